Source: an optimization exercise on an open RTL-to-GDS flow (aim: small area, a short achievable clock period and few clock cycles per item). Production flows keep margins and buffers that such runs may drop. At most, simulation tests tie the RTL to the original design; equivalence was not proved. The runs stand in the order in which they began. Some may have run side by side, so a run need not build on the results above it, and the first need not be the original design. Some runs may be left out. An edit can pass the tests and still lose a function that they never use. For runs 2 and 23, only the layout was checked, not whether the RTL still works. Power and IR drop assume default switching activity.

--- flow/run.sh ---
#!/bin/bash
# synth_recipe.tcl (not shown) runs the flow's synth.tcl, then flattens the netlist and writes it again
# the make line also repeats each setting of config.mk as NAME=value (left out here)
make -C /OpenROAD-flow-scripts/flow DESIGN_CONFIG=/design/flow/config.mk WORK_HOME=/design/flow/orfs CLKGATE_MAP_FILE= SYNTH_SCRIPT=/design/flow/synth_recipe.tcl finish
--- flow/config.mk ---
export PLATFORM = sky130hd
export DESIGN_NAME = fpu_s
export DESIGN_NICKNAME = fpu_s
export VERILOG_FILES = /design/flow/design.v
export SDC_FILE = /design/flow/constraint.sdc
export NUM_CORES = 8
export LEC_CHECK = 0
export CAP_MARGIN = 20
export CORE_MARGIN = 2
export CORE_UTILIZATION = 40
export SLEW_MARGIN = 20
--- flow/constraint.sdc ---
create_clock -name core_clock -period 20.0 [get_ports {clk}]
set_input_delay 4.0000 -clock core_clock [delete_from_list [all_inputs] [get_ports {clk}]]
set_output_delay 4.0000 -clock core_clock [all_outputs]
set_load 0.01 [all_outputs]
--- flow/design.v ---
module fpu_s (
  input         clk,
  input         rst_n,
  input         req_valid,
  input  [6:0]  req_opcode,
  input  [6:0]  req_f7,
  input  [2:0]  req_rm,
  input  [4:0]  req_rs2,
  input  [31:0] req_v1,
  input  [31:0] req_v2,
  input  [31:0] req_v3,
  output        resp_valid,
  output [31:0] resp_value,
  output [4:0]  resp_fflags
);
  wire [63:0] word_fst;
  mkFBox_Core u_fbox (
    .verbosity(4'd0),
    .CLK(clk),
    .RST_N(rst_n),
    .EN_server_reset_request_put(1'b0),
    .RDY_server_reset_request_put(),
    .EN_server_reset_response_get(1'b0),
    .RDY_server_reset_response_get(),
    .req_opcode(req_opcode),
    .req_f7(req_f7),
    .req_rm(req_rm),
    .req_rs2(req_rs2),
    .req_v1({32'hFFFF_FFFF, req_v1}),
    .req_v2({32'hFFFF_FFFF, req_v2}),
    .req_v3({32'hFFFF_FFFF, req_v3}),
    .EN_req(req_valid),
    .valid(resp_valid),
    .word_fst(word_fst),
    .word_snd(resp_fflags)
  );
  assign resp_value = word_fst[31:0];
endmodule
module mkFBox_Core(verbosity,
		   CLK,
		   RST_N,
		   EN_server_reset_request_put,
		   RDY_server_reset_request_put,
		   EN_server_reset_response_get,
		   RDY_server_reset_response_get,
		   req_opcode,
		   req_f7,
		   req_rm,
		   req_rs2,
		   req_v1,
		   req_v2,
		   req_v3,
		   EN_req,
		   valid,
		   word_fst,
		   word_snd);
  input  [3 : 0] verbosity;
  input  CLK;
  input  RST_N;
  input  EN_server_reset_request_put;
  output RDY_server_reset_request_put;
  input  EN_server_reset_response_get;
  output RDY_server_reset_response_get;
  input  [6 : 0] req_opcode;
  input  [6 : 0] req_f7;
  input  [2 : 0] req_rm;
  input  [4 : 0] req_rs2;
  input  [63 : 0] req_v1;
  input  [63 : 0] req_v2;
  input  [63 : 0] req_v3;
  input  EN_req;
  output valid;
  output [63 : 0] word_fst;
  output [4 : 0] word_snd;
  wire [63 : 0] word_fst;
  wire [4 : 0] word_snd;
  wire RDY_server_reset_request_put, RDY_server_reset_response_get, valid;
  wire [68 : 0] dw_result_wget;
  wire dw_valid_wget, dw_valid_whas;
  reg [214 : 0] requestR;
  wire [214 : 0] requestR_D_IN;
  wire requestR_EN;
  reg [69 : 0] resultR;
  reg [69 : 0] resultR_D_IN;
  wire resultR_EN;
  reg [1 : 0] stateR;
  reg [1 : 0] stateR_D_IN;
  wire stateR_EN;
  reg [201 : 0] fpu_server_core_request_put;
  wire [69 : 0] fpu_server_core_response_get;
  wire fpu_EN_server_core_request_put,
       fpu_EN_server_core_response_get,
       fpu_EN_server_reset_request_put,
       fpu_EN_server_reset_response_get,
       fpu_RDY_server_core_request_put,
       fpu_RDY_server_core_response_get,
       fpu_RDY_server_reset_request_put,
       fpu_RDY_server_reset_response_get;
  wire frmFpuF_CLR, frmFpuF_DEQ, frmFpuF_D_IN, frmFpuF_ENQ;
  wire resetReqsF_CLR,
       resetReqsF_DEQ,
       resetReqsF_EMPTY_N,
       resetReqsF_ENQ,
       resetReqsF_FULL_N;
  wire resetRspsF_CLR,
       resetRspsF_DEQ,
       resetRspsF_EMPTY_N,
       resetRspsF_ENQ,
       resetRspsF_FULL_N;
  wire WILL_FIRE_RL_doFADD_S,
       WILL_FIRE_RL_doFCLASS_S,
       WILL_FIRE_RL_doFCVT_S_W,
       WILL_FIRE_RL_doFCVT_S_WU,
       WILL_FIRE_RL_doFCVT_WU_S,
       WILL_FIRE_RL_doFCVT_W_S,
       WILL_FIRE_RL_doFDIV_S,
       WILL_FIRE_RL_doFEQ_S,
       WILL_FIRE_RL_doFLE_S,
       WILL_FIRE_RL_doFLT_S,
       WILL_FIRE_RL_doFMADD_S,
       WILL_FIRE_RL_doFMAX_S,
       WILL_FIRE_RL_doFMIN_S,
       WILL_FIRE_RL_doFMSUB_S,
       WILL_FIRE_RL_doFMUL_S,
       WILL_FIRE_RL_doFMV_W_X,
       WILL_FIRE_RL_doFMV_X_W,
       WILL_FIRE_RL_doFNMADD_S,
       WILL_FIRE_RL_doFNMSUB_S,
       WILL_FIRE_RL_doFSGNJN_S,
       WILL_FIRE_RL_doFSGNJX_S,
       WILL_FIRE_RL_doFSGNJ_S,
       WILL_FIRE_RL_doFSQRT_S,
       WILL_FIRE_RL_doFSUB_S,
       WILL_FIRE_RL_rl_get_fpu_result,
       WILL_FIRE_RL_rl_reset_begin,
       WILL_FIRE_RL_rl_reset_end;
  wire [214 : 0] MUX_requestR_write_1__VAL_2;
  wire [201 : 0] MUX_fpu_server_core_request_put_1__VAL_1,
		 MUX_fpu_server_core_request_put_1__VAL_2,
		 MUX_fpu_server_core_request_put_1__VAL_3,
		 MUX_fpu_server_core_request_put_1__VAL_4,
		 MUX_fpu_server_core_request_put_1__VAL_5,
		 MUX_fpu_server_core_request_put_1__VAL_6,
		 MUX_fpu_server_core_request_put_1__VAL_7,
		 MUX_fpu_server_core_request_put_1__VAL_8,
		 MUX_fpu_server_core_request_put_1__VAL_9;
  wire [69 : 0] MUX_resultR_write_1__VAL_10,
		MUX_resultR_write_1__VAL_11,
		MUX_resultR_write_1__VAL_12,
		MUX_resultR_write_1__VAL_13,
		MUX_resultR_write_1__VAL_14,
		MUX_resultR_write_1__VAL_15,
		MUX_resultR_write_1__VAL_16,
		MUX_resultR_write_1__VAL_17,
		MUX_resultR_write_1__VAL_18,
		MUX_resultR_write_1__VAL_19,
		MUX_resultR_write_1__VAL_4,
		MUX_resultR_write_1__VAL_5,
		MUX_resultR_write_1__VAL_6,
		MUX_resultR_write_1__VAL_7,
		MUX_resultR_write_1__VAL_8,
		MUX_resultR_write_1__VAL_9;
  wire [68 : 0] MUX_dw_result_wset_1__VAL_1;
  reg [31 : 0] v__h1190;
  reg [31 : 0] v__h1673;
  reg [31 : 0] v__h1860;
  reg [31 : 0] v__h2060;
  reg [31 : 0] v__h2274;
  reg [31 : 0] v__h2446;
  reg [31 : 0] v__h2618;
  reg [31 : 0] v__h2797;
  reg [31 : 0] v__h2984;
  reg [31 : 0] v__h3181;
  reg [31 : 0] v__h3364;
  reg [31 : 0] v__h3537;
  reg [31 : 0] v__h3726;
  reg [31 : 0] v__h10932;
  reg [31 : 0] v__h17820;
  reg [31 : 0] v__h19451;
  reg [31 : 0] v__h20238;
  reg [31 : 0] v__h22902;
  reg [31 : 0] v__h25463;
  reg [31 : 0] v__h25623;
  reg [31 : 0] v__h25799;
  reg [31 : 0] v__h27316;
  reg [31 : 0] v__h28421;
  reg [31 : 0] v__h29546;
  reg [31 : 0] v__h1184;
  reg [31 : 0] v__h1667;
  reg [31 : 0] v__h1854;
  reg [31 : 0] v__h2054;
  reg [31 : 0] v__h2268;
  reg [31 : 0] v__h2440;
  reg [31 : 0] v__h2612;
  reg [31 : 0] v__h2791;
  reg [31 : 0] v__h2978;
  reg [31 : 0] v__h3175;
  reg [31 : 0] v__h3358;
  reg [31 : 0] v__h3531;
  reg [31 : 0] v__h3720;
  reg [31 : 0] v__h10926;
  reg [31 : 0] v__h17814;
  reg [31 : 0] v__h19445;
  reg [31 : 0] v__h20232;
  reg [31 : 0] v__h22896;
  reg [31 : 0] v__h25457;
  reg [31 : 0] v__h25617;
  reg [31 : 0] v__h25793;
  reg [31 : 0] v__h27310;
  reg [31 : 0] v__h28415;
  reg [31 : 0] v__h29540;
  reg [22 : 0] CASE_guard453_0b0_sfd___3443_BITS_31_TO_9_0b1__ETC__q19,
	       CASE_guard453_0b0_sfd___3443_BITS_31_TO_9_0b1__ETC__q20,
	       CASE_guard6375_0b0_sfd___36365_BITS_31_TO_9_0b_ETC__q27,
	       CASE_guard6375_0b0_sfd___36365_BITS_31_TO_9_0b_ETC__q28,
	       CASE_guard6901_0b0_sfd___36365_BITS_30_TO_8_0b_ETC__q25,
	       CASE_guard6901_0b0_sfd___36365_BITS_30_TO_8_0b_ETC__q26,
	       CASE_guard983_0b0_sfd___3443_BITS_30_TO_8_0b1__ETC__q21,
	       CASE_guard983_0b0_sfd___3443_BITS_30_TO_8_0b1__ETC__q22,
	       IF_IF_requestR_3_BIT_214_4_THEN_requestR_3_BIT_ETC___d434,
	       IF_IF_requestR_3_BIT_214_4_THEN_requestR_3_BIT_ETC___d452,
	       IF_IF_requestR_3_BIT_214_4_THEN_requestR_3_BIT_ETC___d753,
	       IF_IF_requestR_3_BIT_214_4_THEN_requestR_3_BIT_ETC___d768;
  reg [7 : 0] CASE_guard453_0b0_0_0b1_0_0b10_out_exp872_0b11_ETC__q12,
	      CASE_guard453_0b0_0_0b1_theResult___exp869_0b1_ETC__q11,
	      CASE_guard6375_0b0_0_0b1_0_0b10_out_exp6791_0b_ETC__q6,
	      CASE_guard6375_0b0_0_0b1_theResult___exp6788_0_ETC__q7,
	      CASE_guard6901_0b0_x6916_BITS_7_TO_0_0b1_theRe_ETC__q23,
	      CASE_guard6901_0b0_x6916_BITS_7_TO_0_0b1_x6916_ETC__q24,
	      CASE_guard983_0b0_x998_BITS_7_TO_0_0b1_theResu_ETC__q17,
	      CASE_guard983_0b0_x998_BITS_7_TO_0_0b1_x998_BI_ETC__q18,
	      CASE_requestR_BITS_194_TO_192_0x3_IF_guard6375_ETC__q8,
	      IF_IF_requestR_3_BIT_214_4_THEN_requestR_3_BIT_ETC___d382,
	      IF_IF_requestR_3_BIT_214_4_THEN_requestR_3_BIT_ETC___d411,
	      IF_IF_requestR_3_BIT_214_4_THEN_requestR_3_BIT_ETC___d730;
  reg [2 : 0] IF_IF_requestR_3_BIT_214_4_THEN_requestR_3_BIT_ETC___d45;
  reg CASE_guard453_0b0_requestR_BITS_191_TO_128_BIT_ETC__q13,
      CASE_guard983_0b0_requestR_BITS_191_TO_128_BIT_ETC__q15,
      CASE_requestR_BITS_194_TO_192_0x2_requestR_BIT_ETC__q14,
      CASE_requestR_BITS_194_TO_192_0x2_requestR_BIT_ETC__q16;
  wire [63 : 0] IF_IF_requestR_3_BIT_214_4_THEN_requestR_3_BIT_ETC___d1064,
		IF_IF_requestR_3_BIT_214_4_THEN_requestR_3_BIT_ETC___d1081,
		IF_IF_requestR_3_BIT_214_4_THEN_requestR_3_BIT_ETC___d1157,
		requestR_BITS_127_TO_64__q3,
		requestR_BITS_191_TO_128__q1,
		res___1__h29650,
		res___1__h29885,
		res___1__h29895,
		res___1__h29914,
		res__h21004,
		res__h21240,
		res__h26751,
		res__h28268,
		res__h29373,
		res__h29930,
		res__h30122,
		x__h11019,
		x__h17906,
		x__h19539,
		x__h20328,
		x__h22992,
		x__h25707,
		x__h25885,
		x__h27402,
		x__h28507,
		x__h29630,
		x__h30041,
		x__h3273,
		x__h3449,
		x__h3622,
		x__h3813;
  wire [56 : 0] IF_IF_requestR_3_BIT_214_4_THEN_requestR_3_BIT_ETC___d857,
		b__h18152,
		x__h18828,
		x__h19963;
  wire [32 : 0] _theResult_____2__h18087, out1___1__h18579;
  wire [31 : 0] IF_IF_requestR_3_BIT_214_4_THEN_requestR_3_BIT_ETC___d1059,
		IF_IF_requestR_3_BIT_214_4_THEN_requestR_3_BIT_ETC___d1060,
		IF_IF_requestR_3_BIT_214_4_THEN_requestR_3_BIT_ETC___d1075,
		IF_IF_requestR_3_BIT_214_4_THEN_requestR_3_BIT_ETC___d1077,
		IF_IF_requestR_3_BIT_214_4_THEN_requestR_3_BIT_ETC___d845,
		IF_IF_requestR_3_BIT_214_4_THEN_requestR_3_BIT_ETC___d916,
		IF_IF_requestR_3_BIT_214_4_THEN_requestR_3_BIT_ETC___d977,
		IF_NEG_SEXT_IF_requestR_3_BIT_214_4_THEN_reque_ETC___d912,
		IF_NEG_SEXT_IF_requestR_3_BIT_214_4_THEN_reque_ETC___d914,
		IF_NEG_SEXT_IF_requestR_3_BIT_214_4_THEN_reque_ETC___d975,
		requestR_BITS_191_TO_128_BITS_31_TO_0__q2,
		sfd___3__h16365,
		sfd___3__h9443,
		sfd__h3834,
		x__h17909,
		x__h19542,
		x__h3280,
		x__h3456,
		x__h3629,
		x__h3819;
  wire [24 : 0] sfd__h10013,
		sfd__h16392,
		sfd__h16931,
		sfd__h9470,
		value__h18154;
  wire [22 : 0] IF_IF_IF_IF_requestR_3_BIT_214_4_THEN_requestR_ETC___d428,
		IF_IF_IF_IF_requestR_3_BIT_214_4_THEN_requestR_ETC___d430,
		IF_IF_IF_IF_requestR_3_BIT_214_4_THEN_requestR_ETC___d446,
		IF_IF_IF_IF_requestR_3_BIT_214_4_THEN_requestR_ETC___d448,
		_theResult___fst_sfd__h10520,
		_theResult___fst_sfd__h10523,
		_theResult___fst_sfd__h16885,
		_theResult___fst_sfd__h17437,
		_theResult___fst_sfd__h17440,
		_theResult___fst_sfd__h9967,
		_theResult___sfd__h10423,
		_theResult___sfd__h16789,
		_theResult___sfd__h17341,
		_theResult___sfd__h9870,
		_theResult___snd_fst_sfd__h10526,
		_theResult___snd_fst_sfd__h17443,
		out_sfd__h10426,
		out_sfd__h16792,
		out_sfd__h17344,
		out_sfd__h9873;
  wire [19 : 0] NEG_SEXT_IF_requestR_3_BIT_214_4_THEN_requestR_ETC___d850,
		NEG_SEXT_IF_requestR_3_BIT_214_4_THEN_requestR_ETC___d882,
		NEG_SEXT_IF_requestR_3_BIT_214_4_THEN_requestR_ETC___d883,
		NEG_SEXT_IF_requestR_3_BIT_214_4_THEN_requestR_ETC___d948;
  wire [8 : 0] _32_MINUS_0_CONCAT_IF_IF_IF_requestR_3_BIT_214__ETC___d290,
	       _32_MINUS_0_CONCAT_IF_IF_requestR_3_BIT_214_4_T_ETC___d649,
	       x__h16916,
	       x__h9998;
  wire [7 : 0] IF_IF_IF_IF_requestR_3_BIT_214_4_THEN_requestR_ETC___d379,
	       IF_IF_IF_IF_requestR_3_BIT_214_4_THEN_requestR_ETC___d405,
	       IF_IF_IF_IF_requestR_3_BIT_214_4_THEN_requestR_ETC___d407,
	       IF_IF_requestR_3_BIT_214_4_THEN_requestR_3_BIT_ETC___d417,
	       _theResult___exp__h10422,
	       _theResult___exp__h16788,
	       _theResult___exp__h17340,
	       _theResult___exp__h9869,
	       _theResult___fst_exp__h10519,
	       _theResult___fst_exp__h10522,
	       _theResult___fst_exp__h16884,
	       _theResult___fst_exp__h17436,
	       _theResult___fst_exp__h17439,
	       _theResult___fst_exp__h9966,
	       _theResult___snd_fst_exp__h10525,
	       _theResult___snd_fst_exp__h10528,
	       _theResult___snd_fst_exp__h10531,
	       _theResult___snd_fst_exp__h17442,
	       _theResult___snd_fst_exp__h17445,
	       _theResult___snd_fst_exp__h17448,
	       din_inc___2_exp__h10565,
	       din_inc___2_exp__h17478,
	       out_exp__h10425,
	       out_exp__h16791,
	       out_exp__h17343,
	       out_exp__h9872,
	       requestR_BITS_191_TO_128_BITS_30_TO_23_MINUS_127__q29;
  wire [6 : 0] requestR_BITS_206_TO_200__q32;
  wire [5 : 0] IF_IF_IF_requestR_3_BIT_214_4_THEN_requestR_3__ETC___d287,
	       IF_IF_requestR_3_BIT_214_4_THEN_requestR_3_BIT_ETC___d646;
  wire [4 : 0] x__h10691,
	       x__h17582,
	       x__h19242,
	       x__h20041,
	       x__h22360,
	       x__h28287;
  wire [1 : 0] IF_sfd___3443_BIT_7_THEN_2_ELSE_0__q10,
	       IF_sfd___3443_BIT_8_THEN_2_ELSE_0__q9,
	       IF_sfd___36365_BIT_7_THEN_2_ELSE_0__q5,
	       IF_sfd___36365_BIT_8_THEN_2_ELSE_0__q4,
	       IF_x8828_BIT_24_THEN_2_ELSE_0__q30,
	       IF_x9963_BIT_24_THEN_2_ELSE_0__q31,
	       guard__h16375,
	       guard__h16901,
	       guard__h18085,
	       guard__h18639,
	       guard__h19742,
	       guard__h9453,
	       guard__h9983;
  wire IF_32_MINUS_0_CONCAT_IF_IF_IF_requestR_3_BIT_2_ETC___d357,
       IF_32_MINUS_0_CONCAT_IF_IF_IF_requestR_3_BIT_2_ETC___d507,
       IF_32_MINUS_0_CONCAT_IF_IF_requestR_3_BIT_214__ETC___d822,
       IF_IF_requestR_3_BIT_214_4_THEN_requestR_3_BIT_ETC___d1053,
       IF_IF_requestR_3_BIT_214_4_THEN_requestR_3_BIT_ETC___d498,
       IF_IF_requestR_3_BIT_214_4_THEN_requestR_3_BIT_ETC___d501,
       IF_IF_requestR_3_BIT_214_4_THEN_requestR_3_BIT_ETC___d510,
       IF_IF_requestR_3_BIT_214_4_THEN_requestR_3_BIT_ETC___d874,
       IF_IF_requestR_3_BIT_214_4_THEN_requestR_3_BIT_ETC___d906,
       IF_IF_requestR_3_BIT_214_4_THEN_requestR_3_BIT_ETC___d969,
       IF_NEG_SEXT_IF_requestR_3_BIT_214_4_THEN_reque_ETC___d938,
       IF_requestR_3_BIT_214_4_THEN_requestR_3_BITS_1_ETC___d1018,
       IF_requestR_3_BIT_214_4_THEN_requestR_3_BITS_1_ETC___d1029,
       IF_requestR_3_BIT_214_4_THEN_requestR_3_BITS_1_ETC___d1033,
       IF_requestR_3_BIT_214_4_THEN_requestR_3_BITS_1_ETC___d1042,
       IF_requestR_3_BIT_214_4_THEN_requestR_3_BITS_1_ETC___d1044,
       IF_requestR_3_BIT_214_4_THEN_requestR_3_BITS_1_ETC___d1045,
       IF_requestR_3_BIT_214_4_THEN_requestR_3_BITS_1_ETC___d1049,
       IF_requestR_3_BIT_214_4_THEN_requestR_3_BITS_1_ETC___d1050,
       IF_requestR_3_BIT_214_4_THEN_requestR_3_BITS_1_ETC___d1067,
       IF_requestR_3_BIT_214_4_THEN_requestR_3_BITS_1_ETC___d1107,
       IF_requestR_3_BIT_214_4_THEN_requestR_3_BITS_1_ETC___d1117,
       IF_requestR_3_BIT_214_4_THEN_requestR_3_BITS_1_ETC___d1122,
       IF_requestR_3_BIT_214_4_THEN_requestR_3_BITS_1_ETC___d813,
       IF_requestR_3_BIT_214_4_THEN_requestR_3_BITS_1_ETC___d816,
       IF_requestR_3_BIT_214_4_THEN_requestR_3_BITS_1_ETC___d825,
       IF_requestR_3_BIT_214_4_THEN_requestR_3_BITS_1_ETC___d987,
       IF_requestR_3_BIT_214_4_THEN_requestR_3_BITS_1_ETC___d998,
       NEG_SEXT_IF_requestR_3_BIT_214_4_THEN_requestR_ETC___d885,
       NEG_SEXT_IF_requestR_3_BIT_214_4_THEN_requestR_ETC___d950,
       NOT_IF_IF_requestR_3_BIT_214_4_THEN_requestR_3_ETC___d295,
       NOT_IF_requestR_3_BIT_214_4_THEN_requestR_3_BI_ETC___d1057,
       NOT_IF_requestR_3_BIT_214_4_THEN_requestR_3_BI_ETC___d1118,
       NOT_IF_requestR_3_BIT_214_4_THEN_requestR_3_BI_ETC___d1143,
       NOT_IF_requestR_3_BIT_214_4_THEN_requestR_3_BI_ETC___d739,
       NOT_IF_requestR_3_BIT_214_4_THEN_requestR_3_BI_ETC___d927,
       NOT_IF_requestR_3_BIT_214_4_THEN_requestR_3_BI_ETC___d992,
       NOT_verbosity_ULE_1_6___d27,
       _32_MINUS_0_CONCAT_IF_IF_IF_requestR_3_BIT_214__ETC___d291,
       _32_MINUS_0_CONCAT_IF_IF_IF_requestR_3_BIT_214__ETC___d293,
       _32_MINUS_0_CONCAT_IF_IF_IF_requestR_3_BIT_214__ETC___d296,
       _32_MINUS_0_CONCAT_IF_IF_requestR_3_BIT_214_4_T_ETC___d650,
       _32_MINUS_0_CONCAT_IF_IF_requestR_3_BIT_214_4_T_ETC___d651,
       _32_MINUS_0_CONCAT_IF_IF_requestR_3_BIT_214_4_T_ETC___d652;
  assign RDY_server_reset_request_put = resetReqsF_FULL_N ;
  assign RDY_server_reset_response_get = resetRspsF_EMPTY_N ;
  assign valid = dw_valid_whas && dw_valid_wget ;
  assign word_fst = dw_result_wget[68:5] ;
  assign word_snd = dw_result_wget[4:0] ;
  mkFPU fpu(.CLK(CLK),
	    .RST_N(RST_N),
	    .server_core_request_put(fpu_server_core_request_put),
	    .EN_server_core_request_put(fpu_EN_server_core_request_put),
	    .EN_server_core_response_get(fpu_EN_server_core_response_get),
	    .EN_server_reset_request_put(fpu_EN_server_reset_request_put),
	    .EN_server_reset_response_get(fpu_EN_server_reset_response_get),
	    .RDY_server_core_request_put(fpu_RDY_server_core_request_put),
	    .server_core_response_get(fpu_server_core_response_get),
	    .RDY_server_core_response_get(fpu_RDY_server_core_response_get),
	    .RDY_server_reset_request_put(fpu_RDY_server_reset_request_put),
	    .RDY_server_reset_response_get(fpu_RDY_server_reset_response_get));
  FIFO2 #(.width(32'd1), .guarded(1'd1)) frmFpuF(.RST(RST_N),
						 .CLK(CLK),
						 .D_IN(frmFpuF_D_IN),
						 .ENQ(frmFpuF_ENQ),
						 .DEQ(frmFpuF_DEQ),
						 .CLR(frmFpuF_CLR),
						 .D_OUT(),
						 .FULL_N(),
						 .EMPTY_N());
  FIFO20 #(.guarded(1'd1)) resetReqsF(.RST(RST_N),
				      .CLK(CLK),
				      .ENQ(resetReqsF_ENQ),
				      .DEQ(resetReqsF_DEQ),
				      .CLR(resetReqsF_CLR),
				      .FULL_N(resetReqsF_FULL_N),
				      .EMPTY_N(resetReqsF_EMPTY_N));
  FIFO20 #(.guarded(1'd1)) resetRspsF(.RST(RST_N),
				      .CLK(CLK),
				      .ENQ(resetRspsF_ENQ),
				      .DEQ(resetRspsF_DEQ),
				      .CLR(resetRspsF_CLR),
				      .FULL_N(resetRspsF_FULL_N),
				      .EMPTY_N(resetRspsF_EMPTY_N));
  assign WILL_FIRE_RL_rl_reset_end =
	     fpu_RDY_server_reset_response_get && resetRspsF_FULL_N &&
	     stateR == 2'd0 ;
  assign WILL_FIRE_RL_doFADD_S =
	     fpu_RDY_server_core_request_put && requestR[214] &&
	     stateR == 2'd1 &&
	     requestR[213:207] == 7'b1010011 &&
	     requestR[206:200] == 7'h0 ;
  assign WILL_FIRE_RL_doFSUB_S =
	     fpu_RDY_server_core_request_put && requestR[214] &&
	     stateR == 2'd1 &&
	     requestR[213:207] == 7'b1010011 &&
	     requestR[206:200] == 7'h04 ;
  assign WILL_FIRE_RL_doFMUL_S =
	     fpu_RDY_server_core_request_put && requestR[214] &&
	     stateR == 2'd1 &&
	     requestR[213:207] == 7'b1010011 &&
	     requestR[206:200] == 7'h08 ;
  assign WILL_FIRE_RL_doFMADD_S =
	     fpu_RDY_server_core_request_put && requestR[214] &&
	     stateR == 2'd1 &&
	     requestR[213:207] == 7'b1000011 &&
	     requestR_BITS_206_TO_200__q32[1:0] == 2'd0 ;
  assign WILL_FIRE_RL_doFMSUB_S =
	     fpu_RDY_server_core_request_put && requestR[214] &&
	     stateR == 2'd1 &&
	     requestR[213:207] == 7'b1000111 &&
	     requestR_BITS_206_TO_200__q32[1:0] == 2'd0 ;
  assign WILL_FIRE_RL_doFNMADD_S =
	     fpu_RDY_server_core_request_put && requestR[214] &&
	     stateR == 2'd1 &&
	     requestR[213:207] == 7'b1001111 &&
	     requestR_BITS_206_TO_200__q32[1:0] == 2'd0 ;
  assign WILL_FIRE_RL_doFNMSUB_S =
	     fpu_RDY_server_core_request_put && requestR[214] &&
	     stateR == 2'd1 &&
	     requestR[213:207] == 7'b1001011 &&
	     requestR_BITS_206_TO_200__q32[1:0] == 2'd0 ;
  assign WILL_FIRE_RL_doFDIV_S =
	     fpu_RDY_server_core_request_put && requestR[214] &&
	     stateR == 2'd1 &&
	     requestR[213:207] == 7'b1010011 &&
	     requestR[206:200] == 7'h0C ;
  assign WILL_FIRE_RL_doFSQRT_S =
	     fpu_RDY_server_core_request_put && requestR[214] &&
	     stateR == 2'd1 &&
	     requestR[213:207] == 7'b1010011 &&
	     requestR[206:200] == 7'h2C ;
  assign WILL_FIRE_RL_doFSGNJ_S =
	     requestR[214] && stateR == 2'd1 &&
	     requestR[213:207] == 7'b1010011 &&
	     requestR[206:200] == 7'h10 &&
	     requestR[194:192] == 3'h0 ;
  assign WILL_FIRE_RL_doFSGNJN_S =
	     requestR[214] && stateR == 2'd1 &&
	     requestR[213:207] == 7'b1010011 &&
	     requestR[206:200] == 7'h10 &&
	     requestR[194:192] == 3'h1 ;
  assign WILL_FIRE_RL_doFSGNJX_S =
	     requestR[214] && stateR == 2'd1 &&
	     requestR[213:207] == 7'b1010011 &&
	     requestR[206:200] == 7'h10 &&
	     requestR[194:192] == 3'h2 ;
  assign WILL_FIRE_RL_doFCVT_S_W =
	     requestR[214] && stateR == 2'd1 &&
	     requestR[213:207] == 7'b1010011 &&
	     requestR[206:200] == 7'h68 &&
	     requestR[199:195] == 5'd0 ;
  assign WILL_FIRE_RL_doFCVT_S_WU =
	     requestR[214] && stateR == 2'd1 &&
	     requestR[213:207] == 7'b1010011 &&
	     requestR[206:200] == 7'h68 &&
	     requestR[199:195] == 5'd1 ;
  assign WILL_FIRE_RL_doFCVT_W_S =
	     requestR[214] && stateR == 2'd1 &&
	     requestR[213:207] == 7'b1010011 &&
	     requestR[206:200] == 7'h60 &&
	     requestR[199:195] == 5'd0 ;
  assign WILL_FIRE_RL_doFCVT_WU_S =
	     requestR[214] && stateR == 2'd1 &&
	     requestR[213:207] == 7'b1010011 &&
	     requestR[206:200] == 7'h60 &&
	     requestR[199:195] == 5'd1 ;
  assign WILL_FIRE_RL_doFMIN_S =
	     requestR[214] && stateR == 2'd1 &&
	     requestR[213:207] == 7'b1010011 &&
	     requestR[206:200] == 7'h14 &&
	     requestR[194:192] == 3'h0 ;
  assign WILL_FIRE_RL_doFMAX_S =
	     requestR[214] && stateR == 2'd1 &&
	     requestR[213:207] == 7'b1010011 &&
	     requestR[206:200] == 7'h14 &&
	     requestR[194:192] == 3'h1 ;
  assign WILL_FIRE_RL_doFMV_W_X =
	     requestR[214] && stateR == 2'd1 &&
	     requestR[213:207] == 7'b1010011 &&
	     requestR[206:200] == 7'h78 &&
	     requestR[194:192] == 3'h0 ;
  assign WILL_FIRE_RL_doFMV_X_W =
	     requestR[214] && stateR == 2'd1 &&
	     requestR[213:207] == 7'b1010011 &&
	     requestR[206:200] == 7'h70 &&
	     requestR[194:192] == 3'h0 ;
  assign WILL_FIRE_RL_doFEQ_S =
	     requestR[214] && stateR == 2'd1 &&
	     requestR[213:207] == 7'b1010011 &&
	     requestR[206:200] == 7'h50 &&
	     requestR[194:192] == 3'h2 ;
  assign WILL_FIRE_RL_doFLT_S =
	     requestR[214] && stateR == 2'd1 &&
	     requestR[213:207] == 7'b1010011 &&
	     requestR[206:200] == 7'h50 &&
	     requestR[194:192] == 3'h1 ;
  assign WILL_FIRE_RL_doFLE_S =
	     requestR[214] && stateR == 2'd1 &&
	     requestR[213:207] == 7'b1010011 &&
	     requestR[206:200] == 7'h50 &&
	     requestR[194:192] == 3'h0 ;
  assign WILL_FIRE_RL_doFCLASS_S =
	     requestR[214] && stateR == 2'd1 &&
	     requestR[213:207] == 7'b1010011 &&
	     requestR[206:200] == 7'h70 &&
	     requestR[194:192] == 3'h1 ;
  assign WILL_FIRE_RL_rl_get_fpu_result =
	     fpu_RDY_server_core_response_get && stateR == 2'd2 ;
  assign WILL_FIRE_RL_rl_reset_begin =
	     fpu_RDY_server_reset_request_put && resetReqsF_EMPTY_N ;
  assign MUX_dw_result_wset_1__VAL_1 =
	     { x__h30041, fpu_server_core_response_get[4:0] } ;
  assign MUX_fpu_server_core_request_put_1__VAL_1 =
	     { 1'd1,
	       requestR[191:128],
	       1'd1,
	       requestR[127:64],
	       65'h0AAAAAAAAAAAAAAAA,
	       IF_IF_requestR_3_BIT_214_4_THEN_requestR_3_BIT_ETC___d45,
	       4'd0 } ;
  assign MUX_fpu_server_core_request_put_1__VAL_2 =
	     { 1'd1,
	       requestR[191:128],
	       1'd1,
	       requestR[127:64],
	       65'h0AAAAAAAAAAAAAAAA,
	       IF_IF_requestR_3_BIT_214_4_THEN_requestR_3_BIT_ETC___d45,
	       4'd1 } ;
  assign MUX_fpu_server_core_request_put_1__VAL_3 =
	     { 1'd1,
	       requestR[191:128],
	       1'd1,
	       requestR[127:64],
	       65'h0AAAAAAAAAAAAAAAA,
	       IF_IF_requestR_3_BIT_214_4_THEN_requestR_3_BIT_ETC___d45,
	       4'd2 } ;
  assign MUX_fpu_server_core_request_put_1__VAL_4 =
	     { 1'd1,
	       requestR[191:128],
	       1'd1,
	       requestR[127:64],
	       1'd1,
	       requestR[63:0],
	       IF_IF_requestR_3_BIT_214_4_THEN_requestR_3_BIT_ETC___d45,
	       4'd5 } ;
  assign MUX_fpu_server_core_request_put_1__VAL_5 =
	     { 1'd1,
	       requestR[191:128],
	       1'd1,
	       requestR[127:64],
	       1'd1,
	       requestR[63:0],
	       IF_IF_requestR_3_BIT_214_4_THEN_requestR_3_BIT_ETC___d45,
	       4'd6 } ;
  assign MUX_fpu_server_core_request_put_1__VAL_6 =
	     { 1'd1,
	       requestR[191:128],
	       1'd1,
	       requestR[127:64],
	       1'd1,
	       requestR[63:0],
	       IF_IF_requestR_3_BIT_214_4_THEN_requestR_3_BIT_ETC___d45,
	       4'd7 } ;
  assign MUX_fpu_server_core_request_put_1__VAL_7 =
	     { 1'd1,
	       requestR[191:128],
	       1'd1,
	       requestR[127:64],
	       1'd1,
	       requestR[63:0],
	       IF_IF_requestR_3_BIT_214_4_THEN_requestR_3_BIT_ETC___d45,
	       4'd8 } ;
  assign MUX_fpu_server_core_request_put_1__VAL_8 =
	     { 1'd1,
	       requestR[191:128],
	       1'd1,
	       requestR[127:64],
	       65'h0AAAAAAAAAAAAAAAA,
	       IF_IF_requestR_3_BIT_214_4_THEN_requestR_3_BIT_ETC___d45,
	       4'd3 } ;
  assign MUX_fpu_server_core_request_put_1__VAL_9 =
	     { 1'd1,
	       requestR[191:128],
	       130'h15555555555555554AAAAAAAAAAAAAAAA,
	       IF_IF_requestR_3_BIT_214_4_THEN_requestR_3_BIT_ETC___d45,
	       4'd4 } ;
  assign MUX_requestR_write_1__VAL_2 =
	     { 1'd1,
	       req_opcode,
	       req_f7,
	       req_rs2,
	       req_rm,
	       req_v1,
	       req_v2,
	       req_v3 } ;
  assign MUX_resultR_write_1__VAL_4 =
	     { 1'd1, x__h30041, fpu_server_core_response_get[4:0] } ;
  assign MUX_resultR_write_1__VAL_5 = { 1'd1, x__h29630, 5'd0 } ;
  assign MUX_resultR_write_1__VAL_6 = { 1'd1, x__h28507, x__h28287 } ;
  assign MUX_resultR_write_1__VAL_7 = { 1'd1, x__h27402, x__h28287 } ;
  assign MUX_resultR_write_1__VAL_8 = { 1'd1, x__h25885, x__h22360 } ;
  assign MUX_resultR_write_1__VAL_9 = { 1'd1, x__h25707, 5'd0 } ;
  assign MUX_resultR_write_1__VAL_10 = { 1'd1, res__h21240, 5'd0 } ;
  assign MUX_resultR_write_1__VAL_11 = { 1'd1, x__h22992, x__h22360 } ;
  assign MUX_resultR_write_1__VAL_12 = { 1'd1, x__h20328, x__h22360 } ;
  assign MUX_resultR_write_1__VAL_13 = { 1'd1, x__h19539, x__h20041 } ;
  assign MUX_resultR_write_1__VAL_14 = { 1'd1, x__h17906, x__h19242 } ;
  assign MUX_resultR_write_1__VAL_15 = { 1'd1, x__h11019, x__h17582 } ;
  assign MUX_resultR_write_1__VAL_16 = { 1'd1, x__h3813, x__h10691 } ;
  assign MUX_resultR_write_1__VAL_17 = { 1'd1, x__h3622, 5'd0 } ;
  assign MUX_resultR_write_1__VAL_18 = { 1'd1, x__h3449, 5'd0 } ;
  assign MUX_resultR_write_1__VAL_19 = { 1'd1, x__h3273, 5'd0 } ;
  assign dw_valid_wget = stateR != 2'd3 || resultR[69] ;
  assign dw_valid_whas = stateR == 2'd3 || WILL_FIRE_RL_rl_get_fpu_result ;
  assign dw_result_wget =
	     WILL_FIRE_RL_rl_get_fpu_result ?
	       MUX_dw_result_wset_1__VAL_1 :
	       resultR[68:0] ;
  assign requestR_D_IN =
	     WILL_FIRE_RL_rl_reset_begin ?
	       215'h2AAAAAAAAAAAAAAAAAAAAAAAAAAAAAAAAAAAAAAAAAAAAAAAAAAAAA :
	       MUX_requestR_write_1__VAL_2 ;
  assign requestR_EN = WILL_FIRE_RL_rl_reset_begin || EN_req ;
  always@(WILL_FIRE_RL_rl_reset_begin or
	  EN_req or
	  stateR or
	  WILL_FIRE_RL_rl_get_fpu_result or
	  MUX_resultR_write_1__VAL_4 or
	  WILL_FIRE_RL_doFCLASS_S or
	  MUX_resultR_write_1__VAL_5 or
	  WILL_FIRE_RL_doFLE_S or
	  MUX_resultR_write_1__VAL_6 or
	  WILL_FIRE_RL_doFLT_S or
	  MUX_resultR_write_1__VAL_7 or
	  WILL_FIRE_RL_doFEQ_S or
	  MUX_resultR_write_1__VAL_8 or
	  WILL_FIRE_RL_doFMV_X_W or
	  MUX_resultR_write_1__VAL_9 or
	  WILL_FIRE_RL_doFMV_W_X or
	  MUX_resultR_write_1__VAL_10 or
	  WILL_FIRE_RL_doFMAX_S or
	  MUX_resultR_write_1__VAL_11 or
	  WILL_FIRE_RL_doFMIN_S or
	  MUX_resultR_write_1__VAL_12 or
	  WILL_FIRE_RL_doFCVT_WU_S or
	  MUX_resultR_write_1__VAL_13 or
	  WILL_FIRE_RL_doFCVT_W_S or
	  MUX_resultR_write_1__VAL_14 or
	  WILL_FIRE_RL_doFCVT_S_WU or
	  MUX_resultR_write_1__VAL_15 or
	  WILL_FIRE_RL_doFCVT_S_W or
	  MUX_resultR_write_1__VAL_16 or
	  WILL_FIRE_RL_doFSGNJX_S or
	  MUX_resultR_write_1__VAL_17 or
	  WILL_FIRE_RL_doFSGNJN_S or
	  MUX_resultR_write_1__VAL_18 or
	  WILL_FIRE_RL_doFSGNJ_S or MUX_resultR_write_1__VAL_19)
  case (1'b1)
    WILL_FIRE_RL_rl_reset_begin || EN_req || stateR == 2'd3:
	resultR_D_IN = 70'h0AAAAAAAAAAAAAAAAA;
    WILL_FIRE_RL_rl_get_fpu_result: resultR_D_IN = MUX_resultR_write_1__VAL_4;
    WILL_FIRE_RL_doFCLASS_S: resultR_D_IN = MUX_resultR_write_1__VAL_5;
    WILL_FIRE_RL_doFLE_S: resultR_D_IN = MUX_resultR_write_1__VAL_6;
    WILL_FIRE_RL_doFLT_S: resultR_D_IN = MUX_resultR_write_1__VAL_7;
    WILL_FIRE_RL_doFEQ_S: resultR_D_IN = MUX_resultR_write_1__VAL_8;
    WILL_FIRE_RL_doFMV_X_W: resultR_D_IN = MUX_resultR_write_1__VAL_9;
    WILL_FIRE_RL_doFMV_W_X: resultR_D_IN = MUX_resultR_write_1__VAL_10;
    WILL_FIRE_RL_doFMAX_S: resultR_D_IN = MUX_resultR_write_1__VAL_11;
    WILL_FIRE_RL_doFMIN_S: resultR_D_IN = MUX_resultR_write_1__VAL_12;
    WILL_FIRE_RL_doFCVT_WU_S: resultR_D_IN = MUX_resultR_write_1__VAL_13;
    WILL_FIRE_RL_doFCVT_W_S: resultR_D_IN = MUX_resultR_write_1__VAL_14;
    WILL_FIRE_RL_doFCVT_S_WU: resultR_D_IN = MUX_resultR_write_1__VAL_15;
    WILL_FIRE_RL_doFCVT_S_W: resultR_D_IN = MUX_resultR_write_1__VAL_16;
    WILL_FIRE_RL_doFSGNJX_S: resultR_D_IN = MUX_resultR_write_1__VAL_17;
    WILL_FIRE_RL_doFSGNJN_S: resultR_D_IN = MUX_resultR_write_1__VAL_18;
    WILL_FIRE_RL_doFSGNJ_S: resultR_D_IN = MUX_resultR_write_1__VAL_19;
    default: resultR_D_IN = 70'h2AAAAAAAAAAAAAAAAA   ;
  endcase
  assign resultR_EN =
	     stateR == 2'd3 || WILL_FIRE_RL_rl_reset_begin || EN_req ||
	     WILL_FIRE_RL_doFSGNJ_S ||
	     WILL_FIRE_RL_doFSGNJN_S ||
	     WILL_FIRE_RL_doFSGNJX_S ||
	     WILL_FIRE_RL_doFCVT_S_W ||
	     WILL_FIRE_RL_doFCVT_S_WU ||
	     WILL_FIRE_RL_doFCVT_W_S ||
	     WILL_FIRE_RL_doFCVT_WU_S ||
	     WILL_FIRE_RL_doFMIN_S ||
	     WILL_FIRE_RL_doFMAX_S ||
	     WILL_FIRE_RL_doFMV_W_X ||
	     WILL_FIRE_RL_doFMV_X_W ||
	     WILL_FIRE_RL_doFEQ_S ||
	     WILL_FIRE_RL_doFLT_S ||
	     WILL_FIRE_RL_doFLE_S ||
	     WILL_FIRE_RL_doFCLASS_S ||
	     WILL_FIRE_RL_rl_get_fpu_result ;
  always@(WILL_FIRE_RL_rl_reset_begin or
	  EN_req or
	  WILL_FIRE_RL_rl_get_fpu_result or
	  WILL_FIRE_RL_doFCLASS_S or
	  WILL_FIRE_RL_doFLE_S or
	  WILL_FIRE_RL_doFLT_S or
	  WILL_FIRE_RL_doFEQ_S or
	  WILL_FIRE_RL_doFMV_X_W or
	  WILL_FIRE_RL_doFMV_W_X or
	  WILL_FIRE_RL_doFMAX_S or
	  WILL_FIRE_RL_doFMIN_S or
	  WILL_FIRE_RL_doFCVT_WU_S or
	  WILL_FIRE_RL_doFCVT_W_S or
	  WILL_FIRE_RL_doFCVT_S_WU or
	  WILL_FIRE_RL_doFCVT_S_W or
	  WILL_FIRE_RL_doFSGNJX_S or
	  WILL_FIRE_RL_doFSGNJN_S or
	  WILL_FIRE_RL_doFSGNJ_S or
	  WILL_FIRE_RL_doFSQRT_S or
	  WILL_FIRE_RL_doFDIV_S or
	  WILL_FIRE_RL_doFNMSUB_S or
	  WILL_FIRE_RL_doFNMADD_S or
	  WILL_FIRE_RL_doFMSUB_S or
	  WILL_FIRE_RL_doFMADD_S or
	  WILL_FIRE_RL_doFMUL_S or
	  WILL_FIRE_RL_doFSUB_S or
	  WILL_FIRE_RL_doFADD_S or WILL_FIRE_RL_rl_reset_end)
  case (1'b1)
    WILL_FIRE_RL_rl_reset_begin: stateR_D_IN = 2'd0;
    EN_req: stateR_D_IN = 2'd1;
    WILL_FIRE_RL_rl_get_fpu_result || WILL_FIRE_RL_doFCLASS_S ||
    WILL_FIRE_RL_doFLE_S ||
    WILL_FIRE_RL_doFLT_S ||
    WILL_FIRE_RL_doFEQ_S ||
    WILL_FIRE_RL_doFMV_X_W ||
    WILL_FIRE_RL_doFMV_W_X ||
    WILL_FIRE_RL_doFMAX_S ||
    WILL_FIRE_RL_doFMIN_S ||
    WILL_FIRE_RL_doFCVT_WU_S ||
    WILL_FIRE_RL_doFCVT_W_S ||
    WILL_FIRE_RL_doFCVT_S_WU ||
    WILL_FIRE_RL_doFCVT_S_W ||
    WILL_FIRE_RL_doFSGNJX_S ||
    WILL_FIRE_RL_doFSGNJN_S ||
    WILL_FIRE_RL_doFSGNJ_S:
	stateR_D_IN = 2'd3;
    WILL_FIRE_RL_doFSQRT_S || WILL_FIRE_RL_doFDIV_S ||
    WILL_FIRE_RL_doFNMSUB_S ||
    WILL_FIRE_RL_doFNMADD_S ||
    WILL_FIRE_RL_doFMSUB_S ||
    WILL_FIRE_RL_doFMADD_S ||
    WILL_FIRE_RL_doFMUL_S ||
    WILL_FIRE_RL_doFSUB_S ||
    WILL_FIRE_RL_doFADD_S:
	stateR_D_IN = 2'd2;
    WILL_FIRE_RL_rl_reset_end: stateR_D_IN = 2'd1;
    default: stateR_D_IN = 2'b10   ;
  endcase
  assign stateR_EN =
	     WILL_FIRE_RL_rl_reset_begin || WILL_FIRE_RL_rl_reset_end ||
	     EN_req ||
	     WILL_FIRE_RL_doFSQRT_S ||
	     WILL_FIRE_RL_doFDIV_S ||
	     WILL_FIRE_RL_doFNMSUB_S ||
	     WILL_FIRE_RL_doFNMADD_S ||
	     WILL_FIRE_RL_doFMSUB_S ||
	     WILL_FIRE_RL_doFMADD_S ||
	     WILL_FIRE_RL_doFMUL_S ||
	     WILL_FIRE_RL_doFSUB_S ||
	     WILL_FIRE_RL_doFADD_S ||
	     WILL_FIRE_RL_rl_get_fpu_result ||
	     WILL_FIRE_RL_doFCLASS_S ||
	     WILL_FIRE_RL_doFLE_S ||
	     WILL_FIRE_RL_doFLT_S ||
	     WILL_FIRE_RL_doFEQ_S ||
	     WILL_FIRE_RL_doFMV_X_W ||
	     WILL_FIRE_RL_doFMV_W_X ||
	     WILL_FIRE_RL_doFMAX_S ||
	     WILL_FIRE_RL_doFMIN_S ||
	     WILL_FIRE_RL_doFCVT_WU_S ||
	     WILL_FIRE_RL_doFCVT_W_S ||
	     WILL_FIRE_RL_doFCVT_S_WU ||
	     WILL_FIRE_RL_doFCVT_S_W ||
	     WILL_FIRE_RL_doFSGNJX_S ||
	     WILL_FIRE_RL_doFSGNJN_S ||
	     WILL_FIRE_RL_doFSGNJ_S ;
  always@(WILL_FIRE_RL_doFADD_S or
	  MUX_fpu_server_core_request_put_1__VAL_1 or
	  WILL_FIRE_RL_doFSUB_S or
	  MUX_fpu_server_core_request_put_1__VAL_2 or
	  WILL_FIRE_RL_doFMUL_S or
	  MUX_fpu_server_core_request_put_1__VAL_3 or
	  WILL_FIRE_RL_doFMADD_S or
	  MUX_fpu_server_core_request_put_1__VAL_4 or
	  WILL_FIRE_RL_doFMSUB_S or
	  MUX_fpu_server_core_request_put_1__VAL_5 or
	  WILL_FIRE_RL_doFNMADD_S or
	  MUX_fpu_server_core_request_put_1__VAL_6 or
	  WILL_FIRE_RL_doFNMSUB_S or
	  MUX_fpu_server_core_request_put_1__VAL_7 or
	  WILL_FIRE_RL_doFDIV_S or
	  MUX_fpu_server_core_request_put_1__VAL_8 or
	  WILL_FIRE_RL_doFSQRT_S or MUX_fpu_server_core_request_put_1__VAL_9)
  begin
    case (1'b1) 
      WILL_FIRE_RL_doFADD_S:
	  fpu_server_core_request_put =
	      MUX_fpu_server_core_request_put_1__VAL_1;
      WILL_FIRE_RL_doFSUB_S:
	  fpu_server_core_request_put =
	      MUX_fpu_server_core_request_put_1__VAL_2;
      WILL_FIRE_RL_doFMUL_S:
	  fpu_server_core_request_put =
	      MUX_fpu_server_core_request_put_1__VAL_3;
      WILL_FIRE_RL_doFMADD_S:
	  fpu_server_core_request_put =
	      MUX_fpu_server_core_request_put_1__VAL_4;
      WILL_FIRE_RL_doFMSUB_S:
	  fpu_server_core_request_put =
	      MUX_fpu_server_core_request_put_1__VAL_5;
      WILL_FIRE_RL_doFNMADD_S:
	  fpu_server_core_request_put =
	      MUX_fpu_server_core_request_put_1__VAL_6;
      WILL_FIRE_RL_doFNMSUB_S:
	  fpu_server_core_request_put =
	      MUX_fpu_server_core_request_put_1__VAL_7;
      WILL_FIRE_RL_doFDIV_S:
	  fpu_server_core_request_put =
	      MUX_fpu_server_core_request_put_1__VAL_8;
      WILL_FIRE_RL_doFSQRT_S:
	  fpu_server_core_request_put =
	      MUX_fpu_server_core_request_put_1__VAL_9;
      default: fpu_server_core_request_put =
		   202'h2AAAAAAAAAAAAAAAAAAAAAAAAAAAAAAAAAAAAAAAAAAAAAAAAAA   ;
    endcase
  end
  assign fpu_EN_server_core_request_put =
	     WILL_FIRE_RL_doFADD_S || WILL_FIRE_RL_doFSUB_S ||
	     WILL_FIRE_RL_doFMUL_S ||
	     WILL_FIRE_RL_doFMADD_S ||
	     WILL_FIRE_RL_doFMSUB_S ||
	     WILL_FIRE_RL_doFNMADD_S ||
	     WILL_FIRE_RL_doFNMSUB_S ||
	     WILL_FIRE_RL_doFDIV_S ||
	     WILL_FIRE_RL_doFSQRT_S ;
  assign fpu_EN_server_core_response_get = WILL_FIRE_RL_rl_get_fpu_result ;
  assign fpu_EN_server_reset_request_put = WILL_FIRE_RL_rl_reset_begin ;
  assign fpu_EN_server_reset_response_get = WILL_FIRE_RL_rl_reset_end ;
  assign frmFpuF_D_IN = 1'b0 ;
  assign frmFpuF_ENQ = 1'b0 ;
  assign frmFpuF_DEQ = 1'b0 ;
  assign frmFpuF_CLR = WILL_FIRE_RL_rl_reset_begin ;
  assign resetReqsF_ENQ = EN_server_reset_request_put ;
  assign resetReqsF_DEQ = WILL_FIRE_RL_rl_reset_begin ;
  assign resetReqsF_CLR = 1'b0 ;
  assign resetRspsF_ENQ = WILL_FIRE_RL_rl_reset_end ;
  assign resetRspsF_DEQ = EN_server_reset_response_get ;
  assign resetRspsF_CLR = 1'b0 ;
  assign IF_32_MINUS_0_CONCAT_IF_IF_IF_requestR_3_BIT_2_ETC___d357 =
	     _32_MINUS_0_CONCAT_IF_IF_IF_requestR_3_BIT_214__ETC___d296 ?
	       ((requestR[194:192] != 3'h1 && requestR[194:192] != 3'h2 &&
		 requestR[194:192] != 3'h3 &&
		 requestR[194:192] != 3'h4) ?
		  CASE_guard453_0b0_requestR_BITS_191_TO_128_BIT_ETC__q13 :
		  CASE_requestR_BITS_194_TO_192_0x2_requestR_BIT_ETC__q14) :
	       ((x__h9998[7:0] == 8'd255) ?
		  requestR_BITS_191_TO_128__q1[31] :
		  ((requestR[194:192] != 3'h1 && requestR[194:192] != 3'h2 &&
		    requestR[194:192] != 3'h3 &&
		    requestR[194:192] != 3'h4) ?
		     CASE_guard983_0b0_requestR_BITS_191_TO_128_BIT_ETC__q15 :
		     CASE_requestR_BITS_194_TO_192_0x2_requestR_BIT_ETC__q16)) ;
  assign IF_32_MINUS_0_CONCAT_IF_IF_IF_requestR_3_BIT_2_ETC___d507 =
	     _32_MINUS_0_CONCAT_IF_IF_IF_requestR_3_BIT_214__ETC___d296 ?
	       guard__h9453 != 2'b0 :
	       x__h9998[7:0] != 8'd255 && guard__h9983 != 2'b0 ;
  assign IF_32_MINUS_0_CONCAT_IF_IF_requestR_3_BIT_214__ETC___d822 =
	     _32_MINUS_0_CONCAT_IF_IF_requestR_3_BIT_214_4_T_ETC___d652 ?
	       guard__h16375 != 2'b0 :
	       x__h16916[7:0] != 8'd255 && guard__h16901 != 2'b0 ;
  assign IF_IF_IF_IF_requestR_3_BIT_214_4_THEN_requestR_ETC___d379 =
	     (guard__h9453 == 2'b0) ?
	       8'd0 :
	       (requestR_BITS_191_TO_128__q1[31] ?
		  _theResult___exp__h9869 :
		  8'd0) ;
  assign IF_IF_IF_IF_requestR_3_BIT_214_4_THEN_requestR_ETC___d405 =
	     (guard__h9983 == 2'b0 || requestR_BITS_191_TO_128__q1[31]) ?
	       x__h9998[7:0] :
	       _theResult___exp__h10422 ;
  assign IF_IF_IF_IF_requestR_3_BIT_214_4_THEN_requestR_ETC___d407 =
	     (guard__h9983 == 2'b0) ?
	       x__h9998[7:0] :
	       (requestR_BITS_191_TO_128__q1[31] ?
		  _theResult___exp__h10422 :
		  x__h9998[7:0]) ;
  assign IF_IF_IF_IF_requestR_3_BIT_214_4_THEN_requestR_ETC___d428 =
	     (guard__h9453 == 2'b0 || requestR_BITS_191_TO_128__q1[31]) ?
	       sfd___3__h9443[31:9] :
	       _theResult___sfd__h9870 ;
  assign IF_IF_IF_IF_requestR_3_BIT_214_4_THEN_requestR_ETC___d430 =
	     (guard__h9453 == 2'b0) ?
	       sfd___3__h9443[31:9] :
	       (requestR_BITS_191_TO_128__q1[31] ?
		  _theResult___sfd__h9870 :
		  sfd___3__h9443[31:9]) ;
  assign IF_IF_IF_IF_requestR_3_BIT_214_4_THEN_requestR_ETC___d446 =
	     (guard__h9983 == 2'b0 || requestR_BITS_191_TO_128__q1[31]) ?
	       sfd___3__h9443[30:8] :
	       _theResult___sfd__h10423 ;
  assign IF_IF_IF_IF_requestR_3_BIT_214_4_THEN_requestR_ETC___d448 =
	     (guard__h9983 == 2'b0) ?
	       sfd___3__h9443[30:8] :
	       (requestR_BITS_191_TO_128__q1[31] ?
		  _theResult___sfd__h10423 :
		  sfd___3__h9443[30:8]) ;
  assign IF_IF_IF_requestR_3_BIT_214_4_THEN_requestR_3__ETC___d287 =
	     sfd__h3834[31] ?
	       6'd0 :
	       (sfd__h3834[30] ?
		  6'd1 :
		  (sfd__h3834[29] ?
		     6'd2 :
		     (sfd__h3834[28] ?
			6'd3 :
			(sfd__h3834[27] ?
			   6'd4 :
			   (sfd__h3834[26] ?
			      6'd5 :
			      (sfd__h3834[25] ?
				 6'd6 :
				 (sfd__h3834[24] ?
				    6'd7 :
				    (sfd__h3834[23] ?
				       6'd8 :
				       (sfd__h3834[22] ?
					  6'd9 :
					  (sfd__h3834[21] ?
					     6'd10 :
					     (sfd__h3834[20] ?
						6'd11 :
						(sfd__h3834[19] ?
						   6'd12 :
						   (sfd__h3834[18] ?
						      6'd13 :
						      (sfd__h3834[17] ?
							 6'd14 :
							 (sfd__h3834[16] ?
							    6'd15 :
							    (sfd__h3834[15] ?
							       6'd16 :
							       (sfd__h3834[14] ?
								  6'd17 :
								  (sfd__h3834[13] ?
								     6'd18 :
								     (sfd__h3834[12] ?
									6'd19 :
									(sfd__h3834[11] ?
									   6'd20 :
									   (sfd__h3834[10] ?
									      6'd21 :
									      (sfd__h3834[9] ?
										 6'd22 :
										 (sfd__h3834[8] ?
										    6'd23 :
										    (sfd__h3834[7] ?
										       6'd24 :
										       (sfd__h3834[6] ?
											  6'd25 :
											  (sfd__h3834[5] ?
											     6'd26 :
											     (sfd__h3834[4] ?
												6'd27 :
												(sfd__h3834[3] ?
												   6'd28 :
												   (sfd__h3834[2] ?
												      6'd29 :
												      (sfd__h3834[1] ?
													 6'd30 :
													 (sfd__h3834[0] ?
													    6'd31 :
													    6'd32))))))))))))))))))))))))))))))) ;
  assign IF_IF_requestR_3_BIT_214_4_THEN_requestR_3_BIT_ETC___d1053 =
	     requestR_BITS_191_TO_128__q1[31] ?
	       !IF_requestR_3_BIT_214_4_THEN_requestR_3_BITS_1_ETC___d1042 ||
	       IF_requestR_3_BIT_214_4_THEN_requestR_3_BITS_1_ETC___d1044 &&
	       !IF_requestR_3_BIT_214_4_THEN_requestR_3_BITS_1_ETC___d1045 :
	       IF_requestR_3_BIT_214_4_THEN_requestR_3_BITS_1_ETC___d1049 ||
	       IF_requestR_3_BIT_214_4_THEN_requestR_3_BITS_1_ETC___d1044 &&
	       IF_requestR_3_BIT_214_4_THEN_requestR_3_BITS_1_ETC___d1050 ;
  assign IF_IF_requestR_3_BIT_214_4_THEN_requestR_3_BIT_ETC___d1059 =
	     IF_requestR_3_BIT_214_4_THEN_requestR_3_BITS_1_ETC___d1033 ?
	       requestR_BITS_127_TO_64__q3[31:0] :
	       (NOT_IF_requestR_3_BIT_214_4_THEN_requestR_3_BI_ETC___d1057 ?
		  requestR_BITS_191_TO_128__q1[31:0] :
		  requestR_BITS_127_TO_64__q3[31:0]) ;
  assign IF_IF_requestR_3_BIT_214_4_THEN_requestR_3_BIT_ETC___d1060 =
	     (requestR_BITS_127_TO_64__q3[30:23] == 8'd255 &&
	      requestR_BITS_127_TO_64__q3[22] ||
	      IF_requestR_3_BIT_214_4_THEN_requestR_3_BITS_1_ETC___d1029) ?
	       requestR_BITS_191_TO_128__q1[31:0] :
	       IF_IF_requestR_3_BIT_214_4_THEN_requestR_3_BIT_ETC___d1059 ;
  assign IF_IF_requestR_3_BIT_214_4_THEN_requestR_3_BIT_ETC___d1064 =
	     (requestR_BITS_127_TO_64__q3[30:23] == 8'd255 &&
	      requestR_BITS_127_TO_64__q3[22:0] != 23'd0 &&
	      !requestR_BITS_127_TO_64__q3[22]) ?
	       res__h21240 :
	       ((requestR_BITS_191_TO_128__q1[30:23] == 8'd255 &&
		 requestR_BITS_191_TO_128__q1[22] &&
		 requestR_BITS_127_TO_64__q3[30:23] == 8'd255 &&
		 requestR_BITS_127_TO_64__q3[22]) ?
		  64'hFFFFFFFF7FC00000 :
		  { 32'hFFFFFFFF,
		    (requestR_BITS_191_TO_128__q1[30:23] == 8'd255 &&
		     requestR_BITS_191_TO_128__q1[22]) ?
		      requestR_BITS_127_TO_64__q3[31:0] :
		      IF_IF_requestR_3_BIT_214_4_THEN_requestR_3_BIT_ETC___d1060 }) ;
  assign IF_IF_requestR_3_BIT_214_4_THEN_requestR_3_BIT_ETC___d1075 =
	     IF_requestR_3_BIT_214_4_THEN_requestR_3_BITS_1_ETC___d1033 ?
	       requestR_BITS_191_TO_128__q1[31:0] :
	       (NOT_IF_requestR_3_BIT_214_4_THEN_requestR_3_BI_ETC___d1057 ?
		  requestR_BITS_127_TO_64__q3[31:0] :
		  requestR_BITS_191_TO_128__q1[31:0]) ;
  assign IF_IF_requestR_3_BIT_214_4_THEN_requestR_3_BIT_ETC___d1077 =
	     (requestR_BITS_127_TO_64__q3[30:23] == 8'd255 &&
	      requestR_BITS_127_TO_64__q3[22]) ?
	       requestR_BITS_191_TO_128__q1[31:0] :
	       (IF_requestR_3_BIT_214_4_THEN_requestR_3_BITS_1_ETC___d1029 ?
		  requestR_BITS_127_TO_64__q3[31:0] :
		  IF_IF_requestR_3_BIT_214_4_THEN_requestR_3_BIT_ETC___d1075) ;
  assign IF_IF_requestR_3_BIT_214_4_THEN_requestR_3_BIT_ETC___d1081 =
	     (requestR_BITS_127_TO_64__q3[30:23] == 8'd255 &&
	      requestR_BITS_127_TO_64__q3[22:0] != 23'd0 &&
	      !requestR_BITS_127_TO_64__q3[22]) ?
	       res__h21240 :
	       ((requestR_BITS_191_TO_128__q1[30:23] == 8'd255 &&
		 requestR_BITS_191_TO_128__q1[22] &&
		 requestR_BITS_127_TO_64__q3[30:23] == 8'd255 &&
		 requestR_BITS_127_TO_64__q3[22]) ?
		  64'hFFFFFFFF7FC00000 :
		  { 32'hFFFFFFFF,
		    (requestR_BITS_191_TO_128__q1[30:23] == 8'd255 &&
		     requestR_BITS_191_TO_128__q1[22]) ?
		      requestR_BITS_127_TO_64__q3[31:0] :
		      IF_IF_requestR_3_BIT_214_4_THEN_requestR_3_BIT_ETC___d1077 }) ;
  assign IF_IF_requestR_3_BIT_214_4_THEN_requestR_3_BIT_ETC___d1157 =
	     (requestR_BITS_191_TO_128__q1[30:23] == 8'd0 &&
	      requestR_BITS_191_TO_128__q1[22:0] == 23'd0) ?
	       res___1__h29895 :
	       ((requestR_BITS_191_TO_128__q1[30:23] == 8'd0) ?
		  res___1__h29914 :
		  res__h29930) ;
  assign IF_IF_requestR_3_BIT_214_4_THEN_requestR_3_BIT_ETC___d417 =
	     (requestR_BITS_191_TO_128__q1[31:0] == 32'd0 ||
	      !sfd__h3834[31] && !sfd__h3834[30] && !sfd__h3834[29] &&
	      !sfd__h3834[28] &&
	      !sfd__h3834[27] &&
	      !sfd__h3834[26] &&
	      !sfd__h3834[25] &&
	      !sfd__h3834[24] &&
	      !sfd__h3834[23] &&
	      !sfd__h3834[22] &&
	      !sfd__h3834[21] &&
	      !sfd__h3834[20] &&
	      !sfd__h3834[19] &&
	      !sfd__h3834[18] &&
	      !sfd__h3834[17] &&
	      !sfd__h3834[16] &&
	      !sfd__h3834[15] &&
	      !sfd__h3834[14] &&
	      !sfd__h3834[13] &&
	      !sfd__h3834[12] &&
	      !sfd__h3834[11] &&
	      !sfd__h3834[10] &&
	      !sfd__h3834[9] &&
	      !sfd__h3834[8] &&
	      !sfd__h3834[7] &&
	      !sfd__h3834[6] &&
	      !sfd__h3834[5] &&
	      !sfd__h3834[4] &&
	      !sfd__h3834[3] &&
	      !sfd__h3834[2] &&
	      !sfd__h3834[1] &&
	      !sfd__h3834[0]) ?
	       8'd0 :
	       _theResult___snd_fst_exp__h10531 ;
  assign IF_IF_requestR_3_BIT_214_4_THEN_requestR_3_BIT_ETC___d498 =
	     (sfd__h3834[31] || sfd__h3834[30] || sfd__h3834[29] ||
	      sfd__h3834[28] ||
	      sfd__h3834[27] ||
	      sfd__h3834[26] ||
	      sfd__h3834[25] ||
	      sfd__h3834[24] ||
	      sfd__h3834[23] ||
	      sfd__h3834[22] ||
	      sfd__h3834[21] ||
	      sfd__h3834[20] ||
	      sfd__h3834[19] ||
	      sfd__h3834[18] ||
	      sfd__h3834[17] ||
	      sfd__h3834[16] ||
	      sfd__h3834[15] ||
	      sfd__h3834[14] ||
	      sfd__h3834[13] ||
	      sfd__h3834[12] ||
	      sfd__h3834[11] ||
	      sfd__h3834[10] ||
	      sfd__h3834[9] ||
	      sfd__h3834[8] ||
	      sfd__h3834[7] ||
	      sfd__h3834[6] ||
	      sfd__h3834[5] ||
	      sfd__h3834[4] ||
	      sfd__h3834[3] ||
	      sfd__h3834[2] ||
	      sfd__h3834[1] ||
	      sfd__h3834[0]) &&
	     (!_32_MINUS_0_CONCAT_IF_IF_IF_requestR_3_BIT_214__ETC___d291 ||
	      !_32_MINUS_0_CONCAT_IF_IF_IF_requestR_3_BIT_214__ETC___d293 &&
	      !_32_MINUS_0_CONCAT_IF_IF_IF_requestR_3_BIT_214__ETC___d296 &&
	      _theResult___fst_exp__h10522 == 8'd255 &&
	      _theResult___fst_sfd__h10523 == 23'd0) ;
  assign IF_IF_requestR_3_BIT_214_4_THEN_requestR_3_BIT_ETC___d501 =
	     (sfd__h3834[31] || sfd__h3834[30] || sfd__h3834[29] ||
	      sfd__h3834[28] ||
	      sfd__h3834[27] ||
	      sfd__h3834[26] ||
	      sfd__h3834[25] ||
	      sfd__h3834[24] ||
	      sfd__h3834[23] ||
	      sfd__h3834[22] ||
	      sfd__h3834[21] ||
	      sfd__h3834[20] ||
	      sfd__h3834[19] ||
	      sfd__h3834[18] ||
	      sfd__h3834[17] ||
	      sfd__h3834[16] ||
	      sfd__h3834[15] ||
	      sfd__h3834[14] ||
	      sfd__h3834[13] ||
	      sfd__h3834[12] ||
	      sfd__h3834[11] ||
	      sfd__h3834[10] ||
	      sfd__h3834[9] ||
	      sfd__h3834[8] ||
	      sfd__h3834[7] ||
	      sfd__h3834[6] ||
	      sfd__h3834[5] ||
	      sfd__h3834[4] ||
	      sfd__h3834[3] ||
	      sfd__h3834[2] ||
	      sfd__h3834[1] ||
	      sfd__h3834[0]) &&
	     _32_MINUS_0_CONCAT_IF_IF_IF_requestR_3_BIT_214__ETC___d291 &&
	     _32_MINUS_0_CONCAT_IF_IF_IF_requestR_3_BIT_214__ETC___d293 ;
  assign IF_IF_requestR_3_BIT_214_4_THEN_requestR_3_BIT_ETC___d510 =
	     (sfd__h3834[31] || sfd__h3834[30] || sfd__h3834[29] ||
	      sfd__h3834[28] ||
	      sfd__h3834[27] ||
	      sfd__h3834[26] ||
	      sfd__h3834[25] ||
	      sfd__h3834[24] ||
	      sfd__h3834[23] ||
	      sfd__h3834[22] ||
	      sfd__h3834[21] ||
	      sfd__h3834[20] ||
	      sfd__h3834[19] ||
	      sfd__h3834[18] ||
	      sfd__h3834[17] ||
	      sfd__h3834[16] ||
	      sfd__h3834[15] ||
	      sfd__h3834[14] ||
	      sfd__h3834[13] ||
	      sfd__h3834[12] ||
	      sfd__h3834[11] ||
	      sfd__h3834[10] ||
	      sfd__h3834[9] ||
	      sfd__h3834[8] ||
	      sfd__h3834[7] ||
	      sfd__h3834[6] ||
	      sfd__h3834[5] ||
	      sfd__h3834[4] ||
	      sfd__h3834[3] ||
	      sfd__h3834[2] ||
	      sfd__h3834[1] ||
	      sfd__h3834[0]) &&
	     _32_MINUS_0_CONCAT_IF_IF_IF_requestR_3_BIT_214__ETC___d291 &&
	     !_32_MINUS_0_CONCAT_IF_IF_IF_requestR_3_BIT_214__ETC___d293 &&
	     IF_32_MINUS_0_CONCAT_IF_IF_IF_requestR_3_BIT_2_ETC___d507 ;
  assign IF_IF_requestR_3_BIT_214_4_THEN_requestR_3_BIT_ETC___d646 =
	     requestR_BITS_191_TO_128__q1[31] ?
	       6'd0 :
	       (requestR_BITS_191_TO_128__q1[30] ?
		  6'd1 :
		  (requestR_BITS_191_TO_128__q1[29] ?
		     6'd2 :
		     (requestR_BITS_191_TO_128__q1[28] ?
			6'd3 :
			(requestR_BITS_191_TO_128__q1[27] ?
			   6'd4 :
			   (requestR_BITS_191_TO_128__q1[26] ?
			      6'd5 :
			      (requestR_BITS_191_TO_128__q1[25] ?
				 6'd6 :
				 (requestR_BITS_191_TO_128__q1[24] ?
				    6'd7 :
				    (requestR_BITS_191_TO_128__q1[23] ?
				       6'd8 :
				       (requestR_BITS_191_TO_128__q1[22] ?
					  6'd9 :
					  (requestR_BITS_191_TO_128__q1[21] ?
					     6'd10 :
					     (requestR_BITS_191_TO_128__q1[20] ?
						6'd11 :
						(requestR_BITS_191_TO_128__q1[19] ?
						   6'd12 :
						   (requestR_BITS_191_TO_128__q1[18] ?
						      6'd13 :
						      (requestR_BITS_191_TO_128__q1[17] ?
							 6'd14 :
							 (requestR_BITS_191_TO_128__q1[16] ?
							    6'd15 :
							    (requestR_BITS_191_TO_128__q1[15] ?
							       6'd16 :
							       (requestR_BITS_191_TO_128__q1[14] ?
								  6'd17 :
								  (requestR_BITS_191_TO_128__q1[13] ?
								     6'd18 :
								     (requestR_BITS_191_TO_128__q1[12] ?
									6'd19 :
									(requestR_BITS_191_TO_128__q1[11] ?
									   6'd20 :
									   (requestR_BITS_191_TO_128__q1[10] ?
									      6'd21 :
									      (requestR_BITS_191_TO_128__q1[9] ?
										 6'd22 :
										 (requestR_BITS_191_TO_128__q1[8] ?
										    6'd23 :
										    (requestR_BITS_191_TO_128__q1[7] ?
										       6'd24 :
										       (requestR_BITS_191_TO_128__q1[6] ?
											  6'd25 :
											  (requestR_BITS_191_TO_128__q1[5] ?
											     6'd26 :
											     (requestR_BITS_191_TO_128__q1[4] ?
												6'd27 :
												(requestR_BITS_191_TO_128__q1[3] ?
												   6'd28 :
												   (requestR_BITS_191_TO_128__q1[2] ?
												      6'd29 :
												      (requestR_BITS_191_TO_128__q1[1] ?
													 6'd30 :
													 (requestR_BITS_191_TO_128__q1[0] ?
													    6'd31 :
													    6'd32))))))))))))))))))))))))))))))) ;
  assign IF_IF_requestR_3_BIT_214_4_THEN_requestR_3_BIT_ETC___d845 =
	     requestR_BITS_191_TO_128__q1[31] ? 32'h80000000 : 32'h7FFFFFFF ;
  assign IF_IF_requestR_3_BIT_214_4_THEN_requestR_3_BIT_ETC___d857 =
	     requestR_BITS_191_TO_128__q1[31] ? -b__h18152 : b__h18152 ;
  assign IF_IF_requestR_3_BIT_214_4_THEN_requestR_3_BIT_ETC___d874 =
	     (requestR[194:192] != 3'h1 && requestR[194:192] != 3'h2 &&
	      requestR[194:192] != 3'h3 &&
	      requestR[194:192] != 3'h4) ?
	       ((guard__h18085 == 2'b10) ?
		  IF_IF_requestR_3_BIT_214_4_THEN_requestR_3_BIT_ETC___d857[24] :
		  guard__h18085 == 2'b11) :
	       ((requestR[194:192] == 3'h3) ?
		  guard__h18085 != 2'd0 :
		  requestR[194:192] == 3'h1 &&
		  IF_IF_requestR_3_BIT_214_4_THEN_requestR_3_BIT_ETC___d857[56] &&
		  guard__h18085 != 2'd0) ;
  assign IF_IF_requestR_3_BIT_214_4_THEN_requestR_3_BIT_ETC___d906 =
	     (requestR[194:192] != 3'h1 && requestR[194:192] != 3'h2 &&
	      requestR[194:192] != 3'h3 &&
	      requestR[194:192] != 3'h4) ?
	       ((guard__h18639 == 2'b10) ?
		  x__h18828[25] :
		  guard__h18639 == 2'b11) :
	       ((requestR[194:192] == 3'h3) ?
		  guard__h18639 != 2'd0 :
		  requestR[194:192] == 3'h1 && x__h18828[56] &&
		  guard__h18639 != 2'd0) ;
  assign IF_IF_requestR_3_BIT_214_4_THEN_requestR_3_BIT_ETC___d916 =
	     (requestR_BITS_191_TO_128__q1[30:23] == 8'd255 &&
	      requestR_BITS_191_TO_128__q1[22:0] == 23'd0) ?
	       IF_IF_requestR_3_BIT_214_4_THEN_requestR_3_BIT_ETC___d845 :
	       ((requestR_BITS_191_TO_128__q1[30:23] == 8'd0 &&
		 requestR_BITS_191_TO_128__q1[22:0] == 23'd0) ?
		  32'd0 :
		  IF_NEG_SEXT_IF_requestR_3_BIT_214_4_THEN_reque_ETC___d914) ;
  assign IF_IF_requestR_3_BIT_214_4_THEN_requestR_3_BIT_ETC___d969 =
	     (requestR[194:192] != 3'h1 && requestR[194:192] != 3'h2 &&
	      requestR[194:192] != 3'h3 &&
	      requestR[194:192] != 3'h4) ?
	       ((guard__h19742 == 2'b10) ?
		  x__h19963[25] :
		  guard__h19742 == 2'b11) :
	       requestR[194:192] == 3'h3 && guard__h19742 != 2'd0 ;
  assign IF_IF_requestR_3_BIT_214_4_THEN_requestR_3_BIT_ETC___d977 =
	     (requestR_BITS_191_TO_128__q1[30:23] == 8'd0 &&
	      requestR_BITS_191_TO_128__q1[22:0] == 23'd0) ?
	       32'd0 :
	       (NEG_SEXT_IF_requestR_3_BIT_214_4_THEN_requestR_ETC___d948[19] ?
		  32'hFFFFFFFF :
		  IF_NEG_SEXT_IF_requestR_3_BIT_214_4_THEN_reque_ETC___d975) ;
  assign IF_NEG_SEXT_IF_requestR_3_BIT_214_4_THEN_reque_ETC___d912 =
	     NEG_SEXT_IF_requestR_3_BIT_214_4_THEN_requestR_ETC___d885 ?
	       (IF_IF_requestR_3_BIT_214_4_THEN_requestR_3_BIT_ETC___d906 ?
		  ((x__h18828[56:25] == 32'h7FFFFFFF) ?
		     x__h18828[56:25] :
		     x__h18828[56:25] + 32'd1) :
		  x__h18828[56:25]) :
	       32'd0 ;
  assign IF_NEG_SEXT_IF_requestR_3_BIT_214_4_THEN_reque_ETC___d914 =
	     (NEG_SEXT_IF_requestR_3_BIT_214_4_THEN_requestR_ETC___d850 ==
	      20'd1048545) ?
	       ((_theResult_____2__h18087[32:31] == 2'b11) ?
		  _theResult_____2__h18087[31:0] :
		  IF_IF_requestR_3_BIT_214_4_THEN_requestR_3_BIT_ETC___d845) :
	       (NEG_SEXT_IF_requestR_3_BIT_214_4_THEN_requestR_ETC___d883[19] ?
		  IF_IF_requestR_3_BIT_214_4_THEN_requestR_3_BIT_ETC___d845 :
		  IF_NEG_SEXT_IF_requestR_3_BIT_214_4_THEN_reque_ETC___d912) ;
  assign IF_NEG_SEXT_IF_requestR_3_BIT_214_4_THEN_reque_ETC___d938 =
	     (NEG_SEXT_IF_requestR_3_BIT_214_4_THEN_requestR_ETC___d850 ==
	      20'd1048545) ?
	       _theResult_____2__h18087[32:31] == 2'b11 &&
	       guard__h18085 != 2'd0 :
	       !NEG_SEXT_IF_requestR_3_BIT_214_4_THEN_requestR_ETC___d883[19] &&
	       (!NEG_SEXT_IF_requestR_3_BIT_214_4_THEN_requestR_ETC___d885 ||
		guard__h18639 != 2'd0) ;
  assign IF_NEG_SEXT_IF_requestR_3_BIT_214_4_THEN_reque_ETC___d975 =
	     NEG_SEXT_IF_requestR_3_BIT_214_4_THEN_requestR_ETC___d950 ?
	       (IF_IF_requestR_3_BIT_214_4_THEN_requestR_3_BIT_ETC___d969 ?
		  ((x__h19963[56:25] == 32'hFFFFFFFF) ?
		     x__h19963[56:25] :
		     x__h19963[56:25] + 32'd1) :
		  x__h19963[56:25]) :
	       32'd0 ;
  assign IF_requestR_3_BIT_214_4_THEN_requestR_3_BITS_1_ETC___d1018 =
	     requestR_BITS_191_TO_128__q1[30:23] == 8'd255 &&
	     requestR_BITS_191_TO_128__q1[22:0] != 23'd0 &&
	     !requestR_BITS_191_TO_128__q1[22] &&
	     requestR_BITS_127_TO_64__q3[30:23] == 8'd255 &&
	     requestR_BITS_127_TO_64__q3[22:0] != 23'd0 &&
	     !requestR_BITS_127_TO_64__q3[22] ;
  assign IF_requestR_3_BIT_214_4_THEN_requestR_3_BITS_1_ETC___d1029 =
	     requestR_BITS_191_TO_128__q1[30:23] == 8'd0 &&
	     requestR_BITS_191_TO_128__q1[22:0] == 23'd0 &&
	     requestR_BITS_191_TO_128__q1[31] &&
	     requestR_BITS_127_TO_64__q3[30:23] == 8'd0 &&
	     requestR_BITS_127_TO_64__q3[22:0] == 23'd0 &&
	     !requestR_BITS_127_TO_64__q3[31] ;
  assign IF_requestR_3_BIT_214_4_THEN_requestR_3_BITS_1_ETC___d1033 =
	     requestR_BITS_127_TO_64__q3[30:23] == 8'd0 &&
	     requestR_BITS_127_TO_64__q3[22:0] == 23'd0 &&
	     requestR_BITS_127_TO_64__q3[31] &&
	     requestR_BITS_191_TO_128__q1[30:23] == 8'd0 &&
	     requestR_BITS_191_TO_128__q1[22:0] == 23'd0 &&
	     !requestR_BITS_191_TO_128__q1[31] ;
  assign IF_requestR_3_BIT_214_4_THEN_requestR_3_BITS_1_ETC___d1042 =
	     requestR_BITS_191_TO_128__q1[30:23] <=
	     requestR_BITS_127_TO_64__q3[30:23] ;
  assign IF_requestR_3_BIT_214_4_THEN_requestR_3_BITS_1_ETC___d1044 =
	     requestR_BITS_191_TO_128__q1[30:23] ==
	     requestR_BITS_127_TO_64__q3[30:23] ;
  assign IF_requestR_3_BIT_214_4_THEN_requestR_3_BITS_1_ETC___d1045 =
	     requestR_BITS_191_TO_128__q1[22:0] <=
	     requestR_BITS_127_TO_64__q3[22:0] ;
  assign IF_requestR_3_BIT_214_4_THEN_requestR_3_BITS_1_ETC___d1049 =
	     requestR_BITS_191_TO_128__q1[30:23] <
	     requestR_BITS_127_TO_64__q3[30:23] ;
  assign IF_requestR_3_BIT_214_4_THEN_requestR_3_BITS_1_ETC___d1050 =
	     requestR_BITS_191_TO_128__q1[22:0] <
	     requestR_BITS_127_TO_64__q3[22:0] ;
  assign IF_requestR_3_BIT_214_4_THEN_requestR_3_BITS_1_ETC___d1067 =
	     requestR_BITS_191_TO_128__q1[30:23] == 8'd255 &&
	     requestR_BITS_191_TO_128__q1[22:0] != 23'd0 &&
	     !requestR_BITS_191_TO_128__q1[22] ||
	     requestR_BITS_127_TO_64__q3[30:23] == 8'd255 &&
	     requestR_BITS_127_TO_64__q3[22:0] != 23'd0 &&
	     !requestR_BITS_127_TO_64__q3[22] ;
  assign IF_requestR_3_BIT_214_4_THEN_requestR_3_BITS_1_ETC___d1107 =
	     IF_requestR_3_BIT_214_4_THEN_requestR_3_BITS_1_ETC___d1067 ||
	     requestR_BITS_191_TO_128__q1[30:23] == 8'd255 &&
	     requestR_BITS_191_TO_128__q1[22] ||
	     requestR_BITS_127_TO_64__q3[30:23] == 8'd255 &&
	     requestR_BITS_127_TO_64__q3[22] ;
  assign IF_requestR_3_BIT_214_4_THEN_requestR_3_BITS_1_ETC___d1117 =
	     IF_requestR_3_BIT_214_4_THEN_requestR_3_BITS_1_ETC___d1042 &&
	     (!IF_requestR_3_BIT_214_4_THEN_requestR_3_BITS_1_ETC___d1044 ||
	      IF_requestR_3_BIT_214_4_THEN_requestR_3_BITS_1_ETC___d1045) &&
	     !IF_requestR_3_BIT_214_4_THEN_requestR_3_BITS_1_ETC___d1049 &&
	     (!IF_requestR_3_BIT_214_4_THEN_requestR_3_BITS_1_ETC___d1044 ||
	      !IF_requestR_3_BIT_214_4_THEN_requestR_3_BITS_1_ETC___d1050) ;
  assign IF_requestR_3_BIT_214_4_THEN_requestR_3_BITS_1_ETC___d1122 =
	     requestR_BITS_191_TO_128__q1[30:23] == 8'd0 &&
	     requestR_BITS_191_TO_128__q1[22:0] == 23'd0 &&
	     requestR_BITS_127_TO_64__q3[30:23] == 8'd0 &&
	     requestR_BITS_127_TO_64__q3[22:0] == 23'd0 ||
	     (!requestR_BITS_191_TO_128__q1[31] ||
	      requestR_BITS_127_TO_64__q3[31]) &&
	     (requestR_BITS_191_TO_128__q1[31] ||
	      !requestR_BITS_127_TO_64__q3[31]) &&
	     (requestR_BITS_191_TO_128__q1[31] ?
		IF_requestR_3_BIT_214_4_THEN_requestR_3_BITS_1_ETC___d1117 :
		NOT_IF_requestR_3_BIT_214_4_THEN_requestR_3_BI_ETC___d1118) ;
  assign IF_requestR_3_BIT_214_4_THEN_requestR_3_BITS_1_ETC___d813 =
	     (requestR_BITS_191_TO_128__q1[31] ||
	      requestR_BITS_191_TO_128__q1[30] ||
	      requestR_BITS_191_TO_128__q1[29] ||
	      requestR_BITS_191_TO_128__q1[28] ||
	      requestR_BITS_191_TO_128__q1[27] ||
	      requestR_BITS_191_TO_128__q1[26] ||
	      requestR_BITS_191_TO_128__q1[25] ||
	      requestR_BITS_191_TO_128__q1[24] ||
	      requestR_BITS_191_TO_128__q1[23] ||
	      requestR_BITS_191_TO_128__q1[22] ||
	      requestR_BITS_191_TO_128__q1[21] ||
	      requestR_BITS_191_TO_128__q1[20] ||
	      requestR_BITS_191_TO_128__q1[19] ||
	      requestR_BITS_191_TO_128__q1[18] ||
	      requestR_BITS_191_TO_128__q1[17] ||
	      requestR_BITS_191_TO_128__q1[16] ||
	      requestR_BITS_191_TO_128__q1[15] ||
	      requestR_BITS_191_TO_128__q1[14] ||
	      requestR_BITS_191_TO_128__q1[13] ||
	      requestR_BITS_191_TO_128__q1[12] ||
	      requestR_BITS_191_TO_128__q1[11] ||
	      requestR_BITS_191_TO_128__q1[10] ||
	      requestR_BITS_191_TO_128__q1[9] ||
	      requestR_BITS_191_TO_128__q1[8] ||
	      requestR_BITS_191_TO_128__q1[7] ||
	      requestR_BITS_191_TO_128__q1[6] ||
	      requestR_BITS_191_TO_128__q1[5] ||
	      requestR_BITS_191_TO_128__q1[4] ||
	      requestR_BITS_191_TO_128__q1[3] ||
	      requestR_BITS_191_TO_128__q1[2] ||
	      requestR_BITS_191_TO_128__q1[1] ||
	      requestR_BITS_191_TO_128__q1[0]) &&
	     (!_32_MINUS_0_CONCAT_IF_IF_requestR_3_BIT_214_4_T_ETC___d650 ||
	      !_32_MINUS_0_CONCAT_IF_IF_requestR_3_BIT_214_4_T_ETC___d651 &&
	      !_32_MINUS_0_CONCAT_IF_IF_requestR_3_BIT_214_4_T_ETC___d652 &&
	      _theResult___fst_exp__h17439 == 8'd255 &&
	      _theResult___fst_sfd__h17440 == 23'd0) ;
  assign IF_requestR_3_BIT_214_4_THEN_requestR_3_BITS_1_ETC___d816 =
	     (requestR_BITS_191_TO_128__q1[31] ||
	      requestR_BITS_191_TO_128__q1[30] ||
	      requestR_BITS_191_TO_128__q1[29] ||
	      requestR_BITS_191_TO_128__q1[28] ||
	      requestR_BITS_191_TO_128__q1[27] ||
	      requestR_BITS_191_TO_128__q1[26] ||
	      requestR_BITS_191_TO_128__q1[25] ||
	      requestR_BITS_191_TO_128__q1[24] ||
	      requestR_BITS_191_TO_128__q1[23] ||
	      requestR_BITS_191_TO_128__q1[22] ||
	      requestR_BITS_191_TO_128__q1[21] ||
	      requestR_BITS_191_TO_128__q1[20] ||
	      requestR_BITS_191_TO_128__q1[19] ||
	      requestR_BITS_191_TO_128__q1[18] ||
	      requestR_BITS_191_TO_128__q1[17] ||
	      requestR_BITS_191_TO_128__q1[16] ||
	      requestR_BITS_191_TO_128__q1[15] ||
	      requestR_BITS_191_TO_128__q1[14] ||
	      requestR_BITS_191_TO_128__q1[13] ||
	      requestR_BITS_191_TO_128__q1[12] ||
	      requestR_BITS_191_TO_128__q1[11] ||
	      requestR_BITS_191_TO_128__q1[10] ||
	      requestR_BITS_191_TO_128__q1[9] ||
	      requestR_BITS_191_TO_128__q1[8] ||
	      requestR_BITS_191_TO_128__q1[7] ||
	      requestR_BITS_191_TO_128__q1[6] ||
	      requestR_BITS_191_TO_128__q1[5] ||
	      requestR_BITS_191_TO_128__q1[4] ||
	      requestR_BITS_191_TO_128__q1[3] ||
	      requestR_BITS_191_TO_128__q1[2] ||
	      requestR_BITS_191_TO_128__q1[1] ||
	      requestR_BITS_191_TO_128__q1[0]) &&
	     _32_MINUS_0_CONCAT_IF_IF_requestR_3_BIT_214_4_T_ETC___d650 &&
	     _32_MINUS_0_CONCAT_IF_IF_requestR_3_BIT_214_4_T_ETC___d651 ;
  assign IF_requestR_3_BIT_214_4_THEN_requestR_3_BITS_1_ETC___d825 =
	     (requestR_BITS_191_TO_128__q1[31] ||
	      requestR_BITS_191_TO_128__q1[30] ||
	      requestR_BITS_191_TO_128__q1[29] ||
	      requestR_BITS_191_TO_128__q1[28] ||
	      requestR_BITS_191_TO_128__q1[27] ||
	      requestR_BITS_191_TO_128__q1[26] ||
	      requestR_BITS_191_TO_128__q1[25] ||
	      requestR_BITS_191_TO_128__q1[24] ||
	      requestR_BITS_191_TO_128__q1[23] ||
	      requestR_BITS_191_TO_128__q1[22] ||
	      requestR_BITS_191_TO_128__q1[21] ||
	      requestR_BITS_191_TO_128__q1[20] ||
	      requestR_BITS_191_TO_128__q1[19] ||
	      requestR_BITS_191_TO_128__q1[18] ||
	      requestR_BITS_191_TO_128__q1[17] ||
	      requestR_BITS_191_TO_128__q1[16] ||
	      requestR_BITS_191_TO_128__q1[15] ||
	      requestR_BITS_191_TO_128__q1[14] ||
	      requestR_BITS_191_TO_128__q1[13] ||
	      requestR_BITS_191_TO_128__q1[12] ||
	      requestR_BITS_191_TO_128__q1[11] ||
	      requestR_BITS_191_TO_128__q1[10] ||
	      requestR_BITS_191_TO_128__q1[9] ||
	      requestR_BITS_191_TO_128__q1[8] ||
	      requestR_BITS_191_TO_128__q1[7] ||
	      requestR_BITS_191_TO_128__q1[6] ||
	      requestR_BITS_191_TO_128__q1[5] ||
	      requestR_BITS_191_TO_128__q1[4] ||
	      requestR_BITS_191_TO_128__q1[3] ||
	      requestR_BITS_191_TO_128__q1[2] ||
	      requestR_BITS_191_TO_128__q1[1] ||
	      requestR_BITS_191_TO_128__q1[0]) &&
	     _32_MINUS_0_CONCAT_IF_IF_requestR_3_BIT_214_4_T_ETC___d650 &&
	     !_32_MINUS_0_CONCAT_IF_IF_requestR_3_BIT_214_4_T_ETC___d651 &&
	     IF_32_MINUS_0_CONCAT_IF_IF_requestR_3_BIT_214__ETC___d822 ;
  assign IF_requestR_3_BIT_214_4_THEN_requestR_3_BITS_1_ETC___d987 =
	     requestR_BITS_191_TO_128__q1[30:23] == 8'd255 &&
	     requestR_BITS_191_TO_128__q1[22:0] != 23'd0 ||
	     requestR_BITS_191_TO_128__q1[30:23] == 8'd255 &&
	     requestR_BITS_191_TO_128__q1[22:0] == 23'd0 ||
	     (requestR_BITS_191_TO_128__q1[30:23] != 8'd0 ||
	      requestR_BITS_191_TO_128__q1[22:0] != 23'd0) &&
	     (NEG_SEXT_IF_requestR_3_BIT_214_4_THEN_requestR_ETC___d948[19] ||
	      NEG_SEXT_IF_requestR_3_BIT_214_4_THEN_requestR_ETC___d950 &&
	      IF_IF_requestR_3_BIT_214_4_THEN_requestR_3_BIT_ETC___d969 &&
	      x__h19963[56:25] == 32'hFFFFFFFF) ;
  assign IF_requestR_3_BIT_214_4_THEN_requestR_3_BITS_1_ETC___d998 =
	     { IF_requestR_3_BIT_214_4_THEN_requestR_3_BITS_1_ETC___d987,
	       3'd0,
	       (requestR_BITS_191_TO_128__q1[30:23] != 8'd255 ||
		requestR_BITS_191_TO_128__q1[22:0] == 23'd0) &&
	       (requestR_BITS_191_TO_128__q1[30:23] != 8'd255 ||
		requestR_BITS_191_TO_128__q1[22:0] != 23'd0) &&
	       NOT_IF_requestR_3_BIT_214_4_THEN_requestR_3_BI_ETC___d992 } ==
	     5'd0 ||
	     IF_requestR_3_BIT_214_4_THEN_requestR_3_BITS_1_ETC___d987 ;
  assign IF_sfd___3443_BIT_7_THEN_2_ELSE_0__q10 =
	     sfd___3__h9443[7] ? 2'd2 : 2'd0 ;
  assign IF_sfd___3443_BIT_8_THEN_2_ELSE_0__q9 =
	     sfd___3__h9443[8] ? 2'd2 : 2'd0 ;
  assign IF_sfd___36365_BIT_7_THEN_2_ELSE_0__q5 =
	     sfd___3__h16365[7] ? 2'd2 : 2'd0 ;
  assign IF_sfd___36365_BIT_8_THEN_2_ELSE_0__q4 =
	     sfd___3__h16365[8] ? 2'd2 : 2'd0 ;
  assign IF_x8828_BIT_24_THEN_2_ELSE_0__q30 = x__h18828[24] ? 2'd2 : 2'd0 ;
  assign IF_x9963_BIT_24_THEN_2_ELSE_0__q31 = x__h19963[24] ? 2'd2 : 2'd0 ;
  assign NEG_SEXT_IF_requestR_3_BIT_214_4_THEN_requestR_ETC___d850 =
	     -{ {12{requestR_BITS_191_TO_128_BITS_30_TO_23_MINUS_127__q29[7]}},
		requestR_BITS_191_TO_128_BITS_30_TO_23_MINUS_127__q29 } ;
  assign NEG_SEXT_IF_requestR_3_BIT_214_4_THEN_requestR_ETC___d882 =
	     NEG_SEXT_IF_requestR_3_BIT_214_4_THEN_requestR_ETC___d850 +
	     20'd32 ;
  assign NEG_SEXT_IF_requestR_3_BIT_214_4_THEN_requestR_ETC___d883 =
	     NEG_SEXT_IF_requestR_3_BIT_214_4_THEN_requestR_ETC___d882 -
	     20'd2 ;
  assign NEG_SEXT_IF_requestR_3_BIT_214_4_THEN_requestR_ETC___d885 =
	     (NEG_SEXT_IF_requestR_3_BIT_214_4_THEN_requestR_ETC___d883 ^
	      20'h80000) <=
	     20'd524320 ;
  assign NEG_SEXT_IF_requestR_3_BIT_214_4_THEN_requestR_ETC___d948 =
	     NEG_SEXT_IF_requestR_3_BIT_214_4_THEN_requestR_ETC___d882 -
	     20'd1 ;
  assign NEG_SEXT_IF_requestR_3_BIT_214_4_THEN_requestR_ETC___d950 =
	     (NEG_SEXT_IF_requestR_3_BIT_214_4_THEN_requestR_ETC___d948 ^
	      20'h80000) <=
	     20'd524320 ;
  assign NOT_IF_IF_requestR_3_BIT_214_4_THEN_requestR_3_ETC___d295 =
	     !sfd__h3834[31] && !sfd__h3834[30] && !sfd__h3834[29] &&
	     !sfd__h3834[28] &&
	     !sfd__h3834[27] &&
	     !sfd__h3834[26] &&
	     !sfd__h3834[25] &&
	     !sfd__h3834[24] &&
	     !sfd__h3834[23] &&
	     !sfd__h3834[22] &&
	     !sfd__h3834[21] &&
	     !sfd__h3834[20] &&
	     !sfd__h3834[19] &&
	     !sfd__h3834[18] &&
	     !sfd__h3834[17] &&
	     !sfd__h3834[16] &&
	     !sfd__h3834[15] &&
	     !sfd__h3834[14] &&
	     !sfd__h3834[13] &&
	     !sfd__h3834[12] &&
	     !sfd__h3834[11] &&
	     !sfd__h3834[10] &&
	     !sfd__h3834[9] &&
	     !sfd__h3834[8] &&
	     !sfd__h3834[7] &&
	     !sfd__h3834[6] &&
	     !sfd__h3834[5] &&
	     !sfd__h3834[4] &&
	     !sfd__h3834[3] &&
	     !sfd__h3834[2] &&
	     !sfd__h3834[1] &&
	     !sfd__h3834[0] ||
	     !_32_MINUS_0_CONCAT_IF_IF_IF_requestR_3_BIT_214__ETC___d291 ||
	     _32_MINUS_0_CONCAT_IF_IF_IF_requestR_3_BIT_214__ETC___d293 ;
  assign NOT_IF_requestR_3_BIT_214_4_THEN_requestR_3_BI_ETC___d1057 =
	     (requestR_BITS_191_TO_128__q1[30:23] != 8'd255 ||
	      requestR_BITS_191_TO_128__q1[22:0] == 23'd0) &&
	     (requestR_BITS_127_TO_64__q3[30:23] != 8'd255 ||
	      requestR_BITS_127_TO_64__q3[22:0] == 23'd0) &&
	     (requestR_BITS_191_TO_128__q1[30:23] != 8'd0 ||
	      requestR_BITS_191_TO_128__q1[22:0] != 23'd0 ||
	      requestR_BITS_127_TO_64__q3[30:23] != 8'd0 ||
	      requestR_BITS_127_TO_64__q3[22:0] != 23'd0) &&
	     (requestR_BITS_191_TO_128__q1[31] &&
	      !requestR_BITS_127_TO_64__q3[31] ||
	      (requestR_BITS_191_TO_128__q1[31] ||
	       !requestR_BITS_127_TO_64__q3[31]) &&
	      IF_IF_requestR_3_BIT_214_4_THEN_requestR_3_BIT_ETC___d1053) ;
  assign NOT_IF_requestR_3_BIT_214_4_THEN_requestR_3_BI_ETC___d1118 =
	     !IF_requestR_3_BIT_214_4_THEN_requestR_3_BITS_1_ETC___d1049 &&
	     (!IF_requestR_3_BIT_214_4_THEN_requestR_3_BITS_1_ETC___d1044 ||
	      !IF_requestR_3_BIT_214_4_THEN_requestR_3_BITS_1_ETC___d1050) &&
	     IF_requestR_3_BIT_214_4_THEN_requestR_3_BITS_1_ETC___d1042 &&
	     (!IF_requestR_3_BIT_214_4_THEN_requestR_3_BITS_1_ETC___d1044 ||
	      IF_requestR_3_BIT_214_4_THEN_requestR_3_BITS_1_ETC___d1045) ;
  assign NOT_IF_requestR_3_BIT_214_4_THEN_requestR_3_BI_ETC___d1143 =
	     (requestR_BITS_191_TO_128__q1[30:23] != 8'd255 ||
	      requestR_BITS_191_TO_128__q1[22:0] == 23'd0) &&
	     (requestR_BITS_127_TO_64__q3[30:23] != 8'd255 ||
	      requestR_BITS_127_TO_64__q3[22:0] == 23'd0) &&
	     (requestR_BITS_191_TO_128__q1[31] &&
	      !requestR_BITS_127_TO_64__q3[31] ||
	      (requestR_BITS_191_TO_128__q1[31] ||
	       !requestR_BITS_127_TO_64__q3[31]) &&
	      IF_IF_requestR_3_BIT_214_4_THEN_requestR_3_BIT_ETC___d1053 ||
	      IF_requestR_3_BIT_214_4_THEN_requestR_3_BITS_1_ETC___d1122) ;
  assign NOT_IF_requestR_3_BIT_214_4_THEN_requestR_3_BI_ETC___d739 =
	     !requestR_BITS_191_TO_128__q1[31] &&
	     !requestR_BITS_191_TO_128__q1[30] &&
	     !requestR_BITS_191_TO_128__q1[29] &&
	     !requestR_BITS_191_TO_128__q1[28] &&
	     !requestR_BITS_191_TO_128__q1[27] &&
	     !requestR_BITS_191_TO_128__q1[26] &&
	     !requestR_BITS_191_TO_128__q1[25] &&
	     !requestR_BITS_191_TO_128__q1[24] &&
	     !requestR_BITS_191_TO_128__q1[23] &&
	     !requestR_BITS_191_TO_128__q1[22] &&
	     !requestR_BITS_191_TO_128__q1[21] &&
	     !requestR_BITS_191_TO_128__q1[20] &&
	     !requestR_BITS_191_TO_128__q1[19] &&
	     !requestR_BITS_191_TO_128__q1[18] &&
	     !requestR_BITS_191_TO_128__q1[17] &&
	     !requestR_BITS_191_TO_128__q1[16] &&
	     !requestR_BITS_191_TO_128__q1[15] &&
	     !requestR_BITS_191_TO_128__q1[14] &&
	     !requestR_BITS_191_TO_128__q1[13] &&
	     !requestR_BITS_191_TO_128__q1[12] &&
	     !requestR_BITS_191_TO_128__q1[11] &&
	     !requestR_BITS_191_TO_128__q1[10] &&
	     !requestR_BITS_191_TO_128__q1[9] &&
	     !requestR_BITS_191_TO_128__q1[8] &&
	     !requestR_BITS_191_TO_128__q1[7] &&
	     !requestR_BITS_191_TO_128__q1[6] &&
	     !requestR_BITS_191_TO_128__q1[5] &&
	     !requestR_BITS_191_TO_128__q1[4] &&
	     !requestR_BITS_191_TO_128__q1[3] &&
	     !requestR_BITS_191_TO_128__q1[2] &&
	     !requestR_BITS_191_TO_128__q1[1] &&
	     !requestR_BITS_191_TO_128__q1[0] ||
	     !_32_MINUS_0_CONCAT_IF_IF_requestR_3_BIT_214_4_T_ETC___d650 ||
	     _32_MINUS_0_CONCAT_IF_IF_requestR_3_BIT_214_4_T_ETC___d651 ;
  assign NOT_IF_requestR_3_BIT_214_4_THEN_requestR_3_BI_ETC___d927 =
	     (requestR_BITS_191_TO_128__q1[30:23] != 8'd0 ||
	      requestR_BITS_191_TO_128__q1[22:0] != 23'd0) &&
	     ((NEG_SEXT_IF_requestR_3_BIT_214_4_THEN_requestR_ETC___d850 ==
	       20'd1048545) ?
		_theResult_____2__h18087[32:31] != 2'b11 :
		NEG_SEXT_IF_requestR_3_BIT_214_4_THEN_requestR_ETC___d883[19] ||
		NEG_SEXT_IF_requestR_3_BIT_214_4_THEN_requestR_ETC___d885 &&
		IF_IF_requestR_3_BIT_214_4_THEN_requestR_3_BIT_ETC___d906 &&
		x__h18828[56:25] == 32'h7FFFFFFF) ;
  assign NOT_IF_requestR_3_BIT_214_4_THEN_requestR_3_BI_ETC___d992 =
	     (requestR_BITS_191_TO_128__q1[30:23] != 8'd0 ||
	      requestR_BITS_191_TO_128__q1[22:0] != 23'd0) &&
	     !NEG_SEXT_IF_requestR_3_BIT_214_4_THEN_requestR_ETC___d948[19] &&
	     (!NEG_SEXT_IF_requestR_3_BIT_214_4_THEN_requestR_ETC___d950 ||
	      guard__h19742 != 2'd0) ;
  assign NOT_verbosity_ULE_1_6___d27 = verbosity > 4'd1 ;
  assign _32_MINUS_0_CONCAT_IF_IF_IF_requestR_3_BIT_214__ETC___d290 =
	     (9'd32 -
	      { 3'd0,
		IF_IF_IF_requestR_3_BIT_214_4_THEN_requestR_3__ETC___d287 }) -
	     9'd1 ;
  assign _32_MINUS_0_CONCAT_IF_IF_IF_requestR_3_BIT_214__ETC___d291 =
	     (_32_MINUS_0_CONCAT_IF_IF_IF_requestR_3_BIT_214__ETC___d290 ^
	      9'h100) <=
	     9'd383 ;
  assign _32_MINUS_0_CONCAT_IF_IF_IF_requestR_3_BIT_214__ETC___d293 =
	     (_32_MINUS_0_CONCAT_IF_IF_IF_requestR_3_BIT_214__ETC___d290 ^
	      9'h100) <
	     9'd107 ;
  assign _32_MINUS_0_CONCAT_IF_IF_IF_requestR_3_BIT_214__ETC___d296 =
	     (_32_MINUS_0_CONCAT_IF_IF_IF_requestR_3_BIT_214__ETC___d290 ^
	      9'h100) <
	     9'd130 ;
  assign _32_MINUS_0_CONCAT_IF_IF_requestR_3_BIT_214_4_T_ETC___d649 =
	     (9'd32 -
	      { 3'd0,
		IF_IF_requestR_3_BIT_214_4_THEN_requestR_3_BIT_ETC___d646 }) -
	     9'd1 ;
  assign _32_MINUS_0_CONCAT_IF_IF_requestR_3_BIT_214_4_T_ETC___d650 =
	     (_32_MINUS_0_CONCAT_IF_IF_requestR_3_BIT_214_4_T_ETC___d649 ^
	      9'h100) <=
	     9'd383 ;
  assign _32_MINUS_0_CONCAT_IF_IF_requestR_3_BIT_214_4_T_ETC___d651 =
	     (_32_MINUS_0_CONCAT_IF_IF_requestR_3_BIT_214_4_T_ETC___d649 ^
	      9'h100) <
	     9'd107 ;
  assign _32_MINUS_0_CONCAT_IF_IF_requestR_3_BIT_214_4_T_ETC___d652 =
	     (_32_MINUS_0_CONCAT_IF_IF_requestR_3_BIT_214_4_T_ETC___d649 ^
	      9'h100) <
	     9'd130 ;
  assign _theResult_____2__h18087 =
	     IF_IF_requestR_3_BIT_214_4_THEN_requestR_3_BIT_ETC___d874 ?
	       out1___1__h18579 :
	       IF_IF_requestR_3_BIT_214_4_THEN_requestR_3_BIT_ETC___d857[56:24] ;
  assign _theResult___exp__h10422 =
	     sfd__h10013[24] ?
	       ((x__h9998[7:0] == 8'd254) ?
		  8'd255 :
		  din_inc___2_exp__h10565) :
	       ((x__h9998[7:0] == 8'd0 && sfd__h10013[24:23] == 2'b01) ?
		  8'd1 :
		  x__h9998[7:0]) ;
  assign _theResult___exp__h16788 =
	     (sfd__h16392[24] || sfd__h16392[24:23] == 2'b01) ? 8'd1 : 8'd0 ;
  assign _theResult___exp__h17340 =
	     sfd__h16931[24] ?
	       ((x__h16916[7:0] == 8'd254) ?
		  8'd255 :
		  din_inc___2_exp__h17478) :
	       ((x__h16916[7:0] == 8'd0 && sfd__h16931[24:23] == 2'b01) ?
		  8'd1 :
		  x__h16916[7:0]) ;
  assign _theResult___exp__h9869 =
	     (sfd__h9470[24] || sfd__h9470[24:23] == 2'b01) ? 8'd1 : 8'd0 ;
  assign _theResult___fst_exp__h10519 =
	     (requestR[194:192] != 3'h1 && requestR[194:192] != 3'h2 &&
	      requestR[194:192] != 3'h3 &&
	      requestR[194:192] != 3'h4) ?
	       CASE_guard983_0b0_x998_BITS_7_TO_0_0b1_x998_BI_ETC__q18 :
	       IF_IF_requestR_3_BIT_214_4_THEN_requestR_3_BIT_ETC___d411 ;
  assign _theResult___fst_exp__h10522 =
	     (x__h9998[7:0] == 8'd255) ?
	       x__h9998[7:0] :
	       _theResult___fst_exp__h10519 ;
  assign _theResult___fst_exp__h16884 =
	     (requestR[194:192] != 3'h1 && requestR[194:192] != 3'h2 &&
	      requestR[194:192] != 3'h3 &&
	      requestR[194:192] != 3'h4) ?
	       CASE_guard6375_0b0_0_0b1_0_0b10_out_exp6791_0b_ETC__q6 :
	       CASE_requestR_BITS_194_TO_192_0x3_IF_guard6375_ETC__q8 ;
  assign _theResult___fst_exp__h17436 =
	     (requestR[194:192] != 3'h1 && requestR[194:192] != 3'h2 &&
	      requestR[194:192] != 3'h3 &&
	      requestR[194:192] != 3'h4) ?
	       CASE_guard6901_0b0_x6916_BITS_7_TO_0_0b1_x6916_ETC__q24 :
	       IF_IF_requestR_3_BIT_214_4_THEN_requestR_3_BIT_ETC___d730 ;
  assign _theResult___fst_exp__h17439 =
	     (x__h16916[7:0] == 8'd255) ?
	       x__h16916[7:0] :
	       _theResult___fst_exp__h17436 ;
  assign _theResult___fst_exp__h9966 =
	     (requestR[194:192] != 3'h1 && requestR[194:192] != 3'h2 &&
	      requestR[194:192] != 3'h3 &&
	      requestR[194:192] != 3'h4) ?
	       CASE_guard453_0b0_0_0b1_0_0b10_out_exp872_0b11_ETC__q12 :
	       IF_IF_requestR_3_BIT_214_4_THEN_requestR_3_BIT_ETC___d382 ;
  assign _theResult___fst_sfd__h10520 =
	     (requestR[194:192] != 3'h1 && requestR[194:192] != 3'h2 &&
	      requestR[194:192] != 3'h3 &&
	      requestR[194:192] != 3'h4) ?
	       CASE_guard983_0b0_sfd___3443_BITS_30_TO_8_0b1__ETC__q22 :
	       IF_IF_requestR_3_BIT_214_4_THEN_requestR_3_BIT_ETC___d452 ;
  assign _theResult___fst_sfd__h10523 =
	     (x__h9998[7:0] == 8'd255) ?
	       sfd___3__h9443[30:8] :
	       _theResult___fst_sfd__h10520 ;
  assign _theResult___fst_sfd__h16885 =
	     (requestR[194:192] != 3'h1 && requestR[194:192] != 3'h2 &&
	      requestR[194:192] != 3'h3 &&
	      requestR[194:192] != 3'h4) ?
	       CASE_guard6375_0b0_sfd___36365_BITS_31_TO_9_0b_ETC__q28 :
	       IF_IF_requestR_3_BIT_214_4_THEN_requestR_3_BIT_ETC___d753 ;
  assign _theResult___fst_sfd__h17437 =
	     (requestR[194:192] != 3'h1 && requestR[194:192] != 3'h2 &&
	      requestR[194:192] != 3'h3 &&
	      requestR[194:192] != 3'h4) ?
	       CASE_guard6901_0b0_sfd___36365_BITS_30_TO_8_0b_ETC__q26 :
	       IF_IF_requestR_3_BIT_214_4_THEN_requestR_3_BIT_ETC___d768 ;
  assign _theResult___fst_sfd__h17440 =
	     (x__h16916[7:0] == 8'd255) ?
	       sfd___3__h16365[30:8] :
	       _theResult___fst_sfd__h17437 ;
  assign _theResult___fst_sfd__h9967 =
	     (requestR[194:192] != 3'h1 && requestR[194:192] != 3'h2 &&
	      requestR[194:192] != 3'h3 &&
	      requestR[194:192] != 3'h4) ?
	       CASE_guard453_0b0_sfd___3443_BITS_31_TO_9_0b1__ETC__q20 :
	       IF_IF_requestR_3_BIT_214_4_THEN_requestR_3_BIT_ETC___d434 ;
  assign _theResult___sfd__h10423 =
	     sfd__h10013[24] ?
	       ((x__h9998[7:0] == 8'd254) ? 23'd0 : sfd__h10013[23:1]) :
	       sfd__h10013[22:0] ;
  assign _theResult___sfd__h16789 =
	     sfd__h16392[24] ? sfd__h16392[23:1] : sfd__h16392[22:0] ;
  assign _theResult___sfd__h17341 =
	     sfd__h16931[24] ?
	       ((x__h16916[7:0] == 8'd254) ? 23'd0 : sfd__h16931[23:1]) :
	       sfd__h16931[22:0] ;
  assign _theResult___sfd__h9870 =
	     sfd__h9470[24] ? sfd__h9470[23:1] : sfd__h9470[22:0] ;
  assign _theResult___snd_fst_exp__h10525 =
	     _32_MINUS_0_CONCAT_IF_IF_IF_requestR_3_BIT_214__ETC___d296 ?
	       _theResult___fst_exp__h9966 :
	       _theResult___fst_exp__h10522 ;
  assign _theResult___snd_fst_exp__h10528 =
	     _32_MINUS_0_CONCAT_IF_IF_IF_requestR_3_BIT_214__ETC___d293 ?
	       8'd0 :
	       _theResult___snd_fst_exp__h10525 ;
  assign _theResult___snd_fst_exp__h10531 =
	     _32_MINUS_0_CONCAT_IF_IF_IF_requestR_3_BIT_214__ETC___d291 ?
	       _theResult___snd_fst_exp__h10528 :
	       8'd255 ;
  assign _theResult___snd_fst_exp__h17442 =
	     _32_MINUS_0_CONCAT_IF_IF_requestR_3_BIT_214_4_T_ETC___d652 ?
	       _theResult___fst_exp__h16884 :
	       _theResult___fst_exp__h17439 ;
  assign _theResult___snd_fst_exp__h17445 =
	     _32_MINUS_0_CONCAT_IF_IF_requestR_3_BIT_214_4_T_ETC___d651 ?
	       8'd0 :
	       _theResult___snd_fst_exp__h17442 ;
  assign _theResult___snd_fst_exp__h17448 =
	     _32_MINUS_0_CONCAT_IF_IF_requestR_3_BIT_214_4_T_ETC___d650 ?
	       _theResult___snd_fst_exp__h17445 :
	       8'd255 ;
  assign _theResult___snd_fst_sfd__h10526 =
	     _32_MINUS_0_CONCAT_IF_IF_IF_requestR_3_BIT_214__ETC___d296 ?
	       _theResult___fst_sfd__h9967 :
	       _theResult___fst_sfd__h10523 ;
  assign _theResult___snd_fst_sfd__h17443 =
	     _32_MINUS_0_CONCAT_IF_IF_requestR_3_BIT_214_4_T_ETC___d652 ?
	       _theResult___fst_sfd__h16885 :
	       _theResult___fst_sfd__h17440 ;
  assign b__h18152 = { value__h18154, 32'd0 } ;
  assign din_inc___2_exp__h10565 = x__h9998[7:0] + 8'd1 ;
  assign din_inc___2_exp__h17478 = x__h16916[7:0] + 8'd1 ;
  assign guard__h16375 =
	     { IF_sfd___36365_BIT_8_THEN_2_ELSE_0__q4[1],
	       { sfd___3__h16365[7:0], 23'd0 } != 31'd0 } ;
  assign guard__h16901 =
	     { IF_sfd___36365_BIT_7_THEN_2_ELSE_0__q5[1],
	       { sfd___3__h16365[6:0], 24'd0 } != 31'd0 } ;
  assign guard__h18085 =
	     { IF_IF_requestR_3_BIT_214_4_THEN_requestR_3_BIT_ETC___d857[23],
	       { IF_IF_requestR_3_BIT_214_4_THEN_requestR_3_BIT_ETC___d857[22:0],
		 33'd0 } !=
	       56'd0 } ;
  assign guard__h18639 =
	     { IF_x8828_BIT_24_THEN_2_ELSE_0__q30[1],
	       { x__h18828[23:0], 32'd0 } != 56'd0 } ;
  assign guard__h19742 =
	     { IF_x9963_BIT_24_THEN_2_ELSE_0__q31[1],
	       { x__h19963[23:0], 32'd0 } != 56'd0 } ;
  assign guard__h9453 =
	     { IF_sfd___3443_BIT_8_THEN_2_ELSE_0__q9[1],
	       { sfd___3__h9443[7:0], 23'd0 } != 31'd0 } ;
  assign guard__h9983 =
	     { IF_sfd___3443_BIT_7_THEN_2_ELSE_0__q10[1],
	       { sfd___3__h9443[6:0], 24'd0 } != 31'd0 } ;
  assign out1___1__h18579 =
	     IF_IF_requestR_3_BIT_214_4_THEN_requestR_3_BIT_ETC___d857[56:24] +
	     33'd1 ;
  assign out_exp__h10425 =
	     sfd___3__h9443[8] ? _theResult___exp__h10422 : x__h9998[7:0] ;
  assign out_exp__h16791 =
	     sfd___3__h16365[9] ? _theResult___exp__h16788 : 8'd0 ;
  assign out_exp__h17343 =
	     sfd___3__h16365[8] ? _theResult___exp__h17340 : x__h16916[7:0] ;
  assign out_exp__h9872 = sfd___3__h9443[9] ? _theResult___exp__h9869 : 8'd0 ;
  assign out_sfd__h10426 =
	     sfd___3__h9443[8] ?
	       _theResult___sfd__h10423 :
	       sfd___3__h9443[30:8] ;
  assign out_sfd__h16792 =
	     sfd___3__h16365[9] ?
	       _theResult___sfd__h16789 :
	       sfd___3__h16365[31:9] ;
  assign out_sfd__h17344 =
	     sfd___3__h16365[8] ?
	       _theResult___sfd__h17341 :
	       sfd___3__h16365[30:8] ;
  assign out_sfd__h9873 =
	     sfd___3__h9443[9] ?
	       _theResult___sfd__h9870 :
	       sfd___3__h9443[31:9] ;
  assign requestR_BITS_127_TO_64__q3 = requestR[127:64] ;
  assign requestR_BITS_191_TO_128_BITS_30_TO_23_MINUS_127__q29 =
	     requestR_BITS_191_TO_128__q1[30:23] - 8'd127 ;
  assign requestR_BITS_191_TO_128_BITS_31_TO_0__q2 =
	     requestR_BITS_191_TO_128__q1[31:0] ;
  assign requestR_BITS_191_TO_128__q1 = requestR[191:128] ;
  assign requestR_BITS_206_TO_200__q32 = requestR[206:200] ;
  assign res___1__h29650 =
	     (requestR_BITS_191_TO_128__q1[30:23] == 8'd255 &&
	      requestR_BITS_191_TO_128__q1[22]) ?
	       64'd512 :
	       64'd256 ;
  assign res___1__h29885 =
	     requestR_BITS_191_TO_128__q1[31] ? 64'd1 : 64'd128 ;
  assign res___1__h29895 = requestR_BITS_191_TO_128__q1[31] ? 64'd8 : 64'd16 ;
  assign res___1__h29914 = requestR_BITS_191_TO_128__q1[31] ? 64'd4 : 64'd32 ;
  assign res__h21004 = { 32'hFFFFFFFF, requestR_BITS_127_TO_64__q3[31:0] } ;
  assign res__h21240 = { 32'hFFFFFFFF, requestR_BITS_191_TO_128__q1[31:0] } ;
  assign res__h26751 =
	     ((requestR_BITS_191_TO_128__q1[30:23] != 8'd255 ||
	       requestR_BITS_191_TO_128__q1[22:0] == 23'd0) &&
	      (requestR_BITS_127_TO_64__q3[30:23] != 8'd255 ||
	       requestR_BITS_127_TO_64__q3[22:0] == 23'd0) &&
	      IF_requestR_3_BIT_214_4_THEN_requestR_3_BITS_1_ETC___d1122) ?
	       64'd1 :
	       64'd0 ;
  assign res__h28268 =
	     NOT_IF_requestR_3_BIT_214_4_THEN_requestR_3_BI_ETC___d1057 ?
	       64'd1 :
	       64'd0 ;
  assign res__h29373 =
	     NOT_IF_requestR_3_BIT_214_4_THEN_requestR_3_BI_ETC___d1143 ?
	       64'd1 :
	       64'd0 ;
  assign res__h29930 = requestR_BITS_191_TO_128__q1[31] ? 64'd2 : 64'd64 ;
  assign res__h30122 = { 32'hFFFFFFFF, fpu_server_core_response_get[36:5] } ;
  assign sfd___3__h16365 =
	     requestR_BITS_191_TO_128__q1[31:0] <<
	     IF_IF_requestR_3_BIT_214_4_THEN_requestR_3_BIT_ETC___d646 ;
  assign sfd___3__h9443 =
	     sfd__h3834 <<
	     IF_IF_IF_requestR_3_BIT_214_4_THEN_requestR_3__ETC___d287 ;
  assign sfd__h10013 =
	     { 1'b0, x__h9998[7:0] != 8'd0, sfd___3__h9443[30:8] } + 25'd1 ;
  assign sfd__h16392 = { 2'd0, sfd___3__h16365[31:9] } + 25'd1 ;
  assign sfd__h16931 =
	     { 1'b0, x__h16916[7:0] != 8'd0, sfd___3__h16365[30:8] } + 25'd1 ;
  assign sfd__h3834 =
	     requestR_BITS_191_TO_128__q1[31] ?
	       -requestR_BITS_191_TO_128__q1[31:0] :
	       requestR_BITS_191_TO_128__q1[31:0] ;
  assign sfd__h9470 = { 2'd0, sfd___3__h9443[31:9] } + 25'd1 ;
  assign value__h18154 =
	     { 1'b0,
	       requestR_BITS_191_TO_128__q1[30:23] != 8'd0,
	       requestR_BITS_191_TO_128__q1[22:0] } ;
  assign x__h10691 =
	     { 2'd0,
	       requestR_BITS_191_TO_128__q1[31:0] != 32'd0 &&
	       IF_IF_requestR_3_BIT_214_4_THEN_requestR_3_BIT_ETC___d498,
	       requestR_BITS_191_TO_128__q1[31:0] != 32'd0 &&
	       IF_IF_requestR_3_BIT_214_4_THEN_requestR_3_BIT_ETC___d501,
	       requestR_BITS_191_TO_128__q1[31:0] != 32'd0 &&
	       IF_IF_requestR_3_BIT_214_4_THEN_requestR_3_BIT_ETC___d510 } ;
  assign x__h11019 =
	     { 33'h1FFFFFFFE,
	       (requestR_BITS_191_TO_128__q1[31:0] == 32'd0) ?
		 8'd0 :
		 _theResult___snd_fst_exp__h17448,
	       (requestR_BITS_191_TO_128__q1[31:0] == 32'd0 ||
		NOT_IF_requestR_3_BIT_214_4_THEN_requestR_3_BI_ETC___d739) ?
		 23'd0 :
		 _theResult___snd_fst_sfd__h17443 } ;
  assign x__h16916 =
	     _32_MINUS_0_CONCAT_IF_IF_requestR_3_BIT_214_4_T_ETC___d649 +
	     9'd127 ;
  assign x__h17582 =
	     { 2'd0,
	       requestR_BITS_191_TO_128__q1[31:0] != 32'd0 &&
	       IF_requestR_3_BIT_214_4_THEN_requestR_3_BITS_1_ETC___d813,
	       requestR_BITS_191_TO_128__q1[31:0] != 32'd0 &&
	       IF_requestR_3_BIT_214_4_THEN_requestR_3_BITS_1_ETC___d816,
	       requestR_BITS_191_TO_128__q1[31:0] != 32'd0 &&
	       IF_requestR_3_BIT_214_4_THEN_requestR_3_BITS_1_ETC___d825 } ;
  assign x__h17906 = { {32{x__h17909[31]}}, x__h17909 } ;
  assign x__h17909 =
	     (requestR_BITS_191_TO_128__q1[30:23] == 8'd255 &&
	      requestR_BITS_191_TO_128__q1[22:0] != 23'd0 ||
	      !requestR_BITS_191_TO_128__q1[31] &&
	      requestR_BITS_191_TO_128__q1[30:23] == 8'd255 &&
	      requestR_BITS_191_TO_128__q1[22:0] == 23'd0) ?
	       32'h7FFFFFFF :
	       IF_IF_requestR_3_BIT_214_4_THEN_requestR_3_BIT_ETC___d916 ;
  assign x__h18828 =
	     IF_IF_requestR_3_BIT_214_4_THEN_requestR_3_BIT_ETC___d857 >>
	     NEG_SEXT_IF_requestR_3_BIT_214_4_THEN_requestR_ETC___d883 |
	     ~(57'h1FFFFFFFFFFFFFF >>
	       NEG_SEXT_IF_requestR_3_BIT_214_4_THEN_requestR_ETC___d883) &
	     {57{IF_IF_requestR_3_BIT_214_4_THEN_requestR_3_BIT_ETC___d857[56]}} ;
  assign x__h19242 =
	     { requestR_BITS_191_TO_128__q1[30:23] == 8'd255 &&
	       requestR_BITS_191_TO_128__q1[22:0] != 23'd0 ||
	       requestR_BITS_191_TO_128__q1[30:23] == 8'd255 &&
	       requestR_BITS_191_TO_128__q1[22:0] == 23'd0 ||
	       NOT_IF_requestR_3_BIT_214_4_THEN_requestR_3_BI_ETC___d927,
	       3'd0,
	       (requestR_BITS_191_TO_128__q1[30:23] != 8'd255 ||
		requestR_BITS_191_TO_128__q1[22:0] == 23'd0) &&
	       (requestR_BITS_191_TO_128__q1[30:23] != 8'd255 ||
		requestR_BITS_191_TO_128__q1[22:0] != 23'd0) &&
	       (requestR_BITS_191_TO_128__q1[30:23] != 8'd0 ||
		requestR_BITS_191_TO_128__q1[22:0] != 23'd0) &&
	       IF_NEG_SEXT_IF_requestR_3_BIT_214_4_THEN_reque_ETC___d938 } ;
  assign x__h19539 = { {32{x__h19542[31]}}, x__h19542 } ;
  assign x__h19542 =
	     (requestR_BITS_191_TO_128__q1[30:23] == 8'd255 &&
	      requestR_BITS_191_TO_128__q1[22:0] != 23'd0 ||
	      !requestR_BITS_191_TO_128__q1[31] &&
	      requestR_BITS_191_TO_128__q1[30:23] == 8'd255 &&
	      requestR_BITS_191_TO_128__q1[22:0] == 23'd0) ?
	       32'hFFFFFFFF :
	       (requestR_BITS_191_TO_128__q1[31] ?
		  32'd0 :
		  ((requestR_BITS_191_TO_128__q1[30:23] == 8'd255 &&
		    requestR_BITS_191_TO_128__q1[22:0] == 23'd0) ?
		     32'hFFFFFFFF :
		     IF_IF_requestR_3_BIT_214_4_THEN_requestR_3_BIT_ETC___d977)) ;
  assign x__h19963 =
	     { requestR_BITS_191_TO_128__q1[30:23] != 8'd0,
	       requestR_BITS_191_TO_128__q1[22:0],
	       33'd0 } >>
	     NEG_SEXT_IF_requestR_3_BIT_214_4_THEN_requestR_ETC___d948 ;
  assign x__h20041 =
	     { requestR_BITS_191_TO_128__q1[31] ?
		 IF_requestR_3_BIT_214_4_THEN_requestR_3_BITS_1_ETC___d998 :
		 IF_requestR_3_BIT_214_4_THEN_requestR_3_BITS_1_ETC___d987,
	       3'd0,
	       (requestR_BITS_191_TO_128__q1[30:23] != 8'd255 ||
		requestR_BITS_191_TO_128__q1[22:0] == 23'd0) &&
	       (requestR_BITS_191_TO_128__q1[30:23] != 8'd255 ||
		requestR_BITS_191_TO_128__q1[22:0] != 23'd0) &&
	       NOT_IF_requestR_3_BIT_214_4_THEN_requestR_3_BI_ETC___d992 } ;
  assign x__h20328 =
	     IF_requestR_3_BIT_214_4_THEN_requestR_3_BITS_1_ETC___d1018 ?
	       64'hFFFFFFFF7FC00000 :
	       ((requestR_BITS_191_TO_128__q1[30:23] == 8'd255 &&
		 requestR_BITS_191_TO_128__q1[22:0] != 23'd0 &&
		 !requestR_BITS_191_TO_128__q1[22]) ?
		  res__h21004 :
		  IF_IF_requestR_3_BIT_214_4_THEN_requestR_3_BIT_ETC___d1064) ;
  assign x__h22360 =
	     { IF_requestR_3_BIT_214_4_THEN_requestR_3_BITS_1_ETC___d1067,
	       4'd0 } ;
  assign x__h22992 =
	     IF_requestR_3_BIT_214_4_THEN_requestR_3_BITS_1_ETC___d1018 ?
	       64'hFFFFFFFF7FC00000 :
	       ((requestR_BITS_191_TO_128__q1[30:23] == 8'd255 &&
		 requestR_BITS_191_TO_128__q1[22:0] != 23'd0 &&
		 !requestR_BITS_191_TO_128__q1[22]) ?
		  res__h21004 :
		  IF_IF_requestR_3_BIT_214_4_THEN_requestR_3_BIT_ETC___d1081) ;
  assign x__h25707 =
	     { {32{requestR_BITS_191_TO_128_BITS_31_TO_0__q2[31]}},
	       requestR_BITS_191_TO_128_BITS_31_TO_0__q2 } ;
  assign x__h25885 =
	     IF_requestR_3_BIT_214_4_THEN_requestR_3_BITS_1_ETC___d1107 ?
	       64'd0 :
	       res__h26751 ;
  assign x__h27402 =
	     IF_requestR_3_BIT_214_4_THEN_requestR_3_BITS_1_ETC___d1107 ?
	       64'd0 :
	       res__h28268 ;
  assign x__h28287 =
	     { requestR_BITS_191_TO_128__q1[30:23] == 8'd255 &&
	       requestR_BITS_191_TO_128__q1[22:0] != 23'd0 ||
	       requestR_BITS_127_TO_64__q3[30:23] == 8'd255 &&
	       requestR_BITS_127_TO_64__q3[22:0] != 23'd0,
	       4'd0 } ;
  assign x__h28507 =
	     IF_requestR_3_BIT_214_4_THEN_requestR_3_BITS_1_ETC___d1107 ?
	       64'd0 :
	       res__h29373 ;
  assign x__h29630 =
	     (requestR_BITS_191_TO_128__q1[30:23] == 8'd255 &&
	      requestR_BITS_191_TO_128__q1[22:0] != 23'd0) ?
	       res___1__h29650 :
	       ((requestR_BITS_191_TO_128__q1[30:23] == 8'd255 &&
		 requestR_BITS_191_TO_128__q1[22:0] == 23'd0) ?
		  res___1__h29885 :
		  IF_IF_requestR_3_BIT_214_4_THEN_requestR_3_BIT_ETC___d1157) ;
  assign x__h30041 =
	     fpu_server_core_response_get[69] ?
	       ((fpu_server_core_response_get[35:28] == 8'd255 &&
		 fpu_server_core_response_get[27:5] != 23'd0) ?
		  64'hFFFFFFFF7FC00000 :
		  res__h30122) :
	       ((fpu_server_core_response_get[67:57] == 11'd2047 &&
		 fpu_server_core_response_get[56:5] != 52'd0) ?
		  64'h7FF8000000000000 :
		  fpu_server_core_response_get[68:5]) ;
  assign x__h3273 = { 32'hFFFFFFFF, x__h3280 } ;
  assign x__h3280 =
	     { requestR_BITS_127_TO_64__q3[31],
	       requestR_BITS_191_TO_128__q1[30:0] } ;
  assign x__h3449 = { 32'hFFFFFFFF, x__h3456 } ;
  assign x__h3456 =
	     { !requestR_BITS_127_TO_64__q3[31],
	       requestR_BITS_191_TO_128__q1[30:0] } ;
  assign x__h3622 = { 32'hFFFFFFFF, x__h3629 } ;
  assign x__h3629 =
	     { requestR_BITS_191_TO_128__q1[31] !=
	       requestR_BITS_127_TO_64__q3[31],
	       requestR_BITS_191_TO_128__q1[30:0] } ;
  assign x__h3813 = { 32'hFFFFFFFF, x__h3819 } ;
  assign x__h3819 =
	     { requestR_BITS_191_TO_128__q1[31:0] != 32'd0 &&
	       (NOT_IF_IF_requestR_3_BIT_214_4_THEN_requestR_3_ETC___d295 ?
		  requestR_BITS_191_TO_128__q1[31] :
		  IF_32_MINUS_0_CONCAT_IF_IF_IF_requestR_3_BIT_2_ETC___d357),
	       IF_IF_requestR_3_BIT_214_4_THEN_requestR_3_BIT_ETC___d417,
	       (requestR_BITS_191_TO_128__q1[31:0] == 32'd0 ||
		NOT_IF_IF_requestR_3_BIT_214_4_THEN_requestR_3_ETC___d295) ?
		 23'd0 :
		 _theResult___snd_fst_sfd__h10526 } ;
  assign x__h9998 =
	     _32_MINUS_0_CONCAT_IF_IF_IF_requestR_3_BIT_214__ETC___d290 +
	     9'd127 ;
  always@(guard__h16375 or out_exp__h16791 or _theResult___exp__h16788)
  begin
    case (guard__h16375)
      2'b0, 2'b01:
	  CASE_guard6375_0b0_0_0b1_0_0b10_out_exp6791_0b_ETC__q6 = 8'd0;
      2'b10:
	  CASE_guard6375_0b0_0_0b1_0_0b10_out_exp6791_0b_ETC__q6 =
	      out_exp__h16791;
      2'b11:
	  CASE_guard6375_0b0_0_0b1_0_0b10_out_exp6791_0b_ETC__q6 =
	      _theResult___exp__h16788;
    endcase
  end
  always@(guard__h16375 or _theResult___exp__h16788)
  begin
    case (guard__h16375)
      2'b0: CASE_guard6375_0b0_0_0b1_theResult___exp6788_0_ETC__q7 = 8'd0;
      2'b01, 2'b10, 2'b11:
	  CASE_guard6375_0b0_0_0b1_theResult___exp6788_0_ETC__q7 =
	      _theResult___exp__h16788;
    endcase
  end
  always@(requestR or
	  guard__h16375 or
	  _theResult___exp__h16788 or
	  CASE_guard6375_0b0_0_0b1_theResult___exp6788_0_ETC__q7)
  begin
    case (requestR[194:192])
      3'h3:
	  CASE_requestR_BITS_194_TO_192_0x3_IF_guard6375_ETC__q8 =
	      (guard__h16375 == 2'b0) ? 8'd0 : _theResult___exp__h16788;
      3'h4:
	  CASE_requestR_BITS_194_TO_192_0x3_IF_guard6375_ETC__q8 =
	      CASE_guard6375_0b0_0_0b1_theResult___exp6788_0_ETC__q7;
      default: CASE_requestR_BITS_194_TO_192_0x3_IF_guard6375_ETC__q8 = 8'd0;
    endcase
  end
  always@(requestR)
  begin
    case (requestR[194:192])
      3'h0:
	  IF_IF_requestR_3_BIT_214_4_THEN_requestR_3_BIT_ETC___d45 =
	      requestR[194:192];
      3'h1: IF_IF_requestR_3_BIT_214_4_THEN_requestR_3_BIT_ETC___d45 = 3'd4;
      3'h2: IF_IF_requestR_3_BIT_214_4_THEN_requestR_3_BIT_ETC___d45 = 3'd3;
      3'h3: IF_IF_requestR_3_BIT_214_4_THEN_requestR_3_BIT_ETC___d45 = 3'd2;
      3'h4: IF_IF_requestR_3_BIT_214_4_THEN_requestR_3_BIT_ETC___d45 = 3'd1;
      default: IF_IF_requestR_3_BIT_214_4_THEN_requestR_3_BIT_ETC___d45 =
		   3'd0;
    endcase
  end
  always@(guard__h9453 or _theResult___exp__h9869)
  begin
    case (guard__h9453)
      2'b0: CASE_guard453_0b0_0_0b1_theResult___exp869_0b1_ETC__q11 = 8'd0;
      2'b01, 2'b10, 2'b11:
	  CASE_guard453_0b0_0_0b1_theResult___exp869_0b1_ETC__q11 =
	      _theResult___exp__h9869;
    endcase
  end
  always@(requestR or
	  IF_IF_IF_IF_requestR_3_BIT_214_4_THEN_requestR_ETC___d379 or
	  guard__h9453 or
	  requestR_BITS_191_TO_128__q1 or
	  _theResult___exp__h9869 or
	  CASE_guard453_0b0_0_0b1_theResult___exp869_0b1_ETC__q11)
  begin
    case (requestR[194:192])
      3'h2:
	  IF_IF_requestR_3_BIT_214_4_THEN_requestR_3_BIT_ETC___d382 =
	      IF_IF_IF_IF_requestR_3_BIT_214_4_THEN_requestR_ETC___d379;
      3'h3:
	  IF_IF_requestR_3_BIT_214_4_THEN_requestR_3_BIT_ETC___d382 =
	      (guard__h9453 == 2'b0 || requestR_BITS_191_TO_128__q1[31]) ?
		8'd0 :
		_theResult___exp__h9869;
      3'h4:
	  IF_IF_requestR_3_BIT_214_4_THEN_requestR_3_BIT_ETC___d382 =
	      CASE_guard453_0b0_0_0b1_theResult___exp869_0b1_ETC__q11;
      default: IF_IF_requestR_3_BIT_214_4_THEN_requestR_3_BIT_ETC___d382 =
		   8'd0;
    endcase
  end
  always@(guard__h9453 or out_exp__h9872 or _theResult___exp__h9869)
  begin
    case (guard__h9453)
      2'b0, 2'b01:
	  CASE_guard453_0b0_0_0b1_0_0b10_out_exp872_0b11_ETC__q12 = 8'd0;
      2'b10:
	  CASE_guard453_0b0_0_0b1_0_0b10_out_exp872_0b11_ETC__q12 =
	      out_exp__h9872;
      2'b11:
	  CASE_guard453_0b0_0_0b1_0_0b10_out_exp872_0b11_ETC__q12 =
	      _theResult___exp__h9869;
    endcase
  end
  always@(guard__h9453 or requestR_BITS_191_TO_128__q1)
  begin
    case (guard__h9453)
      2'b0, 2'b01, 2'b10:
	  CASE_guard453_0b0_requestR_BITS_191_TO_128_BIT_ETC__q13 =
	      requestR_BITS_191_TO_128__q1[31];
      2'd3:
	  CASE_guard453_0b0_requestR_BITS_191_TO_128_BIT_ETC__q13 =
	      guard__h9453 == 2'b11 && requestR_BITS_191_TO_128__q1[31];
    endcase
  end
  always@(requestR or requestR_BITS_191_TO_128__q1 or guard__h9453)
  begin
    case (requestR[194:192])
      3'h2, 3'h3:
	  CASE_requestR_BITS_194_TO_192_0x2_requestR_BIT_ETC__q14 =
	      requestR_BITS_191_TO_128__q1[31];
      3'h4:
	  CASE_requestR_BITS_194_TO_192_0x2_requestR_BIT_ETC__q14 =
	      (guard__h9453 == 2'b0) ?
		requestR_BITS_191_TO_128__q1[31] :
		(guard__h9453 == 2'b01 || guard__h9453 == 2'b10 ||
		 guard__h9453 == 2'b11) &&
		requestR_BITS_191_TO_128__q1[31];
      default: CASE_requestR_BITS_194_TO_192_0x2_requestR_BIT_ETC__q14 =
		   requestR[194:192] == 3'h1 &&
		   requestR_BITS_191_TO_128__q1[31];
    endcase
  end
  always@(guard__h9983 or requestR_BITS_191_TO_128__q1)
  begin
    case (guard__h9983)
      2'b0, 2'b01, 2'b10:
	  CASE_guard983_0b0_requestR_BITS_191_TO_128_BIT_ETC__q15 =
	      requestR_BITS_191_TO_128__q1[31];
      2'd3:
	  CASE_guard983_0b0_requestR_BITS_191_TO_128_BIT_ETC__q15 =
	      guard__h9983 == 2'b11 && requestR_BITS_191_TO_128__q1[31];
    endcase
  end
  always@(requestR or requestR_BITS_191_TO_128__q1 or guard__h9983)
  begin
    case (requestR[194:192])
      3'h2, 3'h3:
	  CASE_requestR_BITS_194_TO_192_0x2_requestR_BIT_ETC__q16 =
	      requestR_BITS_191_TO_128__q1[31];
      3'h4:
	  CASE_requestR_BITS_194_TO_192_0x2_requestR_BIT_ETC__q16 =
	      (guard__h9983 == 2'b0) ?
		requestR_BITS_191_TO_128__q1[31] :
		(guard__h9983 == 2'b01 || guard__h9983 == 2'b10 ||
		 guard__h9983 == 2'b11) &&
		requestR_BITS_191_TO_128__q1[31];
      default: CASE_requestR_BITS_194_TO_192_0x2_requestR_BIT_ETC__q16 =
		   requestR[194:192] == 3'h1 &&
		   requestR_BITS_191_TO_128__q1[31];
    endcase
  end
  always@(guard__h9983 or x__h9998 or _theResult___exp__h10422)
  begin
    case (guard__h9983)
      2'b0:
	  CASE_guard983_0b0_x998_BITS_7_TO_0_0b1_theResu_ETC__q17 =
	      x__h9998[7:0];
      2'b01, 2'b10, 2'b11:
	  CASE_guard983_0b0_x998_BITS_7_TO_0_0b1_theResu_ETC__q17 =
	      _theResult___exp__h10422;
    endcase
  end
  always@(requestR or
	  x__h9998 or
	  IF_IF_IF_IF_requestR_3_BIT_214_4_THEN_requestR_ETC___d407 or
	  IF_IF_IF_IF_requestR_3_BIT_214_4_THEN_requestR_ETC___d405 or
	  CASE_guard983_0b0_x998_BITS_7_TO_0_0b1_theResu_ETC__q17)
  begin
    case (requestR[194:192])
      3'h1:
	  IF_IF_requestR_3_BIT_214_4_THEN_requestR_3_BIT_ETC___d411 =
	      x__h9998[7:0];
      3'h2:
	  IF_IF_requestR_3_BIT_214_4_THEN_requestR_3_BIT_ETC___d411 =
	      IF_IF_IF_IF_requestR_3_BIT_214_4_THEN_requestR_ETC___d407;
      3'h3:
	  IF_IF_requestR_3_BIT_214_4_THEN_requestR_3_BIT_ETC___d411 =
	      IF_IF_IF_IF_requestR_3_BIT_214_4_THEN_requestR_ETC___d405;
      3'h4:
	  IF_IF_requestR_3_BIT_214_4_THEN_requestR_3_BIT_ETC___d411 =
	      CASE_guard983_0b0_x998_BITS_7_TO_0_0b1_theResu_ETC__q17;
      default: IF_IF_requestR_3_BIT_214_4_THEN_requestR_3_BIT_ETC___d411 =
		   8'd0;
    endcase
  end
  always@(guard__h9983 or
	  x__h9998 or out_exp__h10425 or _theResult___exp__h10422)
  begin
    case (guard__h9983)
      2'b0, 2'b01:
	  CASE_guard983_0b0_x998_BITS_7_TO_0_0b1_x998_BI_ETC__q18 =
	      x__h9998[7:0];
      2'b10:
	  CASE_guard983_0b0_x998_BITS_7_TO_0_0b1_x998_BI_ETC__q18 =
	      out_exp__h10425;
      2'b11:
	  CASE_guard983_0b0_x998_BITS_7_TO_0_0b1_x998_BI_ETC__q18 =
	      _theResult___exp__h10422;
    endcase
  end
  always@(guard__h9453 or sfd___3__h9443 or _theResult___sfd__h9870)
  begin
    case (guard__h9453)
      2'b0:
	  CASE_guard453_0b0_sfd___3443_BITS_31_TO_9_0b1__ETC__q19 =
	      sfd___3__h9443[31:9];
      2'b01, 2'b10, 2'b11:
	  CASE_guard453_0b0_sfd___3443_BITS_31_TO_9_0b1__ETC__q19 =
	      _theResult___sfd__h9870;
    endcase
  end
  always@(requestR or
	  sfd___3__h9443 or
	  IF_IF_IF_IF_requestR_3_BIT_214_4_THEN_requestR_ETC___d430 or
	  IF_IF_IF_IF_requestR_3_BIT_214_4_THEN_requestR_ETC___d428 or
	  CASE_guard453_0b0_sfd___3443_BITS_31_TO_9_0b1__ETC__q19)
  begin
    case (requestR[194:192])
      3'h1:
	  IF_IF_requestR_3_BIT_214_4_THEN_requestR_3_BIT_ETC___d434 =
	      sfd___3__h9443[31:9];
      3'h2:
	  IF_IF_requestR_3_BIT_214_4_THEN_requestR_3_BIT_ETC___d434 =
	      IF_IF_IF_IF_requestR_3_BIT_214_4_THEN_requestR_ETC___d430;
      3'h3:
	  IF_IF_requestR_3_BIT_214_4_THEN_requestR_3_BIT_ETC___d434 =
	      IF_IF_IF_IF_requestR_3_BIT_214_4_THEN_requestR_ETC___d428;
      3'h4:
	  IF_IF_requestR_3_BIT_214_4_THEN_requestR_3_BIT_ETC___d434 =
	      CASE_guard453_0b0_sfd___3443_BITS_31_TO_9_0b1__ETC__q19;
      default: IF_IF_requestR_3_BIT_214_4_THEN_requestR_3_BIT_ETC___d434 =
		   23'd0;
    endcase
  end
  always@(guard__h9453 or
	  sfd___3__h9443 or out_sfd__h9873 or _theResult___sfd__h9870)
  begin
    case (guard__h9453)
      2'b0, 2'b01:
	  CASE_guard453_0b0_sfd___3443_BITS_31_TO_9_0b1__ETC__q20 =
	      sfd___3__h9443[31:9];
      2'b10:
	  CASE_guard453_0b0_sfd___3443_BITS_31_TO_9_0b1__ETC__q20 =
	      out_sfd__h9873;
      2'b11:
	  CASE_guard453_0b0_sfd___3443_BITS_31_TO_9_0b1__ETC__q20 =
	      _theResult___sfd__h9870;
    endcase
  end
  always@(guard__h9983 or sfd___3__h9443 or _theResult___sfd__h10423)
  begin
    case (guard__h9983)
      2'b0:
	  CASE_guard983_0b0_sfd___3443_BITS_30_TO_8_0b1__ETC__q21 =
	      sfd___3__h9443[30:8];
      2'b01, 2'b10, 2'b11:
	  CASE_guard983_0b0_sfd___3443_BITS_30_TO_8_0b1__ETC__q21 =
	      _theResult___sfd__h10423;
    endcase
  end
  always@(requestR or
	  sfd___3__h9443 or
	  IF_IF_IF_IF_requestR_3_BIT_214_4_THEN_requestR_ETC___d448 or
	  IF_IF_IF_IF_requestR_3_BIT_214_4_THEN_requestR_ETC___d446 or
	  CASE_guard983_0b0_sfd___3443_BITS_30_TO_8_0b1__ETC__q21)
  begin
    case (requestR[194:192])
      3'h1:
	  IF_IF_requestR_3_BIT_214_4_THEN_requestR_3_BIT_ETC___d452 =
	      sfd___3__h9443[30:8];
      3'h2:
	  IF_IF_requestR_3_BIT_214_4_THEN_requestR_3_BIT_ETC___d452 =
	      IF_IF_IF_IF_requestR_3_BIT_214_4_THEN_requestR_ETC___d448;
      3'h3:
	  IF_IF_requestR_3_BIT_214_4_THEN_requestR_3_BIT_ETC___d452 =
	      IF_IF_IF_IF_requestR_3_BIT_214_4_THEN_requestR_ETC___d446;
      3'h4:
	  IF_IF_requestR_3_BIT_214_4_THEN_requestR_3_BIT_ETC___d452 =
	      CASE_guard983_0b0_sfd___3443_BITS_30_TO_8_0b1__ETC__q21;
      default: IF_IF_requestR_3_BIT_214_4_THEN_requestR_3_BIT_ETC___d452 =
		   23'd0;
    endcase
  end
  always@(guard__h9983 or
	  sfd___3__h9443 or out_sfd__h10426 or _theResult___sfd__h10423)
  begin
    case (guard__h9983)
      2'b0, 2'b01:
	  CASE_guard983_0b0_sfd___3443_BITS_30_TO_8_0b1__ETC__q22 =
	      sfd___3__h9443[30:8];
      2'b10:
	  CASE_guard983_0b0_sfd___3443_BITS_30_TO_8_0b1__ETC__q22 =
	      out_sfd__h10426;
      2'b11:
	  CASE_guard983_0b0_sfd___3443_BITS_30_TO_8_0b1__ETC__q22 =
	      _theResult___sfd__h10423;
    endcase
  end
  always@(guard__h16901 or x__h16916 or _theResult___exp__h17340)
  begin
    case (guard__h16901)
      2'b0:
	  CASE_guard6901_0b0_x6916_BITS_7_TO_0_0b1_theRe_ETC__q23 =
	      x__h16916[7:0];
      2'b01, 2'b10, 2'b11:
	  CASE_guard6901_0b0_x6916_BITS_7_TO_0_0b1_theRe_ETC__q23 =
	      _theResult___exp__h17340;
    endcase
  end
  always@(requestR or
	  x__h16916 or
	  guard__h16901 or
	  _theResult___exp__h17340 or
	  CASE_guard6901_0b0_x6916_BITS_7_TO_0_0b1_theRe_ETC__q23)
  begin
    case (requestR[194:192])
      3'h1, 3'h2:
	  IF_IF_requestR_3_BIT_214_4_THEN_requestR_3_BIT_ETC___d730 =
	      x__h16916[7:0];
      3'h3:
	  IF_IF_requestR_3_BIT_214_4_THEN_requestR_3_BIT_ETC___d730 =
	      (guard__h16901 == 2'b0) ?
		x__h16916[7:0] :
		_theResult___exp__h17340;
      3'h4:
	  IF_IF_requestR_3_BIT_214_4_THEN_requestR_3_BIT_ETC___d730 =
	      CASE_guard6901_0b0_x6916_BITS_7_TO_0_0b1_theRe_ETC__q23;
      default: IF_IF_requestR_3_BIT_214_4_THEN_requestR_3_BIT_ETC___d730 =
		   8'd0;
    endcase
  end
  always@(guard__h16901 or
	  x__h16916 or out_exp__h17343 or _theResult___exp__h17340)
  begin
    case (guard__h16901)
      2'b0, 2'b01:
	  CASE_guard6901_0b0_x6916_BITS_7_TO_0_0b1_x6916_ETC__q24 =
	      x__h16916[7:0];
      2'b10:
	  CASE_guard6901_0b0_x6916_BITS_7_TO_0_0b1_x6916_ETC__q24 =
	      out_exp__h17343;
      2'b11:
	  CASE_guard6901_0b0_x6916_BITS_7_TO_0_0b1_x6916_ETC__q24 =
	      _theResult___exp__h17340;
    endcase
  end
  always@(guard__h16901 or sfd___3__h16365 or _theResult___sfd__h17341)
  begin
    case (guard__h16901)
      2'b0:
	  CASE_guard6901_0b0_sfd___36365_BITS_30_TO_8_0b_ETC__q25 =
	      sfd___3__h16365[30:8];
      2'b01, 2'b10, 2'b11:
	  CASE_guard6901_0b0_sfd___36365_BITS_30_TO_8_0b_ETC__q25 =
	      _theResult___sfd__h17341;
    endcase
  end
  always@(requestR or
	  sfd___3__h16365 or
	  guard__h16901 or
	  _theResult___sfd__h17341 or
	  CASE_guard6901_0b0_sfd___36365_BITS_30_TO_8_0b_ETC__q25)
  begin
    case (requestR[194:192])
      3'h1, 3'h2:
	  IF_IF_requestR_3_BIT_214_4_THEN_requestR_3_BIT_ETC___d768 =
	      sfd___3__h16365[30:8];
      3'h3:
	  IF_IF_requestR_3_BIT_214_4_THEN_requestR_3_BIT_ETC___d768 =
	      (guard__h16901 == 2'b0) ?
		sfd___3__h16365[30:8] :
		_theResult___sfd__h17341;
      3'h4:
	  IF_IF_requestR_3_BIT_214_4_THEN_requestR_3_BIT_ETC___d768 =
	      CASE_guard6901_0b0_sfd___36365_BITS_30_TO_8_0b_ETC__q25;
      default: IF_IF_requestR_3_BIT_214_4_THEN_requestR_3_BIT_ETC___d768 =
		   23'd0;
    endcase
  end
  always@(guard__h16901 or
	  sfd___3__h16365 or out_sfd__h17344 or _theResult___sfd__h17341)
  begin
    case (guard__h16901)
      2'b0, 2'b01:
	  CASE_guard6901_0b0_sfd___36365_BITS_30_TO_8_0b_ETC__q26 =
	      sfd___3__h16365[30:8];
      2'b10:
	  CASE_guard6901_0b0_sfd___36365_BITS_30_TO_8_0b_ETC__q26 =
	      out_sfd__h17344;
      2'b11:
	  CASE_guard6901_0b0_sfd___36365_BITS_30_TO_8_0b_ETC__q26 =
	      _theResult___sfd__h17341;
    endcase
  end
  always@(guard__h16375 or sfd___3__h16365 or _theResult___sfd__h16789)
  begin
    case (guard__h16375)
      2'b0:
	  CASE_guard6375_0b0_sfd___36365_BITS_31_TO_9_0b_ETC__q27 =
	      sfd___3__h16365[31:9];
      2'b01, 2'b10, 2'b11:
	  CASE_guard6375_0b0_sfd___36365_BITS_31_TO_9_0b_ETC__q27 =
	      _theResult___sfd__h16789;
    endcase
  end
  always@(requestR or
	  sfd___3__h16365 or
	  guard__h16375 or
	  _theResult___sfd__h16789 or
	  CASE_guard6375_0b0_sfd___36365_BITS_31_TO_9_0b_ETC__q27)
  begin
    case (requestR[194:192])
      3'h1, 3'h2:
	  IF_IF_requestR_3_BIT_214_4_THEN_requestR_3_BIT_ETC___d753 =
	      sfd___3__h16365[31:9];
      3'h3:
	  IF_IF_requestR_3_BIT_214_4_THEN_requestR_3_BIT_ETC___d753 =
	      (guard__h16375 == 2'b0) ?
		sfd___3__h16365[31:9] :
		_theResult___sfd__h16789;
      3'h4:
	  IF_IF_requestR_3_BIT_214_4_THEN_requestR_3_BIT_ETC___d753 =
	      CASE_guard6375_0b0_sfd___36365_BITS_31_TO_9_0b_ETC__q27;
      default: IF_IF_requestR_3_BIT_214_4_THEN_requestR_3_BIT_ETC___d753 =
		   23'd0;
    endcase
  end
  always@(guard__h16375 or
	  sfd___3__h16365 or out_sfd__h16792 or _theResult___sfd__h16789)
  begin
    case (guard__h16375)
      2'b0, 2'b01:
	  CASE_guard6375_0b0_sfd___36365_BITS_31_TO_9_0b_ETC__q28 =
	      sfd___3__h16365[31:9];
      2'b10:
	  CASE_guard6375_0b0_sfd___36365_BITS_31_TO_9_0b_ETC__q28 =
	      out_sfd__h16792;
      2'b11:
	  CASE_guard6375_0b0_sfd___36365_BITS_31_TO_9_0b_ETC__q28 =
	      _theResult___sfd__h16789;
    endcase
  end
  always@(posedge CLK)
  begin
    if (RST_N == 1'b0)
      begin
        stateR <=  2'd0;
      end
    else
      begin
        if (stateR_EN) stateR <=  stateR_D_IN;
      end
    if (requestR_EN) requestR <=  requestR_D_IN;
    if (resultR_EN) resultR <=  resultR_D_IN;
  end
endmodule   
module mkFPU(CLK,
	     RST_N,
	     server_core_request_put,
	     EN_server_core_request_put,
	     RDY_server_core_request_put,
	     EN_server_core_response_get,
	     server_core_response_get,
	     RDY_server_core_response_get,
	     EN_server_reset_request_put,
	     RDY_server_reset_request_put,
	     EN_server_reset_response_get,
	     RDY_server_reset_response_get);
  input  CLK;
  input  RST_N;
  input  [201 : 0] server_core_request_put;
  input  EN_server_core_request_put;
  output RDY_server_core_request_put;
  input  EN_server_core_response_get;
  output [69 : 0] server_core_response_get;
  output RDY_server_core_response_get;
  input  EN_server_reset_request_put;
  output RDY_server_reset_request_put;
  input  EN_server_reset_response_get;
  output RDY_server_reset_response_get;
  wire [69 : 0] server_core_response_get;
  wire RDY_server_core_request_put,
       RDY_server_core_response_get,
       RDY_server_reset_request_put,
       RDY_server_reset_response_get;
  reg [36 : 0] resWire_wget;
  wire crg_done_EN_port0__write,
       crg_done_EN_port1__write,
       crg_done_port1__read,
       crg_done_port2__read,
       resWire_whas;
  reg crg_done;
  wire crg_done_D_IN, crg_done_EN;
  reg [59 : 0] rg_b;
  wire [59 : 0] rg_b_D_IN;
  wire rg_b_EN;
  reg rg_busy;
  wire rg_busy_D_IN, rg_busy_EN;
  reg [4 : 0] rg_index;
  wire [4 : 0] rg_index_D_IN;
  wire rg_index_EN;
  reg [59 : 0] rg_r;
  wire [59 : 0] rg_r_D_IN;
  wire rg_r_EN;
  reg [60 : 0] rg_res;
  wire [60 : 0] rg_res_D_IN;
  wire rg_res_EN;
  reg [59 : 0] rg_s;
  wire [59 : 0] rg_s_D_IN;
  wire rg_s_EN;
  wire [115 : 0] fFirst_D_IN, fFirst_D_OUT;
  wire fFirst_CLR, fFirst_DEQ, fFirst_EMPTY_N, fFirst_ENQ, fFirst_FULL_N;
  wire [115 : 0] fNext_0_D_IN, fNext_0_D_OUT;
  wire fNext_0_CLR, fNext_0_DEQ, fNext_0_EMPTY_N, fNext_0_ENQ, fNext_0_FULL_N;
  wire [115 : 0] fNext_1_D_IN, fNext_1_D_OUT;
  wire fNext_1_CLR, fNext_1_DEQ, fNext_1_EMPTY_N, fNext_1_ENQ, fNext_1_FULL_N;
  wire [115 : 0] fNext_10_D_IN, fNext_10_D_OUT;
  wire fNext_10_CLR,
       fNext_10_DEQ,
       fNext_10_EMPTY_N,
       fNext_10_ENQ,
       fNext_10_FULL_N;
  wire [115 : 0] fNext_11_D_IN, fNext_11_D_OUT;
  wire fNext_11_CLR,
       fNext_11_DEQ,
       fNext_11_EMPTY_N,
       fNext_11_ENQ,
       fNext_11_FULL_N;
  wire [115 : 0] fNext_12_D_IN, fNext_12_D_OUT;
  wire fNext_12_CLR,
       fNext_12_DEQ,
       fNext_12_EMPTY_N,
       fNext_12_ENQ,
       fNext_12_FULL_N;
  wire [115 : 0] fNext_13_D_IN, fNext_13_D_OUT;
  wire fNext_13_CLR,
       fNext_13_DEQ,
       fNext_13_EMPTY_N,
       fNext_13_ENQ,
       fNext_13_FULL_N;
  wire [115 : 0] fNext_14_D_IN, fNext_14_D_OUT;
  wire fNext_14_CLR,
       fNext_14_DEQ,
       fNext_14_EMPTY_N,
       fNext_14_ENQ,
       fNext_14_FULL_N;
  wire [115 : 0] fNext_15_D_IN, fNext_15_D_OUT;
  wire fNext_15_CLR,
       fNext_15_DEQ,
       fNext_15_EMPTY_N,
       fNext_15_ENQ,
       fNext_15_FULL_N;
  wire [115 : 0] fNext_16_D_IN, fNext_16_D_OUT;
  wire fNext_16_CLR,
       fNext_16_DEQ,
       fNext_16_EMPTY_N,
       fNext_16_ENQ,
       fNext_16_FULL_N;
  wire [115 : 0] fNext_17_D_IN, fNext_17_D_OUT;
  wire fNext_17_CLR,
       fNext_17_DEQ,
       fNext_17_EMPTY_N,
       fNext_17_ENQ,
       fNext_17_FULL_N;
  wire [115 : 0] fNext_18_D_IN, fNext_18_D_OUT;
  wire fNext_18_CLR,
       fNext_18_DEQ,
       fNext_18_EMPTY_N,
       fNext_18_ENQ,
       fNext_18_FULL_N;
  wire [115 : 0] fNext_19_D_IN, fNext_19_D_OUT;
  wire fNext_19_CLR,
       fNext_19_DEQ,
       fNext_19_EMPTY_N,
       fNext_19_ENQ,
       fNext_19_FULL_N;
  wire [115 : 0] fNext_2_D_IN, fNext_2_D_OUT;
  wire fNext_2_CLR, fNext_2_DEQ, fNext_2_EMPTY_N, fNext_2_ENQ, fNext_2_FULL_N;
  wire [115 : 0] fNext_20_D_IN, fNext_20_D_OUT;
  wire fNext_20_CLR,
       fNext_20_DEQ,
       fNext_20_EMPTY_N,
       fNext_20_ENQ,
       fNext_20_FULL_N;
  wire [115 : 0] fNext_21_D_IN, fNext_21_D_OUT;
  wire fNext_21_CLR,
       fNext_21_DEQ,
       fNext_21_EMPTY_N,
       fNext_21_ENQ,
       fNext_21_FULL_N;
  wire [115 : 0] fNext_22_D_IN, fNext_22_D_OUT;
  wire fNext_22_CLR,
       fNext_22_DEQ,
       fNext_22_EMPTY_N,
       fNext_22_ENQ,
       fNext_22_FULL_N;
  wire [115 : 0] fNext_23_D_IN, fNext_23_D_OUT;
  wire fNext_23_CLR,
       fNext_23_DEQ,
       fNext_23_EMPTY_N,
       fNext_23_ENQ,
       fNext_23_FULL_N;
  wire [115 : 0] fNext_24_D_IN, fNext_24_D_OUT;
  wire fNext_24_CLR,
       fNext_24_DEQ,
       fNext_24_EMPTY_N,
       fNext_24_ENQ,
       fNext_24_FULL_N;
  wire [115 : 0] fNext_25_D_IN, fNext_25_D_OUT;
  wire fNext_25_CLR,
       fNext_25_DEQ,
       fNext_25_EMPTY_N,
       fNext_25_ENQ,
       fNext_25_FULL_N;
  wire [115 : 0] fNext_26_D_IN, fNext_26_D_OUT;
  wire fNext_26_CLR,
       fNext_26_DEQ,
       fNext_26_EMPTY_N,
       fNext_26_ENQ,
       fNext_26_FULL_N;
  wire [115 : 0] fNext_27_D_IN, fNext_27_D_OUT;
  wire fNext_27_CLR,
       fNext_27_DEQ,
       fNext_27_EMPTY_N,
       fNext_27_ENQ,
       fNext_27_FULL_N;
  wire [115 : 0] fNext_28_D_IN, fNext_28_D_OUT;
  wire fNext_28_CLR,
       fNext_28_DEQ,
       fNext_28_EMPTY_N,
       fNext_28_ENQ,
       fNext_28_FULL_N;
  wire [115 : 0] fNext_3_D_IN, fNext_3_D_OUT;
  wire fNext_3_CLR, fNext_3_DEQ, fNext_3_EMPTY_N, fNext_3_ENQ, fNext_3_FULL_N;
  wire [115 : 0] fNext_4_D_IN, fNext_4_D_OUT;
  wire fNext_4_CLR, fNext_4_DEQ, fNext_4_EMPTY_N, fNext_4_ENQ, fNext_4_FULL_N;
  wire [115 : 0] fNext_5_D_IN, fNext_5_D_OUT;
  wire fNext_5_CLR, fNext_5_DEQ, fNext_5_EMPTY_N, fNext_5_ENQ, fNext_5_FULL_N;
  wire [115 : 0] fNext_6_D_IN, fNext_6_D_OUT;
  wire fNext_6_CLR, fNext_6_DEQ, fNext_6_EMPTY_N, fNext_6_ENQ, fNext_6_FULL_N;
  wire [115 : 0] fNext_7_D_IN, fNext_7_D_OUT;
  wire fNext_7_CLR, fNext_7_DEQ, fNext_7_EMPTY_N, fNext_7_ENQ, fNext_7_FULL_N;
  wire [115 : 0] fNext_8_D_IN, fNext_8_D_OUT;
  wire fNext_8_CLR, fNext_8_DEQ, fNext_8_EMPTY_N, fNext_8_ENQ, fNext_8_FULL_N;
  wire [115 : 0] fNext_9_D_IN, fNext_9_D_OUT;
  wire fNext_9_CLR, fNext_9_DEQ, fNext_9_EMPTY_N, fNext_9_ENQ, fNext_9_FULL_N;
  wire [83 : 0] fRequest_D_IN, fRequest_D_OUT;
  wire fRequest_CLR,
       fRequest_DEQ,
       fRequest_EMPTY_N,
       fRequest_ENQ,
       fRequest_FULL_N;
  wire [55 : 0] fResponse_D_IN, fResponse_D_OUT;
  wire fResponse_CLR,
       fResponse_DEQ,
       fResponse_EMPTY_N,
       fResponse_ENQ,
       fResponse_FULL_N;
  wire [66 : 0] fpu_div_fOperands_S0_D_IN, fpu_div_fOperands_S0_D_OUT;
  wire fpu_div_fOperands_S0_CLR,
       fpu_div_fOperands_S0_DEQ,
       fpu_div_fOperands_S0_EMPTY_N,
       fpu_div_fOperands_S0_ENQ,
       fpu_div_fOperands_S0_FULL_N;
  wire [36 : 0] fpu_div_fResult_S5_D_IN, fpu_div_fResult_S5_D_OUT;
  wire fpu_div_fResult_S5_CLR,
       fpu_div_fResult_S5_DEQ,
       fpu_div_fResult_S5_EMPTY_N,
       fpu_div_fResult_S5_ENQ,
       fpu_div_fResult_S5_FULL_N;
  wire [164 : 0] fpu_div_fState_S1_D_IN, fpu_div_fState_S1_D_OUT;
  wire fpu_div_fState_S1_CLR,
       fpu_div_fState_S1_DEQ,
       fpu_div_fState_S1_EMPTY_N,
       fpu_div_fState_S1_ENQ,
       fpu_div_fState_S1_FULL_N;
  wire [80 : 0] fpu_div_fState_S2_D_IN, fpu_div_fState_S2_D_OUT;
  wire fpu_div_fState_S2_CLR,
       fpu_div_fState_S2_DEQ,
       fpu_div_fState_S2_EMPTY_N,
       fpu_div_fState_S2_ENQ,
       fpu_div_fState_S2_FULL_N;
  wire [101 : 0] fpu_div_fState_S3_D_IN, fpu_div_fState_S3_D_OUT;
  wire fpu_div_fState_S3_CLR,
       fpu_div_fState_S3_DEQ,
       fpu_div_fState_S3_EMPTY_N,
       fpu_div_fState_S3_ENQ,
       fpu_div_fState_S3_FULL_N;
  wire [74 : 0] fpu_div_fState_S4_D_IN, fpu_div_fState_S4_D_OUT;
  wire fpu_div_fState_S4_CLR,
       fpu_div_fState_S4_DEQ,
       fpu_div_fState_S4_EMPTY_N,
       fpu_div_fState_S4_ENQ,
       fpu_div_fState_S4_FULL_N;
  wire [99 : 0] fpu_madd_fOperand_S0_D_IN, fpu_madd_fOperand_S0_D_OUT;
  wire fpu_madd_fOperand_S0_CLR,
       fpu_madd_fOperand_S0_DEQ,
       fpu_madd_fOperand_S0_EMPTY_N,
       fpu_madd_fOperand_S0_ENQ,
       fpu_madd_fOperand_S0_FULL_N;
  wire [47 : 0] fpu_madd_fProd_S2_D_IN, fpu_madd_fProd_S2_D_OUT;
  wire fpu_madd_fProd_S2_CLR,
       fpu_madd_fProd_S2_DEQ,
       fpu_madd_fProd_S2_EMPTY_N,
       fpu_madd_fProd_S2_ENQ,
       fpu_madd_fProd_S2_FULL_N;
  wire [47 : 0] fpu_madd_fProd_S3_D_IN, fpu_madd_fProd_S3_D_OUT;
  wire fpu_madd_fProd_S3_CLR,
       fpu_madd_fProd_S3_DEQ,
       fpu_madd_fProd_S3_EMPTY_N,
       fpu_madd_fProd_S3_ENQ,
       fpu_madd_fProd_S3_FULL_N;
  wire [36 : 0] fpu_madd_fResult_S9_D_IN, fpu_madd_fResult_S9_D_OUT;
  wire fpu_madd_fResult_S9_CLR,
       fpu_madd_fResult_S9_DEQ,
       fpu_madd_fResult_S9_EMPTY_N,
       fpu_madd_fResult_S9_ENQ,
       fpu_madd_fResult_S9_FULL_N;
  wire [132 : 0] fpu_madd_fState_S1_D_IN, fpu_madd_fState_S1_D_OUT;
  wire fpu_madd_fState_S1_CLR,
       fpu_madd_fState_S1_DEQ,
       fpu_madd_fState_S1_EMPTY_N,
       fpu_madd_fState_S1_ENQ,
       fpu_madd_fState_S1_FULL_N;
  wire [84 : 0] fpu_madd_fState_S2_D_IN, fpu_madd_fState_S2_D_OUT;
  wire fpu_madd_fState_S2_CLR,
       fpu_madd_fState_S2_DEQ,
       fpu_madd_fState_S2_EMPTY_N,
       fpu_madd_fState_S2_ENQ,
       fpu_madd_fState_S2_FULL_N;
  wire [84 : 0] fpu_madd_fState_S3_D_IN, fpu_madd_fState_S3_D_OUT;
  wire fpu_madd_fState_S3_CLR,
       fpu_madd_fState_S3_DEQ,
       fpu_madd_fState_S3_EMPTY_N,
       fpu_madd_fState_S3_ENQ,
       fpu_madd_fState_S3_FULL_N;
  wire [107 : 0] fpu_madd_fState_S4_D_IN, fpu_madd_fState_S4_D_OUT;
  wire fpu_madd_fState_S4_CLR,
       fpu_madd_fState_S4_DEQ,
       fpu_madd_fState_S4_EMPTY_N,
       fpu_madd_fState_S4_ENQ,
       fpu_madd_fState_S4_FULL_N;
  wire [119 : 0] fpu_madd_fState_S5_D_IN, fpu_madd_fState_S5_D_OUT;
  wire fpu_madd_fState_S5_CLR,
       fpu_madd_fState_S5_DEQ,
       fpu_madd_fState_S5_EMPTY_N,
       fpu_madd_fState_S5_ENQ,
       fpu_madd_fState_S5_FULL_N;
  wire [109 : 0] fpu_madd_fState_S6_D_IN, fpu_madd_fState_S6_D_OUT;
  wire fpu_madd_fState_S6_CLR,
       fpu_madd_fState_S6_DEQ,
       fpu_madd_fState_S6_EMPTY_N,
       fpu_madd_fState_S6_ENQ,
       fpu_madd_fState_S6_FULL_N;
  wire [109 : 0] fpu_madd_fState_S7_D_IN, fpu_madd_fState_S7_D_OUT;
  wire fpu_madd_fState_S7_CLR,
       fpu_madd_fState_S7_DEQ,
       fpu_madd_fState_S7_EMPTY_N,
       fpu_madd_fState_S7_ENQ,
       fpu_madd_fState_S7_FULL_N;
  wire [76 : 0] fpu_madd_fState_S8_D_IN, fpu_madd_fState_S8_D_OUT;
  wire fpu_madd_fState_S8_CLR,
       fpu_madd_fState_S8_DEQ,
       fpu_madd_fState_S8_EMPTY_N,
       fpu_madd_fState_S8_ENQ,
       fpu_madd_fState_S8_FULL_N;
  wire [34 : 0] fpu_sqr_fOperand_S0_D_IN, fpu_sqr_fOperand_S0_D_OUT;
  wire fpu_sqr_fOperand_S0_CLR,
       fpu_sqr_fOperand_S0_DEQ,
       fpu_sqr_fOperand_S0_EMPTY_N,
       fpu_sqr_fOperand_S0_ENQ,
       fpu_sqr_fOperand_S0_FULL_N;
  wire [36 : 0] fpu_sqr_fResult_S5_D_IN, fpu_sqr_fResult_S5_D_OUT;
  wire fpu_sqr_fResult_S5_CLR,
       fpu_sqr_fResult_S5_DEQ,
       fpu_sqr_fResult_S5_EMPTY_N,
       fpu_sqr_fResult_S5_ENQ,
       fpu_sqr_fResult_S5_FULL_N;
  wire [102 : 0] fpu_sqr_fState_S1_D_IN, fpu_sqr_fState_S1_D_OUT;
  wire fpu_sqr_fState_S1_CLR,
       fpu_sqr_fState_S1_DEQ,
       fpu_sqr_fState_S1_EMPTY_N,
       fpu_sqr_fState_S1_ENQ,
       fpu_sqr_fState_S1_FULL_N;
  wire [72 : 0] fpu_sqr_fState_S2_D_IN, fpu_sqr_fState_S2_D_OUT;
  wire fpu_sqr_fState_S2_CLR,
       fpu_sqr_fState_S2_DEQ,
       fpu_sqr_fState_S2_EMPTY_N,
       fpu_sqr_fState_S2_ENQ,
       fpu_sqr_fState_S2_FULL_N;
  wire [103 : 0] fpu_sqr_fState_S3_D_IN, fpu_sqr_fState_S3_D_OUT;
  wire fpu_sqr_fState_S3_CLR,
       fpu_sqr_fState_S3_DEQ,
       fpu_sqr_fState_S3_EMPTY_N,
       fpu_sqr_fState_S3_ENQ,
       fpu_sqr_fState_S3_FULL_N;
  wire [74 : 0] fpu_sqr_fState_S4_D_IN, fpu_sqr_fState_S4_D_OUT;
  wire fpu_sqr_fState_S4_CLR,
       fpu_sqr_fState_S4_DEQ,
       fpu_sqr_fState_S4_EMPTY_N,
       fpu_sqr_fState_S4_ENQ,
       fpu_sqr_fState_S4_FULL_N;
  wire [201 : 0] iFifo_D_IN, iFifo_D_OUT;
  wire iFifo_CLR, iFifo_DEQ, iFifo_EMPTY_N, iFifo_ENQ, iFifo_FULL_N;
  wire isNegateFifo_CLR,
       isNegateFifo_DEQ,
       isNegateFifo_D_IN,
       isNegateFifo_D_OUT,
       isNegateFifo_EMPTY_N,
       isNegateFifo_ENQ,
       isNegateFifo_FULL_N;
  wire [69 : 0] oFifo_D_IN, oFifo_D_OUT;
  wire oFifo_CLR, oFifo_DEQ, oFifo_EMPTY_N, oFifo_ENQ, oFifo_FULL_N;
  wire resetReqsF_CLR,
       resetReqsF_DEQ,
       resetReqsF_EMPTY_N,
       resetReqsF_ENQ,
       resetReqsF_FULL_N;
  wire resetRspsF_CLR,
       resetRspsF_DEQ,
       resetRspsF_EMPTY_N,
       resetRspsF_ENQ,
       resetRspsF_FULL_N;
  wire [2 : 0] rmdFifo_D_IN;
  wire rmdFifo_CLR, rmdFifo_DEQ, rmdFifo_EMPTY_N, rmdFifo_ENQ, rmdFifo_FULL_N;
  wire WILL_FIRE_RL_fpu_sqr_s2_stage, WILL_FIRE_RL_start_op;
  wire [60 : 0] MUX_rg_res_write_1__VAL_2;
  wire [59 : 0] MUX_rg_b_write_1__VAL_1,
		MUX_rg_b_write_1__VAL_2,
		MUX_rg_r_write_1__VAL_2,
		MUX_rg_s_write_1__VAL_1,
		MUX_rg_s_write_1__VAL_2;
  wire [4 : 0] MUX_rg_index_write_1__VAL_2;
  wire MUX_crg_done_port1__write_1__SEL_1, MUX_crg_done_port1__write_1__SEL_2;
  reg [66 : 0] CASE_iFifoD_OUT_BITS_3_TO_0_0_iFifoD_OUT_BIT_ETC__q49;
  reg [31 : 0] CASE_fpu_div_fState_S4D_OUT_BITS_36_TO_34_0_C_ETC__q45,
	       CASE_fpu_sqr_fState_S4D_OUT_BITS_36_TO_34_0_C_ETC__q55,
	       CASE_iFifoD_OUT_BITS_3_TO_0_0_iFifoD_OUT_BIT_ETC__q48;
  reg [30 : 0] CASE_fpu_div_fState_S3D_OUT_BITS_63_TO_61_0_2_ETC__q47,
	       CASE_fpu_div_fState_S4D_OUT_BITS_1_TO_0_0_0_0_ETC__q44,
	       CASE_fpu_div_fState_S4D_OUT_BITS_1_TO_0_0b0_f_ETC__q43,
	       CASE_fpu_div_fState_S4D_OUT_BITS_36_TO_34_2_I_ETC__q41,
	       CASE_fpu_madd_fState_S8D_OUT_BITS_2_TO_1_0b0__ETC__q36,
	       CASE_fpu_madd_fState_S8D_OUT_BITS_2_TO_1_0b0__ETC__q37,
	       CASE_fpu_madd_fState_S8D_OUT_BITS_38_TO_36_0__ETC__q38,
	       CASE_fpu_sqr_fState_S4D_OUT_BITS_1_TO_0_0_0_0_ETC__q54,
	       CASE_fpu_sqr_fState_S4D_OUT_BITS_1_TO_0_0b0_f_ETC__q53,
	       CASE_fpu_sqr_fState_S4D_OUT_BITS_36_TO_34_2_I_ETC__q51;
  reg [22 : 0] CASE_fpu_div_fState_S4D_OUT_BITS_1_TO_0_0b0_f_ETC__q1,
	       CASE_fpu_div_fState_S4D_OUT_BITS_1_TO_0_0b0_f_ETC__q2,
	       CASE_fpu_madd_fState_S8D_OUT_BITS_2_TO_1_0b0__ETC__q5,
	       CASE_fpu_madd_fState_S8D_OUT_BITS_2_TO_1_0b0__ETC__q6,
	       CASE_fpu_sqr_fState_S4D_OUT_BITS_1_TO_0_0b0_f_ETC__q3,
	       CASE_fpu_sqr_fState_S4D_OUT_BITS_1_TO_0_0b0_f_ETC__q4,
	       _theResult___fst_sfd__h19397,
	       _theResult___fst_sfd__h19683,
	       _theResult___fst_sfd__h32982,
	       _theResult___fst_sfd__h65045,
	       _theResult___fst_sfd__h91534;
  reg [7 : 0] CASE_fpu_div_fState_S4D_OUT_BITS_1_TO_0_0b0_f_ETC__q13,
	      CASE_fpu_div_fState_S4D_OUT_BITS_1_TO_0_0b0_f_ETC__q14,
	      CASE_fpu_madd_fState_S8D_OUT_BITS_2_TO_1_0b0__ETC__q30,
	      CASE_fpu_madd_fState_S8D_OUT_BITS_2_TO_1_0b0__ETC__q31,
	      CASE_fpu_sqr_fState_S4D_OUT_BITS_1_TO_0_0b0_f_ETC__q20,
	      CASE_fpu_sqr_fState_S4D_OUT_BITS_1_TO_0_0b0_f_ETC__q21,
	      _theResult___fst_exp__h19396,
	      _theResult___fst_exp__h32981,
	      _theResult___fst_exp__h65044,
	      _theResult___fst_exp__h91533;
  reg CASE_fpu_div_fOperands_S0D_OUT_BITS_2_TO_0_0__ETC__q9,
      CASE_fpu_div_fState_S3D_OUT_BITS_63_TO_61_0_f_ETC__q46,
      CASE_fpu_div_fState_S4D_OUT_BITS_1_TO_0_0b0_f_ETC__q42,
      CASE_fpu_div_fState_S4D_OUT_BITS_36_TO_34_2_f_ETC__q40,
      CASE_fpu_madd_fState_S8D_OUT_BITS_2_TO_1_0b0__ETC__q32,
      CASE_fpu_madd_fState_S8D_OUT_BITS_38_TO_36_0__ETC__q33,
      CASE_fpu_sqr_fState_S4D_OUT_BITS_1_TO_0_0b0_f_ETC__q52,
      CASE_fpu_sqr_fState_S4D_OUT_BITS_36_TO_34_2_f_ETC__q50;
  wire [76 : 0] IF_NOT_fpu_madd_fState_S4_first__250_BIT_66_25_ETC___d2294;
  wire [65 : 0] IF_NOT_fpu_madd_fState_S4_first__250_BIT_66_25_ETC___d2293;
  wire [60 : 0] IF_IF_rg_index_192_EQ_31_207_THEN_NOT_rg_res_1_ETC___d1233,
		IF_rg_index_192_EQ_31_207_THEN_rg_res_196_ELSE_ETC___d1232;
  wire [59 : 0] IF_IF_rg_index_192_EQ_31_207_OR_rg_res_196_BIT_ETC___d1230,
		IF_rg_index_192_EQ_31_207_OR_rg_res_196_BIT_60_ETC___d1216,
		IF_rg_index_192_EQ_31_207_OR_rg_res_196_BIT_60_ETC___d1227,
		IF_rg_index_192_EQ_31_207_OR_rg_res_196_BIT_60_ETC___d1239,
		IF_rg_res_196_BIT_60_197_THEN_rg_res_196_BITS__ETC___d1205,
		_theResult___fst__h33823,
		_theResult___fst__h33952,
		_theResult___snd_fst__h33825,
		_theResult___snd_fst__h33954,
		_theResult___snd_snd__h34001,
		_theResult___snd_snd__h34076,
		_theResult___snd_snd_snd__h33828,
		_theResult___snd_snd_snd__h33957,
		b___1__h53600,
		b__h33960,
		b__h34073,
		r__h34011,
		r__h34015,
		r__h34085,
		r__h34123,
		s__h34010,
		s__h34084,
		sum__h33958,
		sum__h34071,
		x__h58416;
  wire [57 : 0] IF_fpu_madd_fOperand_S0_first__769_BITS_65_TO__ETC___d1906,
		b__h1067,
		b__h1378,
		b__h1689,
		b__h2000,
		b__h2311,
		b__h2622,
		b__h2933,
		b__h3244,
		b__h3555,
		b__h3866,
		b__h4177,
		b__h4488,
		b__h4799,
		b__h5110,
		b__h5421,
		b__h5732,
		b__h6043,
		b__h6354,
		b__h6665,
		b__h6976,
		b__h7287,
		b__h756,
		b__h7598,
		b__h7909,
		b__h8220,
		b__h8531,
		b__h8842,
		b__h9153,
		b__h9464,
		b__h9698,
		value__h9663;
  wire [55 : 0] x__h25062;
  wire [47 : 0] IF_0_CONCAT_IF_IF_898_MINUS_fpu_madd_fState_S3_ETC__q23,
		_theResult___fst__h76026,
		_theResult___snd__h83566,
		_theResult___snd__h83580,
		_theResult___snd__h83582,
		_theResult___snd__h83594,
		_theResult___snd__h83600,
		_theResult___snd__h83618,
		_theResult___snd__h83623,
		fpu_madd_fProd_S3_first__945_SRL_IF_898_MINUS__ETC___d1948,
		sfdBC__h75325,
		sfdin__h83543,
		x__h76095;
  wire [36 : 0] IF_fpu_madd_fState_S8_first__530_BIT_35_533_AN_ETC___d2651;
  wire [31 : 0] IF_IF_fpu_madd_fOperand_S0_first__769_BIT_99_7_ETC___d1881,
		IF_IF_fpu_madd_fOperand_S0_first__769_BIT_99_7_ETC___d1884,
		IF_fpu_div_fOperands_S0_first__95_BITS_33_TO_2_ETC___d713,
		IF_fpu_madd_fOperand_S0_first__769_BITS_65_TO__ETC___d1883,
		NOT_fpu_div_fOperands_S0_first__95_BITS_65_TO__ETC___d710,
		fpu_div_fState_S3_first__38_BIT_60_55_CONCAT_I_ETC___d1072;
  wire [30 : 0] IF_0_CONCAT_IF_fpu_sqr_fState_S3_first__455_BI_ETC__q18,
		IF_0b0_CONCAT_NOT_fpu_div_fState_S4_first__078_ETC___d1115,
		IF_0b0_CONCAT_NOT_fpu_madd_fState_S8_first__53_ETC___d2635,
		IF_0b0_CONCAT_NOT_fpu_sqr_fState_S4_first__653_ETC___d1690,
		IF_IF_898_MINUS_fpu_madd_fState_S3_first__933__ETC___d2238,
		IF_IF_fpu_div_fState_S3_first__38_BITS_59_TO_5_ETC___d1065,
		IF_IF_fpu_madd_fOperand_S0_first__769_BIT_99_7_ETC___d1876,
		IF_IF_fpu_madd_fState_S7_first__339_BIT_67_343_ETC___d2522,
		IF_fpu_madd_fOperand_S0_first__769_BITS_65_TO__ETC___d1877,
		IF_fpu_madd_fOperand_S0_first__769_BIT_99_770__ETC___d1844,
		IF_fpu_madd_fState_S3_first__933_BITS_9_TO_0_9_ETC___d2240,
		IF_fpu_sqr_fState_S3_first__455_BIT_30_463_AND_ETC___d1645,
		_theResult___snd__h64035,
		_theResult___snd__h64050,
		_theResult___snd__h64052,
		_theResult___snd__h64065,
		_theResult___snd__h64071,
		_theResult___snd__h64089,
		_theResult___snd__h64094,
		result__h58410,
		sfdin__h64012,
		v__h58340;
  wire [29 : 0] sfd___1__h43481, sfd__h34881, sfd__h34883, x__h43472;
  wire [28 : 0] IF_0_CONCAT_IF_IF_fpu_div_fState_S3_first__38__ETC__q11,
		IF_fNext_28D_OUT_BIT_57_THEN_fNext_28_first___ETC__q39,
		_theResult____h25900,
		_theResult___snd__h27543,
		_theResult___snd__h31989,
		_theResult___snd__h32004,
		_theResult___snd__h32006,
		_theResult___snd__h32019,
		_theResult___snd__h32025,
		_theResult___snd__h32043,
		_theResult___snd__h32048,
		_theResult___snd_snd_snd__h27023,
		b__h380,
		fNext_28_first__76_BITS_86_TO_58_78_PLUS_NEG_I_ETC___d481,
		result__h25914,
		result__h25945,
		result__h26095,
		sfdin__h27178,
		sfdin__h31966,
		v__h25858,
		x__h26034;
  wire [27 : 0] IF_0_CONCAT_IF_IF_fpu_madd_fState_S7_first__33_ETC__q28,
		_theResult___snd__h90517,
		_theResult___snd__h90531,
		_theResult___snd__h90533,
		_theResult___snd__h90545,
		_theResult___snd__h90551,
		_theResult___snd__h90569,
		_theResult___snd__h90574,
		fpu_madd_fState_S5_first__299_BITS_27_TO_0_305_ETC___d2310,
		guard__h84951,
		result__h84956,
		sfdA__h84164,
		sfdBC__h84165,
		sfd__h85687,
		sfdin__h90494,
		value__h25958,
		x__h25123,
		x__h84532,
		x__h84536,
		x__h84943,
		x__h85447,
		x__h85456;
  wire [24 : 0] sfd__h32613,
		sfd__h64676,
		sfd__h91157,
		value__h25065,
		value__h38985;
  wire [23 : 0] sfdA__h9983,
		sfdA__h9987,
		sfdB__h9984,
		sfdB__h9989,
		x__h73954,
		x__h73966;
  wire [22 : 0] IF_fpu_div_fOperands_S0_first__95_BITS_33_TO_2_ETC___d708,
		_theResult___fst_sfd__h32985,
		_theResult___fst_sfd__h65048,
		_theResult___fst_sfd__h65657,
		_theResult___sfd__h32904,
		_theResult___sfd__h64967,
		_theResult___sfd__h91456,
		_theResult___snd_fst_sfd__h24998,
		out_sfd__h32907,
		out_sfd__h64970,
		out_sfd__h91459,
		sfd__h19066,
		sfd__h19069,
		sfd__h34934,
		sfd__h67233,
		sfd__h67236,
		sfd__h67239;
  wire [9 : 0] IF_fpu_div_fOperands_S0_first__95_BITS_65_TO_5_ETC___d625,
	       IF_fpu_madd_fState_S4_first__250_BITS_32_TO_25_ETC___d2262,
	       IF_fpu_madd_fState_S4_first__250_BITS_64_TO_57_ETC___d2267,
	       IF_fpu_sqr_fOperand_S0_first__262_BITS_33_TO_2_ETC___d1340,
	       _898_MINUS_fpu_madd_fState_S3_first__933_BITS_9_ETC___d1943,
	       value__h25010,
	       value__h25186,
	       value__h83483,
	       value__h90432,
	       x__h38586,
	       x__h38604,
	       x__h76128,
	       x__h85055;
  wire [8 : 0] IF_IF_898_MINUS_fpu_madd_fState_S3_first__933__ETC___d1967,
	       IF_IF_898_MINUS_fpu_madd_fState_S3_first__933__ETC___d2166,
	       IF_IF_fpu_div_fState_S3_first__38_BITS_59_TO_5_ETC___d1018,
	       IF_IF_fpu_div_fState_S3_first__38_BITS_59_TO_5_ETC___d895,
	       IF_fpu_madd_fState_S7_first__339_BITS_65_TO_56_ETC___d2354,
	       IF_fpu_madd_fState_S7_first__339_BITS_65_TO_56_ETC___d2473,
	       IF_fpu_sqr_fOperand_S0_first__262_BITS_33_TO_2_ETC__q16,
	       IF_fpu_sqr_fState_S3_first__455_BITS_61_TO_54__ETC___d1468,
	       IF_fpu_sqr_fState_S3_first__455_BITS_61_TO_54__ETC___d1599;
  wire [7 : 0] IF_fpu_div_fOperands_S0_first__95_BITS_33_TO_2_ETC___d691,
	       IF_fpu_div_fState_S4_first__078_BITS_32_TO_25__ETC___d1112,
	       IF_fpu_madd_fState_S8_first__530_BITS_33_TO_26_ETC___d2556,
	       IF_fpu_madd_fState_S8_first__530_BITS_33_TO_26_ETC___d2581,
	       IF_fpu_sqr_fState_S4_first__653_BITS_32_TO_25__ETC___d1687,
	       _theResult___exp__h32903,
	       _theResult___exp__h64966,
	       _theResult___exp__h91455,
	       _theResult___fst__h24958,
	       _theResult___fst_exp__h31923,
	       _theResult___fst_exp__h31926,
	       _theResult___fst_exp__h31929,
	       _theResult___fst_exp__h31972,
	       _theResult___fst_exp__h31975,
	       _theResult___fst_exp__h31995,
	       _theResult___fst_exp__h32011,
	       _theResult___fst_exp__h32050,
	       _theResult___fst_exp__h32056,
	       _theResult___fst_exp__h32059,
	       _theResult___fst_exp__h32984,
	       _theResult___fst_exp__h64018,
	       _theResult___fst_exp__h64021,
	       _theResult___fst_exp__h64041,
	       _theResult___fst_exp__h64057,
	       _theResult___fst_exp__h64096,
	       _theResult___fst_exp__h64102,
	       _theResult___fst_exp__h64105,
	       _theResult___fst_exp__h65047,
	       _theResult___fst_exp__h83549,
	       _theResult___fst_exp__h83552,
	       _theResult___fst_exp__h83571,
	       _theResult___fst_exp__h83586,
	       _theResult___fst_exp__h83625,
	       _theResult___fst_exp__h83631,
	       _theResult___fst_exp__h83634,
	       _theResult___fst_exp__h90500,
	       _theResult___fst_exp__h90503,
	       _theResult___fst_exp__h90522,
	       _theResult___fst_exp__h90537,
	       _theResult___fst_exp__h90576,
	       _theResult___fst_exp__h90582,
	       _theResult___fst_exp__h90585,
	       _theResult___snd_fst_exp__h24970,
	       _theResult___snd_fst_exp__h24973,
	       _theResult___snd_fst_exp__h24997,
	       din_exp3466_MINUS_127__q22,
	       din_exp__h83466,
	       din_inc___2_exp__h32994,
	       din_inc___2_exp__h65057,
	       din_inc___2_exp__h91540,
	       fpu_div_fOperands_S0D_OUT_BITS_33_TO_26_MINUS_ETC__q8,
	       fpu_div_fOperands_S0D_OUT_BITS_65_TO_58_MINUS_ETC__q7,
	       fpu_madd_fOperand_S0D_OUT_BITS_33_TO_26_MINUS_ETC__q35,
	       fpu_madd_fOperand_S0D_OUT_BITS_65_TO_58_MINUS_ETC__q34,
	       fpu_madd_fState_S4D_OUT_BITS_32_TO_25_MINUS_127__q25,
	       fpu_madd_fState_S4D_OUT_BITS_64_TO_57_MINUS_127__q26,
	       fpu_sqr_fOperand_S0D_OUT_BITS_33_TO_26_MINUS_127__q15,
	       fpu_sqr_fState_S3D_OUT_BITS_61_TO_54_MINUS_127__q17,
	       out_exp__h32906,
	       out_exp__h64969,
	       out_exp__h91458,
	       theResult___fst_exp1929_MINUS_127__q10,
	       value0432_BITS_7_TO_0_MINUS_127__q27,
	       x__h25177,
	       x__h26041,
	       x__h65583;
  wire [5 : 0] IF_IF_898_MINUS_fpu_madd_fState_S3_first__933__ETC___d2164,
	       IF_fpu_sqr_fState_S1_first__364_BIT_29_370_THE_ETC___d1430,
	       x__h57985;
  wire [4 : 0] IF_IF_fpu_div_fState_S3_first__38_BITS_59_TO_5_ETC___d1016,
	       IF_IF_fpu_div_fState_S3_first__38_BITS_59_TO_5_ETC___d1062,
	       IF_IF_fpu_madd_fState_S7_first__339_BIT_67_343_ETC___d2471,
	       IF_fpu_div_fState_S3_first__38_BITS_59_TO_52_3_ETC___d1057,
	       IF_fpu_madd_fState_S3_first__933_BIT_84_935_TH_ETC___d2229,
	       IF_fpu_sqr_fOperand_S0_first__262_BITS_33_TO_2_ETC___d1338,
	       IF_fpu_sqr_fState_S3_first__455_BIT_30_463_THE_ETC___d1597,
	       b__h11175,
	       b__h15091,
	       fpu_madd_fState_S3_first__933_BITS_51_TO_47_93_ETC___d2205,
	       fpu_madd_fState_S7_first__339_BITS_76_TO_72_34_ETC___d2512,
	       fpu_madd_fState_S8_first__530_BITS_43_TO_39_60_ETC___d2613,
	       x__h43511;
  wire [2 : 0] IF_fpu_sqr_fState_S3_first__455_BIT_103_457_TH_ETC___d1638,
	       NOT_fpu_madd_fState_S3_first__933_BITS_9_TO_0__ETC___d2227;
  wire [1 : 0] IF_sfdin0494_BIT_4_THEN_2_ELSE_0__q29,
	       IF_sfdin1966_BIT_5_THEN_2_ELSE_0__q12,
	       IF_sfdin3543_BIT_24_THEN_2_ELSE_0__q24,
	       IF_sfdin4012_BIT_7_THEN_2_ELSE_0__q19,
	       _theResult___snd_fst__h32078,
	       _theResult___snd_fst__h64124,
	       _theResult___snd_fst__h83651,
	       _theResult___snd_fst__h90602,
	       _theResult___snd_snd__h83971,
	       _theResult___snd_snd_snd__h83957,
	       _theResult___snd_snd_snd__h83969,
	       guardBC__h75329,
	       guard__h27006,
	       guard__h58912,
	       guard__h85691,
	       x__h90885;
  wire IF_IF_fpu_madd_fOperand_S0_first__769_BIT_99_7_ETC___d1866,
       IF_NOT_fpu_madd_fState_S3_first__933_BITS_9_TO_ETC___d2207,
       IF_NOT_fpu_madd_fState_S3_first__933_BITS_9_TO_ETC___d2210,
       IF_fpu_div_fOperands_S0_first__95_BITS_33_TO_2_ETC___d680,
       IF_fpu_div_fOperands_S0_first__95_BITS_65_TO_5_ETC___d626,
       IF_fpu_div_fOperands_S0_first__95_BITS_65_TO_5_ETC___d628,
       IF_fpu_div_fOperands_S0_first__95_BITS_65_TO_5_ETC___d763,
       IF_fpu_div_fState_S3_first__38_BITS_59_TO_52_3_ETC___d872,
       IF_fpu_madd_fOperand_S0_first__769_BIT_99_770__ETC___d1828,
       IF_fpu_madd_fOperand_S0_first__769_BIT_99_770__ETC___d1871,
       IF_fpu_madd_fOperand_S0_first__769_BIT_99_770__ETC___d1894,
       IF_fpu_madd_fState_S3_first__933_BITS_9_TO_0_9_ETC___d2220,
       IF_fpu_madd_fState_S3_first__933_BITS_9_TO_0_9_ETC___d2225,
       IF_fpu_madd_fState_S8_first__530_BIT_35_533_AN_ETC___d2630,
       IF_rg_index_192_EQ_31_207_OR_rg_res_196_BIT_60_ETC___d1241,
       IF_rg_index_192_EQ_31_207_THEN_NOT_rg_res_196__ETC___d1211,
       NOT_IF_fpu_madd_fOperand_S0_first__769_BIT_99__ETC___d1893,
       NOT_fpu_div_fOperands_S0_first__95_BITS_33_TO__ETC___d745,
       NOT_fpu_div_fOperands_S0_first__95_BITS_33_TO__ETC___d752,
       NOT_fpu_div_fOperands_S0_first__95_BITS_65_TO__ETC___d658,
       NOT_fpu_madd_fOperand_S0_first__769_BITS_65_TO_ETC___d1867,
       NOT_fpu_madd_fOperand_S0_first__769_BIT_66_817_ETC___d1820,
       NOT_fpu_madd_fState_S3_first__933_BITS_9_TO_0__ETC___d2214,
       NOT_fpu_madd_fState_S4_first__250_BIT_66_256_2_ETC___d2283,
       _0_CONCAT_IF_IF_898_MINUS_fpu_madd_fState_S3_fi_ETC___d2167,
       _0_CONCAT_IF_IF_fpu_div_fState_S3_first__38_BIT_ETC___d1019,
       _0_CONCAT_IF_IF_fpu_madd_fState_S7_first__339_B_ETC___d2474,
       _0_CONCAT_IF_fpu_sqr_fState_S3_first__455_BIT_3_ETC___d1600,
       _898_MINUS_fpu_madd_fState_S3_first__933_BITS_9_ETC___d1944,
       fpu_div_fOperands_S0_first__95_BITS_33_TO_26_0_ETC___d632,
       fpu_div_fOperands_S0_first__95_BITS_65_TO_58_9_ETC___d659,
       fpu_div_fOperands_S0_first__95_BITS_65_TO_58_9_ETC___d694,
       fpu_div_fOperands_S0_first__95_BITS_65_TO_58_9_ETC___d762,
       fpu_div_fOperands_S0_first__95_BIT_66_61_EQ_fp_ETC___d663,
       fpu_madd_fOperand_S0_first__769_BITS_65_TO_58__ETC___d1823,
       fpu_madd_fOperand_S0_first__769_BITS_65_TO_58__ETC___d1870,
       fpu_madd_fOperand_S0_first__769_BIT_99_770_AND_ETC___d1821,
       fpu_madd_fState_S3_first__933_BITS_9_TO_0_937__ETC___d1938,
       fpu_madd_fState_S3_first__933_BITS_9_TO_0_937__ETC___d1940,
       rg_s_220_ULT_rg_r_203_PLUS_rg_b_198_221___d1222,
       sfdlsb__h25940,
       sfdlsb__h76024,
       value_BIT_23___h39081;
  assign RDY_server_core_request_put = iFifo_FULL_N ;
  assign server_core_response_get = oFifo_D_OUT ;
  assign RDY_server_core_response_get = oFifo_EMPTY_N ;
  assign RDY_server_reset_request_put = resetReqsF_FULL_N ;
  assign RDY_server_reset_response_get = resetRspsF_EMPTY_N ;
  FIFOL1 #(.width(32'd116)) fFirst(.RST(RST_N),
				   .CLK(CLK),
				   .D_IN(fFirst_D_IN),
				   .ENQ(fFirst_ENQ),
				   .DEQ(fFirst_DEQ),
				   .CLR(fFirst_CLR),
				   .D_OUT(fFirst_D_OUT),
				   .FULL_N(fFirst_FULL_N),
				   .EMPTY_N(fFirst_EMPTY_N));
  FIFOL1 #(.width(32'd116)) fNext_0(.RST(RST_N),
				    .CLK(CLK),
				    .D_IN(fNext_0_D_IN),
				    .ENQ(fNext_0_ENQ),
				    .DEQ(fNext_0_DEQ),
				    .CLR(fNext_0_CLR),
				    .D_OUT(fNext_0_D_OUT),
				    .FULL_N(fNext_0_FULL_N),
				    .EMPTY_N(fNext_0_EMPTY_N));
  FIFOL1 #(.width(32'd116)) fNext_1(.RST(RST_N),
				    .CLK(CLK),
				    .D_IN(fNext_1_D_IN),
				    .ENQ(fNext_1_ENQ),
				    .DEQ(fNext_1_DEQ),
				    .CLR(fNext_1_CLR),
				    .D_OUT(fNext_1_D_OUT),
				    .FULL_N(fNext_1_FULL_N),
				    .EMPTY_N(fNext_1_EMPTY_N));
  FIFOL1 #(.width(32'd116)) fNext_10(.RST(RST_N),
				     .CLK(CLK),
				     .D_IN(fNext_10_D_IN),
				     .ENQ(fNext_10_ENQ),
				     .DEQ(fNext_10_DEQ),
				     .CLR(fNext_10_CLR),
				     .D_OUT(fNext_10_D_OUT),
				     .FULL_N(fNext_10_FULL_N),
				     .EMPTY_N(fNext_10_EMPTY_N));
  FIFOL1 #(.width(32'd116)) fNext_11(.RST(RST_N),
				     .CLK(CLK),
				     .D_IN(fNext_11_D_IN),
				     .ENQ(fNext_11_ENQ),
				     .DEQ(fNext_11_DEQ),
				     .CLR(fNext_11_CLR),
				     .D_OUT(fNext_11_D_OUT),
				     .FULL_N(fNext_11_FULL_N),
				     .EMPTY_N(fNext_11_EMPTY_N));
  FIFOL1 #(.width(32'd116)) fNext_12(.RST(RST_N),
				     .CLK(CLK),
				     .D_IN(fNext_12_D_IN),
				     .ENQ(fNext_12_ENQ),
				     .DEQ(fNext_12_DEQ),
				     .CLR(fNext_12_CLR),
				     .D_OUT(fNext_12_D_OUT),
				     .FULL_N(fNext_12_FULL_N),
				     .EMPTY_N(fNext_12_EMPTY_N));
  FIFOL1 #(.width(32'd116)) fNext_13(.RST(RST_N),
				     .CLK(CLK),
				     .D_IN(fNext_13_D_IN),
				     .ENQ(fNext_13_ENQ),
				     .DEQ(fNext_13_DEQ),
				     .CLR(fNext_13_CLR),
				     .D_OUT(fNext_13_D_OUT),
				     .FULL_N(fNext_13_FULL_N),
				     .EMPTY_N(fNext_13_EMPTY_N));
  FIFOL1 #(.width(32'd116)) fNext_14(.RST(RST_N),
				     .CLK(CLK),
				     .D_IN(fNext_14_D_IN),
				     .ENQ(fNext_14_ENQ),
				     .DEQ(fNext_14_DEQ),
				     .CLR(fNext_14_CLR),
				     .D_OUT(fNext_14_D_OUT),
				     .FULL_N(fNext_14_FULL_N),
				     .EMPTY_N(fNext_14_EMPTY_N));
  FIFOL1 #(.width(32'd116)) fNext_15(.RST(RST_N),
				     .CLK(CLK),
				     .D_IN(fNext_15_D_IN),
				     .ENQ(fNext_15_ENQ),
				     .DEQ(fNext_15_DEQ),
				     .CLR(fNext_15_CLR),
				     .D_OUT(fNext_15_D_OUT),
				     .FULL_N(fNext_15_FULL_N),
				     .EMPTY_N(fNext_15_EMPTY_N));
  FIFOL1 #(.width(32'd116)) fNext_16(.RST(RST_N),
				     .CLK(CLK),
				     .D_IN(fNext_16_D_IN),
				     .ENQ(fNext_16_ENQ),
				     .DEQ(fNext_16_DEQ),
				     .CLR(fNext_16_CLR),
				     .D_OUT(fNext_16_D_OUT),
				     .FULL_N(fNext_16_FULL_N),
				     .EMPTY_N(fNext_16_EMPTY_N));
  FIFOL1 #(.width(32'd116)) fNext_17(.RST(RST_N),
				     .CLK(CLK),
				     .D_IN(fNext_17_D_IN),
				     .ENQ(fNext_17_ENQ),
				     .DEQ(fNext_17_DEQ),
				     .CLR(fNext_17_CLR),
				     .D_OUT(fNext_17_D_OUT),
				     .FULL_N(fNext_17_FULL_N),
				     .EMPTY_N(fNext_17_EMPTY_N));
  FIFOL1 #(.width(32'd116)) fNext_18(.RST(RST_N),
				     .CLK(CLK),
				     .D_IN(fNext_18_D_IN),
				     .ENQ(fNext_18_ENQ),
				     .DEQ(fNext_18_DEQ),
				     .CLR(fNext_18_CLR),
				     .D_OUT(fNext_18_D_OUT),
				     .FULL_N(fNext_18_FULL_N),
				     .EMPTY_N(fNext_18_EMPTY_N));
  FIFOL1 #(.width(32'd116)) fNext_19(.RST(RST_N),
				     .CLK(CLK),
				     .D_IN(fNext_19_D_IN),
				     .ENQ(fNext_19_ENQ),
				     .DEQ(fNext_19_DEQ),
				     .CLR(fNext_19_CLR),
				     .D_OUT(fNext_19_D_OUT),
				     .FULL_N(fNext_19_FULL_N),
				     .EMPTY_N(fNext_19_EMPTY_N));
  FIFOL1 #(.width(32'd116)) fNext_2(.RST(RST_N),
				    .CLK(CLK),
				    .D_IN(fNext_2_D_IN),
				    .ENQ(fNext_2_ENQ),
				    .DEQ(fNext_2_DEQ),
				    .CLR(fNext_2_CLR),
				    .D_OUT(fNext_2_D_OUT),
				    .FULL_N(fNext_2_FULL_N),
				    .EMPTY_N(fNext_2_EMPTY_N));
  FIFOL1 #(.width(32'd116)) fNext_20(.RST(RST_N),
				     .CLK(CLK),
				     .D_IN(fNext_20_D_IN),
				     .ENQ(fNext_20_ENQ),
				     .DEQ(fNext_20_DEQ),
				     .CLR(fNext_20_CLR),
				     .D_OUT(fNext_20_D_OUT),
				     .FULL_N(fNext_20_FULL_N),
				     .EMPTY_N(fNext_20_EMPTY_N));
  FIFOL1 #(.width(32'd116)) fNext_21(.RST(RST_N),
				     .CLK(CLK),
				     .D_IN(fNext_21_D_IN),
				     .ENQ(fNext_21_ENQ),
				     .DEQ(fNext_21_DEQ),
				     .CLR(fNext_21_CLR),
				     .D_OUT(fNext_21_D_OUT),
				     .FULL_N(fNext_21_FULL_N),
				     .EMPTY_N(fNext_21_EMPTY_N));
  FIFOL1 #(.width(32'd116)) fNext_22(.RST(RST_N),
				     .CLK(CLK),
				     .D_IN(fNext_22_D_IN),
				     .ENQ(fNext_22_ENQ),
				     .DEQ(fNext_22_DEQ),
				     .CLR(fNext_22_CLR),
				     .D_OUT(fNext_22_D_OUT),
				     .FULL_N(fNext_22_FULL_N),
				     .EMPTY_N(fNext_22_EMPTY_N));
  FIFOL1 #(.width(32'd116)) fNext_23(.RST(RST_N),
				     .CLK(CLK),
				     .D_IN(fNext_23_D_IN),
				     .ENQ(fNext_23_ENQ),
				     .DEQ(fNext_23_DEQ),
				     .CLR(fNext_23_CLR),
				     .D_OUT(fNext_23_D_OUT),
				     .FULL_N(fNext_23_FULL_N),
				     .EMPTY_N(fNext_23_EMPTY_N));
  FIFOL1 #(.width(32'd116)) fNext_24(.RST(RST_N),
				     .CLK(CLK),
				     .D_IN(fNext_24_D_IN),
				     .ENQ(fNext_24_ENQ),
				     .DEQ(fNext_24_DEQ),
				     .CLR(fNext_24_CLR),
				     .D_OUT(fNext_24_D_OUT),
				     .FULL_N(fNext_24_FULL_N),
				     .EMPTY_N(fNext_24_EMPTY_N));
  FIFOL1 #(.width(32'd116)) fNext_25(.RST(RST_N),
				     .CLK(CLK),
				     .D_IN(fNext_25_D_IN),
				     .ENQ(fNext_25_ENQ),
				     .DEQ(fNext_25_DEQ),
				     .CLR(fNext_25_CLR),
				     .D_OUT(fNext_25_D_OUT),
				     .FULL_N(fNext_25_FULL_N),
				     .EMPTY_N(fNext_25_EMPTY_N));
  FIFOL1 #(.width(32'd116)) fNext_26(.RST(RST_N),
				     .CLK(CLK),
				     .D_IN(fNext_26_D_IN),
				     .ENQ(fNext_26_ENQ),
				     .DEQ(fNext_26_DEQ),
				     .CLR(fNext_26_CLR),
				     .D_OUT(fNext_26_D_OUT),
				     .FULL_N(fNext_26_FULL_N),
				     .EMPTY_N(fNext_26_EMPTY_N));
  FIFOL1 #(.width(32'd116)) fNext_27(.RST(RST_N),
				     .CLK(CLK),
				     .D_IN(fNext_27_D_IN),
				     .ENQ(fNext_27_ENQ),
				     .DEQ(fNext_27_DEQ),
				     .CLR(fNext_27_CLR),
				     .D_OUT(fNext_27_D_OUT),
				     .FULL_N(fNext_27_FULL_N),
				     .EMPTY_N(fNext_27_EMPTY_N));
  FIFOL1 #(.width(32'd116)) fNext_28(.RST(RST_N),
				     .CLK(CLK),
				     .D_IN(fNext_28_D_IN),
				     .ENQ(fNext_28_ENQ),
				     .DEQ(fNext_28_DEQ),
				     .CLR(fNext_28_CLR),
				     .D_OUT(fNext_28_D_OUT),
				     .FULL_N(fNext_28_FULL_N),
				     .EMPTY_N(fNext_28_EMPTY_N));
  FIFOL1 #(.width(32'd116)) fNext_3(.RST(RST_N),
				    .CLK(CLK),
				    .D_IN(fNext_3_D_IN),
				    .ENQ(fNext_3_ENQ),
				    .DEQ(fNext_3_DEQ),
				    .CLR(fNext_3_CLR),
				    .D_OUT(fNext_3_D_OUT),
				    .FULL_N(fNext_3_FULL_N),
				    .EMPTY_N(fNext_3_EMPTY_N));
  FIFOL1 #(.width(32'd116)) fNext_4(.RST(RST_N),
				    .CLK(CLK),
				    .D_IN(fNext_4_D_IN),
				    .ENQ(fNext_4_ENQ),
				    .DEQ(fNext_4_DEQ),
				    .CLR(fNext_4_CLR),
				    .D_OUT(fNext_4_D_OUT),
				    .FULL_N(fNext_4_FULL_N),
				    .EMPTY_N(fNext_4_EMPTY_N));
  FIFOL1 #(.width(32'd116)) fNext_5(.RST(RST_N),
				    .CLK(CLK),
				    .D_IN(fNext_5_D_IN),
				    .ENQ(fNext_5_ENQ),
				    .DEQ(fNext_5_DEQ),
				    .CLR(fNext_5_CLR),
				    .D_OUT(fNext_5_D_OUT),
				    .FULL_N(fNext_5_FULL_N),
				    .EMPTY_N(fNext_5_EMPTY_N));
  FIFOL1 #(.width(32'd116)) fNext_6(.RST(RST_N),
				    .CLK(CLK),
				    .D_IN(fNext_6_D_IN),
				    .ENQ(fNext_6_ENQ),
				    .DEQ(fNext_6_DEQ),
				    .CLR(fNext_6_CLR),
				    .D_OUT(fNext_6_D_OUT),
				    .FULL_N(fNext_6_FULL_N),
				    .EMPTY_N(fNext_6_EMPTY_N));
  FIFOL1 #(.width(32'd116)) fNext_7(.RST(RST_N),
				    .CLK(CLK),
				    .D_IN(fNext_7_D_IN),
				    .ENQ(fNext_7_ENQ),
				    .DEQ(fNext_7_DEQ),
				    .CLR(fNext_7_CLR),
				    .D_OUT(fNext_7_D_OUT),
				    .FULL_N(fNext_7_FULL_N),
				    .EMPTY_N(fNext_7_EMPTY_N));
  FIFOL1 #(.width(32'd116)) fNext_8(.RST(RST_N),
				    .CLK(CLK),
				    .D_IN(fNext_8_D_IN),
				    .ENQ(fNext_8_ENQ),
				    .DEQ(fNext_8_DEQ),
				    .CLR(fNext_8_CLR),
				    .D_OUT(fNext_8_D_OUT),
				    .FULL_N(fNext_8_FULL_N),
				    .EMPTY_N(fNext_8_EMPTY_N));
  FIFOL1 #(.width(32'd116)) fNext_9(.RST(RST_N),
				    .CLK(CLK),
				    .D_IN(fNext_9_D_IN),
				    .ENQ(fNext_9_ENQ),
				    .DEQ(fNext_9_DEQ),
				    .CLR(fNext_9_CLR),
				    .D_OUT(fNext_9_D_OUT),
				    .FULL_N(fNext_9_FULL_N),
				    .EMPTY_N(fNext_9_EMPTY_N));
  FIFOL1 #(.width(32'd84)) fRequest(.RST(RST_N),
				    .CLK(CLK),
				    .D_IN(fRequest_D_IN),
				    .ENQ(fRequest_ENQ),
				    .DEQ(fRequest_DEQ),
				    .CLR(fRequest_CLR),
				    .D_OUT(fRequest_D_OUT),
				    .FULL_N(fRequest_FULL_N),
				    .EMPTY_N(fRequest_EMPTY_N));
  FIFOL1 #(.width(32'd56)) fResponse(.RST(RST_N),
				     .CLK(CLK),
				     .D_IN(fResponse_D_IN),
				     .ENQ(fResponse_ENQ),
				     .DEQ(fResponse_DEQ),
				     .CLR(fResponse_CLR),
				     .D_OUT(fResponse_D_OUT),
				     .FULL_N(fResponse_FULL_N),
				     .EMPTY_N(fResponse_EMPTY_N));
  FIFOL1 #(.width(32'd67)) fpu_div_fOperands_S0(.RST(RST_N),
						.CLK(CLK),
						.D_IN(fpu_div_fOperands_S0_D_IN),
						.ENQ(fpu_div_fOperands_S0_ENQ),
						.DEQ(fpu_div_fOperands_S0_DEQ),
						.CLR(fpu_div_fOperands_S0_CLR),
						.D_OUT(fpu_div_fOperands_S0_D_OUT),
						.FULL_N(fpu_div_fOperands_S0_FULL_N),
						.EMPTY_N(fpu_div_fOperands_S0_EMPTY_N));
  FIFOL1 #(.width(32'd37)) fpu_div_fResult_S5(.RST(RST_N),
					      .CLK(CLK),
					      .D_IN(fpu_div_fResult_S5_D_IN),
					      .ENQ(fpu_div_fResult_S5_ENQ),
					      .DEQ(fpu_div_fResult_S5_DEQ),
					      .CLR(fpu_div_fResult_S5_CLR),
					      .D_OUT(fpu_div_fResult_S5_D_OUT),
					      .FULL_N(fpu_div_fResult_S5_FULL_N),
					      .EMPTY_N(fpu_div_fResult_S5_EMPTY_N));
  FIFOL1 #(.width(32'd165)) fpu_div_fState_S1(.RST(RST_N),
					      .CLK(CLK),
					      .D_IN(fpu_div_fState_S1_D_IN),
					      .ENQ(fpu_div_fState_S1_ENQ),
					      .DEQ(fpu_div_fState_S1_DEQ),
					      .CLR(fpu_div_fState_S1_CLR),
					      .D_OUT(fpu_div_fState_S1_D_OUT),
					      .FULL_N(fpu_div_fState_S1_FULL_N),
					      .EMPTY_N(fpu_div_fState_S1_EMPTY_N));
  FIFOL1 #(.width(32'd81)) fpu_div_fState_S2(.RST(RST_N),
					     .CLK(CLK),
					     .D_IN(fpu_div_fState_S2_D_IN),
					     .ENQ(fpu_div_fState_S2_ENQ),
					     .DEQ(fpu_div_fState_S2_DEQ),
					     .CLR(fpu_div_fState_S2_CLR),
					     .D_OUT(fpu_div_fState_S2_D_OUT),
					     .FULL_N(fpu_div_fState_S2_FULL_N),
					     .EMPTY_N(fpu_div_fState_S2_EMPTY_N));
  FIFOL1 #(.width(32'd102)) fpu_div_fState_S3(.RST(RST_N),
					      .CLK(CLK),
					      .D_IN(fpu_div_fState_S3_D_IN),
					      .ENQ(fpu_div_fState_S3_ENQ),
					      .DEQ(fpu_div_fState_S3_DEQ),
					      .CLR(fpu_div_fState_S3_CLR),
					      .D_OUT(fpu_div_fState_S3_D_OUT),
					      .FULL_N(fpu_div_fState_S3_FULL_N),
					      .EMPTY_N(fpu_div_fState_S3_EMPTY_N));
  FIFOL1 #(.width(32'd75)) fpu_div_fState_S4(.RST(RST_N),
					     .CLK(CLK),
					     .D_IN(fpu_div_fState_S4_D_IN),
					     .ENQ(fpu_div_fState_S4_ENQ),
					     .DEQ(fpu_div_fState_S4_DEQ),
					     .CLR(fpu_div_fState_S4_CLR),
					     .D_OUT(fpu_div_fState_S4_D_OUT),
					     .FULL_N(fpu_div_fState_S4_FULL_N),
					     .EMPTY_N(fpu_div_fState_S4_EMPTY_N));
  FIFOL1 #(.width(32'd100)) fpu_madd_fOperand_S0(.RST(RST_N),
						 .CLK(CLK),
						 .D_IN(fpu_madd_fOperand_S0_D_IN),
						 .ENQ(fpu_madd_fOperand_S0_ENQ),
						 .DEQ(fpu_madd_fOperand_S0_DEQ),
						 .CLR(fpu_madd_fOperand_S0_CLR),
						 .D_OUT(fpu_madd_fOperand_S0_D_OUT),
						 .FULL_N(fpu_madd_fOperand_S0_FULL_N),
						 .EMPTY_N(fpu_madd_fOperand_S0_EMPTY_N));
  FIFOL1 #(.width(32'd48)) fpu_madd_fProd_S2(.RST(RST_N),
					     .CLK(CLK),
					     .D_IN(fpu_madd_fProd_S2_D_IN),
					     .ENQ(fpu_madd_fProd_S2_ENQ),
					     .DEQ(fpu_madd_fProd_S2_DEQ),
					     .CLR(fpu_madd_fProd_S2_CLR),
					     .D_OUT(fpu_madd_fProd_S2_D_OUT),
					     .FULL_N(fpu_madd_fProd_S2_FULL_N),
					     .EMPTY_N(fpu_madd_fProd_S2_EMPTY_N));
  FIFOL1 #(.width(32'd48)) fpu_madd_fProd_S3(.RST(RST_N),
					     .CLK(CLK),
					     .D_IN(fpu_madd_fProd_S3_D_IN),
					     .ENQ(fpu_madd_fProd_S3_ENQ),
					     .DEQ(fpu_madd_fProd_S3_DEQ),
					     .CLR(fpu_madd_fProd_S3_CLR),
					     .D_OUT(fpu_madd_fProd_S3_D_OUT),
					     .FULL_N(fpu_madd_fProd_S3_FULL_N),
					     .EMPTY_N(fpu_madd_fProd_S3_EMPTY_N));
  FIFOL1 #(.width(32'd37)) fpu_madd_fResult_S9(.RST(RST_N),
					       .CLK(CLK),
					       .D_IN(fpu_madd_fResult_S9_D_IN),
					       .ENQ(fpu_madd_fResult_S9_ENQ),
					       .DEQ(fpu_madd_fResult_S9_DEQ),
					       .CLR(fpu_madd_fResult_S9_CLR),
					       .D_OUT(fpu_madd_fResult_S9_D_OUT),
					       .FULL_N(fpu_madd_fResult_S9_FULL_N),
					       .EMPTY_N(fpu_madd_fResult_S9_EMPTY_N));
  FIFOL1 #(.width(32'd133)) fpu_madd_fState_S1(.RST(RST_N),
					       .CLK(CLK),
					       .D_IN(fpu_madd_fState_S1_D_IN),
					       .ENQ(fpu_madd_fState_S1_ENQ),
					       .DEQ(fpu_madd_fState_S1_DEQ),
					       .CLR(fpu_madd_fState_S1_CLR),
					       .D_OUT(fpu_madd_fState_S1_D_OUT),
					       .FULL_N(fpu_madd_fState_S1_FULL_N),
					       .EMPTY_N(fpu_madd_fState_S1_EMPTY_N));
  FIFOL1 #(.width(32'd85)) fpu_madd_fState_S2(.RST(RST_N),
					      .CLK(CLK),
					      .D_IN(fpu_madd_fState_S2_D_IN),
					      .ENQ(fpu_madd_fState_S2_ENQ),
					      .DEQ(fpu_madd_fState_S2_DEQ),
					      .CLR(fpu_madd_fState_S2_CLR),
					      .D_OUT(fpu_madd_fState_S2_D_OUT),
					      .FULL_N(fpu_madd_fState_S2_FULL_N),
					      .EMPTY_N(fpu_madd_fState_S2_EMPTY_N));
  FIFOL1 #(.width(32'd85)) fpu_madd_fState_S3(.RST(RST_N),
					      .CLK(CLK),
					      .D_IN(fpu_madd_fState_S3_D_IN),
					      .ENQ(fpu_madd_fState_S3_ENQ),
					      .DEQ(fpu_madd_fState_S3_DEQ),
					      .CLR(fpu_madd_fState_S3_CLR),
					      .D_OUT(fpu_madd_fState_S3_D_OUT),
					      .FULL_N(fpu_madd_fState_S3_FULL_N),
					      .EMPTY_N(fpu_madd_fState_S3_EMPTY_N));
  FIFOL1 #(.width(32'd108)) fpu_madd_fState_S4(.RST(RST_N),
					       .CLK(CLK),
					       .D_IN(fpu_madd_fState_S4_D_IN),
					       .ENQ(fpu_madd_fState_S4_ENQ),
					       .DEQ(fpu_madd_fState_S4_DEQ),
					       .CLR(fpu_madd_fState_S4_CLR),
					       .D_OUT(fpu_madd_fState_S4_D_OUT),
					       .FULL_N(fpu_madd_fState_S4_FULL_N),
					       .EMPTY_N(fpu_madd_fState_S4_EMPTY_N));
  FIFOL1 #(.width(32'd120)) fpu_madd_fState_S5(.RST(RST_N),
					       .CLK(CLK),
					       .D_IN(fpu_madd_fState_S5_D_IN),
					       .ENQ(fpu_madd_fState_S5_ENQ),
					       .DEQ(fpu_madd_fState_S5_DEQ),
					       .CLR(fpu_madd_fState_S5_CLR),
					       .D_OUT(fpu_madd_fState_S5_D_OUT),
					       .FULL_N(fpu_madd_fState_S5_FULL_N),
					       .EMPTY_N(fpu_madd_fState_S5_EMPTY_N));
  FIFOL1 #(.width(32'd110)) fpu_madd_fState_S6(.RST(RST_N),
					       .CLK(CLK),
					       .D_IN(fpu_madd_fState_S6_D_IN),
					       .ENQ(fpu_madd_fState_S6_ENQ),
					       .DEQ(fpu_madd_fState_S6_DEQ),
					       .CLR(fpu_madd_fState_S6_CLR),
					       .D_OUT(fpu_madd_fState_S6_D_OUT),
					       .FULL_N(fpu_madd_fState_S6_FULL_N),
					       .EMPTY_N(fpu_madd_fState_S6_EMPTY_N));
  FIFOL1 #(.width(32'd110)) fpu_madd_fState_S7(.RST(RST_N),
					       .CLK(CLK),
					       .D_IN(fpu_madd_fState_S7_D_IN),
					       .ENQ(fpu_madd_fState_S7_ENQ),
					       .DEQ(fpu_madd_fState_S7_DEQ),
					       .CLR(fpu_madd_fState_S7_CLR),
					       .D_OUT(fpu_madd_fState_S7_D_OUT),
					       .FULL_N(fpu_madd_fState_S7_FULL_N),
					       .EMPTY_N(fpu_madd_fState_S7_EMPTY_N));
  FIFOL1 #(.width(32'd77)) fpu_madd_fState_S8(.RST(RST_N),
					      .CLK(CLK),
					      .D_IN(fpu_madd_fState_S8_D_IN),
					      .ENQ(fpu_madd_fState_S8_ENQ),
					      .DEQ(fpu_madd_fState_S8_DEQ),
					      .CLR(fpu_madd_fState_S8_CLR),
					      .D_OUT(fpu_madd_fState_S8_D_OUT),
					      .FULL_N(fpu_madd_fState_S8_FULL_N),
					      .EMPTY_N(fpu_madd_fState_S8_EMPTY_N));
  FIFOL1 #(.width(32'd35)) fpu_sqr_fOperand_S0(.RST(RST_N),
					       .CLK(CLK),
					       .D_IN(fpu_sqr_fOperand_S0_D_IN),
					       .ENQ(fpu_sqr_fOperand_S0_ENQ),
					       .DEQ(fpu_sqr_fOperand_S0_DEQ),
					       .CLR(fpu_sqr_fOperand_S0_CLR),
					       .D_OUT(fpu_sqr_fOperand_S0_D_OUT),
					       .FULL_N(fpu_sqr_fOperand_S0_FULL_N),
					       .EMPTY_N(fpu_sqr_fOperand_S0_EMPTY_N));
  FIFOL1 #(.width(32'd37)) fpu_sqr_fResult_S5(.RST(RST_N),
					      .CLK(CLK),
					      .D_IN(fpu_sqr_fResult_S5_D_IN),
					      .ENQ(fpu_sqr_fResult_S5_ENQ),
					      .DEQ(fpu_sqr_fResult_S5_DEQ),
					      .CLR(fpu_sqr_fResult_S5_CLR),
					      .D_OUT(fpu_sqr_fResult_S5_D_OUT),
					      .FULL_N(fpu_sqr_fResult_S5_FULL_N),
					      .EMPTY_N(fpu_sqr_fResult_S5_EMPTY_N));
  FIFOL1 #(.width(32'd103)) fpu_sqr_fState_S1(.RST(RST_N),
					      .CLK(CLK),
					      .D_IN(fpu_sqr_fState_S1_D_IN),
					      .ENQ(fpu_sqr_fState_S1_ENQ),
					      .DEQ(fpu_sqr_fState_S1_DEQ),
					      .CLR(fpu_sqr_fState_S1_CLR),
					      .D_OUT(fpu_sqr_fState_S1_D_OUT),
					      .FULL_N(fpu_sqr_fState_S1_FULL_N),
					      .EMPTY_N(fpu_sqr_fState_S1_EMPTY_N));
  FIFOL1 #(.width(32'd73)) fpu_sqr_fState_S2(.RST(RST_N),
					     .CLK(CLK),
					     .D_IN(fpu_sqr_fState_S2_D_IN),
					     .ENQ(fpu_sqr_fState_S2_ENQ),
					     .DEQ(fpu_sqr_fState_S2_DEQ),
					     .CLR(fpu_sqr_fState_S2_CLR),
					     .D_OUT(fpu_sqr_fState_S2_D_OUT),
					     .FULL_N(fpu_sqr_fState_S2_FULL_N),
					     .EMPTY_N(fpu_sqr_fState_S2_EMPTY_N));
  FIFOL1 #(.width(32'd104)) fpu_sqr_fState_S3(.RST(RST_N),
					      .CLK(CLK),
					      .D_IN(fpu_sqr_fState_S3_D_IN),
					      .ENQ(fpu_sqr_fState_S3_ENQ),
					      .DEQ(fpu_sqr_fState_S3_DEQ),
					      .CLR(fpu_sqr_fState_S3_CLR),
					      .D_OUT(fpu_sqr_fState_S3_D_OUT),
					      .FULL_N(fpu_sqr_fState_S3_FULL_N),
					      .EMPTY_N(fpu_sqr_fState_S3_EMPTY_N));
  FIFOL1 #(.width(32'd75)) fpu_sqr_fState_S4(.RST(RST_N),
					     .CLK(CLK),
					     .D_IN(fpu_sqr_fState_S4_D_IN),
					     .ENQ(fpu_sqr_fState_S4_ENQ),
					     .DEQ(fpu_sqr_fState_S4_DEQ),
					     .CLR(fpu_sqr_fState_S4_CLR),
					     .D_OUT(fpu_sqr_fState_S4_D_OUT),
					     .FULL_N(fpu_sqr_fState_S4_FULL_N),
					     .EMPTY_N(fpu_sqr_fState_S4_EMPTY_N));
  FIFO2 #(.width(32'd202), .guarded(1'd1)) iFifo(.RST(RST_N),
						 .CLK(CLK),
						 .D_IN(iFifo_D_IN),
						 .ENQ(iFifo_ENQ),
						 .DEQ(iFifo_DEQ),
						 .CLR(iFifo_CLR),
						 .D_OUT(iFifo_D_OUT),
						 .FULL_N(iFifo_FULL_N),
						 .EMPTY_N(iFifo_EMPTY_N));
  FIFO2 #(.width(32'd1), .guarded(1'd1)) isNegateFifo(.RST(RST_N),
						      .CLK(CLK),
						      .D_IN(isNegateFifo_D_IN),
						      .ENQ(isNegateFifo_ENQ),
						      .DEQ(isNegateFifo_DEQ),
						      .CLR(isNegateFifo_CLR),
						      .D_OUT(isNegateFifo_D_OUT),
						      .FULL_N(isNegateFifo_FULL_N),
						      .EMPTY_N(isNegateFifo_EMPTY_N));
  FIFO2 #(.width(32'd70), .guarded(1'd1)) oFifo(.RST(RST_N),
						.CLK(CLK),
						.D_IN(oFifo_D_IN),
						.ENQ(oFifo_ENQ),
						.DEQ(oFifo_DEQ),
						.CLR(oFifo_CLR),
						.D_OUT(oFifo_D_OUT),
						.FULL_N(oFifo_FULL_N),
						.EMPTY_N(oFifo_EMPTY_N));
  FIFO20 #(.guarded(1'd1)) resetReqsF(.RST(RST_N),
				      .CLK(CLK),
				      .ENQ(resetReqsF_ENQ),
				      .DEQ(resetReqsF_DEQ),
				      .CLR(resetReqsF_CLR),
				      .FULL_N(resetReqsF_FULL_N),
				      .EMPTY_N(resetReqsF_EMPTY_N));
  FIFO20 #(.guarded(1'd1)) resetRspsF(.RST(RST_N),
				      .CLK(CLK),
				      .ENQ(resetRspsF_ENQ),
				      .DEQ(resetRspsF_DEQ),
				      .CLR(resetRspsF_CLR),
				      .FULL_N(resetRspsF_FULL_N),
				      .EMPTY_N(resetRspsF_EMPTY_N));
  FIFO2 #(.width(32'd3), .guarded(1'd1)) rmdFifo(.RST(RST_N),
						 .CLK(CLK),
						 .D_IN(rmdFifo_D_IN),
						 .ENQ(rmdFifo_ENQ),
						 .DEQ(rmdFifo_DEQ),
						 .CLR(rmdFifo_CLR),
						 .D_OUT(),
						 .FULL_N(rmdFifo_FULL_N),
						 .EMPTY_N(rmdFifo_EMPTY_N));
  assign WILL_FIRE_RL_fpu_sqr_s2_stage =
	     fpu_sqr_fState_S1_EMPTY_N && fpu_sqr_fState_S2_FULL_N &&
	     !rg_busy ;
  assign WILL_FIRE_RL_start_op =
	     iFifo_EMPTY_N && isNegateFifo_FULL_N && rmdFifo_FULL_N &&
	     fpu_madd_fOperand_S0_FULL_N &&
	     fpu_div_fOperands_S0_FULL_N &&
	     fpu_sqr_fOperand_S0_FULL_N ;
  assign MUX_crg_done_port1__write_1__SEL_1 = rg_busy && rg_index == 5'd15 ;
  assign MUX_crg_done_port1__write_1__SEL_2 =
	     WILL_FIRE_RL_fpu_sqr_s2_stage && !fpu_sqr_fState_S1_D_OUT[102] ;
  assign MUX_rg_b_write_1__VAL_1 =
	     fpu_sqr_fState_S1_D_OUT[29] ?
	       60'h400000000000000 :
	       b___1__h53600 ;
  assign MUX_rg_b_write_1__VAL_2 =
	     (rg_index == 5'd30) ?
	       IF_rg_index_192_EQ_31_207_OR_rg_res_196_BIT_60_ETC___d1216 :
	       _theResult___fst__h33823 ;
  assign MUX_rg_index_write_1__VAL_2 = rg_index + 5'd1 ;
  assign MUX_rg_r_write_1__VAL_2 =
	     (rg_index == 5'd30) ?
	       IF_rg_index_192_EQ_31_207_OR_rg_res_196_BIT_60_ETC___d1227 :
	       _theResult___snd_snd_snd__h33828 ;
  assign MUX_rg_res_write_1__VAL_2 =
	     (rg_index == 5'd30) ?
	       { rg_res[60] || rg_b == 60'd0,
		 IF_rg_res_196_BIT_60_197_THEN_rg_res_196_BITS__ETC___d1205 } :
	       IF_IF_rg_index_192_EQ_31_207_THEN_NOT_rg_res_1_ETC___d1233 ;
  assign MUX_rg_s_write_1__VAL_1 = { fpu_sqr_fState_S1_D_OUT[29:0], 30'd0 } ;
  assign MUX_rg_s_write_1__VAL_2 =
	     (rg_index == 5'd30) ?
	       IF_rg_index_192_EQ_31_207_OR_rg_res_196_BIT_60_ETC___d1239 :
	       _theResult___snd_fst__h33825 ;
  always@(fpu_madd_fResult_S9_EMPTY_N or
	  fpu_madd_fResult_S9_D_OUT or
	  fpu_div_fResult_S5_EMPTY_N or
	  fpu_div_fResult_S5_D_OUT or
	  fpu_sqr_fResult_S5_EMPTY_N or fpu_sqr_fResult_S5_D_OUT)
  begin
    case (1'b1) 
      fpu_madd_fResult_S9_EMPTY_N: resWire_wget = fpu_madd_fResult_S9_D_OUT;
      fpu_div_fResult_S5_EMPTY_N: resWire_wget = fpu_div_fResult_S5_D_OUT;
      fpu_sqr_fResult_S5_EMPTY_N: resWire_wget = fpu_sqr_fResult_S5_D_OUT;
      default: resWire_wget = 37'h0AAAAAAAAA   ;
    endcase
  end
  assign resWire_whas =
	     fpu_madd_fResult_S9_EMPTY_N || fpu_div_fResult_S5_EMPTY_N ||
	     fpu_sqr_fResult_S5_EMPTY_N ;
  assign crg_done_EN_port0__write =
	     fpu_sqr_fState_S2_EMPTY_N && fpu_sqr_fState_S3_FULL_N &&
	     crg_done &&
	     !fpu_sqr_fState_S2_D_OUT[72] ;
  assign crg_done_port1__read = !crg_done_EN_port0__write && crg_done ;
  assign crg_done_EN_port1__write =
	     rg_busy && rg_index == 5'd15 ||
	     WILL_FIRE_RL_fpu_sqr_s2_stage && !fpu_sqr_fState_S1_D_OUT[102] ;
  assign crg_done_port2__read =
	     crg_done_EN_port1__write ?
	       MUX_crg_done_port1__write_1__SEL_1 :
	       crg_done_port1__read ;
  assign crg_done_D_IN = crg_done_port2__read ;
  assign crg_done_EN = 1'b1 ;
  assign rg_b_D_IN =
	     MUX_crg_done_port1__write_1__SEL_2 ?
	       MUX_rg_b_write_1__VAL_1 :
	       MUX_rg_b_write_1__VAL_2 ;
  assign rg_b_EN =
	     WILL_FIRE_RL_fpu_sqr_s2_stage && !fpu_sqr_fState_S1_D_OUT[102] ||
	     rg_busy ;
  assign rg_busy_D_IN = !MUX_crg_done_port1__write_1__SEL_1 ;
  assign rg_busy_EN =
	     rg_busy && rg_index == 5'd15 ||
	     WILL_FIRE_RL_fpu_sqr_s2_stage && !fpu_sqr_fState_S1_D_OUT[102] ;
  assign rg_index_D_IN =
	     MUX_crg_done_port1__write_1__SEL_2 ?
	       5'd0 :
	       MUX_rg_index_write_1__VAL_2 ;
  assign rg_index_EN =
	     WILL_FIRE_RL_fpu_sqr_s2_stage && !fpu_sqr_fState_S1_D_OUT[102] ||
	     rg_busy ;
  assign rg_r_D_IN =
	     MUX_crg_done_port1__write_1__SEL_2 ?
	       60'd0 :
	       MUX_rg_r_write_1__VAL_2 ;
  assign rg_r_EN =
	     WILL_FIRE_RL_fpu_sqr_s2_stage && !fpu_sqr_fState_S1_D_OUT[102] ||
	     rg_busy ;
  assign rg_res_D_IN =
	     MUX_crg_done_port1__write_1__SEL_2 ?
	       61'h0AAAAAAAAAAAAAAA :
	       MUX_rg_res_write_1__VAL_2 ;
  assign rg_res_EN =
	     WILL_FIRE_RL_fpu_sqr_s2_stage && !fpu_sqr_fState_S1_D_OUT[102] ||
	     rg_busy ;
  assign rg_s_D_IN =
	     MUX_crg_done_port1__write_1__SEL_2 ?
	       MUX_rg_s_write_1__VAL_1 :
	       MUX_rg_s_write_1__VAL_2 ;
  assign rg_s_EN =
	     WILL_FIRE_RL_fpu_sqr_s2_stage && !fpu_sqr_fState_S1_D_OUT[102] ||
	     rg_busy ;
  assign fFirst_D_IN = { b__h380, 31'd0, fRequest_D_OUT[83:28] } ;
  assign fFirst_ENQ = fRequest_EMPTY_N && fFirst_FULL_N ;
  assign fFirst_DEQ = fFirst_EMPTY_N && fNext_0_FULL_N ;
  assign fFirst_CLR = 1'b0 ;
  assign fNext_0_D_IN =
	     { fFirst_D_OUT[115:87],
	       fFirst_D_OUT[85:58],
	       !fFirst_D_OUT[57],
	       fFirst_D_OUT[57] ?
		 { fFirst_D_OUT[56:0], 1'd0 } + b__h756 :
		 { fFirst_D_OUT[56:0], 1'd0 } - b__h756 } ;
  assign fNext_0_ENQ = fFirst_EMPTY_N && fNext_0_FULL_N ;
  assign fNext_0_DEQ = fNext_0_EMPTY_N && fNext_1_FULL_N ;
  assign fNext_0_CLR = 1'b0 ;
  assign fNext_1_D_IN =
	     { fNext_0_D_OUT[115:87],
	       fNext_0_D_OUT[85:58],
	       !fNext_0_D_OUT[57],
	       fNext_0_D_OUT[57] ?
		 { fNext_0_D_OUT[56:0], 1'd0 } + b__h1067 :
		 { fNext_0_D_OUT[56:0], 1'd0 } - b__h1067 } ;
  assign fNext_1_ENQ = fNext_0_EMPTY_N && fNext_1_FULL_N ;
  assign fNext_1_DEQ = fNext_1_EMPTY_N && fNext_2_FULL_N ;
  assign fNext_1_CLR = 1'b0 ;
  assign fNext_10_D_IN =
	     { fNext_9_D_OUT[115:87],
	       fNext_9_D_OUT[85:58],
	       !fNext_9_D_OUT[57],
	       fNext_9_D_OUT[57] ?
		 { fNext_9_D_OUT[56:0], 1'd0 } + b__h3866 :
		 { fNext_9_D_OUT[56:0], 1'd0 } - b__h3866 } ;
  assign fNext_10_ENQ = fNext_9_EMPTY_N && fNext_10_FULL_N ;
  assign fNext_10_DEQ = fNext_10_EMPTY_N && fNext_11_FULL_N ;
  assign fNext_10_CLR = 1'b0 ;
  assign fNext_11_D_IN =
	     { fNext_10_D_OUT[115:87],
	       fNext_10_D_OUT[85:58],
	       !fNext_10_D_OUT[57],
	       fNext_10_D_OUT[57] ?
		 { fNext_10_D_OUT[56:0], 1'd0 } + b__h4177 :
		 { fNext_10_D_OUT[56:0], 1'd0 } - b__h4177 } ;
  assign fNext_11_ENQ = fNext_10_EMPTY_N && fNext_11_FULL_N ;
  assign fNext_11_DEQ = fNext_11_EMPTY_N && fNext_12_FULL_N ;
  assign fNext_11_CLR = 1'b0 ;
  assign fNext_12_D_IN =
	     { fNext_11_D_OUT[115:87],
	       fNext_11_D_OUT[85:58],
	       !fNext_11_D_OUT[57],
	       fNext_11_D_OUT[57] ?
		 { fNext_11_D_OUT[56:0], 1'd0 } + b__h4488 :
		 { fNext_11_D_OUT[56:0], 1'd0 } - b__h4488 } ;
  assign fNext_12_ENQ = fNext_11_EMPTY_N && fNext_12_FULL_N ;
  assign fNext_12_DEQ = fNext_12_EMPTY_N && fNext_13_FULL_N ;
  assign fNext_12_CLR = 1'b0 ;
  assign fNext_13_D_IN =
	     { fNext_12_D_OUT[115:87],
	       fNext_12_D_OUT[85:58],
	       !fNext_12_D_OUT[57],
	       fNext_12_D_OUT[57] ?
		 { fNext_12_D_OUT[56:0], 1'd0 } + b__h4799 :
		 { fNext_12_D_OUT[56:0], 1'd0 } - b__h4799 } ;
  assign fNext_13_ENQ = fNext_12_EMPTY_N && fNext_13_FULL_N ;
  assign fNext_13_DEQ = fNext_13_EMPTY_N && fNext_14_FULL_N ;
  assign fNext_13_CLR = 1'b0 ;
  assign fNext_14_D_IN =
	     { fNext_13_D_OUT[115:87],
	       fNext_13_D_OUT[85:58],
	       !fNext_13_D_OUT[57],
	       fNext_13_D_OUT[57] ?
		 { fNext_13_D_OUT[56:0], 1'd0 } + b__h5110 :
		 { fNext_13_D_OUT[56:0], 1'd0 } - b__h5110 } ;
  assign fNext_14_ENQ = fNext_13_EMPTY_N && fNext_14_FULL_N ;
  assign fNext_14_DEQ = fNext_14_EMPTY_N && fNext_15_FULL_N ;
  assign fNext_14_CLR = 1'b0 ;
  assign fNext_15_D_IN =
	     { fNext_14_D_OUT[115:87],
	       fNext_14_D_OUT[85:58],
	       !fNext_14_D_OUT[57],
	       fNext_14_D_OUT[57] ?
		 { fNext_14_D_OUT[56:0], 1'd0 } + b__h5421 :
		 { fNext_14_D_OUT[56:0], 1'd0 } - b__h5421 } ;
  assign fNext_15_ENQ = fNext_14_EMPTY_N && fNext_15_FULL_N ;
  assign fNext_15_DEQ = fNext_15_EMPTY_N && fNext_16_FULL_N ;
  assign fNext_15_CLR = 1'b0 ;
  assign fNext_16_D_IN =
	     { fNext_15_D_OUT[115:87],
	       fNext_15_D_OUT[85:58],
	       !fNext_15_D_OUT[57],
	       fNext_15_D_OUT[57] ?
		 { fNext_15_D_OUT[56:0], 1'd0 } + b__h5732 :
		 { fNext_15_D_OUT[56:0], 1'd0 } - b__h5732 } ;
  assign fNext_16_ENQ = fNext_15_EMPTY_N && fNext_16_FULL_N ;
  assign fNext_16_DEQ = fNext_16_EMPTY_N && fNext_17_FULL_N ;
  assign fNext_16_CLR = 1'b0 ;
  assign fNext_17_D_IN =
	     { fNext_16_D_OUT[115:87],
	       fNext_16_D_OUT[85:58],
	       !fNext_16_D_OUT[57],
	       fNext_16_D_OUT[57] ?
		 { fNext_16_D_OUT[56:0], 1'd0 } + b__h6043 :
		 { fNext_16_D_OUT[56:0], 1'd0 } - b__h6043 } ;
  assign fNext_17_ENQ = fNext_16_EMPTY_N && fNext_17_FULL_N ;
  assign fNext_17_DEQ = fNext_17_EMPTY_N && fNext_18_FULL_N ;
  assign fNext_17_CLR = 1'b0 ;
  assign fNext_18_D_IN =
	     { fNext_17_D_OUT[115:87],
	       fNext_17_D_OUT[85:58],
	       !fNext_17_D_OUT[57],
	       fNext_17_D_OUT[57] ?
		 { fNext_17_D_OUT[56:0], 1'd0 } + b__h6354 :
		 { fNext_17_D_OUT[56:0], 1'd0 } - b__h6354 } ;
  assign fNext_18_ENQ = fNext_17_EMPTY_N && fNext_18_FULL_N ;
  assign fNext_18_DEQ = fNext_18_EMPTY_N && fNext_19_FULL_N ;
  assign fNext_18_CLR = 1'b0 ;
  assign fNext_19_D_IN =
	     { fNext_18_D_OUT[115:87],
	       fNext_18_D_OUT[85:58],
	       !fNext_18_D_OUT[57],
	       fNext_18_D_OUT[57] ?
		 { fNext_18_D_OUT[56:0], 1'd0 } + b__h6665 :
		 { fNext_18_D_OUT[56:0], 1'd0 } - b__h6665 } ;
  assign fNext_19_ENQ = fNext_18_EMPTY_N && fNext_19_FULL_N ;
  assign fNext_19_DEQ = fNext_19_EMPTY_N && fNext_20_FULL_N ;
  assign fNext_19_CLR = 1'b0 ;
  assign fNext_2_D_IN =
	     { fNext_1_D_OUT[115:87],
	       fNext_1_D_OUT[85:58],
	       !fNext_1_D_OUT[57],
	       fNext_1_D_OUT[57] ?
		 { fNext_1_D_OUT[56:0], 1'd0 } + b__h1378 :
		 { fNext_1_D_OUT[56:0], 1'd0 } - b__h1378 } ;
  assign fNext_2_ENQ = fNext_1_EMPTY_N && fNext_2_FULL_N ;
  assign fNext_2_DEQ = fNext_2_EMPTY_N && fNext_3_FULL_N ;
  assign fNext_2_CLR = 1'b0 ;
  assign fNext_20_D_IN =
	     { fNext_19_D_OUT[115:87],
	       fNext_19_D_OUT[85:58],
	       !fNext_19_D_OUT[57],
	       fNext_19_D_OUT[57] ?
		 { fNext_19_D_OUT[56:0], 1'd0 } + b__h6976 :
		 { fNext_19_D_OUT[56:0], 1'd0 } - b__h6976 } ;
  assign fNext_20_ENQ = fNext_19_EMPTY_N && fNext_20_FULL_N ;
  assign fNext_20_DEQ = fNext_20_EMPTY_N && fNext_21_FULL_N ;
  assign fNext_20_CLR = 1'b0 ;
  assign fNext_21_D_IN =
	     { fNext_20_D_OUT[115:87],
	       fNext_20_D_OUT[85:58],
	       !fNext_20_D_OUT[57],
	       fNext_20_D_OUT[57] ?
		 { fNext_20_D_OUT[56:0], 1'd0 } + b__h7287 :
		 { fNext_20_D_OUT[56:0], 1'd0 } - b__h7287 } ;
  assign fNext_21_ENQ = fNext_20_EMPTY_N && fNext_21_FULL_N ;
  assign fNext_21_DEQ = fNext_21_EMPTY_N && fNext_22_FULL_N ;
  assign fNext_21_CLR = 1'b0 ;
  assign fNext_22_D_IN =
	     { fNext_21_D_OUT[115:87],
	       fNext_21_D_OUT[85:58],
	       !fNext_21_D_OUT[57],
	       fNext_21_D_OUT[57] ?
		 { fNext_21_D_OUT[56:0], 1'd0 } + b__h7598 :
		 { fNext_21_D_OUT[56:0], 1'd0 } - b__h7598 } ;
  assign fNext_22_ENQ = fNext_21_EMPTY_N && fNext_22_FULL_N ;
  assign fNext_22_DEQ = fNext_22_EMPTY_N && fNext_23_FULL_N ;
  assign fNext_22_CLR = 1'b0 ;
  assign fNext_23_D_IN =
	     { fNext_22_D_OUT[115:87],
	       fNext_22_D_OUT[85:58],
	       !fNext_22_D_OUT[57],
	       fNext_22_D_OUT[57] ?
		 { fNext_22_D_OUT[56:0], 1'd0 } + b__h7909 :
		 { fNext_22_D_OUT[56:0], 1'd0 } - b__h7909 } ;
  assign fNext_23_ENQ = fNext_22_EMPTY_N && fNext_23_FULL_N ;
  assign fNext_23_DEQ = fNext_23_EMPTY_N && fNext_24_FULL_N ;
  assign fNext_23_CLR = 1'b0 ;
  assign fNext_24_D_IN =
	     { fNext_23_D_OUT[115:87],
	       fNext_23_D_OUT[85:58],
	       !fNext_23_D_OUT[57],
	       fNext_23_D_OUT[57] ?
		 { fNext_23_D_OUT[56:0], 1'd0 } + b__h8220 :
		 { fNext_23_D_OUT[56:0], 1'd0 } - b__h8220 } ;
  assign fNext_24_ENQ = fNext_23_EMPTY_N && fNext_24_FULL_N ;
  assign fNext_24_DEQ = fNext_24_EMPTY_N && fNext_25_FULL_N ;
  assign fNext_24_CLR = 1'b0 ;
  assign fNext_25_D_IN =
	     { fNext_24_D_OUT[115:87],
	       fNext_24_D_OUT[85:58],
	       !fNext_24_D_OUT[57],
	       fNext_24_D_OUT[57] ?
		 { fNext_24_D_OUT[56:0], 1'd0 } + b__h8531 :
		 { fNext_24_D_OUT[56:0], 1'd0 } - b__h8531 } ;
  assign fNext_25_ENQ = fNext_24_EMPTY_N && fNext_25_FULL_N ;
  assign fNext_25_DEQ = fNext_25_EMPTY_N && fNext_26_FULL_N ;
  assign fNext_25_CLR = 1'b0 ;
  assign fNext_26_D_IN =
	     { fNext_25_D_OUT[115:87],
	       fNext_25_D_OUT[85:58],
	       !fNext_25_D_OUT[57],
	       fNext_25_D_OUT[57] ?
		 { fNext_25_D_OUT[56:0], 1'd0 } + b__h8842 :
		 { fNext_25_D_OUT[56:0], 1'd0 } - b__h8842 } ;
  assign fNext_26_ENQ = fNext_25_EMPTY_N && fNext_26_FULL_N ;
  assign fNext_26_DEQ = fNext_26_EMPTY_N && fNext_27_FULL_N ;
  assign fNext_26_CLR = 1'b0 ;
  assign fNext_27_D_IN =
	     { fNext_26_D_OUT[115:87],
	       fNext_26_D_OUT[85:58],
	       !fNext_26_D_OUT[57],
	       fNext_26_D_OUT[57] ?
		 { fNext_26_D_OUT[56:0], 1'd0 } + b__h9153 :
		 { fNext_26_D_OUT[56:0], 1'd0 } - b__h9153 } ;
  assign fNext_27_ENQ = fNext_26_EMPTY_N && fNext_27_FULL_N ;
  assign fNext_27_DEQ = fNext_27_EMPTY_N && fNext_28_FULL_N ;
  assign fNext_27_CLR = 1'b0 ;
  assign fNext_28_D_IN =
	     { fNext_27_D_OUT[115:87],
	       fNext_27_D_OUT[85:58],
	       !fNext_27_D_OUT[57],
	       fNext_27_D_OUT[57] ?
		 { fNext_27_D_OUT[56:0], 1'd0 } + b__h9464 :
		 { fNext_27_D_OUT[56:0], 1'd0 } - b__h9464 } ;
  assign fNext_28_ENQ = fNext_27_EMPTY_N && fNext_28_FULL_N ;
  assign fNext_28_DEQ = fNext_28_EMPTY_N && fResponse_FULL_N ;
  assign fNext_28_CLR = 1'b0 ;
  assign fNext_3_D_IN =
	     { fNext_2_D_OUT[115:87],
	       fNext_2_D_OUT[85:58],
	       !fNext_2_D_OUT[57],
	       fNext_2_D_OUT[57] ?
		 { fNext_2_D_OUT[56:0], 1'd0 } + b__h1689 :
		 { fNext_2_D_OUT[56:0], 1'd0 } - b__h1689 } ;
  assign fNext_3_ENQ = fNext_2_EMPTY_N && fNext_3_FULL_N ;
  assign fNext_3_DEQ = fNext_3_EMPTY_N && fNext_4_FULL_N ;
  assign fNext_3_CLR = 1'b0 ;
  assign fNext_4_D_IN =
	     { fNext_3_D_OUT[115:87],
	       fNext_3_D_OUT[85:58],
	       !fNext_3_D_OUT[57],
	       fNext_3_D_OUT[57] ?
		 { fNext_3_D_OUT[56:0], 1'd0 } + b__h2000 :
		 { fNext_3_D_OUT[56:0], 1'd0 } - b__h2000 } ;
  assign fNext_4_ENQ = fNext_3_EMPTY_N && fNext_4_FULL_N ;
  assign fNext_4_DEQ = fNext_4_EMPTY_N && fNext_5_FULL_N ;
  assign fNext_4_CLR = 1'b0 ;
  assign fNext_5_D_IN =
	     { fNext_4_D_OUT[115:87],
	       fNext_4_D_OUT[85:58],
	       !fNext_4_D_OUT[57],
	       fNext_4_D_OUT[57] ?
		 { fNext_4_D_OUT[56:0], 1'd0 } + b__h2311 :
		 { fNext_4_D_OUT[56:0], 1'd0 } - b__h2311 } ;
  assign fNext_5_ENQ = fNext_4_EMPTY_N && fNext_5_FULL_N ;
  assign fNext_5_DEQ = fNext_5_EMPTY_N && fNext_6_FULL_N ;
  assign fNext_5_CLR = 1'b0 ;
  assign fNext_6_D_IN =
	     { fNext_5_D_OUT[115:87],
	       fNext_5_D_OUT[85:58],
	       !fNext_5_D_OUT[57],
	       fNext_5_D_OUT[57] ?
		 { fNext_5_D_OUT[56:0], 1'd0 } + b__h2622 :
		 { fNext_5_D_OUT[56:0], 1'd0 } - b__h2622 } ;
  assign fNext_6_ENQ = fNext_5_EMPTY_N && fNext_6_FULL_N ;
  assign fNext_6_DEQ = fNext_6_EMPTY_N && fNext_7_FULL_N ;
  assign fNext_6_CLR = 1'b0 ;
  assign fNext_7_D_IN =
	     { fNext_6_D_OUT[115:87],
	       fNext_6_D_OUT[85:58],
	       !fNext_6_D_OUT[57],
	       fNext_6_D_OUT[57] ?
		 { fNext_6_D_OUT[56:0], 1'd0 } + b__h2933 :
		 { fNext_6_D_OUT[56:0], 1'd0 } - b__h2933 } ;
  assign fNext_7_ENQ = fNext_6_EMPTY_N && fNext_7_FULL_N ;
  assign fNext_7_DEQ = fNext_7_EMPTY_N && fNext_8_FULL_N ;
  assign fNext_7_CLR = 1'b0 ;
  assign fNext_8_D_IN =
	     { fNext_7_D_OUT[115:87],
	       fNext_7_D_OUT[85:58],
	       !fNext_7_D_OUT[57],
	       fNext_7_D_OUT[57] ?
		 { fNext_7_D_OUT[56:0], 1'd0 } + b__h3244 :
		 { fNext_7_D_OUT[56:0], 1'd0 } - b__h3244 } ;
  assign fNext_8_ENQ = fNext_7_EMPTY_N && fNext_8_FULL_N ;
  assign fNext_8_DEQ = fNext_8_EMPTY_N && fNext_9_FULL_N ;
  assign fNext_8_CLR = 1'b0 ;
  assign fNext_9_D_IN =
	     { fNext_8_D_OUT[115:87],
	       fNext_8_D_OUT[85:58],
	       !fNext_8_D_OUT[57],
	       fNext_8_D_OUT[57] ?
		 { fNext_8_D_OUT[56:0], 1'd0 } + b__h3555 :
		 { fNext_8_D_OUT[56:0], 1'd0 } - b__h3555 } ;
  assign fNext_9_ENQ = fNext_8_EMPTY_N && fNext_9_FULL_N ;
  assign fNext_9_DEQ = fNext_9_EMPTY_N && fNext_10_FULL_N ;
  assign fNext_9_CLR = 1'b0 ;
  assign fRequest_D_IN = fpu_div_fState_S1_D_OUT[91:8] ;
  assign fRequest_ENQ =
	     fpu_div_fState_S1_EMPTY_N && fpu_div_fState_S2_FULL_N &&
	     fRequest_FULL_N &&
	     !fpu_div_fState_S1_D_OUT[164] ;
  assign fRequest_DEQ = fRequest_EMPTY_N && fFirst_FULL_N ;
  assign fRequest_CLR = 1'b0 ;
  assign fResponse_D_IN =
	     { IF_fNext_28D_OUT_BIT_57_THEN_fNext_28_first___ETC__q39[27:0],
	       value__h9663[56:29] } ;
  assign fResponse_ENQ = fNext_28_EMPTY_N && fResponse_FULL_N ;
  assign fResponse_DEQ =
	     fpu_div_fState_S2_EMPTY_N && fpu_div_fState_S3_FULL_N &&
	     fResponse_EMPTY_N &&
	     !fpu_div_fState_S2_D_OUT[80] ;
  assign fResponse_CLR = 1'b0 ;
  assign fpu_div_fOperands_S0_D_IN =
	     { iFifo_D_OUT[168:137], iFifo_D_OUT[103:72], iFifo_D_OUT[6:4] } ;
  assign fpu_div_fOperands_S0_ENQ =
	     WILL_FIRE_RL_start_op && iFifo_D_OUT[3:0] == 4'd3 ;
  assign fpu_div_fOperands_S0_DEQ =
	     fpu_div_fOperands_S0_EMPTY_N && fpu_div_fState_S1_FULL_N ;
  assign fpu_div_fOperands_S0_CLR = 1'b0 ;
  assign fpu_div_fResult_S5_D_IN =
	     fpu_div_fState_S4_D_OUT[74] ?
	       fpu_div_fState_S4_D_OUT[73:37] :
	       { (fpu_div_fState_S4_D_OUT[32:25] == 8'd255) ?
		   fpu_div_fState_S4_D_OUT[33:2] :
		   CASE_fpu_div_fState_S4D_OUT_BITS_36_TO_34_0_C_ETC__q45,
		 fpu_div_fState_S4_D_OUT[41:37] |
		 { 2'd0,
		   _theResult___fst_exp__h32984 == 8'd255 &&
		   _theResult___fst_sfd__h32985 == 23'd0,
		   1'd0,
		   fpu_div_fState_S4_D_OUT[32:25] != 8'd255 &&
		   fpu_div_fState_S4_D_OUT[1:0] != 2'b0 } } ;
  assign fpu_div_fResult_S5_ENQ =
	     fpu_div_fState_S4_EMPTY_N && fpu_div_fResult_S5_FULL_N ;
  assign fpu_div_fResult_S5_DEQ = fpu_div_fResult_S5_EMPTY_N ;
  assign fpu_div_fResult_S5_CLR = 1'b0 ;
  assign fpu_div_fState_S1_D_IN =
	     { fpu_div_fOperands_S0_D_OUT[65:58] == 8'd255 &&
	       fpu_div_fOperands_S0_D_OUT[57:35] != 23'd0 &&
	       !fpu_div_fOperands_S0_D_OUT[57] ||
	       fpu_div_fOperands_S0_D_OUT[33:26] == 8'd255 &&
	       fpu_div_fOperands_S0_D_OUT[25:3] != 23'd0 &&
	       !fpu_div_fOperands_S0_D_OUT[25] ||
	       fpu_div_fOperands_S0_D_OUT[65:58] == 8'd255 &&
	       fpu_div_fOperands_S0_D_OUT[57] ||
	       fpu_div_fOperands_S0_D_OUT[33:26] == 8'd255 &&
	       fpu_div_fOperands_S0_D_OUT[25] ||
	       fpu_div_fOperands_S0_first__95_BITS_33_TO_26_0_ETC___d632,
	       (fpu_div_fOperands_S0_D_OUT[65:58] == 8'd255 &&
		fpu_div_fOperands_S0_D_OUT[57:35] != 23'd0 &&
		!fpu_div_fOperands_S0_D_OUT[57]) ?
		 { fpu_div_fOperands_S0_D_OUT[66:58], sfd__h19066 } :
		 IF_fpu_div_fOperands_S0_first__95_BITS_33_TO_2_ETC___d713,
	       fpu_div_fOperands_S0_D_OUT[65:58] == 8'd255 &&
	       fpu_div_fOperands_S0_D_OUT[57:35] != 23'd0 &&
	       !fpu_div_fOperands_S0_D_OUT[57] ||
	       fpu_div_fOperands_S0_D_OUT[33:26] == 8'd255 &&
	       fpu_div_fOperands_S0_D_OUT[25:3] != 23'd0 &&
	       !fpu_div_fOperands_S0_D_OUT[25] ||
	       (fpu_div_fOperands_S0_D_OUT[65:58] != 8'd255 ||
		!fpu_div_fOperands_S0_D_OUT[57]) &&
	       (fpu_div_fOperands_S0_D_OUT[33:26] != 8'd255 ||
		!fpu_div_fOperands_S0_D_OUT[25]) &&
	       fpu_div_fOperands_S0_first__95_BITS_65_TO_58_9_ETC___d694,
	       (fpu_div_fOperands_S0_D_OUT[65:58] != 8'd255 ||
		fpu_div_fOperands_S0_D_OUT[57:35] == 23'd0 ||
		fpu_div_fOperands_S0_D_OUT[57]) &&
	       (fpu_div_fOperands_S0_D_OUT[65:58] != 8'd255 ||
		!fpu_div_fOperands_S0_D_OUT[57]) &&
	       NOT_fpu_div_fOperands_S0_first__95_BITS_65_TO__ETC___d658 &&
	       fpu_div_fOperands_S0_D_OUT[33:26] == 8'd0 &&
	       fpu_div_fOperands_S0_D_OUT[25:3] == 23'd0 &&
	       (fpu_div_fOperands_S0_D_OUT[65:58] != 8'd255 ||
		fpu_div_fOperands_S0_D_OUT[57:35] != 23'd0),
	       (fpu_div_fOperands_S0_D_OUT[65:58] != 8'd255 ||
		fpu_div_fOperands_S0_D_OUT[57:35] == 23'd0 ||
		fpu_div_fOperands_S0_D_OUT[57]) &&
	       (fpu_div_fOperands_S0_D_OUT[33:26] != 8'd255 ||
		fpu_div_fOperands_S0_D_OUT[25:3] == 23'd0 ||
		fpu_div_fOperands_S0_D_OUT[25]) &&
	       (fpu_div_fOperands_S0_D_OUT[65:58] != 8'd255 ||
		!fpu_div_fOperands_S0_D_OUT[57]) &&
	       (fpu_div_fOperands_S0_D_OUT[33:26] != 8'd255 ||
		!fpu_div_fOperands_S0_D_OUT[25]) &&
	       (fpu_div_fOperands_S0_D_OUT[33:26] != 8'd0 ||
		fpu_div_fOperands_S0_D_OUT[25:3] != 23'd0) &&
	       (fpu_div_fOperands_S0_D_OUT[65:58] != 8'd255 ||
		fpu_div_fOperands_S0_D_OUT[57:35] != 23'd0) &&
	       (fpu_div_fOperands_S0_D_OUT[65:58] != 8'd0 ||
		fpu_div_fOperands_S0_D_OUT[57:35] != 23'd0) &&
	       (fpu_div_fOperands_S0_D_OUT[33:26] != 8'd255 ||
		fpu_div_fOperands_S0_D_OUT[25:3] != 23'd0) &&
	       !IF_fpu_div_fOperands_S0_first__95_BITS_65_TO_5_ETC___d626,
	       (fpu_div_fOperands_S0_D_OUT[65:58] != 8'd255 ||
		fpu_div_fOperands_S0_D_OUT[57:35] == 23'd0 ||
		fpu_div_fOperands_S0_D_OUT[57]) &&
	       (fpu_div_fOperands_S0_D_OUT[33:26] != 8'd255 ||
		fpu_div_fOperands_S0_D_OUT[25:3] == 23'd0 ||
		fpu_div_fOperands_S0_D_OUT[25]) &&
	       (fpu_div_fOperands_S0_D_OUT[65:58] != 8'd255 ||
		!fpu_div_fOperands_S0_D_OUT[57]) &&
	       (fpu_div_fOperands_S0_D_OUT[33:26] != 8'd255 ||
		!fpu_div_fOperands_S0_D_OUT[25]) &&
	       NOT_fpu_div_fOperands_S0_first__95_BITS_33_TO__ETC___d745,
	       (fpu_div_fOperands_S0_D_OUT[65:58] != 8'd255 ||
		fpu_div_fOperands_S0_D_OUT[57:35] == 23'd0 ||
		fpu_div_fOperands_S0_D_OUT[57]) &&
	       (fpu_div_fOperands_S0_D_OUT[33:26] != 8'd255 ||
		fpu_div_fOperands_S0_D_OUT[25:3] == 23'd0 ||
		fpu_div_fOperands_S0_D_OUT[25]) &&
	       (fpu_div_fOperands_S0_D_OUT[65:58] != 8'd255 ||
		!fpu_div_fOperands_S0_D_OUT[57]) &&
	       (fpu_div_fOperands_S0_D_OUT[33:26] != 8'd255 ||
		!fpu_div_fOperands_S0_D_OUT[25]) &&
	       NOT_fpu_div_fOperands_S0_first__95_BITS_33_TO__ETC___d752,
	       fpu_div_fOperands_S0_D_OUT[2:0],
	       !fpu_div_fOperands_S0_first__95_BIT_66_61_EQ_fp_ETC___d663,
	       _theResult___snd_fst_exp__h24997,
	       _theResult___snd_fst_sfd__h24998,
	       x__h25062,
	       x__h25123,
	       x__h25177 } ;
  assign fpu_div_fState_S1_ENQ =
	     fpu_div_fOperands_S0_EMPTY_N && fpu_div_fState_S1_FULL_N ;
  assign fpu_div_fState_S1_DEQ =
	     fpu_div_fState_S1_EMPTY_N && fpu_div_fState_S2_FULL_N &&
	     fRequest_FULL_N ;
  assign fpu_div_fState_S1_CLR = 1'b0 ;
  assign fpu_div_fState_S2_D_IN =
	     { fpu_div_fState_S1_D_OUT[164:92],
	       fpu_div_fState_S1_D_OUT[7:0] } ;
  assign fpu_div_fState_S2_ENQ =
	     fpu_div_fState_S1_EMPTY_N && fpu_div_fState_S2_FULL_N &&
	     fRequest_FULL_N ;
  assign fpu_div_fState_S2_DEQ =
	     fpu_div_fState_S2_EMPTY_N && fpu_div_fState_S3_FULL_N &&
	     fResponse_EMPTY_N ;
  assign fpu_div_fState_S2_CLR = 1'b0 ;
  assign fpu_div_fState_S3_D_IN =
	     { fpu_div_fState_S2_D_OUT[80:8], v__h25858 } ;
  assign fpu_div_fState_S3_ENQ =
	     fpu_div_fState_S2_EMPTY_N && fpu_div_fState_S3_FULL_N &&
	     fResponse_EMPTY_N ;
  assign fpu_div_fState_S3_DEQ =
	     fpu_div_fState_S3_EMPTY_N && fpu_div_fState_S4_FULL_N ;
  assign fpu_div_fState_S3_CLR = 1'b0 ;
  assign fpu_div_fState_S4_D_IN =
	     { (fpu_div_fState_S3_D_OUT[59:52] == 8'd255) ?
		 { fpu_div_fState_S3_D_OUT[28:27] != 2'b0 ||
		   fpu_div_fState_S3_D_OUT[101],
		   (fpu_div_fState_S3_D_OUT[28:27] == 2'b0) ?
		     fpu_div_fState_S3_D_OUT[100:69] :
		     { CASE_fpu_div_fState_S3D_OUT_BITS_63_TO_61_0_f_ETC__q46,
		       CASE_fpu_div_fState_S3D_OUT_BITS_63_TO_61_0_2_ETC__q47 } } :
		 fpu_div_fState_S3_D_OUT[101:69],
	       IF_IF_fpu_div_fState_S3_first__38_BITS_59_TO_5_ETC___d1062,
	       fpu_div_fState_S3_D_OUT[63:61],
	       fpu_div_fState_S3_first__38_BIT_60_55_CONCAT_I_ETC___d1072,
	       guard__h27006 } ;
  assign fpu_div_fState_S4_ENQ =
	     fpu_div_fState_S3_EMPTY_N && fpu_div_fState_S4_FULL_N ;
  assign fpu_div_fState_S4_DEQ =
	     fpu_div_fState_S4_EMPTY_N && fpu_div_fResult_S5_FULL_N ;
  assign fpu_div_fState_S4_CLR = 1'b0 ;
  assign fpu_madd_fOperand_S0_D_IN =
	     { iFifo_D_OUT[3:0] != 4'd2,
	       CASE_iFifoD_OUT_BITS_3_TO_0_0_iFifoD_OUT_BIT_ETC__q48,
	       CASE_iFifoD_OUT_BITS_3_TO_0_0_iFifoD_OUT_BIT_ETC__q49 } ;
  assign fpu_madd_fOperand_S0_ENQ =
	     WILL_FIRE_RL_start_op &&
	     (iFifo_D_OUT[3:0] == 4'd0 || iFifo_D_OUT[3:0] == 4'd1 ||
	      iFifo_D_OUT[3:0] == 4'd2 ||
	      iFifo_D_OUT[3:0] == 4'd5 ||
	      iFifo_D_OUT[3:0] == 4'd6 ||
	      iFifo_D_OUT[3:0] == 4'd7 ||
	      iFifo_D_OUT[3:0] == 4'd8) ;
  assign fpu_madd_fOperand_S0_DEQ =
	     fpu_madd_fOperand_S0_EMPTY_N && fpu_madd_fState_S1_FULL_N ;
  assign fpu_madd_fOperand_S0_CLR = 1'b0 ;
  assign fpu_madd_fProd_S2_D_IN =
	     fpu_madd_fState_S1_D_OUT[47:24] *
	     fpu_madd_fState_S1_D_OUT[23:0] ;
  assign fpu_madd_fProd_S2_ENQ =
	     fpu_madd_fState_S1_EMPTY_N && fpu_madd_fProd_S2_FULL_N &&
	     fpu_madd_fState_S2_FULL_N ;
  assign fpu_madd_fProd_S2_DEQ =
	     fpu_madd_fState_S2_EMPTY_N && fpu_madd_fProd_S2_EMPTY_N &&
	     fpu_madd_fProd_S3_FULL_N &&
	     fpu_madd_fState_S3_FULL_N ;
  assign fpu_madd_fProd_S2_CLR = 1'b0 ;
  assign fpu_madd_fProd_S3_D_IN = fpu_madd_fProd_S2_D_OUT ;
  assign fpu_madd_fProd_S3_ENQ =
	     fpu_madd_fState_S2_EMPTY_N && fpu_madd_fProd_S2_EMPTY_N &&
	     fpu_madd_fProd_S3_FULL_N &&
	     fpu_madd_fState_S3_FULL_N ;
  assign fpu_madd_fProd_S3_DEQ =
	     fpu_madd_fState_S3_EMPTY_N && fpu_madd_fProd_S3_EMPTY_N &&
	     fpu_madd_fState_S4_FULL_N ;
  assign fpu_madd_fProd_S3_CLR = 1'b0 ;
  assign fpu_madd_fResult_S9_D_IN =
	     fpu_madd_fState_S8_D_OUT[76] ?
	       fpu_madd_fState_S8_D_OUT[75:39] :
	       IF_fpu_madd_fState_S8_first__530_BIT_35_533_AN_ETC___d2651 ;
  assign fpu_madd_fResult_S9_ENQ =
	     fpu_madd_fState_S8_EMPTY_N && fpu_madd_fResult_S9_FULL_N ;
  assign fpu_madd_fResult_S9_DEQ = fpu_madd_fResult_S9_EMPTY_N ;
  assign fpu_madd_fResult_S9_CLR = 1'b0 ;
  assign fpu_madd_fState_S1_D_IN =
	     { x__h65583 == 8'd255 && _theResult___fst_sfd__h65657 != 23'd0 &&
	       !_theResult___fst_sfd__h65657[22] ||
	       fpu_madd_fOperand_S0_D_OUT[65:58] == 8'd255 &&
	       fpu_madd_fOperand_S0_D_OUT[57:35] != 23'd0 &&
	       !fpu_madd_fOperand_S0_D_OUT[57] ||
	       fpu_madd_fOperand_S0_D_OUT[33:26] == 8'd255 &&
	       fpu_madd_fOperand_S0_D_OUT[25:3] != 23'd0 &&
	       !fpu_madd_fOperand_S0_D_OUT[25] ||
	       IF_fpu_madd_fOperand_S0_first__769_BIT_99_770__ETC___d1828,
	       IF_IF_fpu_madd_fOperand_S0_first__769_BIT_99_7_ETC___d1884,
	       IF_fpu_madd_fOperand_S0_first__769_BIT_99_770__ETC___d1894,
	       4'd0,
	       fpu_madd_fOperand_S0_D_OUT[2:0],
	       fpu_madd_fOperand_S0_D_OUT[99],
	       fpu_madd_fOperand_S0_D_OUT[99] &&
	       fpu_madd_fOperand_S0_D_OUT[98],
	       IF_fpu_madd_fOperand_S0_first__769_BIT_99_770__ETC___d1844,
	       NOT_fpu_madd_fOperand_S0_first__769_BIT_66_817_ETC___d1820,
	       IF_fpu_madd_fOperand_S0_first__769_BITS_65_TO__ETC___d1906 } ;
  assign fpu_madd_fState_S1_ENQ =
	     fpu_madd_fOperand_S0_EMPTY_N && fpu_madd_fState_S1_FULL_N ;
  assign fpu_madd_fState_S1_DEQ =
	     fpu_madd_fState_S1_EMPTY_N && fpu_madd_fProd_S2_FULL_N &&
	     fpu_madd_fState_S2_FULL_N ;
  assign fpu_madd_fState_S1_CLR = 1'b0 ;
  assign fpu_madd_fState_S2_D_IN = fpu_madd_fState_S1_D_OUT[132:48] ;
  assign fpu_madd_fState_S2_ENQ =
	     fpu_madd_fState_S1_EMPTY_N && fpu_madd_fProd_S2_FULL_N &&
	     fpu_madd_fState_S2_FULL_N ;
  assign fpu_madd_fState_S2_DEQ =
	     fpu_madd_fState_S2_EMPTY_N && fpu_madd_fProd_S2_EMPTY_N &&
	     fpu_madd_fProd_S3_FULL_N &&
	     fpu_madd_fState_S3_FULL_N ;
  assign fpu_madd_fState_S2_CLR = 1'b0 ;
  assign fpu_madd_fState_S3_D_IN = fpu_madd_fState_S2_D_OUT ;
  assign fpu_madd_fState_S3_ENQ =
	     fpu_madd_fState_S2_EMPTY_N && fpu_madd_fProd_S2_EMPTY_N &&
	     fpu_madd_fProd_S3_FULL_N &&
	     fpu_madd_fState_S3_FULL_N ;
  assign fpu_madd_fState_S3_DEQ =
	     fpu_madd_fState_S3_EMPTY_N && fpu_madd_fProd_S3_EMPTY_N &&
	     fpu_madd_fState_S4_FULL_N ;
  assign fpu_madd_fState_S3_CLR = 1'b0 ;
  assign fpu_madd_fState_S4_D_IN =
	     { fpu_madd_fState_S3_D_OUT[84:52],
	       IF_fpu_madd_fState_S3_first__933_BIT_84_935_TH_ETC___d2229,
	       fpu_madd_fState_S3_D_OUT[46:11],
	       !fpu_madd_fState_S3_D_OUT[84] && fpu_madd_fState_S3_D_OUT[10],
	       fpu_madd_fState_S3_D_OUT[84] ?
		 31'd0 :
		 IF_fpu_madd_fState_S3_first__933_BITS_9_TO_0_9_ETC___d2240,
	       _theResult___snd_snd_snd__h83957 } ;
  assign fpu_madd_fState_S4_ENQ =
	     fpu_madd_fState_S3_EMPTY_N && fpu_madd_fProd_S3_EMPTY_N &&
	     fpu_madd_fState_S4_FULL_N ;
  assign fpu_madd_fState_S4_DEQ =
	     fpu_madd_fState_S4_EMPTY_N && fpu_madd_fState_S5_FULL_N ;
  assign fpu_madd_fState_S4_CLR = 1'b0 ;
  assign fpu_madd_fState_S5_D_IN =
	     { fpu_madd_fState_S4_D_OUT[107:66],
	       fpu_madd_fState_S4_D_OUT[65] != fpu_madd_fState_S4_D_OUT[33],
	       IF_NOT_fpu_madd_fState_S4_first__250_BIT_66_25_ETC___d2294 } ;
  assign fpu_madd_fState_S5_ENQ =
	     fpu_madd_fState_S4_EMPTY_N && fpu_madd_fState_S5_FULL_N ;
  assign fpu_madd_fState_S5_DEQ =
	     fpu_madd_fState_S5_EMPTY_N && fpu_madd_fState_S6_FULL_N ;
  assign fpu_madd_fState_S5_CLR = 1'b0 ;
  assign fpu_madd_fState_S6_D_IN =
	     { fpu_madd_fState_S5_D_OUT[119:66],
	       fpu_madd_fState_S5_D_OUT[55:28],
	       x__h84943 } ;
  assign fpu_madd_fState_S6_ENQ =
	     fpu_madd_fState_S5_EMPTY_N && fpu_madd_fState_S6_FULL_N ;
  assign fpu_madd_fState_S6_DEQ =
	     fpu_madd_fState_S6_EMPTY_N && fpu_madd_fState_S7_FULL_N ;
  assign fpu_madd_fState_S6_CLR = 1'b0 ;
  assign fpu_madd_fState_S7_D_IN =
	     { fpu_madd_fState_S6_D_OUT[109:56], x__h85447, x__h85456 } ;
  assign fpu_madd_fState_S7_ENQ =
	     fpu_madd_fState_S6_EMPTY_N && fpu_madd_fState_S7_FULL_N ;
  assign fpu_madd_fState_S7_DEQ =
	     fpu_madd_fState_S7_EMPTY_N && fpu_madd_fState_S8_FULL_N ;
  assign fpu_madd_fState_S7_CLR = 1'b0 ;
  assign fpu_madd_fState_S8_D_IN =
	     { fpu_madd_fState_S7_D_OUT[109:77],
	       fpu_madd_fState_S7_D_OUT[109] ?
		 fpu_madd_fState_S7_D_OUT[76:72] :
		 fpu_madd_fState_S7_first__339_BITS_76_TO_72_34_ETC___d2512,
	       fpu_madd_fState_S7_D_OUT[71:68],
	       !fpu_madd_fState_S7_D_OUT[109] && fpu_madd_fState_S7_D_OUT[66],
	       fpu_madd_fState_S7_D_OUT[109] ?
		 31'd0 :
		 IF_IF_fpu_madd_fState_S7_first__339_BIT_67_343_ETC___d2522,
	       x__h90885,
	       fpu_madd_fState_S7_D_OUT[67] } ;
  assign fpu_madd_fState_S8_ENQ =
	     fpu_madd_fState_S7_EMPTY_N && fpu_madd_fState_S8_FULL_N ;
  assign fpu_madd_fState_S8_DEQ =
	     fpu_madd_fState_S8_EMPTY_N && fpu_madd_fResult_S9_FULL_N ;
  assign fpu_madd_fState_S8_CLR = 1'b0 ;
  assign fpu_sqr_fOperand_S0_D_IN =
	     { iFifo_D_OUT[168:137], iFifo_D_OUT[6:4] } ;
  assign fpu_sqr_fOperand_S0_ENQ =
	     WILL_FIRE_RL_start_op && iFifo_D_OUT[3:0] == 4'd4 ;
  assign fpu_sqr_fOperand_S0_DEQ =
	     fpu_sqr_fOperand_S0_EMPTY_N && fpu_sqr_fState_S1_FULL_N ;
  assign fpu_sqr_fOperand_S0_CLR = 1'b0 ;
  assign fpu_sqr_fResult_S5_D_IN =
	     fpu_sqr_fState_S4_D_OUT[74] ?
	       fpu_sqr_fState_S4_D_OUT[73:37] :
	       { (fpu_sqr_fState_S4_D_OUT[32:25] == 8'd255) ?
		   fpu_sqr_fState_S4_D_OUT[33:2] :
		   CASE_fpu_sqr_fState_S4D_OUT_BITS_36_TO_34_0_C_ETC__q55,
		 fpu_sqr_fState_S4_D_OUT[41:37] |
		 { 2'd0,
		   _theResult___fst_exp__h65047 == 8'd255 &&
		   _theResult___fst_sfd__h65048 == 23'd0,
		   1'd0,
		   fpu_sqr_fState_S4_D_OUT[32:25] != 8'd255 &&
		   fpu_sqr_fState_S4_D_OUT[1:0] != 2'b0 } } ;
  assign fpu_sqr_fResult_S5_ENQ =
	     fpu_sqr_fState_S4_EMPTY_N && fpu_sqr_fResult_S5_FULL_N ;
  assign fpu_sqr_fResult_S5_DEQ = fpu_sqr_fResult_S5_EMPTY_N ;
  assign fpu_sqr_fResult_S5_CLR = 1'b0 ;
  assign fpu_sqr_fState_S1_D_IN =
	     (fpu_sqr_fOperand_S0_D_OUT[33:26] == 8'd255 &&
	      fpu_sqr_fOperand_S0_D_OUT[25:3] != 23'd0 &&
	      !fpu_sqr_fOperand_S0_D_OUT[25]) ?
	       { 1'd1,
		 fpu_sqr_fOperand_S0_D_OUT[34:26],
		 sfd__h34934,
		 70'h20AAAAAAAAAAAAAAAA } :
	       ((fpu_sqr_fOperand_S0_D_OUT[33:26] == 8'd255 &&
		 fpu_sqr_fOperand_S0_D_OUT[25] ||
		 fpu_sqr_fOperand_S0_D_OUT[33:26] == 8'd0 &&
		 fpu_sqr_fOperand_S0_D_OUT[25:3] == 23'd0 ||
		 fpu_sqr_fOperand_S0_D_OUT[33:26] == 8'd255 &&
		 fpu_sqr_fOperand_S0_D_OUT[25:3] == 23'd0 &&
		 !fpu_sqr_fOperand_S0_D_OUT[34]) ?
		  { 1'd1,
		    fpu_sqr_fOperand_S0_D_OUT[34:3],
		    70'h00AAAAAAAAAAAAAAAA } :
		  (fpu_sqr_fOperand_S0_D_OUT[34] ?
		     103'h5FF0000020AAAAAAAAAAAAAAAA :
		     { 38'h1555555540,
		       fpu_sqr_fOperand_S0_D_OUT[2:0],
		       fpu_sqr_fOperand_S0_D_OUT[34],
		       x__h38586[7:0],
		       fpu_sqr_fOperand_S0_D_OUT[25:3],
		       x__h43472 })) ;
  assign fpu_sqr_fState_S1_ENQ =
	     fpu_sqr_fOperand_S0_EMPTY_N && fpu_sqr_fState_S1_FULL_N ;
  assign fpu_sqr_fState_S1_DEQ = WILL_FIRE_RL_fpu_sqr_s2_stage ;
  assign fpu_sqr_fState_S1_CLR = 1'b0 ;
  assign fpu_sqr_fState_S2_D_IN = fpu_sqr_fState_S1_D_OUT[102:30] ;
  assign fpu_sqr_fState_S2_ENQ = WILL_FIRE_RL_fpu_sqr_s2_stage ;
  assign fpu_sqr_fState_S2_DEQ =
	     fpu_sqr_fState_S2_EMPTY_N && fpu_sqr_fState_S3_FULL_N &&
	     crg_done ;
  assign fpu_sqr_fState_S2_CLR = 1'b0 ;
  assign fpu_sqr_fState_S3_D_IN = { fpu_sqr_fState_S2_D_OUT, v__h58340 } ;
  assign fpu_sqr_fState_S3_ENQ =
	     fpu_sqr_fState_S2_EMPTY_N && fpu_sqr_fState_S3_FULL_N &&
	     crg_done ;
  assign fpu_sqr_fState_S3_DEQ =
	     fpu_sqr_fState_S3_EMPTY_N && fpu_sqr_fState_S4_FULL_N ;
  assign fpu_sqr_fState_S3_CLR = 1'b0 ;
  assign fpu_sqr_fState_S4_D_IN =
	     { fpu_sqr_fState_S3_D_OUT[103:71],
	       fpu_sqr_fState_S3_D_OUT[103] && fpu_sqr_fState_S3_D_OUT[70],
	       fpu_sqr_fState_S3_D_OUT[103] && fpu_sqr_fState_S3_D_OUT[69],
	       IF_fpu_sqr_fState_S3_first__455_BIT_103_457_TH_ETC___d1638,
	       fpu_sqr_fState_S3_D_OUT[65:62],
	       fpu_sqr_fState_S3_D_OUT[103] ?
		 fpu_sqr_fState_S3_D_OUT[61:31] :
		 IF_fpu_sqr_fState_S3_first__455_BIT_30_463_AND_ETC___d1645,
	       guard__h58912 } ;
  assign fpu_sqr_fState_S4_ENQ =
	     fpu_sqr_fState_S3_EMPTY_N && fpu_sqr_fState_S4_FULL_N ;
  assign fpu_sqr_fState_S4_DEQ =
	     fpu_sqr_fState_S4_EMPTY_N && fpu_sqr_fResult_S5_FULL_N ;
  assign fpu_sqr_fState_S4_CLR = 1'b0 ;
  assign iFifo_D_IN = server_core_request_put ;
  assign iFifo_ENQ = EN_server_core_request_put ;
  assign iFifo_DEQ = WILL_FIRE_RL_start_op ;
  assign iFifo_CLR = resetReqsF_EMPTY_N && resetRspsF_FULL_N ;
  assign isNegateFifo_D_IN =
	     iFifo_D_OUT[3:0] == 4'd7 || iFifo_D_OUT[3:0] == 4'd8 ;
  assign isNegateFifo_ENQ = WILL_FIRE_RL_start_op ;
  assign isNegateFifo_DEQ =
	     isNegateFifo_EMPTY_N && rmdFifo_EMPTY_N && oFifo_FULL_N &&
	     resWire_whas ;
  assign isNegateFifo_CLR = resetReqsF_EMPTY_N && resetRspsF_FULL_N ;
  assign oFifo_D_IN =
	     { 33'h1AAAAAAAA,
	       isNegateFifo_D_OUT ^ resWire_wget[36],
	       resWire_wget[35:0] } ;
  assign oFifo_ENQ =
	     isNegateFifo_EMPTY_N && rmdFifo_EMPTY_N && oFifo_FULL_N &&
	     resWire_whas ;
  assign oFifo_DEQ = EN_server_core_response_get ;
  assign oFifo_CLR = resetReqsF_EMPTY_N && resetRspsF_FULL_N ;
  assign resetReqsF_ENQ = EN_server_reset_request_put ;
  assign resetReqsF_DEQ = resetReqsF_EMPTY_N && resetRspsF_FULL_N ;
  assign resetReqsF_CLR = 1'b0 ;
  assign resetRspsF_ENQ = resetReqsF_EMPTY_N && resetRspsF_FULL_N ;
  assign resetRspsF_DEQ = EN_server_reset_response_get ;
  assign resetRspsF_CLR = 1'b0 ;
  assign rmdFifo_D_IN = iFifo_D_OUT[6:4] ;
  assign rmdFifo_ENQ = WILL_FIRE_RL_start_op ;
  assign rmdFifo_DEQ =
	     isNegateFifo_EMPTY_N && rmdFifo_EMPTY_N && oFifo_FULL_N &&
	     resWire_whas ;
  assign rmdFifo_CLR = resetReqsF_EMPTY_N && resetRspsF_FULL_N ;
  assign IF_0_CONCAT_IF_IF_898_MINUS_fpu_madd_fState_S3_ETC__q23 =
	     _0_CONCAT_IF_IF_898_MINUS_fpu_madd_fState_S3_fi_ETC___d2167 ?
	       _theResult___snd__h83623 :
	       _theResult___snd__h83618 ;
  assign IF_0_CONCAT_IF_IF_fpu_div_fState_S3_first__38__ETC__q11 =
	     _0_CONCAT_IF_IF_fpu_div_fState_S3_first__38_BIT_ETC___d1019 ?
	       _theResult___snd__h32048 :
	       _theResult___snd__h32043 ;
  assign IF_0_CONCAT_IF_IF_fpu_madd_fState_S7_first__33_ETC__q28 =
	     _0_CONCAT_IF_IF_fpu_madd_fState_S7_first__339_B_ETC___d2474 ?
	       _theResult___snd__h90574 :
	       _theResult___snd__h90569 ;
  assign IF_0_CONCAT_IF_fpu_sqr_fState_S3_first__455_BI_ETC__q18 =
	     _0_CONCAT_IF_fpu_sqr_fState_S3_first__455_BIT_3_ETC___d1600 ?
	       _theResult___snd__h64094 :
	       _theResult___snd__h64089 ;
  assign IF_0b0_CONCAT_NOT_fpu_div_fState_S4_first__078_ETC___d1115 =
	     sfd__h32613[24] ?
	       ((fpu_div_fState_S4_D_OUT[32:25] == 8'd254) ?
		  31'h7F800000 :
		  { din_inc___2_exp__h32994, sfd__h32613[23:1] }) :
	       { IF_fpu_div_fState_S4_first__078_BITS_32_TO_25__ETC___d1112,
		 sfd__h32613[22:0] } ;
  assign IF_0b0_CONCAT_NOT_fpu_madd_fState_S8_first__53_ETC___d2635 =
	     sfd__h91157[24] ?
	       ((fpu_madd_fState_S8_D_OUT[33:26] == 8'd254) ?
		  31'h7F800000 :
		  { din_inc___2_exp__h91540, sfd__h91157[23:1] }) :
	       { IF_fpu_madd_fState_S8_first__530_BITS_33_TO_26_ETC___d2556,
		 sfd__h91157[22:0] } ;
  assign IF_0b0_CONCAT_NOT_fpu_sqr_fState_S4_first__653_ETC___d1690 =
	     sfd__h64676[24] ?
	       ((fpu_sqr_fState_S4_D_OUT[32:25] == 8'd254) ?
		  31'h7F800000 :
		  { din_inc___2_exp__h65057, sfd__h64676[23:1] }) :
	       { IF_fpu_sqr_fState_S4_first__653_BITS_32_TO_25__ETC___d1687,
		 sfd__h64676[22:0] } ;
  assign IF_IF_898_MINUS_fpu_madd_fState_S3_first__933__ETC___d1967 =
	     (din_exp__h83466 == 8'd0) ?
	       9'd386 :
	       { din_exp3466_MINUS_127__q22[7], din_exp3466_MINUS_127__q22 } ;
  assign IF_IF_898_MINUS_fpu_madd_fState_S3_first__933__ETC___d2164 =
	     (sfdBC__h75325[47] ?
		6'd0 :
		(sfdBC__h75325[46] ?
		   6'd1 :
		   (sfdBC__h75325[45] ?
		      6'd2 :
		      (sfdBC__h75325[44] ?
			 6'd3 :
			 (sfdBC__h75325[43] ?
			    6'd4 :
			    (sfdBC__h75325[42] ?
			       6'd5 :
			       (sfdBC__h75325[41] ?
				  6'd6 :
				  (sfdBC__h75325[40] ?
				     6'd7 :
				     (sfdBC__h75325[39] ?
					6'd8 :
					(sfdBC__h75325[38] ?
					   6'd9 :
					   (sfdBC__h75325[37] ?
					      6'd10 :
					      (sfdBC__h75325[36] ?
						 6'd11 :
						 (sfdBC__h75325[35] ?
						    6'd12 :
						    (sfdBC__h75325[34] ?
						       6'd13 :
						       (sfdBC__h75325[33] ?
							  6'd14 :
							  (sfdBC__h75325[32] ?
							     6'd15 :
							     (sfdBC__h75325[31] ?
								6'd16 :
								(sfdBC__h75325[30] ?
								   6'd17 :
								   (sfdBC__h75325[29] ?
								      6'd18 :
								      (sfdBC__h75325[28] ?
									 6'd19 :
									 (sfdBC__h75325[27] ?
									    6'd20 :
									    (sfdBC__h75325[26] ?
									       6'd21 :
									       (sfdBC__h75325[25] ?
										  6'd22 :
										  (sfdBC__h75325[24] ?
										     6'd23 :
										     (sfdBC__h75325[23] ?
											6'd24 :
											(sfdBC__h75325[22] ?
											   6'd25 :
											   (sfdBC__h75325[21] ?
											      6'd26 :
											      (sfdBC__h75325[20] ?
												 6'd27 :
												 (sfdBC__h75325[19] ?
												    6'd28 :
												    (sfdBC__h75325[18] ?
												       6'd29 :
												       (sfdBC__h75325[17] ?
													  6'd30 :
													  (sfdBC__h75325[16] ?
													     6'd31 :
													     (sfdBC__h75325[15] ?
														6'd32 :
														(sfdBC__h75325[14] ?
														   6'd33 :
														   (sfdBC__h75325[13] ?
														      6'd34 :
														      (sfdBC__h75325[12] ?
															 6'd35 :
															 (sfdBC__h75325[11] ?
															    6'd36 :
															    (sfdBC__h75325[10] ?
															       6'd37 :
															       (sfdBC__h75325[9] ?
																  6'd38 :
																  (sfdBC__h75325[8] ?
																     6'd39 :
																     (sfdBC__h75325[7] ?
																	6'd40 :
																	(sfdBC__h75325[6] ?
																	   6'd41 :
																	   (sfdBC__h75325[5] ?
																	      6'd42 :
																	      (sfdBC__h75325[4] ?
																		 6'd43 :
																		 (sfdBC__h75325[3] ?
																		    6'd44 :
																		    (sfdBC__h75325[2] ?
																		       6'd45 :
																		       (sfdBC__h75325[1] ?
																			  6'd46 :
																			  (sfdBC__h75325[0] ?
																			     6'd47 :
																			     6'd48)))))))))))))))))))))))))))))))))))))))))))))))) -
	     6'd1 ;
  assign IF_IF_898_MINUS_fpu_madd_fState_S3_first__933__ETC___d2166 =
	     IF_IF_898_MINUS_fpu_madd_fState_S3_first__933__ETC___d1967 -
	     9'd386 ;
  assign IF_IF_898_MINUS_fpu_madd_fState_S3_first__933__ETC___d2238 =
	     (sfdBC__h75325[47] &&
	      IF_IF_898_MINUS_fpu_madd_fState_S3_first__933__ETC___d1967 ==
	      9'd127) ?
	       31'h7F7FFFFF :
	       { _theResult___fst_exp__h83549, sfdin__h83543[47:25] } ;
  assign IF_IF_fpu_div_fState_S3_first__38_BITS_59_TO_5_ETC___d1016 =
	     (sfdin__h27178[28] ?
		5'd0 :
		(sfdin__h27178[27] ?
		   5'd1 :
		   (sfdin__h27178[26] ?
		      5'd2 :
		      (sfdin__h27178[25] ?
			 5'd3 :
			 (sfdin__h27178[24] ?
			    5'd4 :
			    (sfdin__h27178[23] ?
			       5'd5 :
			       (sfdin__h27178[22] ?
				  5'd6 :
				  (sfdin__h27178[21] ?
				     5'd7 :
				     (sfdin__h27178[20] ?
					5'd8 :
					(sfdin__h27178[19] ?
					   5'd9 :
					   (sfdin__h27178[18] ?
					      5'd10 :
					      (sfdin__h27178[17] ?
						 5'd11 :
						 (sfdin__h27178[16] ?
						    5'd12 :
						    (sfdin__h27178[15] ?
						       5'd13 :
						       (sfdin__h27178[14] ?
							  5'd14 :
							  (sfdin__h27178[13] ?
							     5'd15 :
							     (sfdin__h27178[12] ?
								5'd16 :
								(sfdin__h27178[11] ?
								   5'd17 :
								   (sfdin__h27178[10] ?
								      5'd18 :
								      (sfdin__h27178[9] ?
									 5'd19 :
									 (sfdin__h27178[8] ?
									    5'd20 :
									    (sfdin__h27178[7] ?
									       5'd21 :
									       (sfdin__h27178[6] ?
										  5'd22 :
										  (sfdin__h27178[5] ?
										     5'd23 :
										     (sfdin__h27178[4] ?
											5'd24 :
											(sfdin__h27178[3] ?
											   5'd25 :
											   (sfdin__h27178[2] ?
											      5'd26 :
											      (sfdin__h27178[1] ?
												 5'd27 :
												 (sfdin__h27178[0] ?
												    5'd28 :
												    5'd29))))))))))))))))))))))))))))) -
	     5'd1 ;
  assign IF_IF_fpu_div_fState_S3_first__38_BITS_59_TO_5_ETC___d1018 =
	     IF_IF_fpu_div_fState_S3_first__38_BITS_59_TO_5_ETC___d895 -
	     9'd386 ;
  assign IF_IF_fpu_div_fState_S3_first__38_BITS_59_TO_5_ETC___d1062 =
	     IF_fpu_div_fState_S3_first__38_BITS_59_TO_52_3_ETC___d872 ?
	       IF_fpu_div_fState_S3_first__38_BITS_59_TO_52_3_ETC___d1057 :
	       { fpu_div_fState_S3_D_OUT[68:67],
		 (fpu_div_fState_S3_D_OUT[59:52] == 8'd255) ?
		   fpu_div_fState_S3_D_OUT[28:27] != 2'b0 ||
		   fpu_div_fState_S3_D_OUT[66] :
		   fpu_div_fState_S3_D_OUT[66],
		 fpu_div_fState_S3_D_OUT[65],
		 (fpu_div_fState_S3_D_OUT[59:52] == 8'd255) ?
		   fpu_div_fState_S3_D_OUT[28:27] != 2'b0 ||
		   fpu_div_fState_S3_D_OUT[64] :
		   fpu_div_fState_S3_D_OUT[64] } ;
  assign IF_IF_fpu_div_fState_S3_first__38_BITS_59_TO_5_ETC___d1065 =
	     (sfdin__h27178[28] &&
	      IF_IF_fpu_div_fState_S3_first__38_BITS_59_TO_5_ETC___d895 ==
	      9'd127) ?
	       31'h7F7FFFFF :
	       { _theResult___fst_exp__h31972, sfdin__h31966[28:6] } ;
  assign IF_IF_fpu_div_fState_S3_first__38_BITS_59_TO_5_ETC___d895 =
	     (_theResult___fst_exp__h31929 == 8'd0) ?
	       9'd386 :
	       { theResult___fst_exp1929_MINUS_127__q10[7],
		 theResult___fst_exp1929_MINUS_127__q10 } ;
  assign IF_IF_fpu_madd_fOperand_S0_first__769_BIT_99_7_ETC___d1866 =
	     (x__h65583 == 8'd255 && _theResult___fst_sfd__h65657 == 23'd0) ?
	       fpu_madd_fOperand_S0_D_OUT[99] &&
	       fpu_madd_fOperand_S0_D_OUT[98] :
	       ((fpu_madd_fOperand_S0_D_OUT[65:58] == 8'd255 &&
		 fpu_madd_fOperand_S0_D_OUT[57:35] == 23'd0 ||
		 fpu_madd_fOperand_S0_D_OUT[33:26] == 8'd255 &&
		 fpu_madd_fOperand_S0_D_OUT[25:3] == 23'd0) ?
		  NOT_fpu_madd_fOperand_S0_first__769_BIT_66_817_ETC___d1820 :
		  fpu_madd_fOperand_S0_D_OUT[99] &&
		  fpu_madd_fOperand_S0_D_OUT[98]) ;
  assign IF_IF_fpu_madd_fOperand_S0_first__769_BIT_99_7_ETC___d1876 =
	     (x__h65583 == 8'd255 && _theResult___fst_sfd__h65657 == 23'd0) ?
	       IF_fpu_madd_fOperand_S0_first__769_BIT_99_770__ETC___d1844 :
	       ((fpu_madd_fOperand_S0_D_OUT[65:58] == 8'd255 &&
		 fpu_madd_fOperand_S0_D_OUT[57:35] == 23'd0 ||
		 fpu_madd_fOperand_S0_D_OUT[33:26] == 8'd255 &&
		 fpu_madd_fOperand_S0_D_OUT[25:3] == 23'd0) ?
		  31'h7F800000 :
		  IF_fpu_madd_fOperand_S0_first__769_BIT_99_770__ETC___d1844) ;
  assign IF_IF_fpu_madd_fOperand_S0_first__769_BIT_99_7_ETC___d1881 =
	     (x__h65583 == 8'd255 && _theResult___fst_sfd__h65657[22]) ?
	       { fpu_madd_fOperand_S0_D_OUT[99] &&
		 fpu_madd_fOperand_S0_D_OUT[98],
		 IF_fpu_madd_fOperand_S0_first__769_BIT_99_770__ETC___d1844 } :
	       ((fpu_madd_fOperand_S0_D_OUT[65:58] == 8'd255 &&
		 fpu_madd_fOperand_S0_D_OUT[57]) ?
		  fpu_madd_fOperand_S0_D_OUT[66:35] :
		  ((fpu_madd_fOperand_S0_D_OUT[33:26] == 8'd255 &&
		    fpu_madd_fOperand_S0_D_OUT[25]) ?
		     fpu_madd_fOperand_S0_D_OUT[34:3] :
		     { NOT_fpu_madd_fOperand_S0_first__769_BITS_65_TO_ETC___d1867,
		       IF_fpu_madd_fOperand_S0_first__769_BITS_65_TO__ETC___d1877 })) ;
  assign IF_IF_fpu_madd_fOperand_S0_first__769_BIT_99_7_ETC___d1884 =
	     (x__h65583 == 8'd255 && _theResult___fst_sfd__h65657 != 23'd0 &&
	      !_theResult___fst_sfd__h65657[22]) ?
	       { fpu_madd_fOperand_S0_D_OUT[99] &&
		 fpu_madd_fOperand_S0_D_OUT[98],
		 x__h65583,
		 sfd__h67233 } :
	       IF_fpu_madd_fOperand_S0_first__769_BITS_65_TO__ETC___d1883 ;
  assign IF_IF_fpu_madd_fState_S7_first__339_BIT_67_343_ETC___d2471 =
	     (sfd__h85687[27] ?
		5'd0 :
		(sfd__h85687[26] ?
		   5'd1 :
		   (sfd__h85687[25] ?
		      5'd2 :
		      (sfd__h85687[24] ?
			 5'd3 :
			 (sfd__h85687[23] ?
			    5'd4 :
			    (sfd__h85687[22] ?
			       5'd5 :
			       (sfd__h85687[21] ?
				  5'd6 :
				  (sfd__h85687[20] ?
				     5'd7 :
				     (sfd__h85687[19] ?
					5'd8 :
					(sfd__h85687[18] ?
					   5'd9 :
					   (sfd__h85687[17] ?
					      5'd10 :
					      (sfd__h85687[16] ?
						 5'd11 :
						 (sfd__h85687[15] ?
						    5'd12 :
						    (sfd__h85687[14] ?
						       5'd13 :
						       (sfd__h85687[13] ?
							  5'd14 :
							  (sfd__h85687[12] ?
							     5'd15 :
							     (sfd__h85687[11] ?
								5'd16 :
								(sfd__h85687[10] ?
								   5'd17 :
								   (sfd__h85687[9] ?
								      5'd18 :
								      (sfd__h85687[8] ?
									 5'd19 :
									 (sfd__h85687[7] ?
									    5'd20 :
									    (sfd__h85687[6] ?
									       5'd21 :
									       (sfd__h85687[5] ?
										  5'd22 :
										  (sfd__h85687[4] ?
										     5'd23 :
										     (sfd__h85687[3] ?
											5'd24 :
											(sfd__h85687[2] ?
											   5'd25 :
											   (sfd__h85687[1] ?
											      5'd26 :
											      (sfd__h85687[0] ?
												 5'd27 :
												 5'd28)))))))))))))))))))))))))))) -
	     5'd1 ;
  assign IF_IF_fpu_madd_fState_S7_first__339_BIT_67_343_ETC___d2522 =
	     (sfd__h85687[27] &&
	      IF_fpu_madd_fState_S7_first__339_BITS_65_TO_56_ETC___d2354 ==
	      9'd127) ?
	       31'h7F7FFFFF :
	       { _theResult___fst_exp__h90500, sfdin__h90494[27:5] } ;
  assign IF_IF_rg_index_192_EQ_31_207_OR_rg_res_196_BIT_ETC___d1230 =
	     (IF_rg_index_192_EQ_31_207_OR_rg_res_196_BIT_60_ETC___d1216 ==
	      60'd0) ?
	       IF_rg_index_192_EQ_31_207_OR_rg_res_196_BIT_60_ETC___d1227 :
	       ((rg_index == 5'd31) ?
		  rg_res[59:0] :
		  IF_rg_res_196_BIT_60_197_THEN_rg_res_196_BITS__ETC___d1205) ;
  assign IF_IF_rg_index_192_EQ_31_207_THEN_NOT_rg_res_1_ETC___d1233 =
	     IF_rg_index_192_EQ_31_207_THEN_NOT_rg_res_196__ETC___d1211 ?
	       { IF_rg_index_192_EQ_31_207_OR_rg_res_196_BIT_60_ETC___d1216 ==
		 60'd0 ||
		 ((rg_index == 5'd31) ?
		    rg_res[60] :
		    rg_res[60] || rg_b == 60'd0),
		 IF_IF_rg_index_192_EQ_31_207_OR_rg_res_196_BIT_ETC___d1230 } :
	       IF_rg_index_192_EQ_31_207_THEN_rg_res_196_ELSE_ETC___d1232 ;
  assign IF_NOT_fpu_madd_fState_S3_first__933_BITS_9_TO_ETC___d2207 =
	     (!fpu_madd_fState_S3_first__933_BITS_9_TO_0_937__ETC___d1938 ||
	      fpu_madd_fState_S3_first__933_BITS_9_TO_0_937__ETC___d1940) ?
	       fpu_madd_fState_S3_D_OUT[51] :
	       fpu_madd_fState_S3_first__933_BITS_51_TO_47_93_ETC___d2205[4] ;
  assign IF_NOT_fpu_madd_fState_S3_first__933_BITS_9_TO_ETC___d2210 =
	     (!fpu_madd_fState_S3_first__933_BITS_9_TO_0_937__ETC___d1938 ||
	      fpu_madd_fState_S3_first__933_BITS_9_TO_0_937__ETC___d1940) ?
	       fpu_madd_fState_S3_D_OUT[50] :
	       fpu_madd_fState_S3_first__933_BITS_51_TO_47_93_ETC___d2205[3] ;
  assign IF_NOT_fpu_madd_fState_S4_first__250_BIT_66_25_ETC___d2293 =
	     { NOT_fpu_madd_fState_S4_first__250_BIT_66_256_2_ETC___d2283 ?
		 IF_fpu_madd_fState_S4_first__250_BITS_32_TO_25_ETC___d2262 -
		 IF_fpu_madd_fState_S4_first__250_BITS_64_TO_57_ETC___d2267 :
		 IF_fpu_madd_fState_S4_first__250_BITS_64_TO_57_ETC___d2267 -
		 IF_fpu_madd_fState_S4_first__250_BITS_32_TO_25_ETC___d2262,
	       x__h84532,
	       x__h84536 } ;
  assign IF_NOT_fpu_madd_fState_S4_first__250_BIT_66_25_ETC___d2294 =
	     { NOT_fpu_madd_fState_S4_first__250_BIT_66_256_2_ETC___d2283 ?
		 fpu_madd_fState_S4_D_OUT[33] :
		 fpu_madd_fState_S4_D_OUT[65],
	       NOT_fpu_madd_fState_S4_first__250_BIT_66_256_2_ETC___d2283 ?
		 IF_fpu_madd_fState_S4_first__250_BITS_32_TO_25_ETC___d2262 :
		 IF_fpu_madd_fState_S4_first__250_BITS_64_TO_57_ETC___d2267,
	       IF_NOT_fpu_madd_fState_S4_first__250_BIT_66_25_ETC___d2293 } ;
  assign IF_fNext_28D_OUT_BIT_57_THEN_fNext_28_first___ETC__q39 =
	     fNext_28_D_OUT[57] ?
	       fNext_28_first__76_BITS_86_TO_58_78_PLUS_NEG_I_ETC___d481 -
	       29'd1 :
	       fNext_28_first__76_BITS_86_TO_58_78_PLUS_NEG_I_ETC___d481 ;
  assign IF_fpu_div_fOperands_S0_first__95_BITS_33_TO_2_ETC___d680 =
	     (fpu_div_fOperands_S0_D_OUT[33:26] == 8'd0 &&
	      fpu_div_fOperands_S0_D_OUT[25:3] == 23'd0 ||
	      fpu_div_fOperands_S0_first__95_BITS_65_TO_58_9_ETC___d659) ?
	       !fpu_div_fOperands_S0_first__95_BIT_66_61_EQ_fp_ETC___d663 :
	       CASE_fpu_div_fOperands_S0D_OUT_BITS_2_TO_0_0__ETC__q9 ;
  assign IF_fpu_div_fOperands_S0_first__95_BITS_33_TO_2_ETC___d691 =
	     (fpu_div_fOperands_S0_D_OUT[33:26] == 8'd0 &&
	      fpu_div_fOperands_S0_D_OUT[25:3] == 23'd0 ||
	      fpu_div_fOperands_S0_D_OUT[65:58] == 8'd255 &&
	      fpu_div_fOperands_S0_D_OUT[57:35] == 23'd0) ?
	       8'd255 :
	       ((fpu_div_fOperands_S0_D_OUT[65:58] == 8'd0 &&
		 fpu_div_fOperands_S0_D_OUT[57:35] == 23'd0 ||
		 fpu_div_fOperands_S0_D_OUT[33:26] == 8'd255 &&
		 fpu_div_fOperands_S0_D_OUT[25:3] == 23'd0 ||
		 IF_fpu_div_fOperands_S0_first__95_BITS_65_TO_5_ETC___d626) ?
		  8'd0 :
		  _theResult___fst_exp__h19396) ;
  assign IF_fpu_div_fOperands_S0_first__95_BITS_33_TO_2_ETC___d708 =
	     (fpu_div_fOperands_S0_D_OUT[33:26] == 8'd0 &&
	      fpu_div_fOperands_S0_D_OUT[25:3] == 23'd0 ||
	      fpu_div_fOperands_S0_first__95_BITS_65_TO_58_9_ETC___d659) ?
	       23'd0 :
	       (IF_fpu_div_fOperands_S0_first__95_BITS_65_TO_5_ETC___d626 ?
		  _theResult___fst_sfd__h19683 :
		  _theResult___fst_sfd__h19397) ;
  assign IF_fpu_div_fOperands_S0_first__95_BITS_33_TO_2_ETC___d713 =
	     (fpu_div_fOperands_S0_D_OUT[33:26] == 8'd255 &&
	      fpu_div_fOperands_S0_D_OUT[25:3] != 23'd0 &&
	      !fpu_div_fOperands_S0_D_OUT[25]) ?
	       { fpu_div_fOperands_S0_D_OUT[34:26], sfd__h19069 } :
	       ((fpu_div_fOperands_S0_D_OUT[65:58] == 8'd255 &&
		 fpu_div_fOperands_S0_D_OUT[57]) ?
		  fpu_div_fOperands_S0_D_OUT[66:35] :
		  ((fpu_div_fOperands_S0_D_OUT[33:26] == 8'd255 &&
		    fpu_div_fOperands_S0_D_OUT[25]) ?
		     fpu_div_fOperands_S0_D_OUT[34:3] :
		     NOT_fpu_div_fOperands_S0_first__95_BITS_65_TO__ETC___d710)) ;
  assign IF_fpu_div_fOperands_S0_first__95_BITS_65_TO_5_ETC___d625 =
	     (((fpu_div_fOperands_S0_D_OUT[65:58] == 8'd0) ?
		 10'd898 :
		 { {2{fpu_div_fOperands_S0D_OUT_BITS_65_TO_58_MINUS_ETC__q7[7]}},
		   fpu_div_fOperands_S0D_OUT_BITS_65_TO_58_MINUS_ETC__q7 }) -
	      { 5'd0, b__h11175 }) -
	     (((fpu_div_fOperands_S0_D_OUT[33:26] == 8'd0) ?
		 10'd898 :
		 { {2{fpu_div_fOperands_S0D_OUT_BITS_33_TO_26_MINUS_ETC__q8[7]}},
		   fpu_div_fOperands_S0D_OUT_BITS_33_TO_26_MINUS_ETC__q8 }) -
	      { 5'd0, b__h15091 }) ;
  assign IF_fpu_div_fOperands_S0_first__95_BITS_65_TO_5_ETC___d626 =
	     (IF_fpu_div_fOperands_S0_first__95_BITS_65_TO_5_ETC___d625 ^
	      10'h200) <=
	     10'd640 ;
  assign IF_fpu_div_fOperands_S0_first__95_BITS_65_TO_5_ETC___d628 =
	     (IF_fpu_div_fOperands_S0_first__95_BITS_65_TO_5_ETC___d625 ^
	      10'h200) <
	     10'd361 ;
  assign IF_fpu_div_fOperands_S0_first__95_BITS_65_TO_5_ETC___d763 =
	     (IF_fpu_div_fOperands_S0_first__95_BITS_65_TO_5_ETC___d625 ^
	      10'h200) <
	     10'd386 ;
  assign IF_fpu_div_fState_S3_first__38_BITS_59_TO_52_3_ETC___d1057 =
	     ((fpu_div_fState_S3_D_OUT[59:52] == 8'd255) ?
		{ fpu_div_fState_S3_D_OUT[68:67],
		  fpu_div_fState_S3_D_OUT[28:27] != 2'b0 ||
		  fpu_div_fState_S3_D_OUT[66],
		  fpu_div_fState_S3_D_OUT[65],
		  fpu_div_fState_S3_D_OUT[28:27] != 2'b0 ||
		  fpu_div_fState_S3_D_OUT[64] } :
		fpu_div_fState_S3_D_OUT[68:64]) |
	     { 2'd0,
	       sfdin__h27178[28] &&
	       IF_IF_fpu_div_fState_S3_first__38_BITS_59_TO_5_ETC___d895 ==
	       9'd127,
	       _theResult___fst_exp__h31975 == 8'd0 && guard__h27006 != 2'd0,
	       sfdin__h27178[28] &&
	       IF_IF_fpu_div_fState_S3_first__38_BITS_59_TO_5_ETC___d895 ==
	       9'd127 } ;
  assign IF_fpu_div_fState_S3_first__38_BITS_59_TO_52_3_ETC___d872 =
	     (fpu_div_fState_S3_D_OUT[59:52] == 8'd255) ?
	       fpu_div_fState_S3_D_OUT[28:27] == 2'b0 &&
	       !fpu_div_fState_S3_D_OUT[101] :
	       !fpu_div_fState_S3_D_OUT[101] ;
  assign IF_fpu_div_fState_S4_first__078_BITS_32_TO_25__ETC___d1112 =
	     (fpu_div_fState_S4_D_OUT[32:25] == 8'd0 &&
	      sfd__h32613[24:23] == 2'b01) ?
	       8'd1 :
	       fpu_div_fState_S4_D_OUT[32:25] ;
  assign IF_fpu_madd_fOperand_S0_first__769_BITS_65_TO__ETC___d1877 =
	     (fpu_madd_fOperand_S0_first__769_BITS_65_TO_58__ETC___d1870 ||
	      IF_fpu_madd_fOperand_S0_first__769_BIT_99_770__ETC___d1871 &&
	      !fpu_madd_fOperand_S0_first__769_BIT_99_770_AND_ETC___d1821) ?
	       31'h7FC00000 :
	       IF_IF_fpu_madd_fOperand_S0_first__769_BIT_99_7_ETC___d1876 ;
  assign IF_fpu_madd_fOperand_S0_first__769_BITS_65_TO__ETC___d1883 =
	     (fpu_madd_fOperand_S0_D_OUT[65:58] == 8'd255 &&
	      fpu_madd_fOperand_S0_D_OUT[57:35] != 23'd0 &&
	      !fpu_madd_fOperand_S0_D_OUT[57]) ?
	       { fpu_madd_fOperand_S0_D_OUT[66:58], sfd__h67236 } :
	       ((fpu_madd_fOperand_S0_D_OUT[33:26] == 8'd255 &&
		 fpu_madd_fOperand_S0_D_OUT[25:3] != 23'd0 &&
		 !fpu_madd_fOperand_S0_D_OUT[25]) ?
		  { fpu_madd_fOperand_S0_D_OUT[34:26], sfd__h67239 } :
		  IF_IF_fpu_madd_fOperand_S0_first__769_BIT_99_7_ETC___d1881) ;
  assign IF_fpu_madd_fOperand_S0_first__769_BITS_65_TO__ETC___d1906 =
	     { ((fpu_madd_fOperand_S0_D_OUT[65:58] == 8'd0) ?
		  10'd898 :
		  { {2{fpu_madd_fOperand_S0D_OUT_BITS_65_TO_58_MINUS_ETC__q34[7]}},
		    fpu_madd_fOperand_S0D_OUT_BITS_65_TO_58_MINUS_ETC__q34 }) +
	       ((fpu_madd_fOperand_S0_D_OUT[33:26] == 8'd0) ?
		  10'd898 :
		  { {2{fpu_madd_fOperand_S0D_OUT_BITS_33_TO_26_MINUS_ETC__q35[7]}},
		    fpu_madd_fOperand_S0D_OUT_BITS_33_TO_26_MINUS_ETC__q35 }),
	       x__h73954,
	       x__h73966 } ;
  assign IF_fpu_madd_fOperand_S0_first__769_BIT_99_770__ETC___d1828 =
	     x__h65583 == 8'd255 && _theResult___fst_sfd__h65657[22] ||
	     fpu_madd_fOperand_S0_D_OUT[65:58] == 8'd255 &&
	     fpu_madd_fOperand_S0_D_OUT[57] ||
	     fpu_madd_fOperand_S0_D_OUT[33:26] == 8'd255 &&
	     fpu_madd_fOperand_S0_D_OUT[25] ||
	     x__h65583 == 8'd255 && _theResult___fst_sfd__h65657 == 23'd0 ||
	     fpu_madd_fOperand_S0_first__769_BITS_65_TO_58__ETC___d1823 ;
  assign IF_fpu_madd_fOperand_S0_first__769_BIT_99_770__ETC___d1844 =
	     fpu_madd_fOperand_S0_D_OUT[99] ?
	       fpu_madd_fOperand_S0_D_OUT[97:67] :
	       31'd0 ;
  assign IF_fpu_madd_fOperand_S0_first__769_BIT_99_770__ETC___d1871 =
	     x__h65583 == 8'd255 && _theResult___fst_sfd__h65657 == 23'd0 &&
	     (fpu_madd_fOperand_S0_D_OUT[65:58] == 8'd255 &&
	      fpu_madd_fOperand_S0_D_OUT[57:35] == 23'd0 ||
	      fpu_madd_fOperand_S0_D_OUT[33:26] == 8'd255 &&
	      fpu_madd_fOperand_S0_D_OUT[25:3] == 23'd0) ;
  assign IF_fpu_madd_fOperand_S0_first__769_BIT_99_770__ETC___d1894 =
	     x__h65583 == 8'd255 && _theResult___fst_sfd__h65657 != 23'd0 &&
	     !_theResult___fst_sfd__h65657[22] ||
	     fpu_madd_fOperand_S0_D_OUT[65:58] == 8'd255 &&
	     fpu_madd_fOperand_S0_D_OUT[57:35] != 23'd0 &&
	     !fpu_madd_fOperand_S0_D_OUT[57] ||
	     fpu_madd_fOperand_S0_D_OUT[33:26] == 8'd255 &&
	     fpu_madd_fOperand_S0_D_OUT[25:3] != 23'd0 &&
	     !fpu_madd_fOperand_S0_D_OUT[25] ||
	     NOT_IF_fpu_madd_fOperand_S0_first__769_BIT_99__ETC___d1893 ;
  assign IF_fpu_madd_fState_S3_first__933_BITS_9_TO_0_9_ETC___d2220 =
	     fpu_madd_fState_S3_first__933_BITS_9_TO_0_937__ETC___d1940 ?
	       fpu_madd_fProd_S3_D_OUT != 48'd0 ||
	       fpu_madd_fState_S3_D_OUT[48] :
	       fpu_madd_fState_S3_first__933_BITS_51_TO_47_93_ETC___d2205[1] ;
  assign IF_fpu_madd_fState_S3_first__933_BITS_9_TO_0_9_ETC___d2225 =
	     fpu_madd_fState_S3_first__933_BITS_9_TO_0_937__ETC___d1940 ?
	       fpu_madd_fProd_S3_D_OUT != 48'd0 ||
	       fpu_madd_fState_S3_D_OUT[47] :
	       fpu_madd_fState_S3_first__933_BITS_51_TO_47_93_ETC___d2205[0] ;
  assign IF_fpu_madd_fState_S3_first__933_BITS_9_TO_0_9_ETC___d2240 =
	     fpu_madd_fState_S3_first__933_BITS_9_TO_0_937__ETC___d1938 ?
	       (fpu_madd_fState_S3_first__933_BITS_9_TO_0_937__ETC___d1940 ?
		  31'd0 :
		  IF_IF_898_MINUS_fpu_madd_fState_S3_first__933__ETC___d2238) :
	       31'h7F7FFFFF ;
  assign IF_fpu_madd_fState_S3_first__933_BIT_84_935_TH_ETC___d2229 =
	     fpu_madd_fState_S3_D_OUT[84] ?
	       fpu_madd_fState_S3_D_OUT[51:47] :
	       { IF_NOT_fpu_madd_fState_S3_first__933_BITS_9_TO_ETC___d2207,
		 IF_NOT_fpu_madd_fState_S3_first__933_BITS_9_TO_ETC___d2210,
		 NOT_fpu_madd_fState_S3_first__933_BITS_9_TO_0__ETC___d2227 } ;
  assign IF_fpu_madd_fState_S4_first__250_BITS_32_TO_25_ETC___d2262 =
	     (fpu_madd_fState_S4_D_OUT[32:25] == 8'd0) ?
	       10'd898 :
	       { {2{fpu_madd_fState_S4D_OUT_BITS_32_TO_25_MINUS_127__q25[7]}},
		 fpu_madd_fState_S4D_OUT_BITS_32_TO_25_MINUS_127__q25 } ;
  assign IF_fpu_madd_fState_S4_first__250_BITS_64_TO_57_ETC___d2267 =
	     (fpu_madd_fState_S4_D_OUT[64:57] == 8'd0) ?
	       10'd898 :
	       { {2{fpu_madd_fState_S4D_OUT_BITS_64_TO_57_MINUS_127__q26[7]}},
		 fpu_madd_fState_S4D_OUT_BITS_64_TO_57_MINUS_127__q26 } ;
  assign IF_fpu_madd_fState_S7_first__339_BITS_65_TO_56_ETC___d2354 =
	     (value__h90432[7:0] == 8'd0) ?
	       9'd386 :
	       { value0432_BITS_7_TO_0_MINUS_127__q27[7],
		 value0432_BITS_7_TO_0_MINUS_127__q27 } ;
  assign IF_fpu_madd_fState_S7_first__339_BITS_65_TO_56_ETC___d2473 =
	     IF_fpu_madd_fState_S7_first__339_BITS_65_TO_56_ETC___d2354 -
	     9'd386 ;
  assign IF_fpu_madd_fState_S8_first__530_BITS_33_TO_26_ETC___d2556 =
	     (fpu_madd_fState_S8_D_OUT[33:26] == 8'd0 &&
	      sfd__h91157[24:23] == 2'b01) ?
	       8'd1 :
	       fpu_madd_fState_S8_D_OUT[33:26] ;
  assign IF_fpu_madd_fState_S8_first__530_BITS_33_TO_26_ETC___d2581 =
	     (fpu_madd_fState_S8_D_OUT[33:26] == 8'd255) ?
	       fpu_madd_fState_S8_D_OUT[33:26] :
	       _theResult___fst_exp__h91533 ;
  assign IF_fpu_madd_fState_S8_first__530_BIT_35_533_AN_ETC___d2630 =
	     (fpu_madd_fState_S8_D_OUT[35] &&
	      IF_fpu_madd_fState_S8_first__530_BITS_33_TO_26_ETC___d2581 ==
	      8'd0 &&
	      ((fpu_madd_fState_S8_D_OUT[33:26] == 8'd255) ?
		 fpu_madd_fState_S8_D_OUT[25:3] :
		 _theResult___fst_sfd__h91534) ==
	      23'd0 &&
	      !fpu_madd_fState_S8_first__530_BITS_43_TO_39_60_ETC___d2613[0] &&
	      fpu_madd_fState_S8_D_OUT[0]) ?
	       fpu_madd_fState_S8_D_OUT[38:36] == 3'd3 :
	       ((fpu_madd_fState_S8_D_OUT[33:26] == 8'd255) ?
		  fpu_madd_fState_S8_D_OUT[34] :
		  CASE_fpu_madd_fState_S8D_OUT_BITS_38_TO_36_0__ETC__q33) ;
  assign IF_fpu_madd_fState_S8_first__530_BIT_35_533_AN_ETC___d2651 =
	     { IF_fpu_madd_fState_S8_first__530_BIT_35_533_AN_ETC___d2630,
	       (fpu_madd_fState_S8_D_OUT[33:26] == 8'd255) ?
		 fpu_madd_fState_S8_D_OUT[33:3] :
		 CASE_fpu_madd_fState_S8D_OUT_BITS_38_TO_36_0__ETC__q38,
	       fpu_madd_fState_S8_first__530_BITS_43_TO_39_60_ETC___d2613 } ;
  assign IF_fpu_sqr_fOperand_S0_first__262_BITS_33_TO_2_ETC___d1338 =
	     (fpu_sqr_fOperand_S0_D_OUT[33:26] == 8'd0) ?
	       (fpu_sqr_fOperand_S0_D_OUT[25] ?
		  5'd2 :
		  (fpu_sqr_fOperand_S0_D_OUT[24] ?
		     5'd3 :
		     (fpu_sqr_fOperand_S0_D_OUT[23] ?
			5'd4 :
			(fpu_sqr_fOperand_S0_D_OUT[22] ?
			   5'd5 :
			   (fpu_sqr_fOperand_S0_D_OUT[21] ?
			      5'd6 :
			      (fpu_sqr_fOperand_S0_D_OUT[20] ?
				 5'd7 :
				 (fpu_sqr_fOperand_S0_D_OUT[19] ?
				    5'd8 :
				    (fpu_sqr_fOperand_S0_D_OUT[18] ?
				       5'd9 :
				       (fpu_sqr_fOperand_S0_D_OUT[17] ?
					  5'd10 :
					  (fpu_sqr_fOperand_S0_D_OUT[16] ?
					     5'd11 :
					     (fpu_sqr_fOperand_S0_D_OUT[15] ?
						5'd12 :
						(fpu_sqr_fOperand_S0_D_OUT[14] ?
						   5'd13 :
						   (fpu_sqr_fOperand_S0_D_OUT[13] ?
						      5'd14 :
						      (fpu_sqr_fOperand_S0_D_OUT[12] ?
							 5'd15 :
							 (fpu_sqr_fOperand_S0_D_OUT[11] ?
							    5'd16 :
							    (fpu_sqr_fOperand_S0_D_OUT[10] ?
							       5'd17 :
							       (fpu_sqr_fOperand_S0_D_OUT[9] ?
								  5'd18 :
								  (fpu_sqr_fOperand_S0_D_OUT[8] ?
								     5'd19 :
								     (fpu_sqr_fOperand_S0_D_OUT[7] ?
									5'd20 :
									(fpu_sqr_fOperand_S0_D_OUT[6] ?
									   5'd21 :
									   (fpu_sqr_fOperand_S0_D_OUT[5] ?
									      5'd22 :
									      (fpu_sqr_fOperand_S0_D_OUT[4] ?
										 5'd23 :
										 (fpu_sqr_fOperand_S0_D_OUT[3] ?
										    5'd24 :
										    5'd30))))))))))))))))))))))) :
	       5'd1 ;
  assign IF_fpu_sqr_fOperand_S0_first__262_BITS_33_TO_2_ETC___d1340 =
	     ((fpu_sqr_fOperand_S0_D_OUT[33:26] == 8'd0) ?
		10'd898 :
		{ {2{fpu_sqr_fOperand_S0D_OUT_BITS_33_TO_26_MINUS_127__q15[7]}},
		  fpu_sqr_fOperand_S0D_OUT_BITS_33_TO_26_MINUS_127__q15 }) -
	     { 5'd0,
	       IF_fpu_sqr_fOperand_S0_first__262_BITS_33_TO_2_ETC___d1338 } ;
  assign IF_fpu_sqr_fOperand_S0_first__262_BITS_33_TO_2_ETC__q16 =
	     IF_fpu_sqr_fOperand_S0_first__262_BITS_33_TO_2_ETC___d1340[9:1] ;
  assign IF_fpu_sqr_fState_S1_first__364_BIT_29_370_THE_ETC___d1430 =
	     (fpu_sqr_fState_S1_D_OUT[29] ?
		6'd0 :
		(fpu_sqr_fState_S1_D_OUT[28] ?
		   6'd1 :
		   (fpu_sqr_fState_S1_D_OUT[27] ?
		      6'd2 :
		      (fpu_sqr_fState_S1_D_OUT[26] ?
			 6'd3 :
			 (fpu_sqr_fState_S1_D_OUT[25] ?
			    6'd4 :
			    (fpu_sqr_fState_S1_D_OUT[24] ?
			       6'd5 :
			       (fpu_sqr_fState_S1_D_OUT[23] ?
				  6'd6 :
				  (fpu_sqr_fState_S1_D_OUT[22] ?
				     6'd7 :
				     (fpu_sqr_fState_S1_D_OUT[21] ?
					6'd8 :
					(fpu_sqr_fState_S1_D_OUT[20] ?
					   6'd9 :
					   (fpu_sqr_fState_S1_D_OUT[19] ?
					      6'd10 :
					      (fpu_sqr_fState_S1_D_OUT[18] ?
						 6'd11 :
						 (fpu_sqr_fState_S1_D_OUT[17] ?
						    6'd12 :
						    (fpu_sqr_fState_S1_D_OUT[16] ?
						       6'd13 :
						       (fpu_sqr_fState_S1_D_OUT[15] ?
							  6'd14 :
							  (fpu_sqr_fState_S1_D_OUT[14] ?
							     6'd15 :
							     (fpu_sqr_fState_S1_D_OUT[13] ?
								6'd16 :
								(fpu_sqr_fState_S1_D_OUT[12] ?
								   6'd17 :
								   (fpu_sqr_fState_S1_D_OUT[11] ?
								      6'd18 :
								      (fpu_sqr_fState_S1_D_OUT[10] ?
									 6'd19 :
									 (fpu_sqr_fState_S1_D_OUT[9] ?
									    6'd20 :
									    (fpu_sqr_fState_S1_D_OUT[8] ?
									       6'd21 :
									       (fpu_sqr_fState_S1_D_OUT[7] ?
										  6'd22 :
										  (fpu_sqr_fState_S1_D_OUT[6] ?
										     6'd23 :
										     (fpu_sqr_fState_S1_D_OUT[5] ?
											6'd24 :
											(fpu_sqr_fState_S1_D_OUT[4] ?
											   6'd25 :
											   (fpu_sqr_fState_S1_D_OUT[3] ?
											      6'd26 :
											      (fpu_sqr_fState_S1_D_OUT[2] ?
												 6'd27 :
												 (fpu_sqr_fState_S1_D_OUT[1] ?
												    6'd28 :
												    (fpu_sqr_fState_S1_D_OUT[0] ?
												       6'd29 :
												       6'd60)))))))))))))))))))))))))))))) -
	     6'd1 ;
  assign IF_fpu_sqr_fState_S3_first__455_BITS_61_TO_54__ETC___d1468 =
	     (fpu_sqr_fState_S3_D_OUT[61:54] == 8'd0) ?
	       9'd386 :
	       { fpu_sqr_fState_S3D_OUT_BITS_61_TO_54_MINUS_127__q17[7],
		 fpu_sqr_fState_S3D_OUT_BITS_61_TO_54_MINUS_127__q17 } ;
  assign IF_fpu_sqr_fState_S3_first__455_BITS_61_TO_54__ETC___d1599 =
	     IF_fpu_sqr_fState_S3_first__455_BITS_61_TO_54__ETC___d1468 -
	     9'd386 ;
  assign IF_fpu_sqr_fState_S3_first__455_BIT_103_457_TH_ETC___d1638 =
	     fpu_sqr_fState_S3_D_OUT[103] ?
	       fpu_sqr_fState_S3_D_OUT[68:66] :
	       { fpu_sqr_fState_S3_D_OUT[30] &&
		 IF_fpu_sqr_fState_S3_first__455_BITS_61_TO_54__ETC___d1468 ==
		 9'd127,
		 _theResult___fst_exp__h64021 == 8'd0 &&
		 guard__h58912 != 2'd0,
		 fpu_sqr_fState_S3_D_OUT[30] &&
		 IF_fpu_sqr_fState_S3_first__455_BITS_61_TO_54__ETC___d1468 ==
		 9'd127 } ;
  assign IF_fpu_sqr_fState_S3_first__455_BIT_30_463_AND_ETC___d1645 =
	     (fpu_sqr_fState_S3_D_OUT[30] &&
	      IF_fpu_sqr_fState_S3_first__455_BITS_61_TO_54__ETC___d1468 ==
	      9'd127) ?
	       31'h7F7FFFFF :
	       { _theResult___fst_exp__h64018, sfdin__h64012[30:8] } ;
  assign IF_fpu_sqr_fState_S3_first__455_BIT_30_463_THE_ETC___d1597 =
	     (fpu_sqr_fState_S3_D_OUT[30] ?
		5'd0 :
		(fpu_sqr_fState_S3_D_OUT[29] ?
		   5'd1 :
		   (fpu_sqr_fState_S3_D_OUT[28] ?
		      5'd2 :
		      (fpu_sqr_fState_S3_D_OUT[27] ?
			 5'd3 :
			 (fpu_sqr_fState_S3_D_OUT[26] ?
			    5'd4 :
			    (fpu_sqr_fState_S3_D_OUT[25] ?
			       5'd5 :
			       (fpu_sqr_fState_S3_D_OUT[24] ?
				  5'd6 :
				  (fpu_sqr_fState_S3_D_OUT[23] ?
				     5'd7 :
				     (fpu_sqr_fState_S3_D_OUT[22] ?
					5'd8 :
					(fpu_sqr_fState_S3_D_OUT[21] ?
					   5'd9 :
					   (fpu_sqr_fState_S3_D_OUT[20] ?
					      5'd10 :
					      (fpu_sqr_fState_S3_D_OUT[19] ?
						 5'd11 :
						 (fpu_sqr_fState_S3_D_OUT[18] ?
						    5'd12 :
						    (fpu_sqr_fState_S3_D_OUT[17] ?
						       5'd13 :
						       (fpu_sqr_fState_S3_D_OUT[16] ?
							  5'd14 :
							  (fpu_sqr_fState_S3_D_OUT[15] ?
							     5'd15 :
							     (fpu_sqr_fState_S3_D_OUT[14] ?
								5'd16 :
								(fpu_sqr_fState_S3_D_OUT[13] ?
								   5'd17 :
								   (fpu_sqr_fState_S3_D_OUT[12] ?
								      5'd18 :
								      (fpu_sqr_fState_S3_D_OUT[11] ?
									 5'd19 :
									 (fpu_sqr_fState_S3_D_OUT[10] ?
									    5'd20 :
									    (fpu_sqr_fState_S3_D_OUT[9] ?
									       5'd21 :
									       (fpu_sqr_fState_S3_D_OUT[8] ?
										  5'd22 :
										  (fpu_sqr_fState_S3_D_OUT[7] ?
										     5'd23 :
										     (fpu_sqr_fState_S3_D_OUT[6] ?
											5'd24 :
											(fpu_sqr_fState_S3_D_OUT[5] ?
											   5'd25 :
											   (fpu_sqr_fState_S3_D_OUT[4] ?
											      5'd26 :
											      (fpu_sqr_fState_S3_D_OUT[3] ?
												 5'd27 :
												 (fpu_sqr_fState_S3_D_OUT[2] ?
												    5'd28 :
												    (fpu_sqr_fState_S3_D_OUT[1] ?
												       5'd29 :
												       (fpu_sqr_fState_S3_D_OUT[0] ?
													  5'd30 :
													  5'd31))))))))))))))))))))))))))))))) -
	     5'd1 ;
  assign IF_fpu_sqr_fState_S4_first__653_BITS_32_TO_25__ETC___d1687 =
	     (fpu_sqr_fState_S4_D_OUT[32:25] == 8'd0 &&
	      sfd__h64676[24:23] == 2'b01) ?
	       8'd1 :
	       fpu_sqr_fState_S4_D_OUT[32:25] ;
  assign IF_rg_index_192_EQ_31_207_OR_rg_res_196_BIT_60_ETC___d1216 =
	     (rg_index == 5'd31 || rg_res[60] || rg_b == 60'd0) ?
	       rg_b :
	       b__h33960 ;
  assign IF_rg_index_192_EQ_31_207_OR_rg_res_196_BIT_60_ETC___d1227 =
	     (rg_index == 5'd31 || rg_res[60] || rg_b == 60'd0) ?
	       rg_r :
	       _theResult___snd_snd__h34001 ;
  assign IF_rg_index_192_EQ_31_207_OR_rg_res_196_BIT_60_ETC___d1239 =
	     (rg_index == 5'd31 || rg_res[60] || rg_b == 60'd0 ||
	      rg_s_220_ULT_rg_r_203_PLUS_rg_b_198_221___d1222) ?
	       rg_s :
	       s__h34010 ;
  assign IF_rg_index_192_EQ_31_207_OR_rg_res_196_BIT_60_ETC___d1241 =
	     IF_rg_index_192_EQ_31_207_OR_rg_res_196_BIT_60_ETC___d1239 <
	     sum__h34071 ;
  assign IF_rg_index_192_EQ_31_207_THEN_NOT_rg_res_196__ETC___d1211 =
	     (rg_index == 5'd31) ?
	       !rg_res[60] :
	       rg_b != 60'd0 && !rg_res[60] ;
  assign IF_rg_index_192_EQ_31_207_THEN_rg_res_196_ELSE_ETC___d1232 =
	     (rg_index == 5'd31) ?
	       rg_res :
	       { rg_res[60] || rg_b == 60'd0,
		 IF_rg_res_196_BIT_60_197_THEN_rg_res_196_BITS__ETC___d1205 } ;
  assign IF_rg_res_196_BIT_60_197_THEN_rg_res_196_BITS__ETC___d1205 =
	     rg_res[60] ? rg_res[59:0] : rg_r ;
  assign IF_sfdin0494_BIT_4_THEN_2_ELSE_0__q29 =
	     sfdin__h90494[4] ? 2'd2 : 2'd0 ;
  assign IF_sfdin1966_BIT_5_THEN_2_ELSE_0__q12 =
	     sfdin__h31966[5] ? 2'd2 : 2'd0 ;
  assign IF_sfdin3543_BIT_24_THEN_2_ELSE_0__q24 =
	     sfdin__h83543[24] ? 2'd2 : 2'd0 ;
  assign IF_sfdin4012_BIT_7_THEN_2_ELSE_0__q19 =
	     sfdin__h64012[7] ? 2'd2 : 2'd0 ;
  assign NOT_IF_fpu_madd_fOperand_S0_first__769_BIT_99__ETC___d1893 =
	     (x__h65583 != 8'd255 || !_theResult___fst_sfd__h65657[22]) &&
	     (fpu_madd_fOperand_S0_D_OUT[65:58] != 8'd255 ||
	      !fpu_madd_fOperand_S0_D_OUT[57]) &&
	     (fpu_madd_fOperand_S0_D_OUT[33:26] != 8'd255 ||
	      !fpu_madd_fOperand_S0_D_OUT[25]) &&
	     (fpu_madd_fOperand_S0_first__769_BITS_65_TO_58__ETC___d1870 ||
	      IF_fpu_madd_fOperand_S0_first__769_BIT_99_770__ETC___d1871 &&
	      !fpu_madd_fOperand_S0_first__769_BIT_99_770_AND_ETC___d1821) ;
  assign NOT_fpu_div_fOperands_S0_first__95_BITS_33_TO__ETC___d745 =
	     (fpu_div_fOperands_S0_D_OUT[33:26] != 8'd0 ||
	      fpu_div_fOperands_S0_D_OUT[25:3] != 23'd0) &&
	     (fpu_div_fOperands_S0_D_OUT[65:58] != 8'd255 ||
	      fpu_div_fOperands_S0_D_OUT[57:35] != 23'd0) &&
	     (fpu_div_fOperands_S0_D_OUT[65:58] != 8'd0 ||
	      fpu_div_fOperands_S0_D_OUT[57:35] != 23'd0) &&
	     (fpu_div_fOperands_S0_D_OUT[33:26] != 8'd255 ||
	      fpu_div_fOperands_S0_D_OUT[25:3] != 23'd0) &&
	     IF_fpu_div_fOperands_S0_first__95_BITS_65_TO_5_ETC___d626 &&
	     IF_fpu_div_fOperands_S0_first__95_BITS_65_TO_5_ETC___d628 ;
  assign NOT_fpu_div_fOperands_S0_first__95_BITS_33_TO__ETC___d752 =
	     (fpu_div_fOperands_S0_D_OUT[33:26] != 8'd0 ||
	      fpu_div_fOperands_S0_D_OUT[25:3] != 23'd0) &&
	     (fpu_div_fOperands_S0_D_OUT[65:58] != 8'd255 ||
	      fpu_div_fOperands_S0_D_OUT[57:35] != 23'd0) &&
	     (fpu_div_fOperands_S0_D_OUT[65:58] != 8'd0 ||
	      fpu_div_fOperands_S0_D_OUT[57:35] != 23'd0) &&
	     (fpu_div_fOperands_S0_D_OUT[33:26] != 8'd255 ||
	      fpu_div_fOperands_S0_D_OUT[25:3] != 23'd0) &&
	     (!IF_fpu_div_fOperands_S0_first__95_BITS_65_TO_5_ETC___d626 ||
	      IF_fpu_div_fOperands_S0_first__95_BITS_65_TO_5_ETC___d628) ;
  assign NOT_fpu_div_fOperands_S0_first__95_BITS_65_TO__ETC___d658 =
	     (fpu_div_fOperands_S0_D_OUT[65:58] != 8'd255 ||
	      fpu_div_fOperands_S0_D_OUT[57:35] != 23'd0 ||
	      fpu_div_fOperands_S0_D_OUT[33:26] != 8'd255 ||
	      fpu_div_fOperands_S0_D_OUT[25:3] != 23'd0) &&
	     (fpu_div_fOperands_S0_D_OUT[65:58] != 8'd0 ||
	      fpu_div_fOperands_S0_D_OUT[57:35] != 23'd0 ||
	      fpu_div_fOperands_S0_D_OUT[33:26] != 8'd0 ||
	      fpu_div_fOperands_S0_D_OUT[25:3] != 23'd0) ;
  assign NOT_fpu_div_fOperands_S0_first__95_BITS_65_TO__ETC___d710 =
	     { NOT_fpu_div_fOperands_S0_first__95_BITS_65_TO__ETC___d658 &&
	       IF_fpu_div_fOperands_S0_first__95_BITS_33_TO_2_ETC___d680,
	       IF_fpu_div_fOperands_S0_first__95_BITS_33_TO_2_ETC___d691,
	       fpu_div_fOperands_S0_first__95_BITS_65_TO_58_9_ETC___d694 ?
		 23'd4194304 :
		 IF_fpu_div_fOperands_S0_first__95_BITS_33_TO_2_ETC___d708 } ;
  assign NOT_fpu_madd_fOperand_S0_first__769_BITS_65_TO_ETC___d1867 =
	     (fpu_madd_fOperand_S0_D_OUT[65:58] != 8'd255 ||
	      fpu_madd_fOperand_S0_D_OUT[57:35] != 23'd0 ||
	      fpu_madd_fOperand_S0_D_OUT[33:26] != 8'd0 ||
	      fpu_madd_fOperand_S0_D_OUT[25:3] != 23'd0) &&
	     (fpu_madd_fOperand_S0_D_OUT[65:58] != 8'd0 ||
	      fpu_madd_fOperand_S0_D_OUT[57:35] != 23'd0 ||
	      fpu_madd_fOperand_S0_D_OUT[33:26] != 8'd255 ||
	      fpu_madd_fOperand_S0_D_OUT[25:3] != 23'd0) &&
	     (x__h65583 != 8'd255 || _theResult___fst_sfd__h65657 != 23'd0 ||
	      (fpu_madd_fOperand_S0_D_OUT[65:58] != 8'd255 ||
	       fpu_madd_fOperand_S0_D_OUT[57:35] != 23'd0) &&
	      (fpu_madd_fOperand_S0_D_OUT[33:26] != 8'd255 ||
	       fpu_madd_fOperand_S0_D_OUT[25:3] != 23'd0) ||
	      fpu_madd_fOperand_S0_first__769_BIT_99_770_AND_ETC___d1821) &&
	     IF_IF_fpu_madd_fOperand_S0_first__769_BIT_99_7_ETC___d1866 ;
  assign NOT_fpu_madd_fOperand_S0_first__769_BIT_66_817_ETC___d1820 =
	     fpu_madd_fOperand_S0_D_OUT[66] !=
	     fpu_madd_fOperand_S0_D_OUT[34] ;
  assign NOT_fpu_madd_fState_S3_first__933_BITS_9_TO_0__ETC___d2214 =
	     !fpu_madd_fState_S3_first__933_BITS_9_TO_0_937__ETC___d1938 ||
	     (fpu_madd_fState_S3_first__933_BITS_9_TO_0_937__ETC___d1940 ?
		fpu_madd_fState_S3_D_OUT[49] :
		fpu_madd_fState_S3_first__933_BITS_51_TO_47_93_ETC___d2205[2]) ;
  assign NOT_fpu_madd_fState_S3_first__933_BITS_9_TO_0__ETC___d2227 =
	     { NOT_fpu_madd_fState_S3_first__933_BITS_9_TO_0__ETC___d2214,
	       fpu_madd_fState_S3_first__933_BITS_9_TO_0_937__ETC___d1938 ?
		 IF_fpu_madd_fState_S3_first__933_BITS_9_TO_0_9_ETC___d2220 :
		 fpu_madd_fState_S3_D_OUT[48],
	       !fpu_madd_fState_S3_first__933_BITS_9_TO_0_937__ETC___d1938 ||
	       IF_fpu_madd_fState_S3_first__933_BITS_9_TO_0_9_ETC___d2225 } ;
  assign NOT_fpu_madd_fState_S4_first__250_BIT_66_256_2_ETC___d2283 =
	     !fpu_madd_fState_S4_D_OUT[66] ||
	     (IF_fpu_madd_fState_S4_first__250_BITS_32_TO_25_ETC___d2262 ^
	      10'h200) >
	     (IF_fpu_madd_fState_S4_first__250_BITS_64_TO_57_ETC___d2267 ^
	      10'h200) ||
	     IF_fpu_madd_fState_S4_first__250_BITS_32_TO_25_ETC___d2262 ==
	     IF_fpu_madd_fState_S4_first__250_BITS_64_TO_57_ETC___d2267 &&
	     sfdBC__h84165 > sfdA__h84164 ;
  assign _0_CONCAT_IF_IF_898_MINUS_fpu_madd_fState_S3_fi_ETC___d2167 =
	     ({ 3'd0,
		IF_IF_898_MINUS_fpu_madd_fState_S3_first__933__ETC___d2164 } ^
	      9'h100) <=
	     (IF_IF_898_MINUS_fpu_madd_fState_S3_first__933__ETC___d2166 ^
	      9'h100) ;
  assign _0_CONCAT_IF_IF_fpu_div_fState_S3_first__38_BIT_ETC___d1019 =
	     ({ 4'd0,
		IF_IF_fpu_div_fState_S3_first__38_BITS_59_TO_5_ETC___d1016 } ^
	      9'h100) <=
	     (IF_IF_fpu_div_fState_S3_first__38_BITS_59_TO_5_ETC___d1018 ^
	      9'h100) ;
  assign _0_CONCAT_IF_IF_fpu_madd_fState_S7_first__339_B_ETC___d2474 =
	     ({ 4'd0,
		IF_IF_fpu_madd_fState_S7_first__339_BIT_67_343_ETC___d2471 } ^
	      9'h100) <=
	     (IF_fpu_madd_fState_S7_first__339_BITS_65_TO_56_ETC___d2473 ^
	      9'h100) ;
  assign _0_CONCAT_IF_fpu_sqr_fState_S3_first__455_BIT_3_ETC___d1600 =
	     ({ 4'd0,
		IF_fpu_sqr_fState_S3_first__455_BIT_30_463_THE_ETC___d1597 } ^
	      9'h100) <=
	     (IF_fpu_sqr_fState_S3_first__455_BITS_61_TO_54__ETC___d1599 ^
	      9'h100) ;
  assign _898_MINUS_fpu_madd_fState_S3_first__933_BITS_9_ETC___d1943 =
	     10'd898 - fpu_madd_fState_S3_D_OUT[9:0] ;
  assign _898_MINUS_fpu_madd_fState_S3_first__933_BITS_9_ETC___d1944 =
	     (_898_MINUS_fpu_madd_fState_S3_first__933_BITS_9_ETC___d1943 ^
	      10'h200) <=
	     10'd512 ;
  assign _theResult____h25900 =
	     (fpu_div_fState_S2_D_OUT[7:0] < 8'd29) ?
	       result__h25945 :
	       result__h26095 ;
  assign _theResult___exp__h32903 =
	     sfd__h32613[24] ?
	       ((fpu_div_fState_S4_D_OUT[32:25] == 8'd254) ?
		  8'd255 :
		  din_inc___2_exp__h32994) :
	       IF_fpu_div_fState_S4_first__078_BITS_32_TO_25__ETC___d1112 ;
  assign _theResult___exp__h64966 =
	     sfd__h64676[24] ?
	       ((fpu_sqr_fState_S4_D_OUT[32:25] == 8'd254) ?
		  8'd255 :
		  din_inc___2_exp__h65057) :
	       IF_fpu_sqr_fState_S4_first__653_BITS_32_TO_25__ETC___d1687 ;
  assign _theResult___exp__h91455 =
	     sfd__h91157[24] ?
	       ((fpu_madd_fState_S8_D_OUT[33:26] == 8'd254) ?
		  8'd255 :
		  din_inc___2_exp__h91540) :
	       IF_fpu_madd_fState_S8_first__530_BITS_33_TO_26_ETC___d2556 ;
  assign _theResult___fst__h24958 =
	     IF_fpu_div_fOperands_S0_first__95_BITS_65_TO_5_ETC___d763 ?
	       value__h25186[7:0] :
	       8'd0 ;
  assign _theResult___fst__h33823 =
	     IF_rg_index_192_EQ_31_207_THEN_NOT_rg_res_196__ETC___d1211 ?
	       _theResult___fst__h33952 :
	       IF_rg_index_192_EQ_31_207_OR_rg_res_196_BIT_60_ETC___d1216 ;
  assign _theResult___fst__h33952 =
	     (IF_rg_index_192_EQ_31_207_OR_rg_res_196_BIT_60_ETC___d1216 ==
	      60'd0) ?
	       IF_rg_index_192_EQ_31_207_OR_rg_res_196_BIT_60_ETC___d1216 :
	       b__h34073 ;
  assign _theResult___fst__h76026 =
	     { fpu_madd_fProd_S3_first__945_SRL_IF_898_MINUS__ETC___d1948[47:1],
	       fpu_madd_fProd_S3_first__945_SRL_IF_898_MINUS__ETC___d1948[0] |
	       sfdlsb__h76024 } ;
  assign _theResult___fst_exp__h31923 =
	     fpu_div_fState_S3_D_OUT[59:52] - 8'd1 ;
  assign _theResult___fst_exp__h31926 =
	     (fpu_div_fState_S3_D_OUT[28:27] == 2'b0) ?
	       _theResult___fst_exp__h31923 :
	       8'd254 ;
  assign _theResult___fst_exp__h31929 =
	     (fpu_div_fState_S3_D_OUT[59:52] == 8'd255) ?
	       _theResult___fst_exp__h31926 :
	       fpu_div_fState_S3_D_OUT[59:52] ;
  assign _theResult___fst_exp__h31972 =
	     sfdin__h27178[28] ?
	       _theResult___fst_exp__h31995 :
	       _theResult___fst_exp__h32059 ;
  assign _theResult___fst_exp__h31975 =
	     (sfdin__h27178[28] &&
	      IF_IF_fpu_div_fState_S3_first__38_BITS_59_TO_5_ETC___d895 ==
	      9'd127) ?
	       8'd254 :
	       _theResult___fst_exp__h31972 ;
  assign _theResult___fst_exp__h31995 =
	     (_theResult___fst_exp__h31929 == 8'd0) ?
	       8'd2 :
	       _theResult___fst_exp__h31929 + 8'd1 ;
  assign _theResult___fst_exp__h32011 =
	     (_theResult___fst_exp__h31929 == 8'd0) ?
	       8'd1 :
	       _theResult___fst_exp__h31929 ;
  assign _theResult___fst_exp__h32050 =
	     _theResult___fst_exp__h31929 -
	     { 3'd0,
	       IF_IF_fpu_div_fState_S3_first__38_BITS_59_TO_5_ETC___d1016 } ;
  assign _theResult___fst_exp__h32056 =
	     (!sfdin__h27178[28] && !sfdin__h27178[27] &&
	      !sfdin__h27178[26] &&
	      !sfdin__h27178[25] &&
	      !sfdin__h27178[24] &&
	      !sfdin__h27178[23] &&
	      !sfdin__h27178[22] &&
	      !sfdin__h27178[21] &&
	      !sfdin__h27178[20] &&
	      !sfdin__h27178[19] &&
	      !sfdin__h27178[18] &&
	      !sfdin__h27178[17] &&
	      !sfdin__h27178[16] &&
	      !sfdin__h27178[15] &&
	      !sfdin__h27178[14] &&
	      !sfdin__h27178[13] &&
	      !sfdin__h27178[12] &&
	      !sfdin__h27178[11] &&
	      !sfdin__h27178[10] &&
	      !sfdin__h27178[9] &&
	      !sfdin__h27178[8] &&
	      !sfdin__h27178[7] &&
	      !sfdin__h27178[6] &&
	      !sfdin__h27178[5] &&
	      !sfdin__h27178[4] &&
	      !sfdin__h27178[3] &&
	      !sfdin__h27178[2] &&
	      !sfdin__h27178[1] &&
	      !sfdin__h27178[0] ||
	      !_0_CONCAT_IF_IF_fpu_div_fState_S3_first__38_BIT_ETC___d1019) ?
	       8'd0 :
	       _theResult___fst_exp__h32050 ;
  assign _theResult___fst_exp__h32059 =
	     (!sfdin__h27178[28] && sfdin__h27178[27]) ?
	       _theResult___fst_exp__h32011 :
	       _theResult___fst_exp__h32056 ;
  assign _theResult___fst_exp__h32984 =
	     (fpu_div_fState_S4_D_OUT[32:25] == 8'd255) ?
	       fpu_div_fState_S4_D_OUT[32:25] :
	       _theResult___fst_exp__h32981 ;
  assign _theResult___fst_exp__h64018 =
	     fpu_sqr_fState_S3_D_OUT[30] ?
	       _theResult___fst_exp__h64041 :
	       _theResult___fst_exp__h64105 ;
  assign _theResult___fst_exp__h64021 =
	     (fpu_sqr_fState_S3_D_OUT[30] &&
	      IF_fpu_sqr_fState_S3_first__455_BITS_61_TO_54__ETC___d1468 ==
	      9'd127) ?
	       8'd254 :
	       _theResult___fst_exp__h64018 ;
  assign _theResult___fst_exp__h64041 =
	     (fpu_sqr_fState_S3_D_OUT[61:54] == 8'd0) ?
	       8'd2 :
	       fpu_sqr_fState_S3_D_OUT[61:54] + 8'd1 ;
  assign _theResult___fst_exp__h64057 =
	     (fpu_sqr_fState_S3_D_OUT[61:54] == 8'd0) ?
	       8'd1 :
	       fpu_sqr_fState_S3_D_OUT[61:54] ;
  assign _theResult___fst_exp__h64096 =
	     fpu_sqr_fState_S3_D_OUT[61:54] -
	     { 3'd0,
	       IF_fpu_sqr_fState_S3_first__455_BIT_30_463_THE_ETC___d1597 } ;
  assign _theResult___fst_exp__h64102 =
	     (!fpu_sqr_fState_S3_D_OUT[30] && !fpu_sqr_fState_S3_D_OUT[29] &&
	      !fpu_sqr_fState_S3_D_OUT[28] &&
	      !fpu_sqr_fState_S3_D_OUT[27] &&
	      !fpu_sqr_fState_S3_D_OUT[26] &&
	      !fpu_sqr_fState_S3_D_OUT[25] &&
	      !fpu_sqr_fState_S3_D_OUT[24] &&
	      !fpu_sqr_fState_S3_D_OUT[23] &&
	      !fpu_sqr_fState_S3_D_OUT[22] &&
	      !fpu_sqr_fState_S3_D_OUT[21] &&
	      !fpu_sqr_fState_S3_D_OUT[20] &&
	      !fpu_sqr_fState_S3_D_OUT[19] &&
	      !fpu_sqr_fState_S3_D_OUT[18] &&
	      !fpu_sqr_fState_S3_D_OUT[17] &&
	      !fpu_sqr_fState_S3_D_OUT[16] &&
	      !fpu_sqr_fState_S3_D_OUT[15] &&
	      !fpu_sqr_fState_S3_D_OUT[14] &&
	      !fpu_sqr_fState_S3_D_OUT[13] &&
	      !fpu_sqr_fState_S3_D_OUT[12] &&
	      !fpu_sqr_fState_S3_D_OUT[11] &&
	      !fpu_sqr_fState_S3_D_OUT[10] &&
	      !fpu_sqr_fState_S3_D_OUT[9] &&
	      !fpu_sqr_fState_S3_D_OUT[8] &&
	      !fpu_sqr_fState_S3_D_OUT[7] &&
	      !fpu_sqr_fState_S3_D_OUT[6] &&
	      !fpu_sqr_fState_S3_D_OUT[5] &&
	      !fpu_sqr_fState_S3_D_OUT[4] &&
	      !fpu_sqr_fState_S3_D_OUT[3] &&
	      !fpu_sqr_fState_S3_D_OUT[2] &&
	      !fpu_sqr_fState_S3_D_OUT[1] &&
	      !fpu_sqr_fState_S3_D_OUT[0] ||
	      !_0_CONCAT_IF_fpu_sqr_fState_S3_first__455_BIT_3_ETC___d1600) ?
	       8'd0 :
	       _theResult___fst_exp__h64096 ;
  assign _theResult___fst_exp__h64105 =
	     (!fpu_sqr_fState_S3_D_OUT[30] && fpu_sqr_fState_S3_D_OUT[29]) ?
	       _theResult___fst_exp__h64057 :
	       _theResult___fst_exp__h64102 ;
  assign _theResult___fst_exp__h65047 =
	     (fpu_sqr_fState_S4_D_OUT[32:25] == 8'd255) ?
	       fpu_sqr_fState_S4_D_OUT[32:25] :
	       _theResult___fst_exp__h65044 ;
  assign _theResult___fst_exp__h83549 =
	     sfdBC__h75325[47] ?
	       _theResult___fst_exp__h83571 :
	       _theResult___fst_exp__h83634 ;
  assign _theResult___fst_exp__h83552 =
	     (sfdBC__h75325[47] &&
	      IF_IF_898_MINUS_fpu_madd_fState_S3_first__933__ETC___d1967 ==
	      9'd127) ?
	       8'd254 :
	       _theResult___fst_exp__h83549 ;
  assign _theResult___fst_exp__h83571 =
	     (din_exp__h83466 == 8'd0) ? 8'd2 : din_exp__h83466 + 8'd1 ;
  assign _theResult___fst_exp__h83586 =
	     (din_exp__h83466 == 8'd0) ? 8'd1 : din_exp__h83466 ;
  assign _theResult___fst_exp__h83625 =
	     din_exp__h83466 -
	     { 2'd0,
	       IF_IF_898_MINUS_fpu_madd_fState_S3_first__933__ETC___d2164 } ;
  assign _theResult___fst_exp__h83631 =
	     (!sfdBC__h75325[47] && !sfdBC__h75325[46] &&
	      !sfdBC__h75325[45] &&
	      !sfdBC__h75325[44] &&
	      !sfdBC__h75325[43] &&
	      !sfdBC__h75325[42] &&
	      !sfdBC__h75325[41] &&
	      !sfdBC__h75325[40] &&
	      !sfdBC__h75325[39] &&
	      !sfdBC__h75325[38] &&
	      !sfdBC__h75325[37] &&
	      !sfdBC__h75325[36] &&
	      !sfdBC__h75325[35] &&
	      !sfdBC__h75325[34] &&
	      !sfdBC__h75325[33] &&
	      !sfdBC__h75325[32] &&
	      !sfdBC__h75325[31] &&
	      !sfdBC__h75325[30] &&
	      !sfdBC__h75325[29] &&
	      !sfdBC__h75325[28] &&
	      !sfdBC__h75325[27] &&
	      !sfdBC__h75325[26] &&
	      !sfdBC__h75325[25] &&
	      !sfdBC__h75325[24] &&
	      !sfdBC__h75325[23] &&
	      !sfdBC__h75325[22] &&
	      !sfdBC__h75325[21] &&
	      !sfdBC__h75325[20] &&
	      !sfdBC__h75325[19] &&
	      !sfdBC__h75325[18] &&
	      !sfdBC__h75325[17] &&
	      !sfdBC__h75325[16] &&
	      !sfdBC__h75325[15] &&
	      !sfdBC__h75325[14] &&
	      !sfdBC__h75325[13] &&
	      !sfdBC__h75325[12] &&
	      !sfdBC__h75325[11] &&
	      !sfdBC__h75325[10] &&
	      !sfdBC__h75325[9] &&
	      !sfdBC__h75325[8] &&
	      !sfdBC__h75325[7] &&
	      !sfdBC__h75325[6] &&
	      !sfdBC__h75325[5] &&
	      !sfdBC__h75325[4] &&
	      !sfdBC__h75325[3] &&
	      !sfdBC__h75325[2] &&
	      !sfdBC__h75325[1] &&
	      !sfdBC__h75325[0] ||
	      !_0_CONCAT_IF_IF_898_MINUS_fpu_madd_fState_S3_fi_ETC___d2167) ?
	       8'd0 :
	       _theResult___fst_exp__h83625 ;
  assign _theResult___fst_exp__h83634 =
	     (!sfdBC__h75325[47] && sfdBC__h75325[46]) ?
	       _theResult___fst_exp__h83586 :
	       _theResult___fst_exp__h83631 ;
  assign _theResult___fst_exp__h90500 =
	     sfd__h85687[27] ?
	       _theResult___fst_exp__h90522 :
	       _theResult___fst_exp__h90585 ;
  assign _theResult___fst_exp__h90503 =
	     (sfd__h85687[27] &&
	      IF_fpu_madd_fState_S7_first__339_BITS_65_TO_56_ETC___d2354 ==
	      9'd127) ?
	       8'd254 :
	       _theResult___fst_exp__h90500 ;
  assign _theResult___fst_exp__h90522 =
	     (value__h90432[7:0] == 8'd0) ? 8'd2 : value__h90432[7:0] + 8'd1 ;
  assign _theResult___fst_exp__h90537 =
	     (value__h90432[7:0] == 8'd0) ? 8'd1 : value__h90432[7:0] ;
  assign _theResult___fst_exp__h90576 =
	     value__h90432[7:0] -
	     { 3'd0,
	       IF_IF_fpu_madd_fState_S7_first__339_BIT_67_343_ETC___d2471 } ;
  assign _theResult___fst_exp__h90582 =
	     (!sfd__h85687[27] && !sfd__h85687[26] && !sfd__h85687[25] &&
	      !sfd__h85687[24] &&
	      !sfd__h85687[23] &&
	      !sfd__h85687[22] &&
	      !sfd__h85687[21] &&
	      !sfd__h85687[20] &&
	      !sfd__h85687[19] &&
	      !sfd__h85687[18] &&
	      !sfd__h85687[17] &&
	      !sfd__h85687[16] &&
	      !sfd__h85687[15] &&
	      !sfd__h85687[14] &&
	      !sfd__h85687[13] &&
	      !sfd__h85687[12] &&
	      !sfd__h85687[11] &&
	      !sfd__h85687[10] &&
	      !sfd__h85687[9] &&
	      !sfd__h85687[8] &&
	      !sfd__h85687[7] &&
	      !sfd__h85687[6] &&
	      !sfd__h85687[5] &&
	      !sfd__h85687[4] &&
	      !sfd__h85687[3] &&
	      !sfd__h85687[2] &&
	      !sfd__h85687[1] &&
	      !sfd__h85687[0] ||
	      !_0_CONCAT_IF_IF_fpu_madd_fState_S7_first__339_B_ETC___d2474) ?
	       8'd0 :
	       _theResult___fst_exp__h90576 ;
  assign _theResult___fst_exp__h90585 =
	     (!sfd__h85687[27] && sfd__h85687[26]) ?
	       _theResult___fst_exp__h90537 :
	       _theResult___fst_exp__h90582 ;
  assign _theResult___fst_sfd__h32985 =
	     (fpu_div_fState_S4_D_OUT[32:25] == 8'd255) ?
	       fpu_div_fState_S4_D_OUT[24:2] :
	       _theResult___fst_sfd__h32982 ;
  assign _theResult___fst_sfd__h65048 =
	     (fpu_sqr_fState_S4_D_OUT[32:25] == 8'd255) ?
	       fpu_sqr_fState_S4_D_OUT[24:2] :
	       _theResult___fst_sfd__h65045 ;
  assign _theResult___fst_sfd__h65657 =
	     fpu_madd_fOperand_S0_D_OUT[99] ?
	       fpu_madd_fOperand_S0_D_OUT[89:67] :
	       23'd0 ;
  assign _theResult___sfd__h32904 =
	     sfd__h32613[24] ?
	       ((fpu_div_fState_S4_D_OUT[32:25] == 8'd254) ?
		  23'd0 :
		  sfd__h32613[23:1]) :
	       sfd__h32613[22:0] ;
  assign _theResult___sfd__h64967 =
	     sfd__h64676[24] ?
	       ((fpu_sqr_fState_S4_D_OUT[32:25] == 8'd254) ?
		  23'd0 :
		  sfd__h64676[23:1]) :
	       sfd__h64676[22:0] ;
  assign _theResult___sfd__h91456 =
	     sfd__h91157[24] ?
	       ((fpu_madd_fState_S8_D_OUT[33:26] == 8'd254) ?
		  23'd0 :
		  sfd__h91157[23:1]) :
	       sfd__h91157[22:0] ;
  assign _theResult___snd__h27543 = { fpu_div_fState_S3_D_OUT[27:0], 1'd0 } ;
  assign _theResult___snd__h31989 = { sfdin__h27178[27:0], 1'd0 } ;
  assign _theResult___snd__h32004 =
	     (!sfdin__h27178[28] && sfdin__h27178[27]) ?
	       _theResult___snd__h32006 :
	       _theResult___snd__h32019 ;
  assign _theResult___snd__h32006 = { sfdin__h27178[26:0], 2'd0 } ;
  assign _theResult___snd__h32019 =
	     (!sfdin__h27178[28] && !sfdin__h27178[27] &&
	      !sfdin__h27178[26] &&
	      !sfdin__h27178[25] &&
	      !sfdin__h27178[24] &&
	      !sfdin__h27178[23] &&
	      !sfdin__h27178[22] &&
	      !sfdin__h27178[21] &&
	      !sfdin__h27178[20] &&
	      !sfdin__h27178[19] &&
	      !sfdin__h27178[18] &&
	      !sfdin__h27178[17] &&
	      !sfdin__h27178[16] &&
	      !sfdin__h27178[15] &&
	      !sfdin__h27178[14] &&
	      !sfdin__h27178[13] &&
	      !sfdin__h27178[12] &&
	      !sfdin__h27178[11] &&
	      !sfdin__h27178[10] &&
	      !sfdin__h27178[9] &&
	      !sfdin__h27178[8] &&
	      !sfdin__h27178[7] &&
	      !sfdin__h27178[6] &&
	      !sfdin__h27178[5] &&
	      !sfdin__h27178[4] &&
	      !sfdin__h27178[3] &&
	      !sfdin__h27178[2] &&
	      !sfdin__h27178[1] &&
	      !sfdin__h27178[0]) ?
	       sfdin__h27178 :
	       _theResult___snd__h32025 ;
  assign _theResult___snd__h32025 =
	     { IF_0_CONCAT_IF_IF_fpu_div_fState_S3_first__38__ETC__q11[26:0],
	       2'd0 } ;
  assign _theResult___snd__h32043 =
	     sfdin__h27178 <<
	     IF_IF_fpu_div_fState_S3_first__38_BITS_59_TO_5_ETC___d1018 ;
  assign _theResult___snd__h32048 =
	     sfdin__h27178 <<
	     IF_IF_fpu_div_fState_S3_first__38_BITS_59_TO_5_ETC___d1016 ;
  assign _theResult___snd__h64035 = { fpu_sqr_fState_S3_D_OUT[29:0], 1'd0 } ;
  assign _theResult___snd__h64050 =
	     (!fpu_sqr_fState_S3_D_OUT[30] && fpu_sqr_fState_S3_D_OUT[29]) ?
	       _theResult___snd__h64052 :
	       _theResult___snd__h64065 ;
  assign _theResult___snd__h64052 = { fpu_sqr_fState_S3_D_OUT[28:0], 2'd0 } ;
  assign _theResult___snd__h64065 =
	     (!fpu_sqr_fState_S3_D_OUT[30] && !fpu_sqr_fState_S3_D_OUT[29] &&
	      !fpu_sqr_fState_S3_D_OUT[28] &&
	      !fpu_sqr_fState_S3_D_OUT[27] &&
	      !fpu_sqr_fState_S3_D_OUT[26] &&
	      !fpu_sqr_fState_S3_D_OUT[25] &&
	      !fpu_sqr_fState_S3_D_OUT[24] &&
	      !fpu_sqr_fState_S3_D_OUT[23] &&
	      !fpu_sqr_fState_S3_D_OUT[22] &&
	      !fpu_sqr_fState_S3_D_OUT[21] &&
	      !fpu_sqr_fState_S3_D_OUT[20] &&
	      !fpu_sqr_fState_S3_D_OUT[19] &&
	      !fpu_sqr_fState_S3_D_OUT[18] &&
	      !fpu_sqr_fState_S3_D_OUT[17] &&
	      !fpu_sqr_fState_S3_D_OUT[16] &&
	      !fpu_sqr_fState_S3_D_OUT[15] &&
	      !fpu_sqr_fState_S3_D_OUT[14] &&
	      !fpu_sqr_fState_S3_D_OUT[13] &&
	      !fpu_sqr_fState_S3_D_OUT[12] &&
	      !fpu_sqr_fState_S3_D_OUT[11] &&
	      !fpu_sqr_fState_S3_D_OUT[10] &&
	      !fpu_sqr_fState_S3_D_OUT[9] &&
	      !fpu_sqr_fState_S3_D_OUT[8] &&
	      !fpu_sqr_fState_S3_D_OUT[7] &&
	      !fpu_sqr_fState_S3_D_OUT[6] &&
	      !fpu_sqr_fState_S3_D_OUT[5] &&
	      !fpu_sqr_fState_S3_D_OUT[4] &&
	      !fpu_sqr_fState_S3_D_OUT[3] &&
	      !fpu_sqr_fState_S3_D_OUT[2] &&
	      !fpu_sqr_fState_S3_D_OUT[1] &&
	      !fpu_sqr_fState_S3_D_OUT[0]) ?
	       fpu_sqr_fState_S3_D_OUT[30:0] :
	       _theResult___snd__h64071 ;
  assign _theResult___snd__h64071 =
	     { IF_0_CONCAT_IF_fpu_sqr_fState_S3_first__455_BI_ETC__q18[28:0],
	       2'd0 } ;
  assign _theResult___snd__h64089 =
	     fpu_sqr_fState_S3_D_OUT[30:0] <<
	     IF_fpu_sqr_fState_S3_first__455_BITS_61_TO_54__ETC___d1599 ;
  assign _theResult___snd__h64094 =
	     fpu_sqr_fState_S3_D_OUT[30:0] <<
	     IF_fpu_sqr_fState_S3_first__455_BIT_30_463_THE_ETC___d1597 ;
  assign _theResult___snd__h83566 = { sfdBC__h75325[46:0], 1'd0 } ;
  assign _theResult___snd__h83580 =
	     (!sfdBC__h75325[47] && sfdBC__h75325[46]) ?
	       _theResult___snd__h83582 :
	       _theResult___snd__h83594 ;
  assign _theResult___snd__h83582 = { sfdBC__h75325[45:0], 2'd0 } ;
  assign _theResult___snd__h83594 =
	     (!sfdBC__h75325[47] && !sfdBC__h75325[46] &&
	      !sfdBC__h75325[45] &&
	      !sfdBC__h75325[44] &&
	      !sfdBC__h75325[43] &&
	      !sfdBC__h75325[42] &&
	      !sfdBC__h75325[41] &&
	      !sfdBC__h75325[40] &&
	      !sfdBC__h75325[39] &&
	      !sfdBC__h75325[38] &&
	      !sfdBC__h75325[37] &&
	      !sfdBC__h75325[36] &&
	      !sfdBC__h75325[35] &&
	      !sfdBC__h75325[34] &&
	      !sfdBC__h75325[33] &&
	      !sfdBC__h75325[32] &&
	      !sfdBC__h75325[31] &&
	      !sfdBC__h75325[30] &&
	      !sfdBC__h75325[29] &&
	      !sfdBC__h75325[28] &&
	      !sfdBC__h75325[27] &&
	      !sfdBC__h75325[26] &&
	      !sfdBC__h75325[25] &&
	      !sfdBC__h75325[24] &&
	      !sfdBC__h75325[23] &&
	      !sfdBC__h75325[22] &&
	      !sfdBC__h75325[21] &&
	      !sfdBC__h75325[20] &&
	      !sfdBC__h75325[19] &&
	      !sfdBC__h75325[18] &&
	      !sfdBC__h75325[17] &&
	      !sfdBC__h75325[16] &&
	      !sfdBC__h75325[15] &&
	      !sfdBC__h75325[14] &&
	      !sfdBC__h75325[13] &&
	      !sfdBC__h75325[12] &&
	      !sfdBC__h75325[11] &&
	      !sfdBC__h75325[10] &&
	      !sfdBC__h75325[9] &&
	      !sfdBC__h75325[8] &&
	      !sfdBC__h75325[7] &&
	      !sfdBC__h75325[6] &&
	      !sfdBC__h75325[5] &&
	      !sfdBC__h75325[4] &&
	      !sfdBC__h75325[3] &&
	      !sfdBC__h75325[2] &&
	      !sfdBC__h75325[1] &&
	      !sfdBC__h75325[0]) ?
	       sfdBC__h75325 :
	       _theResult___snd__h83600 ;
  assign _theResult___snd__h83600 =
	     { IF_0_CONCAT_IF_IF_898_MINUS_fpu_madd_fState_S3_ETC__q23[45:0],
	       2'd0 } ;
  assign _theResult___snd__h83618 =
	     sfdBC__h75325 <<
	     IF_IF_898_MINUS_fpu_madd_fState_S3_first__933__ETC___d2166 ;
  assign _theResult___snd__h83623 =
	     sfdBC__h75325 <<
	     IF_IF_898_MINUS_fpu_madd_fState_S3_first__933__ETC___d2164 ;
  assign _theResult___snd__h90517 = { sfd__h85687[26:0], 1'd0 } ;
  assign _theResult___snd__h90531 =
	     (!sfd__h85687[27] && sfd__h85687[26]) ?
	       _theResult___snd__h90533 :
	       _theResult___snd__h90545 ;
  assign _theResult___snd__h90533 = { sfd__h85687[25:0], 2'd0 } ;
  assign _theResult___snd__h90545 =
	     (!sfd__h85687[27] && !sfd__h85687[26] && !sfd__h85687[25] &&
	      !sfd__h85687[24] &&
	      !sfd__h85687[23] &&
	      !sfd__h85687[22] &&
	      !sfd__h85687[21] &&
	      !sfd__h85687[20] &&
	      !sfd__h85687[19] &&
	      !sfd__h85687[18] &&
	      !sfd__h85687[17] &&
	      !sfd__h85687[16] &&
	      !sfd__h85687[15] &&
	      !sfd__h85687[14] &&
	      !sfd__h85687[13] &&
	      !sfd__h85687[12] &&
	      !sfd__h85687[11] &&
	      !sfd__h85687[10] &&
	      !sfd__h85687[9] &&
	      !sfd__h85687[8] &&
	      !sfd__h85687[7] &&
	      !sfd__h85687[6] &&
	      !sfd__h85687[5] &&
	      !sfd__h85687[4] &&
	      !sfd__h85687[3] &&
	      !sfd__h85687[2] &&
	      !sfd__h85687[1] &&
	      !sfd__h85687[0]) ?
	       sfd__h85687 :
	       _theResult___snd__h90551 ;
  assign _theResult___snd__h90551 =
	     { IF_0_CONCAT_IF_IF_fpu_madd_fState_S7_first__33_ETC__q28[25:0],
	       2'd0 } ;
  assign _theResult___snd__h90569 =
	     sfd__h85687 <<
	     IF_fpu_madd_fState_S7_first__339_BITS_65_TO_56_ETC___d2473 ;
  assign _theResult___snd__h90574 =
	     sfd__h85687 <<
	     IF_IF_fpu_madd_fState_S7_first__339_BIT_67_343_ETC___d2471 ;
  assign _theResult___snd_fst__h32078 =
	     { IF_sfdin1966_BIT_5_THEN_2_ELSE_0__q12[1],
	       { sfdin__h31966[4:0], 23'd0 } != 28'd0 } ;
  assign _theResult___snd_fst__h33825 =
	     IF_rg_index_192_EQ_31_207_THEN_NOT_rg_res_196__ETC___d1211 ?
	       _theResult___snd_fst__h33954 :
	       IF_rg_index_192_EQ_31_207_OR_rg_res_196_BIT_60_ETC___d1239 ;
  assign _theResult___snd_fst__h33954 =
	     (IF_rg_index_192_EQ_31_207_OR_rg_res_196_BIT_60_ETC___d1216 ==
	      60'd0 ||
	      IF_rg_index_192_EQ_31_207_OR_rg_res_196_BIT_60_ETC___d1241) ?
	       IF_rg_index_192_EQ_31_207_OR_rg_res_196_BIT_60_ETC___d1239 :
	       s__h34084 ;
  assign _theResult___snd_fst__h64124 =
	     { IF_sfdin4012_BIT_7_THEN_2_ELSE_0__q19[1],
	       { sfdin__h64012[6:0], 23'd0 } != 30'd0 } ;
  assign _theResult___snd_fst__h83651 =
	     { IF_sfdin3543_BIT_24_THEN_2_ELSE_0__q24[1],
	       { sfdin__h83543[23:0], 23'd0 } != 47'd0 } ;
  assign _theResult___snd_fst__h90602 =
	     { IF_sfdin0494_BIT_4_THEN_2_ELSE_0__q29[1],
	       { sfdin__h90494[3:0], 23'd0 } != 27'd0 } ;
  assign _theResult___snd_fst_exp__h24970 =
	     (IF_fpu_div_fOperands_S0_first__95_BITS_65_TO_5_ETC___d628 ||
	      IF_fpu_div_fOperands_S0_first__95_BITS_65_TO_5_ETC___d763) ?
	       8'd0 :
	       value__h25010[7:0] ;
  assign _theResult___snd_fst_exp__h24973 =
	     IF_fpu_div_fOperands_S0_first__95_BITS_65_TO_5_ETC___d626 ?
	       _theResult___snd_fst_exp__h24970 :
	       8'd254 ;
  assign _theResult___snd_fst_exp__h24997 =
	     fpu_div_fOperands_S0_first__95_BITS_65_TO_58_9_ETC___d762 ?
	       8'd0 :
	       _theResult___snd_fst_exp__h24973 ;
  assign _theResult___snd_fst_sfd__h24998 =
	     (fpu_div_fOperands_S0_first__95_BITS_65_TO_58_9_ETC___d762 ||
	      IF_fpu_div_fOperands_S0_first__95_BITS_65_TO_5_ETC___d626) ?
	       23'd0 :
	       23'd8388607 ;
  assign _theResult___snd_snd__h34001 =
	     rg_s_220_ULT_rg_r_203_PLUS_rg_b_198_221___d1222 ?
	       r__h34015 :
	       r__h34011 ;
  assign _theResult___snd_snd__h34076 =
	     IF_rg_index_192_EQ_31_207_OR_rg_res_196_BIT_60_ETC___d1241 ?
	       r__h34123 :
	       r__h34085 ;
  assign _theResult___snd_snd__h83971 =
	     (fpu_madd_fProd_S3_D_OUT == 48'd0) ? 2'd0 : 2'd1 ;
  assign _theResult___snd_snd_snd__h27023 =
	     (fpu_div_fState_S3_D_OUT[28:27] == 2'b0) ?
	       _theResult___snd__h27543 :
	       fpu_div_fState_S3_D_OUT[28:0] ;
  assign _theResult___snd_snd_snd__h33828 =
	     IF_rg_index_192_EQ_31_207_THEN_NOT_rg_res_196__ETC___d1211 ?
	       _theResult___snd_snd_snd__h33957 :
	       IF_rg_index_192_EQ_31_207_OR_rg_res_196_BIT_60_ETC___d1227 ;
  assign _theResult___snd_snd_snd__h33957 =
	     (IF_rg_index_192_EQ_31_207_OR_rg_res_196_BIT_60_ETC___d1216 ==
	      60'd0) ?
	       IF_rg_index_192_EQ_31_207_OR_rg_res_196_BIT_60_ETC___d1227 :
	       _theResult___snd_snd__h34076 ;
  assign _theResult___snd_snd_snd__h83957 =
	     fpu_madd_fState_S3_first__933_BITS_9_TO_0_937__ETC___d1938 ?
	       _theResult___snd_snd_snd__h83969 :
	       2'd3 ;
  assign _theResult___snd_snd_snd__h83969 =
	     fpu_madd_fState_S3_first__933_BITS_9_TO_0_937__ETC___d1940 ?
	       _theResult___snd_snd__h83971 :
	       guardBC__h75329 ;
  assign b___1__h53600 = 60'h400000000000000 >> x__h57985 ;
  assign b__h1067 = { fNext_0_D_OUT[115:87], 29'd0 } ;
  assign b__h11175 =
	     (fpu_div_fOperands_S0_D_OUT[65:58] == 8'd0) ?
	       (fpu_div_fOperands_S0_D_OUT[57] ?
		  5'd1 :
		  (fpu_div_fOperands_S0_D_OUT[56] ?
		     5'd2 :
		     (fpu_div_fOperands_S0_D_OUT[55] ?
			5'd3 :
			(fpu_div_fOperands_S0_D_OUT[54] ?
			   5'd4 :
			   (fpu_div_fOperands_S0_D_OUT[53] ?
			      5'd5 :
			      (fpu_div_fOperands_S0_D_OUT[52] ?
				 5'd6 :
				 (fpu_div_fOperands_S0_D_OUT[51] ?
				    5'd7 :
				    (fpu_div_fOperands_S0_D_OUT[50] ?
				       5'd8 :
				       (fpu_div_fOperands_S0_D_OUT[49] ?
					  5'd9 :
					  (fpu_div_fOperands_S0_D_OUT[48] ?
					     5'd10 :
					     (fpu_div_fOperands_S0_D_OUT[47] ?
						5'd11 :
						(fpu_div_fOperands_S0_D_OUT[46] ?
						   5'd12 :
						   (fpu_div_fOperands_S0_D_OUT[45] ?
						      5'd13 :
						      (fpu_div_fOperands_S0_D_OUT[44] ?
							 5'd14 :
							 (fpu_div_fOperands_S0_D_OUT[43] ?
							    5'd15 :
							    (fpu_div_fOperands_S0_D_OUT[42] ?
							       5'd16 :
							       (fpu_div_fOperands_S0_D_OUT[41] ?
								  5'd17 :
								  (fpu_div_fOperands_S0_D_OUT[40] ?
								     5'd18 :
								     (fpu_div_fOperands_S0_D_OUT[39] ?
									5'd19 :
									(fpu_div_fOperands_S0_D_OUT[38] ?
									   5'd20 :
									   (fpu_div_fOperands_S0_D_OUT[37] ?
									      5'd21 :
									      (fpu_div_fOperands_S0_D_OUT[36] ?
										 5'd22 :
										 (fpu_div_fOperands_S0_D_OUT[35] ?
										    5'd23 :
										    5'd24))))))))))))))))))))))) :
	       5'd0 ;
  assign b__h1378 = { fNext_1_D_OUT[115:87], 29'd0 } ;
  assign b__h15091 =
	     (fpu_div_fOperands_S0_D_OUT[33:26] == 8'd0) ?
	       (fpu_div_fOperands_S0_D_OUT[25] ?
		  5'd1 :
		  (fpu_div_fOperands_S0_D_OUT[24] ?
		     5'd2 :
		     (fpu_div_fOperands_S0_D_OUT[23] ?
			5'd3 :
			(fpu_div_fOperands_S0_D_OUT[22] ?
			   5'd4 :
			   (fpu_div_fOperands_S0_D_OUT[21] ?
			      5'd5 :
			      (fpu_div_fOperands_S0_D_OUT[20] ?
				 5'd6 :
				 (fpu_div_fOperands_S0_D_OUT[19] ?
				    5'd7 :
				    (fpu_div_fOperands_S0_D_OUT[18] ?
				       5'd8 :
				       (fpu_div_fOperands_S0_D_OUT[17] ?
					  5'd9 :
					  (fpu_div_fOperands_S0_D_OUT[16] ?
					     5'd10 :
					     (fpu_div_fOperands_S0_D_OUT[15] ?
						5'd11 :
						(fpu_div_fOperands_S0_D_OUT[14] ?
						   5'd12 :
						   (fpu_div_fOperands_S0_D_OUT[13] ?
						      5'd13 :
						      (fpu_div_fOperands_S0_D_OUT[12] ?
							 5'd14 :
							 (fpu_div_fOperands_S0_D_OUT[11] ?
							    5'd15 :
							    (fpu_div_fOperands_S0_D_OUT[10] ?
							       5'd16 :
							       (fpu_div_fOperands_S0_D_OUT[9] ?
								  5'd17 :
								  (fpu_div_fOperands_S0_D_OUT[8] ?
								     5'd18 :
								     (fpu_div_fOperands_S0_D_OUT[7] ?
									5'd19 :
									(fpu_div_fOperands_S0_D_OUT[6] ?
									   5'd20 :
									   (fpu_div_fOperands_S0_D_OUT[5] ?
									      5'd21 :
									      (fpu_div_fOperands_S0_D_OUT[4] ?
										 5'd22 :
										 (fpu_div_fOperands_S0_D_OUT[3] ?
										    5'd23 :
										    5'd24))))))))))))))))))))))) :
	       5'd0 ;
  assign b__h1689 = { fNext_2_D_OUT[115:87], 29'd0 } ;
  assign b__h2000 = { fNext_3_D_OUT[115:87], 29'd0 } ;
  assign b__h2311 = { fNext_4_D_OUT[115:87], 29'd0 } ;
  assign b__h2622 = { fNext_5_D_OUT[115:87], 29'd0 } ;
  assign b__h2933 = { fNext_6_D_OUT[115:87], 29'd0 } ;
  assign b__h3244 = { fNext_7_D_OUT[115:87], 29'd0 } ;
  assign b__h33960 = { 2'd0, rg_b[59:2] } ;
  assign b__h34073 =
	     { 2'd0,
	       IF_rg_index_192_EQ_31_207_OR_rg_res_196_BIT_60_ETC___d1216[59:2] } ;
  assign b__h3555 = { fNext_8_D_OUT[115:87], 29'd0 } ;
  assign b__h380 = { 1'd0, fRequest_D_OUT[27:0] } ;
  assign b__h3866 = { fNext_9_D_OUT[115:87], 29'd0 } ;
  assign b__h4177 = { fNext_10_D_OUT[115:87], 29'd0 } ;
  assign b__h4488 = { fNext_11_D_OUT[115:87], 29'd0 } ;
  assign b__h4799 = { fNext_12_D_OUT[115:87], 29'd0 } ;
  assign b__h5110 = { fNext_13_D_OUT[115:87], 29'd0 } ;
  assign b__h5421 = { fNext_14_D_OUT[115:87], 29'd0 } ;
  assign b__h5732 = { fNext_15_D_OUT[115:87], 29'd0 } ;
  assign b__h6043 = { fNext_16_D_OUT[115:87], 29'd0 } ;
  assign b__h6354 = { fNext_17_D_OUT[115:87], 29'd0 } ;
  assign b__h6665 = { fNext_18_D_OUT[115:87], 29'd0 } ;
  assign b__h6976 = { fNext_19_D_OUT[115:87], 29'd0 } ;
  assign b__h7287 = { fNext_20_D_OUT[115:87], 29'd0 } ;
  assign b__h756 = { fFirst_D_OUT[115:87], 29'd0 } ;
  assign b__h7598 = { fNext_21_D_OUT[115:87], 29'd0 } ;
  assign b__h7909 = { fNext_22_D_OUT[115:87], 29'd0 } ;
  assign b__h8220 = { fNext_23_D_OUT[115:87], 29'd0 } ;
  assign b__h8531 = { fNext_24_D_OUT[115:87], 29'd0 } ;
  assign b__h8842 = { fNext_25_D_OUT[115:87], 29'd0 } ;
  assign b__h9153 = { fNext_26_D_OUT[115:87], 29'd0 } ;
  assign b__h9464 = { fNext_27_D_OUT[115:87], 29'd0 } ;
  assign b__h9698 = { fNext_28_D_OUT[115:87], 29'd0 } ;
  assign din_exp3466_MINUS_127__q22 = din_exp__h83466 - 8'd127 ;
  assign din_exp__h83466 =
	     _898_MINUS_fpu_madd_fState_S3_first__933_BITS_9_ETC___d1944 ?
	       value__h83483[7:0] :
	       8'd0 ;
  assign din_inc___2_exp__h32994 = fpu_div_fState_S4_D_OUT[32:25] + 8'd1 ;
  assign din_inc___2_exp__h65057 = fpu_sqr_fState_S4_D_OUT[32:25] + 8'd1 ;
  assign din_inc___2_exp__h91540 = fpu_madd_fState_S8_D_OUT[33:26] + 8'd1 ;
  assign fNext_28_first__76_BITS_86_TO_58_78_PLUS_NEG_I_ETC___d481 =
	     fNext_28_D_OUT[86:58] + -(~fNext_28_D_OUT[86:58]) ;
  assign fpu_div_fOperands_S0D_OUT_BITS_33_TO_26_MINUS_ETC__q8 =
	     fpu_div_fOperands_S0_D_OUT[33:26] - 8'd127 ;
  assign fpu_div_fOperands_S0D_OUT_BITS_65_TO_58_MINUS_ETC__q7 =
	     fpu_div_fOperands_S0_D_OUT[65:58] - 8'd127 ;
  assign fpu_div_fOperands_S0_first__95_BITS_33_TO_26_0_ETC___d632 =
	     fpu_div_fOperands_S0_D_OUT[33:26] == 8'd0 &&
	     fpu_div_fOperands_S0_D_OUT[25:3] == 23'd0 ||
	     fpu_div_fOperands_S0_D_OUT[65:58] == 8'd255 &&
	     fpu_div_fOperands_S0_D_OUT[57:35] == 23'd0 ||
	     fpu_div_fOperands_S0_D_OUT[65:58] == 8'd0 &&
	     fpu_div_fOperands_S0_D_OUT[57:35] == 23'd0 ||
	     fpu_div_fOperands_S0_D_OUT[33:26] == 8'd255 &&
	     fpu_div_fOperands_S0_D_OUT[25:3] == 23'd0 ||
	     !IF_fpu_div_fOperands_S0_first__95_BITS_65_TO_5_ETC___d626 ||
	     IF_fpu_div_fOperands_S0_first__95_BITS_65_TO_5_ETC___d628 ;
  assign fpu_div_fOperands_S0_first__95_BITS_65_TO_58_9_ETC___d659 =
	     fpu_div_fOperands_S0_D_OUT[65:58] == 8'd255 &&
	     fpu_div_fOperands_S0_D_OUT[57:35] == 23'd0 ||
	     fpu_div_fOperands_S0_D_OUT[65:58] == 8'd0 &&
	     fpu_div_fOperands_S0_D_OUT[57:35] == 23'd0 ||
	     fpu_div_fOperands_S0_D_OUT[33:26] == 8'd255 &&
	     fpu_div_fOperands_S0_D_OUT[25:3] == 23'd0 ;
  assign fpu_div_fOperands_S0_first__95_BITS_65_TO_58_9_ETC___d694 =
	     fpu_div_fOperands_S0_D_OUT[65:58] == 8'd255 &&
	     fpu_div_fOperands_S0_D_OUT[57:35] == 23'd0 &&
	     fpu_div_fOperands_S0_D_OUT[33:26] == 8'd255 &&
	     fpu_div_fOperands_S0_D_OUT[25:3] == 23'd0 ||
	     fpu_div_fOperands_S0_D_OUT[65:58] == 8'd0 &&
	     fpu_div_fOperands_S0_D_OUT[57:35] == 23'd0 &&
	     fpu_div_fOperands_S0_D_OUT[33:26] == 8'd0 &&
	     fpu_div_fOperands_S0_D_OUT[25:3] == 23'd0 ;
  assign fpu_div_fOperands_S0_first__95_BITS_65_TO_58_9_ETC___d762 =
	     fpu_div_fOperands_S0_D_OUT[65:58] == 8'd255 &&
	     fpu_div_fOperands_S0_D_OUT[57:35] != 23'd0 &&
	     !fpu_div_fOperands_S0_D_OUT[57] ||
	     fpu_div_fOperands_S0_D_OUT[33:26] == 8'd255 &&
	     fpu_div_fOperands_S0_D_OUT[25:3] != 23'd0 &&
	     !fpu_div_fOperands_S0_D_OUT[25] ||
	     fpu_div_fOperands_S0_D_OUT[65:58] == 8'd255 &&
	     fpu_div_fOperands_S0_D_OUT[57] ||
	     fpu_div_fOperands_S0_D_OUT[33:26] == 8'd255 &&
	     fpu_div_fOperands_S0_D_OUT[25] ||
	     fpu_div_fOperands_S0_D_OUT[33:26] == 8'd0 &&
	     fpu_div_fOperands_S0_D_OUT[25:3] == 23'd0 ||
	     fpu_div_fOperands_S0_first__95_BITS_65_TO_58_9_ETC___d659 ;
  assign fpu_div_fOperands_S0_first__95_BIT_66_61_EQ_fp_ETC___d663 =
	     fpu_div_fOperands_S0_D_OUT[66] ==
	     fpu_div_fOperands_S0_D_OUT[34] ;
  assign fpu_div_fState_S3_first__38_BIT_60_55_CONCAT_I_ETC___d1072 =
	     { fpu_div_fState_S3_D_OUT[60],
	       IF_fpu_div_fState_S3_first__38_BITS_59_TO_52_3_ETC___d872 ?
		 IF_IF_fpu_div_fState_S3_first__38_BITS_59_TO_5_ETC___d1065 :
		 ((fpu_div_fState_S3_D_OUT[59:52] == 8'd255) ?
		    ((fpu_div_fState_S3_D_OUT[28:27] == 2'b0) ?
		       { _theResult___fst_exp__h31923,
			 fpu_div_fState_S3_D_OUT[51:29] } :
		       31'h7F7FFFFF) :
		    fpu_div_fState_S3_D_OUT[59:29]) } ;
  assign fpu_madd_fOperand_S0D_OUT_BITS_33_TO_26_MINUS_ETC__q35 =
	     fpu_madd_fOperand_S0_D_OUT[33:26] - 8'd127 ;
  assign fpu_madd_fOperand_S0D_OUT_BITS_65_TO_58_MINUS_ETC__q34 =
	     fpu_madd_fOperand_S0_D_OUT[65:58] - 8'd127 ;
  assign fpu_madd_fOperand_S0_first__769_BITS_65_TO_58__ETC___d1823 =
	     fpu_madd_fOperand_S0_D_OUT[65:58] == 8'd255 &&
	     fpu_madd_fOperand_S0_D_OUT[57:35] == 23'd0 ||
	     fpu_madd_fOperand_S0_D_OUT[33:26] == 8'd255 &&
	     fpu_madd_fOperand_S0_D_OUT[25:3] == 23'd0 ||
	     x__h65583 == 8'd0 && _theResult___fst_sfd__h65657 == 23'd0 &&
	     (fpu_madd_fOperand_S0_D_OUT[65:58] == 8'd0 &&
	      fpu_madd_fOperand_S0_D_OUT[57:35] == 23'd0 ||
	      fpu_madd_fOperand_S0_D_OUT[33:26] == 8'd0 &&
	      fpu_madd_fOperand_S0_D_OUT[25:3] == 23'd0) &&
	     fpu_madd_fOperand_S0_first__769_BIT_99_770_AND_ETC___d1821 ;
  assign fpu_madd_fOperand_S0_first__769_BITS_65_TO_58__ETC___d1870 =
	     fpu_madd_fOperand_S0_D_OUT[65:58] == 8'd255 &&
	     fpu_madd_fOperand_S0_D_OUT[57:35] == 23'd0 &&
	     fpu_madd_fOperand_S0_D_OUT[33:26] == 8'd0 &&
	     fpu_madd_fOperand_S0_D_OUT[25:3] == 23'd0 ||
	     fpu_madd_fOperand_S0_D_OUT[65:58] == 8'd0 &&
	     fpu_madd_fOperand_S0_D_OUT[57:35] == 23'd0 &&
	     fpu_madd_fOperand_S0_D_OUT[33:26] == 8'd255 &&
	     fpu_madd_fOperand_S0_D_OUT[25:3] == 23'd0 ;
  assign fpu_madd_fOperand_S0_first__769_BIT_99_770_AND_ETC___d1821 =
	     (fpu_madd_fOperand_S0_D_OUT[99] &&
	      fpu_madd_fOperand_S0_D_OUT[98]) ==
	     NOT_fpu_madd_fOperand_S0_first__769_BIT_66_817_ETC___d1820 ;
  assign fpu_madd_fProd_S3_first__945_SRL_IF_898_MINUS__ETC___d1948 =
	     fpu_madd_fProd_S3_D_OUT >>
	     _898_MINUS_fpu_madd_fState_S3_first__933_BITS_9_ETC___d1943 ;
  assign fpu_madd_fState_S3_first__933_BITS_51_TO_47_93_ETC___d2205 =
	     fpu_madd_fState_S3_D_OUT[51:47] |
	     { 2'd0,
	       sfdBC__h75325[47] &&
	       IF_IF_898_MINUS_fpu_madd_fState_S3_first__933__ETC___d1967 ==
	       9'd127,
	       _theResult___fst_exp__h83552 == 8'd0 &&
	       guardBC__h75329 != 2'd0,
	       sfdBC__h75325[47] &&
	       IF_IF_898_MINUS_fpu_madd_fState_S3_first__933__ETC___d1967 ==
	       9'd127 } ;
  assign fpu_madd_fState_S3_first__933_BITS_9_TO_0_937__ETC___d1938 =
	     (fpu_madd_fState_S3_D_OUT[9:0] ^ 10'h200) <= 10'd639 ;
  assign fpu_madd_fState_S3_first__933_BITS_9_TO_0_937__ETC___d1940 =
	     (fpu_madd_fState_S3_D_OUT[9:0] ^ 10'h200) < 10'd361 ;
  assign fpu_madd_fState_S4D_OUT_BITS_32_TO_25_MINUS_127__q25 =
	     fpu_madd_fState_S4_D_OUT[32:25] - 8'd127 ;
  assign fpu_madd_fState_S4D_OUT_BITS_64_TO_57_MINUS_127__q26 =
	     fpu_madd_fState_S4_D_OUT[64:57] - 8'd127 ;
  assign fpu_madd_fState_S5_first__299_BITS_27_TO_0_305_ETC___d2310 =
	     fpu_madd_fState_S5_D_OUT[27:0] >>
	     fpu_madd_fState_S5_D_OUT[65:56] ;
  assign fpu_madd_fState_S7_first__339_BITS_76_TO_72_34_ETC___d2512 =
	     fpu_madd_fState_S7_D_OUT[76:72] |
	     { 2'd0,
	       sfd__h85687[27] &&
	       IF_fpu_madd_fState_S7_first__339_BITS_65_TO_56_ETC___d2354 ==
	       9'd127,
	       _theResult___fst_exp__h90503 == 8'd0 && guard__h85691 != 2'd0,
	       sfd__h85687[27] &&
	       IF_fpu_madd_fState_S7_first__339_BITS_65_TO_56_ETC___d2354 ==
	       9'd127 } ;
  assign fpu_madd_fState_S8_first__530_BITS_43_TO_39_60_ETC___d2613 =
	     fpu_madd_fState_S8_D_OUT[43:39] |
	     { 2'd0,
	       IF_fpu_madd_fState_S8_first__530_BITS_33_TO_26_ETC___d2581 ==
	       8'd255 &&
	       ((fpu_madd_fState_S8_D_OUT[33:26] == 8'd255) ?
		  fpu_madd_fState_S8_D_OUT[25:3] :
		  _theResult___fst_sfd__h91534) ==
	       23'd0,
	       1'd0,
	       fpu_madd_fState_S8_D_OUT[33:26] != 8'd255 &&
	       fpu_madd_fState_S8_D_OUT[2:1] != 2'b0 } ;
  assign fpu_sqr_fOperand_S0D_OUT_BITS_33_TO_26_MINUS_127__q15 =
	     fpu_sqr_fOperand_S0_D_OUT[33:26] - 8'd127 ;
  assign fpu_sqr_fState_S3D_OUT_BITS_61_TO_54_MINUS_127__q17 =
	     fpu_sqr_fState_S3_D_OUT[61:54] - 8'd127 ;
  assign guardBC__h75329 =
	     (sfdBC__h75325[47] &&
	      IF_IF_898_MINUS_fpu_madd_fState_S3_first__933__ETC___d1967 ==
	      9'd127) ?
	       2'd3 :
	       _theResult___snd_fst__h83651 ;
  assign guard__h27006 =
	     (sfdin__h27178[28] &&
	      IF_IF_fpu_div_fState_S3_first__38_BITS_59_TO_5_ETC___d895 ==
	      9'd127) ?
	       2'd3 :
	       _theResult___snd_fst__h32078 ;
  assign guard__h58912 =
	     (fpu_sqr_fState_S3_D_OUT[30] &&
	      IF_fpu_sqr_fState_S3_first__455_BITS_61_TO_54__ETC___d1468 ==
	      9'd127) ?
	       2'd3 :
	       _theResult___snd_fst__h64124 ;
  assign guard__h84951 = fpu_madd_fState_S5_D_OUT[27:0] << x__h85055 ;
  assign guard__h85691 =
	     (sfd__h85687[27] &&
	      IF_fpu_madd_fState_S7_first__339_BITS_65_TO_56_ETC___d2354 ==
	      9'd127) ?
	       2'd3 :
	       _theResult___snd_fst__h90602 ;
  assign out_exp__h32906 =
	     fpu_div_fState_S4_D_OUT[2] ?
	       _theResult___exp__h32903 :
	       fpu_div_fState_S4_D_OUT[32:25] ;
  assign out_exp__h64969 =
	     fpu_sqr_fState_S4_D_OUT[2] ?
	       _theResult___exp__h64966 :
	       fpu_sqr_fState_S4_D_OUT[32:25] ;
  assign out_exp__h91458 =
	     fpu_madd_fState_S8_D_OUT[3] ?
	       _theResult___exp__h91455 :
	       fpu_madd_fState_S8_D_OUT[33:26] ;
  assign out_sfd__h32907 =
	     fpu_div_fState_S4_D_OUT[2] ?
	       _theResult___sfd__h32904 :
	       fpu_div_fState_S4_D_OUT[24:2] ;
  assign out_sfd__h64970 =
	     fpu_sqr_fState_S4_D_OUT[2] ?
	       _theResult___sfd__h64967 :
	       fpu_sqr_fState_S4_D_OUT[24:2] ;
  assign out_sfd__h91459 =
	     fpu_madd_fState_S8_D_OUT[3] ?
	       _theResult___sfd__h91456 :
	       fpu_madd_fState_S8_D_OUT[25:3] ;
  assign r__h34011 = r__h34015 + rg_b ;
  assign r__h34015 = { 1'd0, rg_r[59:1] } ;
  assign r__h34085 =
	     r__h34123 +
	     IF_rg_index_192_EQ_31_207_OR_rg_res_196_BIT_60_ETC___d1216 ;
  assign r__h34123 =
	     { 1'd0,
	       IF_rg_index_192_EQ_31_207_OR_rg_res_196_BIT_60_ETC___d1227[59:1] } ;
  assign result__h25914 = { _theResult____h25900[28:1], 1'd1 } ;
  assign result__h25945 =
	     { 1'd0,
	       value__h25958[27:1],
	       value__h25958[0] | sfdlsb__h25940 } ;
  assign result__h26095 = (fResponse_D_OUT[55:28] == 28'd0) ? 29'd0 : 29'd1 ;
  assign result__h58410 = { x__h58416[30:1], 1'd1 } ;
  assign result__h84956 =
	     { fpu_madd_fState_S5_first__299_BITS_27_TO_0_305_ETC___d2310[27:1],
	       fpu_madd_fState_S5_first__299_BITS_27_TO_0_305_ETC___d2310[0] |
	       guard__h84951 != 28'd0 } ;
  assign rg_s_220_ULT_rg_r_203_PLUS_rg_b_198_221___d1222 =
	     rg_s < sum__h33958 ;
  assign s__h34010 = rg_s - sum__h33958 ;
  assign s__h34084 =
	     IF_rg_index_192_EQ_31_207_OR_rg_res_196_BIT_60_ETC___d1239 -
	     sum__h34071 ;
  assign sfdA__h84164 =
	     { 1'b0,
	       fpu_madd_fState_S4_D_OUT[64:57] != 8'd0,
	       fpu_madd_fState_S4_D_OUT[56:34],
	       3'b0 } ;
  assign sfdA__h9983 =
	     { fpu_div_fOperands_S0_D_OUT[65:58] != 8'd0,
	       fpu_div_fOperands_S0_D_OUT[57:35] } ;
  assign sfdA__h9987 = sfdA__h9983 << b__h11175 ;
  assign sfdBC__h75325 =
	     _898_MINUS_fpu_madd_fState_S3_first__933_BITS_9_ETC___d1944 ?
	       fpu_madd_fProd_S3_D_OUT :
	       _theResult___fst__h76026 ;
  assign sfdBC__h84165 =
	     { 1'b0,
	       fpu_madd_fState_S4_D_OUT[32:25] != 8'd0,
	       fpu_madd_fState_S4_D_OUT[24:0],
	       1'b0 } ;
  assign sfdB__h9984 =
	     { fpu_div_fOperands_S0_D_OUT[33:26] != 8'd0,
	       fpu_div_fOperands_S0_D_OUT[25:3] } ;
  assign sfdB__h9989 = sfdB__h9984 << b__h15091 ;
  assign sfd___1__h43481 = { 1'd0, sfd__h34883[29:1] } ;
  assign sfd__h19066 = { 1'd1, fpu_div_fOperands_S0_D_OUT[56:35] } ;
  assign sfd__h19069 = { 1'd1, fpu_div_fOperands_S0_D_OUT[24:3] } ;
  assign sfd__h32613 =
	     { 1'b0,
	       fpu_div_fState_S4_D_OUT[32:25] != 8'd0,
	       fpu_div_fState_S4_D_OUT[24:2] } +
	     25'd1 ;
  assign sfd__h34881 = { value__h38985, 5'd0 } ;
  assign sfd__h34883 = sfd__h34881 << x__h43511 ;
  assign sfd__h34934 = { 1'd1, fpu_sqr_fOperand_S0_D_OUT[24:3] } ;
  assign sfd__h64676 =
	     { 1'b0,
	       fpu_sqr_fState_S4_D_OUT[32:25] != 8'd0,
	       fpu_sqr_fState_S4_D_OUT[24:2] } +
	     25'd1 ;
  assign sfd__h67233 = { 1'd1, _theResult___fst_sfd__h65657[21:0] } ;
  assign sfd__h67236 = { 1'd1, fpu_madd_fOperand_S0_D_OUT[56:35] } ;
  assign sfd__h67239 = { 1'd1, fpu_madd_fOperand_S0_D_OUT[24:3] } ;
  assign sfd__h85687 =
	     fpu_madd_fState_S7_D_OUT[67] ?
	       fpu_madd_fState_S7_D_OUT[27:0] :
	       fpu_madd_fState_S7_D_OUT[55:28] ;
  assign sfd__h91157 =
	     { 1'b0,
	       fpu_madd_fState_S8_D_OUT[33:26] != 8'd0,
	       fpu_madd_fState_S8_D_OUT[25:3] } +
	     25'd1 ;
  assign sfdin__h27178 =
	     (fpu_div_fState_S3_D_OUT[59:52] == 8'd255) ?
	       _theResult___snd_snd_snd__h27023 :
	       fpu_div_fState_S3_D_OUT[28:0] ;
  assign sfdin__h31966 =
	     sfdin__h27178[28] ?
	       _theResult___snd__h31989 :
	       _theResult___snd__h32004 ;
  assign sfdin__h64012 =
	     fpu_sqr_fState_S3_D_OUT[30] ?
	       _theResult___snd__h64035 :
	       _theResult___snd__h64050 ;
  assign sfdin__h83543 =
	     sfdBC__h75325[47] ?
	       _theResult___snd__h83566 :
	       _theResult___snd__h83580 ;
  assign sfdin__h90494 =
	     sfd__h85687[27] ?
	       _theResult___snd__h90517 :
	       _theResult___snd__h90531 ;
  assign sfdlsb__h25940 = x__h26034 != 29'd0 ;
  assign sfdlsb__h76024 = x__h76095 != 48'd0 ;
  assign sum__h33958 = rg_r + rg_b ;
  assign sum__h34071 =
	     IF_rg_index_192_EQ_31_207_OR_rg_res_196_BIT_60_ETC___d1227 +
	     IF_rg_index_192_EQ_31_207_OR_rg_res_196_BIT_60_ETC___d1216 ;
  assign theResult___fst_exp1929_MINUS_127__q10 =
	     _theResult___fst_exp__h31929 - 8'd127 ;
  assign v__h25858 =
	     (fResponse_D_OUT[27:0] == 28'd0) ?
	       _theResult____h25900 :
	       result__h25914 ;
  assign v__h58340 = (rg_s == 60'd0) ? x__h58416[30:0] : result__h58410 ;
  assign value0432_BITS_7_TO_0_MINUS_127__q27 = value__h90432[7:0] - 8'd127 ;
  assign value_BIT_23___h39081 = fpu_sqr_fOperand_S0_D_OUT[33:26] != 8'd0 ;
  assign value__h25010 =
	     IF_fpu_div_fOperands_S0_first__95_BITS_65_TO_5_ETC___d625 +
	     10'd127 ;
  assign value__h25065 = { 1'b0, sfdA__h9987 } ;
  assign value__h25186 =
	     10'd898 -
	     IF_fpu_div_fOperands_S0_first__95_BITS_65_TO_5_ETC___d625 ;
  assign value__h25958 =
	     fResponse_D_OUT[55:28] >> fpu_div_fState_S2_D_OUT[7:0] ;
  assign value__h38985 =
	     { 1'b0,
	       value_BIT_23___h39081,
	       fpu_sqr_fOperand_S0_D_OUT[25:3] } ;
  assign value__h83483 = fpu_madd_fState_S3_D_OUT[9:0] + 10'd127 ;
  assign value__h90432 = fpu_madd_fState_S7_D_OUT[65:56] + 10'd127 ;
  assign value__h9663 =
	     fNext_28_D_OUT[57] ?
	       fNext_28_D_OUT[57:0] + b__h9698 :
	       fNext_28_D_OUT[57:0] ;
  assign x__h25062 = { value__h25065, 31'd0 } ;
  assign x__h25123 = { sfdB__h9989, 4'b0 } ;
  assign x__h25177 =
	     (fpu_div_fOperands_S0_D_OUT[65:58] == 8'd255 &&
	      fpu_div_fOperands_S0_D_OUT[57:35] != 23'd0 &&
	      !fpu_div_fOperands_S0_D_OUT[57] ||
	      fpu_div_fOperands_S0_D_OUT[33:26] == 8'd255 &&
	      fpu_div_fOperands_S0_D_OUT[25:3] != 23'd0 &&
	      !fpu_div_fOperands_S0_D_OUT[25] ||
	      fpu_div_fOperands_S0_D_OUT[65:58] == 8'd255 &&
	      fpu_div_fOperands_S0_D_OUT[57] ||
	      fpu_div_fOperands_S0_D_OUT[33:26] == 8'd255 &&
	      fpu_div_fOperands_S0_D_OUT[25] ||
	      fpu_div_fOperands_S0_first__95_BITS_33_TO_26_0_ETC___d632) ?
	       8'd0 :
	       _theResult___fst__h24958 ;
  assign x__h26034 = { 1'd0, fResponse_D_OUT[55:28] } << x__h26041 ;
  assign x__h26041 = 8'd29 - fpu_div_fState_S2_D_OUT[7:0] ;
  assign x__h38586 = x__h38604 + 10'd128 ;
  assign x__h38604 =
	     { IF_fpu_sqr_fOperand_S0_first__262_BITS_33_TO_2_ETC__q16[8],
	       IF_fpu_sqr_fOperand_S0_first__262_BITS_33_TO_2_ETC__q16 } ;
  assign x__h43472 =
	     IF_fpu_sqr_fOperand_S0_first__262_BITS_33_TO_2_ETC___d1340[0] ?
	       sfd__h34883 :
	       sfd___1__h43481 ;
  assign x__h43511 =
	     IF_fpu_sqr_fOperand_S0_first__262_BITS_33_TO_2_ETC___d1338 -
	     5'd1 ;
  assign x__h57985 =
	     IF_fpu_sqr_fState_S1_first__364_BIT_29_370_THE_ETC___d1430[0] ?
	       IF_fpu_sqr_fState_S1_first__364_BIT_29_370_THE_ETC___d1430 +
	       6'd1 :
	       IF_fpu_sqr_fState_S1_first__364_BIT_29_370_THE_ETC___d1430 ;
  assign x__h58416 = rg_res[60] ? rg_res[59:0] : 60'd0 ;
  assign x__h65583 =
	     fpu_madd_fOperand_S0_D_OUT[99] ?
	       fpu_madd_fOperand_S0_D_OUT[97:90] :
	       8'd0 ;
  assign x__h73954 =
	     { fpu_madd_fOperand_S0_D_OUT[65:58] != 8'd0,
	       fpu_madd_fOperand_S0_D_OUT[57:35] } ;
  assign x__h73966 =
	     { fpu_madd_fOperand_S0_D_OUT[33:26] != 8'd0,
	       fpu_madd_fOperand_S0_D_OUT[25:3] } ;
  assign x__h76095 = fpu_madd_fProd_S3_D_OUT << x__h76128 ;
  assign x__h76128 =
	     10'd48 -
	     _898_MINUS_fpu_madd_fState_S3_first__933_BITS_9_ETC___d1943 ;
  assign x__h84532 =
	     { 1'b0,
	       NOT_fpu_madd_fState_S4_first__250_BIT_66_256_2_ETC___d2283 ?
		 { fpu_madd_fState_S4_D_OUT[32:25] != 8'd0,
		   fpu_madd_fState_S4_D_OUT[24:0],
		   1'b0 } :
		 { fpu_madd_fState_S4_D_OUT[64:57] != 8'd0,
		   fpu_madd_fState_S4_D_OUT[56:34],
		   3'b0 } } ;
  assign x__h84536 =
	     { 1'b0,
	       NOT_fpu_madd_fState_S4_first__250_BIT_66_256_2_ETC___d2283 ?
		 { fpu_madd_fState_S4_D_OUT[64:57] != 8'd0,
		   fpu_madd_fState_S4_D_OUT[56:34],
		   3'b0 } :
		 { fpu_madd_fState_S4_D_OUT[32:25] != 8'd0,
		   fpu_madd_fState_S4_D_OUT[24:0],
		   1'b0 } } ;
  assign x__h84943 =
	     fpu_madd_fState_S5_D_OUT[119] ?
	       fpu_madd_fState_S5_D_OUT[27:0] :
	       (((fpu_madd_fState_S5_D_OUT[65:56] ^ 10'h200) < 10'd540) ?
		  result__h84956 :
		  ((fpu_madd_fState_S5_D_OUT[27:0] == 28'd0) ?
		     fpu_madd_fState_S5_D_OUT[27:0] :
		     28'd1)) ;
  assign x__h85055 = 10'd28 - fpu_madd_fState_S5_D_OUT[65:56] ;
  assign x__h85447 =
	     fpu_madd_fState_S6_D_OUT[55:28] +
	     fpu_madd_fState_S6_D_OUT[27:0] ;
  assign x__h85456 =
	     fpu_madd_fState_S6_D_OUT[55:28] -
	     fpu_madd_fState_S6_D_OUT[27:0] ;
  assign x__h90885 = fpu_madd_fState_S7_D_OUT[109] ? 2'd0 : guard__h85691 ;
  always@(fpu_div_fState_S4_D_OUT or
	  out_sfd__h32907 or _theResult___sfd__h32904)
  begin
    case (fpu_div_fState_S4_D_OUT[1:0])
      2'b0, 2'b01:
	  CASE_fpu_div_fState_S4D_OUT_BITS_1_TO_0_0b0_f_ETC__q1 =
	      fpu_div_fState_S4_D_OUT[24:2];
      2'b10:
	  CASE_fpu_div_fState_S4D_OUT_BITS_1_TO_0_0b0_f_ETC__q1 =
	      out_sfd__h32907;
      2'b11:
	  CASE_fpu_div_fState_S4D_OUT_BITS_1_TO_0_0b0_f_ETC__q1 =
	      _theResult___sfd__h32904;
    endcase
  end
  always@(fpu_div_fState_S4_D_OUT or _theResult___sfd__h32904)
  begin
    case (fpu_div_fState_S4_D_OUT[1:0])
      2'b0:
	  CASE_fpu_div_fState_S4D_OUT_BITS_1_TO_0_0b0_f_ETC__q2 =
	      fpu_div_fState_S4_D_OUT[24:2];
      2'b01, 2'b10, 2'b11:
	  CASE_fpu_div_fState_S4D_OUT_BITS_1_TO_0_0b0_f_ETC__q2 =
	      _theResult___sfd__h32904;
    endcase
  end
  always@(fpu_div_fState_S4_D_OUT or
	  CASE_fpu_div_fState_S4D_OUT_BITS_1_TO_0_0b0_f_ETC__q1 or
	  CASE_fpu_div_fState_S4D_OUT_BITS_1_TO_0_0b0_f_ETC__q2 or
	  _theResult___sfd__h32904)
  begin
    case (fpu_div_fState_S4_D_OUT[36:34])
      3'd0:
	  _theResult___fst_sfd__h32982 =
	      CASE_fpu_div_fState_S4D_OUT_BITS_1_TO_0_0b0_f_ETC__q1;
      3'd1:
	  _theResult___fst_sfd__h32982 =
	      CASE_fpu_div_fState_S4D_OUT_BITS_1_TO_0_0b0_f_ETC__q2;
      3'd2:
	  _theResult___fst_sfd__h32982 =
	      (fpu_div_fState_S4_D_OUT[1:0] == 2'b0 ||
	       fpu_div_fState_S4_D_OUT[33]) ?
		fpu_div_fState_S4_D_OUT[24:2] :
		_theResult___sfd__h32904;
      3'd3:
	  _theResult___fst_sfd__h32982 =
	      (fpu_div_fState_S4_D_OUT[1:0] == 2'b0) ?
		fpu_div_fState_S4_D_OUT[24:2] :
		(fpu_div_fState_S4_D_OUT[33] ?
		   _theResult___sfd__h32904 :
		   fpu_div_fState_S4_D_OUT[24:2]);
      3'd4: _theResult___fst_sfd__h32982 = fpu_div_fState_S4_D_OUT[24:2];
      default: _theResult___fst_sfd__h32982 = 23'd0;
    endcase
  end
  always@(fpu_sqr_fState_S4_D_OUT or
	  out_sfd__h64970 or _theResult___sfd__h64967)
  begin
    case (fpu_sqr_fState_S4_D_OUT[1:0])
      2'b0, 2'b01:
	  CASE_fpu_sqr_fState_S4D_OUT_BITS_1_TO_0_0b0_f_ETC__q3 =
	      fpu_sqr_fState_S4_D_OUT[24:2];
      2'b10:
	  CASE_fpu_sqr_fState_S4D_OUT_BITS_1_TO_0_0b0_f_ETC__q3 =
	      out_sfd__h64970;
      2'b11:
	  CASE_fpu_sqr_fState_S4D_OUT_BITS_1_TO_0_0b0_f_ETC__q3 =
	      _theResult___sfd__h64967;
    endcase
  end
  always@(fpu_sqr_fState_S4_D_OUT or _theResult___sfd__h64967)
  begin
    case (fpu_sqr_fState_S4_D_OUT[1:0])
      2'b0:
	  CASE_fpu_sqr_fState_S4D_OUT_BITS_1_TO_0_0b0_f_ETC__q4 =
	      fpu_sqr_fState_S4_D_OUT[24:2];
      2'b01, 2'b10, 2'b11:
	  CASE_fpu_sqr_fState_S4D_OUT_BITS_1_TO_0_0b0_f_ETC__q4 =
	      _theResult___sfd__h64967;
    endcase
  end
  always@(fpu_sqr_fState_S4_D_OUT or
	  CASE_fpu_sqr_fState_S4D_OUT_BITS_1_TO_0_0b0_f_ETC__q3 or
	  CASE_fpu_sqr_fState_S4D_OUT_BITS_1_TO_0_0b0_f_ETC__q4 or
	  _theResult___sfd__h64967)
  begin
    case (fpu_sqr_fState_S4_D_OUT[36:34])
      3'd0:
	  _theResult___fst_sfd__h65045 =
	      CASE_fpu_sqr_fState_S4D_OUT_BITS_1_TO_0_0b0_f_ETC__q3;
      3'd1:
	  _theResult___fst_sfd__h65045 =
	      CASE_fpu_sqr_fState_S4D_OUT_BITS_1_TO_0_0b0_f_ETC__q4;
      3'd2:
	  _theResult___fst_sfd__h65045 =
	      (fpu_sqr_fState_S4_D_OUT[1:0] == 2'b0 ||
	       fpu_sqr_fState_S4_D_OUT[33]) ?
		fpu_sqr_fState_S4_D_OUT[24:2] :
		_theResult___sfd__h64967;
      3'd3:
	  _theResult___fst_sfd__h65045 =
	      (fpu_sqr_fState_S4_D_OUT[1:0] == 2'b0) ?
		fpu_sqr_fState_S4_D_OUT[24:2] :
		(fpu_sqr_fState_S4_D_OUT[33] ?
		   _theResult___sfd__h64967 :
		   fpu_sqr_fState_S4_D_OUT[24:2]);
      3'd4: _theResult___fst_sfd__h65045 = fpu_sqr_fState_S4_D_OUT[24:2];
      default: _theResult___fst_sfd__h65045 = 23'd0;
    endcase
  end
  always@(fpu_madd_fState_S8_D_OUT or
	  out_sfd__h91459 or _theResult___sfd__h91456)
  begin
    case (fpu_madd_fState_S8_D_OUT[2:1])
      2'b0, 2'b01:
	  CASE_fpu_madd_fState_S8D_OUT_BITS_2_TO_1_0b0__ETC__q5 =
	      fpu_madd_fState_S8_D_OUT[25:3];
      2'b10:
	  CASE_fpu_madd_fState_S8D_OUT_BITS_2_TO_1_0b0__ETC__q5 =
	      out_sfd__h91459;
      2'b11:
	  CASE_fpu_madd_fState_S8D_OUT_BITS_2_TO_1_0b0__ETC__q5 =
	      _theResult___sfd__h91456;
    endcase
  end
  always@(fpu_madd_fState_S8_D_OUT or _theResult___sfd__h91456)
  begin
    case (fpu_madd_fState_S8_D_OUT[2:1])
      2'b0:
	  CASE_fpu_madd_fState_S8D_OUT_BITS_2_TO_1_0b0__ETC__q6 =
	      fpu_madd_fState_S8_D_OUT[25:3];
      2'b01, 2'b10, 2'b11:
	  CASE_fpu_madd_fState_S8D_OUT_BITS_2_TO_1_0b0__ETC__q6 =
	      _theResult___sfd__h91456;
    endcase
  end
  always@(fpu_madd_fState_S8_D_OUT or
	  CASE_fpu_madd_fState_S8D_OUT_BITS_2_TO_1_0b0__ETC__q5 or
	  CASE_fpu_madd_fState_S8D_OUT_BITS_2_TO_1_0b0__ETC__q6 or
	  _theResult___sfd__h91456)
  begin
    case (fpu_madd_fState_S8_D_OUT[38:36])
      3'd0:
	  _theResult___fst_sfd__h91534 =
	      CASE_fpu_madd_fState_S8D_OUT_BITS_2_TO_1_0b0__ETC__q5;
      3'd1:
	  _theResult___fst_sfd__h91534 =
	      CASE_fpu_madd_fState_S8D_OUT_BITS_2_TO_1_0b0__ETC__q6;
      3'd2:
	  _theResult___fst_sfd__h91534 =
	      (fpu_madd_fState_S8_D_OUT[2:1] == 2'b0 ||
	       fpu_madd_fState_S8_D_OUT[34]) ?
		fpu_madd_fState_S8_D_OUT[25:3] :
		_theResult___sfd__h91456;
      3'd3:
	  _theResult___fst_sfd__h91534 =
	      (fpu_madd_fState_S8_D_OUT[2:1] == 2'b0) ?
		fpu_madd_fState_S8_D_OUT[25:3] :
		(fpu_madd_fState_S8_D_OUT[34] ?
		   _theResult___sfd__h91456 :
		   fpu_madd_fState_S8_D_OUT[25:3]);
      3'd4: _theResult___fst_sfd__h91534 = fpu_madd_fState_S8_D_OUT[25:3];
      default: _theResult___fst_sfd__h91534 = 23'd0;
    endcase
  end
  always@(fpu_div_fOperands_S0_D_OUT or
	  fpu_div_fOperands_S0_first__95_BIT_66_61_EQ_fp_ETC___d663)
  begin
    case (fpu_div_fOperands_S0_D_OUT[2:0])
      3'd0, 3'd1: _theResult___fst_exp__h19396 = 8'd255;
      3'd2:
	  _theResult___fst_exp__h19396 =
	      fpu_div_fOperands_S0_first__95_BIT_66_61_EQ_fp_ETC___d663 ?
		8'd255 :
		8'd254;
      3'd3:
	  _theResult___fst_exp__h19396 =
	      fpu_div_fOperands_S0_first__95_BIT_66_61_EQ_fp_ETC___d663 ?
		8'd254 :
		8'd255;
      3'd4: _theResult___fst_exp__h19396 = 8'd254;
      default: _theResult___fst_exp__h19396 = 8'd0;
    endcase
  end
  always@(fpu_div_fOperands_S0_D_OUT or
	  fpu_div_fOperands_S0_first__95_BIT_66_61_EQ_fp_ETC___d663)
  begin
    case (fpu_div_fOperands_S0_D_OUT[2:0])
      3'd0, 3'd1: _theResult___fst_sfd__h19397 = 23'd0;
      3'd2:
	  _theResult___fst_sfd__h19397 =
	      fpu_div_fOperands_S0_first__95_BIT_66_61_EQ_fp_ETC___d663 ?
		23'd0 :
		23'd8388607;
      3'd3:
	  _theResult___fst_sfd__h19397 =
	      fpu_div_fOperands_S0_first__95_BIT_66_61_EQ_fp_ETC___d663 ?
		23'd8388607 :
		23'd0;
      3'd4: _theResult___fst_sfd__h19397 = 23'd8388607;
      default: _theResult___fst_sfd__h19397 = 23'd0;
    endcase
  end
  always@(fpu_div_fOperands_S0_D_OUT or
	  fpu_div_fOperands_S0_first__95_BIT_66_61_EQ_fp_ETC___d663)
  begin
    case (fpu_div_fOperands_S0_D_OUT[2:0])
      3'd0: _theResult___fst_sfd__h19683 = 23'd0;
      3'd1: _theResult___fst_sfd__h19683 = 23'd1;
      3'd2:
	  _theResult___fst_sfd__h19683 =
	      fpu_div_fOperands_S0_first__95_BIT_66_61_EQ_fp_ETC___d663 ?
		23'd1 :
		23'd0;
      3'd3:
	  _theResult___fst_sfd__h19683 =
	      fpu_div_fOperands_S0_first__95_BIT_66_61_EQ_fp_ETC___d663 ?
		23'd0 :
		23'd1;
      default: _theResult___fst_sfd__h19683 = 23'd0;
    endcase
  end
  always@(fpu_div_fOperands_S0_D_OUT or
	  fpu_div_fOperands_S0_first__95_BIT_66_61_EQ_fp_ETC___d663)
  begin
    case (fpu_div_fOperands_S0_D_OUT[2:0])
      3'd0, 3'd1, 3'd2, 3'd3:
	  CASE_fpu_div_fOperands_S0D_OUT_BITS_2_TO_0_0__ETC__q9 =
	      !fpu_div_fOperands_S0_first__95_BIT_66_61_EQ_fp_ETC___d663;
      default: CASE_fpu_div_fOperands_S0D_OUT_BITS_2_TO_0_0__ETC__q9 =
		   fpu_div_fOperands_S0_D_OUT[2:0] == 3'd4 &&
		   !fpu_div_fOperands_S0_first__95_BIT_66_61_EQ_fp_ETC___d663;
    endcase
  end
  always@(fpu_div_fState_S4_D_OUT or
	  out_exp__h32906 or _theResult___exp__h32903)
  begin
    case (fpu_div_fState_S4_D_OUT[1:0])
      2'b0, 2'b01:
	  CASE_fpu_div_fState_S4D_OUT_BITS_1_TO_0_0b0_f_ETC__q13 =
	      fpu_div_fState_S4_D_OUT[32:25];
      2'b10:
	  CASE_fpu_div_fState_S4D_OUT_BITS_1_TO_0_0b0_f_ETC__q13 =
	      out_exp__h32906;
      2'b11:
	  CASE_fpu_div_fState_S4D_OUT_BITS_1_TO_0_0b0_f_ETC__q13 =
	      _theResult___exp__h32903;
    endcase
  end
  always@(fpu_div_fState_S4_D_OUT or _theResult___exp__h32903)
  begin
    case (fpu_div_fState_S4_D_OUT[1:0])
      2'b0:
	  CASE_fpu_div_fState_S4D_OUT_BITS_1_TO_0_0b0_f_ETC__q14 =
	      fpu_div_fState_S4_D_OUT[32:25];
      2'b01, 2'b10, 2'b11:
	  CASE_fpu_div_fState_S4D_OUT_BITS_1_TO_0_0b0_f_ETC__q14 =
	      _theResult___exp__h32903;
    endcase
  end
  always@(fpu_div_fState_S4_D_OUT or
	  CASE_fpu_div_fState_S4D_OUT_BITS_1_TO_0_0b0_f_ETC__q13 or
	  CASE_fpu_div_fState_S4D_OUT_BITS_1_TO_0_0b0_f_ETC__q14 or
	  _theResult___exp__h32903)
  begin
    case (fpu_div_fState_S4_D_OUT[36:34])
      3'd0:
	  _theResult___fst_exp__h32981 =
	      CASE_fpu_div_fState_S4D_OUT_BITS_1_TO_0_0b0_f_ETC__q13;
      3'd1:
	  _theResult___fst_exp__h32981 =
	      CASE_fpu_div_fState_S4D_OUT_BITS_1_TO_0_0b0_f_ETC__q14;
      3'd2:
	  _theResult___fst_exp__h32981 =
	      (fpu_div_fState_S4_D_OUT[1:0] == 2'b0 ||
	       fpu_div_fState_S4_D_OUT[33]) ?
		fpu_div_fState_S4_D_OUT[32:25] :
		_theResult___exp__h32903;
      3'd3:
	  _theResult___fst_exp__h32981 =
	      (fpu_div_fState_S4_D_OUT[1:0] == 2'b0) ?
		fpu_div_fState_S4_D_OUT[32:25] :
		(fpu_div_fState_S4_D_OUT[33] ?
		   _theResult___exp__h32903 :
		   fpu_div_fState_S4_D_OUT[32:25]);
      3'd4: _theResult___fst_exp__h32981 = fpu_div_fState_S4_D_OUT[32:25];
      default: _theResult___fst_exp__h32981 = 8'd0;
    endcase
  end
  always@(fpu_sqr_fState_S4_D_OUT or
	  out_exp__h64969 or _theResult___exp__h64966)
  begin
    case (fpu_sqr_fState_S4_D_OUT[1:0])
      2'b0, 2'b01:
	  CASE_fpu_sqr_fState_S4D_OUT_BITS_1_TO_0_0b0_f_ETC__q20 =
	      fpu_sqr_fState_S4_D_OUT[32:25];
      2'b10:
	  CASE_fpu_sqr_fState_S4D_OUT_BITS_1_TO_0_0b0_f_ETC__q20 =
	      out_exp__h64969;
      2'b11:
	  CASE_fpu_sqr_fState_S4D_OUT_BITS_1_TO_0_0b0_f_ETC__q20 =
	      _theResult___exp__h64966;
    endcase
  end
  always@(fpu_sqr_fState_S4_D_OUT or _theResult___exp__h64966)
  begin
    case (fpu_sqr_fState_S4_D_OUT[1:0])
      2'b0:
	  CASE_fpu_sqr_fState_S4D_OUT_BITS_1_TO_0_0b0_f_ETC__q21 =
	      fpu_sqr_fState_S4_D_OUT[32:25];
      2'b01, 2'b10, 2'b11:
	  CASE_fpu_sqr_fState_S4D_OUT_BITS_1_TO_0_0b0_f_ETC__q21 =
	      _theResult___exp__h64966;
    endcase
  end
  always@(fpu_sqr_fState_S4_D_OUT or
	  CASE_fpu_sqr_fState_S4D_OUT_BITS_1_TO_0_0b0_f_ETC__q20 or
	  CASE_fpu_sqr_fState_S4D_OUT_BITS_1_TO_0_0b0_f_ETC__q21 or
	  _theResult___exp__h64966)
  begin
    case (fpu_sqr_fState_S4_D_OUT[36:34])
      3'd0:
	  _theResult___fst_exp__h65044 =
	      CASE_fpu_sqr_fState_S4D_OUT_BITS_1_TO_0_0b0_f_ETC__q20;
      3'd1:
	  _theResult___fst_exp__h65044 =
	      CASE_fpu_sqr_fState_S4D_OUT_BITS_1_TO_0_0b0_f_ETC__q21;
      3'd2:
	  _theResult___fst_exp__h65044 =
	      (fpu_sqr_fState_S4_D_OUT[1:0] == 2'b0 ||
	       fpu_sqr_fState_S4_D_OUT[33]) ?
		fpu_sqr_fState_S4_D_OUT[32:25] :
		_theResult___exp__h64966;
      3'd3:
	  _theResult___fst_exp__h65044 =
	      (fpu_sqr_fState_S4_D_OUT[1:0] == 2'b0) ?
		fpu_sqr_fState_S4_D_OUT[32:25] :
		(fpu_sqr_fState_S4_D_OUT[33] ?
		   _theResult___exp__h64966 :
		   fpu_sqr_fState_S4_D_OUT[32:25]);
      3'd4: _theResult___fst_exp__h65044 = fpu_sqr_fState_S4_D_OUT[32:25];
      default: _theResult___fst_exp__h65044 = 8'd0;
    endcase
  end
  always@(fpu_madd_fState_S8_D_OUT or
	  out_exp__h91458 or _theResult___exp__h91455)
  begin
    case (fpu_madd_fState_S8_D_OUT[2:1])
      2'b0, 2'b01:
	  CASE_fpu_madd_fState_S8D_OUT_BITS_2_TO_1_0b0__ETC__q30 =
	      fpu_madd_fState_S8_D_OUT[33:26];
      2'b10:
	  CASE_fpu_madd_fState_S8D_OUT_BITS_2_TO_1_0b0__ETC__q30 =
	      out_exp__h91458;
      2'b11:
	  CASE_fpu_madd_fState_S8D_OUT_BITS_2_TO_1_0b0__ETC__q30 =
	      _theResult___exp__h91455;
    endcase
  end
  always@(fpu_madd_fState_S8_D_OUT or _theResult___exp__h91455)
  begin
    case (fpu_madd_fState_S8_D_OUT[2:1])
      2'b0:
	  CASE_fpu_madd_fState_S8D_OUT_BITS_2_TO_1_0b0__ETC__q31 =
	      fpu_madd_fState_S8_D_OUT[33:26];
      2'b01, 2'b10, 2'b11:
	  CASE_fpu_madd_fState_S8D_OUT_BITS_2_TO_1_0b0__ETC__q31 =
	      _theResult___exp__h91455;
    endcase
  end
  always@(fpu_madd_fState_S8_D_OUT or
	  CASE_fpu_madd_fState_S8D_OUT_BITS_2_TO_1_0b0__ETC__q30 or
	  CASE_fpu_madd_fState_S8D_OUT_BITS_2_TO_1_0b0__ETC__q31 or
	  _theResult___exp__h91455)
  begin
    case (fpu_madd_fState_S8_D_OUT[38:36])
      3'd0:
	  _theResult___fst_exp__h91533 =
	      CASE_fpu_madd_fState_S8D_OUT_BITS_2_TO_1_0b0__ETC__q30;
      3'd1:
	  _theResult___fst_exp__h91533 =
	      CASE_fpu_madd_fState_S8D_OUT_BITS_2_TO_1_0b0__ETC__q31;
      3'd2:
	  _theResult___fst_exp__h91533 =
	      (fpu_madd_fState_S8_D_OUT[2:1] == 2'b0 ||
	       fpu_madd_fState_S8_D_OUT[34]) ?
		fpu_madd_fState_S8_D_OUT[33:26] :
		_theResult___exp__h91455;
      3'd3:
	  _theResult___fst_exp__h91533 =
	      (fpu_madd_fState_S8_D_OUT[2:1] == 2'b0) ?
		fpu_madd_fState_S8_D_OUT[33:26] :
		(fpu_madd_fState_S8_D_OUT[34] ?
		   _theResult___exp__h91455 :
		   fpu_madd_fState_S8_D_OUT[33:26]);
      3'd4: _theResult___fst_exp__h91533 = fpu_madd_fState_S8_D_OUT[33:26];
      default: _theResult___fst_exp__h91533 = 8'd0;
    endcase
  end
  always@(fpu_madd_fState_S8_D_OUT)
  begin
    case (fpu_madd_fState_S8_D_OUT[2:1])
      2'b0, 2'b01, 2'b10:
	  CASE_fpu_madd_fState_S8D_OUT_BITS_2_TO_1_0b0__ETC__q32 =
	      fpu_madd_fState_S8_D_OUT[34];
      2'd3:
	  CASE_fpu_madd_fState_S8D_OUT_BITS_2_TO_1_0b0__ETC__q32 =
	      fpu_madd_fState_S8_D_OUT[2:1] == 2'b11 &&
	      fpu_madd_fState_S8_D_OUT[34];
    endcase
  end
  always@(fpu_madd_fState_S8_D_OUT or
	  CASE_fpu_madd_fState_S8D_OUT_BITS_2_TO_1_0b0__ETC__q32)
  begin
    case (fpu_madd_fState_S8_D_OUT[38:36])
      3'd0:
	  CASE_fpu_madd_fState_S8D_OUT_BITS_38_TO_36_0__ETC__q33 =
	      CASE_fpu_madd_fState_S8D_OUT_BITS_2_TO_1_0b0__ETC__q32;
      3'd1:
	  CASE_fpu_madd_fState_S8D_OUT_BITS_38_TO_36_0__ETC__q33 =
	      (fpu_madd_fState_S8_D_OUT[2:1] == 2'b0) ?
		fpu_madd_fState_S8_D_OUT[34] :
		(fpu_madd_fState_S8_D_OUT[2:1] == 2'b01 ||
		 fpu_madd_fState_S8_D_OUT[2:1] == 2'b10 ||
		 fpu_madd_fState_S8_D_OUT[2:1] == 2'b11) &&
		fpu_madd_fState_S8_D_OUT[34];
      3'd2, 3'd3:
	  CASE_fpu_madd_fState_S8D_OUT_BITS_38_TO_36_0__ETC__q33 =
	      fpu_madd_fState_S8_D_OUT[34];
      default: CASE_fpu_madd_fState_S8D_OUT_BITS_38_TO_36_0__ETC__q33 =
		   fpu_madd_fState_S8_D_OUT[38:36] == 3'd4 &&
		   fpu_madd_fState_S8_D_OUT[34];
    endcase
  end
  always@(fpu_madd_fState_S8_D_OUT or
	  IF_0b0_CONCAT_NOT_fpu_madd_fState_S8_first__53_ETC___d2635)
  begin
    case (fpu_madd_fState_S8_D_OUT[2:1])
      2'b0, 2'b01:
	  CASE_fpu_madd_fState_S8D_OUT_BITS_2_TO_1_0b0__ETC__q36 =
	      fpu_madd_fState_S8_D_OUT[33:3];
      2'b10:
	  CASE_fpu_madd_fState_S8D_OUT_BITS_2_TO_1_0b0__ETC__q36 =
	      fpu_madd_fState_S8_D_OUT[3] ?
		IF_0b0_CONCAT_NOT_fpu_madd_fState_S8_first__53_ETC___d2635 :
		fpu_madd_fState_S8_D_OUT[33:3];
      2'b11:
	  CASE_fpu_madd_fState_S8D_OUT_BITS_2_TO_1_0b0__ETC__q36 =
	      IF_0b0_CONCAT_NOT_fpu_madd_fState_S8_first__53_ETC___d2635;
    endcase
  end
  always@(fpu_madd_fState_S8_D_OUT or
	  IF_0b0_CONCAT_NOT_fpu_madd_fState_S8_first__53_ETC___d2635)
  begin
    case (fpu_madd_fState_S8_D_OUT[2:1])
      2'b0:
	  CASE_fpu_madd_fState_S8D_OUT_BITS_2_TO_1_0b0__ETC__q37 =
	      fpu_madd_fState_S8_D_OUT[33:3];
      2'b01, 2'b10, 2'b11:
	  CASE_fpu_madd_fState_S8D_OUT_BITS_2_TO_1_0b0__ETC__q37 =
	      IF_0b0_CONCAT_NOT_fpu_madd_fState_S8_first__53_ETC___d2635;
    endcase
  end
  always@(fpu_madd_fState_S8_D_OUT or
	  CASE_fpu_madd_fState_S8D_OUT_BITS_2_TO_1_0b0__ETC__q36 or
	  CASE_fpu_madd_fState_S8D_OUT_BITS_2_TO_1_0b0__ETC__q37 or
	  IF_0b0_CONCAT_NOT_fpu_madd_fState_S8_first__53_ETC___d2635)
  begin
    case (fpu_madd_fState_S8_D_OUT[38:36])
      3'd0:
	  CASE_fpu_madd_fState_S8D_OUT_BITS_38_TO_36_0__ETC__q38 =
	      CASE_fpu_madd_fState_S8D_OUT_BITS_2_TO_1_0b0__ETC__q36;
      3'd1:
	  CASE_fpu_madd_fState_S8D_OUT_BITS_38_TO_36_0__ETC__q38 =
	      CASE_fpu_madd_fState_S8D_OUT_BITS_2_TO_1_0b0__ETC__q37;
      3'd2:
	  CASE_fpu_madd_fState_S8D_OUT_BITS_38_TO_36_0__ETC__q38 =
	      (fpu_madd_fState_S8_D_OUT[2:1] == 2'b0 ||
	       fpu_madd_fState_S8_D_OUT[34]) ?
		fpu_madd_fState_S8_D_OUT[33:3] :
		IF_0b0_CONCAT_NOT_fpu_madd_fState_S8_first__53_ETC___d2635;
      3'd3:
	  CASE_fpu_madd_fState_S8D_OUT_BITS_38_TO_36_0__ETC__q38 =
	      (fpu_madd_fState_S8_D_OUT[2:1] == 2'b0) ?
		fpu_madd_fState_S8_D_OUT[33:3] :
		(fpu_madd_fState_S8_D_OUT[34] ?
		   IF_0b0_CONCAT_NOT_fpu_madd_fState_S8_first__53_ETC___d2635 :
		   fpu_madd_fState_S8_D_OUT[33:3]);
      3'd4:
	  CASE_fpu_madd_fState_S8D_OUT_BITS_38_TO_36_0__ETC__q38 =
	      fpu_madd_fState_S8_D_OUT[33:3];
      default: CASE_fpu_madd_fState_S8D_OUT_BITS_38_TO_36_0__ETC__q38 = 31'd0;
    endcase
  end
  always@(fpu_div_fState_S4_D_OUT)
  begin
    case (fpu_div_fState_S4_D_OUT[36:34])
      3'd2, 3'd3:
	  CASE_fpu_div_fState_S4D_OUT_BITS_36_TO_34_2_f_ETC__q40 =
	      fpu_div_fState_S4_D_OUT[33];
      default: CASE_fpu_div_fState_S4D_OUT_BITS_36_TO_34_2_f_ETC__q40 =
		   fpu_div_fState_S4_D_OUT[36:34] == 3'd4 &&
		   fpu_div_fState_S4_D_OUT[33];
    endcase
  end
  always@(fpu_div_fState_S4_D_OUT or
	  IF_0b0_CONCAT_NOT_fpu_div_fState_S4_first__078_ETC___d1115)
  begin
    case (fpu_div_fState_S4_D_OUT[36:34])
      3'd2:
	  CASE_fpu_div_fState_S4D_OUT_BITS_36_TO_34_2_I_ETC__q41 =
	      (fpu_div_fState_S4_D_OUT[1:0] == 2'b0 ||
	       fpu_div_fState_S4_D_OUT[33]) ?
		fpu_div_fState_S4_D_OUT[32:2] :
		IF_0b0_CONCAT_NOT_fpu_div_fState_S4_first__078_ETC___d1115;
      3'd3:
	  CASE_fpu_div_fState_S4D_OUT_BITS_36_TO_34_2_I_ETC__q41 =
	      (fpu_div_fState_S4_D_OUT[1:0] == 2'b0) ?
		fpu_div_fState_S4_D_OUT[32:2] :
		(fpu_div_fState_S4_D_OUT[33] ?
		   IF_0b0_CONCAT_NOT_fpu_div_fState_S4_first__078_ETC___d1115 :
		   fpu_div_fState_S4_D_OUT[32:2]);
      3'd4:
	  CASE_fpu_div_fState_S4D_OUT_BITS_36_TO_34_2_I_ETC__q41 =
	      fpu_div_fState_S4_D_OUT[32:2];
      default: CASE_fpu_div_fState_S4D_OUT_BITS_36_TO_34_2_I_ETC__q41 = 31'd0;
    endcase
  end
  always@(fpu_div_fState_S4_D_OUT)
  begin
    case (fpu_div_fState_S4_D_OUT[1:0])
      2'b0, 2'b01, 2'b10:
	  CASE_fpu_div_fState_S4D_OUT_BITS_1_TO_0_0b0_f_ETC__q42 =
	      fpu_div_fState_S4_D_OUT[33];
      2'd3:
	  CASE_fpu_div_fState_S4D_OUT_BITS_1_TO_0_0b0_f_ETC__q42 =
	      fpu_div_fState_S4_D_OUT[1:0] == 2'b11 &&
	      fpu_div_fState_S4_D_OUT[33];
    endcase
  end
  always@(fpu_div_fState_S4_D_OUT or
	  IF_0b0_CONCAT_NOT_fpu_div_fState_S4_first__078_ETC___d1115)
  begin
    case (fpu_div_fState_S4_D_OUT[1:0])
      2'b0, 2'b01:
	  CASE_fpu_div_fState_S4D_OUT_BITS_1_TO_0_0b0_f_ETC__q43 =
	      fpu_div_fState_S4_D_OUT[32:2];
      2'b10:
	  CASE_fpu_div_fState_S4D_OUT_BITS_1_TO_0_0b0_f_ETC__q43 =
	      fpu_div_fState_S4_D_OUT[2] ?
		IF_0b0_CONCAT_NOT_fpu_div_fState_S4_first__078_ETC___d1115 :
		fpu_div_fState_S4_D_OUT[32:2];
      2'b11:
	  CASE_fpu_div_fState_S4D_OUT_BITS_1_TO_0_0b0_f_ETC__q43 =
	      IF_0b0_CONCAT_NOT_fpu_div_fState_S4_first__078_ETC___d1115;
    endcase
  end
  always@(fpu_div_fState_S4_D_OUT or
	  IF_0b0_CONCAT_NOT_fpu_div_fState_S4_first__078_ETC___d1115)
  begin
    case (fpu_div_fState_S4_D_OUT[1:0])
      2'd0: CASE_fpu_div_fState_S4D_OUT_BITS_1_TO_0_0_0_0_ETC__q44 = 31'd0;
      2'b01, 2'b10, 2'b11:
	  CASE_fpu_div_fState_S4D_OUT_BITS_1_TO_0_0_0_0_ETC__q44 =
	      IF_0b0_CONCAT_NOT_fpu_div_fState_S4_first__078_ETC___d1115;
    endcase
  end
  always@(fpu_div_fState_S4_D_OUT or
	  CASE_fpu_div_fState_S4D_OUT_BITS_36_TO_34_2_f_ETC__q40 or
	  CASE_fpu_div_fState_S4D_OUT_BITS_36_TO_34_2_I_ETC__q41 or
	  CASE_fpu_div_fState_S4D_OUT_BITS_1_TO_0_0b0_f_ETC__q42 or
	  CASE_fpu_div_fState_S4D_OUT_BITS_1_TO_0_0b0_f_ETC__q43 or
	  CASE_fpu_div_fState_S4D_OUT_BITS_1_TO_0_0_0_0_ETC__q44)
  begin
    case (fpu_div_fState_S4_D_OUT[36:34])
      3'd0:
	  CASE_fpu_div_fState_S4D_OUT_BITS_36_TO_34_0_C_ETC__q45 =
	      { CASE_fpu_div_fState_S4D_OUT_BITS_1_TO_0_0b0_f_ETC__q42,
		CASE_fpu_div_fState_S4D_OUT_BITS_1_TO_0_0b0_f_ETC__q43 };
      3'd1:
	  CASE_fpu_div_fState_S4D_OUT_BITS_36_TO_34_0_C_ETC__q45 =
	      (fpu_div_fState_S4_D_OUT[1:0] == 2'b0) ?
		fpu_div_fState_S4_D_OUT[33:2] :
		{ (fpu_div_fState_S4_D_OUT[1:0] == 2'b01 ||
		   fpu_div_fState_S4_D_OUT[1:0] == 2'b10 ||
		   fpu_div_fState_S4_D_OUT[1:0] == 2'b11) &&
		  fpu_div_fState_S4_D_OUT[33],
		  CASE_fpu_div_fState_S4D_OUT_BITS_1_TO_0_0_0_0_ETC__q44 };
      default: CASE_fpu_div_fState_S4D_OUT_BITS_36_TO_34_0_C_ETC__q45 =
		   { CASE_fpu_div_fState_S4D_OUT_BITS_36_TO_34_2_f_ETC__q40,
		     CASE_fpu_div_fState_S4D_OUT_BITS_36_TO_34_2_I_ETC__q41 };
    endcase
  end
  always@(fpu_div_fState_S3_D_OUT)
  begin
    case (fpu_div_fState_S3_D_OUT[63:61])
      3'd0, 3'd1, 3'd2, 3'd3:
	  CASE_fpu_div_fState_S3D_OUT_BITS_63_TO_61_0_f_ETC__q46 =
	      fpu_div_fState_S3_D_OUT[60];
      default: CASE_fpu_div_fState_S3D_OUT_BITS_63_TO_61_0_f_ETC__q46 =
		   fpu_div_fState_S3_D_OUT[63:61] == 3'd4 &&
		   fpu_div_fState_S3_D_OUT[60];
    endcase
  end
  always@(fpu_div_fState_S3_D_OUT)
  begin
    case (fpu_div_fState_S3_D_OUT[63:61])
      3'd0, 3'd1:
	  CASE_fpu_div_fState_S3D_OUT_BITS_63_TO_61_0_2_ETC__q47 =
	      31'h7F800000;
      3'd2:
	  CASE_fpu_div_fState_S3D_OUT_BITS_63_TO_61_0_2_ETC__q47 =
	      fpu_div_fState_S3_D_OUT[60] ? 31'h7F7FFFFF : 31'h7F800000;
      3'd3:
	  CASE_fpu_div_fState_S3D_OUT_BITS_63_TO_61_0_2_ETC__q47 =
	      fpu_div_fState_S3_D_OUT[60] ? 31'h7F800000 : 31'h7F7FFFFF;
      3'd4:
	  CASE_fpu_div_fState_S3D_OUT_BITS_63_TO_61_0_2_ETC__q47 =
	      31'h7F7FFFFF;
      default: CASE_fpu_div_fState_S3D_OUT_BITS_63_TO_61_0_2_ETC__q47 = 31'd0;
    endcase
  end
  always@(iFifo_D_OUT)
  begin
    case (iFifo_D_OUT[3:0])
      4'd0, 4'd1:
	  CASE_iFifoD_OUT_BITS_3_TO_0_0_iFifoD_OUT_BIT_ETC__q48 =
	      iFifo_D_OUT[168:137];
      4'd5, 4'd7:
	  CASE_iFifoD_OUT_BITS_3_TO_0_0_iFifoD_OUT_BIT_ETC__q48 =
	      iFifo_D_OUT[38:7];
      4'd6:
	  CASE_iFifoD_OUT_BITS_3_TO_0_0_iFifoD_OUT_BIT_ETC__q48 =
	      { !iFifo_D_OUT[38], iFifo_D_OUT[37:7] };
      default: CASE_iFifoD_OUT_BITS_3_TO_0_0_iFifoD_OUT_BIT_ETC__q48 =
		   { !iFifo_D_OUT[38], iFifo_D_OUT[37:7] };
    endcase
  end
  always@(iFifo_D_OUT)
  begin
    case (iFifo_D_OUT[3:0])
      4'd0:
	  CASE_iFifoD_OUT_BITS_3_TO_0_0_iFifoD_OUT_BIT_ETC__q49 =
	      { iFifo_D_OUT[103:72], 32'd1065353216, iFifo_D_OUT[6:4] };
      4'd1:
	  CASE_iFifoD_OUT_BITS_3_TO_0_0_iFifoD_OUT_BIT_ETC__q49 =
	      { !iFifo_D_OUT[103],
		iFifo_D_OUT[102:72],
		32'd1065353216,
		iFifo_D_OUT[6:4] };
      default: CASE_iFifoD_OUT_BITS_3_TO_0_0_iFifoD_OUT_BIT_ETC__q49 =
		   { iFifo_D_OUT[168:137],
		     iFifo_D_OUT[103:72],
		     iFifo_D_OUT[6:4] };
    endcase
  end
  always@(fpu_sqr_fState_S4_D_OUT)
  begin
    case (fpu_sqr_fState_S4_D_OUT[36:34])
      3'd2, 3'd3:
	  CASE_fpu_sqr_fState_S4D_OUT_BITS_36_TO_34_2_f_ETC__q50 =
	      fpu_sqr_fState_S4_D_OUT[33];
      default: CASE_fpu_sqr_fState_S4D_OUT_BITS_36_TO_34_2_f_ETC__q50 =
		   fpu_sqr_fState_S4_D_OUT[36:34] == 3'd4 &&
		   fpu_sqr_fState_S4_D_OUT[33];
    endcase
  end
  always@(fpu_sqr_fState_S4_D_OUT or
	  IF_0b0_CONCAT_NOT_fpu_sqr_fState_S4_first__653_ETC___d1690)
  begin
    case (fpu_sqr_fState_S4_D_OUT[36:34])
      3'd2:
	  CASE_fpu_sqr_fState_S4D_OUT_BITS_36_TO_34_2_I_ETC__q51 =
	      (fpu_sqr_fState_S4_D_OUT[1:0] == 2'b0 ||
	       fpu_sqr_fState_S4_D_OUT[33]) ?
		fpu_sqr_fState_S4_D_OUT[32:2] :
		IF_0b0_CONCAT_NOT_fpu_sqr_fState_S4_first__653_ETC___d1690;
      3'd3:
	  CASE_fpu_sqr_fState_S4D_OUT_BITS_36_TO_34_2_I_ETC__q51 =
	      (fpu_sqr_fState_S4_D_OUT[1:0] == 2'b0) ?
		fpu_sqr_fState_S4_D_OUT[32:2] :
		(fpu_sqr_fState_S4_D_OUT[33] ?
		   IF_0b0_CONCAT_NOT_fpu_sqr_fState_S4_first__653_ETC___d1690 :
		   fpu_sqr_fState_S4_D_OUT[32:2]);
      3'd4:
	  CASE_fpu_sqr_fState_S4D_OUT_BITS_36_TO_34_2_I_ETC__q51 =
	      fpu_sqr_fState_S4_D_OUT[32:2];
      default: CASE_fpu_sqr_fState_S4D_OUT_BITS_36_TO_34_2_I_ETC__q51 = 31'd0;
    endcase
  end
  always@(fpu_sqr_fState_S4_D_OUT)
  begin
    case (fpu_sqr_fState_S4_D_OUT[1:0])
      2'b0, 2'b01, 2'b10:
	  CASE_fpu_sqr_fState_S4D_OUT_BITS_1_TO_0_0b0_f_ETC__q52 =
	      fpu_sqr_fState_S4_D_OUT[33];
      2'd3:
	  CASE_fpu_sqr_fState_S4D_OUT_BITS_1_TO_0_0b0_f_ETC__q52 =
	      fpu_sqr_fState_S4_D_OUT[1:0] == 2'b11 &&
	      fpu_sqr_fState_S4_D_OUT[33];
    endcase
  end
  always@(fpu_sqr_fState_S4_D_OUT or
	  IF_0b0_CONCAT_NOT_fpu_sqr_fState_S4_first__653_ETC___d1690)
  begin
    case (fpu_sqr_fState_S4_D_OUT[1:0])
      2'b0, 2'b01:
	  CASE_fpu_sqr_fState_S4D_OUT_BITS_1_TO_0_0b0_f_ETC__q53 =
	      fpu_sqr_fState_S4_D_OUT[32:2];
      2'b10:
	  CASE_fpu_sqr_fState_S4D_OUT_BITS_1_TO_0_0b0_f_ETC__q53 =
	      fpu_sqr_fState_S4_D_OUT[2] ?
		IF_0b0_CONCAT_NOT_fpu_sqr_fState_S4_first__653_ETC___d1690 :
		fpu_sqr_fState_S4_D_OUT[32:2];
      2'b11:
	  CASE_fpu_sqr_fState_S4D_OUT_BITS_1_TO_0_0b0_f_ETC__q53 =
	      IF_0b0_CONCAT_NOT_fpu_sqr_fState_S4_first__653_ETC___d1690;
    endcase
  end
  always@(fpu_sqr_fState_S4_D_OUT or
	  IF_0b0_CONCAT_NOT_fpu_sqr_fState_S4_first__653_ETC___d1690)
  begin
    case (fpu_sqr_fState_S4_D_OUT[1:0])
      2'd0: CASE_fpu_sqr_fState_S4D_OUT_BITS_1_TO_0_0_0_0_ETC__q54 = 31'd0;
      2'b01, 2'b10, 2'b11:
	  CASE_fpu_sqr_fState_S4D_OUT_BITS_1_TO_0_0_0_0_ETC__q54 =
	      IF_0b0_CONCAT_NOT_fpu_sqr_fState_S4_first__653_ETC___d1690;
    endcase
  end
  always@(fpu_sqr_fState_S4_D_OUT or
	  CASE_fpu_sqr_fState_S4D_OUT_BITS_36_TO_34_2_f_ETC__q50 or
	  CASE_fpu_sqr_fState_S4D_OUT_BITS_36_TO_34_2_I_ETC__q51 or
	  CASE_fpu_sqr_fState_S4D_OUT_BITS_1_TO_0_0b0_f_ETC__q52 or
	  CASE_fpu_sqr_fState_S4D_OUT_BITS_1_TO_0_0b0_f_ETC__q53 or
	  CASE_fpu_sqr_fState_S4D_OUT_BITS_1_TO_0_0_0_0_ETC__q54)
  begin
    case (fpu_sqr_fState_S4_D_OUT[36:34])
      3'd0:
	  CASE_fpu_sqr_fState_S4D_OUT_BITS_36_TO_34_0_C_ETC__q55 =
	      { CASE_fpu_sqr_fState_S4D_OUT_BITS_1_TO_0_0b0_f_ETC__q52,
		CASE_fpu_sqr_fState_S4D_OUT_BITS_1_TO_0_0b0_f_ETC__q53 };
      3'd1:
	  CASE_fpu_sqr_fState_S4D_OUT_BITS_36_TO_34_0_C_ETC__q55 =
	      (fpu_sqr_fState_S4_D_OUT[1:0] == 2'b0) ?
		fpu_sqr_fState_S4_D_OUT[33:2] :
		{ (fpu_sqr_fState_S4_D_OUT[1:0] == 2'b01 ||
		   fpu_sqr_fState_S4_D_OUT[1:0] == 2'b10 ||
		   fpu_sqr_fState_S4_D_OUT[1:0] == 2'b11) &&
		  fpu_sqr_fState_S4_D_OUT[33],
		  CASE_fpu_sqr_fState_S4D_OUT_BITS_1_TO_0_0_0_0_ETC__q54 };
      default: CASE_fpu_sqr_fState_S4D_OUT_BITS_36_TO_34_0_C_ETC__q55 =
		   { CASE_fpu_sqr_fState_S4D_OUT_BITS_36_TO_34_2_f_ETC__q50,
		     CASE_fpu_sqr_fState_S4D_OUT_BITS_36_TO_34_2_I_ETC__q51 };
    endcase
  end
  always@(posedge CLK)
  begin
    if (RST_N == 1'b0)
      begin
        crg_done <=  1'd0;
	rg_busy <=  1'd0;
      end
    else
      begin
        if (crg_done_EN) crg_done <=  crg_done_D_IN;
	if (rg_busy_EN) rg_busy <=  rg_busy_D_IN;
      end
    if (rg_b_EN) rg_b <=  rg_b_D_IN;
    if (rg_index_EN) rg_index <=  rg_index_D_IN;
    if (rg_r_EN) rg_r <=  rg_r_D_IN;
    if (rg_res_EN) rg_res <=  rg_res_D_IN;
    if (rg_s_EN) rg_s <=  rg_s_D_IN;
  end
endmodule   
module FIFO2(CLK,
             RST,
             D_IN,
             ENQ,
             FULL_N,
             D_OUT,
             DEQ,
             EMPTY_N,
             CLR);
   parameter width = 1;
   parameter guarded = 1;
   input     CLK ;
   input     RST ;
   input [width - 1 : 0] D_IN;
   input                 ENQ;
   input                 DEQ;
   input                 CLR ;
   output                FULL_N;
   output                EMPTY_N;
   output [width - 1 : 0] D_OUT;
   reg                    full_reg;
   reg                    empty_reg;
   reg [width - 1 : 0]    data0_reg;
   reg [width - 1 : 0]    data1_reg;
   assign                 FULL_N = full_reg ;
   assign                 EMPTY_N = empty_reg ;
   assign                 D_OUT = data0_reg ;
   wire                   d0di = (ENQ && ! empty_reg ) || ( ENQ && DEQ && full_reg ) ;
   wire                   d0d1 = DEQ && ! full_reg ;
   wire                   d0h = ((! DEQ) && (! ENQ )) || (!DEQ && empty_reg ) || ( ! ENQ &&full_reg) ;
   wire                   d1di = ENQ & empty_reg ;
   always@(posedge CLK )
     begin
        if (RST == 1'b0)
          begin
             empty_reg <=  1'b0;
             full_reg  <=  1'b1;
          end  
        else
          begin
             if (CLR)
               begin
                  empty_reg <=  1'b0;
                  full_reg  <=  1'b1;
               end  
             else if ( ENQ && ! DEQ )  
               begin
                  empty_reg <=  1'b1;
                  full_reg <=  ! empty_reg ;
               end
             else if ( DEQ && ! ENQ )
               begin
                  full_reg  <=  1'b1;
                  empty_reg <=  ! full_reg;
               end  
          end  
     end  
   always@(posedge CLK )
     begin
          begin
             data0_reg  <= 
                           {width{d0di}} & D_IN | {width{d0d1}} & data1_reg | {width{d0h}} & data0_reg ;
             data1_reg <= 
                          d1di ? D_IN : data1_reg ;
          end  
     end  
endmodule
module FIFO20(CLK,
              RST,
              ENQ,
              FULL_N,
              DEQ,
              EMPTY_N,
              CLR
              );
   parameter guarded = 1;
   input  RST;
   input  CLK;
   input  ENQ;
   input  CLR;
   input  DEQ;
   output FULL_N;
   output EMPTY_N;
   reg    empty_reg;
   reg    full_reg;
   assign FULL_N  = full_reg ;
   assign EMPTY_N = empty_reg ;
   always@(posedge CLK )
      begin
         if (RST == 1'b0)
           begin
              empty_reg <=  1'b0;
              full_reg  <=  1'b1;
           end  
         else
           begin
              if (CLR)
                begin
                   empty_reg <=  1'b0;
                   full_reg  <=  1'b1;
                end
              else if (ENQ && !DEQ)
                begin
                   empty_reg <=  1'b1;
                   full_reg  <=  ! empty_reg;
                end  
              else if (!ENQ && DEQ)
                begin
                   full_reg  <=  1'b1;
                   empty_reg <=  ! full_reg;
                end  
           end  
      end  
endmodule
module FIFOL1(CLK,
              RST,
              D_IN,
              ENQ,
              FULL_N,
              D_OUT,
              DEQ,
              EMPTY_N,
              CLR);
   parameter             width = 1;
   input                 CLK;
   input                 RST;
   input [width - 1 : 0] D_IN;
   input                 ENQ;
   input                 DEQ;
   input                 CLR ;
   output                FULL_N;
   output                 EMPTY_N;
   output [width - 1 : 0] D_OUT;
   reg                    empty_reg ;
   reg [width - 1 : 0]    D_OUT;
   assign FULL_N = !empty_reg || DEQ;
   assign EMPTY_N = empty_reg ;
   always@(posedge CLK )
     begin
        if (RST == 1'b0)
           begin
             empty_reg <=  1'b0;
           end
        else
           begin
              if (CLR)
                begin
                   empty_reg <=  1'b0;
                end
              else if (ENQ)
                begin
                   empty_reg <=  1'b1;
                end
              else if (DEQ)
                begin
                   empty_reg <=  1'b0;
                end  
           end  
     end  
   always@(posedge CLK )
     begin
          begin
              if (ENQ)
                D_OUT     <=  D_IN;
           end  
     end  
endmodule
==> results of run 1 <==
cell usage after synthesis, types with 306 or more instances:
library cell / n / area, µm²
edfxtp_1: 4293 / 129000
nand2_1: 2616 / 9820
a21oi_1: 2297 / 11500
nor2_1: 2237 / 8400
inv_1: 1746 / 6550
ha_1: 1537 / 19200
o21ai_0: 1413 / 7070
xnor2_1: 1176 / 10300
clkbuf_1: 1142 / 4290
xor2_1: 834 / 7300
nor3_1: 743 / 3720
mux2i_1: 688 / 6890
nand3_1: 590 / 2950
fa_1: 538 / 10800
o21bai_1: 479 / 3600
and2_1: 458 / 2870
a21o_1: 437 / 3280
and3_1: 321 / 2010
mux2_2: 306 / 3450
kinds of logic (layout without fill, tap and decap cells):
family	Yosys count	after routing
and+or+nand+nor	8578	8578
AOI/OAI and AO/OA	7324	7324
DFF	4532	4532
buffers and inverters	3103	3366
adders and majority gates	2079	2079
xor gates and xnor gates	2015	2015
muxes	1143	1143
other	1	49
metal layers:
layer	vias up	GRT usage [%]	share of wire [%]
met1	113000	34.6	42
met2	8707	41.1	45
met3	1875	3.93	7.1
met5	-	0	0.018
met4	24	11.8	5.4
li1	106000	-	-
placed cells by master, fill, tap and decap left out, drive strengths merged, types with 297 or more instances in the layout:
cell type,n
mux2i,690
xnor2,1176
a21o,437
clkbuf,579
xor2,834
and2,464
inv,1786
nor2b,297
and3,321
a21oi,2297
mux2,307
fa,538
nor3,746
edfxtp,4293
o21ai,1436
o21bai,479
nand2,2616
nor4,307
nor2,2239
buf,535
nand3,590
ha,1537
per-stage QoR:
step	setup slack (ns)	instance area, µm²
after floorplan	6.14	295000
after global placement	2.55	308000
after detailed placement	2.74	308000
after CTS	2.54	325000
after global routing	0.936	325000
final	2.22	325000
power groups by stage:
stage | combinational (mW) | clock, mW | sequential (mW)
2_1_floorplan | 3.59 | 0 | 10.8
3_3_place_gp | 4.92 | 0 | 10.9
3_5_place_dp | 4.95 | 0 | 10.9
4_1_cts | 4.99 | 9.40 | 10.7
5_1_grt | 5.56 | 9.75 | 10.7
6_report | 5.01 | 9.19 | 10.7
layout make-up:
type | count | area share (%)
multi-input cells | 21100 | 46.2
flip-flops and latches | 4532 | 41.1
clock buffers | 578 | 3.90
well taps | 9827 | 3.78
inverters | 1769 | 2.04
repair buffers | 692 | 1.77
clock inverters | 327 | 1.10
diodes | 47 | 0.0362
worst max-delay path by stage:
stage                                       from                           endpoint  slack (ns)
floorplan           u_fbox.fpu.rg_b[1]$_DFFE_PP_   u_fbox.fpu.rg_s[3]$_SDFFCE_PP0P_        6.14
global placement    u_fbox.fpu.rg_b[0]$_DFFE_PP_      u_fbox.fpu.rg_s[49]$_DFFE_PP_        2.55
detailed placement  u_fbox.fpu.rg_b[0]$_DFFE_PP_      u_fbox.fpu.rg_s[49]$_DFFE_PP_        2.74
CTS                 u_fbox.fpu.rg_b[0]$_DFFE_PP_      u_fbox.fpu.rg_s[49]$_DFFE_PP_        2.54
global route        u_fbox.fpu.rg_b[0]$_DFFE_PP_  u_fbox.fpu.rg_r[49]$_SDFFCE_PP0P_        0.94
finish              u_fbox.fpu.rg_b[0]$_DFFE_PP_  u_fbox.fpu.rg_r[49]$_SDFFCE_PP0P_        2.22
==> summary.txt, run 1 <==
Floorplan
The die covers 744000 µm². The initial cell density of the core is between 40% and 50%. In this run the core area contains ~320 standard-cell rows. The die width is roughly 860 µm. The number of top-level design ports is around 160. The height of the die is 862 µm. The floorplan core area is 735000 µm².

Status
The run finished with no timing, DRC or antenna violations.

Power
The internal portion of the total power is 17.7 mW. The leakage component of the power is around 120 nW. Of the total power, the clock network draws approximately 37%. Power spread over the standard cell area amounts to 76.5 nW/µm².

Registers are responsible for 42.9% of the overall power. The analysis attributes to net switching a power of roughly 7.1 mW. In this run, the combinational gates consume 20.1% of the power. The total design power is between 20 and 25 mW.

The largest vdd supply drop is roughly 0.21 mV. Net switching is about 29% of the power.

Finish
In the final design database the tool counted a little over 30000 nets. The area growth from synthesis to layout is 10.3%. The register with the most flip-flops in the layout has about 130 of them.

The register name with the most flops is u_fbox.fpu.fpu_madd_fState_S1.D_OUT. Of the cells placed in the final design, the portion with a size suffix greater than 1 is under 10%. In the final layout, the registers with the most flip-flops are u_fbox.fpu.fpu_madd_fState_S1.D_OUT (129), u_fbox.requestR (118), u_fbox.fpu.fpu_madd_fState_S5.D_OUT (113). The core utilization of the finished layout is between 40% and 50%. The number of fill cells is just under 70000. The number of standard cells in the layout, taps in and fillers out is a little under 40000.

The area taken by multi-input logic gates is about 150000 µm². The area occupied by registers is around 130000 µm².

Placed design
The count of buffers added on input and output ports is around 160. The half-perimeter wire length of the detailed placement result is roughly 750 mm. The cell count after placement is approximately 38000. The placer's final routability congestion estimate is ~1.0.

Setup path
The critical path class is reg -> reg. The family with the most delay on the worst path is compound AO/OA/AOI/OAI gates. For this design, the slowest cell found on the critical path is o21ai_0. The worst endpoint required time is roughly 21 ns. The worst register-to-register path has a setup slack of approximately 2.2 ns. The critical path runs through a total of 69 cells. The worst setup path is captured at a register. By instance count, the cell type seen most on the critical path is o21ai_0. STA classifies the critical path startpoint as a register. The worst path arrival time is 18.55 ns. The end of the worst register-to-register path is u_fbox.fpu.rg_r[49]$_SDFFCE_PP0P_.

The depth of the most critical reg-to-reg path is just under 70. The worst register-to-register path begins at u_fbox.fpu.rg_b[0]$_DFFE_PP_. In this design, the stage delay of the slowest critical-path cell is 0.76 ns. The maximum net fanout on the critical path is 18. The total buffers and inverters traversed by the critical path is 3.

Yosys
The synthesized netlist devotes between 10% and 20% of its cell area to adder and majority cells. After Yosys synthesis, and, or, nand and nor cells account for 13.8% of the synthesized area. The area of the mapped netlist is slightly below 300000 µm². Synthesis produced approximately 29000 cells. The main combinational cell family by area after synthesis is compound AO/OA/AOI/OAI gates. The number of warnings printed during yosys synthesis is 28. The mean instance size in the synthesized netlist is between 10 and 15 µm². Sequential cells were found to cover roughly 45% of the synthesized design area.

The multiplexer fraction of the synthesized cell area is 4.64%. The share of synthesized flip-flops with an asynchronous set or reset is 0%. The count of flip-flops with a built-in enable after synthesis is between 4000 and 5000.

The most instantiated flip-flop cell in the synthesis netlist is edfxtp_1. The xor/xnor share of the synthesized area is about 6.0%. The synthesized netlist devotes roughly 16% of its cell area to compound gates. The flip-flop and latch count after synthesis is around 4500. The number of distinct library cells after synthesis is roughly 130.

Clock network
The clock drives 4532 sinks. Buffers added to address setup during post-CTS repair amount to 0. After clock tree synthesis, the clock-pin slew on the worst setup and hold paths is 0.06 ns. Buffers inserted to repair hold after CTS numbered 0. At the later pin of the worst-skew pair, clock insertion delay measures approximately 1.1 ns.

Counting the buffers created by CTS gives between 400 and 500. The post-cts repair resize count is 0. TritonCTS built the clock tree. The clock root buffer is clkbuf_16. In this run the deepest clock path goes through 4 buffers.

The count of H-tree levels built during CTS is 5.

STA
Dividing the final minimum period by the clock period gives a little under 90%. The total of endpoints with negative setup slack in the final report is 0. The clock arrives with between 0.1 and 0.15 ns of skew. The time the final worst path needs with I/O delays and setup is about 18 ns. The worst slew margin relative to its limit is about 15%.

Summed over all failing endpoints, the final setup total negative slack is 0 ns. For the pin with the worst max-slew slack, the measured transition is about 1.3 ns. Based on the critical path, the design can be clocked at up to ~56 MHz. Setup repair after global routing left no endpoint under its margin. The final hold violation count is 0. The final count of pins violating max slew was 0. The worst hold margin is ~0.33 ns.

Routing
The wire length reported by the detailed router is between 900 and 1000 mm. The detailed router finished its first iteration with roughly 24000 violations. The pre-antenna-repair detailed-routing pass consisted of 9 iterations. The number of nets with antenna violations after detailed routing is 0. After detailed routing, the average wire length per cell comes to 25.5 µm. The number of remaining DRC errors is 0. Across all layers, the routed design uses 229000 vias. The vias per cell is ~6.

Global route
The via count of the first global-routing pass is ~220k. The first global-routing pass estimated 1460 mm of wire. The aggregate global-route resource usage is between 20% and 30%. The initial antenna violation count is 78. The aggregate global routing overflow is 0.

Entering global routing, the biggest net connects ~140 pins.

Run
Across the run, the number of max-cap violations was 0.

Min path
The worst hold path begins at u_fbox.fpu.fpu_sqr_fState_S1.D_OUT[95]$_DFFE_PP_. The min-delay analysis places its worst path in the category reg -> reg. The sink of the worst hold path is u_fbox.fpu.fpu_sqr_fState_S2.D_OUT[65]$_DFFE_PP_. Along the worst hold path, the cell count comes to 0.
Testbench counts, summed over its fixed seeds: cycles 22,930, ops 2,400.
==> run 2: too many edits to list; what changed since run 1 <==
flow/design.v: 7868 -> 459 lines; modules unchanged: 0
  fpu_s: edited, 38 -> 134 lines, shown in part
  fma_mul: new, 33 lines, not shown
  fp_round: new, 26 lines, not shown
  fma_abform: new, 29 lines, not shown
  fma_add: new, 75 lines, not shown
  fpu_misc: new, 54 lines, not shown
  fpu_cvt: new, 89 lines, not shown
  divsqrt_step: new, 19 lines, not shown
  removed: mkFBox_Core, mkFPU, FIFO2, FIFO20, FIFOL1
==> module fpu_s, changes in run 2, first 18 of 143 lines <==
@@ -15,24 +15,120 @@
 );
-  wire [63:0] word_fst;
-  mkFBox_Core u_fbox (
-    .verbosity(4'd0),
-    .CLK(clk),
-    .RST_N(rst_n),
-    .EN_server_reset_request_put(1'b0),
-    .RDY_server_reset_request_put(),
-    .EN_server_reset_response_get(1'b0),
-    .RDY_server_reset_response_get(),
-    .req_opcode(req_opcode),
-    .req_f7(req_f7),
-    .req_rm(req_rm),
-    .req_rs2(req_rs2),
-    .req_v1({32'hFFFF_FFFF, req_v1}),
-    .req_v2({32'hFFFF_FFFF, req_v2}),
-    .req_v3({32'hFFFF_FFFF, req_v3}),
==> summary.txt, run 2 <==
Status
The checks that failed were negative setup slack. The run finished, with violations left.

Floorplan
The overall die area is 162000 µm² (-78%). The height of the die came to 403 µm (-53%). The number of top-level design ports came to 159 (unchanged). The die width is 403 µm (-53%). The initial cell density of the core is 40.2% (+0.12 points). The placement row count is 146 (-54%).

Placed design
The post-placement worst setup slack came to -3.85 ns (-6.59 ns). The placer's final routability congestion estimate came to 1.06 (+4.4%).

Routing
The wire length reported by the detailed router is 313 mm (-68%). The average routed wire per standard cell is 25.9 µm (+1.6%). The violation count after the first detailed-route iteration was 8368 (-65%).

The number of remaining DRC errors is 0 (unchanged). The count of vias placed by the detailed router is 73600 (-68%).

Global route
The via count of the first global-routing pass is 71600 (-67%). The aggregate global-route resource usage came to 37.3% (+12 points). The largest net degree at the start of global routing is 82 (-43%).

Finish
The share of post-route cells with drive strength above 1 was 26.2% (+19 points). The area occupied by registers was 6910 µm² (-95%).

STA
The worst hold margin is 0.518 ns (+0.188 ns). The total of endpoints with negative setup slack in the final report came to 45 (+45). The final worst setup slack is -2.23 ns (-4.45 ns).

Setup path
The depth of the most critical reg-to-reg path was 131 (+90%). The sort of element at the end of the critical path is a register. The cell family contributing the most delay on the critical path is compound AO/OA/AOI/OAI gates. The critical path class is reg -> reg.

Yosys
By count the netlist is led by 1125 x nand2_1, 808 x inv_1, 668 x nor2_1, 582 x o21ai_0, 580 x a21oi_1. The flip-flop and latch count after synthesis is 244 (-95%). The number of warnings printed during yosys synthesis is 5 (-82%). The share of synthesized flip-flops with an asynchronous set or reset is 0% (unchanged).

Clock network
The insertion delay of the later-clocked pin in the worst-skew pair came to 0.64 ns (-0.48 ns). The count of buffers added by post-CTS timing repair for setup came to 154 (+154).

Min path
The start point of the worst hold path is cnt[1]$_SDFFE_PP0P_.
## run 2: final cells by class
cell class,count,area share (%)
Antenna cell,11,0.0327
Inverter,813,3.65
Clock buffer,38,1.00
Timing Repair Buffer,2038,19.2
Tap cell,2072,3.08
Clock inverter,18,0.211
Multi-Input combinational cell,6870,64.6
Sequential cell,244,8.22
## run 2: cell families after synthesis
| logic type | Yosys count | synth area share (%) |
|---|---|---|
| simple gates | 2903 | 21.2 |
| fa+ha+maj | 1008 | 25.6 |
| buf+inv | 1346 | 8.35 |
| other cells | 1 | 0.00589 |
| flops | 244 | 10.9 |
| mux | 306 | 5.50 |
| xor+xnor | 356 | 4.90 |
| compound gates | 2295 | 23.6 |
## run 2: per-layer routing
layer  up-vias  part of all wire, %  global-route usage [%]  routed length [µm]
li1      32800                    -                       -                   -
met1     35900                   40                    48.4              125000
met5         -                0.026                       0                  81
met4        14                  6.4                    18.6               19900
met3       953                  9.3                    6.77               29100
met2      3896                   44                    59.4              139000
Power of run 2 is not shown: default switching activity piles up to over one toggle a cycle in this logic, so the estimate is an artifact.
## Run 3: large edit since run 2, in outline
flow/design.v: 459 -> 2095 lines; modules unchanged: 3
  fpu_s: edited, 134 -> 150 lines, not shown
  fma_spec: new, 33 lines, not shown
  fma_pre: new, 33 lines, not shown
  fma_add: edited, 75 -> 78 lines, not shown
  fpu_cvt: edited, 89 -> 90 lines, not shown
  f2i_post: new, 15 lines, not shown
  mul24: new, 1597 lines, not shown
  removed: fma_mul, fma_abform
==> summary.txt, run 3 <==
Yosys
The synthesized-area fraction occupied by ao, oa, aoi and oai cells is 22.4% (-1.2 points). After synthesis, the largest family of logic cells by area is adder cells. The post-synthesis adder-cell area fraction is 23.4% (-2.3 points). The share of synthesized flip-flops with an asynchronous set or reset is 0% (unchanged). After synthesis, the most frequently instantiated cells are 827 x inv_1, 802 x nand2_1, 703 x a21oi_1, 697 x nor2_1, 523 x o21ai_0.

The flip-flop and latch count after synthesis came to 299 (+23%).

Global route
The aggregate global-route resource usage is 33.4% (-3.9 points). The met2 usage in global routing is 53.8% (-5.6 points). The met3 usage came to 4.95% (-1.8 points). The most used routing layer in global routing is met2. The via count of the first global-routing pass was 63900 (-11%).

Floorplan
The placement row count came to 147 (+0.68%). The height of the die is 405 µm (+0.45%). The die width is 405 µm (+0.45%). The number of tapcells is 2086 (+0.68%). The overall die area is 164000 µm² (+0.90%).

Finish
The number of combinational gates with multiple inputs was 6733 (-2.0%). The sequential share of cell area is 11.9% (+3.7 points). The clock network area share is 1.65% (+0.44 points). The layout inverter count without the clock tree was 832 (+2.3%).

Routing
The average routed wire per standard cell is 26.4 µm (+1.9%). The sum of routed wire segments on met1 is 114 mm (-9.4%). The top routing layer in use is met5. The wire length on met3 is 24.2 mm (-17%).

STA
The total of endpoints with negative setup slack in the final report came to 0 (-100%). The final worst setup slack is 0.702 ns (+2.93 ns).

Clock network
The count of buffers added by post-CTS timing repair for setup is 4 (-97%). The insertion delay of the later-clocked pin in the worst-skew pair is 0.58 ns (-0.06 ns).

Placed design
The post-placement worst setup slack is -0.479 ns (+3.38 ns).

Min path
The worst hold path begins at ds_q[24]$_SDFFE_PP0P_.

Setup path
The critical path class is reg -> out. The depth of the most critical reg-to-reg path came to 100 (-24%). The worst setup path is captured at an output port.

Status
The flow ran to the end and the layout has no timing, DRC or antenna violations.
## run 3: cell types whose count changed after synthesis, sizes merged, moves of 55 or more
cell and change:
ha -115, nand2 -326, o21ai -59, a21oi +123, edfxtp +56, and2 +229
mux2i +55
## run 3: metrics by stage
step           setup TNS (ns)  hold slack (ns)  instances  utilization, %  cell area (µm²)
6_report                    0            0.502      10700            45.0            72000
5_1_grt                -0.132            0.533      10700            45.0            72000
4_1_cts                     0            0.500      10600            44.6            71400
3_5_place_dp            -9.59            0.486      10600            43.8            70100
3_3_place_gp            -5.81            0.476      10600            43.8            70100
2_1_floorplan               0            0.435       8378               -            64200
## run 3: worst max-delay path: cells and delay by family (launching register included)
family	cells	cell delay, ns
flip-flops	1	0.47
buffers and inverters	11	2.51
AND/OR/NAND/NOR	18	3.61
AO/OA/AOI/OAI	26	5.94
multiplexers	6	1.29
adder cells (fa/ha/maj)	3	0.89
Testbench counts for the RTL of run 3, summed over its fixed seeds: cycles 3,379, ops 2,400.
Power of run 3 is left out for the same reason.
==> run 4: too many edits to list; what changed since run 3 <==
flow/design.v: 2095 -> 2194 lines; modules unchanged: 5
  fpu_s: edited, 150 -> 185 lines, shown in part
  fma_spec: edited, 33 -> 36 lines, not shown
  fma_pre: edited, 33 -> 39 lines, not shown
  fma_align: new, 29 lines, not shown
  lzc32: new, 24 lines, not shown
  fma_add: edited, 78 -> 74 lines, not shown
  srt_step: new, 25 lines, not shown
  removed: divsqrt_step
==> module fpu_s, changes in run 4, first 13 of 190 lines <==
@@ -18,3 +18,4 @@
   localparam N = K * NC;             
-  localparam W = N + 3;
+  localparam F = N + 2;              
+  localparam WD = F + 3;
   wire [31:0] a = req_v1, b = req_v2, c = req_v3;
@@ -36,2 +37,12 @@
   always @* case (req_rm) 3'd0: brm = 0; 3'd1: brm = 4; 3'd2: brm = 3; 3'd3: brm = 2; 3'd4: brm = 1; default: brm = 0; endcase
+  reg        pend;           
+  reg        slowm;          
+  reg        replay;         
+  reg        v_misc;         
+  reg [31:0] misc_res; reg [4:0] misc_fl; reg m_rnd, m_inc, m_s, m_uns;
==> summary.txt, run 4 <==
Status
The run finished with no timing, DRC or antenna violations.

STA
The final worst setup slack is 1.03 ns (+0.328 ns). The summed negative setup slack over all endpoints came to 0 ns (unchanged). The total of endpoints with negative setup slack in the final report is 0 (unchanged).

The final cycle utilization of the critical path is between 90 and 100%. The worst hold margin came to 0.510 ns (+0.00798 ns).

Placed design
The cell count after placement was 11900 (+12%). The post-placement worst setup slack is 1.85 ns (+2.32 ns).

Setup path
The depth of the most critical reg-to-reg path is 52 (-48%). The critical path is of the reg -> out type. The family with the most delay on the worst path is compound AO/OA/AOI/OAI gates. The total stage count of the critical path is 47 (-27%).

Routing
The top routing layer in use is met5. The sum of routed wire segments on met1 is 136 mm (+20%). The wire length on met3 is 42.6 mm (+76%). The average routed wire per standard cell is 29.2 µm (+11%).

Yosys
The flip-flop and latch count after synthesis came to 306 (+2.3%). The share of synthesized flip-flops with an asynchronous set or reset is 0% (unchanged). The most instantiated flip-flop cell in the synthesis netlist is edfxtp_1. Counting instances in the post-synthesis netlist gives the leading cell types as 991 x nand2_1, 972 x inv_1, 912 x nor2_1, 807 x a21oi_1, 648 x o21ai_0.

Finish
In the layout the commonest cells are 986 x nand2_1, 972 x inv_1, 899 x nor2_1. The number of standard cells in the layout, taps in and fillers out is 12000 (+12%).

Floorplan
The placement row count is 156 (+6.1%). The height of the die is 429 µm (+6.1%). The overall die area was 184000 µm² (+13%). The die width came to 429 µm (+6.1%).

Clock network
The count of buffers added by post-CTS timing repair for setup is 0 (-4). The longest clock path from root to sink contains 3 buffers.

Global route
The met2 usage in global routing was 54.4% (+0.59 points). The aggregate global routing overflow is 0. The via count of the first global-routing pass came to 74200 (+16%). In this run the most used layer during global routing was met2. The met3 usage is 9.40% (+4.4 points).

Min path
The startpoint identified for the worst hold timing path is slowm$_SDFF_PN0_.
[run 4: logic make-up (layout without fill, tap and decap cells)]
family                     after synthesis  after routing  share of synthesized area (%)
adders and majority gates              995            995                           23.7
buffers and inverters                 1623           1506                           8.54
DFF                                    306            306                           11.5
other                                    1             16                        0.00518
xor gates and xnor gates               323            323                           3.93
AOI/OAI and AO/OA                     2796           2796                           24.7
and+or+nand+nor                       3227           3227                           21.1
muxes                                  435            435                           6.57
[run 4: through the flow]
step / cell area [µm²] / utilization, %
after CTS: 78000 / 43.3
final: 78100 / 43.3
after detailed placement: 76800 / 42.6
after global routing: 78100 / 43.3
after global placement: 76800 / 42.6
after floorplan: 72400 / -
[run 4: cell type report]
cell class / instances / area, µm²
flip-flops and latches: 306 / 8350
clock inverters: 22 / 282
fillers: 18500 / 102000
diodes: 15 / 37.5
multi-input cells: 7777 / 58200
clock buffers: 44 / 941
inverters: 991 / 3730
repair buffers: 449 / 3650
well taps: 2370 / 2970
Testbench counts for the RTL of run 4, summed over its fixed seeds: cycles 3,389, ops 2,400.
Power of run 4 is left out for the same reason.
--- run 5: outline of the changes from run 4 ---
flow/design.v: 2194 -> 2195 lines; modules unchanged: 9
  fpu_s: edited, 185 -> 189 lines, not shown
  fma_align: edited, 29 -> 31 lines, not shown
  fma_add: edited, 74 -> 69 lines, not shown
==> summary.txt, run 5 <==
Status
The flow ran to the end and the layout has no timing, DRC or antenna violations.

Finish
The clock buffer instance count of the final layout is 53 (+20%). The number of standard cells in the layout, taps in and fillers out came to 12500 (+4.2%). The number of flip-flops and latches is 301 (-1.6%). The total of plain and repair buffers excluding clock buffers came to 482 (+7.3%). In the layout the commonest cells are 1060 x inv_1, 977 x nand2_1, 939 x nor2_1. The layout inverter count without the clock tree is 1096 (+11%). The multi-input logic portion of the cell area came to 74.3% (-0.15 points). The diode insertion count for antenna repair is 14 (-1).

STA
The total of endpoints with negative setup slack in the final report was 0 (unchanged). The worst hold margin is 0.491 ns (-0.0193 ns). The summed negative setup slack over all endpoints came to 0 ns (unchanged). The final cycle utilization of the critical path is 91.6% (-3.3 points).

Floorplan
The number of tapcells is 2495 (+5.3%). The die width came to 437 µm (+1.8%). The overall die area is 191000 µm² (+3.7%). The placement row count is 159 (+1.9%).

Routing
The average routed wire per standard cell is 33.0 µm (+13%). The top routing layer in use is met5. The sum of routed wire segments on met1 is 164 mm (+20%). The wire length on met3 is 40.6 mm (-4.5%).

Setup path
The critical path class is reg -> out.

Yosys
The flip-flop and latch count after synthesis is 301 (-1.6%). Ranked by instance count, the synthesized netlist is headed by 1062 x inv_1, 980 x nand2_1, 944 x nor2_1, 723 x a21oi_1, 656 x fa_1. The multiplexer fraction of the synthesized cell area is 5.53% (-1.0 points). The xor/xnor share of the synthesized area came to 4.12% (+0.20 points).

The share of synthesized flip-flops with an asynchronous set or reset came to 0% (unchanged). In the synthesized netlist the dominant register cell turns out to be edfxtp_1. After synthesis, the largest family of logic cells by area is compound AO/OA/AOI/OAI gates.

Global route
The most used routing layer in global routing is met2. The via count of the first global-routing pass was 77500 (+4.6%). The met2 usage in global routing was 62.9% (+8.6 points).

The met3 usage is 8.35% (-1.1 points).

Min path
In this run the most critical hold path is launched from slowm$_SDFF_PN0_.
[run 5: changes by cell type after synthesis, moves of 35 or more]
| cell | change |
|---|---|
| ha_1 | +38 |
| o221ai_1 | +35 |
| a21oi_1 | -84 |
| nand4_1 | +35 |
| buf_2 | +42 |
| inv_1 | +90 |
[run 5: per-stage QoR]
step	worst slack [ns]	instance area, µm²
after floorplan	5.31	75100
after global placement	2.68	79900
after detailed placement	2.47	79900
after CTS	2.11	81400
after global routing	0.776	81400
final	1.68	81500
[run 5: path summary, 6_finish.rpt]
path         depth (start not counted)  slack [ns]            endpoint
max                                 34        1.68      resp_value[23]
min                                  1        0.49   replay$_SDFF_PN0_
max reg2reg                         52        4.44  ds_ws[5]$_DFFE_PP_
min reg2reg                          1        0.49   replay$_SDFF_PN0_
Testbench counts for the RTL of run 5, summed over its fixed seeds: cycles 3,389, ops 2,400.
Power of run 5 is left out for the same reason.
--- run 6: outline of the changes from run 5 ---
flow/design.v: 2195 -> 2228 lines; modules unchanged: 9
  fpu_s: edited, 189 -> 190 lines, not shown
  fma_align: edited, 31 -> 33 lines, not shown
  fp_round2: new, 27 lines, not shown
  fma_add: edited, 69 -> 72 lines, shown in part
==> module fma_add, changes in run 6, first 20 of 52 lines <==
@@ -2,3 +2,4 @@
   input  [27:0] x,
-  input  [27:0] y,
+  input  [27:0] y,           
+  input         sub,
   input         ab_gt, e_eq,
@@ -23,6 +24,5 @@
 );
-  wire sub = sgn_c ^ sgn_ab;
-  wire [28:0] mainsum = {1'b0, x} + {1'b0, sub ? ~y : y} + {28'd0, sub};
+  wire [28:0] mainsum = {1'b0, x} + {1'b0, y} + {28'd0, sub};
   wire borrow = sub & ~mainsum[28];
-  wire [27:0] alt = y - x;                
+  wire [27:0] alt = ~(x + y);             
   wire swap = e_eq & borrow;
@@ -31,2 +31,3 @@
   wire [7:0] maxsh = xe - 8'd1;
+  wire [7:0] xe1 = xe + 8'd1;
   wire [27:0] sent = (maxsh > 8'd26) ? 28'd0 : (28'd1 << (5'd26 - maxsh[4:0]));
@@ -34,6 +35,6 @@
==> summary.txt, run 6 <==
Yosys
The flip-flop and latch count after synthesis was 302 (+0.33%). The most instantiated flip-flop cell in the synthesis netlist is edfxtp_1. The share of the Yosys chip area taken by registers is 11.0%.

The xor/xnor share of the synthesized area is 3.80% (-0.32 points). The share of synthesized flip-flops with an asynchronous set or reset is 0% (unchanged). After synthesis, the most frequently instantiated cells are 999 x nand2_1, 996 x inv_1, 943 x nor2_1, 753 x a21oi_1, 678 x o21ai_0.

The multiplexer fraction of the synthesized cell area is 5.27% (-0.26 points). After synthesis, the largest family of logic cells by area is compound AO/OA/AOI/OAI gates.

Finish
In the layout the commonest cells are 995 x inv_1, 995 x nand2_1, 936 x nor2_1. The post-route cell area was 80800 µm² (-0.82%). The number of standard cells in the layout, taps in and fillers out is 12400 (-0.50%).

Floorplan
The placement row count came to 158 (-0.63%). The overall die area came to 191000 µm² (-0.37%). The die width came to 437 µm (-0.18%). The initial utilization of the core area, before any placement, comes to 40.3%.

STA
The final worst setup slack is 3.24 ns (+1.55 ns). The total of endpoints with negative setup slack in the final report is 0 (unchanged). The summed negative setup slack over all endpoints came to 0 ns (unchanged).

The final cycle utilization of the critical path is 83.8% (-7.8 points). The final count of pins violating max slew was 0.

Clock network
The number of buffers created by CTS is 45. The clock root buffer is clkbuf_16.

Setup path
The critical path class is reg -> out. The worst setup path is launched from a register.

Placed design
Once placement completed, the tool counted placed cells totaling about 12000. The area of placed instances is 79100 µm² (-1.0%).

Routing
The wire length on met3 was 44.5 mm (+9.4%). Routed signal wires occupy layers up through met5. The average routed wire per standard cell came to 31.6 µm (-4.4%). The sum of routed wire segments on met1 is 150 mm (-8.3%).

Status
The flow ran to the end and the layout has no timing, DRC or antenna violations.

Global route
The via count of the first global-routing pass was 77300 (-0.32%). The first-pass GRT wire length is 557 mm. The met3 usage was 9.39% (+1.0 points).
run 6: area by class of cell:
class	count	area [µm²]
Fill cell	18900	105000
Multi-Input combinational cell	8076	60400
Sequential cell	302	8230
Inverter	1024	3850
Timing Repair Buffer	432	3560
Tap cell	2480	3100
Clock buffer	48	1140
Clock inverter	36	455
Antenna cell	18	45.0
run 6: worst paths after layout:
path | slack, ns | start | depth (start not counted) | end
max reg2reg | 5.38 | ds_ws[30]$_DFFE_PP_ | 58 | ds_ws[19]$_DFFE_PP_
min reg2reg | 0.44 | slowm$_SDFF_PN0_ | 2 | replay$_SDFF_PN0_
min | 0.44 | slowm$_SDFF_PN0_ | 2 | replay$_SDFF_PN0_
max | 3.24 | f_x[0]$_DFFE_PP_ | 28 | resp_value[8]
run 6: logic make-up (layout without fill, tap and decap cells):
logic type	count (synthesis)	after routing
other	1	19
xor gates and xnor gates	325	325
adders and majority gates	1035	1035
and+or+nand+nor	3393	3393
AOI/OAI and AO/OA	2940	2940
buffers and inverters	1712	1540
DFF	302	302
muxes	382	382
Testbench counts for the RTL of run 6, summed over its fixed seeds: cycles 3,389, ops 2,400.
Power of run 6 is left out for the same reason.
==> run 7, diff against run 6 <==
--- a/flow/config.mk
+++ b/flow/config.mk
@@ -10,2 +10,3 @@
 export CORE_UTILIZATION = 40
+export SETUP_SLACK_MARGIN = 5
 export SLEW_MARGIN = 20
==> summary.txt, run 7 <==
Setup path
The total stage count of the critical path was 35 (+25%). In this run the worst setup path begins at req_v1[9]. The critical path class is in -> reg. The depth of the most critical reg-to-reg path is 59 (+1.7%). The setup slack on the worst flop-to-flop path is 5.60 ns (+0.22 ns). The startpoint class of the critical path is an input pin. The start of the worst register-to-register path is ds_ws[30]$_DFFE_PP_.

Status
The run finished with no timing, DRC or antenna violations.

STA
The summed negative setup slack over all endpoints is 0 ns (unchanged). The final worst setup slack is 5.01 ns (+1.77 ns). The total of endpoints with negative setup slack in the final report is 0 (unchanged). The final cycle utilization of the critical path is 75.0% (-8.9 points).

Floorplan
The initial cell density of the core was 40.3% (unchanged). The placement row count is 158 (unchanged). The overall die area is 191000 µm² (unchanged).

Placed design
The cell count after placement is 12300 (unchanged).

Yosys
The most instantiated flip-flop cell in the synthesis netlist is edfxtp_1. In the synthesized netlist, the cells that appear most often are 999 x nand2_1, 996 x inv_1, 943 x nor2_1, 753 x a21oi_1, 678 x o21ai_0. The sequential-to-total area share from yosys stat is 11.0% (unchanged).

Routing
The top routing layer in use is met5. The wire length on met3 is 44.2 mm (-0.66%). The sum of routed wire segments on met1 is 151 mm (+0.20%). The average routed wire per standard cell is 31.6 µm (+0.12%). The count of vias placed by the detailed router is roughly 80000.

Min path
The sink of the worst hold path is replay$_SDFF_PN0_. The start point of the worst hold path is slowm$_SDFF_PN0_.

Finish
The number of standard cells in the layout, taps in and fillers out is 12400 (+0.072%). The post-route cell area came to 81400 µm² (+0.72%). In the layout the commonest cells are 993 x nand2_1, 991 x inv_1, 930 x nor2_1.

Global route
The aggregate global routing overflow is 0. The first-pass GRT wire length is 558 mm (about the same). The via count of the first global-routing pass is 77200 (-0.13%).

Clock network
The number of buffers created by CTS is 45 (unchanged). The clock root buffer is clkbuf_16.
run 7: cell counts after synthesis:
No cell type changed its count.
run 7: final cells by class:
class | instances | area, µm²
Fill cell | 18800 | 104000
Timing Repair inverter | 1 | 5.00
Clock buffer | 48 | 1140
Timing Repair Buffer | 442 | 3710
Multi-Input combinational cell | 8077 | 60800
Tap cell | 2480 | 3100
Antenna cell | 15 | 37.5
Sequential cell | 302 | 8230
Inverter | 1024 | 3870
Clock inverter | 36 | 455
run 7: kinds of logic (layout without fill, tap and decap cells):
logic type / Yosys count / count (layout) / synth area share [%]
compound gates: 2940 / 2941 / 25.6
xor+xnor: 325 / 325 / 3.80
fa+ha+maj: 1035 / 1035 / 23.9
buf+inv: 1712 / 1551 / 8.75
flops: 302 / 302 / 11.0
mux: 382 / 382 / 5.27
other cells: 1 / 16 / 0.00501
simple gates: 3393 / 3393 / 21.6
Power of run 7 is left out for the same reason.
--- run 8: outline of the changes from run 7 ---
flow/design.v: 2228 -> 2199 lines; modules unchanged: 9
  fpu_s: edited, 190 -> 195 lines, not shown
  fma_pre: edited, 39 -> 39 lines, not shown
  fpu_cvt: edited, 90 -> 82 lines, not shown
  removed: fp_round
==> summary.txt, run 8 <==
Global route
The first-pass GRT wire length is 587 mm (+5.2%). The via count of the first global-routing pass is 76400 (-1.1%).

Status
The flow ran to the end and the layout has no timing, DRC or antenna violations.

Yosys
The commonest cells after synthesis are 1098 x nand2_1, 944 x inv_1, 917 x nor2_1, 786 x a21oi_1, 648 x fa_1. By area, the combinational part of the netlist is dominated by compound AO/OA/AOI/OAI gates. The sequential-to-total area share from yosys stat was 9.37% (-1.6 points). Among all flip-flop cells after synthesis, the most frequent one is edfxtp_1.

The xor/xnor share of the synthesized area was 4.06% (+0.26 points).

Clock network
The cell sitting at the root of the clock tree is a clkbuf_16. The number of buffers created by CTS is 37 (-18%).

Finish
The total of plain and repair buffers excluding clock buffers was 503 (+14%). The sequential share of cell area is 8.61% (-1.5 points). The post-route cell area is 79900 µm² (-1.8%).

The clock buffer instance count of the final layout is 51 (+6.3%). The number of combinational gates with multiple inputs is 8015 (-0.77%). The number of flip-flops and latches is 271 (-10%). The multi-input logic portion of the cell area came to 76.2% (+1.4 points).

In the layout the commonest cells are 1091 x nand2_1, 933 x inv_1, 902 x nor2_1. The area taken by multi-input logic gates is 60800 µm² (about the same). The most area-hungry cell class in the final design is multi-input gates. The number of fill cells is 18700 (-0.71%).

Routing
The wire length on met3 is 47.4 mm (+7.2%). The average routed wire per standard cell is 34.5 µm (+9.1%). The sum of routed wire segments on met1 is 163 mm (+8.1%). The top routing layer in use is met5.

Min path
For hold timing, the worst endpoint is cnt[1]$_SDFFE_PP0P_.

Setup path
The setup slack on the worst flop-to-flop path is 5.54 ns (-0.06 ns). In this run the critical register-to-register path is launched from ds_ws[29]$_DFFE_PP_. The critical path is of the in -> reg type. The worst setup path startpoint is req_v2[15]. STA classifies the critical path startpoint as an input pin.

STA
The summed negative setup slack over all endpoints is 0 ns (unchanged). The total of endpoints with negative setup slack in the final report is 0 (unchanged).

Floorplan
The initial cell density of the core was 40.1% (-0.17 points).
[run 8: cell count changes after synthesis, moves of 37 or more]
cell      change
mux2i_1      +77
o21ai_0      -37
xnor2_1      -48
nand2_1      +99
inv_1        -52
xor2_1       +50
dfxtp_1      +42
edfxtp_1     -73
and2_1       -72
[run 8: through the flow]
stage / std cells / util (%)
2_1_floorplan: 9983 / -
3_3_place_gp: 12100 / 42.4
3_5_place_dp: 12100 / 42.4
4_1_cts: 12200 / 43.4
5_1_grt: 12200 / 43.7
6_report: 12200 / 43.8
[run 8: worst max-delay path, delay by kind of cell]
| family | cells | cell delay, ns |
|---|---|---|
| xor+xnor | 1 | 0.12 |
| simple gates | 5 | 0.91 |
| mux | 3 | 1.14 |
| buf+inv | 8 | 1.91 |
| fa+ha+maj | 7 | 3.03 |
| compound gates | 12 | 4.15 |
Testbench counts for the RTL of run 8, summed over its fixed seeds: cycles 3,389, ops 2,400.
Power of run 8 is left out for the same reason.
==> run 9, diff against run 8 <==
--- a/flow/design.v
+++ b/flow/design.v
@@ -16,4 +16,4 @@
   localparam K = 4;                  
-  localparam NC = 7;                 
-  localparam N = K * NC;             
+  localparam NC = 6;                 
+  localparam N = K * NC + 1;         
   localparam F = N + 2;              
@@ -112,12 +112,14 @@
   wire ds_last = busy & (cnt == NC - 1);
-  wire [WD-1:0] fw = ds_ws + ds_wc;
-  wire [WD-1:0] tend = ds_sq ? (({{(WD-N-1){1'b0}}, ds_qm} << (F - N)) | ({{(WD-1){1'b0}}, 1'b1} << (F - N - 1))) : dd;
-  wire [WD-1:0] t3s = ds_ws ^ ds_wc ^ tend;
-  wire [WD-1:0] t3c = {((ds_ws & ds_wc) | (ds_ws & tend) | (ds_wc & tend)), 1'b0};
-  wire [WD-1:0] o2 = {(ds_ws[WD-2:0] | ds_wc[WD-2:0]), 1'b0};
+  wire [WD-1:0] lws = sws[1], lwc = swc[1];      
+  wire [N:0] lq = qq[1], lqm = qm[1];
+  wire [WD-1:0] fw = lws + lwc;
+  wire [WD-1:0] tend = ds_sq ? (({{(WD-N-1){1'b0}}, lqm} << (F - N)) | ({{(WD-1){1'b0}}, 1'b1} << (F - N - 1))) : dd;
+  wire [WD-1:0] t3s = lws ^ lwc ^ tend;
+  wire [WD-1:0] t3c = {((lws & lwc) | (lws & tend) | (lwc & tend)), 1'b0};
+  wire [WD-1:0] o2 = {(lws[WD-2:0] | lwc[WD-2:0]), 1'b0};
   wire [WD-1:0] o3 = {(t3s[WD-2:0] | t3c[WD-2:0]), 1'b0};
-  wire fw_z  = (ds_ws ^ ds_wc) == o2;
+  wire fw_z  = (lws ^ lwc) == o2;
   wire fw2_z = (t3s ^ t3c) == o3;
   wire fneg = fw[WD-1];
-  wire [N:0] fq = fneg ? ds_qm : ds_q;
+  wire [N:0] fq = fneg ? lqm : lq;
   wire ds_sticky = fneg ? ~fw2_z : ~fw_z;
==> summary.txt, run 9 <==
Finish
The post-route cell area is 76700 µm² (-3.9%). The library cells used most frequently in the layout, excluding fill and tap cells, are 1052 x nand2_1, 915 x nor2_1, 882 x inv_1. The core utilization of the finished layout is 44.1% (+0.29 points). The area taken by multi-input logic gates was 58600 µm² (-3.6%).

The number of fill cells is 18000 (-4.0%). The number of standard cells in the layout, taps in and fillers out is 11800 (-3.8%). For this run, the post-layout net count is about 11000.

Min path
For hold timing, the worst endpoint is ds_qm[7]$_SDFFE_PP0P_. The worst min-delay path category is reg -> reg.

STA
The final count of pins violating max slew came to 0. Clock skew on the completed layout was measured at ~0.05 ns. The summed negative setup slack over all endpoints is 0 ns (unchanged). The total of endpoints with negative setup slack in the final report was 0 (unchanged).

Routing
In this run the top signal layer used is met5. The sum of routed wire segments on met1 is 142 mm (-13%). After detailed routing, the number of remaining DRC violations is 0. The average routed wire per standard cell is 31.6 µm (-8.4%).

Yosys
The xor/xnor share of the synthesized area was 4.14% (+0.074 points). The count of flip-flops with a built-in enable after synthesis is roughly 140. The most instantiated flip-flop cell in the synthesis netlist is edfxtp_1.

After synthesis, the largest family of logic cells by area is compound AO/OA/AOI/OAI gates. The commonest cells after synthesis are 1063 x nand2_1, 929 x nor2_1, 886 x inv_1, 769 x a21oi_1, 633 x fa_1. The count of mapped cells out of synthesis is between 9000 and 10000.

Setup path
The startpoint class of the critical path is a register. By startpoint and endpoint, the worst setup path is classified as reg -> out. The most critical setup path has its startpoint at ds_ws[26]$_DFFE_PP_.

The worst register-to-register path has a depth of 51. The setup slack on the worst flop-to-flop path is 5.66 ns (+0.12 ns). The worst register-to-register path begins at ds_ws[26]$_DFFE_PP_.

Clock network
The number of buffers created by CTS is 36 (-2.7%).

Floorplan
The floorplan core area is 174000 µm². The initial cell density of the core is 40.3% (+0.18 points).

Global route
The via count of the first global-routing pass is 73500 (-3.8%).

Status
The flow ran to the end and the layout has no timing, DRC or antenna violations.
-- run 9: cell count changes in the layout (fill, tap and decap cells not counted), moves of 38 or more --
cell	previous run	this run
nor3_1	192	154
inv_1	933	882
a211oi_1	147	97
and2_1	286	345
nand2_1	1091	1052
o21ai_0	621	560
-- run 9: worst max-delay path: cells and delay by family (launching register included) --
kind,cells,cell delay [ns]
AOI/OAI and AO/OA,18,3.53
and+or+nand+nor,7,2.31
buffers and inverters,7,1.86
adders and majority gates,3,1.16
muxes,3,0.96
DFF,1,0.40
xor gates and xnor gates,1,0.11
-- run 9: cell type report --
type / instances / share of cell area (%)
Antenna cell: 16 / 0.0522
Clock buffer: 47 / 1.33
Clock inverter: 18 / 0.262
Inverter: 910 / 4.49
Multi-Input combinational cell: 7723 / 76.4
Sequential cell: 257 / 8.50
Tap cell: 2325 / 3.79
Timing Repair Buffer: 476 / 5.18
Testbench counts for the RTL of run 9, summed over its fixed seeds: cycles 3,255, ops 2,400.
Power of run 9 is left out for the same reason.
==> run 10, diff against run 9 <==
--- a/flow/design.v
+++ b/flow/design.v
@@ -166,6 +166,9 @@
     end
+    ds_ws <= start ? ds_w0 : sws[K];
+    ds_wc <= start ? {WD{1'b0}} : swc[K];
+    ds_q  <= start ? (d_sqrt ? {1'b1, {N{1'b0}}} : {(N+1){1'b0}}) : qq[K];
+    ds_qm <= start ? {(N+1){1'b0}} : qm[K];
+    ds_m  <= start ? {2'b01, {(N-1){1'b0}}} : mm[K];
     if (start) begin
       cnt <= 3'd0;
-      ds_ws <= ds_w0; ds_wc <= {WD{1'b0}};
-      ds_q <= d_sqrt ? {1'b1, {N{1'b0}}} : {(N+1){1'b0}}; ds_qm <= {(N+1){1'b0}}; ds_m <= {2'b01, {(N-1){1'b0}}};
       ds_sq <= d_sqrt;
@@ -182,3 +185,2 @@
       cnt <= cnt + 3'd1;
-      ds_ws <= sws[K]; ds_wc <= swc[K]; ds_q <= qq[K]; ds_qm <= qm[K]; ds_m <= mm[K];
     end
==> summary.txt, run 10 <==
STA
The total of endpoints with negative setup slack in the final report was 0 (unchanged). The final worst setup slack is 5.04 ns. The final count of pins violating max slew is 0 (unchanged). The summed negative setup slack over all endpoints is 0 ns (unchanged). The clock skew is 0.0405 ns (-0.0101 ns). In this run the tightest slew margin relative to its limit is 15.4%. The tightest hold path in the finished design has a slack of 0.459 ns.

Routing
The top routing layer in use is met5. The number of remaining DRC errors is 0 (unchanged). The sum of routed wire segments on met1 was 146 mm (+2.8%). The average routed wire per standard cell is 32.8 µm (+3.9%).

Floorplan
The floorplan core area is 173000 µm² (-0.44%). The initial cell density of the core is 40.2% (-0.13 points).

Finish
The post-route cell area came to 76100 µm² (-0.84%). In the layout the commonest cells are 1058 x nand2_1, 875 x nor2_1, 861 x inv_1. The number of fill cells was 18000 (+0.084%).

The number of standard cells in the layout, taps in and fillers out is 11800 (+0.059%). The number of nets in the layout is 10500 (+0.17%). The largest registers in the layout are misc_res (32), ds_ws (29).

Setup path
The setup slack on the worst flop-to-flop path is 5.35 ns (-0.31 ns). The slowest stage of the critical path belongs to the cell a2bb2oi_1. The critical path class is in -> reg. The startpoint class of the critical path is an input pin.

Clock network
The clock drives 257 sinks. The number of buffers created by CTS was 31 (-14%).

Global route
The via count of the first global-routing pass is 73300 (-0.18%).

Yosys
Among all flip-flop cells after synthesis, the most frequent one is dfxtp_1. The count of mapped cells out of synthesis was 9587 (+0.43%). By area, the combinational part of the netlist is dominated by compound AO/OA/AOI/OAI gates. The count of flip-flops with a built-in enable after synthesis is 82 (-40%). By area the synthesized netlist is led by fa_1 18%, ha_1 6.3%, nand2_1 5.7%. By count the netlist is led by 1064 x nand2_1, 886 x nor2_1, 868 x inv_1, 738 x a21oi_1, 658 x o21ai_0.

Min path
The min-delay analysis places its worst path in the category reg -> reg.

Status
The flow ran to the end and the layout has no timing, DRC or antenna violations.
==> run 10: worst max-delay path: cells and delay by family <==
family                   cells  cell delay [ns]
AO/OA/AOI/OAI               16             4.82
buffers and inverters        5             1.53
multiplexers                 1             0.58
AND/OR/NAND/NOR              3             0.59
adder cells (fa/ha/maj)      7             3.20
XOR/XNOR                     2             0.58
==> run 10: final timing paths <==
check / end / from / cells after the start
max: f_y[0]$_SDFFCE_PP0N_ / req_v2[12] / 34
min: misc_res[19]$_DFF_P_ / misc_res[19]$_DFF_P_ / 2
max reg2reg: ds_ws[23]$_DFF_P_ / ds_ws[25]$_DFF_P_ / 47
min reg2reg: misc_res[19]$_DFF_P_ / misc_res[19]$_DFF_P_ / 2
==> run 10: final cells by class <==
cell class	instances	share of cell area [%]
tap	2325	3.82
clock buffer	35	1.05
antenna	7	0.0230
inverter	890	4.44
timing repair inverter	2	0.0230
multi-input combinational	7761	77.1
clock inverter	23	0.421
sequential	257	7.84
timing repair buffer	479	5.29
Testbench counts for the RTL of run 10, summed over its fixed seeds: cycles 3,255, ops 2,400.
Power of run 10 is left out for the same reason.
--- run 11: outline of the changes from run 10 ---
flow/design.v: 2203 -> 2199 lines; modules unchanged: 11
  fpu_s: edited, 199 -> 195 lines, shown in part
==> module fpu_s, changes in run 11, first 18 of 66 lines <==
@@ -39,3 +39,2 @@
   reg        slowm;          
-  reg        replay;         
   reg        v_misc;         
@@ -64,2 +63,9 @@
                  .norm(cv_norm), .lz(cv_lz), .i2f_neg(cv_neg));
+  wire [47:0] sp = {f_x, f_y[27:8]};
+  wire signed [9:0] sx = f_exp;
+  wire s_ovf46 = sx > 10'sd127;
+  wire s_tiny = sx < -10'sd151;
+  wire s_l = ~sp[47] & ~sp[46] & (sp != 0) & (sx > -10'sd126) & ~s_ovf46;
+  wire s_r = (sp != 0) & ~s_tiny & (sp[47] ? (sx < -10'sd127) : (sx < -10'sd126));
+  wire replay = slowm & ~s_l & ~s_r;
   wire [47:0] p_src = replay ? {f_x, f_y[27:8]} : d_i2f ? {1'b0, cv_norm, 15'd0}
@@ -126,11 +132,5 @@
   wire [47:0] pd = {1'b0, fq[N-1:0], ds_sticky, {(47-N-1){1'b0}}};
-  wire [47:0] sp = {f_x, f_y[27:8]};
-  wire signed [9:0] sx = f_exp;
==> summary.txt, run 11 <==
Min path
The count of cells along the worst hold path is 2 (unchanged). The path with the worst hold slack has its endpoint at f_neg$_DFF_P_. The startpoint identified for the worst hold timing path is f_neg$_DFF_P_.

STA
The worst hold margin was 0.539 ns (+0.0802 ns). The final count of pins violating max slew is 0 (unchanged). The clock skew is 0.0445 ns (+0.00402 ns). The total of endpoints with negative setup slack in the final report is 0 (unchanged). The worst slew margin relative to its limit is 15.7% (+0.32 points).

Setup path
The start of the worst register-to-register path is ds_ws[26]$_DFF_P_. In this run the critical register-to-register path is captured at ds_ws[19]$_DFF_P_. The most critical setup path has its endpoint at resp_value[28]. Grouping stages by cell kind, the critical path spends the most delay in compound AO/OA/AOI/OAI gates. The total buffers and inverters traversed by the critical path came to 7 (+2). The startpoint class of the critical path is a register. The setup slack on the worst flop-to-flop path is 5.61 ns (+0.26 ns).

The worst setup path startpoint is ds_ws[26]$_DFF_P_. The depth of the most critical reg-to-reg path is 47 (unchanged). The total stage count of the critical path is 37 (+8.8%). The cell with the largest stage delay on the worst path is a31oi_1.

Finish
The number of standard cells in the layout, taps in and fillers out is 12000 (+1.6%). The post-route cell area is 76000 µm² (-0.15%). The number of fill cells is 17900 (-0.23%). The largest registers in the layout are misc_res (32), ds_ws (29).

The library cells used most frequently in the layout, excluding fill and tap cells, are 1087 x nand2_1, 905 x nor2_1, 863 x inv_1. The number of nets in the layout is 10700 (+1.8%).

Floorplan
The floorplan core area is 174000 µm² (+0.22%).

Yosys
The commonest cells after synthesis are 1092 x nand2_1, 914 x nor2_1, 870 x inv_1, 754 x a21oi_1, 687 x o21ai_0. For this run, the leading register cell type out of synthesis is dfxtp_1. The count of flip-flops with a built-in enable after synthesis was 17 (-79%).

Status
The flow ran to the end and the layout has no timing, DRC or antenna violations.

Routing
The sum of routed wire segments on met1 is 143 mm (-2.2%). The detailed router used layers up to and including met5.

Clock network
The count of clock tree sinks came to 256 (-0.39%).

Global route
The via count of the first global-routing pass came to 75600 (+3.1%).
-- run 11: changes by cell type in the layout (fill, tap and decap cells not counted), moves of 30 or more --
cell	delta
o211ai_1	+67
edfxtp_1	-65
dfxtp_1	+59
a22oi_1	+48
xor2_1	-35
a211oi_1	-34
and2_1	-34
a31oi_1	+33
nor2_1	+30
o21ai_0	+30
-- run 11: logic make-up after synthesis --
logic type,count (synthesis),synth area share (%)
buf+inv,1618,8.96
fa+ha+maj,985,24.4
flops,256,7.58
mux,335,5.01
simple gates,3432,23.6
xor+xnor,292,3.66
compound gates,2895,26.8
other cells,1,0.00537
-- run 11: layout make-up --
class | instances | area [µm²] | area share, %
Sequential cell | 256 | 5300 | 6.98
Clock buffer | 42 | 877 | 1.15
Tap cell | 2325 | 2910 | 3.83
Antenna cell | 9 | 22.5 | 0.0296
Timing Repair Buffer | 478 | 4020 | 5.29
Clock inverter | 16 | 258 | 0.339
Inverter | 900 | 3430 | 4.51
Multi-Input combinational cell | 7942 | 59200 | 77.9
Testbench counts for the RTL of run 11, summed over its fixed seeds: cycles 3,250, ops 2,400.
Power of run 11 is left out for the same reason.
--- run 12: outline of the changes from run 11 ---
flow/design.v: 2199 -> 2200 lines; modules unchanged: 11
  fpu_s: edited, 195 -> 196 lines, not shown
==> summary.txt, run 12 <==
Routing
The sum of routed wire segments on met1 is 148 mm (+3.5%). The top routing layer in use is met5.

Setup path
The cell with the largest stage delay on the worst path is nor2_1. The family with the most delay on the worst path is compound AO/OA/AOI/OAI gates. The total buffers and inverters traversed by the critical path is 5 (-2).

The setup slack on the worst flop-to-flop path is 5.56 ns (-0.05 ns). The most critical setup path has its startpoint at req_v1[0]. The total stage count of the critical path is 27 (-27%).

Yosys
The xor/xnor share of the synthesized area is 4.29% (+0.63 points). The simple-gate area share of the yosys netlist is 23.7% (+0.15 points). The multiplexer fraction of the synthesized cell area was 3.67% (-1.3 points). The most instantiated flip-flop cell in the synthesis netlist is dfxtp_1.

The synthesized-area fraction occupied by ao, oa, aoi and oai cells came to 27.7% (+0.96 points).

Min path
The sink of the worst hold path is misc_res[14]$_DFF_P_. The count of cells along the worst hold path was 2 (unchanged).

Finish
The largest registers in the layout are misc_res (32), ds_ws (29). The post-route cell area is 76500 µm² (+0.75%). The number of nets in the layout is 10800 (+1.1%).

The library cells used most frequently in the layout, excluding fill and tap cells, are 1100 x nand2_1, 901 x nor2_1, 882 x inv_1.

STA
The worst slew margin relative to its limit is 10.9% (-4.8 points). The total of endpoints with negative setup slack in the final report is 0 (unchanged).

Global route
The via count of the first global-routing pass is 76700 (+1.4%).

Status
The flow ran to the end and the layout has no timing, DRC or antenna violations.
[run 12: cell types whose count changed in the layout (fill, tap and decap cells not counted), moves of 31 or more]
| cell | previous run | this run |
|---|---|---|
| a211oi_1 | 84 | 130 |
| a21o_1 | 113 | 150 |
| a21oi_1 | 741 | 795 |
| and2_1 | 347 | 401 |
| mux2i_1 | 263 | 166 |
| nor2b_1 | 66 | 35 |
| nor3_1 | 171 | 206 |
| o211ai_1 | 153 | 115 |
| o21ai_0 | 673 | 642 |
[run 12: layout make-up]
cell class | instances | area, µm²
multi-input combinational | 8052 | 59800
clock buffer | 49 | 1090
sequential | 252 | 5220
inverter | 910 | 3430
timing repair buffer | 472 | 3900
antenna | 27 | 67.6
clock inverter | 14 | 149
tap | 2325 | 2910
fill | 18000 | 97700
[run 12: worst reg2reg max path, delay by kind of cell, from the launching register on]
family,cells,cell delay [ns]
compound gates,17,3.36
mux,2,0.44
simple gates,10,2.24
buf+inv,13,3.30
flops,1,0.33
xor+xnor,6,0.94
fa+ha+maj,9,3.61
Testbench counts for the RTL of run 12, summed over its fixed seeds: cycles 3,250, ops 2,400.
Power of run 12 is left out for the same reason.
==> run 13, diff against run 12 <==
--- a/flow/design.v
+++ b/flow/design.v
@@ -18,3 +18,3 @@
   localparam N = K * NC + 1;         
-  localparam F = N + 2;              
+  localparam F = N + 1;              
   localparam WD = F + 3;
==> flow/flow/run.sh (new file) <==
#!/bin/bash
# Layout flow: the standard synthesis unchanged, then the standard ORFS
# steps (floorplan to finish) with timing repair aimed at a setup margin of
# 6 ns. The clock period and all constraints stay the design's.
# Each step's full output goes to a log file in this folder.
set -euo pipefail
bash standard.sh synth > synth.log 2>&1
bash standard.sh SETUP_SLACK_MARGIN=6 finish > layout.log 2>&1
==> flow/standard.sh (new file) <==
#!/bin/bash
# synth_recipe.tcl (not shown) runs the flow's synth.tcl, then flattens the netlist and writes it again
# the make line also repeats each setting of config.mk as NAME=value (left out here)
make -C /OpenROAD-flow-scripts/flow DESIGN_CONFIG=/design/flow/config.mk WORK_HOME=/design/flow/orfs CLKGATE_MAP_FILE= SYNTH_SCRIPT=/design/flow/synth_recipe.tcl "${@:-finish}"
--- a/flow/config.mk
+++ b/flow/config.mk
@@ -10,3 +10,2 @@
 export CORE_UTILIZATION = 40
-export SETUP_SLACK_MARGIN = 5
 export SLEW_MARGIN = 20
removed: flow/run.sh
==> summary.txt, run 13 <==
Setup path
For this design, the slowest cell found on the critical path is o21ai_0. For the worst setup path, the data required time is roughly 20 ns. STA puts the critical path data arrival time at between 10 and 15 ns.

The total buffers and inverters traversed by the critical path is 9 (+4). The worst setup path is launched from an input pin. The family with the most delay on the worst path is compound AO/OA/AOI/OAI gates. The sort of element at the end of the critical path is a register.

Routing
The wire length reported by the detailed router is around 400 mm. The number of remaining DRC errors is 0. After detailed routing, no signal wire sits above met5. The sum of routed wire segments on met1 is 150 mm (+2.0%).

Yosys
The xor/xnor share of the synthesized area is 4.71% (+0.42 points). The most instantiated flip-flop cell in the synthesis netlist is dfxtp_1. The simple-gate area share of the yosys netlist is 22.3% (-1.4 points). The multiplexer fraction of the synthesized cell area was 5.65% (+2.0 points). The synthesized design contains 250 register bits.

The Yosys step of the flow raised 6 warnings. The synthesized-area fraction occupied by ao, oa, aoi and oai cells is 26.2% (-1.5 points).

Finish
The post-route cell area is 78200 µm² (+2.2%). The number of nets in the layout was 10600 (-1.9%). The register name with the most flops is misc_res. In the layout the commonest cells are 971 x nand2_1, 931 x nor2_1, 858 x inv_1.

Clock network
The cts-stage hold buffer count is 0. TritonCTS built the clock tree. Clock-pin slew was measured on the worst setup and hold paths at around 0.070 ns.

Global route
Entering global routing, the biggest net connects roughly 150 pins. The via count of the first global-routing pass came to 74500 (-2.8%).

STA
The time the final worst path needs with I/O delays and setup is 14.22 ns. Across all setup checks in the final design, the least slack found is around 5.8 ns. The final hold violation count came to 0. The worst slew margin relative to its limit is 17.8% (+6.8 points).

The total of endpoints with negative setup slack in the final report was 0 (unchanged).

Placed design
The total of buffers placed on input and output ports is 153.

Status
The flow ran to the end and the layout has no timing, DRC or antenna violations.
[run 13: cell count changes after synthesis, sizes merged, moves of 34 or more]
cell / previous run / this run
a31oi: 134 / 95
and2: 407 / 299
mux2i: 171 / 254
nand2: 1108 / 991
nand3: 246 / 201
nor2: 911 / 958
o211ai: 117 / 83
o21ai: 704 / 619
[run 13: worst paths after layout]
check                        from                   end  slack [ns]  cells past startpoint
max reg2reg  ds_wc[25]$_SDFF_PP0_     ds_ws[15]$_DFF_P_        6.57                     51
max                     req_v1[8]  f_y[0]$_SDFFCE_PP0P_        5.78                     37
min             f_abfl[0]$_DFF_P_     f_abfl[0]$_DFF_P_        0.49                      2
min reg2reg     f_abfl[0]$_DFF_P_     f_abfl[0]$_DFF_P_        0.49                      2
[run 13: area by class of cell]
type                       count  area (µm²)
fill                       17400       91600
antenna                       16        40.0
clock inverter                20         290
tap                         2218        2780
clock buffer                  42         921
timing repair buffer         625        5620
sequential                   250        5190
multi-input combinational   7713       59800
timing repair inverter         2        17.5
inverter                     906        3530
Testbench counts for the RTL of run 13, summed over its fixed seeds: cycles 3,250, ops 2,400.
Power of run 13 is left out for the same reason.
==> run 14, diff against run 13 <==
==> flow/run.sh (new file) <==
#!/bin/bash
# synth_recipe.tcl (not shown) runs the flow's synth.tcl, then flattens the netlist and writes it again
# the make line also repeats each setting of config.mk as NAME=value (left out here)
make -C /OpenROAD-flow-scripts/flow DESIGN_CONFIG=/design/flow/config.mk WORK_HOME=/design/flow/orfs CLKGATE_MAP_FILE= SYNTH_SCRIPT=/design/flow/synth_recipe.tcl finish
--- a/flow/config.mk
+++ b/flow/config.mk
@@ -10,2 +10,3 @@
 export CORE_UTILIZATION = 40
+export SETUP_SLACK_MARGIN = 5
 export SLEW_MARGIN = 20
removed: flow/flow/run.sh
removed: flow/standard.sh
==> summary.txt, run 14 <==
Yosys
The most used flip-flop cell after synthesis is dfxtp_1. The simple-gate area share of the yosys netlist came to 22.3% (unchanged). The xor/xnor share of the synthesized area is 4.71% (unchanged). The multiplexer fraction of the synthesized cell area is 5.65% (unchanged). After synthesis, flip-flops and latches occupy about 7.6% of the total area.

Finish
The diode insertion count for antenna repair is 27 (+11). The top cell types in the final layout, fill and taps aside, are 980 x nand2_1, 940 x nor2_1, 873 x inv_1. The post-route cell area is 74900 µm² (-4.2%).

The multi-input logic portion of the cell area was 77.9% (+1.4 points). The number of flip-flops and latches is 250 (unchanged). The area taken by multi-input logic gates came to 58300 µm² (-2.5%). By area, the class that comes first in the final layout consists of multi-input gates.

The number of nets in the layout is 10500 (-1.5%). The total of plain and repair buffers excluding clock buffers was 469 (-25%). The sequential share of cell area is 6.91% (+0.28 points). The area occupied by registers is 5180 µm² (-0.22%).

The clock network area share was 1.46% (-0.087 points). The clock buffer instance count of the final layout is 46 (+9.5%).

STA
The time the final worst path needs with I/O delays and setup is 15.02 ns (+0.795 ns). The final worst setup slack is 4.98 ns (-0.795 ns). The worst slew margin relative to its limit is 14.9% (-2.9 points). The total of endpoints with negative setup slack in the final report was 0 (unchanged).

Placed design
The total of buffers placed on input and output ports is 153 (unchanged).

Clock network
The cts-stage hold buffer count was 0 (unchanged). TritonCTS built the clock tree. The clock input transition at the sequential cells of the worst setup and hold paths came to 0.06 ns (about the same).

Floorplan
The number of tapcells is 2218 (unchanged).

Setup path
The total buffers and inverters traversed by the critical path is 6 (-3). The worst path arrival time came to 15.34 ns (+0.79 ns). The sort of element at the end of the critical path is a register.

Routing
The top routing layer in use is met5. The sum of routed wire segments on met1 is 135 mm (-10%).

Global route
The via count of the first global-routing pass is 73700 (-1.1%).

Status
The flow ran to the end and the layout has no timing, DRC or antenna violations.
## run 14: cell count changes in the layout (fill, tap and decap cells not counted), moves of 15 or more
| cell | before | now |
|---|---|---|
| buf_4 | 401 | 301 |
| fa_1 | 595 | 627 |
| fa_2 | 33 | 1 |
| buf_6 | 32 | 4 |
| mux2i_1 | 205 | 230 |
| mux2i_4 | 32 | 8 |
| o21ai_0 | 551 | 573 |
| clkdlybuf4s50_1 | 112 | 132 |
| buf_12 | 22 | 7 |
| inv_1 | 858 | 873 |
## run 14: worst paths after layout
kind / from / to / slack, ns / depth (start not counted)
worst min-delay path: f_abfl[0]$_DFF_P_ / f_abfl[0]$_DFF_P_ / 0.49 / 2
worst min register to register: f_abfl[0]$_DFF_P_ / f_abfl[0]$_DFF_P_ / 0.49 / 2
worst max-delay path: req_v1[27] / f_y[0]$_SDFFCE_PP0P_ / 4.98 / 39
worst max register to register: ds_ws[25]$_DFF_P_ / ds_ws[6]$_DFF_P_ / 5.50 / 51
Power of run 14 is left out for the same reason.
==> run 15, diff against run 14 <==
==> flow/flow/run.sh (new file) <==
#!/bin/bash
# Layout flow: the standard synthesis unchanged, then the standard ORFS
# steps (floorplan to finish) with timing repair aimed at a setup margin of
# 7 ns. The clock period and all constraints stay the design's.
# Each step's full output goes to a log file in this folder.
set -euo pipefail
bash standard.sh synth > synth.log 2>&1
bash standard.sh SETUP_SLACK_MARGIN=7 finish > layout.log 2>&1
==> flow/standard.sh (new file) <==
#!/bin/bash
# synth_recipe.tcl (not shown) runs the flow's synth.tcl, then flattens the netlist and writes it again
# the make line also repeats each setting of config.mk as NAME=value (left out here)
make -C /OpenROAD-flow-scripts/flow DESIGN_CONFIG=/design/flow/config.mk WORK_HOME=/design/flow/orfs CLKGATE_MAP_FILE= SYNTH_SCRIPT=/design/flow/synth_recipe.tcl "${@:-finish}"
--- a/flow/config.mk
+++ b/flow/config.mk
@@ -10,3 +10,2 @@
 export CORE_UTILIZATION = 40
-export SETUP_SLACK_MARGIN = 5
 export SLEW_MARGIN = 20
removed: flow/run.sh
==> summary.txt, run 15 <==
Clock network
TritonCTS built the clock tree. The clock input transition at the sequential cells of the worst setup and hold paths is 0.07 ns (about the same). The cts-stage hold buffer count is 0 (unchanged).

STA
The final count of pins violating max slew was 4. The time the final worst path needs with I/O delays and setup was 14.27 ns (-0.741 ns). The timing-limited maximum frequency is 70.1 MHz. The total of endpoints with negative setup slack in the final report is 0 (unchanged). The worst slew margin relative to its limit is -5.08% (-20 points).

The final worst setup slack is 5.73 ns (+0.741 ns).

Setup path
The worst path arrival time is 14.63 ns (-0.71 ns). The total buffers and inverters traversed by the critical path came to 9 (+3). In this run the worst setup path begins at req_v2[12]. The sort of element at the end of the critical path is a register.

The endpoint of the most critical setup path is f_y[0]$_SDFFCE_PP0P_. The depth of the most critical reg-to-reg path is 47 (-7.8%).

Status
The run finished, with violations left. The checks that failed were max-capacitance violations, max-slew violations.

Run
Max-cap violations in this run came to 1.

Global route
The via count of the first global-routing pass is 75700 (+2.8%). The first global-routing pass estimated about 560 mm of wire.

Routing
The routed layout has about 80000 vias. The sum of routed wire segments on met1 is 148 mm (+9.3%). The highest metal layer carrying signal wires in the routed design is met5.

Min path
The count of cells along the worst hold path is 2 (unchanged). The start point of the worst hold path is cnt[1]$_SDFFE_PP0P_.

Yosys
By count the netlist is led by 988 x nand2_1, 955 x nor2_1, 880 x inv_1, 803 x a21oi_1, 628 x fa_1. The simple-gate area share of the yosys netlist is 22.3% (unchanged). The multiplexer fraction of the synthesized cell area is 5.65% (unchanged). The most instantiated flip-flop cell in the synthesis netlist is dfxtp_1. The sequential-to-total area share from yosys stat was 7.55% (unchanged). The xor/xnor share of the synthesized area is 4.71% (unchanged).

Finish
The number of nets in the layout is 10800 (+2.8%). The post-route cell area was 81100 µm² (+8.2%). The top cell types in the final layout, fill and taps aside, are 958 x nand2_1, 925 x nor2_1, 862 x inv_1.
-- run 15: changes by cell type in the layout (fill, tap and decap cells not counted), sizes merged, moves of 2 or more --
| cell | change |
|---|---|
| buf | +273 |
| bufbuf | +6 |
| clkbuf | +19 |
| clkdlybuf4s15 | +3 |
| clkdlybuf4s50 | -37 |
| clkinvlp | +5 |
| diode | -9 |
| dlygate4sd2 | +10 |
| dlymetal6s2s | +7 |
| inv | +3 |
| nand2 | +2 |
-- run 15: cell type report --
class                   instances  area, µm²  area share (%)
diodes                         18       45.0          0.0556
clock buffers                  50       1030            1.28
clock inverters                18        183           0.225
inverters                     906       3510            4.33
multi-input cells            7714      61400            75.7
flip-flops and latches        250       5210            6.42
well taps                    2218       2780            3.42
repair buffers                746       6900            8.51
repair inverters                6       55.1          0.0679
Power of run 15 is left out for the same reason.
==> run 16: too many edits to list; what changed since run 15 <==
flow/design.v: 2200 -> 2275 lines; modules unchanged: 10
  fpu_s: edited, 196 -> 193 lines, shown in part
  srt4_sel: new, 25 lines, not shown
  srt4_step: new, 30 lines, not shown
  srt4_first: new, 48 lines, not shown
  removed: srt_step
==> module fpu_s, changes in run 16, first 7 of 74 lines <==
@@ -15,7 +15,4 @@
 );
-  localparam K = 4;                  
-  localparam NC = 6;                 
-  localparam N = K * NC + 1;         
-  localparam F = N + 1;              
-  localparam WD = F + 3;
removed: flow/flow/run.sh
removed: flow/standard.sh
==> flow/run.sh (new file) <==
#!/bin/bash
# synth_recipe.tcl (not shown) runs the flow's synth.tcl, then flattens the netlist and writes it again
# the make line also repeats each setting of config.mk as NAME=value (left out here)
make -C /OpenROAD-flow-scripts/flow DESIGN_CONFIG=/design/flow/config.mk WORK_HOME=/design/flow/orfs CLKGATE_MAP_FILE= SYNTH_SCRIPT=/design/flow/synth_recipe.tcl finish
--- a/flow/config.mk
+++ b/flow/config.mk
@@ -10,2 +10,3 @@
 export CORE_UTILIZATION = 40
+export SETUP_SLACK_MARGIN = 5
 export SLEW_MARGIN = 20
==> summary.txt, run 16 <==
Status
The run finished with no timing, DRC or antenna violations.

Routing
Signal routing reaches up to met5. The count of vias placed by the detailed router is 87900 (+10%).

STA
The final count of pins violating max slew is 0 (-4). The timing-limited maximum frequency is 67.6 MHz (-3.5%). The worst slew margin relative to its limit came to 10.4% (+15 points). The time the final worst path needs with I/O delays and setup was 14.79 ns (+0.513 ns). The final worst setup slack is 5.21 ns (-0.513 ns). The total of endpoints with negative setup slack in the final report is 0 (unchanged).

Global route
The via count of the first global-routing pass is 83100 (+9.7%).

Finish
The area taken by multi-input logic gates is 66200 µm² (+7.9%). The number of nets in the layout is 11900 (+10%). The clock buffer instance count of the final layout is 48 (-4.0%). The layout inverter count without the clock tree is 1058 (+16%).

The number of flip-flops and latches was 269 (+7.6%). Ranked by total area, the top cell class in this layout is multi-input gates. The sequential share of cell area is 6.58% (+0.16 points).

The multi-input logic portion of the cell area is 78.1% (+2.4 points). The diode insertion count for antenna repair is 13 (-5). The clock network area share was 1.44% (-0.063 points).

Run
The max capacitance violation total is 0 (-1).

Yosys
The most instantiated flip-flop cell in the synthesis netlist is dfxtp_1. In the synthesized netlist, the cells that appear most often are 1173 x nand2_1, 1036 x inv_1, 1036 x nor2_1, 789 x a21oi_1, 617 x o21ai_0. The simple-gate area share of the yosys netlist came to 23.0% (+0.66 points). The xor/xnor share of the synthesized area is 4.07% (-0.64 points).

Min path
The start point of the worst hold path is cnt[2]$_SDFFE_PP0P_. The count of cells along the worst hold path was 2 (unchanged).

Clock network
The clock input transition at the sequential cells of the worst setup and hold paths was 0.07 ns (about the same). The CTS tree is built.

Floorplan
The number of tapcells came to 2526 (+14%).

Setup path
The depth of the most critical reg-to-reg path is 55 (+17%). The worst path arrival time is 15.11 ns (+0.48 ns). The total buffers and inverters traversed by the critical path is 10 (+1). The worst setup path startpoint is req_v1[15].
-- run 16: cell count changes after synthesis, moves of 27 or more --
cell / change
ha_1: +164
inv_1: +156
o21ai_0: +34
clkbuf_1: +95
o31ai_1: +42
and3_1: +28
mux4_2: +44
or3_1: +27
nand2_1: +185
a31oi_1: +37
and2_1: +111
nor2_1: +81
a21boi_0: +27
mux2i_1: +42
-- run 16: repair_timing --
item	CTS	global route
setup endpoints to repair	170	133
cloned	3	5
buffers inserted	17	29
pin swaps	8	16
resized for setup	118	167
hold buffers	0	0
-- run 16: worst reg2reg max path, delay by kind of cell (launching register included) --
| family | cells | cell delay (ns) |
|---|---|---|
| AO/OA/AOI/OAI | 19 | 3.60 |
| XOR/XNOR | 3 | 0.81 |
| adder cells (fa/ha/maj) | 10 | 3.90 |
| buffers and inverters | 11 | 1.67 |
| flip-flops | 1 | 0.49 |
| multiplexers | 4 | 1.62 |
| AND/OR/NAND/NOR | 8 | 2.29 |
Testbench counts for the RTL of run 16, summed over its fixed seeds: cycles 2,982, ops 2,400.
Power of run 16 is left out for the same reason.
==> run 17, diff against run 16 <==
==> flow/flow/run.sh (new file) <==
#!/bin/bash
# Layout flow: the standard synthesis unchanged, then the standard ORFS
# steps (floorplan to finish) with timing repair aimed at a setup margin of
# 6 ns. The clock period and all constraints stay the design's.
# Each step's full output goes to a log file in this folder.
set -euo pipefail
bash standard.sh synth > synth.log 2>&1
bash standard.sh SETUP_SLACK_MARGIN=6 finish > layout.log 2>&1
==> flow/standard.sh (new file) <==
#!/bin/bash
# synth_recipe.tcl (not shown) runs the flow's synth.tcl, then flattens the netlist and writes it again
# the make line also repeats each setting of config.mk as NAME=value (left out here)
make -C /OpenROAD-flow-scripts/flow DESIGN_CONFIG=/design/flow/config.mk WORK_HOME=/design/flow/orfs CLKGATE_MAP_FILE= SYNTH_SCRIPT=/design/flow/synth_recipe.tcl "${@:-finish}"
--- a/flow/config.mk
+++ b/flow/config.mk
@@ -10,3 +10,2 @@
 export CORE_UTILIZATION = 40
-export SETUP_SLACK_MARGIN = 5
 export SLEW_MARGIN = 20
removed: flow/run.sh
==> summary.txt, run 17 <==
STA
The final count of pins violating max slew is 0 (unchanged). The clock skew is roughly 0.056 ns. The total of endpoints with negative setup slack in the final report is 0 (unchanged). The worst slew margin relative to its limit is 16.5% (+6.1 points). The timing-limited maximum frequency is 72.2 MHz (+6.7%). The final worst setup slack is 6.14 ns (+0.928 ns). The time the final worst path needs with I/O delays and setup is 13.86 ns (-0.928 ns).

Clock network
The cts-stage hold buffer count is 0 (unchanged). The clock input transition at the sequential cells of the worst setup and hold paths is 0.06 ns (about the same). The CTS tree is built.

The post-cts repair resize count is 401 (+240%).

Status
The run finished with no timing, DRC or antenna violations.

Finish
The most area-hungry cell class in the final design is multi-input gates. The sequential share of cell area is 6.37% (-0.21 points). The clock network area share came to 1.43% (-0.0063 points).

The number of flip-flops and latches was 269 (unchanged). The clock buffer instance count of the final layout came to 52 (+8.3%). The number of nets in the layout is 12000 (+1.1%). The diode insertion count for antenna repair was 26 (+13).

Counting plain and timing-repair buffers in the layout gives 670.

Global route
The met2 usage in global routing is around 60%. The via count of the first global-routing pass is 83100 (-0.024%).

Yosys
The most used flip-flop cell after synthesis is dfxtp_1. In the synthesized netlist, the cells that appear most often are 1173 x nand2_1, 1036 x inv_1, 1036 x nor2_1, 789 x a21oi_1, 617 x o21ai_0. The leading area contributor after synthesis is fa_1.

Floorplan
The number of tapcells came to 2526 (unchanged).

Setup path
The start of the worst register-to-register path is ds_sq$_DFFE_PP_. The depth of the most critical reg-to-reg path is 63 (+15%). The worst path arrival time is 14.12 ns (-0.99 ns). The total buffers and inverters traversed by the critical path is 11 (+1).

Run
The max capacitance violation total is 0 (unchanged).

Routing
The count of vias placed by the detailed router is 88200 (+0.42%). The highest layer touched by signal routing is met5.

Min path
The count of cells along the worst hold path came to 2 (unchanged).
[run 17: cell counts after synthesis]
Identical to the previous run, type by type.
[run 17: cell families after synthesis]
kind of cell / Yosys count / share of synthesized area (%)
mux: 452 / 6.95
compound gates: 3022 / 25.7
fa+ha+maj: 1127 / 24.2
other cells: 1 / 0.00485
simple gates: 3754 / 23.0
flops: 269 / 7.18
buf+inv: 1801 / 8.90
xor+xnor: 359 / 4.07
[run 17: worst max-delay path by stage]
stage | endpoint | slack, ns | from | cells past startpoint
after floorplan | f_y[0]$_SDFFCE_PP0P_ | 6.05 | req_v1[27] | 44
after global placement | ds_qm[29]$_DFF_P_ | 2.63 | req_v1[0] | 39
after detailed placement | ds_qm[29]$_DFF_P_ | 2.54 | req_v1[0] | 40
after CTS | ds_ws[17]$_DFF_P_ | 6.00 | ds_sq$_DFFE_PP_ | 61
after global routing | ds_ws[21]$_DFF_P_ | 5.90 | ds_sq$_DFFE_PP_ | 61
final | f_y[0]$_SDFFCE_PP0P_ | 6.14 | req_v2[5] | 36
Power of run 17 is left out for the same reason.
--- run 18: outline of the changes from run 17 ---
flow/design.v: 2275 -> 2200 lines; modules unchanged: 10
  fpu_s: edited, 193 -> 196 lines, shown in part
  srt_step: new, 25 lines, not shown
  removed: srt4_sel, srt4_step, srt4_first
==> module fpu_s, changes in run 18, first 9 of 73 lines <==
@@ -15,4 +15,7 @@
 );
-  localparam K = 3;                  
+  localparam K = 6;                  
   localparam NC = 4;                 
+  localparam N = K * NC + 1;         
+  localparam F = N + 1;              
+  localparam WD = F + 3;
   wire [31:0] a = req_v1, b = req_v2, c = req_v3;
removed: flow/flow/run.sh
removed: flow/standard.sh
==> flow/run.sh (new file) <==
#!/bin/bash
# synth_recipe.tcl (not shown) runs the flow's synth.tcl, then flattens the netlist and writes it again
# the make line also repeats each setting of config.mk as NAME=value (left out here)
make -C /OpenROAD-flow-scripts/flow DESIGN_CONFIG=/design/flow/config.mk WORK_HOME=/design/flow/orfs CLKGATE_MAP_FILE= SYNTH_SCRIPT=/design/flow/synth_recipe.tcl finish
--- a/flow/config.mk
+++ b/flow/config.mk
@@ -10,2 +10,3 @@
 export CORE_UTILIZATION = 40
+export SETUP_SLACK_MARGIN = 5
 export SLEW_MARGIN = 20
==> summary.txt, run 18 <==
Status
The run finished with no timing, DRC or antenna violations.

Setup path
The start of the worst register-to-register path is ds_ws[25]$_DFF_P_. The most critical setup path has its endpoint at ds_ws[26]$_DFF_P_. The total buffers and inverters traversed by the critical path is 21 (+10). The depth of the most critical reg-to-reg path came to 79 (+25%). The total stage count of the critical path was 79 (+120%). The worst path arrival time is 15.94 ns (+1.82 ns).

The critical path starts at ds_ws[25]$_DFF_P_.

STA
The time the final worst path needs with I/O delays and setup is 15.38 ns (+1.52 ns). The worst slew margin relative to its limit was 13.9% (-2.6 points). In the final timing run, aggregate negative setup slack is 0 ns. The total of endpoints with negative setup slack in the final report was 0 (unchanged).

The timing-limited maximum frequency was 65.0 MHz (-9.9%). The final worst setup slack came to 4.62 ns (-1.52 ns). The final count of pins violating max slew came to 0 (unchanged).

Clock network
The clock input transition at the sequential cells of the worst setup and hold paths is 0.06 ns (about the same). TritonCTS built the clock tree. The count of H-tree levels built during CTS is 2. The post-cts repair resize count came to 259 (-35%).

Run
The max capacitance violation total came to 0 (unchanged).

Finish
The register with the most flip-flops in the layout has 32 of them. Counting flops per register, the top entry is misc_res. The number of nets in the layout is 11200 (-6.4%).

Global route
The met1 demand-to-capacity share in global routing is ~55%. The met2 usage in global routing was 67.3% (+6.2 points). The via count of the first global-routing pass is 78600 (-5.4%).

Yosys
The biggest area contributor in the post-synthesis netlist is fa_1. After synthesis, the most frequently instantiated cells are 1044 x nand2_1, 988 x nor2_1, 965 x inv_1, 845 x a21oi_1, 678 x fa_1. The synthesized design devotes to its leading area cell type 18.8% of total area. In the synthesized netlist the dominant register cell turns out to be dfxtp_1. In this run, synthesis produced a sequential element count of about 250.

Routing
The top routing layer in use is met5. The count of vias placed by the detailed router came to 83100 (-5.8%).

Min path
The count of cells along the worst hold path is 2 (unchanged).
## run 18: cell types whose count changed in the layout (fill, tap and decap cells not counted), sizes merged, moves of 54 or more
cell and change:
nand2 -127, ha -154, a21oi +54, a211oi -57, inv -59, fa +64
o211ai +64
## run 18: final cells by class
type / instances / area, µm²
antenna: 34 / 85.1
clock buffer: 48 / 1020
clock inverter: 15 / 180
fill: 18200 / 96900
inverter: 991 / 3800
multi-input combinational: 8154 / 62900
sequential: 248 / 5150
tap: 2355 / 2950
timing repair buffer: 647 / 5770
timing repair inverter: 3 / 26.3
## run 18: kinds of logic (layout without fill, tap and decap cells)
| group | after synthesis | count (layout) | share of synthesized area, % |
|---|---|---|---|
| fa+ha+maj | 1037 | 1037 | 25.0 |
| buf+inv | 1698 | 1704 | 9.02 |
| mux | 400 | 400 | 5.76 |
| compound gates | 2909 | 2910 | 26.0 |
| flops | 248 | 248 | 7.12 |
| other cells | 1 | 35 | 0.00520 |
| simple gates | 3455 | 3455 | 22.8 |
| xor+xnor | 351 | 351 | 4.28 |
Testbench counts for the RTL of run 18, summed over its fixed seeds: cycles 2,982, ops 2,400.
Power of run 18 is left out for the same reason.
==> run 19, diff against run 18 <==
--- a/flow/design.v
+++ b/flow/design.v
@@ -45,3 +45,3 @@
   reg        busy; reg [2:0] cnt; reg f_dmode;
-  reg [WD-1:0] ds_ws, ds_wc; reg [N:0] ds_q, ds_qm, ds_m; reg ds_sq; reg ds_s;
+  reg [WD-1:0] ds_ws, ds_wc; reg [N:0] ds_q, ds_qm; wire [N:0] ds_m; reg ds_sq; reg ds_s;
   wire [23:0] ds_d = misc_res[23:0];    
@@ -117,2 +117,6 @@
   genvar g;
+  generate for (g = 0; g <= N; g = g + 1) begin : mw
+    if (g < N && (N - 1 - g) % K == 0) assign ds_m[g] = cnt == (N - 1 - g) / K;
+    else assign ds_m[g] = 1'b0;
+  end endgenerate
   generate for (g = 0; g < K; g = g + 1) begin : st
@@ -169,3 +173,2 @@
     ds_qm <= start ? {(N+1){1'b0}} : qm[K];
-    ds_m  <= start ? {2'b01, {(N-1){1'b0}}} : mm[K];
     if (start) begin
==> summary.txt, run 19 <==
Yosys
The most instantiated flip-flop cell in the synthesis netlist is dfxtp_1. The flip-flop and latch count after synthesis is 243 (-2.0%). The area share of the largest cell type after synthesis is 18.8% (-0.068 points).

STA
The time the final worst path needs with I/O delays and setup is 14.87 ns (-0.509 ns). The final count of pins violating max slew is 0 (unchanged). The summed negative setup slack over all endpoints came to 0 ns (unchanged).

The timing-limited maximum frequency is 67.2 MHz (+3.4%). The worst slew margin relative to its limit is 14.8% (+0.92 points). The total of endpoints with negative setup slack in the final report came to 0 (unchanged).

Finish
The flip-flop count of the largest register, all copies and words added is 32 (unchanged). The clock network area share is 1.46% (-0.0085 points). The area taken by multi-input logic gates is 62500 µm² (-0.61%). The area occupied by registers is 5040 µm² (-2.0%). The proportion of final cell area spent on non-clock buffers is 6.68% (-0.36 points).

The sequential share of cell area is 6.23% (-0.057 points). The number of combinational gates with multiple inputs is 8137 (-0.21%). The number of nets in the layout is 11200 (-0.43%). The diode insertion count for antenna repair is 16 (-53%). The clock buffer instance count of the final layout is 50 (+4.2%).

Setup path
The worst setup path startpoint is req_v1[16]. The worst path arrival time was 15.30 ns (-0.64 ns). The depth of the most critical reg-to-reg path was 76 (-3.8%). The total stage count of the critical path came to 39 (-51%). The start of the worst register-to-register path is ds_wc[25]$_SDFF_PP0_. The total buffers and inverters traversed by the critical path is 10 (-52%). The endpoint of the most critical setup path is f_y[3]$_SDFFCE_PP0P_.

Clock network
The CTS tree is built. The clock input transition at the sequential cells of the worst setup and hold paths was 0.07 ns (about the same). The count of H-tree levels built during CTS is 2 (unchanged).

Run
The max capacitance violation total came to 0 (unchanged).

Status
The run finished with no timing, DRC or antenna violations.

Global route
The met1 demand-to-capacity share in global routing is 53.2% (-2.0 points). The met2 usage in global routing was 63.2% (-4.2 points).

Floorplan
The number of tapcells is 2370 (+0.64%).
[run 19: cell count changes after synthesis, sizes merged, moves of 16 or more]
| cell | before | now |
|---|---|---|
| and2 | 406 | 427 |
| mux2i | 332 | 379 |
| nor2 | 989 | 950 |
| a21o | 119 | 142 |
| a21oi | 851 | 835 |
| o211ai | 147 | 120 |
| nand2 | 1046 | 993 |
| a31oi | 114 | 144 |
[run 19: cell families after synthesis]
family | share of synthesized area, %
buf+inv | 9.07
compound gates | 25.9
flops | 6.96
mux | 6.50
fa+ha+maj | 25.0
simple gates | 22.4
other cells | 0.00518
xor+xnor | 4.21
[run 19: routing by layer]
metal | vias to the layer above | routed length [µm]
li1 | 35100 | -
met1 | 40300 | 154000
met2 | 5964 | 170000
met3 | 1526 | 50200
met4 | 16 | 37200
met5 | - | 101
[run 19: repair_timing]
item / CTS / global route
gates resized for setup: 149 / 218
pin swaps: 36 / 88
setup buffers: 62 / 73
cloned: 11 / 3
setup endpoints to repair: 170 / 156
Testbench counts for the RTL of run 19, summed over its fixed seeds: cycles 2,982, ops 2,400.
Power of run 19 is left out for the same reason.
==> run 20, diff against run 19 <==
--- a/flow/design.v
+++ b/flow/design.v
@@ -15,4 +15,4 @@
 );
-  localparam K = 6;                  
-  localparam NC = 4;                 
+  localparam K = 4;                  
+  localparam NC = 6;                 
   localparam N = K * NC + 1;         
@@ -45,3 +45,3 @@
   reg        busy; reg [2:0] cnt; reg f_dmode;
-  reg [WD-1:0] ds_ws, ds_wc; reg [N:0] ds_q, ds_qm; wire [N:0] ds_m; reg ds_sq; reg ds_s;
+  reg [WD-1:0] ds_ws, ds_wc; reg [N:0] ds_q, ds_qm, ds_m; reg ds_sq; reg ds_s;
   wire [23:0] ds_d = misc_res[23:0];    
@@ -117,6 +117,2 @@
   genvar g;
-  generate for (g = 0; g <= N; g = g + 1) begin : mw
-    if (g < N && (N - 1 - g) % K == 0) assign ds_m[g] = cnt == (N - 1 - g) / K;
-    else assign ds_m[g] = 1'b0;
-  end endgenerate
   generate for (g = 0; g < K; g = g + 1) begin : st
@@ -173,2 +169,3 @@
     ds_qm <= start ? {(N+1){1'b0}} : qm[K];
+    ds_m  <= start ? {2'b01, {(N-1){1'b0}}} : mm[K];
     if (start) begin
--- a/flow/config.mk
+++ b/flow/config.mk
@@ -7,2 +7,3 @@
 export LEC_CHECK = 0
+export ABC_AREA = 1
 export CAP_MARGIN = 20
==> summary.txt, run 20 <==
Status
The flow ran to the end and the layout has no timing, DRC or antenna violations.

Clock network
The clock input transition at the sequential cells of the worst setup and hold paths was 0.07 ns (about the same). The count of buffers added by post-CTS timing repair for setup came to 0 (-100%). After clock tree synthesis, the flow added hold-fix buffers numbering 0.

The post-cts repair resize count was 1 (-99%). TritonCTS built the clock tree. The count of H-tree levels built during CTS is 1 (-1).

STA
The time the final worst path needs with I/O delays and setup is 14.75 ns (-0.122 ns). The summed negative setup slack over all endpoints is 0 ns (unchanged). The total of endpoints with negative setup slack in the final report came to 0 (unchanged). Across all setup checks in the final design, the least slack found is between 5 and 6 ns. The final count of pins violating max slew is 0 (unchanged).

Setup path
The endpoint of the most critical setup path is resp_value[4]. The depth of the most critical reg-to-reg path is 56 (-26%). The start of the worst register-to-register path is ds_ws[24]$_DFF_P_. STA classifies the critical path startpoint as a register. The worst path arrival time came to 10.75 ns (-4.55 ns). In this run the worst setup path begins at ds_ws[24]$_DFF_P_.

The maximum net fanout on the critical path is 40.

Yosys
Ranked by instance count, the synthesized netlist is headed by 3270 x nand2_1, 2052 x inv_1, 1069 x o21ai_0, 876 x nand3_1, 794 x nor2_1. The synthesized-area fraction occupied by ao, oa, aoi and oai cells was 18.3% (-7.7 points). The multiplexer fraction of the synthesized cell area came to 0.257% (-6.2 points).

The area share of the largest cell type after synthesis is 17.8% (-0.97 points). The flip-flop and latch count after synthesis is 250 (+2.9%). The xor/xnor share of the synthesized area is 3.10% (-1.1 points). The simple-gate area share of the yosys netlist came to 32.2% (+9.8 points). The most instantiated flip-flop cell in the synthesis netlist is dfxtp_1.

The post-synthesis adder-cell area fraction is 24.0% (-1.0 points).

Finish
The number of nets in the layout was 12800 (+14%). The area occupied by registers is 5170 µm² (+2.6%). The flip-flop count of the largest register, all copies and words added is 32 (unchanged).

Routing
The average routed wire per standard cell is approximately 27 µm. The violation count after the first detailed-route iteration is 9922.

Placed design
The area of placed instances is around 74000 µm².
[run 20: cell types whose count changed in the layout (fill, tap and decap cells not counted), moves of 153 or more]
cell,change
buf_4,-209
xnor2_1,-153
nand3_1,+650
and2_1,-412
a21oi_1,-206
inv_1,+1084
o21ai_0,+462
nand2_1,+2280
mux2i_1,-341
[run 20: routing by layer]
metal  global-route usage, %  share of wire [%]
met1                    52.9                 40
met2                    61.6                 43
met4                    26.2                7.7
met5                       0              0.017
met3                    6.76                9.5
[run 20: area by class of cell]
class,count,share of cell area [%]
Antenna cell,15,0.0497
Clock buffer,42,1.19
Clock inverter,16,0.331
Inverter,2133,10.6
Multi-Input combinational cell,8927,73.1
Sequential cell,250,6.85
Tap cell,2340,3.88
Timing Repair Buffer,357,4.01
[run 20: critical path, delay by kind of cell (launching register included)]
kind / cells / cell delay (ns)
AO/OA/AOI/OAI: 7 / 2.46
adder cells (fa/ha/maj): 4 / 1.64
buffers and inverters: 8 / 2.54
flip-flops: 1 / 0.47
AND/OR/NAND/NOR: 14 / 2.83
Testbench counts for the RTL of run 20, summed over its fixed seeds: cycles 3,250, ops 2,400.
Power of run 20 is left out for the same reason.
--- run 21: outline of the changes from run 20 ---
flow/design.v: 2200 -> 2203 lines; modules unchanged: 11
  fpu_s: edited, 196 -> 199 lines, not shown
removed: flow/run.sh
==> flow/flow/run.sh (new file) <==
#!/bin/bash
# Layout flow: the standard synthesis unchanged, then the standard ORFS
# steps (floorplan to finish) with timing repair aimed at a setup margin of
# 7 ns. The clock period and all constraints stay the design's.
# Each step's full output goes to a log file in this folder.
set -euo pipefail
bash standard.sh synth > synth.log 2>&1
bash standard.sh SETUP_SLACK_MARGIN=7 finish > layout.log 2>&1
==> flow/standard.sh (new file) <==
#!/bin/bash
# synth_recipe.tcl (not shown) runs the flow's synth.tcl, then flattens the netlist and writes it again
# the make line also repeats each setting of config.mk as NAME=value (left out here)
make -C /OpenROAD-flow-scripts/flow DESIGN_CONFIG=/design/flow/config.mk WORK_HOME=/design/flow/orfs CLKGATE_MAP_FILE= SYNTH_SCRIPT=/design/flow/synth_recipe.tcl "${@:-finish}"
--- a/flow/config.mk
+++ b/flow/config.mk
@@ -11,3 +11,2 @@
 export CORE_UTILIZATION = 40
-export SETUP_SLACK_MARGIN = 5
 export SLEW_MARGIN = 20
==> summary.txt, run 21 <==
Status
The flow ran to the end and the layout has no timing, DRC or antenna violations.

Yosys
The most instantiated flip-flop cell in the synthesis netlist is dfxtp_1. The xor/xnor share of the synthesized area is 2.96% (-0.14 points). The multiplexer fraction of the synthesized cell area was 0.220% (-0.036 points). The simple-gate area share of the yosys netlist was 31.9% (-0.29 points).

The post-synthesis adder-cell area fraction is 24.5% (+0.53 points). The area share of the largest cell type after synthesis was 18.4% (+0.61 points). By count the netlist is led by 3416 x nand2_1, 2212 x inv_1, 1266 x o21ai_0, 938 x nand3_1, 808 x nor2_1.

Routing
The average routed wire per standard cell was 27.5 µm (+3.1%).

Setup path
The endpoint of the most critical setup path is ds_ws[22]$_DFF_P_. In this run the worst setup path begins at ds_ws[26]$_DFF_P_. The worst setup path is launched from a register. Among cell families on the critical path, the largest total delay comes from buffers and inverters.

The start of the worst register-to-register path is ds_ws[26]$_DFF_P_. The depth of the most critical reg-to-reg path is 95 (+70%). The worst path arrival time is 14.83 ns (+4.08 ns). The total stage count of the critical path is 95 (+190%). The total buffers and inverters traversed by the critical path is 37 (+29). The maximum net fanout on the critical path is 8 (-80%).

Global route
The global routing stage identified its most utilized layer as met2. The met1 demand-to-capacity share in global routing is 53.8% (+0.93 points). The met2 usage in global routing is 62.3% (+0.69 points).

The met3 usage came to 12.0% (+5.2 points).

STA
The final worst setup slack is 5.72 ns (+0.466 ns). The summed negative setup slack over all endpoints was 0 ns (unchanged). The time the final worst path needs with I/O delays and setup is 14.28 ns (-0.466 ns). The total of endpoints with negative setup slack in the final report was 0 (unchanged).

Finish
The flip-flop count of the largest register, all copies and words added was 32 (unchanged). The number of nets in the layout is 13700 (+7.2%). The area occupied by registers came to 5040 µm² (-2.5%).

Clock network
The clock input transition at the sequential cells of the worst setup and hold paths is 0.06 ns (about the same). The count of H-tree levels built during CTS is 2 (+1). The cts-stage hold buffer count is 0 (unchanged). TritonCTS built the clock tree.
[run 21: cell count changes after synthesis, moves of 13 or more]
cell,delta
nor2_1,+14
inv_2,-18
nand3_1,+62
nor4_1,+17
inv_1,+160
nand2_1,+146
nor2_2,-13
o21ai_0,+197
nand3b_1,+14
fa_1,+50
clkbuf_1,+58
o2bb2ai_1,+13
a21oi_1,-24
[run 21: repair_timing]
action,CTS,global route
setup buffers,159,96
cloned,30,12
gates resized for setup,455,459
setup endpoints to repair,235,190
pin swaps,130,137
[run 21: area by class of cell]
type / instances / share of cell area, %
multi-input combinational: 9367 / 71.4
inverter: 2280 / 10.3
timing repair buffer: 620 / 7.00
sequential: 243 / 5.93
tap: 2464 / 3.62
clock buffer: 52 / 1.30
clock inverter: 14 / 0.252
timing repair inverter: 10 / 0.144
antenna: 19 / 0.0559
[run 21: per-layer routing]
metal | up-vias | part of all wire (%)
met1 | 42600 | 38
met5 | - | 0.036
met3 | 1411 | 13
met2 | 6162 | 41
li1 | 39900 | -
met4 | 18 | 8.1
Testbench counts for the RTL of run 21, summed over its fixed seeds: cycles 2,982, ops 2,400.
Power of run 21 is left out for the same reason.
==> run 22, diff against run 21 <==
--- a/flow/design.v
+++ b/flow/design.v
@@ -15,4 +15,4 @@
 );
-  localparam K = 6;                  
-  localparam NC = 4;                 
+  localparam K = 4;                  
+  localparam NC = 6;                 
   localparam N = K * NC + 1;         
@@ -45,3 +45,3 @@
   reg        busy; reg [2:0] cnt; reg f_dmode;
-  reg [WD-1:0] ds_ws, ds_wc; reg [N:0] ds_q, ds_qm; wire [N:0] ds_m; reg ds_sq; reg ds_s;
+  reg [WD-1:0] ds_ws, ds_wc; reg [N:0] ds_q, ds_qm, ds_m; reg ds_sq; reg ds_s;
   wire [23:0] ds_d = misc_res[23:0];    
@@ -117,6 +117,2 @@
   genvar g;
-  generate for (g = 0; g <= N; g = g + 1) begin : mw
-    if (g < N && (N - 1 - g) % K == 0) assign ds_m[g] = cnt == (N - 1 - g) / K;
-    else assign ds_m[g] = 1'b0;
-  end endgenerate
   generate for (g = 0; g < K; g = g + 1) begin : st
@@ -173,2 +169,3 @@
     ds_qm <= start ? {(N+1){1'b0}} : qm[K];
+    ds_m  <= start ? {2'b01, {(N-1){1'b0}}} : mm[K];
     if (start) begin
==> summary.txt, run 22 <==
Setup path
The family with the most delay on the worst path is simple AND/OR/NAND/NOR gates. The total buffers and inverters traversed by the critical path is 10 (-73%). The total stage count of the critical path is 41 (-57%).

The worst register-to-register path begins at ds_ws[25]$_DFF_P_. The depth of the most critical reg-to-reg path was 60 (-37%). The worst setup path is launched from an input pin. In this run the worst setup path begins at req_v1[31]. The endpoint of the most critical setup path is f_y[0]$_SDFFCE_PP0P_.

The maximum net fanout on the critical path came to 35 (+27). The worst path arrival time is 13.30 ns (-1.53 ns).

Finish
The number of flip-flops and latches is 250 (+2.9%). The proportion of final cell area spent on non-clock buffers came to 5.63% (-1.4 points). The multi-input logic portion of the cell area is 72.1% (+0.73 points). The area occupied by registers came to 5180 µm² (+2.8%). The number of combinational gates with multiple inputs was 8933 (-4.6%). The flip-flop count of the largest register, all copies and words added is 32 (unchanged). By area, the class that comes first in the final layout consists of multi-input gates. The clock buffer instance count of the final layout came to 42 (-19%). The layout inverter count without the clock tree is 2134 (-6.8%). The sequential share of cell area is 6.64% (+0.71 points).

The diode insertion count for antenna repair is 10 (-9).

Routing
The average routed wire per standard cell is 26.8 µm (-2.5%).

Yosys
The area share of the largest cell type after synthesis is 17.8% (-0.61 points). The simple-gate area share of the yosys netlist came to 32.2% (+0.29 points). The post-synthesis adder-cell area fraction is 24.0% (-0.53 points). Among all flip-flop cells after synthesis, the most frequent one is dfxtp_1. The xor/xnor share of the synthesized area is 3.10% (+0.14 points).

Clock network
The cts-stage hold buffer count is 0 (unchanged). The count of H-tree levels built during CTS is 1 (-1). The post-cts repair resize count is 167 (-63%).

Floorplan
The number of tapcells is 2340 (-5.0%).

STA
The time the final worst path needs with I/O delays and setup is 12.90 ns (-1.39 ns). The total of endpoints with negative setup slack in the final report is 0 (unchanged).

Status
The run finished with no timing, DRC or antenna violations.
## run 22: cell types whose count changed in the layout (fill, tap and decap cells not counted), moves of 53 or more
cell     before   now
buf_4       354   246
inv_1      2148  2032
nand2_1    3310  3222
nand3_1     919   859
o21ai_0    1090  1012
o21ai_2      95    42
## run 22: stage by stage
step           instances  instance area (µm²)  hold WS [ns]
5_1_grt            14200                78000         0.509
3_5_place_dp       14000                74200         0.466
4_1_cts            14100                76400         0.481
2_1_floorplan      11900                70700         0.444
6_report           14200                78000         0.489
3_3_place_gp       14000                74200         0.459
## run 22: layer usage
metal / up-vias / track usage [%] / routed length (µm)
met1: 39700 / 53.4 / 153000
met3: 1034 / 6.82 / 35800
met5: - / 0 / 26
met2: 4758 / 61.9 / 162000
li1: 37700 / - / -
met4: 4 / 27.1 / 30800
Testbench counts for the RTL of run 22, summed over its fixed seeds: cycles 3,250, ops 2,400.
Power of run 22 is left out for the same reason.
--- run 23: outline of the changes from run 22 ---
flow/design.v: 2200 -> 2200 lines; modules unchanged: 11
  mul24: edited, 1597 -> 1597 lines, not shown
==> summary.txt, run 23 <==
Min path
The tightest min-delay check is of the reg -> reg type. The worst hold path passes through 2 cells.

Setup path
The endpoint of the most critical setup path is resp_value[7]. The family with the most delay on the worst path is compound AO/OA/AOI/OAI gates. The worst setup path startpoint is ds_ws[25]$_DFF_P_. The worst setup path is launched from a register.

The depth of the most critical reg-to-reg path is 57 (-5.0%). The start of the worst register-to-register path is ds_ws[25]$_DFF_P_. The total stage count of the critical path was 31 (-24%). The total buffers and inverters traversed by the critical path is 6 (-4). The maximum net fanout on the critical path is 36 (+2.9%).

STA
The time the final worst path needs with I/O delays and setup is 12.90 ns (+0.00207 ns). The total of endpoints with negative setup slack in the final report is 0 (unchanged). The worst hold margin came to 0.499 ns (+0.0103 ns).

Clock network
The cts-stage hold buffer count is 0 (unchanged). The post-cts repair resize count is 209 (+25%). The count of H-tree levels built during CTS is 1 (unchanged).

Routing
The detailed-routed wire length on met2 is 162 mm (-0.11%). The average routed wire per standard cell is 27.3 µm (+1.6%). The top routing layer in use is met5. The wire length on met3 is 40.0 mm (+12%). The sum of routed wire segments on met1 is 153 mm (+0.12%).

Yosys
The area share of the largest cell type after synthesis is 17.9% (+0.15 points). In the synthesized netlist the dominant register cell turns out to be dfxtp_1. The post-synthesis adder-cell area fraction is 24.2% (+0.20 points). The xor/xnor share of the synthesized area is 3.30% (+0.19 points). The share of synthesized flip-flops with an asynchronous set or reset is 0%. The simple-gate area share of the yosys netlist came to 31.8% (-0.35 points).

Placed design
The area of placed instances is 73600 µm² (-0.82%). The cell count after placement is 13900 (-0.97%).

Status
The flow ran to the end and the layout has no timing, DRC or antenna violations.

Finish
The area occupied by registers is 5180 µm² (about the same). The number of standard cells in the layout, taps in and fillers out was 14100 (-0.60%). The post-route cell area is 78200 µm² (+0.27%).
-- run 23: cell count changes in the layout (fill, tap and decap cells not counted), sizes merged, moves of 12 or more --
cell,change
inv,-53
buf,+40
clkinvlp,+12
nand3,-42
xor2,+13
nand2,-74
or2,+16
nor3,+28
o21ai,-51
o211ai,+16
o32ai,+19
nand4,+13
-- run 23: metal layers --
| metal | vias to the layer above | global-route usage (%) |
|---|---|---|
| met5 | - | 0 |
| met4 | 12 | 25.6 |
| met3 | 1022 | 7.33 |
| met2 | 4907 | 61.9 |
| met1 | 39500 | 54.5 |
| li1 | 37400 | - |
-- run 23: final cells by class --
cell class                      instances  share of cell area [%]
Antenna cell                            6                  0.0192
Clock buffer                           42                    1.10
Clock inverter                         16                   0.238
Inverter                             2093                    10.2
Multi-Input combinational cell       8852                    71.8
Sequential cell                       250                    6.62
Tap cell                             2325                    3.72
Timing Repair Buffer                  513                    6.25
Timing Repair inverter                  6                  0.0464
Power of run 23 is left out for the same reason.
--- run 24: outline of the changes from run 23 ---
flow/design.v: 2200 -> 2205 lines; modules unchanged: 11
  fpu_s: edited, 196 -> 201 lines, not shown
==> summary.txt, run 24 <==
Status
The run finished with no timing, DRC or antenna violations.

Setup path
The maximum net fanout on the critical path is 32 (-11%). The total buffers and inverters traversed by the critical path is 13 (+7). The depth of the most critical reg-to-reg path is 59 (+3.5%). The endpoint of the most critical setup path is r_y[21]$_SDFF_PP0_. The startpoint class of the critical path is an input pin. The total stage count of the critical path is 54 (+74%).

The worst setup path startpoint is req_f7[1]. The startpoint identified for the worst register-to-register timing path is r_x[26]$_DFF_P_.

Global route
The met2 usage in global routing was 69.7% (+7.8 points). The met3 usage is 8.67% (+1.3 points). The global routing stage identified its most utilized layer as met2.

The met1 demand-to-capacity share in global routing is 52.2% (-2.3 points).

Min path
The count of cells along the worst hold path is 2 (unchanged). The worst min-delay path category is reg -> reg.

Finish
The number of nets in the layout is roughly 13000. The number of standard cells in the layout, taps in and fillers out came to 14000 (-1.0%). The post-route cell area is 77500 µm² (-0.93%).

Yosys
The most instantiated flip-flop cell in the synthesis netlist is dfxtp_1. The area share of the largest cell type after synthesis is 18.2% (+0.29 points). The share of synthesized flip-flops with an asynchronous set or reset is 0% (unchanged).

Clock network
The count of H-tree levels built during CTS is 4 (+3). The post-cts repair resize count came to 287 (+37%). The cts-stage hold buffer count came to 0 (unchanged).

Routing
The average routed wire per standard cell is 29.2 µm (+7.1%). The detailed-routed wire length on met2 is 178 mm (+10%). Routed signal wires occupy layers up through met5. The wire length on met3 was 37.3 mm (-6.6%).

STA
The worst slew margin relative to its limit is around a tenth. The time the final worst path needs with I/O delays and setup is 13.02 ns (+0.124 ns). The worst hold margin is 0.478 ns (-0.0212 ns).

Placed design
The area of placed instances is 72600 µm² (-1.4%). The cell count after placement came to 13700 (-1.1%).

Floorplan
The floorplan step defined a die boundary enclosing 176000 µm².
==> run 24: cell types whose count changed in the layout (fill, tap and decap cells not counted), sizes merged, moves of 46 or more <==
cell and change:
nor2 -51, a21oi +92, nand2 -142, inv -48, buf +46, dfxtp -54
==> run 24: kinds of logic (layout without fill, tap and decap cells) <==
| logic type | count (synthesis) | after routing | synth area share [%] |
|---|---|---|---|
| xor+xnor | 259 | 259 | 3.28 |
| simple gates | 5140 | 5146 | 31.5 |
| buf+inv | 2641 | 2634 | 15.0 |
| other cells | 1 | 24 | 0.00543 |
| compound gates | 2404 | 2404 | 19.8 |
| flops | 188 | 188 | 5.58 |
| fa+ha+maj | 977 | 977 | 24.5 |
| mux | 14 | 14 | 0.206 |
==> run 24: cell type report <==
class	count	area (µm²)
Tap cell	2310	2890
Clock inverter	14	168
Timing Repair Buffer	561	5450
Fill cell	18700	94100
Sequential cell	188	3870
Clock buffer	18	439
Inverter	2038	7790
Antenna cell	23	57.6
Multi-Input combinational cell	8801	56800
Timing Repair inverter	3	23.8
Testbench counts for the RTL of run 24, summed over its fixed seeds: cycles 3,250, ops 2,400.
Power of run 24 is left out for the same reason.
==> run 25, diff against run 24 <==
==> flow/flow/run.sh (replaced) <==
#!/bin/bash
# Layout flow: the standard synthesis unchanged, then the standard ORFS
# steps (floorplan to finish) with timing repair aimed at a setup margin of
# 7.5 ns. The clock period and all constraints stay the design's.
# Each step's full output goes to a log file in this folder.
set -euo pipefail
bash standard.sh synth > synth.log 2>&1
bash standard.sh SETUP_SLACK_MARGIN=7.5 finish > layout.log 2>&1
==> summary.txt, run 25 <==
Finish
The layout inverter count without the clock tree is 2042 (+0.049%). The number of combinational gates with multiple inputs is 8804 (+0.034%). The sequential share of cell area was 4.90% (-0.10 points). The diode insertion count for antenna repair is 30 (+30%). The clock buffer instance count of the final layout was 18 (unchanged). The clock network area share is 0.761% (-0.022 points).

The number of nets in the layout is 12800 (+0.66%). The proportion of final cell area spent on non-clock buffers is 8.31% (+1.3 points). The area taken by multi-input logic gates came to 57800 µm² (+1.7%).

The total of plain and repair buffers excluding clock buffers came to 641 (+14%). The number of flip-flops and latches is 188 (unchanged). The multi-input logic portion of the cell area is 72.4% (-0.86 points). The number of fill cells is 18400 (-1.4%).

The post-route cell area came to 79800 µm² (+2.9%).

Clock network
The count of H-tree levels built during CTS was 4 (unchanged). The cts-stage hold buffer count is 0 (unchanged).

Routing
The sum of routed wire segments on met1 is approximately 150 mm. The average routed wire per standard cell came to 29.6 µm (+1.2%). The wire length on met3 is 39.1 mm (+4.6%).

STA
The time the final worst path needs with I/O delays and setup came to 12.46 ns (-0.564 ns). The worst hold margin is 0.475 ns (-0.00277 ns). Derived from the worst setup path, the maximum achievable clock frequency is about 80 MHz. The worst slew margin relative to its limit came to 15.6% (+5.1 points).

Floorplan
The overall die area came to 176000 µm² (unchanged). The number of tapcells is 2310 (unchanged).

Placed design
The area of placed instances is 72600 µm² (unchanged). The cell count after placement came to 13700 (unchanged).

Min path
The worst min-delay path category is reg -> reg.

Yosys
The most instantiated flip-flop cell in the synthesis netlist is dfxtp_1. The share of synthesized flip-flops with an asynchronous set or reset is 0% (unchanged).

Global route
The met1 demand-to-capacity share in global routing is 52.8% (+0.59 points). The met3 usage is 9.30% (+0.63 points).

Status
The run finished with no timing, DRC or antenna violations.

Setup path
The startpoint class of the critical path is an input pin.
[run 25: cell counts after synthesis]
Identical to the previous run, type by type.
[run 25: cell families after synthesis]
| family | Yosys count | share of synthesized area (%) |
|---|---|---|
| and+or+nand+nor | 5140 | 31.5 |
| other | 1 | 0.00543 |
| AOI/OAI and AO/OA | 2404 | 19.8 |
| xor gates and xnor gates | 259 | 3.28 |
| buffers and inverters | 2641 | 15.0 |
| DFF | 188 | 5.58 |
| adders and majority gates | 977 | 24.5 |
| muxes | 14 | 0.206 |
[run 25: path summary, 6_finish.rpt]
| check | start | cells after the start | end |
|---|---|---|---|
| min | f_abfl[1]$_DFF_P_ | 2 | f_abfl[1]$_DFF_P_ |
| max reg2reg | r_y[26]$_SDFF_PP0_ | 62 | r_x[21]$_DFF_P_ |
| min reg2reg | f_abfl[1]$_DFF_P_ | 2 | f_abfl[1]$_DFF_P_ |
| max | req_v1[27] | 42 | r_y[0]$_SDFFE_PP0P_ |
Power of run 25 is left out for the same reason.
==> run 26, diff against run 25 <==
==> flow/flow/run.sh (replaced) <==
#!/bin/bash
# Layout flow: the standard synthesis unchanged, then the standard ORFS
# steps (floorplan to finish) with timing repair aimed at a setup margin of
# 8 ns. The clock period and all constraints stay the design's.
# Each step's full output goes to a log file in this folder.
set -euo pipefail
bash standard.sh synth > synth.log 2>&1
bash standard.sh SETUP_SLACK_MARGIN=8 finish > layout.log 2>&1
==> summary.txt, run 26 <==
Finish
The area taken by multi-input logic gates was 60200 µm² (+4.2%). The post-route cell area is 84800 µm² (+6.3%). The number of fill cells is 17700 (-4.1%). The largest registers in the layout are misc_res (32), r_x (28), r_y (28). The number of nets in the layout came to 13000 (+1.5%).

Placed design
The area of placed instances was 72400 µm² (-0.20%). The cell count after placement was 13700 (-0.15%).

Setup path
The maximum net fanout on the critical path is 8. In this run the critical register-to-register path is captured at r_x[15]$_DFF_P_. Tracing the worst setup path back leads to its startpoint at r_x[26]$_DFF_P_.

The worst setup path is launched from a register. The critical path contains buffers and inverters numbering 8 combined. The start of the worst register-to-register path is r_x[26]$_DFF_P_. The critical path ends at resp_value[12].

Yosys
The simple-gate area share of the yosys netlist is 31.5% (unchanged). The synthesized-area fraction occupied by ao, oa, aoi and oai cells is 19.8% (unchanged). By area, the combinational part of the netlist is dominated by simple AND/OR/NAND/NOR gates.

The share of synthesized flip-flops with an asynchronous set or reset was 0% (unchanged). The xor/xnor share of the synthesized area came to 3.28% (unchanged). In the synthesized netlist the dominant register cell turns out to be dfxtp_1.

The multiplexer fraction of the synthesized cell area was 0.206% (unchanged).

Routing
The wire length on met3 is 48.4 mm (+24%). The sum of routed wire segments on met1 is 147 mm (-1.5%).

STA
The final hold violation count was 0. The timing-limited maximum frequency was 81.3 MHz (+1.3%). The worst hold margin came to 0.482 ns (+0.00703 ns).

The time the final worst path needs with I/O delays and setup is 12.30 ns (-0.160 ns).

Status
The flow ran to the end and the layout has no timing, DRC or antenna violations.

Clock network
The cts-stage hold buffer count was 0 (unchanged). The count of H-tree levels built during CTS is 4 (unchanged).

Min path
The worst min-delay path category is reg -> reg.

Global route
The met1 demand-to-capacity share in global routing is 53.4% (+0.59 points). The met3 usage is 10.9% (+1.6 points).

Floorplan
The overall die area came to 176000 µm² (unchanged).
## run 26: cell counts after synthesis
No cell type changed its count.
## run 26: how the worst min path moves through the flow
stage / cells after the start / startpoint / endpoint
after floorplan: 2 / f_abfl[2]$_DFF_P_ / f_abfl[2]$_DFF_P_
after global placement: 2 / f_abfl[1]$_DFF_P_ / f_abfl[1]$_DFF_P_
after detailed placement: 2 / f_abfl[1]$_DFF_P_ / f_abfl[1]$_DFF_P_
after CTS: 2 / f_abfl[1]$_DFF_P_ / f_abfl[1]$_DFF_P_
after global routing: 2 / f_abfl[1]$_DFF_P_ / f_abfl[1]$_DFF_P_
final: 2 / f_abfl[1]$_DFF_P_ / f_abfl[1]$_DFF_P_
## run 26: layout make-up
class | instances | share of cell area (%)
clock inverters | 11 | 0.146
flip-flops and latches | 188 | 4.69
repair buffers | 822 | 10.7
well taps | 2310 | 3.41
repair inverters | 8 | 0.0945
diodes | 16 | 0.0472
inverters | 2038 | 9.35
multi-input cells | 8806 | 71.1
clock buffers | 21 | 0.543
Power of run 26 is left out for the same reason.
==> run 27, diff against run 26 <==
==> flow/flow/run.sh (replaced) <==
#!/bin/bash
# Layout flow: the standard synthesis unchanged, then the standard ORFS
# steps (floorplan to finish) with timing repair aimed at a setup margin of
# 7 ns. The clock period and all constraints stay the design's.
# Each step's full output goes to a log file in this folder.
set -euo pipefail
bash standard.sh synth > synth.log 2>&1
bash standard.sh SETUP_SLACK_MARGIN=7 finish > layout.log 2>&1
--- a/flow/config.mk
+++ b/flow/config.mk
@@ -10,3 +10,3 @@
 export CORE_MARGIN = 2
-export CORE_UTILIZATION = 40
+export CORE_UTILIZATION = 60
 export SLEW_MARGIN = 20
==> summary.txt, run 27 <==
Status
The flow ran to the end, but the layout failed its checks. The layout checks failed on max-capacitance violations, max-slew violations.

Floorplan
The number of tapcells came to 1512 (-35%). The overall die area is 118000 µm² (-33%).

Finish
The sequential share of cell area is 5.16% (+0.47 points). The proportion of final cell area spent on non-clock buffers is 5.86% (-4.8 points). The clock network area share was 0.792% (+0.10 points). The number of flip-flops and latches came to 188 (unchanged).

The multi-input logic portion of the cell area was 75.1% (+4.1 points). The area taken by multi-input logic gates is 56500 µm² (-6.2%). The layout inverter count without the clock tree is 2043 (-0.15%). By area, multi-input gates come first. The post-route cell area is 75200 µm² (-11%).

The number of nets in the layout is 12600 (-2.9%). The diode insertion count for antenna repair was 40 (+24). The number of fill cells is 10300 (-42%).

Yosys
The xor/xnor share of the synthesized area is 3.28% (unchanged). The main combinational cell family by area after synthesis is simple AND/OR/NAND/NOR gates. The multiplexer fraction of the synthesized cell area was 0.206% (unchanged). The synthesized-area fraction occupied by ao, oa, aoi and oai cells is 19.8% (unchanged).

The share of synthesized flip-flops with an asynchronous set or reset is 0% (unchanged). The simple-gate area share of the yosys netlist is 31.5% (unchanged).

STA
The final hold violation count is 0 (unchanged). The timing-limited maximum frequency is 73.7 MHz (-9.4%). The worst hold margin is 0.508 ns (+0.0253 ns). The final count of pins violating max slew came to 8.

Setup path
In this run the critical register-to-register path is launched from r_x[27]$_DFF_P_. The startpoint class of the critical path is an input pin.

Min path
The path with the worst hold slack has its endpoint at f_neg$_DFF_P_. In this run the most critical hold path is launched from f_neg$_DFF_P_. The count of cells along the worst hold path is 2 (unchanged).

Run
Across the run, the number of max-cap violations was 1.

Clock network
The count of H-tree levels built during CTS is 4 (unchanged).

Placed design
The cell count after placement is 12900 (-6.0%).
-- run 27: critical path: cells and delay by family --
family	cells	cell delay, ns
buf+inv	6	2.97
compound gates	7	1.41
simple gates	23	5.06
fa+ha+maj	2	0.47
-- run 27: worst max path at each step --
stage	slack (ns)	depth (start not counted)	end	startpoint
floorplan	7.81	47	r_y[15]$_SDFF_PP0_	req_v1[23]
global route	6.62	49	r_y[17]$_SDFF_PP0_	req_f7[6]
CTS	6.95	43	resp_value[22]	r_y[26]$_SDFF_PP0_
detailed placement	4.11	55	r_y[15]$_SDFF_PP0_	req_opcode[3]
finish	6.42	38	r_y[14]$_SDFF_PP0_	req_v1[28]
global placement	4.39	55	r_y[15]$_SDFF_PP0_	req_opcode[3]
-- run 27: layer usage --
metal / GRT usage (%) / vias up / share of wire, %
met4: 55.9 / 38 / 13
met3: 26.8 / 2880 / 17
met1: 65.7 / 39400 / 31
li1: - / 37100 / -
met5: 2.76 / - / 0.15
met2: 82.1 / 8402 / 39
Power of run 27 is left out for the same reason.

## static timing again, ports no longer ideal
In the flow no input, the clock included, has a driving cell. The finished layouts below were timed again as built, in two steps. Step 1, drivers: a clkbuf_16 drives clk and a buf_2 each remaining input, both assumed. Step 2 also shifts input and output timing later by t, the mid clock arrival at the registers, as if the neighbouring blocks saw the same clock. Slacks: no drivers / after step 1 / after step 2; pairs: no drivers / after step 1.
| run | t, ns | setup slack, ns | worst data-port slew with drivers (ns) |
|---|---|---|---|
| run 1 | 1.188 | 2.224 / 2.224 / 2.224 | 0.08 |
| run 2 | 0.688 | -2.227 / -2.227 / -2.227 | 0.14 |
| run 3 | 0.637 | 0.702 / 0.620 / 1.258 | 0.11 |
| run 4 | 0.673 | 1.030 / 0.952 / 1.625 | 0.34 |
| run 5 | 0.770 | 1.683 / 1.589 / 2.152 | 0.15 |
| run 6 | 0.749 | 3.236 / 3.144 / 2.733 | 0.13 |
| run 7 | 0.744 | 5.007 / 5.010 / 4.329 | 0.13 |
| run 8 | 0.670 | 4.948 / 4.904 / 4.325 | 0.17 |
| run 9 | 0.678 | 4.990 / 4.910 / 4.608 | 0.20 |
| run 10 | 0.714 | 5.038 / 5.079 / 4.365 | 0.19 |
| run 11 | 0.721 | 5.043 / 4.968 / 4.528 | 0.28 |
| run 12 | 0.674 | 5.138 / 5.161 / 4.490 | 0.34 |
| run 13 | 0.663 | 5.780 / 5.827 / 5.164 | 0.15 |
| run 14 | 0.666 | 4.985 / 4.952 / 4.358 | 0.27 |
| run 15 | 0.690 | 5.725 / 5.780 / 5.091 | 0.09 |
| run 16 | 0.661 | 5.213 / 5.184 / 4.605 | 0.10 |
| run 17 | 0.665 | 6.141 / 6.190 / 5.525 | 0.09 |
| run 18 | 0.675 | 4.621 / 4.621 / 4.534 | 0.09 |
| run 19 | 0.659 | 5.129 / 5.057 / 4.521 | 0.16 |
| run 20 | 0.716 | 5.251 / 5.184 / 4.877 | 0.19 |
| run 21 | 0.684 | 5.718 / 5.718 / 5.718 | 0.24 |
| run 22 | 0.722 | 7.104 / 7.072 / 6.415 | 0.19 |
| run 23 | 0.747 | 7.102 / 7.020 / 6.565 | 0.10 |
| run 24 | 0.633 | 6.978 / 7.007 / 6.396 | 0.13 |
| run 25 | 0.642 | 7.541 / 7.497 / 6.859 | 0.13 |
| run 26 | 0.613 | 7.701 / 7.630 / 7.132 | 0.14 |
| run 27 | 0.595 | 6.423 / 6.233 / 5.638 | 0.25 |
The setup slack of run 27, which loses most, moves by -0.190 ns with the drivers and by -0.785 ns with both steps.
